This design comes from an exercise in tuning for small area, a short achievable clock period and few clock cycles on the open sky130 flow, not from production work.
RTL that was checked went through simulation tests only; none was proved equivalent to the original.
The runs stand in the order in which they began. Some may have run side by side, so a run need not build on the results above it, and the first need not be the original design.
Not every run is shown, and edits may drop behaviour that the tests do not exercise.
Only the layout flow was run in runs 4 to 10, 13 to 15, 19 and 20; the RTL was not checked for function there.

`design/flow/run.sh`:
```
#!/bin/bash
# synth_recipe.tcl (not shown) runs the flow's synth.tcl, then flattens the netlist and writes it again
# the make line also repeats each setting of config.mk as NAME=value (left out here)
make -C /OpenROAD-flow-scripts/flow DESIGN_CONFIG=/design/flow/config.mk WORK_HOME=/design/flow/orfs CLKGATE_MAP_FILE= SYNTH_SCRIPT=/design/flow/synth_recipe.tcl finish
```
`design/flow/config.mk`:
```
export PLATFORM = sky130hd
export DESIGN_NAME = conv_top
export DESIGN_NICKNAME = conv_top
export VERILOG_FILES = /design/flow/design.v
export SDC_FILE = /design/flow/constraint.sdc
export NUM_CORES = 4
export LEC_CHECK = 0
export CAP_MARGIN = 20
export CORE_MARGIN = 2
export CORE_UTILIZATION = 40
export SLEW_MARGIN = 20
```
`design/flow/constraint.sdc`:
```
create_clock -name core_clock -period 10.0 [get_ports {CLK}]
set_input_delay 2.0000 -clock core_clock [delete_from_list [all_inputs] [get_ports {CLK}]]
set_output_delay 2.0000 -clock core_clock [all_outputs]
set_load 0.01 [all_outputs]
```
`design/flow/design.v`:
```
`timescale 1ns / 1ps
module conv_top
  #(
    parameter integer C_S00_AXIS_TDATA_WIDTH = 32
  )
  (
    input wire CLK,
    input wire RESETN,
    output wire S_AXIS_TREADY,
    input wire [C_S00_AXIS_TDATA_WIDTH-1 : 0] S_AXIS_TDATA,
    input wire [(C_S00_AXIS_TDATA_WIDTH/8)-1 : 0] S_AXIS_TKEEP,
    input wire S_AXIS_TUSER,
    input wire S_AXIS_TLAST,
    input wire S_AXIS_TVALID,
    input wire M_AXIS_TREADY,
    output wire M_AXIS_TUSER,
    output wire [C_S00_AXIS_TDATA_WIDTH-1 : 0] M_AXIS_TDATA,
    output wire [(C_S00_AXIS_TDATA_WIDTH/8)-1 : 0] M_AXIS_TKEEP,
    output wire M_AXIS_TLAST,
    output wire M_AXIS_TVALID,
    input wire [31:0] PADDR,
    input wire PSEL,
    input wire PENABLE,
    input wire PWRITE,
    input wire [31:0] PWDATA,
    output wire PSLVERR,
    output wire PREADY,
    output wire [31:0] PRDATA,
    output wire [13:0] MEM_ADDR,
    output wire [31:0] MEM_WDATA,
    output wire MEM_EN,
    output wire MEM_WE,
    input wire [31:0] MEM_RDATA
  );
  assign PREADY  = 1'b1;
  assign PSLVERR = 1'b0;
  assign M_AXIS_TUSER = 1'b0;
  assign M_AXIS_TKEEP = 4'hF;
  wire       cmd_wr;
  wire [4:0] ic, oc;
  wire       fl8;
  wire       f_done, b_done, r_done, t_done;
  wire       prdata0;
  assign PRDATA = {31'd0, prdata0};
  conv_apb u_conv_apb (
    .clk(CLK), .rstn(RESETN),
    .paddr(PADDR[15:0]), .psel(PSEL), .penable(PENABLE), .pwrite(PWRITE), .pwdata(PWDATA),
    .prdata0(prdata0),
    .f_done(f_done), .b_done(b_done), .r_done(r_done), .t_done(t_done),
    .cmd_wr(cmd_wr), .ic(ic), .oc(oc), .fl8(fl8)
  );
  conv_module u_conv_module (
    .clk(CLK), .rstn(RESETN),
    .cmd_wr(cmd_wr), .cmd(PWDATA[2:0]), .ic(ic), .oc(oc), .fl8(fl8),
    .f_done(f_done), .b_done(b_done), .r_done(r_done), .t_done(t_done),
    .s_tready(S_AXIS_TREADY), .s_tdata(S_AXIS_TDATA), .s_tlast(S_AXIS_TLAST), .s_tvalid(S_AXIS_TVALID),
    .m_tdata(M_AXIS_TDATA), .m_tlast(M_AXIS_TLAST), .m_tvalid(M_AXIS_TVALID),
    .mem_addr(MEM_ADDR), .mem_wdata(MEM_WDATA), .mem_en(MEM_EN), .mem_we(MEM_WE), .mem_rdata(MEM_RDATA)
  );
endmodule
module conv_module (
  input  wire        clk,
  input  wire        rstn,
  input  wire        cmd_wr,
  input  wire [2:0]  cmd,
  input  wire [4:0]  ic,
  input  wire [4:0]  oc,
  input  wire        fl8,
  output reg         f_done,
  output reg         b_done,
  output reg         r_done,
  output reg         t_done,
  output reg         s_tready,
  input  wire [31:0] s_tdata,
  input  wire        s_tlast,
  input  wire        s_tvalid,
  output wire [31:0] m_tdata,
  output reg         m_tlast,
  output reg         m_tvalid,
  output wire [13:0] mem_addr,
  output wire [31:0] mem_wdata,
  output reg         mem_en,
  output reg         mem_we,
  input  wire [31:0] mem_rdata
);
  localparam P_IDLE = 3'd0, P_FEAT = 3'd1, P_BIAS = 3'd2, P_WLD = 3'd3,
             P_SEND = 3'd4, P_COMP = 3'd5, P_PRE = 3'd6;
  localparam OP_NONE = 3'd0, OP_A = 3'd1, OP_W = 3'd2, OP_B = 3'd3,
             OP_BIAS = 3'd4, OP_SEND = 3'd5;
  reg  [2:0]  ph;
  reg  [10:0] ma;
  reg  [63:0] rs;           
  reg         wsel;
  assign mem_addr  = {3'b000, ma};
  assign mem_wdata = wsel ? rs[63:32] : rs[31:0];
  assign m_tdata   = rs[31:0];
  wire take = s_tvalid & s_tready;
  reg  [9:0]  cnt;
  reg  [1:0]  nrep;
  reg  [23:0] lrep;
  reg         wl_last;
  reg  [23:0] trip;
  always @(*) begin
    case (nrep)
      2'd0:    trip = s_tdata[23:0];
      2'd1:    trip = {s_tdata[15:0], lrep[23:16]};
      2'd2:    trip = {s_tdata[7:0], lrep[23:8]};
      default: trip = lrep;
    endcase
  end
  reg  [3:0]  o, i;
  reg  [2:0]  r;
  reg  [1:0]  kr, q;
  reg  [2:0]  sidx;
  reg  [9:0]  wbase;
  reg  [5:0]  wi3;
  reg  [8:0]  rptr;
  reg         have_res, dummy;
  wire [1:0]  qlast    = fl8 ? 2'd3 : 2'd2;
  wire [2:0]  flm1     = fl8 ? 3'd7 : 3'd3;
  wire        r_last   = (r == flm1);
  wire [1:0]  kr_first = (r == 3'd0) ? 2'd1 : 2'd0;
  wire [1:0]  kr_last  = r_last ? 2'd1 : 2'd2;
  wire [2:0]  y        = r + {1'b0, kr} - 3'd1;
  wire [7:0]  fa0      = fl8 ? {i, y, 1'b0} : {2'b00, i, y[1:0]};
  wire [7:0]  fa1      = {i, y, 1'b1};
  wire [9:0]  waddr    = wbase + {4'd0, wi3} + {8'd0, kr};
  wire [3:0]  o_next   = r_last ? o + 4'd1 : o;
  wire        i_last   = ({1'b0, i} == ic - 5'd1);
  wire        o_last   = ({1'b0, o} == oc - 5'd1);
  reg  [2:0]  op1, op2;
  reg  [1:0]  bs1, bs2;
  reg         last1, last2;
  reg         d1a, d2a, d3a, d4a;
  reg  [1:0]  d1q, d2q, d3q, d4q;
  reg         d1f, d2f, d3f, d4f;
  reg         s2_rot, s2_first;
  reg  [31:0] fa, fb;       
  reg  [23:0] wt;           
  reg  [7:0]  bias;
  always @(posedge clk or negedge rstn) begin
    if (!rstn) begin
      ph <= P_IDLE;
      f_done <= 1'b0; b_done <= 1'b0; r_done <= 1'b0; t_done <= 1'b0;
      s_tready <= 1'b0;
      m_tvalid <= 1'b0;
      mem_en <= 1'b0; mem_we <= 1'b0;
      op1 <= OP_NONE; op2 <= OP_NONE;
      d1a <= 1'b0; d2a <= 1'b0; d3a <= 1'b0; d4a <= 1'b0;
      s2_rot <= 1'b0;
    end else begin
      mem_en <= 1'b0;
      mem_we <= 1'b0;
      op1 <= OP_NONE;
      op2 <= op1;
      m_tvalid <= (op2 == OP_SEND);
      if (m_tvalid && m_tlast) t_done <= 1'b1;
      d1a <= (ph == P_COMP);
      d2a <= d1a; d3a <= d2a; d4a <= d3a;
      s2_rot <= d4a & (fl8 | ~d4q[1]);
      if (cmd_wr) begin
        case (cmd)
          3'd1: begin ph <= P_FEAT; s_tready <= 1'b1; end
          3'd2: begin ph <= P_BIAS; s_tready <= 1'b1; end
          3'd3: begin ph <= P_WLD;  s_tready <= 1'b1; end
          3'd4: begin ph <= P_SEND; end
          default: begin
            ph <= P_IDLE; s_tready <= 1'b0;
            f_done <= 1'b0; b_done <= 1'b0; r_done <= 1'b0; t_done <= 1'b0;
          end
        endcase
      end else begin
        case (ph)
          P_FEAT, P_BIAS: begin
            if (take) begin
              mem_en <= 1'b1; mem_we <= 1'b1;
              if (s_tlast) begin
                s_tready <= 1'b0;
                ph <= P_IDLE;
                if (ph == P_FEAT) f_done <= 1'b1; else b_done <= 1'b1;
              end
            end
          end
          P_WLD: begin
            if (take) begin
              mem_en <= 1'b1; mem_we <= 1'b1;
              s_tready <= (nrep != 2'd2) & ~s_tlast;
              if (s_tlast && nrep != 2'd2) ph <= P_PRE;
            end else if (nrep == 2'd3) begin
              mem_en <= 1'b1; mem_we <= 1'b1;
              s_tready <= ~wl_last;
              if (wl_last) ph <= P_PRE;
            end
          end
          P_PRE: begin
            mem_en <= 1'b1;
            op1 <= OP_BIAS;
            ph <= P_COMP;
          end
          P_COMP: begin
            if (q == 2'd0) begin
              mem_en <= 1'b1; op1 <= OP_A;
            end else if (q == 2'd1) begin
              mem_en <= 1'b1; op1 <= OP_W;
            end else if (q == 2'd2 && fl8) begin
              mem_en <= 1'b1; op1 <= OP_B;
            end else begin
              if (sidx == 3'd1) begin
                mem_en <= 1'b1; op1 <= OP_BIAS;
              end else if (have_res && (sidx == 3'd2 || (sidx == 3'd3 && fl8))) begin
                mem_en <= 1'b1; mem_we <= 1'b1;
              end
            end
            if (q == qlast && dummy && sidx == (fl8 ? 3'd3 : 3'd2)) begin
              ph <= P_IDLE;
              r_done <= 1'b1;
            end
          end
          P_SEND: begin
            if (cnt != rptr) begin
              mem_en <= 1'b1; op1 <= OP_SEND;
            end
          end
          default: ;
        endcase
      end
    end
  end
  reg  signed [7:0] x0, x1, x2, x3;
  always @(*) begin
    case (d4q)
      2'd0: begin x0 = 8'd0;     x1 = fa[7:0];   x2 = fa[15:8];  x3 = fa[23:16]; end
      2'd1: begin x0 = fa[15:8]; x1 = fa[23:16]; x2 = fa[31:24]; x3 = fl8 ? fb[7:0] : 8'd0; end
      2'd2: begin x0 = fa[31:24]; x1 = fb[7:0];  x2 = fb[15:8];  x3 = fb[23:16]; end
      default: begin x0 = fb[15:8]; x1 = fb[23:16]; x2 = fb[31:24]; x3 = 8'd0; end
    endcase
  end
  wire signed [7:0] w0 = wt[7:0];
  wire signed [7:0] w1 = wt[15:8];
  wire signed [7:0] w2 = wt[23:16];
  wire signed [16:0] sum0 = w0 * x0 + w1 * x1 + w2 * x2;
  wire signed [16:0] sum1 = w0 * x1 + w1 * x2 + w2 * x3;
  reg  signed [16:0] s0, s1;
  reg  signed [22:0] p0a, p0b, p1a, p1b, p2a, p2b, p3a, p3b;
  wire signed [22:0] bias64 = {{9{bias[7]}}, bias, 6'd0};
  wire signed [22:0] base_a = s2_first ? bias64 : p0a;
  wire signed [22:0] base_b = s2_first ? bias64 : p0b;
  wire signed [22:0] new_a  = base_a + {{6{s0[16]}}, s0};
  wire signed [22:0] new_b  = base_b + {{6{s1[16]}}, s1};
  function [7:0] sat;
    input [22:0] v;
    begin
      if (v[22])              sat = 8'd0;
      else if (|v[21:13])     sat = 8'h7F;
      else                    sat = {1'b0, v[12:6]};
    end
  endfunction
  always @(posedge clk) begin
    d1q <= q; d2q <= d1q; d3q <= d2q; d4q <= d3q;
    d1f <= (sidx == 3'd0); d2f <= d1f; d3f <= d2f; d4f <= d3f;
    s2_first <= d4f;
    bs2 <= bs1;
    last2 <= last1;
    s0 <= sum0;
    s1 <= sum1;
    case (op2)
      OP_A:    fa <= mem_rdata;
      OP_W:    wt <= mem_rdata[23:0];
      OP_B:    fb <= mem_rdata;
      OP_BIAS: begin
        case (bs2)
          2'd0: bias <= mem_rdata[7:0];
          2'd1: bias <= mem_rdata[15:8];
          2'd2: bias <= mem_rdata[23:16];
          default: bias <= mem_rdata[31:24];
        endcase
      end
      OP_SEND: begin
        rs[31:0] <= mem_rdata;
        m_tlast <= last2;
      end
      default: ;
    endcase
    if (s2_rot) begin
      p0a <= p1a; p0b <= p1b;
      p1a <= fl8 ? p2a : new_a;
      p1b <= fl8 ? p2b : new_b;
      p2a <= p3a; p2b <= p3b;
      p3a <= new_a; p3b <= new_b;
      if (s2_first) rs <= {sat(p0b), sat(p0a), rs[63:16]};
    end
    if (cmd_wr) begin
      cnt <= 10'd0;
      nrep <= 2'd0;
      wl_last <= 1'b0;
    end else begin
      case (ph)
        P_FEAT, P_BIAS: begin
          if (take) begin
            ma <= (ph == P_FEAT) ? {3'b000, cnt[7:0]} : {9'b001000000, cnt[1:0]};
            wsel <= 1'b0;
            rs[31:0] <= s_tdata;
            cnt <= cnt + 10'd1;
          end
        end
        P_WLD: begin
          if (take) begin
            ma <= {1'b1, cnt};
            wsel <= 1'b0;
            rs[31:0] <= {s_tdata[31:24], trip};
            cnt <= cnt + 10'd1;
            lrep <= s_tdata[31:8];
            nrep <= nrep + 2'd1;
            if (s_tlast) wl_last <= 1'b1;
          end else if (nrep == 2'd3) begin
            ma <= {1'b1, cnt};
            rs[23:0] <= lrep;
            cnt <= cnt + 10'd1;
            nrep <= 2'd0;
          end
        end
        P_PRE: begin
          ma <= {3'b001, 8'd0};
          bs1 <= 2'd0;
          o <= 4'd0; r <= 3'd0; i <= 4'd0; kr <= 2'd1; q <= 2'd0;
          sidx <= 3'd0; wbase <= 10'd0; wi3 <= 6'd0; rptr <= 9'd0;
          have_res <= 1'b0; dummy <= 1'b0;
        end
        P_COMP: begin
          if (q == 2'd0) ma <= {3'b000, fa0};
          else if (q == 2'd1) ma <= {1'b1, waddr};
          else if (q == 2'd2 && fl8) ma <= {3'b000, fa1};
          else if (sidx == 3'd1) begin
            ma <= {9'b001000000, o_next[3:2]};
            bs1 <= o_next[1:0];
          end else begin
            ma <= {3'b010, rptr[7:0]};
            wsel <= ~fl8 | (sidx == 3'd3);
            if (have_res && (sidx == 3'd2 || (sidx == 3'd3 && fl8))) rptr <= rptr + 9'd1;
          end
          if (q == qlast) begin
            q <= 2'd0;
            if (dummy) begin
              if (sidx != 3'd4) sidx <= sidx + 3'd1;
            end else if (kr != kr_last) begin
              kr <= kr + 2'd1;
              if (sidx != 3'd4) sidx <= sidx + 3'd1;
            end else if (!i_last) begin
              i <= i + 4'd1;
              wi3 <= wi3 + 6'd3;
              kr <= kr_first;
              if (sidx != 3'd4) sidx <= sidx + 3'd1;
            end else begin
              i <= 4'd0;
              wi3 <= 6'd0;
              have_res <= 1'b1;
              sidx <= 3'd0;
              if (!r_last) begin
                r <= r + 3'd1;
                kr <= 2'd0;
              end else begin
                r <= 3'd0;
                kr <= 2'd1;
                if (!o_last) begin
                  o <= o + 4'd1;
                  wbase <= wbase + {3'd0, ic, 1'b0} + {5'd0, ic};
                end else begin
                  dummy <= 1'b1;
                end
              end
            end
          end else begin
            q <= q + 2'd1;
          end
        end
        P_SEND: begin
          if (cnt[8:0] != rptr) begin
            ma <= {3'b010, cnt[7:0]};
            last1 <= (cnt[8:0] == rptr - 9'd1);
            cnt <= cnt + 10'd1;
          end
        end
        default: ;
      endcase
    end
  end
endmodule
module conv_apb (
  input  wire        clk,
  input  wire        rstn,
  input  wire [15:0] paddr,
  input  wire        psel,
  input  wire        penable,
  input  wire        pwrite,
  input  wire [31:0] pwdata,
  output reg         prdata0,
  input  wire        f_done,
  input  wire        b_done,
  input  wire        r_done,
  input  wire        t_done,
  output wire        cmd_wr,      
  output reg  [4:0]  ic,
  output reg  [4:0]  oc,
  output reg         fl8
);
  wire hi0  = (paddr[15:6] == 10'd0);
  wire wr   = psel & penable & pwrite & hi0;
  assign cmd_wr = wr & (paddr[5:2] == 4'h0);
  always @(posedge clk) begin
    if (wr && paddr[5:2] == 4'h1) ic  <= pwdata[4:0];
    if (wr && paddr[5:2] == 4'h2) oc  <= pwdata[4:0];
    if (wr && paddr[5:2] == 4'h3) fl8 <= pwdata[3];
  end
  reg st;
  always @(*) begin
    case (paddr[5:2])
      4'h8: st = f_done;
      4'h9: st = b_done;
      4'hA: st = r_done;
      4'hB: st = t_done;
      default: st = 1'b0;
    endcase
  end
  always @(posedge clk or negedge rstn) begin
    if (!rstn) prdata0 <= 1'b0;
    else       prdata0 <= psel & ~penable & ~pwrite & hi0 & st;
  end
endmodule
```
==> impl_metrics.env, run 1 <==
export IMPL_worst_slew_pin_slew_ns=1.139
export IMPL_synth_cells=4124
export IMPL_fin_crit_sh=0.7999
export IMPL_num_vias=29050
export IMPL_grt_max_degree=91
export IMPL_critPathArrivalTime_ns=8.55
export IMPL_die_area_um2=108000
export IMPL_core_rowCount=119
export IMPL_first_pass_iters=7
export IMPL_die_w_um=328.6
export IMPL_setup_violations_final=0
export IMPL_cp_end_kind="register"
export IMPL_numCtsBuffers=56
export IMPL_grt_overflow_total=0
export IMPL_endpoint="u_conv_module.s0[16]"
export IMPL_holdBufCountCts=0
export IMPL_grt_pass1_wl_mm=168.8
export IMPL_synth_cell_type_count=81
export IMPL_cpMaxStageDelayCell="a22oi_1"
export IMPL_max_stage_delay_ns=0.78
export IMPL_slew_viol_final=0
export IMPL_vias_per_cell=5.139
export IMPL_path_buf_inv=4
export IMPL_clockBufferDepth=3
export IMPL_cts_tree="built"
export IMPL_relSlewSlack=0.2406
export IMPL_finalCriticalPeriod_ns=7.999
export IMPL_drtIter0Drc=1922
export IMPL_syn_area_um2=42150
export IMPL_hold_violations=0
export IMPL_hpwl_mm=81.12
export IMPL_crit_cells=27
export IMPL_io_buffer_count=170
export IMPL_cp_max_fo=25
export IMPL_synth_area_per_cell_um2=10.22
export IMPL_htreeDepth=2
export IMPL_timing_rr_start="u_conv_module.d4q[1]"
export IMPL_async_reset_ff_frac=0.04406
export IMPL_antenna_found_initial=10
export IMPL_finalWirelength_mm=107.7
export IMPL_status="finished clean"
export IMPL_fin_tns_setup_ns=0
export IMPL_ff2ff_path_depth=27
export IMPL_grt_pass1_vias=28880
export IMPL_post_cts_resize_count=0
export IMPL_ys_ff_latch=522
export IMPL_drive_gt1_frac=0.06128
export IMPL_reg2reg_to="u_conv_module.s0[16]"
export IMPL_grt_total_usage=0.2001
export IMPL_gp_congestion=0.8822
export IMPL_synth_edf_count=404
export IMPL_synth_seq_area_share=0.3466
export IMPL_clockRootBuffer="clkbuf_16"
export IMPL_startpoint="u_conv_module.d4q[1]"
export IMPL_dp_cells=5543
export IMPL_cp_start_kind="register"
export IMPL_wire_per_inst_um=19.06
export IMPL_clock_sinks=522
export IMPL_path_clk_slew_ns=0.06
export IMPL_max_freq_mhz=125.0
export IMPL_io_pins=263
export IMPL_core_area_um2=105000
export IMPL_worstSetupPathType="register to register"
export IMPL_fin_skew_ns=0.06221
export IMPL_syn_to_final_growth_pct=11.42
export IMPL_cp_top_family="adder cells"
export IMPL_die_y_um=328.6
export IMPL_yosysWarnings=2
export IMPL_initial_core_util=0.4016
export IMPL_finalNonFillerCells=5652
export IMPL_drc=0
export IMPL_rrSetupSlack_ns=2.00
export IMPL_fin_nets=5022
export IMPL_cts_setup_buffers=0
export IMPL_rsz0062_at_grt="no"
export IMPL_worst_endpoint_required_ns=10.55
export IMPL_drv_cap=0
export IMPL_hp_class="register to register"
export IMPL_clk_insertion_delay_late_ns=0.64
export IMPL_synthFlopType="edfxtp_1"
export IMPL_ant_nets=0
==> layer usage <==
layer	share of wire	global-route usage
met1	0.45	0.2820
met3	0.045	0.02207
met4	0.024	0.05211
met5	0.00035	0
met2	0.48	0.3281
==> synth_stat cells, types with 15 or more instances <==
cell,count,area (um2)
buf_4,74,555.5
or2_2,20,125.1
edfxtp_1,404,12130
a21oi_1,266,1331
buf_1,15,56.30
a22oi_1,34,255.2
ha_1,294,3679
nand3_1,48,240.2
nand2b_1,41,256.5
a21boi_0,20,150.1
a31oi_1,26,162.7
o21ai_0,144,720.7
a21o_1,55,412.9
inv_1,645,2421
o21bai_1,21,157.7
dfrtp_1,23,575.6
clkbuf_1,128,480.5
a2bb2oi_1,16,140.1
mux2_2,65,732.0
dfxtp_1,95,1902
and2_1,203,1270
nor3_1,33,165.2
nand2_1,328,1231
xor2_1,73,639.4
nor2_1,171,641.9
fa_1,375,7507
nor2b_1,95,594.3
xnor2_1,166,1454
mux2i_1,23,230.2
==> layout by cell type (no fill, tap or decap), types with 166 or more instances in the layout <==
| cell type | count |
|---|---|
| xnor2_1 | 166 |
| fa_1 | 375 |
| edfxtp_1 | 404 |
| clkdlybuf4s50_1 | 170 |
| a21oi_1 | 259 |
| ha_1 | 294 |
| nor2_1 | 171 |
| and2_1 | 202 |
| nand2_1 | 328 |
| inv_1 | 645 |
==> stage by stage <==
step | instance area [um2] | worst slack, ns | hold slack, ns | util
floorplan | 42300 | 2.993 | 0.3096 | -
global placement | 44990 | 2.123 | 0.3103 | 0.4286
detailed placement | 45000 | 2.055 | 0.3121 | 0.4287
CTS | 46940 | 1.977 | 0.3202 | 0.4472
global route | 46970 | 1.523 | 0.3255 | 0.4474
finish | 46970 | 2.001 | 0.3244 | 0.4474
==> worst register-to-register path, stage by stage, from the launching register on <==
cell	delay (ns)
dfxtp_2	0.58
buf_4	0.44
mux2_2	0.41
a22oi_1	0.78
nor2b_1	0.12
ha_1	0.36
fa_1	0.47
ha_1	0.31
inv_1	0.06
fa_1	0.47
inv_1	0.04
ha_1	0.21
fa_1	0.47
a21o_1	0.21
a21oi_1	0.23
o21bai_1	0.09
a21oi_1	0.24
o21ai_0	0.21
a21o_1	0.22
a21oi_1	0.17
xor2_1	0.30
fa_1	0.45
inv_1	0.07
ha_1	0.24
or2_2	0.32
a21oi_1	0.17
a21oi_2	0.05
xnor2_1	0.23
==> worst min-delay path by stage <==
| stage | startpoint | end | slack (ns) | cells past startpoint |
|---|---|---|---|---|
| after CTS | u_conv_module.d2q[0] | u_conv_module.d3q[0] | 0.32 | 0 |
| after global placement | u_conv_module.d3f | u_conv_module.d4f | 0.31 | 0 |
| final | u_conv_module.d2q[0] | u_conv_module.d3q[0] | 0.32 | 0 |
| after global routing | u_conv_module.d2q[0] | u_conv_module.d3q[0] | 0.33 | 0 |
| after detailed placement | u_conv_module.d2q[0] | u_conv_module.d3q[0] | 0.31 | 0 |
| after floorplan | u_conv_module.d1f | u_conv_module.d2f | 0.31 | 0 |
==> cell families after synthesis <==
family                     Yosys count  share of synthesized area
other                                2                  0.0001782
DFF                                522                     0.3466
muxes                              102                    0.03031
buffers and inverters              870                    0.08427
adders and majority gates          670                     0.2656
xor gates and xnor gates           239                    0.04966
AOI/OAI and AO/OA                  712                     0.1049
and+or+nand+nor                   1007                     0.1185
==> registers in the layout, summed over array words and instances (netlist names), 8 cells and up <==
| name | flops |
|---|---|
| u_conv_module.ma | 11 |
| u_conv_module.wbase | 10 |
| u_conv_module.s0 | 17 |
| u_conv_module.fb | 32 |
| u_conv_module.p3b | 23 |
| u_conv_module.p2a | 23 |
| u_conv_module.s1 | 17 |
| u_conv_module.rs | 60 |
| u_conv_module.p2b | 23 |
| u_conv_module.p0b | 23 |
| u_conv_module.p1a | 23 |
| u_conv_module.p1b | 23 |
| u_conv_module.bias | 8 |
| u_conv_module.p3a | 23 |
| u_conv_module.cnt | 10 |
| u_conv_module.rptr | 9 |
| u_conv_module.wt | 24 |
| u_conv_module.fa | 32 |
| u_conv_module.p0a | 23 |
| u_conv_module.lrep | 24 |
==> cell type report <==
type	instances	area, um2
diodes	2	5.005
clock buffers	74	1521
clock inverters	31	419.2
fillers	9946	58000
inverters	646	2425
multi-input cells	2771	24200
flip-flops and latches	522	14620
well taps	1391	1740
repair buffers	215	2039
Testbench counts, summed over its fixed seeds: cycles 11,340.
Power of run 1 is not shown: the default activity estimate is doubtful for this run.
==> inputs of run 2 (changes only) <==
--- a/design/flow/design.v
+++ b/design/flow/design.v
@@ -85,7 +85,7 @@
 );
   localparam P_IDLE = 3'd0, P_FEAT = 3'd1, P_BIAS = 3'd2, P_WLD = 3'd3,
-             P_SEND = 3'd4, P_COMP = 3'd5, P_PRE = 3'd6;
+             P_SEND = 3'd4, P_COMP = 3'd5;
   localparam OP_NONE = 3'd0, OP_A = 3'd1, OP_W = 3'd2, OP_B = 3'd3,
-             OP_BIAS = 3'd4, OP_SEND = 3'd5;
+             OP_BW = 3'd4, OP_SEND = 3'd5;
   reg  [2:0]  ph;
   reg  [10:0] ma;
@@ -97,14 +97,17 @@
   wire take = s_tvalid & s_tready;
   reg  [9:0]  cnt;
-  reg  [1:0]  nrep;
-  reg  [23:0] lrep;
+  reg  [31:0] fa, fb;       
+  reg  [23:0] wt;           
+  reg  [7:0]  bias;         
+  reg  [1:0]  nrep;         
   reg         wl_last;
+  reg  [1:0]  bst;          
   reg  [23:0] trip;
   always @(*) begin
     case (nrep)
       2'd0:    trip = s_tdata[23:0];
-      2'd1:    trip = {s_tdata[15:0], lrep[23:16]};
-      2'd2:    trip = {s_tdata[7:0], lrep[23:8]};
-      default: trip = lrep;
+      2'd1:    trip = {s_tdata[15:0], fa[31:24]};
+      2'd2:    trip = {s_tdata[7:0], fa[31:16]};
+      default: trip = fa[31:8];
     endcase
   end
@@ -114,8 +117,10 @@
   reg  [2:0]  sidx;
   reg  [9:0]  wbase;
-  reg  [5:0]  wi3;
+  reg  [5:0]  wi3;          
   reg  [8:0]  rptr;
   reg         have_res, dummy;
-  wire [1:0]  qlast    = fl8 ? 2'd3 : 2'd2;
+  wire [6:0]  ic3      = {1'b0, ic, 1'b0} + {2'b00, ic};
+  wire        wr_step  = have_res & ((sidx == 3'd2) | (fl8 & (sidx == 3'd3)));
+  wire [1:0]  qlast    = fl8 ? 2'd3 : ((have_res & (sidx == 3'd2)) ? 2'd2 : 2'd1);
   wire [2:0]  flm1     = fl8 ? 3'd7 : 3'd3;
   wire        r_last   = (r == flm1);
@@ -126,9 +131,8 @@
   wire [7:0]  fa1      = {i, y, 1'b1};
   wire [9:0]  waddr    = wbase + {4'd0, wi3} + {8'd0, kr};
-  wire [3:0]  o_next   = r_last ? o + 4'd1 : o;
   wire        i_last   = ({1'b0, i} == ic - 5'd1);
   wire        o_last   = ({1'b0, o} == oc - 5'd1);
+  wire        wch_end  = ({1'b0, wi3} == ic3 - 7'd1);
   reg  [2:0]  op1, op2;
-  reg  [1:0]  bs1, bs2;
   reg         last1, last2;
   reg         d1a, d2a, d3a, d4a;
@@ -136,7 +140,10 @@
   reg         d1f, d2f, d3f, d4f;
   reg         s2_rot, s2_first;
-  reg  [31:0] fa, fb;       
-  reg  [23:0] wt;           
-  reg  [7:0]  bias;
+  wire        wl_wr    = take | ((nrep == 2'd3) & (bst == 2'd0));
+  wire [1:0]  nrep_nx  = take ? nrep + 2'd1 : 2'd0;
+  wire        bst_nx   = wch_end & (o[1:0] == 2'd3);
+  wire        wlast_nx = wl_last | (take & s_tlast);
+  wire        wl_go    = (bst == 2'd0) &
+                         (wl_wr ? (wlast_nx & (nrep_nx != 2'd3) & ~bst_nx) : wl_last);
   always @(posedge clk or negedge rstn) begin
     if (!rstn) begin
@@ -156,7 +163,7 @@
       m_tvalid <= (op2 == OP_SEND);
       if (m_tvalid && m_tlast) t_done <= 1'b1;
-      d1a <= (ph == P_COMP);
+      d1a <= (ph == P_COMP) & (fl8 | (q != 2'd2));
       d2a <= d1a; d3a <= d2a; d4a <= d3a;
-      s2_rot <= d4a & (fl8 | ~d4q[1]);
+      s2_rot <= d4a;
       if (cmd_wr) begin
         case (cmd)
@@ -183,18 +190,13 @@
           end
           P_WLD: begin
-            if (take) begin
-              mem_en <= 1'b1; mem_we <= 1'b1;
-              s_tready <= (nrep != 2'd2) & ~s_tlast;
-              if (s_tlast && nrep != 2'd2) ph <= P_PRE;
-            end else if (nrep == 2'd3) begin
+            if (bst == 2'd1) begin
+              mem_en <= 1'b1; op1 <= OP_BW;
+            end else if (bst == 2'd2) begin
+              if (op2 == OP_BW) s_tready <= (nrep != 2'd3) & ~wl_last;
+            end else if (wl_wr) begin
               mem_en <= 1'b1; mem_we <= 1'b1;
-              s_tready <= ~wl_last;
-              if (wl_last) ph <= P_PRE;
+              s_tready <= (nrep_nx != 2'd3) & ~bst_nx & ~wlast_nx;
             end
-          end
-          P_PRE: begin
-            mem_en <= 1'b1;
-            op1 <= OP_BIAS;
-            ph <= P_COMP;
+            if (wl_go) ph <= P_COMP;
           end
           P_COMP: begin
@@ -205,10 +207,6 @@
             end else if (q == 2'd2 && fl8) begin
               mem_en <= 1'b1; op1 <= OP_B;
-            end else begin
-              if (sidx == 3'd1) begin
-                mem_en <= 1'b1; op1 <= OP_BIAS;
-              end else if (have_res && (sidx == 3'd2 || (sidx == 3'd3 && fl8))) begin
-                mem_en <= 1'b1; mem_we <= 1'b1;
-              end
+            end else if (wr_step) begin
+              mem_en <= 1'b1; mem_we <= 1'b1;
             end
             if (q == qlast && dummy && sidx == (fl8 ? 3'd3 : 3'd2)) begin
@@ -218,5 +216,5 @@
           end
           P_SEND: begin
-            if (cnt != rptr) begin
+            if (cnt[8:0] != rptr) begin
               mem_en <= 1'b1; op1 <= OP_SEND;
             end
@@ -227,25 +225,23 @@
     end
   end
-  reg  signed [7:0] x0, x1, x2, x3;
+  reg  [7:0] x0, x1, x2, x3;
   always @(*) begin
     case (d4q)
-      2'd0: begin x0 = 8'd0;     x1 = fa[7:0];   x2 = fa[15:8];  x3 = fa[23:16]; end
-      2'd1: begin x0 = fa[15:8]; x1 = fa[23:16]; x2 = fa[31:24]; x3 = fl8 ? fb[7:0] : 8'd0; end
-      2'd2: begin x0 = fa[31:24]; x1 = fb[7:0];  x2 = fb[15:8];  x3 = fb[23:16]; end
+      2'd0: begin x0 = 8'd0;      x1 = fa[7:0];   x2 = fa[15:8];  x3 = fa[23:16]; end
+      2'd1: begin x0 = fa[15:8];  x1 = fa[23:16]; x2 = fa[31:24]; x3 = fb[7:0];   end
+      2'd2: begin x0 = fa[31:24]; x1 = fb[7:0];   x2 = fb[15:8];  x3 = fb[23:16]; end
       default: begin x0 = fb[15:8]; x1 = fb[23:16]; x2 = fb[31:24]; x3 = 8'd0; end
     endcase
   end
-  wire signed [7:0] w0 = wt[7:0];
-  wire signed [7:0] w1 = wt[15:8];
-  wire signed [7:0] w2 = wt[23:16];
-  wire signed [16:0] sum0 = w0 * x0 + w1 * x1 + w2 * x2;
-  wire signed [16:0] sum1 = w0 * x1 + w1 * x2 + w2 * x3;
-  reg  signed [16:0] s0, s1;
-  reg  signed [22:0] p0a, p0b, p1a, p1b, p2a, p2b, p3a, p3b;
-  wire signed [22:0] bias64 = {{9{bias[7]}}, bias, 6'd0};
-  wire signed [22:0] base_a = s2_first ? bias64 : p0a;
-  wire signed [22:0] base_b = s2_first ? bias64 : p0b;
-  wire signed [22:0] new_a  = base_a + {{6{s0[16]}}, s0};
-  wire signed [22:0] new_b  = base_b + {{6{s1[16]}}, s1};
+  wire [16:0] ra0, rb0, ra1, rb1;
+  csa3 u_m0 (.x0(x0), .x1(x1), .x2(x2), .w0(wt[7:0]), .w1(wt[15:8]), .w2(wt[23:16]), .ra(ra0), .rb(rb0));
+  csa3 u_m1 (.x0(x1), .x1(x2), .x2(x3), .w0(wt[7:0]), .w1(wt[15:8]), .w2(wt[23:16]), .ra(ra1), .rb(rb1));
+  reg  [16:0] sa0, sb0, sa1, sb1;
+  reg  [22:0] p0a, p0b, p1a, p1b, p2a, p2b, p3a, p3b;
+  wire [22:0] bias64 = {{9{bias[7]}}, bias, 6'd0};
+  wire [22:0] base_a = s2_first ? bias64 : p0a;
+  wire [22:0] base_b = s2_first ? bias64 : p0b;
+  wire [22:0] new_a  = base_a + {6'h3F, sa0} + {6'h00, sb0};
+  wire [22:0] new_b  = base_b + {6'h3F, sa1} + {6'h00, sb1};
   function [7:0] sat;
     input [22:0] v;
@@ -257,23 +253,15 @@
   endfunction
   always @(posedge clk) begin
-    d1q <= q; d2q <= d1q; d3q <= d2q; d4q <= d3q;
+    d1q <= fl8 ? q : {q[0], q[0]}; d2q <= d1q; d3q <= d2q; d4q <= d3q;
     d1f <= (sidx == 3'd0); d2f <= d1f; d3f <= d2f; d4f <= d3f;
     s2_first <= d4f;
-    bs2 <= bs1;
     last2 <= last1;
-    s0 <= sum0;
-    s1 <= sum1;
+    sa0 <= ra0; sb0 <= rb0;
+    sa1 <= ra1; sb1 <= rb1;
     case (op2)
       OP_A:    fa <= mem_rdata;
-      OP_W:    wt <= mem_rdata[23:0];
+      OP_W:    begin wt <= mem_rdata[23:0]; bias <= mem_rdata[31:24]; end
       OP_B:    fb <= mem_rdata;
-      OP_BIAS: begin
-        case (bs2)
-          2'd0: bias <= mem_rdata[7:0];
-          2'd1: bias <= mem_rdata[15:8];
-          2'd2: bias <= mem_rdata[23:16];
-          default: bias <= mem_rdata[31:24];
-        endcase
-      end
+      OP_BW:   fb <= mem_rdata;
       OP_SEND: begin
         rs[31:0] <= mem_rdata;
@@ -282,4 +270,5 @@
       default: ;
     endcase
+    if (!fl8 && d4a && d4q == 2'd0) fb <= fa;
     if (s2_rot) begin
       p0a <= p1a; p0b <= p1b;
@@ -294,4 +283,7 @@
       nrep <= 2'd0;
       wl_last <= 1'b0;
+      bst <= 2'd0;
+      o <= 4'd0;
+      wi3 <= 6'd0;
     end else begin
       case (ph)
@@ -302,28 +294,40 @@
             rs[31:0] <= s_tdata;
             cnt <= cnt + 10'd1;
+            if (ph == P_BIAS && cnt[1:0] == 2'd0) fb <= s_tdata;
           end
         end
         P_WLD: begin
-          if (take) begin
+          if (bst == 2'd1) begin
+            ma <= {9'b001000000, o[3:2]};
+            bst <= 2'd2;
+          end else if (bst == 2'd2) begin
+            if (op2 == OP_BW) bst <= 2'd0;
+          end else if (wl_wr) begin
             ma <= {1'b1, cnt};
             wsel <= 1'b0;
-            rs[31:0] <= {s_tdata[31:24], trip};
-            cnt <= cnt + 10'd1;
-            lrep <= s_tdata[31:8];
-            nrep <= nrep + 2'd1;
-            if (s_tlast) wl_last <= 1'b1;
-          end else if (nrep == 2'd3) begin
-            ma <= {1'b1, cnt};
-            rs[23:0] <= lrep;
+            case (o[1:0])
+              2'd0: rs[31:24] <= fb[7:0];
+              2'd1: rs[31:24] <= fb[15:8];
+              2'd2: rs[31:24] <= fb[23:16];
+              default: rs[31:24] <= fb[31:24];
+            endcase
+            rs[23:0] <= trip;
             cnt <= cnt + 10'd1;
-            nrep <= 2'd0;
+            nrep <= nrep_nx;
+            if (take) fa[31:8] <= s_tdata[31:8];
+            if (take && s_tlast) wl_last <= 1'b1;
+            if (wch_end) begin
+              wi3 <= 6'd0;
+              o <= o + 4'd1;
+              if (bst_nx) bst <= 2'd1;
+            end else begin
+              wi3 <= wi3 + 6'd1;
+            end
+          end
+          if (wl_go) begin
+            o <= 4'd0; r <= 3'd0; i <= 4'd0; kr <= 2'd1; q <= 2'd0;
+            sidx <= 3'd0; wbase <= 10'd0; wi3 <= 6'd0; rptr <= 9'd0;
+            have_res <= 1'b0; dummy <= 1'b0;
           end
-        end
-        P_PRE: begin
-          ma <= {3'b001, 8'd0};
-          bs1 <= 2'd0;
-          o <= 4'd0; r <= 3'd0; i <= 4'd0; kr <= 2'd1; q <= 2'd0;
-          sidx <= 3'd0; wbase <= 10'd0; wi3 <= 6'd0; rptr <= 9'd0;
-          have_res <= 1'b0; dummy <= 1'b0;
         end
         P_COMP: begin
@@ -331,11 +335,8 @@
           else if (q == 2'd1) ma <= {1'b1, waddr};
           else if (q == 2'd2 && fl8) ma <= {3'b000, fa1};
-          else if (sidx == 3'd1) begin
-            ma <= {9'b001000000, o_next[3:2]};
-            bs1 <= o_next[1:0];
-          end else begin
+          else begin
             ma <= {3'b010, rptr[7:0]};
             wsel <= ~fl8 | (sidx == 3'd3);
-            if (have_res && (sidx == 3'd2 || (sidx == 3'd3 && fl8))) rptr <= rptr + 9'd1;
+            if (wr_step) rptr <= rptr + 9'd1;
           end
           if (q == qlast) begin
@@ -364,5 +365,5 @@
                 if (!o_last) begin
                   o <= o + 4'd1;
-                  wbase <= wbase + {3'd0, ic, 1'b0} + {5'd0, ic};
+                  wbase <= wbase + {3'd0, ic3};
                 end else begin
                   dummy <= 1'b1;
@@ -386,4 +387,355 @@
   end
 endmodule
+module csa3 (
+  input  wire [7:0] x0, x1, x2, w0, w1, w2,
+  output wire [16:0] ra, rb    
+);
+  wire t1, t2;
+  assign {t2, t1} = (x0[0] & w0[6]) + (x0[1] & w0[5]) + (x0[2] & w0[4]);
+  wire t3, t4;
+  assign {t4, t3} = {~(x0[0] & w0[7])} + (x0[1] & w0[6]) + (x0[2] & w0[5]);
+  wire t5, t6;
+  assign {t6, t5} = (x0[3] & w0[4]) + (x0[4] & w0[3]) + (x0[5] & w0[2]);
+  wire t7, t8;
+  assign {t8, t7} = (x0[6] & w0[1]) + {~(x0[7] & w0[0])} + {~(x1[0] & w1[7])};
+  wire t9, t10;
+  assign {t10, t9} = {~(x0[1] & w0[7])} + (x0[2] & w0[6]) + (x0[3] & w0[5]);
+  wire t11, t12;
+  assign {t12, t11} = (x0[4] & w0[4]) + (x0[5] & w0[3]) + (x0[6] & w0[2]);
+  wire t13, t14;
+  assign {t14, t13} = {~(x0[7] & w0[1])} + {~(x1[1] & w1[7])} + (x1[2] & w1[6]);
+  wire t15, t16;
+  assign {t16, t15} = {~(x0[2] & w0[7])} + (x0[3] & w0[6]) + (x0[4] & w0[5]);
+  wire t17, t18;
+  assign {t18, t17} = (x0[5] & w0[4]) + (x0[6] & w0[3]);
+  wire t19, t20;
+  assign {t20, t19} = (x0[0] & w0[4]) + (x0[1] & w0[3]) + (x0[2] & w0[2]);
+  wire t21, t22;
+  assign {t22, t21} = (x0[0] & w0[5]) + (x0[1] & w0[4]) + (x0[2] & w0[3]);
+  wire t23, t24;
+  assign {t24, t23} = (x0[3] & w0[2]) + (x0[4] & w0[1]) + (x0[5] & w0[0]);
+  wire t25, t26;
+  assign {t26, t25} = (x1[0] & w1[5]) + (x1[1] & w1[4]) + (x1[2] & w1[3]);
+  wire t27, t28;
+  assign {t28, t27} = (x0[3] & w0[3]) + (x0[4] & w0[2]) + (x0[5] & w0[1]);
+  wire t29, t30;
+  assign {t30, t29} = (x0[6] & w0[0]) + (x1[0] & w1[6]) + (x1[1] & w1[5]);
+  wire t31, t32;
+  assign {t32, t31} = (x1[2] & w1[4]) + (x1[3] & w1[3]) + (x1[4] & w1[2]);
+  wire t33, t34;
+  assign {t34, t33} = (x1[5] & w1[1]) + (x1[6] & w1[0]) + (x2[0] & w2[6]);
+  wire t35, t36;
+  assign {t36, t35} = (x2[1] & w2[5]) + (x2[2] & w2[4]);
+  wire t37, t38;
+  assign {t38, t37} = (x1[1] & w1[6]) + (x1[2] & w1[5]) + (x1[3] & w1[4]);
+  wire t39, t40;
+  assign {t40, t39} = (x1[4] & w1[3]) + (x1[5] & w1[2]) + (x1[6] & w1[1]);
+  wire t41, t42;
+  assign {t42, t41} = {~(x1[7] & w1[0])} + {~(x2[0] & w2[7])} + (x2[1] & w2[6]);
+  wire t43, t44;
+  assign {t44, t43} = (x2[2] & w2[5]) + (x2[3] & w2[4]) + (x2[4] & w2[3]);
+  wire t45, t46;
+  assign {t46, t45} = (x2[5] & w2[2]) + (x2[6] & w2[1]) + {~(x2[7] & w2[0])};
+  wire t47, t48;
+  assign {t48, t47} = t2 + t3;
+  wire t49, t50;
+  assign {t50, t49} = (x1[3] & w1[5]) + (x1[4] & w1[4]) + (x1[5] & w1[3]);
+  wire t51, t52;
+  assign {t52, t51} = (x1[6] & w1[2]) + {~(x1[7] & w1[1])} + {~(x2[1] & w2[7])};
+  wire t53, t54;
+  assign {t54, t53} = (x2[2] & w2[6]) + (x2[3] & w2[5]) + (x2[4] & w2[4]);
+  wire t55, t56;
+  assign {t56, t55} = (x2[5] & w2[3]) + (x2[6] & w2[2]) + {~(x2[7] & w2[1])};
+  wire t57, t58;
+  assign {t58, t57} = 1'b1 + t4 + t6;
+  wire t59, t60;
+  assign {t60, t59} = t8 + t9 + t11;
+  wire t61, t62;
+  assign {t62, t61} = {~(x0[7] & w0[2])} + {~(x1[2] & w1[7])} + (x1[3] & w1[6]);
+  wire t63, t64;
+  assign {t64, t63} = (x1[4] & w1[5]) + (x1[5] & w1[4]) + (x1[6] & w1[3]);
+  wire t65, t66;
+  assign {t66, t65} = {~(x1[7] & w1[2])} + {~(x2[2] & w2[7])} + (x2[3] & w2[6]);
+  wire t67, t68;
+  assign {t68, t67} = (x2[4] & w2[5]) + (x2[5] & w2[4]) + (x2[6] & w2[3]);
+  wire t69, t70;
+  assign {t70, t69} = {~(x2[7] & w2[2])} + 1'b1 + t10;
+  wire t71, t72;
+  assign {t72, t71} = t12 + t14 + t15;
+  wire t73, t74;
+  assign {t74, t73} = {~(x0[3] & w0[7])} + (x0[4] & w0[6]) + (x0[5] & w0[5]);
+  wire t75, t76;
+  assign {t76, t75} = (x0[6] & w0[4]) + {~(x0[7] & w0[3])} + {~(x1[3] & w1[7])};
+  wire t77, t78;
+  assign {t78, t77} = (x1[4] & w1[6]) + (x1[5] & w1[5]) + (x1[6] & w1[4]);
+  wire t79, t80;
+  assign {t80, t79} = {~(x1[7] & w1[3])} + {~(x2[3] & w2[7])} + (x2[4] & w2[6]);
+  wire t81, t82;
+  assign {t82, t81} = (x2[5] & w2[5]) + (x2[6] & w2[4]) + {~(x2[7] & w2[3])};
+  wire t83, t84;
+  assign {t84, t83} = {~(x0[4] & w0[7])} + (x0[5] & w0[6]) + (x0[6] & w0[5]);
+  wire t85, t86;
+  assign {t86, t85} = {~(x0[7] & w0[4])} + {~(x1[4] & w1[7])} + (x1[5] & w1[6]);
+  wire t87, t88;
+  assign {t88, t87} = (x0[0] & w0[3]) + (x0[1] & w0[2]) + (x0[2] & w0[1]);
+  wire t89, t90;
+  assign {t90, t89} = (x0[3] & w0[0]) + (x1[0] & w1[3]);
+  wire t91, t92;
+  assign {t92, t91} = (x0[3] & w0[1]) + (x0[4] & w0[0]) + (x1[0] & w1[4]);
+  wire t93, t94;
+  assign {t94, t93} = (x1[1] & w1[3]) + (x1[2] & w1[2]) + (x1[3] & w1[1]);
+  wire t95, t96;
+  assign {t96, t95} = (x1[4] & w1[0]) + (x2[0] & w2[4]) + (x2[1] & w2[3]);
+  wire t97, t98;
+  assign {t98, t97} = (x1[3] & w1[2]) + (x1[4] & w1[1]) + (x1[5] & w1[0]);
+  wire t99, t100;
+  assign {t100, t99} = (x2[0] & w2[5]) + (x2[1] & w2[4]) + (x2[2] & w2[3]);
+  wire t101, t102;
+  assign {t102, t101} = (x2[3] & w2[2]) + (x2[4] & w2[1]) + (x2[5] & w2[0]);
+  wire t103, t104;
+  assign {t104, t103} = t20 + t21;
+  wire t105, t106;
+  assign {t106, t105} = (x2[3] & w2[3]) + (x2[4] & w2[2]) + (x2[5] & w2[1]);
+  wire t107, t108;
+  assign {t108, t107} = (x2[6] & w2[0]) + t1 + t22;
+  wire t109, t110;
+  assign {t110, t109} = t24 + t26 + t27;
+  wire t111, t112;
+  assign {t112, t111} = t29 + t31 + t33;
+  wire t113, t114;
+  assign {t114, t113} = t5 + t7 + t28;
+  wire t115, t116;
+  assign {t116, t115} = t30 + t32 + t34;
+  wire t117, t118;
+  assign {t118, t117} = t36 + t37 + t39;
+  wire t119, t120;
+  assign {t120, t119} = t41 + t43 + t45;
+  wire t121, t122;
+  assign {t122, t121} = t13 + t38 + t40;
+  wire t123, t124;
+  assign {t124, t123} = t42 + t44 + t46;
+  wire t125, t126;
+  assign {t126, t125} = t48 + t49 + t51;
+  wire t127, t128;
+  assign {t128, t127} = t53 + t55 + t57;
+  wire t129, t130;
+  assign {t130, t129} = t17 + t50 + t52;
+  wire t131, t132;
+  assign {t132, t131} = t54 + t56 + t58;
+  wire t133, t134;
+  assign {t134, t133} = t60 + t61 + t63;
+  wire t135, t136;
+  assign {t136, t135} = t65 + t67 + t69;
+  wire t137, t138;
+  assign {t138, t137} = t16 + t18 + t62;
+  wire t139, t140;
+  assign {t140, t139} = t64 + t66 + t68;
+  wire t141, t142;
+  assign {t142, t141} = t70 + t72 + t73;
+  wire t143, t144;
+  assign {t144, t143} = t75 + t77 + t79;
+  wire t145, t146;
+  assign {t146, t145} = (x1[6] & w1[5]) + {~(x1[7] & w1[4])} + {~(x2[4] & w2[7])};
+  wire t147, t148;
+  assign {t148, t147} = (x2[5] & w2[6]) + (x2[6] & w2[5]) + {~(x2[7] & w2[4])};
+  wire t149, t150;
+  assign {t150, t149} = t74 + t76 + t78;
+  wire t151, t152;
+  assign {t152, t151} = t80 + t82 + t83;
+  wire t153, t154;
+  assign {t154, t153} = {~(x0[5] & w0[7])} + (x0[6] & w0[6]) + {~(x0[7] & w0[5])};
+  wire t155, t156;
+  assign {t156, t155} = {~(x1[5] & w1[7])} + (x1[6] & w1[6]) + {~(x1[7] & w1[5])};
+  wire t157, t158;
+  assign {t158, t157} = {~(x2[5] & w2[7])} + (x2[6] & w2[6]) + {~(x2[7] & w2[5])};
+  wire t159, t160;
+  assign {t160, t159} = (x0[0] & w0[2]) + (x0[1] & w0[1]) + (x0[2] & w0[0]);
+  wire t161, t162;
+  assign {t162, t161} = (x1[0] & w1[2]) + (x1[1] & w1[1]);
+  wire t163, t164;
+  assign {t164, t163} = (x1[1] & w1[2]) + (x1[2] & w1[1]) + (x1[3] & w1[0]);
+  wire t165, t166;
+  assign {t166, t165} = (x2[0] & w2[3]) + (x2[1] & w2[2]) + (x2[2] & w2[1]);
+  wire t167, t168;
+  assign {t168, t167} = (x2[3] & w2[0]) + t87;
+  wire t169, t170;
+  assign {t170, t169} = (x2[2] & w2[2]) + (x2[3] & w2[1]) + (x2[4] & w2[0]);
+  wire t171, t172;
+  assign {t172, t171} = t19 + t88 + t90;
+  wire t173, t174;
+  assign {t174, t173} = t91 + t93 + t95;
+  wire t175, t176;
+  assign {t176, t175} = t23 + t25 + t92;
+  wire t177, t178;
+  assign {t178, t177} = t94 + t96 + t97;
+  wire t179, t180;
+  assign {t180, t179} = t99 + t101 + t103;
+  wire t181, t182;
+  assign {t182, t181} = t35 + t98 + t100;
+  wire t183, t184;
+  assign {t184, t183} = t102 + t104 + t105;
+  wire t185, t186;
+  assign {t186, t185} = t107 + t109 + t111;
+  wire t187, t188;
+  assign {t188, t187} = t47 + t106 + t108;
+  wire t189, t190;
+  assign {t190, t189} = t110 + t112 + t113;
+  wire t191, t192;
+  assign {t192, t191} = t115 + t117 + t119;
+  wire t193, t194;
+  assign {t194, t193} = t59 + t114 + t116;
+  wire t195, t196;
+  assign {t196, t195} = t118 + t120 + t121;
+  wire t197, t198;
+  assign {t198, t197} = t123 + t125 + t127;
+  wire t199, t200;
+  assign {t200, t199} = t71 + t122 + t124;
+  wire t201, t202;
+  assign {t202, t201} = t126 + t128 + t129;
+  wire t203, t204;
+  assign {t204, t203} = t131 + t133 + t135;
+  wire t205, t206;
+  assign {t206, t205} = t81 + t130 + t132;
+  wire t207, t208;
+  assign {t208, t207} = t134 + t136 + t137;
+  wire t209, t210;
+  assign {t210, t209} = t139 + t141 + t143;
+  wire t211, t212;
+  assign {t212, t211} = t85 + t138 + t140;
+  wire t213, t214;
+  assign {t214, t213} = t142 + t144 + t145;
+  wire t215, t216;
+  assign {t216, t215} = t147 + t149 + t151;
+  wire t217, t218;
+  assign {t218, t217} = t84 + t86 + t146;
+  wire t219, t220;
+  assign {t220, t219} = t148 + t150 + t152;
+  wire t221, t222;
+  assign {t222, t221} = t153 + t155 + t157;
+  wire t223, t224;
+  assign {t224, t223} = {~(x0[6] & w0[7])} + {~(x0[7] & w0[6])} + {~(x1[6] & w1[7])};
+  wire t225, t226;
+  assign {t226, t225} = {~(x1[7] & w1[6])} + {~(x2[6] & w2[7])} + {~(x2[7] & w2[6])};
+  wire t227, t228;
+  assign {t228, t227} = t154 + t156 + t158;
+  wire t229, t230;
+  assign {t230, t229} = (x0[0] & w0[1]) + (x0[1] & w0[0]) + (x1[0] & w1[1]);
+  wire t231, t232;
+  assign {t232, t231} = (x1[2] & w1[0]) + (x2[0] & w2[2]) + (x2[1] & w2[1]);
+  wire t233, t234;
+  assign {t234, t233} = (x2[2] & w2[0]) + t159;
+  wire t235, t236;
+  assign {t236, t235} = t89 + t160 + t162;
+  wire t237, t238;
+  assign {t238, t237} = t163 + t165 + t167;
+  wire t239, t240;
+  assign {t240, t239} = t164 + t166 + t168;
+  wire t241, t242;
+  assign {t242, t241} = t169 + t171 + t173;
+  wire t243, t244;
+  assign {t244, t243} = t170 + t172 + t174;
+  wire t245, t246;
+  assign {t246, t245} = t175 + t177 + t179;
+  wire t247, t248;
+  assign {t248, t247} = t176 + t178 + t180;
+  wire t249, t250;
+  assign {t250, t249} = t181 + t183 + t185;
+  wire t251, t252;
+  assign {t252, t251} = t182 + t184 + t186;
+  wire t253, t254;
+  assign {t254, t253} = t187 + t189 + t191;
+  wire t255, t256;
+  assign {t256, t255} = t188 + t190 + t192;
+  wire t257, t258;
+  assign {t258, t257} = t193 + t195 + t197;
+  wire t259, t260;
+  assign {t260, t259} = t194 + t196 + t198;
+  wire t261, t262;
+  assign {t262, t261} = t199 + t201 + t203;
+  wire t263, t264;
+  assign {t264, t263} = t200 + t202 + t204;
+  wire t265, t266;
+  assign {t266, t265} = t205 + t207 + t209;
+  wire t267, t268;
+  assign {t268, t267} = t206 + t208 + t210;
+  wire t269, t270;
+  assign {t270, t269} = t211 + t213 + t215;
+  wire t271, t272;
+  assign {t272, t271} = t212 + t214 + t216;
+  wire t273, t274;
+  assign {t274, t273} = t217 + t219 + t221;
+  wire t275, t276;
+  assign {t276, t275} = t218 + t220 + t222;
+  wire t277, t278;
+  assign {t278, t277} = t223 + t225 + t227;
+  wire t279, t280;
+  assign {t280, t279} = (x0[7] & w0[7]) + (x1[7] & w1[7]) + (x2[7] & w2[7]);
+  wire t281, t282;
+  assign {t282, t281} = t224 + t226 + t228;
+  wire t283, t284;
+  assign {t284, t283} = (x1[1] & w1[0]) + (x2[0] & w2[1]);
+  wire t285, t286;
+  assign {t286, t285} = t161 + t230 + t231;
+  wire t287, t288;
+  assign {t288, t287} = t232 + t234 + t235;
+  wire t289, t290;
+  assign {t290, t289} = t236 + t238 + t239;
+  wire t291, t292;
+  assign {t292, t291} = t240 + t242 + t243;
+  wire t293, t294;
+  assign {t294, t293} = t244 + t246 + t247;
+  wire t295, t296;
+  assign {t296, t295} = t248 + t250 + t251;
+  wire t297, t298;
+  assign {t298, t297} = t252 + t254 + t255;
+  wire t299, t300;
+  assign {t300, t299} = t256 + t258 + t259;
+  wire t301, t302;
+  assign {t302, t301} = t260 + t262 + t263;
+  wire t303, t304;
+  assign {t304, t303} = t264 + t266 + t267;
+  wire t305, t306;
+  assign {t306, t305} = t268 + t270 + t271;
+  wire t307, t308;
+  assign {t308, t307} = t272 + t274 + t275;
+  wire t309, t310;
+  assign {t310, t309} = t276 + t278 + t279;
+  wire t311, t312;
+  assign {t312, t311} = 1'b1 + t280;
+  wire t313, t314;
+  assign {t314, t313} = (x0[0] & w0[0]) + (x1[0] & w1[0]);
+  wire t315, t316;
+  assign {t316, t315} = (x2[1] & w2[0]) + t229 + t283;
+  wire t317, t318;
+  assign {t318, t317} = t233 + t284 + t285;
+  wire t319, t320;
+  assign {t320, t319} = t237 + t286 + t287;
+  wire t321, t322;
+  assign {t322, t321} = t241 + t288 + t289;
+  wire t323, t324;
+  assign {t324, t323} = t245 + t290 + t291;
+  wire t325, t326;
+  assign {t326, t325} = t249 + t292 + t293;
+  wire t327, t328;
+  assign {t328, t327} = t253 + t294 + t295;
+  wire t329, t330;
+  assign {t330, t329} = t257 + t296 + t297;
+  wire t331, t332;
+  assign {t332, t331} = t261 + t298 + t299;
+  wire t333, t334;
+  assign {t334, t333} = t265 + t300 + t301;
+  wire t335, t336;
+  assign {t336, t335} = t269 + t302 + t303;
+  wire t337, t338;
+  assign {t338, t337} = t273 + t304 + t305;
+  wire t339, t340;
+  assign {t340, t339} = t277 + t306 + t307;
+  wire t341, t342;
+  assign {t342, t341} = t281 + t308 + t309;
+  wire t343, t344;
+  assign {t344, t343} = t282 + t310 + t311;
+  assign ra = {t312, t342, t340, t338, t336, t334, t332, t330, t328, t326, t324, t322, t320, t318, t316, t314, (x2[0] & w2[0])};
+  assign rb = {t344, t343, t341, t339, t337, t335, t333, t331, t329, t327, t325, t323, t321, t319, t317, t315, t313};
+endmodule
 module conv_apb (
   input  wire        clk,
--- a/design/flow/config.mk
+++ b/design/flow/config.mk
@@ -9,3 +9,4 @@
 export CORE_MARGIN = 2
 export CORE_UTILIZATION = 40
+export SETUP_SLACK_MARGIN = 5
 export SLEW_MARGIN = 20
==> run 2 against run 1 <==
Against the previous run: maximum frequency is 61% higher; register-to-register slack better by 3.0 ns; synthesized cell count is 14% lower; worst setup slack better by 3.0 ns; cell area is 9.7% lower; wire length is 0.20% lower.
==> impl_metrics.env, run 2 <==
export IMPL_placed_area_um2=39340
export IMPL_synth_mux_area_frac=0.04150
export IMPL_syn_to_final_growth_pct=14.99
export IMPL_synthSimpleGateAreaFrac=0.1393
export IMPL_clk_insertion_delay_late_ns=0.70
export IMPL_cp_max_fo=7
export IMPL_io_buffer_count=170
export IMPL_hold_end="u_conv_module.d4f"
export IMPL_relSlewSlack=0.3056
export IMPL_drive_gt1_frac=0.1011
export IMPL_core_area_um2=91520
export IMPL_antenna_found_initial=1
export IMPL_worstHoldStart="u_conv_module.d3f"
export IMPL_max_freq_mhz=201.4
export IMPL_ys_ff_latch=530
export IMPL_drtIter0Drc=2372
export IMPL_holdBufCountCts=0
export IMPL_first_pass_iters=6
export IMPL_clockRootBuffer="clkbuf_16"
export IMPL_grt_pass1_wl_mm=163.7
export IMPL_hold_violations=0
export IMPL_fin_crit_sh=0.4965
export IMPL_vias_per_cell=5.459
export IMPL_wire_per_inst_um=21.91
export IMPL_cp_end_kind="register"
export IMPL_post_place_ws_ns=4.002
export IMPL_io_pins=263
export IMPL_htreeDepth=2
export IMPL_synth_compound_area_share=0.1130
export IMPL_timing_rr_start="u_conv_module.d4q[1]"
export IMPL_num_vias=26780
export IMPL_yosys_top_cells_count="nand2_1, fa_1, edfxtp_1"
export IMPL_synth_area_per_cell_um2=10.36
export IMPL_gp_congestion=0.9167
export IMPL_initial_core_util=0.4029
export IMPL_synth_edf_count=312
export IMPL_synth_cell_type_count=91
export IMPL_fillers=8516
export IMPL_synth_cells=3560
export IMPL_worstSetupPathType="register to register"
export IMPL_cp_start_kind="register"
export IMPL_synth_top_family_by_area="adder cells"
export IMPL_synth_top_cell_area_share=0.2541
export IMPL_grt_pass1_vias=26710
export IMPL_synth_seq_area_share=0.3756
export IMPL_core_rowCount=111
export IMPL_worst_endpoint_required_ns=10.50
export IMPL_hpwl_mm=78.02
export IMPL_grt_overflow_total=0
export IMPL_status="finished clean"
export IMPL_final_common_cell="nand2_1"
export IMPL_synth_most_common_cell="nand2_1"
export IMPL_worst_slack_ns=5.035
export IMPL_async_reset_ff_frac=0.04340
export IMPL_critPathArrivalTime_ns=5.47
export IMPL_drv_cap=0
export IMPL_worst_slew_pin_slew_ns=1.042
export IMPL_fin_nets=4292
export IMPL_yosys_area_top_type="edfxtp_1"
export IMPL_path_clk_slew_ns=0.06
export IMPL_rrSetupSlack_ns=5.04
export IMPL_grt_max_degree=91
export IMPL_synth_area_top_cells="edfxtp_1, fa_1, dfxtp_1"
export IMPL_whs_path_depth=0
export IMPL_drc=0
export IMPL_clock_sinks=530
export IMPL_ff2ff_path_depth=14
export IMPL_cts_tree="built"
export IMPL_synthFlopType="edfxtp_1"
export IMPL_clockBufferDepth=3
export IMPL_slew_viol_final=0
export IMPL_grt_total_usage=0.2271
export IMPL_setup_violations_final=0
export IMPL_layout_common_cells="nand2_1, fa_1, edfxtp_1"
export IMPL_syn_area_um2=36870
export IMPL_numCtsBuffers=60
export IMPL_largest_reg_flops=60
export IMPL_hp_class="register to register"
export IMPL_largestRegisters="u_conv_module.rs: 60 flops, u_conv_module.fa: 32 flops, u_conv_module.fb: 32 flops"
export IMPL_synth_xor_area_share=0.02701
export IMPL_fin_tns_setup_ns=0
export IMPL_reg2reg_to="u_conv_module.sb0[10]"
export IMPL_rsz0062_at_grt="yes"
export IMPL_ant_nets=0
export IMPL_synth_fa_ha_area_frac=0.2376
export IMPL_finalWirelength_mm=107.5
export IMPL_fin_area_um2=42400
export IMPL_finalCriticalPeriod_ns=4.965
export IMPL_die_y_um=307.6
export IMPL_top_register="u_conv_module.rs"
export IMPL_die_area_um2=94620
export IMPL_yosysWarnings=2
export IMPL_fin_skew_ns=0.09361
export IMPL_die_w_um=307.6
-- run 2: worst max path at each step --
stage	startpoint	endpoint	slack, ns	depth (start not counted)
final	u_conv_module.d4q[1]	u_conv_module.sb0[10]	5.04	14
after global placement	u_conv_module.d4q[0]	u_conv_module.sb0[11]	4.01	13
after global routing	u_conv_module.d4q[1]	u_conv_module.sb0[10]	4.95	14
after CTS	u_conv_module.d4q[1]	u_conv_module.sb0[11]	4.98	13
after detailed placement	u_conv_module.d4q[0]	u_conv_module.sb0[11]	4.00	13
after floorplan	u_conv_module.d4q[1]	u_conv_module.sb1[11]	5.02	15
-- run 2: per-stage QoR --
stage | hold slack (ns) | util | instances
2_1_floorplan | 0.3096 | - | 3599
3_3_place_gp | 0.3099 | 0.4298 | 4735
3_5_place_dp | 0.3121 | 0.4298 | 4735
4_1_cts | 0.3276 | 0.4597 | 4887
5_1_grt | 0.3332 | 0.4632 | 4905
6_report | 0.3237 | 0.4633 | 4906
-- run 2: cell families after synthesis --
| logic type | Yosys count |
|---|---|
| simple gates | 1066 |
| compound gates | 656 |
| mux | 144 |
| fa+ha+maj | 485 |
| buf+inv | 569 |
| xor+xnor | 108 |
| other cells | 2 |
| flops | 530 |
-- run 2: what timing repair did --
| item | CTS | global route |
|---|---|---|
| setup buffers | 35 | 17 |
| gates resized for setup | 77 | 43 |
| pin swaps | 25 | 31 |
| endpoints found under the setup margin | 42 | 21 |
| gates cloned | 3 | 1 |
-- run 2: critical path, cell delays in order, from the launching register on --
cell	delay, ns
dfxtp_4	0.47
buf_12	0.18
buf_6	0.10
mux2_4	0.29
a22o_4	0.27
and2_4	0.17
fa_1	0.49
inv_2	0.05
fa_2	0.37
fa_2	0.56
fa_2	0.45
fa_2	0.36
fa_2	0.46
fa_1	0.50
inv_2	0.05
-- run 2: final cells by class --
| class | instances | area, um2 | area share |
|---|---|---|---|
| Inverter | 308 | 1156 | 0.02727 |
| Clock inverter | 42 | 476.7 | 0.01124 |
| Sequential cell | 530 | 13860 | 0.3269 |
| Tap cell | 1186 | 1484 | 0.03500 |
| Clock buffer | 72 | 1588 | 0.03745 |
| Timing Repair Buffer | 267 | 2592 | 0.06114 |
| Multi-Input combinational cell | 2500 | 21240 | 0.5010 |
| Antenna cell | 1 | 2.502 | 0.00005902 |
-- run 2: layer usage --
| layer | vias to the layer above | part of all wire | GRT usage |
|---|---|---|---|
| met3 | 178 | 0.068 | 0.03702 |
| li1 | 12160 | - | - |
| met2 | 1071 | 0.46 | 0.3596 |
| met4 | 0 | 0.040 | 0.08406 |
| met5 | - | 0 | 0 |
| met1 | 13370 | 0.43 | 0.3137 |
Testbench counts for the RTL of run 2, summed over its fixed seeds: cycles 10,494.
Power of run 2 is not shown: the default activity estimate is doubtful for this run.
==> inputs of run 3 (changes only) <==
--- a/design/flow/config.mk
+++ b/design/flow/config.mk
@@ -9,4 +9,3 @@
 export CORE_MARGIN = 2
 export CORE_UTILIZATION = 40
-export SETUP_SLACK_MARGIN = 5
 export SLEW_MARGIN = 20
==> run 3 against run 2 <==
Against the previous run: still clean on timing, DRC and antenna; utilization is 0.97 points lower; register-to-register slack got worse by 1.1 ns; worst setup slack worse by 1.1 ns; clock-buffer cell count up 16; final cell count down 1.0%; flip-flop and latch count unchanged; worst hold slack lost 0.0015 ns.
==> impl_metrics.env, run 3 <==
export IMPL_status="finished clean"
export IMPL_io_pins=263
export IMPL_syn_area_um2=36870
export IMPL_core_area_um2=91520
export IMPL_first_pass_iters=7
export IMPL_largest_reg_flops=60
export IMPL_synth_seq_area_share=0.3756
export IMPL_layout_common_cells="nand2_1, fa_1, edfxtp_1"
export IMPL_antenna_found_initial=2
export IMPL_largestRegisters="u_conv_module.rs: 60 flops, u_conv_module.fa: 32 flops, u_conv_module.fb: 32 flops"
export IMPL_final_common_cell="nand2_1"
export IMPL_fin_skew_ns=0.06660
export IMPL_synth_area_per_cell_um2=10.36
export IMPL_vias_per_cell=5.446
export IMPL_relSlewSlack=0.2138
export IMPL_rrSetupSlack_ns=3.98
export IMPL_grt_max_degree=91
export IMPL_yosys_top_cells_count="nand2_1, fa_1, edfxtp_1"
export IMPL_holdBufCountCts=0
export IMPL_rsz0062_at_grt="no"
export IMPL_htreeDepth=3
export IMPL_wire_per_inst_um=21.64
export IMPL_cts_tree="built"
export IMPL_synthFlopType="edfxtp_1"
export IMPL_synth_cell_type_count=91
export IMPL_max_freq_mhz=166.2
export IMPL_critPathArrivalTime_ns=6.51
export IMPL_synth_cells=3560
export IMPL_num_vias=26450
export IMPL_setup_violations_final=0
export IMPL_top_register="u_conv_module.rs"
export IMPL_worst_endpoint_required_ns=10.49
export IMPL_synth_most_common_cell="nand2_1"
export IMPL_syn_to_final_growth_pct=12.60
export IMPL_async_reset_ff_frac=0.04340
export IMPL_clk_insertion_delay_late_ns=0.67
export IMPL_drv_cap=0
export IMPL_die_w_um=307.6
export IMPL_synth_top_cell_area_share=0.2541
export IMPL_grt_pass1_vias=26350
export IMPL_hp_class="register to register"
export IMPL_die_y_um=307.6
export IMPL_grt_total_usage=0.2236
export IMPL_io_buffer_count=170
export IMPL_fin_tns_setup_ns=0
export IMPL_worstSetupPathType="register to register"
export IMPL_finalCriticalPeriod_ns=6.017
export IMPL_drc=0
export IMPL_ant_nets=0
export IMPL_cp_start_kind="register"
export IMPL_grt_pass1_wl_mm=161.0
export IMPL_cp_max_fo=43
export IMPL_clockRootBuffer="clkbuf_16"
export IMPL_drtIter0Drc=2520
export IMPL_finalWirelength_mm=105.1
export IMPL_yosys_area_top_type="edfxtp_1"
export IMPL_synth_area_top_cells="edfxtp_1, fa_1, dfxtp_1"
export IMPL_grt_overflow_total=0
export IMPL_ys_ff_latch=530
export IMPL_slew_viol_final=0
export IMPL_drive_gt1_frac=0.06812
export IMPL_fin_crit_sh=0.6017
export IMPL_yosysWarnings=2
export IMPL_fin_nets=4241
export IMPL_path_clk_slew_ns=0.07
export IMPL_initial_core_util=0.4029
export IMPL_core_rowCount=111
export IMPL_cts_setup_buffers=0
export IMPL_clockBufferDepth=3
export IMPL_hpwl_mm=77.31
export IMPL_die_area_um2=94620
export IMPL_post_cts_resize_count=0
export IMPL_clock_sinks=530
export IMPL_hold_violations=0
export IMPL_gp_congestion=0.8825
export IMPL_worst_slew_pin_slew_ns=1.179
export IMPL_cp_end_kind="register"
export IMPL_numCtsBuffers=66
export IMPL_synth_edf_count=312
## run 3: cell types whose count changed in the layout (fill, tap and decap cells not counted), sizes merged
cell / before / now
clkbuf: 73 / 89
bufbuf: 2 / 0
bufinv: 7 / 3
inv: 311 / 310
clkinv: 28 / 24
clkinvlp: 4 / 5
clkdlybuf4s50: 170 / 169
buf: 94 / 40
## run 3: area by class of cell
cell class,instances,area (um2)
inverters,308,1156
clock inverters,34,424.2
multi-input cells,2500,20840
fillers,8497,50010
well taps,1186,1484
clock buffers,88,1758
diodes,1,2.502
repair buffers,210,1997
flip-flops and latches,530,13850
## run 3: cells by family (layout without fill, tap and decap cells)
kind of cell / after synthesis / in the layout / share of synthesized area
compound gates: 656 / 656 / 0.1130
xor+xnor: 108 / 108 / 0.02701
fa+ha+maj: 485 / 485 / 0.2376
buf+inv: 569 / 640 / 0.06580
flops: 530 / 530 / 0.3756
mux: 144 / 144 / 0.04150
other cells: 2 / 42 / 0.0002037
simple gates: 1066 / 1066 / 0.1393
## run 3: worst max-delay path, cell delays in order (launching register included)
cell and delay [ns]:
dfxtp_2 0.31, buf_4 0.47, mux2_2 0.41, a22oi_1 0.81, nor2b_1 0.17, fa_1 0.58, inv_1 0.05, fa_1 0.43
fa_1 0.52, fa_1 0.40, fa_1 0.50, fa_1 0.51, fa_1 0.53, inv_1 0.08
## run 3: path summary, 6_finish.rpt
check	cells after the start	to	startpoint
max	13	u_conv_module.sb0[10]	u_conv_module.d4q[1]
min	0	u_conv_module.d4q[1]	u_conv_module.d3q[1]
max reg2reg	13	u_conv_module.sb0[10]	u_conv_module.d4q[1]
min reg2reg	0	u_conv_module.d4q[1]	u_conv_module.d3q[1]
max in group asynchronous	1	u_conv_module.s2_rot	RESETN
min in group asynchronous	1	u_conv_module.r_done	RESETN
## run 3: per-layer routing
metal / GRT usage / wire [um]
met5: 0 / 0
met2: 0.3470 / 47570
met1: 0.3142 / 45910
met4: 0.07986 / 3852
met3: 0.03902 / 7776
## run 3: stage by stage
step                      utilization  hold slack, ns  cell area, um2  std cells  setup slack [ns]
after floorplan                     -          0.3096           37020       3599             3.895
after CTS                      0.4535          0.3232           41500       4855             3.982
final                          0.4536          0.3222           41520       4857             3.983
after global placement         0.4296          0.3115           39320       4733             4.107
after global routing           0.4536          0.3244           41510       4856             3.763
after detailed placement       0.4296          0.3147           39320       4733             4.053
Power of run 3 is not shown: the default activity estimate is doubtful for this run.
==> inputs of run 4 (changes only) <==
--- a/design/flow/design.v
+++ b/design/flow/design.v
@@ -97,5 +97,5 @@
   wire take = s_tvalid & s_tready;
   reg  [9:0]  cnt;
-  reg  [31:0] fa, fb;       
+  reg  [31:0] sw;           
   reg  [23:0] wt;           
   reg  [7:0]  bias;         
@@ -107,7 +107,7 @@
     case (nrep)
       2'd0:    trip = s_tdata[23:0];
-      2'd1:    trip = {s_tdata[15:0], fa[31:24]};
-      2'd2:    trip = {s_tdata[7:0], fa[31:16]};
-      default: trip = fa[31:8];
+      2'd1:    trip = {s_tdata[15:0], sw[31:24]};
+      2'd2:    trip = {s_tdata[7:0], sw[31:16]};
+      default: trip = sw[31:8];
     endcase
   end
@@ -122,5 +122,5 @@
   wire [6:0]  ic3      = {1'b0, ic, 1'b0} + {2'b00, ic};
   wire        wr_step  = have_res & ((sidx == 3'd2) | (fl8 & (sidx == 3'd3)));
-  wire [1:0]  qlast    = fl8 ? 2'd3 : ((have_res & (sidx == 3'd2)) ? 2'd2 : 2'd1);
+  wire [1:0]  qlast    = (fl8 | (have_res & (sidx == 3'd2))) ? 2'd3 : 2'd1;
   wire [2:0]  flm1     = fl8 ? 3'd7 : 3'd3;
   wire        r_last   = (r == flm1);
@@ -137,5 +137,5 @@
   reg         last1, last2;
   reg         d1a, d2a, d3a, d4a;
-  reg  [1:0]  d1q, d2q, d3q, d4q;
+  reg  [1:0]  d1q, d2q, d3q;
   reg         d1f, d2f, d3f, d4f;
   reg         s2_rot, s2_first;
@@ -163,5 +163,5 @@
       m_tvalid <= (op2 == OP_SEND);
       if (m_tvalid && m_tlast) t_done <= 1'b1;
-      d1a <= (ph == P_COMP) & (fl8 | (q != 2'd2));
+      d1a <= (ph == P_COMP) & (fl8 | ~q[1]);
       d2a <= d1a; d3a <= d2a; d4a <= d3a;
       s2_rot <= d4a;
@@ -207,5 +207,5 @@
             end else if (q == 2'd2 && fl8) begin
               mem_en <= 1'b1; op1 <= OP_B;
-            end else if (wr_step) begin
+            end else if (wr_step && (fl8 || q == 2'd2)) begin
               mem_en <= 1'b1; mem_we <= 1'b1;
             end
@@ -226,11 +226,14 @@
   end
   reg  [7:0] x0, x1, x2, x3;
+  reg  [7:0] nx0, nx1, nx2, nx3;
   always @(*) begin
-    case (d4q)
-      2'd0: begin x0 = 8'd0;      x1 = fa[7:0];   x2 = fa[15:8];  x3 = fa[23:16]; end
-      2'd1: begin x0 = fa[15:8];  x1 = fa[23:16]; x2 = fa[31:24]; x3 = fb[7:0];   end
-      2'd2: begin x0 = fa[31:24]; x1 = fb[7:0];   x2 = fb[15:8];  x3 = fb[23:16]; end
-      default: begin x0 = fb[15:8]; x1 = fb[23:16]; x2 = fb[31:24]; x3 = 8'd0; end
-    endcase
+    if (d3q == 2'd0) begin
+      nx0 = 8'd0;  nx1 = sw[7:0];  nx2 = sw[15:8];  nx3 = sw[23:16];
+    end else begin
+      nx0 = x2;    nx1 = x3;
+      nx2 = d3q[0] ? sw[31:24] : sw[15:8];
+      nx3 = (d3q == 2'd2) ? sw[23:16] : ((d3q == 2'd1 && fl8) ? mem_rdata[7:0] : 8'd0);
+    end
+    if (!d3a) begin nx0 = 8'd0; nx1 = 8'd0; nx2 = 8'd0; nx3 = 8'd0; end
   end
   wire [16:0] ra0, rb0, ra1, rb1;
@@ -253,5 +256,6 @@
   endfunction
   always @(posedge clk) begin
-    d1q <= fl8 ? q : {q[0], q[0]}; d2q <= d1q; d3q <= d2q; d4q <= d3q;
+    d1q <= q; d2q <= d1q; d3q <= d2q;
+    x0 <= nx0; x1 <= nx1; x2 <= nx2; x3 <= nx3;
     d1f <= (sidx == 3'd0); d2f <= d1f; d3f <= d2f; d4f <= d3f;
     s2_first <= d4f;
@@ -260,8 +264,8 @@
     sa1 <= ra1; sb1 <= rb1;
     case (op2)
-      OP_A:    fa <= mem_rdata;
+      OP_A:    sw <= mem_rdata;
       OP_W:    begin wt <= mem_rdata[23:0]; bias <= mem_rdata[31:24]; end
-      OP_B:    fb <= mem_rdata;
-      OP_BW:   fb <= mem_rdata;
+      OP_B:    sw <= mem_rdata;
+      OP_BW:   rs[63:32] <= mem_rdata;
       OP_SEND: begin
         rs[31:0] <= mem_rdata;
@@ -270,13 +274,10 @@
       default: ;
     endcase
-    if (!fl8 && d4a && d4q == 2'd0) fb <= fa;
-    if (s2_rot) begin
-      p0a <= p1a; p0b <= p1b;
-      p1a <= fl8 ? p2a : new_a;
-      p1b <= fl8 ? p2b : new_b;
-      p2a <= p3a; p2b <= p3b;
-      p3a <= new_a; p3b <= new_b;
-      if (s2_first) rs <= {sat(p0b), sat(p0a), rs[63:16]};
-    end
+    p0a <= p1a; p0b <= p1b;
+    p1a <= fl8 ? p2a : new_a;
+    p1b <= fl8 ? p2b : new_b;
+    p2a <= p3a; p2b <= p3b;
+    p3a <= new_a; p3b <= new_b;
+    if (s2_rot && s2_first) rs <= {sat(p0b), sat(p0a), rs[63:16]};
     if (cmd_wr) begin
       cnt <= 10'd0;
@@ -294,5 +295,5 @@
             rs[31:0] <= s_tdata;
             cnt <= cnt + 10'd1;
-            if (ph == P_BIAS && cnt[1:0] == 2'd0) fb <= s_tdata;
+            if (ph == P_BIAS && cnt[1:0] == 2'd0) rs[63:32] <= s_tdata;
           end
         end
@@ -307,13 +308,13 @@
             wsel <= 1'b0;
             case (o[1:0])
-              2'd0: rs[31:24] <= fb[7:0];
-              2'd1: rs[31:24] <= fb[15:8];
-              2'd2: rs[31:24] <= fb[23:16];
-              default: rs[31:24] <= fb[31:24];
+              2'd0: rs[31:24] <= rs[39:32];
+              2'd1: rs[31:24] <= rs[47:40];
+              2'd2: rs[31:24] <= rs[55:48];
+              default: rs[31:24] <= rs[63:56];
             endcase
             rs[23:0] <= trip;
             cnt <= cnt + 10'd1;
             nrep <= nrep_nx;
-            if (take) fa[31:8] <= s_tdata[31:8];
+            if (take) sw[31:8] <= s_tdata[31:8];
             if (take && s_tlast) wl_last <= 1'b1;
             if (wch_end) begin
@@ -338,5 +339,5 @@
             ma <= {3'b010, rptr[7:0]};
             wsel <= ~fl8 | (sidx == 3'd3);
-            if (wr_step) rptr <= rptr + 9'd1;
+            if (wr_step && (fl8 || q == 2'd2)) rptr <= rptr + 9'd1;
           end
           if (q == qlast) begin
--- a/design/flow/config.mk
+++ b/design/flow/config.mk
@@ -9,3 +9,4 @@
 export CORE_MARGIN = 2
 export CORE_UTILIZATION = 40
+export SETUP_SLACK_MARGIN = 5
 export SLEW_MARGIN = 20
==> run 4 against run 3 <==
Against the previous run: non-clock buffer count up 4; die area down 5.8%; flip-flop and latch count up 2; synthesized area down 5.9%; worst setup slack better by 1.3 ns; cell area down 5.8%; final cell count down 1.1%; global-route usage down 0.12 points; highest routed layer is now met5; utilization down 0.054 points; still clean; register-to-register slack better by 1.3 ns.
==> impl_metrics.env, run 4 <==
export IMPL_clockRootBuffer="clkbuf_16"
export IMPL_synth_area_top_cells="dfxtp_1, fa_1, edfxtp_1"
export IMPL_final_common_cell="dfxtp_1"
export IMPL_cp_start_kind="register"
export IMPL_vias_per_cell=5.316
export IMPL_grt_total_usage=0.2223
export IMPL_slew_viol_final=0
export IMPL_antenna_found_initial=5
export IMPL_clock_sinks=532
export IMPL_worst_endpoint_required_ns=10.26
export IMPL_wire_per_inst_um=20.60
export IMPL_core_area_um2=86350
export IMPL_cp_max_fo=24
export IMPL_path_cells="buf_4 > nor2b_1 > nand2_1 > inv_1 > nand3_1 > o21ai_0 > o21ai_0 > nor2_1"
export IMPL_cp_end_kind="register"
export IMPL_syn_to_final_growth_pct=12.76
export IMPL_yosys_top_cells_count="dfxtp_1, fa_1, nand2_1"
export IMPL_critPathArrivalTime_ns=4.97
export IMPL_synth_area_per_cell_um2=9.811
export IMPL_worstSetupPathType="register to register"
export IMPL_largest_reg_flops=64
export IMPL_yosys_area_top_type="dfxtp_1"
export IMPL_relSlewSlack=0.3076
export IMPL_die_area_um2=89110
export IMPL_initial_core_util=0.4018
export IMPL_drv_cap=0
export IMPL_die_y_um=298.5
export IMPL_top_register="u_conv_module.rs"
export IMPL_crit_top_cell="o21ai_0"
export IMPL_fin_crit_sh=0.4710
export IMPL_async_reset_ff_frac=0.04323
export IMPL_worst_slew_pin_slew_ns=1.039
export IMPL_synth_edf_count=100
export IMPL_layout_common_cells="dfxtp_1, fa_1, nand2_1"
export IMPL_num_vias=25550
export IMPL_synthFlopType="dfxtp_1"
export IMPL_drtIter0Drc=2015
export IMPL_clk_insertion_delay_late_ns=0.65
export IMPL_ys_ff_latch=532
export IMPL_path_clk_slew_ns=0.06
export IMPL_rsz0062_at_grt="no"
export IMPL_synth_top_cell_area_share=0.2360
export IMPL_die_w_um=298.5
export IMPL_numCtsBuffers=59
export IMPL_htreeDepth=2
export IMPL_hpwl_mm=70.65
export IMPL_grt_overflow_total=0
export IMPL_io_buffer_count=170
export IMPL_first_pass_iters=7
export IMPL_fin_nets=4223
export IMPL_status="finished clean"
export IMPL_hp_class="register to register"
export IMPL_max_freq_mhz=212.3
export IMPL_ant_nets=0
export IMPL_hold_violations=0
export IMPL_clockBufferDepth=3
export IMPL_core_rowCount=108
export IMPL_max_stage_delay_ns=0.91
export IMPL_cts_tree="built"
export IMPL_finalWirelength_mm=99.01
export IMPL_setup_violations_final=0
export IMPL_yosysWarnings=2
export IMPL_fin_tns_setup_ns=0
export IMPL_post_place_ws_ns=4.425
export IMPL_final_core_util=0.4531
export IMPL_largestRegisters="u_conv_module.rs: 64 flops, u_conv_module.sw: 32 flops, u_conv_module.wt: 24 flops"
export IMPL_drc=0
export IMPL_finalCriticalPeriod_ns=4.710
export IMPL_holdBufCountCts=0
export IMPL_grt_pass1_vias=26050
export IMPL_gp_congestion=0.8506
export IMPL_syn_area_um2=34690
export IMPL_grt_pass1_wl_mm=154.7
export IMPL_drive_gt1_frac=0.06334
export IMPL_grt_max_degree=65
export IMPL_fin_skew_ns=0.04773
export IMPL_cpMaxStageDelayCell="nor2_1"
export IMPL_io_pins=263
export IMPL_synth_most_common_cell="dfxtp_1"
export IMPL_worst_slack_ns=5.290
export IMPL_synth_cell_type_count=81
export IMPL_synth_seq_area_share=0.3392
export IMPL_synth_cells=3536
[run 4: final cells by class]
type	count	area, um2
Clock buffer	81	1712
Tap cell	1155	1445
Multi-Input combinational cell	2454	20610
Antenna cell	4	10.01
Clock inverter	30	281.5
Inverter	336	1264
Sequential cell	532	11770
Fill cell	8248	47230
Timing Repair Buffer	214	2032
[run 4: layer usage]
metal | GRT usage | vias to the layer above | part of all wire
li1 | - | 11730 | -
met1 | 0.3139 | 12680 | 0.44
met2 | 0.3567 | 968 | 0.46
met3 | 0.03162 | 164 | 0.072
met4 | 0.06222 | 2 | 0.025
met5 | 0 | - | 0.00013
[run 4: cells by family after synthesis]
kind of cell | Yosys count | synth area share
AOI/OAI and AO/OA | 619 | 0.1125
xor gates and xnor gates | 104 | 0.02690
adders and majority gates | 485 | 0.2526
muxes | 133 | 0.04075
DFF | 532 | 0.3392
and+or+nand+nor | 1072 | 0.1557
other | 2 | 0.0002165
buffers and inverters | 589 | 0.07216
[run 4: stage by stage]
step | hold WS, ns | cells | instance area (um2)
floorplan | 0.3096 | 3575 | 34840
global placement | 0.3098 | 4691 | 37110
detailed placement | 0.3121 | 4691 | 37110
global route | 0.3217 | 4802 | 39110
finish | 0.3013 | 4806 | 39120
CTS | 0.3067 | 4802 | 39110
[run 4: path summary, 6_finish.rpt]
kind	from	endpoint	slack (ns)	cells past startpoint
max	u_conv_module.ph[0]	u_conv_module.wbase[9]	5.29	8
max in group asynchronous	RESETN	u_conv_module.d2a	7.98	2
min in group asynchronous	RESETN	u_conv_module.mem_en	1.73	2
max reg2reg	u_conv_module.ph[0]	u_conv_module.wbase[9]	5.29	8
min	u_conv_module.p3b[19]	u_conv_module.p2b[19]	0.30	0
min reg2reg	u_conv_module.p3b[19]	u_conv_module.p2b[19]	0.30	0
[run 4: timing repair]
action	CTS	global route
pin swaps	0	0
buffers inserted	0	0
resized for setup	1	2
endpoints found under the setup margin	1	1
[run 4: worst max-delay path: cells and delay by family (launching register included)]
family / cells / cell delay [ns]
buf+inv: 2 / 0.84
flops: 1 / 0.32
simple gates: 4 / 1.89
compound gates: 2 / 1.25
Power of run 4 is not shown: the default activity estimate is doubtful for this run.
==> inputs of run 5 (changes only) <==
==> design/flow/design.v (replaced) <==
`timescale 1ns / 1ps
module conv_top
  #(
    parameter integer C_S00_AXIS_TDATA_WIDTH = 32
  )
  (
    input wire CLK,
    input wire RESETN,
    output wire S_AXIS_TREADY,
    input wire [C_S00_AXIS_TDATA_WIDTH-1 : 0] S_AXIS_TDATA,
    input wire [(C_S00_AXIS_TDATA_WIDTH/8)-1 : 0] S_AXIS_TKEEP,
    input wire S_AXIS_TUSER,
    input wire S_AXIS_TLAST,
    input wire S_AXIS_TVALID,
    input wire M_AXIS_TREADY,
    output wire M_AXIS_TUSER,
    output wire [C_S00_AXIS_TDATA_WIDTH-1 : 0] M_AXIS_TDATA,
    output wire [(C_S00_AXIS_TDATA_WIDTH/8)-1 : 0] M_AXIS_TKEEP,
    output wire M_AXIS_TLAST,
    output wire M_AXIS_TVALID,
    input wire [31:0] PADDR,
    input wire PSEL,
    input wire PENABLE,
    input wire PWRITE,
    input wire [31:0] PWDATA,
    output wire PSLVERR,
    output wire PREADY,
    output wire [31:0] PRDATA,
    output wire [13:0] MEM_ADDR,
    output wire [31:0] MEM_WDATA,
    output wire MEM_EN,
    output wire MEM_WE,
    input wire [31:0] MEM_RDATA
  );
  assign PREADY  = 1'b1;
  assign PSLVERR = 1'b0;
  assign M_AXIS_TUSER = 1'b0;
  assign M_AXIS_TKEEP = 4'hF;
  wire       cmd_wr;
  wire [4:0] ic, oc;
  wire       fl8;
  wire       f_done, b_done, r_done, t_done;
  wire       prdata0;
  assign PRDATA = {31'd0, prdata0};
  conv_apb u_conv_apb (
    .clk(CLK), .rstn(RESETN),
    .paddr(PADDR[15:0]), .psel(PSEL), .penable(PENABLE), .pwrite(PWRITE), .pwdata(PWDATA),
    .prdata0(prdata0),
    .f_done(f_done), .b_done(b_done), .r_done(r_done), .t_done(t_done),
    .cmd_wr(cmd_wr), .ic(ic), .oc(oc), .fl8(fl8)
  );
  conv_module u_conv_module (
    .clk(CLK), .rstn(RESETN),
    .cmd_wr(cmd_wr), .cmd(PWDATA[2:0]), .ic(ic), .oc(oc), .fl8(fl8),
    .f_done(f_done), .b_done(b_done), .r_done(r_done), .t_done(t_done),
    .s_tready(S_AXIS_TREADY), .s_tdata(S_AXIS_TDATA), .s_tlast(S_AXIS_TLAST), .s_tvalid(S_AXIS_TVALID),
    .m_tdata(M_AXIS_TDATA), .m_tlast(M_AXIS_TLAST), .m_tvalid(M_AXIS_TVALID),
    .mem_addr(MEM_ADDR), .mem_wdata(MEM_WDATA), .mem_en(MEM_EN), .mem_we(MEM_WE), .mem_rdata(MEM_RDATA)
  );
endmodule
module conv_module (
  input  wire        clk,
  input  wire        rstn,
  input  wire        cmd_wr,
  input  wire [2:0]  cmd,
  input  wire [4:0]  ic,
  input  wire [4:0]  oc,
  input  wire        fl8,
  output reg         f_done,
  output reg         b_done,
  output reg         r_done,
  output reg         t_done,
  output reg         s_tready,
  input  wire [31:0] s_tdata,
  input  wire        s_tlast,
  input  wire        s_tvalid,
  output wire [31:0] m_tdata,
  output reg         m_tlast,
  output reg         m_tvalid,
  output wire [13:0] mem_addr,
  output wire [31:0] mem_wdata,
  output reg         mem_en,
  output reg         mem_we,
  input  wire [31:0] mem_rdata
);
  localparam P_IDLE = 3'd0, P_FEAT = 3'd1, P_BIAS = 3'd2, P_WLD = 3'd3,
             P_SEND = 3'd4, P_COMP = 3'd5;
  localparam OP_NONE = 3'd0, OP_A = 3'd1, OP_W = 3'd2, OP_B = 3'd3,
             OP_BW = 3'd4, OP_SEND = 3'd5;
  reg  [2:0]  ph;
  reg  [10:0] ma;
  reg  [63:0] rs;           
  reg         wsel;
  assign mem_addr  = {3'b000, ma};
  assign mem_wdata = wsel ? rs[63:32] : rs[31:0];
  assign m_tdata   = rs[31:0];
  wire take = s_tvalid & s_tready;
  reg  [9:0]  cnt;
  reg  [31:0] sw;           
  reg  [23:0] wt;           
  reg  [7:0]  bias;         
  reg  [1:0]  nrep;         
  reg         wl_last;
  reg  [1:0]  bst;          
  reg  [23:0] trip;
  always @(*) begin
    case (nrep)
      2'd0:    trip = s_tdata[23:0];
      2'd1:    trip = {s_tdata[15:0], sw[31:24]};
      2'd2:    trip = {s_tdata[7:0], sw[31:16]};
      default: trip = sw[31:8];
    endcase
  end
  reg  [3:0]  o, i;
  reg  [2:0]  r;
  reg  [1:0]  kr, q;
  reg  [2:0]  sidx;
  reg  [9:0]  wbase;
  reg  [5:0]  wi3;          
  reg  [8:0]  rptr;
  reg         have_res, dummy;
  reg         q_end, kl_r, il_r, rl_r, r0_r, ol_r;
  wire [6:0]  ic3      = {1'b0, ic, 1'b0} + {2'b00, ic};
  wire        wr_step  = have_res & ((sidx == 3'd2) | (fl8 & (sidx == 3'd3)));
  wire [1:0]  qlast    = (fl8 | (have_res & (sidx == 3'd2))) ? 2'd3 : 2'd1;
  wire        r_last   = (r == (fl8 ? 3'd7 : 3'd3));
  wire [2:0]  y        = r + {1'b0, kr} - 3'd1;
  wire [7:0]  fa0      = fl8 ? {i, y, 1'b0} : {2'b00, i, y[1:0]};
  wire [7:0]  fa1      = {i, y, 1'b1};
  wire [9:0]  waddr    = wbase + {4'd0, wi3} + {8'd0, kr};
  wire        wch_end  = ({1'b0, wi3} == ic3 - 7'd1);
  wire        fin      = q_end & dummy & (sidx == (fl8 ? 3'd3 : 3'd2));
  reg  [2:0]  op1, op2;
  reg         last1, last2;
  reg         d1a, d2a, d3a, d4a;
  reg  [1:0]  d1q, d2q, d3q;
  reg         d1f, d2f, d3f, d4f;
  wire        wl_wr    = take | ((nrep == 2'd3) & (bst == 2'd0));
  wire [1:0]  nrep_nx  = take ? nrep + 2'd1 : 2'd0;
  wire        bst_nx   = wch_end & (o[1:0] == 2'd3);
  wire        wlast_nx = wl_last | (take & s_tlast);
  wire        wl_go    = (bst == 2'd0) &
                         (wl_wr ? (wlast_nx & (nrep_nx != 2'd3) & ~bst_nx) : wl_last);
  always @(posedge clk or negedge rstn) begin
    if (!rstn) begin
      ph <= P_IDLE;
      f_done <= 1'b0; b_done <= 1'b0; r_done <= 1'b0; t_done <= 1'b0;
      s_tready <= 1'b0;
      m_tvalid <= 1'b0;
      mem_en <= 1'b0; mem_we <= 1'b0;
      op1 <= OP_NONE; op2 <= OP_NONE;
      d1a <= 1'b0; d2a <= 1'b0; d3a <= 1'b0; d4a <= 1'b0;
    end else begin
      mem_en <= 1'b0;
      mem_we <= 1'b0;
      op1 <= OP_NONE;
      op2 <= op1;
      m_tvalid <= (op2 == OP_SEND);
      if (m_tvalid && m_tlast) t_done <= 1'b1;
      d1a <= (ph == P_COMP) & (fl8 | ~q[1]);
      d2a <= d1a; d3a <= d2a; d4a <= d3a;
      case (ph)
        P_FEAT, P_BIAS: begin
          if (take) begin
            mem_en <= 1'b1; mem_we <= 1'b1;
            if (s_tlast) begin
              s_tready <= 1'b0;
              ph <= P_IDLE;
              if (ph == P_FEAT) f_done <= 1'b1; else b_done <= 1'b1;
            end
          end
        end
        P_WLD: begin
          if (bst == 2'd1) begin
            mem_en <= 1'b1; op1 <= OP_BW;
          end else if (bst == 2'd2) begin
            if (op2 == OP_BW) s_tready <= (nrep != 2'd3) & ~wl_last;
          end else if (wl_wr) begin
            mem_en <= 1'b1; mem_we <= 1'b1;
            s_tready <= (nrep_nx != 2'd3) & ~bst_nx & ~wlast_nx;
          end
          if (wl_go) ph <= P_COMP;
        end
        P_COMP: begin
          if (q == 2'd0) begin
            mem_en <= 1'b1; op1 <= OP_A;
          end else if (q == 2'd1) begin
            mem_en <= 1'b1; op1 <= OP_W;
          end else if (q == 2'd2 && fl8) begin
            mem_en <= 1'b1; op1 <= OP_B;
          end else if (wr_step && (fl8 || q == 2'd2)) begin
            mem_en <= 1'b1; mem_we <= 1'b1;
          end
          if (fin) begin
            ph <= P_IDLE;
            r_done <= 1'b1;
          end
        end
        P_SEND: begin
          if (cnt[8:0] != rptr) begin
            mem_en <= 1'b1; op1 <= OP_SEND;
          end
        end
        default: ;
      endcase
      if (cmd_wr) begin
        case (cmd)
          3'd1: begin ph <= P_FEAT; s_tready <= 1'b1; end
          3'd2: begin ph <= P_BIAS; s_tready <= 1'b1; end
          3'd3: begin ph <= P_WLD;  s_tready <= 1'b1; end
          3'd4: begin ph <= P_SEND; end
          default: begin
            ph <= P_IDLE; s_tready <= 1'b0;
            f_done <= 1'b0; b_done <= 1'b0; r_done <= 1'b0; t_done <= 1'b0;
          end
        endcase
      end
    end
  end
  reg  [7:0] x0, x1, x2, x3;
  reg  [7:0] nx0, nx1, nx2, nx3;
  always @(*) begin
    if (d3q == 2'd0) begin
      nx0 = 8'd0;  nx1 = sw[7:0];  nx2 = sw[15:8];  nx3 = sw[23:16];
    end else begin
      nx0 = x2;    nx1 = x3;
      nx2 = d3q[0] ? sw[31:24] : sw[15:8];
      nx3 = (d3q == 2'd2) ? sw[23:16] : ((d3q == 2'd1 && fl8) ? mem_rdata[7:0] : 8'd0);
    end
    if (!d3a) begin nx0 = 8'd0; nx1 = 8'd0; nx2 = 8'd0; nx3 = 8'd0; end
  end
  wire [15:0] ra0, rb0, rc0, ra1, rb1, rc1;
  csa3 u_m0 (.x0(x0), .x1(x1), .x2(x2), .w0(wt[7:0]), .w1(wt[15:8]), .w2(wt[23:16]),
             .ra(ra0), .rb(rb0), .rc(rc0));
  csa3 u_m1 (.x0(x1), .x1(x2), .x2(x3), .w0(wt[7:0]), .w1(wt[15:8]), .w2(wt[23:16]),
             .ra(ra1), .rb(rb1), .rc(rc1));
  reg  [15:0] sa0, sb0, sc0, sa1, sb1, sc1;
  localparam [22:0] KCONST = 23'h7E8300;    
  reg  [22:0] p0a, p0b, p1a, p1b, p2a, p2b, p3a, p3b;
  wire [22:0] bias64 = {{9{bias[7]}}, bias, 6'd0};
  wire [22:0] rin_a  = fl8 ? p1a : p3a;
  wire [22:0] rin_b  = fl8 ? p1b : p3b;
  wire [22:0] new_a  = p0a + {7'd0, sa0} + {7'd0, sb0} + {7'd0, sc0} + KCONST;
  wire [22:0] new_b  = p0b + {7'd0, sa1} + {7'd0, sb1} + {7'd0, sc1} + KCONST;
  function [7:0] sat;
    input [22:0] v;
    begin
      if (v[22])              sat = 8'd0;
      else if (|v[21:13])     sat = 8'h7F;
      else                    sat = {1'b0, v[12:6]};
    end
  endfunction
  always @(posedge clk) begin
    d1q <= q; d2q <= d1q; d3q <= d2q;
    d1f <= (sidx == 3'd0); d2f <= d1f; d3f <= d2f; d4f <= d3f;
    x0 <= nx0; x1 <= nx1; x2 <= nx2; x3 <= nx3;
    last2 <= last1;
    sa0 <= ra0; sb0 <= rb0; sc0 <= rc0;
    sa1 <= ra1; sb1 <= rb1; sc1 <= rc1;
    case (op2)
      OP_A:    sw <= mem_rdata;
      OP_W:    begin wt <= mem_rdata[23:0]; bias <= mem_rdata[31:24]; end
      OP_B:    sw <= mem_rdata;
      OP_BW:   rs[63:32] <= mem_rdata;
      OP_SEND: begin
        rs[31:0] <= mem_rdata;
        m_tlast <= last2;
      end
      default: ;
    endcase
    p0a <= d4f ? bias64 : rin_a;
    p0b <= d4f ? bias64 : rin_b;
    p1a <= p2a; p1b <= p2b;
    p2a <= p3a; p2b <= p3b;
    p3a <= new_a; p3b <= new_b;
    if (d4a && d4f) rs <= {sat(rin_b), sat(rin_a), rs[63:16]};
    q_end <= (ph == P_COMP) & ~q_end & ((q + 2'd1) == qlast);
    kl_r  <= (kr == (r_last ? 2'd1 : 2'd2));
    il_r  <= ({1'b0, i} == ic - 5'd1);
    rl_r  <= r_last;
    r0_r  <= (r == 3'd0);
    ol_r  <= ({1'b0, o} == oc - 5'd1);
    case (ph)
      P_IDLE: begin
        cnt <= 10'd0;
        nrep <= 2'd0;
        wl_last <= 1'b0;
        bst <= 2'd0;
        o <= 4'd0;
        wi3 <= 6'd0;
      end
      P_FEAT, P_BIAS: begin
        if (take) begin
          ma <= (ph == P_FEAT) ? {3'b000, cnt[7:0]} : {9'b001000000, cnt[1:0]};
          wsel <= 1'b0;
          rs[31:0] <= s_tdata;
          cnt <= cnt + 10'd1;
          if (ph == P_BIAS && cnt[1:0] == 2'd0) rs[63:32] <= s_tdata;
        end
      end
      P_WLD: begin
        if (bst == 2'd1) begin
          ma <= {9'b001000000, o[3:2]};
          bst <= 2'd2;
        end else if (bst == 2'd2) begin
          if (op2 == OP_BW) bst <= 2'd0;
        end else if (wl_wr) begin
          ma <= {1'b1, cnt};
          wsel <= 1'b0;
          case (o[1:0])
            2'd0: rs[31:24] <= rs[39:32];
            2'd1: rs[31:24] <= rs[47:40];
            2'd2: rs[31:24] <= rs[55:48];
            default: rs[31:24] <= rs[63:56];
          endcase
          rs[23:0] <= trip;
          cnt <= cnt + 10'd1;
          nrep <= nrep_nx;
          if (take) sw[31:8] <= s_tdata[31:8];
          if (take && s_tlast) wl_last <= 1'b1;
          if (wch_end) begin
            wi3 <= 6'd0;
            o <= o + 4'd1;
            if (bst_nx) bst <= 2'd1;
          end else begin
            wi3 <= wi3 + 6'd1;
          end
        end
        if (wl_go) begin
          o <= 4'd0; r <= 3'd0; i <= 4'd0; kr <= 2'd1; q <= 2'd0; q_end <= 1'b0;
          sidx <= 3'd0; wbase <= 10'd0; wi3 <= 6'd0; rptr <= 9'd0;
          have_res <= 1'b0; dummy <= 1'b0;
        end
      end
      P_COMP: begin
        if (q == 2'd0) ma <= {3'b000, fa0};
        else if (q == 2'd1) ma <= {1'b1, waddr};
        else if (q == 2'd2 && fl8) ma <= {3'b000, fa1};
        else begin
          ma <= {3'b010, rptr[7:0]};
          wsel <= ~fl8 | (sidx == 3'd3);
          if (wr_step && (fl8 || q == 2'd2)) rptr <= rptr + 9'd1;
        end
        if (q_end) begin
          q <= 2'd0;
          if (dummy) begin
            if (sidx != 3'd4) sidx <= sidx + 3'd1;
          end else if (!kl_r) begin
            kr <= kr + 2'd1;
            if (sidx != 3'd4) sidx <= sidx + 3'd1;
          end else if (!il_r) begin
            i <= i + 4'd1;
            wi3 <= wi3 + 6'd3;
            kr <= r0_r ? 2'd1 : 2'd0;
            if (sidx != 3'd4) sidx <= sidx + 3'd1;
          end else begin
            i <= 4'd0;
            wi3 <= 6'd0;
            have_res <= 1'b1;
            sidx <= 3'd0;
            if (!rl_r) begin
              r <= r + 3'd1;
              kr <= 2'd0;
            end else begin
              r <= 3'd0;
              kr <= 2'd1;
              if (!ol_r) begin
                o <= o + 4'd1;
                wbase <= wbase + {3'd0, ic3};
              end else begin
                dummy <= 1'b1;
              end
            end
          end
        end else begin
          q <= q + 2'd1;
        end
      end
      P_SEND: begin
        if (cnt[8:0] != rptr) begin
          ma <= {3'b010, cnt[7:0]};
          last1 <= (cnt[8:0] == rptr - 9'd1);
          cnt <= cnt + 10'd1;
        end
      end
      default: ;
    endcase
  end
endmodule
module csa3 (
  input  wire [7:0] x0, x1, x2, w0, w1, w2,
  output wire [15:0] ra, rb, rc
);
  wire t1, t2;
  assign {t2, t1} = (x0[0] & w0[6]) + (x0[1] & w0[5]) + (x0[2] & w0[4]);
  wire t3, t4;
  assign {t4, t3} = {~(x0[0] & w0[7])} + (x0[1] & w0[6]) + (x0[2] & w0[5]);
  wire t5, t6;
  assign {t6, t5} = (x0[3] & w0[4]) + (x0[4] & w0[3]) + (x0[5] & w0[2]);
  wire t7, t8;
  assign {t8, t7} = (x0[6] & w0[1]) + {~(x0[7] & w0[0])} + {~(x1[0] & w1[7])};
  wire t9, t10;
  assign {t10, t9} = {~(x0[1] & w0[7])} + (x0[2] & w0[6]) + (x0[3] & w0[5]);
  wire t11, t12;
  assign {t12, t11} = (x0[4] & w0[4]) + (x0[5] & w0[3]) + (x0[6] & w0[2]);
  wire t13, t14;
  assign {t14, t13} = {~(x0[7] & w0[1])} + {~(x1[1] & w1[7])};
  wire t15, t16;
  assign {t16, t15} = {~(x0[2] & w0[7])} + (x0[3] & w0[6]) + (x0[4] & w0[5]);
  wire t17, t18;
  assign {t18, t17} = (x0[0] & w0[4]) + (x0[1] & w0[3]) + (x0[2] & w0[2]);
  wire t19, t20;
  assign {t20, t19} = (x0[0] & w0[5]) + (x0[1] & w0[4]) + (x0[2] & w0[3]);
  wire t21, t22;
  assign {t22, t21} = (x0[3] & w0[2]) + (x0[4] & w0[1]) + (x0[5] & w0[0]);
  wire t23, t24;
  assign {t24, t23} = (x1[0] & w1[5]) + (x1[1] & w1[4]) + (x1[2] & w1[3]);
  wire t25, t26;
  assign {t26, t25} = (x0[3] & w0[3]) + (x0[4] & w0[2]) + (x0[5] & w0[1]);
  wire t27, t28;
  assign {t28, t27} = (x0[6] & w0[0]) + (x1[0] & w1[6]) + (x1[1] & w1[5]);
  wire t29, t30;
  assign {t30, t29} = (x1[2] & w1[4]) + (x1[3] & w1[3]) + (x1[4] & w1[2]);
  wire t31, t32;
  assign {t32, t31} = (x1[5] & w1[1]) + (x1[6] & w1[0]) + (x2[0] & w2[6]);
  wire t33, t34;
  assign {t34, t33} = (x2[1] & w2[5]) + (x2[2] & w2[4]);
  wire t35, t36;
  assign {t36, t35} = (x1[1] & w1[6]) + (x1[2] & w1[5]) + (x1[3] & w1[4]);
  wire t37, t38;
  assign {t38, t37} = (x1[4] & w1[3]) + (x1[5] & w1[2]) + (x1[6] & w1[1]);
  wire t39, t40;
  assign {t40, t39} = {~(x1[7] & w1[0])} + {~(x2[0] & w2[7])} + (x2[1] & w2[6]);
  wire t41, t42;
  assign {t42, t41} = (x2[2] & w2[5]) + (x2[3] & w2[4]) + (x2[4] & w2[3]);
  wire t43, t44;
  assign {t44, t43} = (x2[5] & w2[2]) + (x2[6] & w2[1]) + {~(x2[7] & w2[0])};
  wire t45, t46;
  assign {t46, t45} = t2 + t3;
  wire t47, t48;
  assign {t48, t47} = (x1[2] & w1[6]) + (x1[3] & w1[5]) + (x1[4] & w1[4]);
  wire t49, t50;
  assign {t50, t49} = (x1[5] & w1[3]) + (x1[6] & w1[2]) + {~(x1[7] & w1[1])};
  wire t51, t52;
  assign {t52, t51} = {~(x2[1] & w2[7])} + (x2[2] & w2[6]) + (x2[3] & w2[5]);
  wire t53, t54;
  assign {t54, t53} = (x2[4] & w2[4]) + (x2[5] & w2[3]) + (x2[6] & w2[2]);
  wire t55, t56;
  assign {t56, t55} = {~(x2[7] & w2[1])} + t4 + t6;
  wire t57, t58;
  assign {t58, t57} = t8 + t9 + t11;
  wire t59, t60;
  assign {t60, t59} = (x0[5] & w0[4]) + (x0[6] & w0[3]) + {~(x0[7] & w0[2])};
  wire t61, t62;
  assign {t62, t61} = {~(x1[2] & w1[7])} + (x1[3] & w1[6]) + (x1[4] & w1[5]);
  wire t63, t64;
  assign {t64, t63} = (x1[5] & w1[4]) + (x1[6] & w1[3]) + {~(x1[7] & w1[2])};
  wire t65, t66;
  assign {t66, t65} = {~(x2[2] & w2[7])} + (x2[3] & w2[6]) + (x2[4] & w2[5]);
  wire t67, t68;
  assign {t68, t67} = (x2[5] & w2[4]) + (x2[6] & w2[3]) + {~(x2[7] & w2[2])};
  wire t69, t70;
  assign {t70, t69} = t10 + t12 + t14;
  wire t71, t72;
  assign {t72, t71} = {~(x0[3] & w0[7])} + (x0[4] & w0[6]) + (x0[5] & w0[5]);
  wire t73, t74;
  assign {t74, t73} = (x0[6] & w0[4]) + {~(x0[7] & w0[3])} + {~(x1[3] & w1[7])};
  wire t75, t76;
  assign {t76, t75} = (x1[4] & w1[6]) + (x1[5] & w1[5]) + (x1[6] & w1[4]);
  wire t77, t78;
  assign {t78, t77} = {~(x1[7] & w1[3])} + {~(x2[3] & w2[7])} + (x2[4] & w2[6]);
  wire t79, t80;
  assign {t80, t79} = (x2[5] & w2[5]) + (x2[6] & w2[4]);
  wire t81, t82;
  assign {t82, t81} = {~(x0[4] & w0[7])} + (x0[5] & w0[6]) + (x0[6] & w0[5]);
  wire t83, t84;
  assign {t84, t83} = {~(x0[7] & w0[4])} + {~(x1[4] & w1[7])} + (x1[5] & w1[6]);
  wire t85, t86;
  assign {t86, t85} = (x0[0] & w0[3]) + (x0[1] & w0[2]) + (x0[2] & w0[1]);
  wire t87, t88;
  assign {t88, t87} = (x0[3] & w0[0]) + (x1[0] & w1[3]);
  wire t89, t90;
  assign {t90, t89} = (x0[3] & w0[1]) + (x0[4] & w0[0]) + (x1[0] & w1[4]);
  wire t91, t92;
  assign {t92, t91} = (x1[1] & w1[3]) + (x1[2] & w1[2]) + (x1[3] & w1[1]);
  wire t93, t94;
  assign {t94, t93} = (x1[4] & w1[0]) + (x2[0] & w2[4]) + (x2[1] & w2[3]);
  wire t95, t96;
  assign {t96, t95} = (x1[3] & w1[2]) + (x1[4] & w1[1]) + (x1[5] & w1[0]);
  wire t97, t98;
  assign {t98, t97} = (x2[0] & w2[5]) + (x2[1] & w2[4]) + (x2[2] & w2[3]);
  wire t99, t100;
  assign {t100, t99} = (x2[3] & w2[2]) + (x2[4] & w2[1]) + (x2[5] & w2[0]);
  wire t101, t102;
  assign {t102, t101} = t18 + t19;
  wire t103, t104;
  assign {t104, t103} = (x2[3] & w2[3]) + (x2[4] & w2[2]) + (x2[5] & w2[1]);
  wire t105, t106;
  assign {t106, t105} = (x2[6] & w2[0]) + t1 + t20;
  wire t107, t108;
  assign {t108, t107} = t22 + t24 + t25;
  wire t109, t110;
  assign {t110, t109} = t27 + t29 + t31;
  wire t111, t112;
  assign {t112, t111} = t5 + t7 + t26;
  wire t113, t114;
  assign {t114, t113} = t28 + t30 + t32;
  wire t115, t116;
  assign {t116, t115} = t34 + t35 + t37;
  wire t117, t118;
  assign {t118, t117} = t39 + t41 + t43;
  wire t119, t120;
  assign {t120, t119} = t13 + t36 + t38;
  wire t121, t122;
  assign {t122, t121} = t40 + t42 + t44;
  wire t123, t124;
  assign {t124, t123} = t46 + t47 + t49;
  wire t125, t126;
  assign {t126, t125} = t51 + t53 + t55;
  wire t127, t128;
  assign {t128, t127} = t15 + t48 + t50;
  wire t129, t130;
  assign {t130, t129} = t52 + t54 + t56;
  wire t131, t132;
  assign {t132, t131} = t58 + t59 + t61;
  wire t133, t134;
  assign {t134, t133} = t63 + t65 + t67;
  wire t135, t136;
  assign {t136, t135} = {~(x2[7] & w2[3])} + t16 + t60;
  wire t137, t138;
  assign {t138, t137} = t62 + t64 + t66;
  wire t139, t140;
  assign {t140, t139} = t68 + t70 + t71;
  wire t141, t142;
  assign {t142, t141} = t73 + t75 + t77;
  wire t143, t144;
  assign {t144, t143} = (x1[6] & w1[5]) + {~(x1[7] & w1[4])} + {~(x2[4] & w2[7])};
  wire t145, t146;
  assign {t146, t145} = (x2[5] & w2[6]) + (x2[6] & w2[5]) + {~(x2[7] & w2[4])};
  wire t147, t148;
  assign {t148, t147} = t72 + t74 + t76;
  wire t149, t150;
  assign {t150, t149} = t78 + t80 + t81;
  wire t151, t152;
  assign {t152, t151} = {~(x0[5] & w0[7])} + (x0[6] & w0[6]) + {~(x0[7] & w0[5])};
  wire t153, t154;
  assign {t154, t153} = {~(x1[5] & w1[7])} + (x1[6] & w1[6]) + {~(x1[7] & w1[5])};
  wire t155, t156;
  assign {t156, t155} = {~(x2[5] & w2[7])} + (x2[6] & w2[6]) + {~(x2[7] & w2[5])};
  wire t157, t158;
  assign {t158, t157} = (x0[0] & w0[2]) + (x0[1] & w0[1]) + (x0[2] & w0[0]);
  wire t159, t160;
  assign {t160, t159} = (x1[0] & w1[2]) + (x1[1] & w1[1]);
  wire t161, t162;
  assign {t162, t161} = (x1[1] & w1[2]) + (x1[2] & w1[1]) + (x1[3] & w1[0]);
  wire t163, t164;
  assign {t164, t163} = (x2[0] & w2[3]) + (x2[1] & w2[2]) + (x2[2] & w2[1]);
  wire t165, t166;
  assign {t166, t165} = (x2[3] & w2[0]) + t85;
  wire t167, t168;
  assign {t168, t167} = (x2[2] & w2[2]) + (x2[3] & w2[1]) + (x2[4] & w2[0]);
  wire t169, t170;
  assign {t170, t169} = t17 + t86 + t88;
  wire t171, t172;
  assign {t172, t171} = t89 + t91 + t93;
  wire t173, t174;
  assign {t174, t173} = t21 + t23 + t90;
  wire t175, t176;
  assign {t176, t175} = t92 + t94 + t95;
  wire t177, t178;
  assign {t178, t177} = t97 + t99 + t101;
  wire t179, t180;
  assign {t180, t179} = t33 + t96 + t98;
  wire t181, t182;
  assign {t182, t181} = t100 + t102 + t103;
  wire t183, t184;
  assign {t184, t183} = t105 + t107 + t109;
  wire t185, t186;
  assign {t186, t185} = t45 + t104 + t106;
  wire t187, t188;
  assign {t188, t187} = t108 + t110 + t111;
  wire t189, t190;
  assign {t190, t189} = t113 + t115 + t117;
  wire t191, t192;
  assign {t192, t191} = t57 + t112 + t114;
  wire t193, t194;
  assign {t194, t193} = t116 + t118 + t119;
  wire t195, t196;
  assign {t196, t195} = t121 + t123 + t125;
  wire t197, t198;
  assign {t198, t197} = t69 + t120 + t122;
  wire t199, t200;
  assign {t200, t199} = t124 + t126 + t127;
  wire t201, t202;
  assign {t202, t201} = t129 + t131 + t133;
  wire t203, t204;
  assign {t204, t203} = t79 + t128 + t130;
  wire t205, t206;
  assign {t206, t205} = t132 + t134 + t135;
  wire t207, t208;
  assign {t208, t207} = t137 + t139 + t141;
  wire t209, t210;
  assign {t210, t209} = t83 + t136 + t138;
  wire t211, t212;
  assign {t212, t211} = t140 + t142 + t143;
  wire t213, t214;
  assign {t214, t213} = t145 + t147 + t149;
  wire t215, t216;
  assign {t216, t215} = t82 + t84 + t144;
  wire t217, t218;
  assign {t218, t217} = t146 + t148 + t150;
  wire t219, t220;
  assign {t220, t219} = t151 + t153 + t155;
  wire t221, t222;
  assign {t222, t221} = {~(x0[6] & w0[7])} + {~(x0[7] & w0[6])} + {~(x1[6] & w1[7])};
  wire t223, t224;
  assign {t224, t223} = {~(x1[7] & w1[6])} + {~(x2[6] & w2[7])} + {~(x2[7] & w2[6])};
  wire t225, t226;
  assign {t226, t225} = t152 + t154 + t156;
  wire t227, t228;
  assign {t228, t227} = (x0[0] & w0[1]) + (x0[1] & w0[0]) + (x1[0] & w1[1]);
  wire t229, t230;
  assign {t230, t229} = (x1[2] & w1[0]) + (x2[0] & w2[2]) + (x2[1] & w2[1]);
  wire t231, t232;
  assign {t232, t231} = (x2[2] & w2[0]) + t157;
  wire t233, t234;
  assign {t234, t233} = t87 + t158 + t160;
  wire t235, t236;
  assign {t236, t235} = t161 + t163 + t165;
  wire t237, t238;
  assign {t238, t237} = t162 + t164 + t166;
  wire t239, t240;
  assign {t240, t239} = t167 + t169 + t171;
  wire t241, t242;
  assign {t242, t241} = t168 + t170 + t172;
  wire t243, t244;
  assign {t244, t243} = t173 + t175 + t177;
  wire t245, t246;
  assign {t246, t245} = t174 + t176 + t178;
  wire t247, t248;
  assign {t248, t247} = t179 + t181 + t183;
  wire t249, t250;
  assign {t250, t249} = t180 + t182 + t184;
  wire t251, t252;
  assign {t252, t251} = t185 + t187 + t189;
  wire t253, t254;
  assign {t254, t253} = t186 + t188 + t190;
  wire t255, t256;
  assign {t256, t255} = t191 + t193 + t195;
  wire t257, t258;
  assign {t258, t257} = t192 + t194 + t196;
  wire t259, t260;
  assign {t260, t259} = t197 + t199 + t201;
  wire t261, t262;
  assign {t262, t261} = t198 + t200 + t202;
  wire t263, t264;
  assign {t264, t263} = t203 + t205 + t207;
  wire t265, t266;
  assign {t266, t265} = t204 + t206 + t208;
  wire t267, t268;
  assign {t268, t267} = t209 + t211 + t213;
  wire t269, t270;
  assign {t270, t269} = t210 + t212 + t214;
  wire t271, t272;
  assign {t272, t271} = t215 + t217 + t219;
  wire t273, t274;
  assign {t274, t273} = t216 + t218 + t220;
  wire t275, t276;
  assign {t276, t275} = t221 + t223 + t225;
  wire t277, t278;
  assign {t278, t277} = (x0[7] & w0[7]) + (x1[7] & w1[7]) + (x2[7] & w2[7]);
  wire t279, t280;
  assign {t280, t279} = t222 + t224 + t226;
  wire t281, t282;
  assign {t282, t281} = (x1[1] & w1[0]) + (x2[0] & w2[1]);
  wire t283, t284;
  assign {t284, t283} = t159 + t228 + t229;
  wire t285, t286;
  assign {t286, t285} = t230 + t232 + t233;
  wire t287, t288;
  assign {t288, t287} = t234 + t236 + t237;
  wire t289, t290;
  assign {t290, t289} = t238 + t240 + t241;
  wire t291, t292;
  assign {t292, t291} = t242 + t244 + t245;
  wire t293, t294;
  assign {t294, t293} = t246 + t248 + t249;
  wire t295, t296;
  assign {t296, t295} = t250 + t252 + t253;
  wire t297, t298;
  assign {t298, t297} = t254 + t256 + t257;
  wire t299, t300;
  assign {t300, t299} = t258 + t260 + t261;
  wire t301, t302;
  assign {t302, t301} = t262 + t264 + t265;
  wire t303, t304;
  assign {t304, t303} = t266 + t268 + t269;
  wire t305, t306;
  assign {t306, t305} = t270 + t272 + t273;
  wire t307, t308;
  assign {t308, t307} = t274 + t276 + t277;
  assign ra = {t278, t279, t275, t271, t267, t263, t259, t255, t251, t247, t243, t239, t235, t231, (x2[1] & w2[0]), (x0[0] & w0[0])};
  assign rb = {t280, t306, t304, t302, t300, t298, t296, t294, t292, t290, t288, t286, t284, t282, t227, (x1[0] & w1[0])};
  assign rc = {t308, t307, t305, t303, t301, t299, t297, t295, t293, t291, t289, t287, t285, t283, t281, (x2[0] & w2[0])};
endmodule
module conv_apb (
  input  wire        clk,
  input  wire        rstn,
  input  wire [15:0] paddr,
  input  wire        psel,
  input  wire        penable,
  input  wire        pwrite,
  input  wire [31:0] pwdata,
  output reg         prdata0,
  input  wire        f_done,
  input  wire        b_done,
  input  wire        r_done,
  input  wire        t_done,
  output wire        cmd_wr,      
  output reg  [4:0]  ic,
  output reg  [4:0]  oc,
  output reg         fl8
);
  wire hi0  = (paddr[15:6] == 10'd0);
  wire wr   = psel & penable & pwrite & hi0;
  assign cmd_wr = wr & (paddr[5:2] == 4'h0);
  always @(posedge clk) begin
    if (wr && paddr[5:2] == 4'h1) ic  <= pwdata[4:0];
    if (wr && paddr[5:2] == 4'h2) oc  <= pwdata[4:0];
    if (wr && paddr[5:2] == 4'h3) fl8 <= pwdata[3];
  end
  reg st;
  always @(*) begin
    case (paddr[5:2])
      4'h8: st = f_done;
      4'h9: st = b_done;
      4'hA: st = r_done;
      4'hB: st = t_done;
      default: st = 1'b0;
    endcase
  end
  always @(posedge clk or negedge rstn) begin
    if (!rstn) prdata0 <= 1'b0;
    else       prdata0 <= psel & ~penable & ~pwrite & hi0 & st;
  end
endmodule
==> run 5 against run 4 <==
Against the previous run: still clean on timing, DRC and antenna; synthesized cell count fell by 1.8%; flip-flop and latch count rose by 32; synthesized area rose by 1.8%; first-iteration DRC count rose by 4.8%; worst setup slack improved by 0.042 ns; final cell count fell by 1.0%; clock-buffer cell count rose by 17; wire length fell by 1.4%; cell area rose by 2.2%; via count fell by 1.9%; sequential share of layout area rose by 1.6 points; largest cell class unchanged.
==> impl_metrics.env, run 5 <==
export IMPL_crit_top_cell="fa_1"
export IMPL_synth_cells=3472
export IMPL_worstSetupPathType="register to register"
export IMPL_synth_top_cell_area_share=0.2365
export IMPL_syn_area_um2=35300
export IMPL_antenna_found_initial=5
export IMPL_clockBufferDepth=3
export IMPL_whs_path_depth=0
export IMPL_numCtsBuffers=67
export IMPL_drtIter0Drc=2112
export IMPL_io_buffer_count=170
export IMPL_top_register="u_conv_module.rs"
export IMPL_clockRootBuffer="clkbuf_16"
export IMPL_setup_violations_final=0
export IMPL_clock_sinks=564
export IMPL_yosys_top_cells_count="dfxtp_1, nand2_1, fa_1"
export IMPL_die_y_um=301.1
export IMPL_startpoint="u_conv_module.p0b[2]"
export IMPL_fin_crit_sh=0.4667
export IMPL_fin_nets=4204
export IMPL_met2_length_mm=44.86
export IMPL_synth_edf_count=125
export IMPL_max_freq_mhz=214.3
export IMPL_synth_area_per_cell_um2=10.17
export IMPL_grt_total_usage=0.2178
export IMPL_hpwl_mm=70.90
export IMPL_critPathArrivalTime_ns=5.17
export IMPL_finalWirelength_mm=97.61
export IMPL_gp_congestion=0.8813
export IMPL_drc=0
export IMPL_worst_slew_pin_slew_ns=1.157
export IMPL_hold_violations=0
export IMPL_first_pass_iters=8
export IMPL_grt_pass1_wl_mm=152.2
export IMPL_crit_cells=13
export IMPL_core_rowCount=108
export IMPL_grt_overflow_total=0
export IMPL_status="finished clean"
export IMPL_largest_reg_flops=64
export IMPL_cp_max_fo=3
export IMPL_cpMaxStageDelayCell="a2111oi_1"
export IMPL_grt_max_degree=98
export IMPL_wl_met3_mm=7.175
export IMPL_synth_area_top_cells="dfxtp_1, fa_1, edfxtp_1"
export IMPL_highest_layer="met5"
export IMPL_timing_rr_start="u_conv_module.p0b[2]"
export IMPL_drv_cap=0
export IMPL_finalCriticalPeriod_ns=4.667
export IMPL_drive_gt1_frac=0.05812
export IMPL_htreeDepth=3
export IMPL_wl_met1_mm=43.04
export IMPL_async_reset_ff_frac=0.03901
export IMPL_die_area_um2=90650
export IMPL_synthFlopType="dfxtp_1"
export IMPL_fillers=8301
export IMPL_endpoint="u_conv_module.p3b[22]"
export IMPL_worst_endpoint_required_ns=10.51
export IMPL_ys_ff_latch=564
export IMPL_slew_viol_final=0
export IMPL_path_clk_slew_ns=0.06
export IMPL_finalNonFillerCells=4756
export IMPL_ant_nets=0
export IMPL_reg2reg_to="u_conv_module.p3b[22]"
export IMPL_synth_cell_type_count=82
export IMPL_relSlewSlack=0.2288
export IMPL_rsz0062_at_grt="no"
export IMPL_cts_tree="built"
export IMPL_wire_per_inst_um=20.52
export IMPL_vias_per_cell=5.271
export IMPL_layout_common_cells="dfxtp_1, nand2_1, fa_1"
export IMPL_cp_start_kind="register"
export IMPL_synth_most_common_cell="dfxtp_1"
export IMPL_syn_to_final_growth_pct=13.26
export IMPL_ff2ff_path_depth=13
export IMPL_hp_class="register to register"
export IMPL_synth_seq_area_share=0.3584
export IMPL_cp_top_family="adder cells"
export IMPL_fin_skew_ns=0.04048
export IMPL_holdBufCountCts=0
export IMPL_path_buf_inv=0
export IMPL_largestRegisters="u_conv_module.rs: 64 flops, u_conv_module.sw: 32 flops, u_conv_module.wt: 24 flops"
export IMPL_max_stage_delay_ns=0.57
export IMPL_rrSetupSlack_ns=5.33
export IMPL_yosysWarnings=2
export IMPL_path_cells="fa_1 > fa_1 > ha_1 > ha_1 > fa_1 > a211o_1 > a2111oi_1 > nor3_1 > o2111ai_1 > a21boi_0 > o21a_1 > a221o_1 > xnor2_1"
export IMPL_dp_cells=4627
export IMPL_io_pins=263
export IMPL_clk_insertion_delay_late_ns=0.64
export IMPL_grt_pass1_vias=25850
export IMPL_die_w_um=301.1
export IMPL_yosys_area_top_type="dfxtp_1"
export IMPL_final_common_cell="dfxtp_1"
export IMPL_core_area_um2=87160
export IMPL_num_vias=25070
export IMPL_fin_tns_setup_ns=0
export IMPL_initial_core_util=0.4050
export IMPL_cp_end_kind="register"
-- run 5: cell count changes in the layout (fill, tap and decap cells not counted), sizes merged, moves of 17 or more --
cell,previous run,this run
ha,126,165
clkbuf,81,98
inv,342,359
mux2i,76,98
nor2,157,123
o21ai,135,210
a21oi,212,128
and2,315,279
nand3,48,71
buf,44,20
edfxtp,100,125
o22ai,37,1
and3,36,19
-- run 5: what timing repair did --
item,4_1_cts,5_1_grt
setup buffers,0,0
endpoints found under the setup margin,0,1
gates resized for setup,0,1
-- run 5: cells by family after synthesis --
kind of cell,Yosys count,share of synthesized area
AOI/OAI and AO/OA,551,0.09881
buffers and inverters,583,0.06989
other,2,0.0002127
xor gates and xnor gates,111,0.02775
and+or+nand+nor,989,0.1389
adders and majority gates,523,0.2612
DFF,564,0.3584
muxes,149,0.04483
-- run 5: worst register-to-register path: cells and delay by family, from the launching register on --
family / cells / cell delay (ns)
AND/OR/NAND/NOR: 1 / 0.21
flip-flops: 1 / 0.32
adder cells (fa/ha/maj): 5 / 2.01
XOR/XNOR: 1 / 0.12
AO/OA/AOI/OAI: 6 / 1.88
-- run 5: layout make-up --
| cell class | instances | area, um2 | area share |
|---|---|---|---|
| antenna | 5 | 12.51 | 0.0003129 |
| clock buffer | 98 | 1964 | 0.04913 |
| tap | 1155 | 1445 | 0.03614 |
| inverter | 355 | 1333 | 0.03333 |
| sequential | 564 | 12650 | 0.3164 |
| clock inverter | 26 | 346.6 | 0.008668 |
| timing repair buffer | 189 | 1839 | 0.04600 |
| multi-input combinational | 2364 | 20390 | 0.5100 |
-- run 5: worst min path at each step --
stage,from,endpoint,slack (ns)
after floorplan,u_conv_module.d1f,u_conv_module.d2f,0.31
after global placement,u_conv_module.p2b[13],u_conv_module.p1b[13],0.31
after detailed placement,u_conv_module.p2b[1],u_conv_module.p1b[1],0.31
after CTS,u_conv_module.p2b[15],u_conv_module.p1b[15],0.31
after global routing,u_conv_module.p2b[14],u_conv_module.p1b[14],0.32
final,u_conv_module.p2b[15],u_conv_module.p1b[15],0.32
-- run 5: per-layer routing --
metal  vias to the layer above  global-route usage
li1                      11520                   -
met1                     12500              0.3057
met2                       873              0.3433
met3                       177             0.04193
met4                         2             0.06053
met5                         -                   0
-- run 5: per-stage QoR --
stage	cell area (um2)	hold WS (ns)	setup slack [ns]	utilization
after floorplan	35450	0.3096	5.851	-
after global placement	37660	0.3099	5.082	0.4321
after detailed placement	37660	0.3135	5.038	0.4321
after CTS	39970	0.3136	5.209	0.4586
after global routing	39970	0.3188	5.064	0.4586
final	39980	0.3161	5.333	0.4587
Power of run 5 is not shown: the default activity estimate is doubtful for this run.
==> inputs of run 6 (changes only) <==
--- a/design/flow/config.mk
+++ b/design/flow/config.mk
@@ -8,5 +8,5 @@
 export CAP_MARGIN = 20
 export CORE_MARGIN = 2
-export CORE_UTILIZATION = 40
+export CORE_UTILIZATION = 60
 export SETUP_SLACK_MARGIN = 5
 export SLEW_MARGIN = 20
==> run 6 against run 5 <==
Against the previous run: flip-flop and latch count is the same; largest cell class unchanged; cell area shrank 1.6%; critical path depth shrank 1; wire length grew 2.3%; clock skew shrank 0.014 ns; synthesized area is the same; maximum frequency shrank 3.7%; non-clock buffer count grew 7; final cell count shrank 8.3%; critical endpoint is now u_conv_module.p3a[21]; still clean on timing, DRC and antenna; worst hold slack gained 0.0020 ns.
==> impl_metrics.env, run 6 <==
export IMPL_io_pins=263
export IMPL_grt_pass1_wl_mm=153.2
export IMPL_die_y_um=246.6
export IMPL_clock_sinks=564
export IMPL_grt_overflow_total=0
export IMPL_yosysWarnings=2
export IMPL_grt_pass1_vias=26690
export IMPL_post_place_ws_ns=5.043
export IMPL_placed_area_um2=37220
export IMPL_cpMaxStageDelayCell="a2111oi_1"
export IMPL_fin_area_um2=39350
export IMPL_final_common_cell="dfxtp_1"
export IMPL_initial_core_util=0.6096
export IMPL_synth_most_common_cell="dfxtp_1"
export IMPL_die_area_um2=60790
export IMPL_relSlewSlack=0.1986
export IMPL_drc=0
export IMPL_layout_common_cells="dfxtp_1, nand2_1, fa_1"
export IMPL_synthFlopType="dfxtp_1"
export IMPL_finalWirelength_mm=99.86
export IMPL_fin_skew_ns=0.02690
export IMPL_synth_area_top_cells="dfxtp_1, fa_1, edfxtp_1"
export IMPL_status="finished clean"
export IMPL_worstSetupPathType="register to register"
export IMPL_cp_end_kind="register"
export IMPL_fin_nets=4205
export IMPL_fin_crit_sh=0.4848
export IMPL_syn_area_um2=35300
export IMPL_htreeDepth=2
export IMPL_synth_top_cell_area_share=0.2365
export IMPL_max_stage_delay_ns=0.63
export IMPL_clockRootBuffer="clkbuf_16"
export IMPL_largestRegisters="u_conv_module.rs: 64 flops, u_conv_module.sw: 32 flops, u_conv_module.wt: 24 flops"
export IMPL_path_buf_inv=0
export IMPL_clk_insertion_delay_late_ns=0.64
export IMPL_fin_tns_setup_ns=0
export IMPL_first_pass_iters=9
export IMPL_synth_edf_count=125
export IMPL_path_clk_slew_ns=0.06
export IMPL_hpwl_mm=72.39
export IMPL_holdBufCountCts=0
export IMPL_core_rowCount=88
export IMPL_finalCriticalPeriod_ns=4.848
export IMPL_grt_max_degree=98
export IMPL_antenna_found_initial=1
export IMPL_cp_max_fo=4
export IMPL_max_freq_mhz=206.3
export IMPL_holdWs_ns=0.3180
export IMPL_io_buffer_count=170
export IMPL_largest_reg_flops=64
export IMPL_slew_viol_final=0
export IMPL_drv_cap=0
export IMPL_yosys_top_cells_count="dfxtp_1, nand2_1, fa_1"
export IMPL_top_register="u_conv_module.rs"
export IMPL_worst_slack_ns=5.152
export IMPL_drive_gt1_frac=0.05702
export IMPL_die_w_um=246.6
export IMPL_synth_cells=3472
export IMPL_synth_area_per_cell_um2=10.17
export IMPL_synth_seq_area_share=0.3584
export IMPL_clockBufferDepth=3
export IMPL_vias_per_cell=5.950
export IMPL_cts_tree="built"
export IMPL_worst_slew_pin_slew_ns=1.201
export IMPL_ant_nets=0
export IMPL_numCtsBuffers=61
export IMPL_syn_to_final_growth_pct=11.45
export IMPL_wire_per_inst_um=22.89
export IMPL_num_vias=25960
export IMPL_cp_top_family="compound AO/OA/AOI/OAI gates"
export IMPL_grt_total_usage=0.3325
export IMPL_rsz0062_at_grt="no"
export IMPL_async_reset_ff_frac=0.03901
export IMPL_gp_congestion=0.9581
export IMPL_yosys_area_top_type="dfxtp_1"
export IMPL_ys_ff_latch=564
export IMPL_synth_cell_type_count=82
export IMPL_cp_start_kind="register"
export IMPL_critPathArrivalTime_ns=5.36
export IMPL_setup_violations_final=0
export IMPL_path_cells="fa_1 > fa_1 > ha_1 > ha_1 > and2_1 > a2111oi_1 > o21ai_0 > a21oi_1 > o21ai_0 > a311o_1 > o31a_1 > xor2_1"
export IMPL_hp_class="register to register"
export IMPL_drtIter0Drc=2528
export IMPL_worst_endpoint_required_ns=10.51
export IMPL_core_area_um2=57920
export IMPL_hold_violations=0
## run 6: cell counts after synthesis
Identical to the previous run, type by type.
## run 6: metrics by stage
step                      std cells    util
after floorplan                3511       -
after global placement         4244  0.6426
after detailed placement       4244  0.6426
after CTS                      4360  0.6792
after global routing           4360  0.6793
final                          4362  0.6794
## run 6: metal layers
metal  up-vias  routed length, um  track usage
met5         -                  0            0
met4         0               4675       0.1439
met3       297               8547      0.06057
met2      1275              46860       0.5436
met1     12860              39770       0.4347
li1      11520                  -            -
## run 6: timing repair
action,in CTS,in global routing
endpoints found under the setup margin,0,2
hold endpoints to repair,0,0
gates resized for setup,0,1
buffers inserted,0,0
## run 6: area by class of cell
type                    instances  area [um2]
multi-input cells            2364       20380
well taps                     765       957.2
repair buffers                196        1892
flip-flops and latches        564       12650
clock buffers                  85        1729
fillers                      4532       18570
clock inverters                31       391.6
inverters                     355        1333
diodes                          2       5.005
## run 6: path summary, 6_finish.rpt
path | from | to | slack, ns | cells after the start
worst max-delay path | u_conv_module.p0a[5] | u_conv_module.p3a[21] | 5.15 | 12
worst min-delay path | u_conv_module.p2b[0] | u_conv_module.p1b[0] | 0.32 | 0
worst max register to register | u_conv_module.p0a[5] | u_conv_module.p3a[21] | 5.15 | 12
worst min register to register | u_conv_module.p2b[0] | u_conv_module.p1b[0] | 0.32 | 0
max in group asynchronous | RESETN | u_conv_module.d4a | 8.28 | 1
min in group asynchronous | RESETN | u_conv_module.mem_we | 1.35 | 1
## run 6: cells by family after synthesis
logic type,Yosys count,share of synthesized area
AOI/OAI and AO/OA,551,0.09881
other,2,0.0002127
adders and majority gates,523,0.2612
muxes,149,0.04483
xor gates and xnor gates,111,0.02775
and+or+nand+nor,989,0.1389
DFF,564,0.3584
buffers and inverters,583,0.06989
Power of run 6 is not shown: the default activity estimate is doubtful for this run.
==> inputs of run 7 (changes only) <==
==> design/flow/flow/run.sh (new file) <==
#!/bin/bash
# The standard layout, with ORFS's timing repair aiming further below the
# fixed 10 ns clock (the clock and constraints are unchanged).
set -euo pipefail
bash standard.sh SETUP_SLACK_MARGIN=6.5 finish > flow_make.log 2>&1
==> design/flow/standard.sh (new file) <==
#!/bin/bash
# synth_recipe.tcl (not shown) runs the flow's synth.tcl, then flattens the netlist and writes it again
# the make line also repeats each setting of config.mk as NAME=value (left out here)
make -C /OpenROAD-flow-scripts/flow DESIGN_CONFIG=/design/flow/config.mk WORK_HOME=/design/flow/orfs CLKGATE_MAP_FILE= SYNTH_SCRIPT=/design/flow/synth_recipe.tcl "${@:-finish}"
--- a/design/flow/config.mk
+++ b/design/flow/config.mk
@@ -8,5 +8,5 @@
 export CAP_MARGIN = 20
 export CORE_MARGIN = 2
-export CORE_UTILIZATION = 60
+export CORE_UTILIZATION = 40
 export SETUP_SLACK_MARGIN = 5
 export SLEW_MARGIN = 20
removed: design/flow/run.sh
==> run 7 against run 6 <==
Against the previous run: still clean on timing, DRC and antenna; synthesized area did not move; wire length rose by 2.2%; die area rose by 49%; first-iteration DRC count fell by 22%; final cell count rose by 12%; cell area rose by 7.2%; worst hold slack got worse by 0.059 ns.
==> impl_metrics.env, run 7 <==
export IMPL_met1_usage=0.3005
export IMPL_fin_nets=4348
export IMPL_grt_pass1_vias=26530
export IMPL_critPathArrivalTime_ns=4.62
export IMPL_synth_seq_area_share=0.3584
export IMPL_fin_crit_sh=0.4129
export IMPL_synthFlopType="dfxtp_1"
export IMPL_initial_core_util=0.4050
export IMPL_clockBufferDepth=3
export IMPL_layout_common_cells="dfxtp_1, nand2_1, inv_1"
export IMPL_dp_cells=4627
export IMPL_globalRoute_busiestLayer="met2"
export IMPL_drtIter0Drc=1962
export IMPL_vias_per_cell=5.311
export IMPL_num_vias=25990
export IMPL_syn_area_um2=35300
export IMPL_synth_top_cell_area_share=0.2365
export IMPL_grt_overflow_total=0
export IMPL_synth_most_common_cell="dfxtp_1"
export IMPL_synth_cells=3472
export IMPL_core_area_um2=87160
export IMPL_worst_slew_pin_slew_ns=1.103
export IMPL_setup_violations_final=0
export IMPL_fin_tns_setup_ns=0
export IMPL_clockRootBuffer="clkbuf_16"
export IMPL_synth_edf_count=125
export IMPL_yosys_top_cells_count="dfxtp_1, nand2_1, fa_1"
export IMPL_timing_rr_start="u_conv_module.p0b[2]"
export IMPL_hold_violations=0
export IMPL_antenna_found_initial=3
export IMPL_drc=0
export IMPL_io_buffer_count=170
export IMPL_worstSetupPathType="register to register"
export IMPL_diodes=0
export IMPL_yosys_area_top_type="dfxtp_1"
export IMPL_worst_endpoint_required_ns=10.49
export IMPL_reg2reg_to="u_conv_module.p3b[22]"
export IMPL_hold_end="u_conv_module.p1b[8]"
export IMPL_largest_reg_flops=64
export IMPL_synth_area_per_cell_um2=10.17
export IMPL_htreeDepth=2
export IMPL_ys_ff_latch=564
export IMPL_clk_insertion_delay_late_ns=0.68
export IMPL_wire_per_inst_um=20.86
export IMPL_final_common_cell="dfxtp_1"
export IMPL_finalCriticalPeriod_ns=4.129
export IMPL_drive_gt1_frac=0.1629
export IMPL_synth_area_top_cells="dfxtp_1, fa_1, edfxtp_1"
export IMPL_numCtsBuffers=61
export IMPL_ff2ff_path_depth=13
export IMPL_finalWirelength_mm=102.1
export IMPL_hp_class="register to register"
export IMPL_synth_cell_type_count=82
export IMPL_first_pass_iters=7
export IMPL_rsz0062_at_grt="yes"
export IMPL_clock_sinks=564
export IMPL_grt_total_usage=0.2239
export IMPL_fin_skew_ns=0.08079
export IMPL_yosysWarnings=2
export IMPL_io_pins=263
export IMPL_whs_path_depth=0
export IMPL_rrSetupSlack_ns=5.87
export IMPL_grt_util_met3=0.04279
export IMPL_max_freq_mhz=242.2
export IMPL_grt_max_degree=98
export IMPL_gr_usage_met2=0.3591
export IMPL_cp_end_kind="register"
export IMPL_worstHoldStart="u_conv_module.p2b[8]"
export IMPL_finalNonFillerCells=4893
export IMPL_holdBufCountCts=0
export IMPL_cp_max_fo=3
export IMPL_status="finished clean"
export IMPL_hpwl_mm=71.47
export IMPL_path_clk_slew_ns=0.06
export IMPL_drv_cap=0
export IMPL_die_w_um=301.1
export IMPL_slew_viol_final=0
export IMPL_relSlewSlack=0.2650
export IMPL_async_reset_ff_frac=0.03901
export IMPL_top_register="u_conv_module.rs"
export IMPL_die_y_um=301.1
export IMPL_fillers=8033
export IMPL_syn_to_final_growth_pct=19.46
export IMPL_cp_start_kind="register"
export IMPL_grt_pass1_wl_mm=156.3
export IMPL_ant_nets=0
export IMPL_cts_tree="built"
export IMPL_largestRegisters="u_conv_module.rs: 64 flops, u_conv_module.sw: 32 flops, u_conv_module.wt: 24 flops"
export IMPL_gp_congestion=0.8841
export IMPL_core_rowCount=108
export IMPL_die_area_um2=90650
run 7: cell counts after synthesis:
No cell type changed its count.
run 7: cell families after synthesis:
group	share of synthesized area
other	0.0002127
DFF	0.3584
muxes	0.04483
and+or+nand+nor	0.1389
AOI/OAI and AO/OA	0.09881
buffers and inverters	0.06989
xor gates and xnor gates	0.02775
adders and majority gates	0.2612
run 7: per-layer routing:
| metal | vias to the layer above | part of all wire |
|---|---|---|
| li1 | 11810 | - |
| met1 | 12970 | 0.43 |
| met2 | 986 | 0.46 |
| met3 | 221 | 0.072 |
| met4 | 2 | 0.037 |
| met5 | - | 0.00013 |
run 7: cell type report:
class | count | area [um2] | share of cell area
Multi-Input combinational cell | 2367 | 21370 | 0.5067
Tap cell | 1155 | 1445 | 0.03427
Clock buffer | 85 | 1800 | 0.04269
Inverter | 355 | 1333 | 0.03160
Clock inverter | 31 | 455.4 | 0.01080
Timing Repair Buffer | 336 | 3044 | 0.07218
Sequential cell | 564 | 12730 | 0.3018
run 7: worst max-delay path: stages, from the launching register on:
cell,delay [ns]
dfxtp_2,0.32
fa_1,0.50
fa_1,0.59
ha_4,0.21
ha_4,0.16
fa_2,0.34
a211o_1,0.36
a2111oi_4,0.43
nor3_2,0.11
o2111ai_2,0.22
a21boi_2,0.10
o21a_1,0.22
a221o_1,0.33
xnor2_1,0.13
run 7: worst max path at each step:
stage,start,endpoint,cells past startpoint
2_1_floorplan,u_conv_module.sb1[2],u_conv_module.p3b[22],13
3_3_place_gp,S_AXIS_TVALID,u_conv_module.rs[54],7
3_5_place_dp,S_AXIS_TVALID,u_conv_module.rs[54],7
4_1_cts,u_conv_module.sb1[2],u_conv_module.p3b[22],13
5_1_grt,u_conv_module.p0b[2],u_conv_module.p3b[22],13
6_report,u_conv_module.p0b[2],u_conv_module.p3b[22],13
run 7: through the flow:
step / utilization / hold slack (ns) / setup WS [ns] / cell area, um2
after floorplan: - / 0.3096 / 6.099 / 35790
final: 0.4839 / 0.2587 / 5.871 / 42170
after detailed placement: 0.4352 / 0.3121 / 5.313 / 37940
after global placement: 0.4352 / 0.3101 / 5.343 / 37940
after CTS: 0.4770 / 0.2592 / 5.873 / 41570
after global routing: 0.4839 / 0.2798 / 5.717 / 42170
run 7: repair_timing:
item / in CTS / in global routing
setup endpoints to repair: 259 / 197
pin swaps: 78 / 91
cloned: 4 / 2
buffers inserted: 105 / 39
resized for setup: 224 / 182
Power of run 7 is not shown: the default activity estimate is doubtful for this run.
==> inputs of run 8 (changes only) <==
--- a/design/flow/design.v
+++ b/design/flow/design.v
@@ -91,7 +91,6 @@
   reg  [10:0] ma;
   reg  [63:0] rs;           
-  reg         wsel;
   assign mem_addr  = {3'b000, ma};
-  assign mem_wdata = wsel ? rs[63:32] : rs[31:0];
+  assign mem_wdata = rs[31:0];
   assign m_tdata   = rs[31:0];
   wire take = s_tvalid & s_tready;
@@ -121,5 +120,5 @@
   reg         have_res, dummy;
   reg         q_end, kl_r, il_r, rl_r, r0_r, ol_r;
-  wire [6:0]  ic3      = {1'b0, ic, 1'b0} + {2'b00, ic};
+  reg  [6:0]  ic3;         
   wire        wr_step  = have_res & ((sidx == 3'd2) | (fl8 & (sidx == 3'd3)));
   wire [1:0]  qlast    = (fl8 | (have_res & (sidx == 3'd2))) ? 2'd3 : 2'd1;
@@ -230,17 +229,17 @@
     if (!d3a) begin nx0 = 8'd0; nx1 = 8'd0; nx2 = 8'd0; nx3 = 8'd0; end
   end
-  wire [15:0] ra0, rb0, rc0, ra1, rb1, rc1;
+  wire [22:0] ra0, rb0, rc0, ra1, rb1, rc1;
   csa3 u_m0 (.x0(x0), .x1(x1), .x2(x2), .w0(wt[7:0]), .w1(wt[15:8]), .w2(wt[23:16]),
              .ra(ra0), .rb(rb0), .rc(rc0));
   csa3 u_m1 (.x0(x1), .x1(x2), .x2(x3), .w0(wt[7:0]), .w1(wt[15:8]), .w2(wt[23:16]),
              .ra(ra1), .rb(rb1), .rc(rc1));
-  reg  [15:0] sa0, sb0, sc0, sa1, sb1, sc1;
-  localparam [22:0] KCONST = 23'h7E8300;    
+  reg  [16:0] sa0, sa1;
+  reg  [15:0] sb0, sc0, sb1, sc1;
   reg  [22:0] p0a, p0b, p1a, p1b, p2a, p2b, p3a, p3b;
   wire [22:0] bias64 = {{9{bias[7]}}, bias, 6'd0};
   wire [22:0] rin_a  = fl8 ? p1a : p3a;
   wire [22:0] rin_b  = fl8 ? p1b : p3b;
-  wire [22:0] new_a  = p0a + {7'd0, sa0} + {7'd0, sb0} + {7'd0, sc0} + KCONST;
-  wire [22:0] new_b  = p0b + {7'd0, sa1} + {7'd0, sb1} + {7'd0, sc1} + KCONST;
+  wire [22:0] new_a  = p0a + {6'h3F, sa0} + {7'd0, sb0} + {7'd0, sc0};
+  wire [22:0] new_b  = p0b + {6'h3F, sa1} + {7'd0, sb1} + {7'd0, sc1};
   function [7:0] sat;
     input [22:0] v;
@@ -256,6 +255,7 @@
     x0 <= nx0; x1 <= nx1; x2 <= nx2; x3 <= nx3;
     last2 <= last1;
-    sa0 <= ra0; sb0 <= rb0; sc0 <= rc0;
-    sa1 <= ra1; sb1 <= rb1; sc1 <= rc1;
+    sa0 <= ra0[16:0]; sb0 <= rb0[15:0]; sc0 <= rc0[15:0];
+    sa1 <= ra1[16:0]; sb1 <= rb1[15:0]; sc1 <= rc1[15:0];
+    ic3 <= {1'b0, ic, 1'b0} + {2'b00, ic};
     case (op2)
       OP_A:    sw <= mem_rdata;
@@ -274,5 +274,9 @@
     p2a <= p3a; p2b <= p3b;
     p3a <= new_a; p3b <= new_b;
-    if (d4a && d4f) rs <= {sat(rin_b), sat(rin_a), rs[63:16]};
+    if (d4a && d4f) begin
+      if (fl8) rs <= {sat(rin_b), sat(rin_a), rs[63:16]};
+      else     rs[31:0] <= {sat(rin_b), sat(rin_a), rs[31:16]};
+    end
+    if (ph == P_COMP && fl8 && sidx == 3'd3 && q == 2'd0) rs[31:0] <= rs[63:32];
     q_end <= (ph == P_COMP) & ~q_end & ((q + 2'd1) == qlast);
     kl_r  <= (kr == (r_last ? 2'd1 : 2'd2));
@@ -293,5 +297,4 @@
         if (take) begin
           ma <= (ph == P_FEAT) ? {3'b000, cnt[7:0]} : {9'b001000000, cnt[1:0]};
-          wsel <= 1'b0;
           rs[31:0] <= s_tdata;
           cnt <= cnt + 10'd1;
@@ -307,5 +310,4 @@
         end else if (wl_wr) begin
           ma <= {1'b1, cnt};
-          wsel <= 1'b0;
           case (o[1:0])
             2'd0: rs[31:24] <= rs[39:32];
@@ -339,5 +341,4 @@
         else begin
           ma <= {3'b010, rptr[7:0]};
-          wsel <= ~fl8 | (sidx == 3'd3);
           if (wr_step && (fl8 || q == 2'd2)) rptr <= rptr + 9'd1;
         end
@@ -390,5 +391,5 @@
 module csa3 (
   input  wire [7:0] x0, x1, x2, w0, w1, w2,
-  output wire [15:0] ra, rb, rc
+  output wire [22:0] ra, rb, rc
 );
   wire t1, t2;
@@ -405,302 +406,306 @@
   assign {t12, t11} = (x0[4] & w0[4]) + (x0[5] & w0[3]) + (x0[6] & w0[2]);
   wire t13, t14;
-  assign {t14, t13} = {~(x0[7] & w0[1])} + {~(x1[1] & w1[7])};
+  assign {t14, t13} = {~(x0[7] & w0[1])} + {~(x1[1] & w1[7])} + (x1[2] & w1[6]);
   wire t15, t16;
   assign {t16, t15} = {~(x0[2] & w0[7])} + (x0[3] & w0[6]) + (x0[4] & w0[5]);
   wire t17, t18;
-  assign {t18, t17} = (x0[0] & w0[4]) + (x0[1] & w0[3]) + (x0[2] & w0[2]);
+  assign {t18, t17} = (x0[5] & w0[4]) + (x0[6] & w0[3]);
   wire t19, t20;
-  assign {t20, t19} = (x0[0] & w0[5]) + (x0[1] & w0[4]) + (x0[2] & w0[3]);
+  assign {t20, t19} = (x0[0] & w0[4]) + (x0[1] & w0[3]) + (x0[2] & w0[2]);
   wire t21, t22;
-  assign {t22, t21} = (x0[3] & w0[2]) + (x0[4] & w0[1]) + (x0[5] & w0[0]);
+  assign {t22, t21} = (x0[0] & w0[5]) + (x0[1] & w0[4]) + (x0[2] & w0[3]);
   wire t23, t24;
-  assign {t24, t23} = (x1[0] & w1[5]) + (x1[1] & w1[4]) + (x1[2] & w1[3]);
+  assign {t24, t23} = (x0[3] & w0[2]) + (x0[4] & w0[1]) + (x0[5] & w0[0]);
   wire t25, t26;
-  assign {t26, t25} = (x0[3] & w0[3]) + (x0[4] & w0[2]) + (x0[5] & w0[1]);
+  assign {t26, t25} = (x1[0] & w1[5]) + (x1[1] & w1[4]) + (x1[2] & w1[3]);
   wire t27, t28;
-  assign {t28, t27} = (x0[6] & w0[0]) + (x1[0] & w1[6]) + (x1[1] & w1[5]);
+  assign {t28, t27} = (x0[3] & w0[3]) + (x0[4] & w0[2]) + (x0[5] & w0[1]);
   wire t29, t30;
-  assign {t30, t29} = (x1[2] & w1[4]) + (x1[3] & w1[3]) + (x1[4] & w1[2]);
+  assign {t30, t29} = (x0[6] & w0[0]) + (x1[0] & w1[6]) + (x1[1] & w1[5]);
   wire t31, t32;
-  assign {t32, t31} = (x1[5] & w1[1]) + (x1[6] & w1[0]) + (x2[0] & w2[6]);
+  assign {t32, t31} = (x1[2] & w1[4]) + (x1[3] & w1[3]) + (x1[4] & w1[2]);
   wire t33, t34;
-  assign {t34, t33} = (x2[1] & w2[5]) + (x2[2] & w2[4]);
+  assign {t34, t33} = (x1[5] & w1[1]) + (x1[6] & w1[0]) + (x2[0] & w2[6]);
   wire t35, t36;
-  assign {t36, t35} = (x1[1] & w1[6]) + (x1[2] & w1[5]) + (x1[3] & w1[4]);
+  assign {t36, t35} = (x2[1] & w2[5]) + (x2[2] & w2[4]);
   wire t37, t38;
-  assign {t38, t37} = (x1[4] & w1[3]) + (x1[5] & w1[2]) + (x1[6] & w1[1]);
+  assign {t38, t37} = (x1[1] & w1[6]) + (x1[2] & w1[5]) + (x1[3] & w1[4]);
   wire t39, t40;
-  assign {t40, t39} = {~(x1[7] & w1[0])} + {~(x2[0] & w2[7])} + (x2[1] & w2[6]);
+  assign {t40, t39} = (x1[4] & w1[3]) + (x1[5] & w1[2]) + (x1[6] & w1[1]);
   wire t41, t42;
-  assign {t42, t41} = (x2[2] & w2[5]) + (x2[3] & w2[4]) + (x2[4] & w2[3]);
+  assign {t42, t41} = {~(x1[7] & w1[0])} + {~(x2[0] & w2[7])} + (x2[1] & w2[6]);
   wire t43, t44;
-  assign {t44, t43} = (x2[5] & w2[2]) + (x2[6] & w2[1]) + {~(x2[7] & w2[0])};
+  assign {t44, t43} = (x2[2] & w2[5]) + (x2[3] & w2[4]) + (x2[4] & w2[3]);
   wire t45, t46;
-  assign {t46, t45} = t2 + t3;
+  assign {t46, t45} = (x2[5] & w2[2]) + (x2[6] & w2[1]) + {~(x2[7] & w2[0])};
   wire t47, t48;
-  assign {t48, t47} = (x1[2] & w1[6]) + (x1[3] & w1[5]) + (x1[4] & w1[4]);
+  assign {t48, t47} = t2 + t3;
   wire t49, t50;
-  assign {t50, t49} = (x1[5] & w1[3]) + (x1[6] & w1[2]) + {~(x1[7] & w1[1])};
+  assign {t50, t49} = (x1[3] & w1[5]) + (x1[4] & w1[4]) + (x1[5] & w1[3]);
   wire t51, t52;
-  assign {t52, t51} = {~(x2[1] & w2[7])} + (x2[2] & w2[6]) + (x2[3] & w2[5]);
+  assign {t52, t51} = (x1[6] & w1[2]) + {~(x1[7] & w1[1])} + {~(x2[1] & w2[7])};
   wire t53, t54;
-  assign {t54, t53} = (x2[4] & w2[4]) + (x2[5] & w2[3]) + (x2[6] & w2[2]);
+  assign {t54, t53} = (x2[2] & w2[6]) + (x2[3] & w2[5]) + (x2[4] & w2[4]);
   wire t55, t56;
-  assign {t56, t55} = {~(x2[7] & w2[1])} + t4 + t6;
+  assign {t56, t55} = (x2[5] & w2[3]) + (x2[6] & w2[2]) + {~(x2[7] & w2[1])};
   wire t57, t58;
-  assign {t58, t57} = t8 + t9 + t11;
+  assign {t58, t57} = 1'b1 + t4 + t6;
   wire t59, t60;
-  assign {t60, t59} = (x0[5] & w0[4]) + (x0[6] & w0[3]) + {~(x0[7] & w0[2])};
+  assign {t60, t59} = t8 + t9 + t11;
   wire t61, t62;
-  assign {t62, t61} = {~(x1[2] & w1[7])} + (x1[3] & w1[6]) + (x1[4] & w1[5]);
+  assign {t62, t61} = {~(x0[7] & w0[2])} + {~(x1[2] & w1[7])} + (x1[3] & w1[6]);
   wire t63, t64;
-  assign {t64, t63} = (x1[5] & w1[4]) + (x1[6] & w1[3]) + {~(x1[7] & w1[2])};
+  assign {t64, t63} = (x1[4] & w1[5]) + (x1[5] & w1[4]) + (x1[6] & w1[3]);
   wire t65, t66;
-  assign {t66, t65} = {~(x2[2] & w2[7])} + (x2[3] & w2[6]) + (x2[4] & w2[5]);
+  assign {t66, t65} = {~(x1[7] & w1[2])} + {~(x2[2] & w2[7])} + (x2[3] & w2[6]);
   wire t67, t68;
-  assign {t68, t67} = (x2[5] & w2[4]) + (x2[6] & w2[3]) + {~(x2[7] & w2[2])};
+  assign {t68, t67} = (x2[4] & w2[5]) + (x2[5] & w2[4]) + (x2[6] & w2[3]);
   wire t69, t70;
-  assign {t70, t69} = t10 + t12 + t14;
+  assign {t70, t69} = {~(x2[7] & w2[2])} + 1'b1 + t10;
   wire t71, t72;
-  assign {t72, t71} = {~(x0[3] & w0[7])} + (x0[4] & w0[6]) + (x0[5] & w0[5]);
+  assign {t72, t71} = t12 + t14 + t15;
   wire t73, t74;
-  assign {t74, t73} = (x0[6] & w0[4]) + {~(x0[7] & w0[3])} + {~(x1[3] & w1[7])};
+  assign {t74, t73} = {~(x0[3] & w0[7])} + (x0[4] & w0[6]) + (x0[5] & w0[5]);
   wire t75, t76;
-  assign {t76, t75} = (x1[4] & w1[6]) + (x1[5] & w1[5]) + (x1[6] & w1[4]);
+  assign {t76, t75} = (x0[6] & w0[4]) + {~(x0[7] & w0[3])} + {~(x1[3] & w1[7])};
   wire t77, t78;
-  assign {t78, t77} = {~(x1[7] & w1[3])} + {~(x2[3] & w2[7])} + (x2[4] & w2[6]);
+  assign {t78, t77} = (x1[4] & w1[6]) + (x1[5] & w1[5]) + (x1[6] & w1[4]);
   wire t79, t80;
-  assign {t80, t79} = (x2[5] & w2[5]) + (x2[6] & w2[4]);
+  assign {t80, t79} = {~(x1[7] & w1[3])} + {~(x2[3] & w2[7])} + (x2[4] & w2[6]);
   wire t81, t82;
-  assign {t82, t81} = {~(x0[4] & w0[7])} + (x0[5] & w0[6]) + (x0[6] & w0[5]);
+  assign {t82, t81} = (x2[5] & w2[5]) + (x2[6] & w2[4]) + {~(x2[7] & w2[3])};
   wire t83, t84;
-  assign {t84, t83} = {~(x0[7] & w0[4])} + {~(x1[4] & w1[7])} + (x1[5] & w1[6]);
+  assign {t84, t83} = {~(x0[4] & w0[7])} + (x0[5] & w0[6]) + (x0[6] & w0[5]);
   wire t85, t86;
-  assign {t86, t85} = (x0[0] & w0[3]) + (x0[1] & w0[2]) + (x0[2] & w0[1]);
+  assign {t86, t85} = {~(x0[7] & w0[4])} + {~(x1[4] & w1[7])} + (x1[5] & w1[6]);
   wire t87, t88;
-  assign {t88, t87} = (x0[3] & w0[0]) + (x1[0] & w1[3]);
+  assign {t88, t87} = (x0[0] & w0[3]) + (x0[1] & w0[2]) + (x0[2] & w0[1]);
   wire t89, t90;
-  assign {t90, t89} = (x0[3] & w0[1]) + (x0[4] & w0[0]) + (x1[0] & w1[4]);
+  assign {t90, t89} = (x0[3] & w0[0]) + (x1[0] & w1[3]);
   wire t91, t92;
-  assign {t92, t91} = (x1[1] & w1[3]) + (x1[2] & w1[2]) + (x1[3] & w1[1]);
+  assign {t92, t91} = (x0[3] & w0[1]) + (x0[4] & w0[0]) + (x1[0] & w1[4]);
   wire t93, t94;
-  assign {t94, t93} = (x1[4] & w1[0]) + (x2[0] & w2[4]) + (x2[1] & w2[3]);
+  assign {t94, t93} = (x1[1] & w1[3]) + (x1[2] & w1[2]) + (x1[3] & w1[1]);
   wire t95, t96;
-  assign {t96, t95} = (x1[3] & w1[2]) + (x1[4] & w1[1]) + (x1[5] & w1[0]);
+  assign {t96, t95} = (x1[4] & w1[0]) + (x2[0] & w2[4]) + (x2[1] & w2[3]);
   wire t97, t98;
-  assign {t98, t97} = (x2[0] & w2[5]) + (x2[1] & w2[4]) + (x2[2] & w2[3]);
+  assign {t98, t97} = (x1[3] & w1[2]) + (x1[4] & w1[1]) + (x1[5] & w1[0]);
   wire t99, t100;
-  assign {t100, t99} = (x2[3] & w2[2]) + (x2[4] & w2[1]) + (x2[5] & w2[0]);
+  assign {t100, t99} = (x2[0] & w2[5]) + (x2[1] & w2[4]) + (x2[2] & w2[3]);
   wire t101, t102;
-  assign {t102, t101} = t18 + t19;
+  assign {t102, t101} = (x2[3] & w2[2]) + (x2[4] & w2[1]) + (x2[5] & w2[0]);
   wire t103, t104;
-  assign {t104, t103} = (x2[3] & w2[3]) + (x2[4] & w2[2]) + (x2[5] & w2[1]);
+  assign {t104, t103} = t20 + t21;
   wire t105, t106;
-  assign {t106, t105} = (x2[6] & w2[0]) + t1 + t20;
+  assign {t106, t105} = (x2[3] & w2[3]) + (x2[4] & w2[2]) + (x2[5] & w2[1]);
   wire t107, t108;
-  assign {t108, t107} = t22 + t24 + t25;
+  assign {t108, t107} = (x2[6] & w2[0]) + t1 + t22;
   wire t109, t110;
-  assign {t110, t109} = t27 + t29 + t31;
+  assign {t110, t109} = t24 + t26 + t27;
   wire t111, t112;
-  assign {t112, t111} = t5 + t7 + t26;
+  assign {t112, t111} = t29 + t31 + t33;
   wire t113, t114;
-  assign {t114, t113} = t28 + t30 + t32;
+  assign {t114, t113} = t5 + t7 + t28;
   wire t115, t116;
-  assign {t116, t115} = t34 + t35 + t37;
+  assign {t116, t115} = t30 + t32 + t34;
   wire t117, t118;
-  assign {t118, t117} = t39 + t41 + t43;
+  assign {t118, t117} = t36 + t37 + t39;
   wire t119, t120;
-  assign {t120, t119} = t13 + t36 + t38;
+  assign {t120, t119} = t41 + t43 + t45;
   wire t121, t122;
-  assign {t122, t121} = t40 + t42 + t44;
+  assign {t122, t121} = t13 + t38 + t40;
   wire t123, t124;
-  assign {t124, t123} = t46 + t47 + t49;
+  assign {t124, t123} = t42 + t44 + t46;
   wire t125, t126;
-  assign {t126, t125} = t51 + t53 + t55;
+  assign {t126, t125} = t48 + t49 + t51;
   wire t127, t128;
-  assign {t128, t127} = t15 + t48 + t50;
+  assign {t128, t127} = t53 + t55 + t57;
   wire t129, t130;
-  assign {t130, t129} = t52 + t54 + t56;
+  assign {t130, t129} = t17 + t50 + t52;
   wire t131, t132;
-  assign {t132, t131} = t58 + t59 + t61;
+  assign {t132, t131} = t54 + t56 + t58;
   wire t133, t134;
-  assign {t134, t133} = t63 + t65 + t67;
+  assign {t134, t133} = t60 + t61 + t63;
   wire t135, t136;
-  assign {t136, t135} = {~(x2[7] & w2[3])} + t16 + t60;
+  assign {t136, t135} = t65 + t67 + t69;
   wire t137, t138;
-  assign {t138, t137} = t62 + t64 + t66;
+  assign {t138, t137} = t16 + t18 + t62;
   wire t139, t140;
-  assign {t140, t139} = t68 + t70 + t71;
+  assign {t140, t139} = t64 + t66 + t68;
   wire t141, t142;
-  assign {t142, t141} = t73 + t75 + t77;
+  assign {t142, t141} = t70 + t72 + t73;
   wire t143, t144;
-  assign {t144, t143} = (x1[6] & w1[5]) + {~(x1[7] & w1[4])} + {~(x2[4] & w2[7])};
+  assign {t144, t143} = t75 + t77 + t79;
   wire t145, t146;
-  assign {t146, t145} = (x2[5] & w2[6]) + (x2[6] & w2[5]) + {~(x2[7] & w2[4])};
+  assign {t146, t145} = (x1[6] & w1[5]) + {~(x1[7] & w1[4])} + {~(x2[4] & w2[7])};
   wire t147, t148;
-  assign {t148, t147} = t72 + t74 + t76;
+  assign {t148, t147} = (x2[5] & w2[6]) + (x2[6] & w2[5]) + {~(x2[7] & w2[4])};
   wire t149, t150;
-  assign {t150, t149} = t78 + t80 + t81;
+  assign {t150, t149} = t74 + t76 + t78;
   wire t151, t152;
-  assign {t152, t151} = {~(x0[5] & w0[7])} + (x0[6] & w0[6]) + {~(x0[7] & w0[5])};
+  assign {t152, t151} = t80 + t82 + t83;
   wire t153, t154;
-  assign {t154, t153} = {~(x1[5] & w1[7])} + (x1[6] & w1[6]) + {~(x1[7] & w1[5])};
+  assign {t154, t153} = {~(x0[5] & w0[7])} + (x0[6] & w0[6]) + {~(x0[7] & w0[5])};
   wire t155, t156;
-  assign {t156, t155} = {~(x2[5] & w2[7])} + (x2[6] & w2[6]) + {~(x2[7] & w2[5])};
+  assign {t156, t155} = {~(x1[5] & w1[7])} + (x1[6] & w1[6]) + {~(x1[7] & w1[5])};
   wire t157, t158;
-  assign {t158, t157} = (x0[0] & w0[2]) + (x0[1] & w0[1]) + (x0[2] & w0[0]);
+  assign {t158, t157} = {~(x2[5] & w2[7])} + (x2[6] & w2[6]) + {~(x2[7] & w2[5])};
   wire t159, t160;
-  assign {t160, t159} = (x1[0] & w1[2]) + (x1[1] & w1[1]);
+  assign {t160, t159} = (x0[0] & w0[2]) + (x0[1] & w0[1]) + (x0[2] & w0[0]);
   wire t161, t162;
-  assign {t162, t161} = (x1[1] & w1[2]) + (x1[2] & w1[1]) + (x1[3] & w1[0]);
+  assign {t162, t161} = (x1[0] & w1[2]) + (x1[1] & w1[1]);
   wire t163, t164;
-  assign {t164, t163} = (x2[0] & w2[3]) + (x2[1] & w2[2]) + (x2[2] & w2[1]);
+  assign {t164, t163} = (x1[1] & w1[2]) + (x1[2] & w1[1]) + (x1[3] & w1[0]);
   wire t165, t166;
-  assign {t166, t165} = (x2[3] & w2[0]) + t85;
+  assign {t166, t165} = (x2[0] & w2[3]) + (x2[1] & w2[2]) + (x2[2] & w2[1]);
   wire t167, t168;
-  assign {t168, t167} = (x2[2] & w2[2]) + (x2[3] & w2[1]) + (x2[4] & w2[0]);
+  assign {t168, t167} = (x2[3] & w2[0]) + t87;
   wire t169, t170;
-  assign {t170, t169} = t17 + t86 + t88;
+  assign {t170, t169} = (x2[2] & w2[2]) + (x2[3] & w2[1]) + (x2[4] & w2[0]);
   wire t171, t172;
-  assign {t172, t171} = t89 + t91 + t93;
+  assign {t172, t171} = t19 + t88 + t90;
   wire t173, t174;
-  assign {t174, t173} = t21 + t23 + t90;
+  assign {t174, t173} = t91 + t93 + t95;
   wire t175, t176;
-  assign {t176, t175} = t92 + t94 + t95;
+  assign {t176, t175} = t23 + t25 + t92;
   wire t177, t178;
-  assign {t178, t177} = t97 + t99 + t101;
+  assign {t178, t177} = t94 + t96 + t97;
   wire t179, t180;
-  assign {t180, t179} = t33 + t96 + t98;
+  assign {t180, t179} = t99 + t101 + t103;
   wire t181, t182;
-  assign {t182, t181} = t100 + t102 + t103;
+  assign {t182, t181} = t35 + t98 + t100;
   wire t183, t184;
-  assign {t184, t183} = t105 + t107 + t109;
+  assign {t184, t183} = t102 + t104 + t105;
   wire t185, t186;
-  assign {t186, t185} = t45 + t104 + t106;
+  assign {t186, t185} = t107 + t109 + t111;
   wire t187, t188;
-  assign {t188, t187} = t108 + t110 + t111;
+  assign {t188, t187} = t47 + t106 + t108;
   wire t189, t190;
-  assign {t190, t189} = t113 + t115 + t117;
+  assign {t190, t189} = t110 + t112 + t113;
   wire t191, t192;
-  assign {t192, t191} = t57 + t112 + t114;
+  assign {t192, t191} = t115 + t117 + t119;
   wire t193, t194;
-  assign {t194, t193} = t116 + t118 + t119;
+  assign {t194, t193} = t59 + t114 + t116;
   wire t195, t196;
-  assign {t196, t195} = t121 + t123 + t125;
+  assign {t196, t195} = t118 + t120 + t121;
   wire t197, t198;
-  assign {t198, t197} = t69 + t120 + t122;
+  assign {t198, t197} = t123 + t125 + t127;
   wire t199, t200;
-  assign {t200, t199} = t124 + t126 + t127;
+  assign {t200, t199} = t71 + t122 + t124;
   wire t201, t202;
-  assign {t202, t201} = t129 + t131 + t133;
+  assign {t202, t201} = t126 + t128 + t129;
   wire t203, t204;
-  assign {t204, t203} = t79 + t128 + t130;
+  assign {t204, t203} = t131 + t133 + t135;
   wire t205, t206;
-  assign {t206, t205} = t132 + t134 + t135;
+  assign {t206, t205} = t81 + t130 + t132;
   wire t207, t208;
-  assign {t208, t207} = t137 + t139 + t141;
+  assign {t208, t207} = t134 + t136 + t137;
   wire t209, t210;
-  assign {t210, t209} = t83 + t136 + t138;
+  assign {t210, t209} = t139 + t141 + t143;
   wire t211, t212;
-  assign {t212, t211} = t140 + t142 + t143;
+  assign {t212, t211} = t85 + t138 + t140;
   wire t213, t214;
-  assign {t214, t213} = t145 + t147 + t149;
+  assign {t214, t213} = t142 + t144 + t145;
   wire t215, t216;
-  assign {t216, t215} = t82 + t84 + t144;
+  assign {t216, t215} = t147 + t149 + t151;
   wire t217, t218;
-  assign {t218, t217} = t146 + t148 + t150;
+  assign {t218, t217} = t84 + t86 + t146;
   wire t219, t220;
-  assign {t220, t219} = t151 + t153 + t155;
+  assign {t220, t219} = t148 + t150 + t152;
   wire t221, t222;
-  assign {t222, t221} = {~(x0[6] & w0[7])} + {~(x0[7] & w0[6])} + {~(x1[6] & w1[7])};
+  assign {t222, t221} = t153 + t155 + t157;
   wire t223, t224;
-  assign {t224, t223} = {~(x1[7] & w1[6])} + {~(x2[6] & w2[7])} + {~(x2[7] & w2[6])};
+  assign {t224, t223} = {~(x0[6] & w0[7])} + {~(x0[7] & w0[6])} + {~(x1[6] & w1[7])};
   wire t225, t226;
-  assign {t226, t225} = t152 + t154 + t156;
+  assign {t226, t225} = {~(x1[7] & w1[6])} + {~(x2[6] & w2[7])} + {~(x2[7] & w2[6])};
   wire t227, t228;
-  assign {t228, t227} = (x0[0] & w0[1]) + (x0[1] & w0[0]) + (x1[0] & w1[1]);
+  assign {t228, t227} = t154 + t156 + t158;
   wire t229, t230;
-  assign {t230, t229} = (x1[2] & w1[0]) + (x2[0] & w2[2]) + (x2[1] & w2[1]);
+  assign {t230, t229} = (x0[0] & w0[1]) + (x0[1] & w0[0]) + (x1[0] & w1[1]);
   wire t231, t232;
-  assign {t232, t231} = (x2[2] & w2[0]) + t157;
+  assign {t232, t231} = (x1[2] & w1[0]) + (x2[0] & w2[2]) + (x2[1] & w2[1]);
   wire t233, t234;
-  assign {t234, t233} = t87 + t158 + t160;
+  assign {t234, t233} = (x2[2] & w2[0]) + t159;
   wire t235, t236;
-  assign {t236, t235} = t161 + t163 + t165;
+  assign {t236, t235} = t89 + t160 + t162;
   wire t237, t238;
-  assign {t238, t237} = t162 + t164 + t166;
+  assign {t238, t237} = t163 + t165 + t167;
   wire t239, t240;
-  assign {t240, t239} = t167 + t169 + t171;
+  assign {t240, t239} = t164 + t166 + t168;
   wire t241, t242;
-  assign {t242, t241} = t168 + t170 + t172;
+  assign {t242, t241} = t169 + t171 + t173;
   wire t243, t244;
-  assign {t244, t243} = t173 + t175 + t177;
+  assign {t244, t243} = t170 + t172 + t174;
   wire t245, t246;
-  assign {t246, t245} = t174 + t176 + t178;
+  assign {t246, t245} = t175 + t177 + t179;
   wire t247, t248;
-  assign {t248, t247} = t179 + t181 + t183;
+  assign {t248, t247} = t176 + t178 + t180;
   wire t249, t250;
-  assign {t250, t249} = t180 + t182 + t184;
+  assign {t250, t249} = t181 + t183 + t185;
   wire t251, t252;
-  assign {t252, t251} = t185 + t187 + t189;
+  assign {t252, t251} = t182 + t184 + t186;
   wire t253, t254;
-  assign {t254, t253} = t186 + t188 + t190;
+  assign {t254, t253} = t187 + t189 + t191;
   wire t255, t256;
-  assign {t256, t255} = t191 + t193 + t195;
+  assign {t256, t255} = t188 + t190 + t192;
   wire t257, t258;
-  assign {t258, t257} = t192 + t194 + t196;
+  assign {t258, t257} = t193 + t195 + t197;
   wire t259, t260;
-  assign {t260, t259} = t197 + t199 + t201;
+  assign {t260, t259} = t194 + t196 + t198;
   wire t261, t262;
-  assign {t262, t261} = t198 + t200 + t202;
+  assign {t262, t261} = t199 + t201 + t203;
   wire t263, t264;
-  assign {t264, t263} = t203 + t205 + t207;
+  assign {t264, t263} = t200 + t202 + t204;
   wire t265, t266;
-  assign {t266, t265} = t204 + t206 + t208;
+  assign {t266, t265} = t205 + t207 + t209;
   wire t267, t268;
-  assign {t268, t267} = t209 + t211 + t213;
+  assign {t268, t267} = t206 + t208 + t210;
   wire t269, t270;
-  assign {t270, t269} = t210 + t212 + t214;
+  assign {t270, t269} = t211 + t213 + t215;
   wire t271, t272;
-  assign {t272, t271} = t215 + t217 + t219;
+  assign {t272, t271} = t212 + t214 + t216;
   wire t273, t274;
-  assign {t274, t273} = t216 + t218 + t220;
+  assign {t274, t273} = t217 + t219 + t221;
   wire t275, t276;
-  assign {t276, t275} = t221 + t223 + t225;
+  assign {t276, t275} = t218 + t220 + t222;
   wire t277, t278;
-  assign {t278, t277} = (x0[7] & w0[7]) + (x1[7] & w1[7]) + (x2[7] & w2[7]);
+  assign {t278, t277} = t223 + t225 + t227;
   wire t279, t280;
-  assign {t280, t279} = t222 + t224 + t226;
+  assign {t280, t279} = (x0[7] & w0[7]) + (x1[7] & w1[7]) + (x2[7] & w2[7]);
   wire t281, t282;
-  assign {t282, t281} = (x1[1] & w1[0]) + (x2[0] & w2[1]);
+  assign {t282, t281} = t224 + t226 + t228;
   wire t283, t284;
-  assign {t284, t283} = t159 + t228 + t229;
+  assign {t284, t283} = (x1[1] & w1[0]) + (x2[0] & w2[1]);
   wire t285, t286;
-  assign {t286, t285} = t230 + t232 + t233;
+  assign {t286, t285} = t161 + t230 + t231;
   wire t287, t288;
-  assign {t288, t287} = t234 + t236 + t237;
+  assign {t288, t287} = t232 + t234 + t235;
   wire t289, t290;
-  assign {t290, t289} = t238 + t240 + t241;
+  assign {t290, t289} = t236 + t238 + t239;
   wire t291, t292;
-  assign {t292, t291} = t242 + t244 + t245;
+  assign {t292, t291} = t240 + t242 + t243;
   wire t293, t294;
-  assign {t294, t293} = t246 + t248 + t249;
+  assign {t294, t293} = t244 + t246 + t247;
   wire t295, t296;
-  assign {t296, t295} = t250 + t252 + t253;
+  assign {t296, t295} = t248 + t250 + t251;
   wire t297, t298;
-  assign {t298, t297} = t254 + t256 + t257;
+  assign {t298, t297} = t252 + t254 + t255;
   wire t299, t300;
-  assign {t300, t299} = t258 + t260 + t261;
+  assign {t300, t299} = t256 + t258 + t259;
   wire t301, t302;
-  assign {t302, t301} = t262 + t264 + t265;
+  assign {t302, t301} = t260 + t262 + t263;
   wire t303, t304;
-  assign {t304, t303} = t266 + t268 + t269;
+  assign {t304, t303} = t264 + t266 + t267;
   wire t305, t306;
-  assign {t306, t305} = t270 + t272 + t273;
+  assign {t306, t305} = t268 + t270 + t271;
   wire t307, t308;
-  assign {t308, t307} = t274 + t276 + t277;
-  assign ra = {t278, t279, t275, t271, t267, t263, t259, t255, t251, t247, t243, t239, t235, t231, (x2[1] & w2[0]), (x0[0] & w0[0])};
-  assign rb = {t280, t306, t304, t302, t300, t298, t296, t294, t292, t290, t288, t286, t284, t282, t227, (x1[0] & w1[0])};
-  assign rc = {t308, t307, t305, t303, t301, t299, t297, t295, t293, t291, t289, t287, t285, t283, t281, (x2[0] & w2[0])};
+  assign {t308, t307} = t272 + t274 + t275;
+  wire t309, t310;
+  assign {t310, t309} = t276 + t278 + t279;
+  wire t311, t312;
+  assign {t312, t311} = 1'b1 + t280;
+  assign ra = {1'b1, 1'b1, 1'b1, 1'b1, 1'b1, 1'b1, t312, t282, t281, t277, t273, t269, t265, t261, t257, t253, t249, t245, t241, t237, t233, (x2[1] & w2[0]), (x0[0] & w0[0])};
+  assign rb = {1'b0, 1'b0, 1'b0, 1'b0, 1'b0, 1'b0, 1'b0, t310, t308, t306, t304, t302, t300, t298, t296, t294, t292, t290, t288, t286, t284, t229, (x1[0] & w1[0])};
+  assign rc = {1'b0, 1'b0, 1'b0, 1'b0, 1'b0, 1'b0, 1'b0, t311, t309, t307, t305, t303, t301, t299, t297, t295, t293, t291, t289, t287, t285, t283, (x2[0] & w2[0])};
 endmodule
 module conv_apb (
==> design/flow/run.sh (new file) <==
#!/bin/bash
# synth_recipe.tcl (not shown) runs the flow's synth.tcl, then flattens the netlist and writes it again
# the make line also repeats each setting of config.mk as NAME=value (left out here)
make -C /OpenROAD-flow-scripts/flow DESIGN_CONFIG=/design/flow/config.mk WORK_HOME=/design/flow/orfs CLKGATE_MAP_FILE= SYNTH_SCRIPT=/design/flow/synth_recipe.tcl finish
removed: design/flow/flow/run.sh
removed: design/flow/standard.sh
==> run 8 against run 7 <==
Against the previous run: worst hold slack better by 0.061 ns; clock skew is 0.035 ns lower; largest cell class unchanged; worst setup slack worse by 0.11 ns; still clean.
==> impl_metrics.env, run 8 <==
export IMPL_yosysWarnings=2
export IMPL_wire_per_inst_um=21.38
export IMPL_endpoint="u_conv_module.sc1[10]"
export IMPL_core_area_um2=88240
export IMPL_clockBufferDepth=3
export IMPL_finalCriticalPeriod_ns=4.240
export IMPL_synth_cell_type_count=75
export IMPL_gp_congestion=0.8677
export IMPL_slew_viol_final=0
export IMPL_hpwl_mm=73.10
export IMPL_worst_slew_pin_slew_ns=1.184
export IMPL_clockRootBuffer="clkbuf_16"
export IMPL_fin_tns_setup_ns=0
export IMPL_yosys_area_top_type="dfxtp_1"
export IMPL_drive_gt1_frac=0.05040
export IMPL_cts_tree="built"
export IMPL_crit_cells=8
export IMPL_drtIter0Drc=2031
export IMPL_core_rowCount=109
export IMPL_holdBufCountCts=0
export IMPL_fin_crit_sh=0.4240
export IMPL_status="finished clean"
export IMPL_grt_pass1_vias=26190
export IMPL_worst_endpoint_required_ns=10.50
export IMPL_grt_total_usage=0.2290
export IMPL_synth_edf_count=124
export IMPL_synth_cells=3553
export IMPL_worstSetupPathType="register to register"
export IMPL_finalWirelength_mm=103.0
export IMPL_grt_overflow_total=0
export IMPL_num_vias=25550
export IMPL_synth_most_common_cell="dfxtp_1"
export IMPL_drc=0
export IMPL_max_freq_mhz=235.8
export IMPL_cpMaxStageDelayCell="dfxtp_1"
export IMPL_cts_setup_buffers=0
export IMPL_cp_end_kind="register"
export IMPL_first_pass_iters=10
export IMPL_grt_max_degree=63
export IMPL_io_pins=263
export IMPL_path_clk_slew_ns=0.06
export IMPL_numCtsBuffers=68
export IMPL_crit_top_cell="fa_1"
export IMPL_post_place_ws_ns=5.357
export IMPL_ant_nets=0
export IMPL_ff2ff_path_depth=8
export IMPL_vias_per_cell=5.305
export IMPL_startpoint="u_conv_module.x1[3]"
export IMPL_rrSetupSlack_ns=5.76
export IMPL_rsz0062_at_grt="no"
export IMPL_final_core_util=0.4539
export IMPL_hp_class="register to register"
export IMPL_synth_top_cell_area_share=0.2399
export IMPL_ys_ff_latch=572
export IMPL_io_buffer_count=170
export IMPL_antenna_found_initial=7
export IMPL_htreeDepth=3
export IMPL_synth_seq_area_share=0.3601
export IMPL_cp_top_family="adder cells"
export IMPL_die_y_um=302.1
export IMPL_worst_slack_ns=5.760
export IMPL_post_cts_resize_count=0
export IMPL_setup_violations_final=0
export IMPL_reg2reg_to="u_conv_module.sc1[10]"
export IMPL_grt_pass1_wl_mm=158.3
export IMPL_synth_area_top_cells="dfxtp_1, fa_1, edfxtp_1"
export IMPL_drv_cap=0
export IMPL_fin_nets=4231
export IMPL_top_register="u_conv_module.rs"
export IMPL_initial_core_util=0.4029
export IMPL_die_w_um=302.1
export IMPL_holdWs_ns=0.3196
export IMPL_path_cells="nand2_1 > fa_1 > fa_1 > fa_1 > fa_1 > inv_1 > fa_1 > fa_1"
export IMPL_die_area_um2=91270
export IMPL_clock_sinks=572
export IMPL_relSlewSlack=0.2104
export IMPL_async_reset_ff_frac=0.03846
export IMPL_cp_start_kind="register"
export IMPL_path_buf_inv=1
export IMPL_largest_reg_flops=64
export IMPL_cp_max_fo=16
export IMPL_hold_violations=0
export IMPL_syn_area_um2=35550
export IMPL_largestRegisters="u_conv_module.rs: 64 flops, u_conv_module.sw: 32 flops, u_conv_module.wt: 24 flops"
export IMPL_timing_rr_start="u_conv_module.x1[3]"
export IMPL_synthFlopType="dfxtp_1"
export IMPL_clk_insertion_delay_late_ns=0.63
export IMPL_syn_to_final_growth_pct=12.66
export IMPL_fin_skew_ns=0.04564
export IMPL_synth_area_per_cell_um2=10.01
export IMPL_yosys_top_cells_count="dfxtp_1, fa_1, inv_1"
export IMPL_max_stage_delay_ns=1.03
export IMPL_critPathArrivalTime_ns=4.74
export IMPL_final_common_cell="dfxtp_1"
export IMPL_layout_common_cells="dfxtp_1, fa_1, inv_1"
run 8: cell types whose count changed after synthesis, sizes merged, moves of 23 or more:
cell    change
a21oi      +82
a22oi      -32
a31oi      +23
buf        +29
ha         -29
mux2       -36
nand2      -55
nor2       +94
o21ai      -57
o221ai     +34
run 8: layer usage:
metal,part of all wire,track usage,routed length [um],vias up
met5,0,0,0,-
met4,0.034,0.08286,3465,0
met3,0.063,0.03124,6445,200
met2,0.47,0.3733,48370,965
met1,0.43,0.3120,44710,12690
li1,-,-,-,11700
run 8: kinds of logic after synthesis:
group	after synthesis	share of synthesized area
buffers and inverters	609	0.07613
and+or+nand+nor	1040	0.1447
xor gates and xnor gates	113	0.02784
DFF	572	0.3601
muxes	133	0.03829
AOI/OAI and AO/OA	590	0.1035
other	2	0.0002113
adders and majority gates	494	0.2492
run 8: per-stage QoR:
| stage | cells | cell area [um2] |
|---|---|---|
| 6_report | 4817 | 40050 |
| 3_5_place_dp | 4691 | 37740 |
| 2_1_floorplan | 3592 | 35690 |
| 3_3_place_gp | 4691 | 37740 |
| 5_1_grt | 4817 | 40050 |
| 4_1_cts | 4815 | 40020 |
run 8: how the worst min path moves through the flow:
stage	from	to	slack (ns)	cells past startpoint
5_1_grt	u_conv_module.p2b[17]	u_conv_module.p1b[17]	0.33	0
3_3_place_gp	u_conv_module.p2a[10]	u_conv_module.p1a[10]	0.31	0
2_1_floorplan	u_conv_module.d1f	u_conv_module.d2f	0.31	0
3_5_place_dp	u_conv_module.d2f	u_conv_module.d3f	0.31	0
4_1_cts	u_conv_module.p2a[16]	u_conv_module.p1a[16]	0.32	0
6_report	u_conv_module.p2a[16]	u_conv_module.p1a[16]	0.32	0
run 8: area by class of cell:
| type | instances | area (um2) |
|---|---|---|
| Inverter | 337 | 1265 |
| Tap cell | 1165 | 1458 |
| Clock inverter | 36 | 410.4 |
| Sequential cell | 572 | 12800 |
| Clock buffer | 88 | 1869 |
| Multi-Input combinational cell | 2411 | 20250 |
| Antenna cell | 1 | 2.502 |
| Fill cell | 8422 | 48190 |
| Timing Repair Buffer | 207 | 1992 |
Power of run 8 is not shown: the default activity estimate is doubtful for this run.
==> inputs of run 9 (changes only) <==
--- a/design/flow/design.v
+++ b/design/flow/design.v
@@ -240,6 +240,7 @@
   wire [22:0] rin_a  = fl8 ? p1a : p3a;
   wire [22:0] rin_b  = fl8 ? p1b : p3b;
-  wire [22:0] new_a  = p0a + {6'h3F, sa0} + {7'd0, sb0} + {7'd0, sc0};
-  wire [22:0] new_b  = p0b + {6'h3F, sa1} + {7'd0, sb1} + {7'd0, sc1};
+  wire [22:0] new_a, new_b;
+  acc4 u_acc_a (.p(p0a), .ra({6'h3F, sa0}), .rb({7'd0, sb0}), .rc({7'd0, sc0}), .s(new_a));
+  acc4 u_acc_b (.p(p0b), .ra({6'h3F, sa1}), .rb({7'd0, sb1}), .rc({7'd0, sc1}), .s(new_b));
   function [7:0] sat;
     input [22:0] v;
@@ -389,4 +390,14 @@
   end
 endmodule
+module acc4 (
+  input  wire [22:0] p, ra, rb, rc,
+  output wire [22:0] s
+);
+  wire [22:0] s1 = p ^ ra ^ rb;
+  wire [22:0] c1 = {(p[21:0] & ra[21:0]) | (p[21:0] & rb[21:0]) | (ra[21:0] & rb[21:0]), 1'b0};
+  wire [22:0] s2 = s1 ^ rc ^ c1;
+  wire [22:0] c2 = {(s1[21:0] & rc[21:0]) | (s1[21:0] & c1[21:0]) | (rc[21:0] & c1[21:0]), 1'b0};
+  assign s = s2 + c2;
+endmodule
 module csa3 (
   input  wire [7:0] x0, x1, x2, w0, w1, w2,
==> design/flow/flow/run.sh (new file) <==
#!/bin/bash
# The standard layout, with ORFS's timing repair aiming further below the
# fixed 10 ns clock (the clock and constraints are unchanged).
set -euo pipefail
bash standard.sh SETUP_SLACK_MARGIN=6.5 finish > flow_make.log 2>&1
==> design/flow/standard.sh (new file) <==
#!/bin/bash
# synth_recipe.tcl (not shown) runs the flow's synth.tcl, then flattens the netlist and writes it again
# the make line also repeats each setting of config.mk as NAME=value (left out here)
make -C /OpenROAD-flow-scripts/flow DESIGN_CONFIG=/design/flow/config.mk WORK_HOME=/design/flow/orfs CLKGATE_MAP_FILE= SYNTH_SCRIPT=/design/flow/synth_recipe.tcl "${@:-finish}"
removed: design/flow/run.sh
==> run 9 against run 8 <==
Against the previous run: still clean on timing, DRC and antenna; utilization increased by 1.8 points; synthesized area about the same; clock skew decreased by 0.017 ns; flip-flop and latch count unchanged; worst setup slack improved by 0.42 ns; non-clock buffer count increased by 88; worst hold slack got worse by 0.013 ns; synthesized cell count about the same; cell area increased by 4.0%; via count increased by 2.2%; critical path type unchanged.
==> impl_metrics.env, run 9 <==
export IMPL_path_buf_inv=1
export IMPL_die_w_um=302.1
export IMPL_cp_max_fo=2
export IMPL_core_area_um2=88240
export IMPL_num_vias=26110
export IMPL_syn_area_um2=35550
export IMPL_grt_total_usage=0.2378
export IMPL_path_clk_slew_ns=0.06
export IMPL_yosysWarnings=2
export IMPL_slew_viol_final=0
export IMPL_io_buffer_count=170
export IMPL_ys_ff_latch=572
export IMPL_synth_cell_type_count=77
export IMPL_synth_seq_area_share=0.3601
export IMPL_yosys_top_cells_count="dfxtp_1, fa_1, inv_1"
export IMPL_syn_to_final_growth_pct=17.10
export IMPL_rsz0062_at_grt="yes"
export IMPL_clock_sinks=572
export IMPL_numCtsBuffers=67
export IMPL_cpMaxStageDelayCell="fa_1"
export IMPL_clk_insertion_delay_late_ns=0.62
export IMPL_path_cells="fa_1 > fa_1 > ha_2 > inv_2 > fa_2 > nor2b_2 > o31a_1 > o311ai_4 > o211ai_1 > o41a_1 > a41o_1 > o41ai_2 > xnor2_1"
export IMPL_critPathArrivalTime_ns=4.36
export IMPL_first_pass_iters=9
export IMPL_initial_core_util=0.4029
export IMPL_grt_pass1_vias=26560
export IMPL_synth_area_per_cell_um2=9.998
export IMPL_hold_violations=0
export IMPL_crit_top_cell="fa_1"
export IMPL_ant_nets=0
export IMPL_gr_usage_met2=0.3785
export IMPL_cts_tree="built"
export IMPL_drv_cap=0
export IMPL_core_rowCount=109
export IMPL_synth_cells=3556
export IMPL_worst_endpoint_required_ns=10.54
export IMPL_globalRoute_busiestLayer="met2"
export IMPL_drc=0
export IMPL_fin_tns_setup_ns=0
export IMPL_worstSetupPathType="register to register"
export IMPL_synth_top_cell_area_share=0.2399
export IMPL_die_area_um2=91290
export IMPL_top_register="u_conv_module.rs"
export IMPL_hpwl_mm=75.94
export IMPL_gp_congestion=0.8783
export IMPL_largest_reg_flops=64
export IMPL_htreeDepth=3
export IMPL_grt_overflow_total=0
export IMPL_synthFlopType="dfxtp_1"
export IMPL_vias_per_cell=5.322
export IMPL_cp_top_family="compound AO/OA/AOI/OAI gates"
export IMPL_holdBufCountCts=0
export IMPL_relSlewSlack=0.3136
export IMPL_final_common_cell="dfxtp_1"
export IMPL_finalWirelength_mm=107.8
export IMPL_hp_class="register to register"
export IMPL_clockRootBuffer="clkbuf_16"
export IMPL_synth_edf_count=124
export IMPL_largestRegisters="u_conv_module.rs: 64 flops, u_conv_module.sw: 32 flops, u_conv_module.wt: 24 flops"
export IMPL_wire_per_inst_um=21.99
export IMPL_synth_area_top_cells="dfxtp_1, fa_1, edfxtp_1"
export IMPL_yosys_area_top_type="dfxtp_1"
export IMPL_holdWs_ns=0.3070
export IMPL_setup_violations_final=0
export IMPL_fin_nets=4319
export IMPL_grt_max_degree=85
export IMPL_drtIter0Drc=2329
export IMPL_worst_slew_pin_slew_ns=1.030
export IMPL_die_y_um=302.1
export IMPL_async_reset_ff_frac=0.03846
export IMPL_finalCriticalPeriod_ns=3.822
export IMPL_fin_crit_sh=0.3822
export IMPL_cp_start_kind="register"
export IMPL_io_pins=263
export IMPL_antenna_found_initial=3
export IMPL_met1_usage=0.3230
export IMPL_fin_skew_ns=0.02884
export IMPL_clockBufferDepth=3
export IMPL_max_freq_mhz=261.6
export IMPL_synth_most_common_cell="dfxtp_1"
export IMPL_grt_pass1_wl_mm=163.8
export IMPL_status="finished clean"
export IMPL_cp_end_kind="register"
export IMPL_max_stage_delay_ns=0.50
export IMPL_drive_gt1_frac=0.1233
export IMPL_layout_common_cells="dfxtp_1, inv_1, fa_1"
export IMPL_grt_util_met3=0.04475
## run 9: changes by cell type in the layout (fill, tap and decap cells not counted), moves of 40 or more
| cell | delta |
|---|---|
| fa_2 | +57 |
| fa_1 | -57 |
| dfxtp_1 | -40 |
| o21ai_0 | +58 |
| clkdlybuf4s50_1 | -82 |
| dlygate4sd2_1 | +80 |
| buf_4 | +57 |
## run 9: cell families (layout without fill, tap and decap cells)
family,after synthesis,count (layout),share of synthesized area
fa+ha+maj,495,495,0.2495
xor+xnor,112,112,0.02759
simple gates,995,995,0.1390
mux,135,135,0.03885
flops,572,572,0.3601
other cells,2,42,0.0002112
compound gates,631,631,0.1085
buf+inv,614,758,0.07629
## run 9: layer usage
metal / wire length, um / share of wire
met1: 46210 / 0.43
met2: 49320 / 0.46
met3: 8487 / 0.079
met4: 3805 / 0.035
met5: 8 / 0.000074
## run 9: timing repair
action	4_1_cts	5_1_grt
pin swaps	51	67
setup endpoints to repair	249	62
gates resized for setup	223	89
setup buffers	82	11
## run 9: metrics by stage
step           setup slack (ns)  utilization  std cells  instance area [um2]
5_1_grt                   6.059       0.4718       4904                41630
2_1_floorplan             6.317            -       3595                35810
6_report                  6.178       0.4718       4905                41630
4_1_cts                   6.208       0.4676       4893                41260
3_5_place_dp              5.057       0.4282       4688                37790
3_3_place_gp              5.099       0.4282       4688                37790
## run 9: path summary, 6_finish.rpt
| kind | startpoint | end | cells after the start | slack [ns] |
|---|---|---|---|---|
| worst min-delay path | u_conv_module.d2q[0] | u_conv_module.d3q[0] | 0 | 0.31 |
| worst max register to register | u_conv_module.p0b[1] | u_conv_module.p3b[21] | 13 | 6.18 |
| worst min register to register | u_conv_module.d2q[0] | u_conv_module.d3q[0] | 0 | 0.31 |
| max in group asynchronous | RESETN | u_conv_module.s_tready | 2 | 7.95 |
| worst max-delay path | u_conv_module.p0b[1] | u_conv_module.p3b[21] | 13 | 6.18 |
| min in group asynchronous | RESETN | u_conv_module.mem_we | 2 | 1.76 |
## run 9: worst register-to-register path, stage by stage, from the launching register on
cell and delay (ns):
dfxtp_2 0.32, fa_1 0.50, fa_1 0.49, ha_2 0.20, inv_2 0.05, fa_2 0.21, nor2b_2 0.05, o31a_1 0.34
o311ai_4 0.30, o211ai_1 0.17, o41a_1 0.41, a41o_1 0.29, o41ai_2 0.26, xnor2_1 0.16
## run 9: layout make-up
cell class                 count  area (um2)
clock buffer                  93        2002
clock inverter                30       345.3
tap                         1165        1458
timing repair buffer         295        2800
inverter                     340        1276
multi-input combinational   2409       20870
sequential                   572       12880
antenna                        1       2.502
fill                        8198       46610
Power of run 9 is not shown: the default activity estimate is doubtful for this run.
==> inputs of run 10 (changes only) <==
==> design/flow/flow/run.sh (replaced) <==
#!/bin/bash
# The standard layout, with ORFS's timing repair aiming further below the
# fixed 10 ns clock (the clock and constraints are unchanged).
set -euo pipefail
bash standard.sh SETUP_SLACK_MARGIN=7.0 finish > flow_make.log 2>&1
==> run 10 against run 9 <==
Against the previous run: global-route usage is 0.22 points higher; clock-buffer cell count is 3 lower; synthesized area stayed put; sequential share of layout area is 1.1 points lower; wire length is 1.1% higher; still clean on timing, DRC and antenna; utilization is 1.9 points higher.
==> impl_metrics.env, run 10 <==
export IMPL_holdBufCountCts=0
export IMPL_fin_skew_ns=0.02794
export IMPL_wire_per_inst_um=21.85
export IMPL_cpMaxStageDelayCell="or4_4"
export IMPL_hold_end="u_conv_module.p1a[10]"
export IMPL_io_pins=263
export IMPL_slew_viol_final=0
export IMPL_worst_slew_pin_slew_ns=1.091
export IMPL_drc=0
export IMPL_top_register="u_conv_module.rs"
export IMPL_yosys_area_top_type="dfxtp_1"
export IMPL_synth_seq_area_share=0.3601
export IMPL_vias_per_cell=5.287
export IMPL_reg2reg_to="u_conv_module.p3b[21]"
export IMPL_cp_max_fo=5
export IMPL_relSlewSlack=0.2706
export IMPL_syn_to_final_growth_pct=21.79
export IMPL_crit_top_cell="fa_1"
export IMPL_synth_area_top_cells="dfxtp_1, fa_1, edfxtp_1"
export IMPL_finalCriticalPeriod_ns=3.982
export IMPL_htreeDepth=3
export IMPL_layout_common_cells="dfxtp_1, inv_1, nand2_1"
export IMPL_die_area_um2=91290
export IMPL_drv_cap=0
export IMPL_fin_nets=4402
export IMPL_yosysWarnings=2
export IMPL_synth_area_per_cell_um2=9.998
export IMPL_drtIter0Drc=2314
export IMPL_cp_top_family="compound AO/OA/AOI/OAI gates"
export IMPL_clockBufferDepth=3
export IMPL_grt_pass1_vias=26700
export IMPL_grt_overflow_total=0
export IMPL_grt_pass1_wl_mm=164.4
export IMPL_num_vias=26370
export IMPL_clockRootBuffer="clkbuf_16"
export IMPL_io_buffer_count=170
export IMPL_synth_edf_count=124
export IMPL_setup_violations_final=0
export IMPL_ff2ff_path_depth=10
export IMPL_rsz0062_at_grt="yes"
export IMPL_hpwl_mm=73.30
export IMPL_worstSetupPathType="register to register"
export IMPL_first_pass_iters=8
export IMPL_timing_rr_start="u_conv_module.p0b[10]"
export IMPL_synthFlopType="dfxtp_1"
export IMPL_final_common_cell="dfxtp_1"
export IMPL_path_cells="fa_1 > fa_1 > ha_1 > or4_4 > o311ai_4 > o211ai_1 > o41a_1 > a41o_1 > o41ai_2 > xnor2_1"
export IMPL_rrSetupSlack_ns=6.02
export IMPL_fin_tns_setup_ns=0
export IMPL_clk_insertion_delay_late_ns=0.63
export IMPL_antenna_found_initial=5
export IMPL_cp_start_kind="register"
export IMPL_ys_ff_latch=572
export IMPL_cp_end_kind="register"
export IMPL_path_buf_inv=0
export IMPL_die_w_um=302.1
export IMPL_max_stage_delay_ns=0.52
export IMPL_async_reset_ff_frac=0.03846
export IMPL_largestRegisters="u_conv_module.rs: 64 flops, u_conv_module.sw: 32 flops, u_conv_module.wt: 24 flops"
export IMPL_synth_most_common_cell="dfxtp_1"
export IMPL_drive_gt1_frac=0.2070
export IMPL_cts_tree="built"
export IMPL_synth_top_cell_area_share=0.2399
export IMPL_core_rowCount=109
export IMPL_grt_total_usage=0.2400
export IMPL_initial_core_util=0.4029
export IMPL_largest_reg_flops=64
export IMPL_clock_sinks=572
export IMPL_worst_endpoint_required_ns=10.54
export IMPL_die_y_um=302.1
export IMPL_hp_class="register to register"
export IMPL_finalWirelength_mm=109.0
export IMPL_max_freq_mhz=251.2
export IMPL_fin_crit_sh=0.3982
export IMPL_gp_congestion=0.9092
export IMPL_hold_violations=0
export IMPL_whs_path_depth=0
export IMPL_numCtsBuffers=67
export IMPL_core_area_um2=88240
export IMPL_synth_cells=3556
export IMPL_worstHoldStart="u_conv_module.p2a[10]"
export IMPL_status="finished clean"
export IMPL_grt_max_degree=85
export IMPL_path_clk_slew_ns=0.06
export IMPL_synth_cell_type_count=77
export IMPL_critPathArrivalTime_ns=4.52
export IMPL_yosys_top_cells_count="dfxtp_1, fa_1, inv_1"
export IMPL_ant_nets=0
export IMPL_syn_area_um2=35550
-- run 10: kinds of logic after synthesis --
family / after synthesis / synth area share
flip-flops: 572 / 0.3601
adder cells (fa/ha/maj): 495 / 0.2495
XOR/XNOR: 112 / 0.02759
AO/OA/AOI/OAI: 631 / 0.1085
other: 2 / 0.0002112
buffers and inverters: 614 / 0.07629
multiplexers: 135 / 0.03885
AND/OR/NAND/NOR: 995 / 0.1390
-- run 10: worst max path at each step --
| stage | to | startpoint | slack (ns) | cells after the start |
|---|---|---|---|---|
| floorplan | u_conv_module.wi3[3] | S_AXIS_TLAST | 6.32 | 8 |
| global placement | u_conv_module.o[1] | S_AXIS_TVALID | 5.19 | 7 |
| detailed placement | u_conv_module.o[1] | S_AXIS_TVALID | 5.17 | 7 |
| CTS | u_conv_module.p3b[21] | u_conv_module.p0b[1] | 5.97 | 13 |
| global route | u_conv_module.p3b[21] | u_conv_module.p0b[1] | 5.91 | 13 |
| finish | u_conv_module.p3b[21] | u_conv_module.p0b[10] | 6.02 | 10 |
-- run 10: layout make-up --
class,count,area (um2)
Fill cell,8026,44940
Multi-Input combinational cell,2411,21500
Sequential cell,572,12940
Timing Repair Buffer,375,3862
Clock buffer,90,1896
Tap cell,1165,1458
Inverter,340,1280
Clock inverter,32,356.6
Timing Repair inverter,1,5.005
Antenna cell,1,2.502
-- run 10: timing repair --
item                                    4_1_cts  5_1_grt
pin swaps                                   108       97
setup buffers                               144       29
endpoints found under the setup margin      345      308
cloned                                        2        1
resized for setup                           625      139
-- run 10: per-stage QoR --
step           setup WS [ns]  area [um2]  hold WS (ns)  utilization  instances
6_report               6.018       43300        0.3136       0.4907       4987
5_1_grt                5.914       43300        0.3153       0.4907       4986
4_1_cts                5.975       42590        0.3132       0.4827       4956
3_5_place_dp           5.174       38220        0.3121       0.4332       4688
3_3_place_gp           5.186       38220        0.3097       0.4332       4688
2_1_floorplan          6.317       36370        0.3096            -       3595
-- run 10: layer usage --
| metal | share of wire | global-route usage | vias up |
|---|---|---|---|
| met1 | 0.42 | 0.3178 | 13160 |
| met3 | 0.074 | 0.04827 | 210 |
| met2 | 0.47 | 0.3939 | 952 |
| met5 | 0 | 0 | - |
| met4 | 0.034 | 0.07885 | 0 |
| li1 | - | - | 12040 |
Power of run 10 is not shown: the default activity estimate is doubtful for this run.
==> inputs of run 11 (changes only) <==
--- a/design/flow/design.v
+++ b/design/flow/design.v
@@ -93,5 +93,5 @@
   assign mem_addr  = {3'b000, ma};
   assign mem_wdata = rs[31:0];
-  assign m_tdata   = rs[31:0];
+  assign m_tdata   = sw;
   wire take = s_tvalid & s_tready;
   reg  [9:0]  cnt;
@@ -263,7 +263,7 @@
       OP_W:    begin wt <= mem_rdata[23:0]; bias <= mem_rdata[31:24]; end
       OP_B:    sw <= mem_rdata;
-      OP_BW:   rs[63:32] <= mem_rdata;
+      OP_BW:   {bias, wt} <= mem_rdata;
       OP_SEND: begin
-        rs[31:0] <= mem_rdata;
+        sw <= mem_rdata;
         m_tlast <= last2;
       end
@@ -298,7 +298,8 @@
         if (take) begin
           ma <= (ph == P_FEAT) ? {3'b000, cnt[7:0]} : {9'b001000000, cnt[1:0]};
-          rs[31:0] <= s_tdata;
+          rs[31:24] <= s_tdata[31:24];
+          rs[23:0] <= trip;         
           cnt <= cnt + 10'd1;
-          if (ph == P_BIAS && cnt[1:0] == 2'd0) rs[63:32] <= s_tdata;
+          if (ph == P_BIAS && cnt[1:0] == 2'd0) {bias, wt} <= s_tdata;
         end
       end
@@ -312,8 +313,8 @@
           ma <= {1'b1, cnt};
           case (o[1:0])
-            2'd0: rs[31:24] <= rs[39:32];
-            2'd1: rs[31:24] <= rs[47:40];
-            2'd2: rs[31:24] <= rs[55:48];
-            default: rs[31:24] <= rs[63:56];
+            2'd0: rs[31:24] <= wt[7:0];
+            2'd1: rs[31:24] <= wt[15:8];
+            2'd2: rs[31:24] <= wt[23:16];
+            default: rs[31:24] <= bias;
           endcase
           rs[23:0] <= trip;
==> design/flow/run.sh (new file) <==
#!/bin/bash
# synth_recipe.tcl (not shown) runs the flow's synth.tcl, then flattens the netlist and writes it again
# the make line also repeats each setting of config.mk as NAME=value (left out here)
make -C /OpenROAD-flow-scripts/flow DESIGN_CONFIG=/design/flow/config.mk WORK_HOME=/design/flow/orfs CLKGATE_MAP_FILE= SYNTH_SCRIPT=/design/flow/synth_recipe.tcl finish
removed: design/flow/flow/run.sh
removed: design/flow/standard.sh
==> run 11 against run 10 <==
Against the previous run: synthesized cell count decreased by 4.3%; worst hold slack improved by 0.0094 ns; utilization decreased by 2.8 points; still clean on timing, DRC and antenna; critical endpoint is now u_conv_module.wi3[2].
==> impl_metrics.env, run 11 <==
export IMPL_die_w_um=298.0
export IMPL_largestRegisters="u_conv_module.rs: 60 flops, u_conv_module.sw: 32 flops, u_conv_module.wt: 24 flops"
export IMPL_cts_tree="built"
export IMPL_drtIter0Drc=2129
export IMPL_path_buf_inv=1
export IMPL_finalWirelength_mm=102.4
export IMPL_grt_pass1_vias=25660
export IMPL_placed_area_um2=37130
export IMPL_synth_cells=3403
export IMPL_syn_area_um2=34590
export IMPL_synth_cell_type_count=84
export IMPL_die_y_um=298.0
export IMPL_synth_area_top_cells="dfxtp_1, fa_1, edfxtp_1"
export IMPL_grt_pass1_wl_mm=158.3
export IMPL_fin_tns_setup_ns=0
export IMPL_core_rowCount=107
export IMPL_numCtsBuffers=67
export IMPL_register_area_um2=12680
export IMPL_finalCriticalPeriod_ns=4.399
export IMPL_synth_most_common_cell="dfxtp_1"
export IMPL_yosys_top_cells_count="dfxtp_1, fa_1, inv_1"
export IMPL_layout_common_cells="dfxtp_1, fa_1, inv_1"
export IMPL_fin_area_um2=39490
export IMPL_synth_xor_area_share=0.02786
export IMPL_clockBufferDepth=3
export IMPL_largest_reg_flops=60
export IMPL_cpMaxStageDelayCell="a21boi_0"
export IMPL_wire_per_inst_um=21.78
export IMPL_antenna_found_initial=7
export IMPL_worst_endpoint_required_ns=10.24
export IMPL_async_reset_ff_frac=0.03873
export IMPL_holdBufCountCts=0
export IMPL_fillers=8144
export IMPL_cts_setup_buffers=0
export IMPL_io_pins=263
export IMPL_fin_crit_sh=0.4399
export IMPL_grt_overflow_total=0
export IMPL_grt_util_met3=0.04660
export IMPL_fin_skew_ns=0.03795
export IMPL_core_area_um2=85410
export IMPL_hp_class="register to register"
export IMPL_startpoint="S_AXIS_TVALID"
export IMPL_gr_usage_met2=0.3874
export IMPL_synth_edf_count=120
export IMPL_endpoint="u_conv_module.wi3[2]"
export IMPL_critPathArrivalTime_ns=4.64
export IMPL_ant_nets=0
export IMPL_clockRootBuffer="clkbuf_16"
export IMPL_drc=0
export IMPL_vias_per_cell=5.283
export IMPL_hold_violations=0
export IMPL_synth_seq_area_share=0.3667
export IMPL_max_freq_mhz=227.3
export IMPL_die_area_um2=88830
export IMPL_cp_start_kind="input pin"
export IMPL_synth_top_cell_area_share=0.2466
export IMPL_grt_max_degree=65
export IMPL_yosys_area_top_type="dfxtp_1"
export IMPL_synth_mux_area_frac=0.03372
export IMPL_timing_rr_start="u_conv_module.p0b[1]"
export IMPL_drive_gt1_frac=0.05229
export IMPL_final_common_cell="dfxtp_1"
export IMPL_num_vias=24840
export IMPL_synth_compound_area_share=0.09779
export IMPL_post_cts_resize_count=0
export IMPL_multi_input_area_um2=19690
export IMPL_rsz0062_at_grt="no"
export IMPL_clk_insertion_delay_late_ns=0.63
export IMPL_cp_top_family="compound AO/OA/AOI/OAI gates"
export IMPL_synth_top_family_by_area="adder cells"
export IMPL_cp_end_kind="register"
export IMPL_globalRoute_busiestLayer="met2"
export IMPL_met1_usage=0.3077
export IMPL_hpwl_mm=75.20
export IMPL_slew_viol_final=0
export IMPL_ff2ff_path_depth=14
export IMPL_initial_core_util=0.4049
export IMPL_synthSimpleGateAreaFrac=0.1473
export IMPL_worst_slew_pin_slew_ns=1.195
export IMPL_yosysWarnings=2
export IMPL_top_register="u_conv_module.rs"
export IMPL_fin_nets=4139
export IMPL_crit_cells=7
export IMPL_status="finished clean"
export IMPL_path_cells="clkdlybuf4s50_1 > and2_1 > nand3_1 > o2111ai_2 > and2_2 > a32oi_1 > a21boi_0"
export IMPL_synth_fa_ha_area_frac=0.2568
export IMPL_syn_to_final_growth_pct=14.17
export IMPL_gp_congestion=0.8994
export IMPL_htreeDepth=3
export IMPL_worstSetupPathType="input pin to register"
export IMPL_synthFlopType="dfxtp_1"
export IMPL_ys_ff_latch=568
export IMPL_rrSetupSlack_ns=5.75
export IMPL_first_pass_iters=10
export IMPL_path_clk_slew_ns=0.06
export IMPL_synth_area_per_cell_um2=10.16
export IMPL_setup_violations_final=0
export IMPL_max_stage_delay_ns=0.84
export IMPL_drv_cap=0
export IMPL_cp_max_fo=8
export IMPL_reg2reg_to="u_conv_module.p3b[21]"
export IMPL_relSlewSlack=0.2023
export IMPL_clock_sinks=568
export IMPL_grt_total_usage=0.2351
export IMPL_io_buffer_count=170
## run 11: final cells by class
class,count,share of cell area
diodes,1,0.00006337
repair buffers,215,0.05152
clock buffers,85,0.04674
inverters,342,0.03251
clock inverters,37,0.01299
multi-input cells,2310,0.4987
flip-flops and latches,568,0.3212
well taps,1144,0.03625
## run 11: cell families after synthesis
kind of cell             count (synthesis)
multiplexers                           115
flip-flops                             568
buffers and inverters                  564
adder cells (fa/ha/maj)                496
AO/OA/AOI/OAI                          532
AND/OR/NAND/NOR                       1016
other                                    2
XOR/XNOR                               110
## run 11: worst min-delay path by stage
stage | startpoint | endpoint | slack [ns] | cells after the start
final | u_conv_module.p2b[7] | u_conv_module.p1b[7] | 0.32 | 0
after CTS | u_conv_module.p2b[7] | u_conv_module.p1b[7] | 0.32 | 0
after global placement | u_conv_module.p2b[12] | u_conv_module.p1b[12] | 0.31 | 0
after floorplan | u_conv_module.d1f | u_conv_module.d2f | 0.31 | 0
after detailed placement | u_conv_module.p2a[22] | u_conv_module.p1a[22] | 0.31 | 0
after global routing | u_conv_module.p2b[7] | u_conv_module.p1b[7] | 0.32 | 0
## run 11: per-layer routing
layer	vias up	part of all wire	routed length, um
met4	2	0.036	3678
met5	-	0.00013	13
met2	1006	0.47	48400
met3	208	0.078	7950
met1	12310	0.41	42390
li1	11310	-	-
## run 11: worst reg2reg max path: stages, from the launching register on
cell      delay [ns]
dfxtp_1         0.32
fa_1            0.51
fa_1            0.55
ha_1            0.16
inv_1           0.06
fa_1            0.40
nor2b_1         0.14
o21ai_1         0.10
a21boi_1        0.41
o311a_1         0.26
o21a_1          0.28
nor2_1          0.14
nor4_1          0.49
o31a_1          0.24
xor2_1          0.15
## run 11: through the flow
| step | setup slack [ns] | hold WS (ns) | instances | utilization |
|---|---|---|---|---|
| after floorplan | 5.861 | 0.3096 | 3442 | - |
| after global placement | 4.978 | 0.3096 | 4578 | 0.4346 |
| after detailed placement | 4.921 | 0.3121 | 4579 | 0.4347 |
| after CTS | 5.590 | 0.3207 | 4701 | 0.4623 |
| after global routing | 5.495 | 0.3243 | 4702 | 0.4623 |
| final | 5.601 | 0.3230 | 4702 | 0.4623 |
Testbench counts for the RTL of run 11, summed over its fixed seeds: cycles 10,602.
Power of run 11 is not shown: the default activity estimate is doubtful for this run.
==> inputs of run 12 (changes only) <==
==> design/flow/flow/run.sh (new file) <==
#!/bin/bash
# The standard layout, with ORFS's timing repair aiming further below the
# fixed 10 ns clock (the clock and constraints are unchanged).
set -euo pipefail
bash standard.sh SETUP_SLACK_MARGIN=6.5 finish > flow_make.log 2>&1
==> design/flow/standard.sh (new file) <==
#!/bin/bash
# synth_recipe.tcl (not shown) runs the flow's synth.tcl, then flattens the netlist and writes it again
# the make line also repeats each setting of config.mk as NAME=value (left out here)
make -C /OpenROAD-flow-scripts/flow DESIGN_CONFIG=/design/flow/config.mk WORK_HOME=/design/flow/orfs CLKGATE_MAP_FILE= SYNTH_SCRIPT=/design/flow/synth_recipe.tcl "${@:-finish}"
removed: design/flow/run.sh
==> run 12 against run 11 <==
Against the previous run: clock skew up 0.00081 ns; die area unchanged; still clean; global-route usage down 0.20 points; clock-buffer cell count up 2.
==> impl_metrics.env, run 12 <==
export IMPL_wl_met1_mm=43.30
export IMPL_grt_max_degree=93
export IMPL_slew_viol_final=0
export IMPL_cpMaxStageDelayCell="fa_1"
export IMPL_finalCriticalPeriod_ns=3.754
export IMPL_timing_rr_start="u_conv_module.sa1[2]"
export IMPL_cp_top_family="adder cells"
export IMPL_worst_slew_pin_slew_ns=1.115
export IMPL_relSlewSlack=0.2511
export IMPL_crit_top_cell="fa_1"
export IMPL_layout_common_cells="dfxtp_1, inv_1, fa_1"
export IMPL_yosysWarnings=2
export IMPL_cts_tree="built"
export IMPL_gp_congestion=0.9174
export IMPL_register_area_um2=12850
export IMPL_hp_class="register to register"
export IMPL_path_cells="fa_1 > fa_1 > ha_1 > a21oi_2 > nand4b_1 > nand4_1 > a41o_4 > a22oi_2 > o21ai_2 > or3_4 > a2111oi_4 > nor3_1"
export IMPL_initial_core_util=0.4049
export IMPL_numCtsBuffers=67
export IMPL_io_buffer_count=170
export IMPL_htreeDepth=3
export IMPL_rrSetupSlack_ns=6.25
export IMPL_worstSetupPathType="register to register"
export IMPL_yosys_top_cells_count="dfxtp_1, fa_1, inv_1"
export IMPL_hpwl_mm=74.13
export IMPL_ant_nets=0
export IMPL_grt_pass1_vias=25160
export IMPL_hold_violations=0
export IMPL_holdBufCountCts=0
export IMPL_status="finished clean"
export IMPL_grt_total_usage=0.2331
export IMPL_die_area_um2=88830
export IMPL_vias_per_cell=5.215
export IMPL_cp_start_kind="register"
export IMPL_grt_pass1_wl_mm=156.8
export IMPL_synth_most_common_cell="dfxtp_1"
export IMPL_syn_area_um2=34590
export IMPL_async_reset_ff_frac=0.03873
export IMPL_worst_endpoint_required_ns=10.48
export IMPL_largest_reg_flops=60
export IMPL_synth_top_cell_area_share=0.2466
export IMPL_critPathArrivalTime_ns=4.23
export IMPL_wire_per_inst_um=21.60
export IMPL_fillers=8083
export IMPL_max_stage_delay_ns=0.55
export IMPL_synth_seq_area_share=0.3667
export IMPL_multi_input_area_um2=20200
export IMPL_drc=0
export IMPL_core_rowCount=107
export IMPL_yosys_area_top_type="dfxtp_1"
export IMPL_synth_area_per_cell_um2=10.16
export IMPL_drive_gt1_frac=0.1158
export IMPL_worstHoldStart="u_conv_module.p2a[13]"
export IMPL_finalNonFillerCells=4766
export IMPL_fin_nets=4199
export IMPL_first_pass_iters=8
export IMPL_clock_sinks=568
export IMPL_wl_met3_mm=7.085
export IMPL_finalWirelength_mm=103.0
export IMPL_clk_insertion_delay_late_ns=0.63
export IMPL_die_y_um=298.0
export IMPL_synth_cell_type_count=84
export IMPL_highest_layer="met4"
export IMPL_rsz0062_at_grt="yes"
export IMPL_fin_tns_setup_ns=0
export IMPL_synth_area_top_cells="dfxtp_1, fa_1, edfxtp_1"
export IMPL_synth_edf_count=120
export IMPL_setup_violations_final=0
export IMPL_path_clk_slew_ns=0.06
export IMPL_dp_cells=4570
export IMPL_num_vias=24850
export IMPL_clockBufferDepth=3
export IMPL_path_buf_inv=0
export IMPL_ys_ff_latch=568
export IMPL_antenna_found_initial=5
export IMPL_synthFlopType="dfxtp_1"
export IMPL_met2_length_mm=48.69
export IMPL_syn_to_final_growth_pct=17.74
export IMPL_largestRegisters="u_conv_module.rs: 60 flops, u_conv_module.sw: 32 flops, u_conv_module.wt: 24 flops"
export IMPL_top_register="u_conv_module.rs"
export IMPL_drtIter0Drc=2128
export IMPL_fin_skew_ns=0.03875
export IMPL_grt_overflow_total=0
export IMPL_final_common_cell="dfxtp_1"
export IMPL_drv_cap=0
export IMPL_die_w_um=298.0
export IMPL_synth_cells=3403
export IMPL_startpoint="u_conv_module.sa1[2]"
export IMPL_fin_crit_sh=0.3754
export IMPL_core_area_um2=85410
export IMPL_max_freq_mhz=266.4
export IMPL_final_core_util=0.4767
export IMPL_cp_max_fo=3
export IMPL_io_pins=263
export IMPL_cp_end_kind="register"
export IMPL_clockRootBuffer="clkbuf_16"
run 12: cell counts after synthesis:
No cell type changed its count.
run 12: cell families after synthesis:
group                      count (synthesis)  synth area share
and+or+nand+nor                         1016            0.1473
DFF                                      568            0.3667
buffers and inverters                    564           0.06957
AOI/OAI and AO/OA                        532           0.09779
adders and majority gates                496            0.2568
muxes                                    115           0.03372
xor gates and xnor gates                 110           0.02786
other                                      2         0.0002171
run 12: repair_timing:
| item | 4_1_cts | 5_1_grt |
|---|---|---|
| gates resized for setup | 235 | 106 |
| buffers inserted | 38 | 30 |
| cloned | 0 | 1 |
| hold endpoints to repair | 0 | 0 |
| pin swaps | 37 | 62 |
| setup endpoints to repair | 235 | 85 |
run 12: stage by stage:
stage	hold WS, ns	area (um2)	worst slack [ns]
CTS	0.3187	40130	6.294
floorplan	0.3096	34870	6.285
detailed placement	0.3121	37160	5.326
global placement	0.3100	37160	5.403
global route	0.3254	40710	6.151
finish	0.3178	40720	6.246
run 12: final cells by class:
cell class | count | share of cell area
Multi-Input combinational cell | 2310 | 0.4962
Sequential cell | 568 | 0.3155
Timing Repair Buffer | 275 | 0.06342
Clock buffer | 87 | 0.04603
Tap cell | 1144 | 0.03515
Inverter | 342 | 0.03153
Clock inverter | 36 | 0.01198
Antenna cell | 4 | 0.0002458
run 12: path summary, 6_finish.rpt:
kind	cells past startpoint	endpoint
max in group asynchronous	2	u_conv_module.ph[2]
hold reg to reg	0	u_conv_module.p1a[13]
setup / recovery	12	u_conv_module.p3b[22]
min in group asynchronous	2	u_conv_module.mem_we
hold / removal	0	u_conv_module.p1a[13]
setup reg to reg	12	u_conv_module.p3b[22]
run 12: metal layers:
layer | global-route usage | up-vias
met4 | 0.07980 | 0
met5 | 0 | -
met1 | 0.3061 | 12410
met3 | 0.04565 | 187
li1 | - | 11430
met2 | 0.3846 | 828
run 12: worst register-to-register path: cells and delay by family (launching register included):
kind,cells,cell delay (ns)
DFF,1,0.32
AOI/OAI and AO/OA,5,1.13
adders and majority gates,3,1.29
and+or+nand+nor,4,0.90
Power of run 12 is not shown: the default activity estimate is doubtful for this run.
==> inputs of run 13 (changes only) <==
--- a/design/flow/design.v
+++ b/design/flow/design.v
@@ -236,11 +236,18 @@
   reg  [16:0] sa0, sa1;
   reg  [15:0] sb0, sc0, sb1, sc1;
-  reg  [22:0] p0a, p0b, p1a, p1b, p2a, p2b, p3a, p3b;
+  reg  [22:0] p0a, p0b, p1a, p1b, p2a, p2b;
+  reg  [11:0] mla, mlb;
+  reg         mca, mcb;
+  reg  [10:0] mha, mhb, mka, mkb;
   wire [22:0] bias64 = {{9{bias[7]}}, bias, 6'd0};
-  wire [22:0] rin_a  = fl8 ? p1a : p3a;
-  wire [22:0] rin_b  = fl8 ? p1b : p3b;
-  wire [22:0] new_a, new_b;
-  acc4 u_acc_a (.p(p0a), .ra({6'h3F, sa0}), .rb({7'd0, sb0}), .rc({7'd0, sc0}), .s(new_a));
-  acc4 u_acc_b (.p(p0b), .ra({6'h3F, sa1}), .rb({7'd0, sb1}), .rc({7'd0, sc1}), .s(new_b));
+  wire [22:0] fin_a  = {mha + mka + {10'd0, mca}, mla};
+  wire [22:0] fin_b  = {mhb + mkb + {10'd0, mcb}, mlb};
+  wire [22:0] rin_a  = fl8 ? p1a : fin_a;
+  wire [22:0] rin_b  = fl8 ? p1b : fin_b;
+  wire [22:0] u1a, u2a, u1b, u2b;
+  csa4 u_acc_a (.p(p0a), .ra({6'h3F, sa0}), .rb({7'd0, sb0}), .rc({7'd0, sc0}), .s1(u1a), .s2(u2a));
+  csa4 u_acc_b (.p(p0b), .ra({6'h3F, sa1}), .rb({7'd0, sb1}), .rc({7'd0, sc1}), .s1(u1b), .s2(u2b));
+  wire [12:0] lo_a = {1'b0, u1a[11:0]} + {1'b0, u2a[11:0]};
+  wire [12:0] lo_b = {1'b0, u1b[11:0]} + {1'b0, u2b[11:0]};
   function [7:0] sat;
     input [22:0] v;
@@ -273,6 +280,7 @@
     p0b <= d4f ? bias64 : rin_b;
     p1a <= p2a; p1b <= p2b;
-    p2a <= p3a; p2b <= p3b;
-    p3a <= new_a; p3b <= new_b;
+    p2a <= fin_a; p2b <= fin_b;
+    mla <= lo_a[11:0]; mca <= lo_a[12]; mha <= u1a[22:12]; mka <= u2a[22:12];
+    mlb <= lo_b[11:0]; mcb <= lo_b[12]; mhb <= u1b[22:12]; mkb <= u2b[22:12];
     if (d4a && d4f) begin
       if (fl8) rs <= {sat(rin_b), sat(rin_a), rs[63:16]};
@@ -391,13 +399,12 @@
   end
 endmodule
-module acc4 (
+module csa4 (
   input  wire [22:0] p, ra, rb, rc,
-  output wire [22:0] s
+  output wire [22:0] s1, s2
 );
-  wire [22:0] s1 = p ^ ra ^ rb;
+  wire [22:0] t1 = p ^ ra ^ rb;
   wire [22:0] c1 = {(p[21:0] & ra[21:0]) | (p[21:0] & rb[21:0]) | (ra[21:0] & rb[21:0]), 1'b0};
-  wire [22:0] s2 = s1 ^ rc ^ c1;
-  wire [22:0] c2 = {(s1[21:0] & rc[21:0]) | (s1[21:0] & c1[21:0]) | (rc[21:0] & c1[21:0]), 1'b0};
-  assign s = s2 + c2;
+  assign s1 = t1 ^ rc ^ c1;
+  assign s2 = {(t1[21:0] & rc[21:0]) | (t1[21:0] & c1[21:0]) | (rc[21:0] & c1[21:0]), 1'b0};
 endmodule
 module csa3 (
==> run 13 against run 12 <==
Against the previous run: still clean; maximum frequency up 7.6%; worst setup slack better by 0.27 ns; synthesized area grew 1.9%; clock skew fell by 0.010 ns; critical path type unchanged; critical endpoint is now u_conv_module.sc1[10]; largest cell class unchanged; highest routed layer is now met5.
==> impl_metrics.env, run 13 <==
export IMPL_status="finished clean"
export IMPL_vias_per_cell=5.256
export IMPL_worst_endpoint_required_ns=10.48
export IMPL_htreeDepth=3
export IMPL_top_register="u_conv_module.rs"
export IMPL_synthFlopType="dfxtp_1"
export IMPL_ant_nets=0
export IMPL_grt_max_degree=65
export IMPL_fin_area_um2=41180
export IMPL_gp_congestion=0.8933
export IMPL_hpwl_mm=73.89
export IMPL_drv_cap=0
export IMPL_grt_overflow_total=0
export IMPL_grt_total_usage=0.2335
export IMPL_fin_skew_ns=0.02841
export IMPL_largest_reg_flops=60
export IMPL_holdBufCountCts=0
export IMPL_clk_insertion_delay_late_ns=0.63
export IMPL_yosys_top_cells_count="dfxtp_1, inv_1, fa_1"
export IMPL_cp_max_fo=5
export IMPL_setup_violations_final=0
export IMPL_final_common_cell="dfxtp_1"
export IMPL_die_area_um2=90500
export IMPL_cpMaxStageDelayCell="fa_1"
export IMPL_numCtsBuffers=68
export IMPL_hold_violations=0
export IMPL_cp_start_kind="register"
export IMPL_num_vias=25280
export IMPL_crit_top_cell="fa_2"
export IMPL_syn_to_final_growth_pct=16.83
export IMPL_synth_cell_type_count=96
export IMPL_first_pass_iters=10
export IMPL_synth_edf_count=120
export IMPL_worst_slew_pin_slew_ns=1.089
export IMPL_slew_viol_final=0
export IMPL_die_w_um=300.8
export IMPL_relSlewSlack=0.2741
export IMPL_cts_tree="built"
export IMPL_synth_seq_area_share=0.3735
export IMPL_grt_pass1_wl_mm=159.6
export IMPL_cp_top_family="adder cells"
export IMPL_synth_cells=3444
export IMPL_max_freq_mhz=286.7
export IMPL_core_rowCount=108
export IMPL_finalWirelength_mm=104.4
export IMPL_synth_area_per_cell_um2=10.23
export IMPL_max_stage_delay_ns=0.53
export IMPL_core_area_um2=87020
export IMPL_wire_per_inst_um=21.72
export IMPL_largestRegisters="u_conv_module.rs: 60 flops, u_conv_module.sw: 32 flops, u_conv_module.wt: 24 flops"
export IMPL_synth_area_top_cells="dfxtp_1, fa_1, edfxtp_1"
export IMPL_path_clk_slew_ns=0.06
export IMPL_drc=0
export IMPL_io_pins=263
export IMPL_path_cells="buf_8 > and2_4 > fa_1 > inv_1 > fa_2 > fa_2 > fa_2 > inv_1 > fa_2 > fa_1"
export IMPL_synth_top_cell_area_share=0.2556
export IMPL_hp_class="register to register"
export IMPL_io_buffer_count=170
export IMPL_cp_end_kind="register"
export IMPL_layout_common_cells="dfxtp_1, inv_1, fa_1"
export IMPL_path_buf_inv=3
export IMPL_clockBufferDepth=3
export IMPL_clockRootBuffer="clkbuf_16"
export IMPL_critPathArrivalTime_ns=3.97
export IMPL_yosysWarnings=2
export IMPL_grt_pass1_vias=25890
export IMPL_synth_most_common_cell="dfxtp_1"
export IMPL_fin_nets=4235
export IMPL_yosys_area_top_type="dfxtp_1"
export IMPL_fin_crit_sh=0.3488
export IMPL_fin_tns_setup_ns=0
export IMPL_antenna_found_initial=2
export IMPL_syn_area_um2=35250
export IMPL_drive_gt1_frac=0.1057
export IMPL_drtIter0Drc=2136
export IMPL_initial_core_util=0.4050
export IMPL_clock_sinks=592
export IMPL_finalCriticalPeriod_ns=3.488
export IMPL_rsz0062_at_grt="yes"
export IMPL_ys_ff_latch=592
export IMPL_async_reset_ff_frac=0.03716
export IMPL_worstSetupPathType="register to register"
export IMPL_die_y_um=300.8
export IMPL_placed_area_um2=37880
==> run 13: layout make-up <==
| class | count | area (um2) |
|---|---|---|
| inverter | 375 | 1408 |
| timing repair buffer | 269 | 2618 |
| clock inverter | 22 | 252.7 |
| sequential | 592 | 13280 |
| clock buffer | 103 | 2038 |
| tap | 1155 | 1445 |
| antenna | 1 | 2.502 |
| multi-input combinational | 2292 | 20140 |
| fill | 8175 | 45850 |
==> run 13: logic make-up after synthesis <==
logic type	synth area share
adder cells (fa/ha/maj)	0.2535
buffers and inverters	0.07217
other	0.0002131
flip-flops	0.3735
AND/OR/NAND/NOR	0.1445
multiplexers	0.03170
AO/OA/AOI/OAI	0.1008
XOR/XNOR	0.02361
==> run 13: layer usage <==
metal	wire, um	GRT usage	up-vias
met2	47680	0.3723	951
met1	44780	0.3157	12590
met4	3124	0.07202	2
met3	8855	0.05346	189
met5	7	0	-
li1	-	-	11540
==> run 13: what timing repair did <==
item                       CTS  global route
resized for setup          208            95
buffers inserted            28            23
setup endpoints to repair  232            88
cloned                       0             1
pin swaps                   33            45
==> run 13: metrics by stage <==
stage               setup WS [ns]  instances    util  hold WS, ns
global route                6.426       4808  0.4732       0.3275
floorplan                   6.358       3483       -       0.3096
global placement            5.458       4631  0.4353       0.3096
detailed placement          5.433       4631  0.4352       0.3121
CTS                         6.448       4784  0.4674       0.3138
finish                      6.512       4809  0.4732       0.3134
==> run 13: final timing paths <==
| check | slack, ns | endpoint | startpoint | cells past startpoint |
|---|---|---|---|---|
| worst max-delay path | 6.51 | u_conv_module.sc1[10] | u_conv_module.x1[4] | 10 |
| worst min register to register | 0.31 | u_conv_module.p1b[2] | u_conv_module.p2b[2] | 0 |
| worst max register to register | 6.51 | u_conv_module.sc1[10] | u_conv_module.x1[4] | 10 |
| max in group asynchronous | 8.24 | u_conv_module.s_tready | RESETN | 1 |
| min in group asynchronous | 1.36 | u_conv_module.mem_en | RESETN | 1 |
| worst min-delay path | 0.31 | u_conv_module.p1b[2] | u_conv_module.p2b[2] | 0 |
Power of run 13 is not shown: the default activity estimate is doubtful for this run.
==> inputs of run 14 (changes only) <==
--- a/design/flow/design.v
+++ b/design/flow/design.v
@@ -229,11 +229,13 @@
     if (!d3a) begin nx0 = 8'd0; nx1 = 8'd0; nx2 = 8'd0; nx3 = 8'd0; end
   end
-  wire [22:0] ra0, rb0, rc0, ra1, rb1, rc1;
+  wire [22:0] ra0, rb0, rc0, rd0, ra1, rb1, rc1, rd1;
   csa3 u_m0 (.x0(x0), .x1(x1), .x2(x2), .w0(wt[7:0]), .w1(wt[15:8]), .w2(wt[23:16]),
-             .ra(ra0), .rb(rb0), .rc(rc0));
+             .ra(ra0), .rb(rb0), .rc(rc0), .rd(rd0));
   csa3 u_m1 (.x0(x1), .x1(x2), .x2(x3), .w0(wt[7:0]), .w1(wt[15:8]), .w2(wt[23:16]),
-             .ra(ra1), .rb(rb1), .rc(rc1));
-  reg  [16:0] sa0, sa1;
+             .ra(ra1), .rb(rb1), .rc(rc1), .rd(rd1));
+  reg  [14:0] sa0, sa1;
   reg  [15:0] sb0, sc0, sb1, sc1;
+  reg  [13:0] sd0, sd1;
+  wire [22:0] csa_ka = 23'h7E8000;
   reg  [22:0] p0a, p0b, p1a, p1b, p2a, p2b;
   reg  [11:0] mla, mlb;
@@ -246,6 +248,8 @@
   wire [22:0] rin_b  = fl8 ? p1b : fin_b;
   wire [22:0] u1a, u2a, u1b, u2b;
-  csa4 u_acc_a (.p(p0a), .ra({6'h3F, sa0}), .rb({7'd0, sb0}), .rc({7'd0, sc0}), .s1(u1a), .s2(u2a));
-  csa4 u_acc_b (.p(p0b), .ra({6'h3F, sa1}), .rb({7'd0, sb1}), .rc({7'd0, sc1}), .s1(u1b), .s2(u2b));
+  csa5 u_acc_a (.p(p0a), .ra(csa_ka | {8'd0, sa0}), .rb({7'd0, sb0}), .rc({7'd0, sc0}),
+                .rd({8'd0, sd0, 1'b0}), .s1(u1a), .s2(u2a));
+  csa5 u_acc_b (.p(p0b), .ra(csa_ka | {8'd0, sa1}), .rb({7'd0, sb1}), .rc({7'd0, sc1}),
+                .rd({8'd0, sd1, 1'b0}), .s1(u1b), .s2(u2b));
   wire [12:0] lo_a = {1'b0, u1a[11:0]} + {1'b0, u2a[11:0]};
   wire [12:0] lo_b = {1'b0, u1b[11:0]} + {1'b0, u2b[11:0]};
@@ -263,6 +267,6 @@
     x0 <= nx0; x1 <= nx1; x2 <= nx2; x3 <= nx3;
     last2 <= last1;
-    sa0 <= ra0[16:0]; sb0 <= rb0[15:0]; sc0 <= rc0[15:0];
-    sa1 <= ra1[16:0]; sb1 <= rb1[15:0]; sc1 <= rc1[15:0];
+    sa0 <= ra0[14:0]; sb0 <= rb0[15:0]; sc0 <= rc0[15:0]; sd0 <= rd0[14:1];
+    sa1 <= ra1[14:0]; sb1 <= rb1[15:0]; sc1 <= rc1[15:0]; sd1 <= rd1[14:1];
     ic3 <= {1'b0, ic, 1'b0} + {2'b00, ic};
     case (op2)
@@ -399,16 +403,18 @@
   end
 endmodule
-module csa4 (
-  input  wire [22:0] p, ra, rb, rc,
+module csa5 (
+  input  wire [22:0] p, ra, rb, rc, rd,
   output wire [22:0] s1, s2
 );
   wire [22:0] t1 = p ^ ra ^ rb;
   wire [22:0] c1 = {(p[21:0] & ra[21:0]) | (p[21:0] & rb[21:0]) | (ra[21:0] & rb[21:0]), 1'b0};
-  assign s1 = t1 ^ rc ^ c1;
-  assign s2 = {(t1[21:0] & rc[21:0]) | (t1[21:0] & c1[21:0]) | (rc[21:0] & c1[21:0]), 1'b0};
+  wire [22:0] t2 = t1 ^ rc ^ rd;
+  wire [22:0] c2 = {(t1[21:0] & rc[21:0]) | (t1[21:0] & rd[21:0]) | (rc[21:0] & rd[21:0]), 1'b0};
+  assign s1 = t2 ^ c1 ^ c2;
+  assign s2 = {(t2[21:0] & c1[21:0]) | (t2[21:0] & c2[21:0]) | (c1[21:0] & c2[21:0]), 1'b0};
 endmodule
 module csa3 (
   input  wire [7:0] x0, x1, x2, w0, w1, w2,
-  output wire [22:0] ra, rb, rc
+  output wire [22:0] ra, rb, rc, rd
 );
   wire t1, t2;
@@ -694,37 +700,8 @@
   wire t281, t282;
   assign {t282, t281} = t224 + t226 + t228;
-  wire t283, t284;
-  assign {t284, t283} = (x1[1] & w1[0]) + (x2[0] & w2[1]);
-  wire t285, t286;
-  assign {t286, t285} = t161 + t230 + t231;
-  wire t287, t288;
-  assign {t288, t287} = t232 + t234 + t235;
-  wire t289, t290;
-  assign {t290, t289} = t236 + t238 + t239;
-  wire t291, t292;
-  assign {t292, t291} = t240 + t242 + t243;
-  wire t293, t294;
-  assign {t294, t293} = t244 + t246 + t247;
-  wire t295, t296;
-  assign {t296, t295} = t248 + t250 + t251;
-  wire t297, t298;
-  assign {t298, t297} = t252 + t254 + t255;
-  wire t299, t300;
-  assign {t300, t299} = t256 + t258 + t259;
-  wire t301, t302;
-  assign {t302, t301} = t260 + t262 + t263;
-  wire t303, t304;
-  assign {t304, t303} = t264 + t266 + t267;
-  wire t305, t306;
-  assign {t306, t305} = t268 + t270 + t271;
-  wire t307, t308;
-  assign {t308, t307} = t272 + t274 + t275;
-  wire t309, t310;
-  assign {t310, t309} = t276 + t278 + t279;
-  wire t311, t312;
-  assign {t312, t311} = 1'b1 + t280;
-  assign ra = {1'b1, 1'b1, 1'b1, 1'b1, 1'b1, 1'b1, t312, t282, t281, t277, t273, t269, t265, t261, t257, t253, t249, t245, t241, t237, t233, (x2[1] & w2[0]), (x0[0] & w0[0])};
-  assign rb = {1'b0, 1'b0, 1'b0, 1'b0, 1'b0, 1'b0, 1'b0, t310, t308, t306, t304, t302, t300, t298, t296, t294, t292, t290, t288, t286, t284, t229, (x1[0] & w1[0])};
-  assign rc = {1'b0, 1'b0, 1'b0, 1'b0, 1'b0, 1'b0, 1'b0, t311, t309, t307, t305, t303, t301, t299, t297, t295, t293, t291, t289, t287, t285, t283, (x2[0] & w2[0])};
+  assign ra = {1'b1, 1'b1, 1'b1, 1'b1, 1'b1, 1'b1, 1'b0, 1'b1, t276, t272, t268, t264, t260, t256, t252, t248, t244, t240, t236, t232, t161, (x1[1] & w1[0]), (x0[0] & w0[0])};
+  assign rb = {1'b0, 1'b0, 1'b0, 1'b0, 1'b0, 1'b0, 1'b0, t280, t278, t274, t270, t266, t262, t258, t254, t250, t246, t242, t238, t234, t230, (x2[0] & w2[1]), (x1[0] & w1[0])};
+  assign rc = {1'b0, 1'b0, 1'b0, 1'b0, 1'b0, 1'b0, 1'b0, t282, t279, t275, t271, t267, t263, t259, t255, t251, t247, t243, t239, t235, t231, (x2[1] & w2[0]), (x2[0] & w2[0])};
+  assign rd = {1'b0, 1'b0, 1'b0, 1'b0, 1'b0, 1'b0, 1'b0, 1'b0, t281, t277, t273, t269, t265, t261, t257, t253, t249, t245, t241, t237, t233, t229, 1'b0};
 endmodule
 module conv_apb (
==> run 14 against run 13 <==
Against the previous run: non-clock buffer count fell by 13; worst hold slack worse by 0.026 ns; sequential share of layout area grew 0.52 points; first-iteration DRC count increased by 1.2%; critical path depth is 6 higher; global-route usage up 0.053 points; final cell count rose by 2.4%; via count up 0.70%; flip-flop and latch count up 22; clock skew up 0.025 ns; critical path type unchanged.
==> impl_metrics.env, run 14 <==
export IMPL_yosys_area_top_type="dfxtp_1"
export IMPL_ant_nets=0
export IMPL_worst_endpoint_required_ns=10.51
export IMPL_initial_core_util=0.4048
export IMPL_synthFlopType="dfxtp_1"
export IMPL_fillers=8351
export IMPL_clk_insertion_delay_late_ns=0.63
export IMPL_synth_edf_count=120
export IMPL_synth_cells=3558
export IMPL_io_buffer_count=170
export IMPL_hpwl_mm=74.81
export IMPL_top_register="u_conv_module.rs"
export IMPL_htreeDepth=3
export IMPL_syn_to_final_growth_pct=16.49
export IMPL_fin_crit_sh=0.3620
export IMPL_die_w_um=303.5
export IMPL_ys_ff_latch=614
export IMPL_setup_violations_final=0
export IMPL_multi_input_area_um2=19960
export IMPL_worst_slew_pin_slew_ns=1.015
export IMPL_cp_max_fo=2
export IMPL_relSlewSlack=0.3234
export IMPL_worstSetupPathType="register to register"
export IMPL_grt_total_usage=0.2340
export IMPL_drv_cap=0
export IMPL_first_pass_iters=9
export IMPL_synth_seq_area_share=0.3791
export IMPL_drc=0
export IMPL_synth_area_top_cells="dfxtp_1, fa_1, edfxtp_1"
export IMPL_diodes=0
export IMPL_die_area_um2=92120
export IMPL_vias_per_cell=5.170
export IMPL_hold_violations=0
export IMPL_largest_reg_flops=60
export IMPL_cp_end_kind="register"
export IMPL_clock_sinks=614
export IMPL_largestRegisters="u_conv_module.rs: 60 flops, u_conv_module.sw: 32 flops, u_conv_module.wt: 24 flops"
export IMPL_syn_area_um2=35880
export IMPL_io_pins=263
export IMPL_wire_per_inst_um=21.38
export IMPL_slew_viol_final=0
export IMPL_num_vias=25450
export IMPL_status="finished clean"
export IMPL_fin_nets=4333
export IMPL_async_reset_ff_frac=0.03583
export IMPL_rsz0062_at_grt="yes"
export IMPL_gp_congestion=0.8886
export IMPL_yosysWarnings=2
export IMPL_finalCriticalPeriod_ns=3.620
export IMPL_synth_top_cell_area_share=0.2633
export IMPL_holdWs_ns=0.2876
export IMPL_cp_start_kind="register"
export IMPL_die_y_um=303.5
export IMPL_drtIter0Drc=2162
export IMPL_holdBufCountCts=0
export IMPL_register_area_um2=13700
export IMPL_fin_skew_ns=0.05372
export IMPL_hp_class="register to register"
export IMPL_numCtsBuffers=72
export IMPL_core_rowCount=109
export IMPL_path_clk_slew_ns=0.06
export IMPL_final_common_cell="inv_1"
export IMPL_grt_pass1_vias=26240
export IMPL_layout_common_cells="inv_1, dfxtp_1, fa_1"
export IMPL_synth_area_per_cell_um2=10.09
export IMPL_antenna_found_initial=2
export IMPL_rrSetupSlack_ns=6.38
export IMPL_fin_tns_setup_ns=0
export IMPL_grt_pass1_wl_mm=161.2
export IMPL_core_area_um2=88650
export IMPL_grt_overflow_total=0
export IMPL_cts_tree="built"
export IMPL_grt_max_degree=65
export IMPL_clockRootBuffer="clkbuf_16"
export IMPL_finalWirelength_mm=105.3
export IMPL_max_freq_mhz=276.2
export IMPL_clockBufferDepth=3
export IMPL_yosys_top_cells_count="dfxtp_1, inv_1, fa_1"
export IMPL_drive_gt1_frac=0.1022
export IMPL_synth_cell_type_count=88
export IMPL_critPathArrivalTime_ns=4.13
[run 14: cell types whose count changed after synthesis, sizes merged, moves of 9 or more]
cell,before,now
a22oi,4,16
and2,296,309
buf,92,110
clkbuf,132,121
dfxtp,450,472
inv,375,473
o21ai,158,173
or3,17,8
[run 14: layer usage]
metal  GRT usage  vias to the layer above  wire, um
met4     0.08287                        0      4068
met2      0.3784                      973     48440
li1            -                    11660         -
met3     0.04926                      236      8346
met5           0                        -         0
met1      0.3108                    12580     44400
[run 14: stage by stage]
stage / instances / util / worst slack (ns) / instance area, um2
final: 4923 / 0.4715 / 6.380 / 41800
after floorplan: 3597 / - / 6.400 / 36140
after global placement: 4737 / 0.4329 / 5.185 / 38380
after detailed placement: 4737 / 0.4329 / 5.168 / 38380
after global routing: 4923 / 0.4715 / 6.180 / 41800
after CTS: 4905 / 0.4671 / 6.327 / 41400
[run 14: layout make-up]
class	count	share of cell area
clock buffers	94	0.04879
clock inverters	36	0.01200
inverters	475	0.04289
multi-input cells	2282	0.4775
flip-flops and latches	614	0.3277
well taps	1165	0.03487
repair buffers	256	0.05618
repair inverters	1	0.0001197
[run 14: timing repair]
action,in CTS,in global routing
setup buffers,32,18
resized for setup,199,58
cloned,6,0
pin swaps,42,35
setup endpoints to repair,267,80
[run 14: worst max-delay path, stage by stage (launching register included)]
cell,delay (ns)
dfxtp_2,0.32
fa_1,0.54
inv_2,0.04
fa_1,0.49
fa_1,0.42
inv_2,0.09
ha_4,0.14
inv_2,0.03
fa_2,0.34
nor2b_2,0.14
o21ai_2,0.09
a21boi_2,0.23
o21a_1,0.17
o21ai_1,0.07
nand2b_1,0.15
a21oi_2,0.10
xnor2_1,0.14
[run 14: final timing paths]
kind                                  startpoint  cells after the start                    end
setup / recovery            u_conv_module.sa0[2]                     16  u_conv_module.mla[10]
hold / removal             u_conv_module.p2b[12]                      0  u_conv_module.p1b[12]
setup reg to reg            u_conv_module.sa0[2]                     16  u_conv_module.mla[10]
hold reg to reg            u_conv_module.p2b[12]                      0  u_conv_module.p1b[12]
max in group asynchronous                 RESETN                      2    u_conv_module.ph[0]
min in group asynchronous                 RESETN                      2     u_conv_apb.prdata0
[run 14: cells by family (layout without fill, tap and decap cells)]
family                     Yosys count  count (layout)  share of synthesized area
DFF                                614             614                     0.3791
buffers and inverters              706             862                    0.08340
xor gates and xnor gates           103             103                    0.02514
AOI/OAI and AO/OA                  530             530                    0.09306
adders and majority gates          493             493                     0.2477
muxes                              109             109                    0.03121
other                                2              41                  0.0002093
and+or+nand+nor                   1001            1006                     0.1402
Power of run 14 is not shown: the default activity estimate is doubtful for this run.
==> inputs of run 15 (changes only) <==
==> design/flow/design.v: back to that of run 13 <==
==> design/flow/flow/run.sh (replaced) <==
#!/bin/bash
# The standard layout, with ORFS's timing repair aiming further below the
# fixed 10 ns clock (the clock and constraints are unchanged).
set -euo pipefail
bash standard.sh SETUP_SLACK_MARGIN=7.0 finish > flow_make.log 2>&1
==> run 15 against run 14 <==
Against the previous run: still clean; sequential share of layout area shrank 2.1 points; non-clock buffer count grew 172; first-iteration DRC count grew 8.5%; final cell count grew 0.98%; flip-flop and latch count shrank 22; critical endpoint is now u_conv_module.sc1[10]; highest routed layer unchanged.
==> impl_metrics.env, run 15 <==
export IMPL_largest_reg_flops=60
export IMPL_fin_skew_ns=0.03174
export IMPL_cp_top_family="adder cells"
export IMPL_first_pass_iters=9
export IMPL_grt_pass1_wl_mm=163.8
export IMPL_synthFlopType="dfxtp_1"
export IMPL_final_core_util=0.5051
export IMPL_clockRootBuffer="clkbuf_16"
export IMPL_holdWs_ns=0.3178
export IMPL_top_register="u_conv_module.rs"
export IMPL_wire_per_inst_um=21.98
export IMPL_register_area_um2=13470
export IMPL_holdBufCountCts=0
export IMPL_io_pins=263
export IMPL_critPathArrivalTime_ns=4.13
export IMPL_yosys_area_top_type="dfxtp_1"
export IMPL_syn_area_um2=35250
export IMPL_grt_total_usage=0.2400
export IMPL_rsz0062_at_grt="yes"
export IMPL_synth_cell_type_count=96
export IMPL_gp_congestion=0.8798
export IMPL_hp_class="register to register"
export IMPL_max_freq_mhz=280.9
export IMPL_crit_top_cell="fa_2"
export IMPL_cpMaxStageDelayCell="fa_1"
export IMPL_synth_cells=3444
export IMPL_die_w_um=300.8
export IMPL_clk_insertion_delay_late_ns=0.62
export IMPL_die_y_um=300.8
export IMPL_worstSetupPathType="register to register"
export IMPL_hpwl_mm=72.87
export IMPL_synth_seq_area_share=0.3735
export IMPL_htreeDepth=3
export IMPL_grt_overflow_total=0
export IMPL_yosys_top_cells_count="dfxtp_1, inv_1, fa_1"
export IMPL_path_buf_inv=2
export IMPL_fin_nets=4397
export IMPL_io_buffer_count=170
export IMPL_synth_most_common_cell="dfxtp_1"
export IMPL_fillers=7910
export IMPL_fin_crit_sh=0.3560
export IMPL_synth_edf_count=120
export IMPL_path_clk_slew_ns=0.07
export IMPL_antenna_found_initial=4
export IMPL_path_cells="and2_4 > fa_1 > inv_2 > fa_2 > fa_2 > fa_1 > inv_2 > fa_2 > fa_2"
export IMPL_setup_violations_final=0
export IMPL_grt_pass1_vias=26570
export IMPL_clockBufferDepth=3
export IMPL_synth_top_cell_area_share=0.2556
export IMPL_fin_tns_setup_ns=0
export IMPL_relSlewSlack=0.2519
export IMPL_max_stage_delay_ns=0.57
export IMPL_cp_end_kind="register"
export IMPL_cp_start_kind="register"
export IMPL_syn_to_final_growth_pct=24.72
export IMPL_ys_ff_latch=592
export IMPL_drv_cap=0
export IMPL_slew_viol_final=0
export IMPL_synth_area_per_cell_um2=10.23
export IMPL_layout_common_cells="dfxtp_1, inv_1, nand2_1"
export IMPL_status="finished clean"
export IMPL_final_common_cell="dfxtp_1"
export IMPL_largestRegisters="u_conv_module.rs: 60 flops, u_conv_module.sw: 32 flops, u_conv_module.wt: 24 flops"
export IMPL_clock_sinks=592
export IMPL_finalWirelength_mm=109.3
export IMPL_die_area_um2=90500
export IMPL_vias_per_cell=5.286
export IMPL_fin_area_um2=43960
export IMPL_ant_nets=0
export IMPL_finalCriticalPeriod_ns=3.560
export IMPL_cp_max_fo=5
export IMPL_numCtsBuffers=70
export IMPL_worst_slew_pin_slew_ns=1.122
export IMPL_worst_endpoint_required_ns=10.57
export IMPL_multi_input_area_um2=21250
export IMPL_core_rowCount=108
export IMPL_grt_max_degree=65
export IMPL_yosysWarnings=2
export IMPL_hold_violations=0
export IMPL_num_vias=26280
export IMPL_drtIter0Drc=2345
export IMPL_drc=0
export IMPL_drive_gt1_frac=0.2470
export IMPL_synth_area_top_cells="dfxtp_1, fa_1, edfxtp_1"
export IMPL_cts_tree="built"
export IMPL_async_reset_ff_frac=0.03716
export IMPL_placed_area_um2=38190
export IMPL_initial_core_util=0.4050
export IMPL_core_area_um2=87020
## run 15: cell count changes after synthesis, sizes merged, moves of 9 or more
cell and delta:
dfxtp -22, inv -98, buf -18, and2 -13, clkbuf +11, or3 +9, o21ai -15, a22oi -12
## run 15: cells by family after synthesis
group           share of synthesized area
simple gates                       0.1445
buf+inv                           0.07217
flops                              0.3735
compound gates                     0.1008
fa+ha+maj                          0.2535
mux                               0.03170
xor+xnor                          0.02361
other cells                     0.0002131
## run 15: repair_timing
item / in CTS / in global routing
pin swaps: 152 / 124
setup endpoints to repair: 369 / 250
cloned: 4 / 0
buffers inserted: 186 / 33
gates resized for setup: 850 / 134
## run 15: path summary, 6_finish.rpt
check | from | to | slack, ns | cells past startpoint
max | u_conv_module.wt[4] | u_conv_module.sc1[10] | 6.44 | 9
min | u_conv_module.p2a[5] | u_conv_module.p1a[5] | 0.32 | 0
max reg2reg | u_conv_module.wt[4] | u_conv_module.sc1[10] | 6.44 | 9
min reg2reg | u_conv_module.p2a[5] | u_conv_module.p1a[5] | 0.32 | 0
max in group asynchronous | RESETN | u_conv_module.s_tready | 8.27 | 1
min in group asynchronous | RESETN | u_conv_module.ph[1] | 1.34 | 1
## run 15: cell type report
type / count / share of cell area
multi-input cells: 2293 / 0.4834
flip-flops and latches: 592 / 0.3065
repair buffers: 428 / 0.09376
clock buffers: 104 / 0.04645
well taps: 1155 / 0.03288
inverters: 375 / 0.03216
clock inverters: 21 / 0.004668
diodes: 3 / 0.0001708
## run 15: metrics by stage
step,worst slack [ns],std cells
4_1_cts,6.489,4935
5_1_grt,6.388,4969
2_1_floorplan,6.359,3483
3_5_place_dp,5.450,4620
6_report,6.440,4971
3_3_place_gp,5.462,4620
## run 15: per-layer routing
layer | vias up | GRT usage | part of all wire
li1 | 11850 | - | -
met1 | 13110 | 0.3308 | 0.43
met2 | 1098 | 0.3773 | 0.45
met3 | 225 | 0.04776 | 0.082
met4 | 0 | 0.08162 | 0.035
met5 | - | 0 | 0
## run 15: worst register-to-register path: cells and delay by family, from the launching register on
| kind | cells | cell delay [ns] |
|---|---|---|
| simple gates | 1 | 0.17 |
| fa+ha+maj | 6 | 2.85 |
| buf+inv | 2 | 0.09 |
| flops | 1 | 0.39 |
Power of run 15 is not shown: the default activity estimate is doubtful for this run.
==> inputs of run 16 (changes only) <==
--- a/design/flow/design.v
+++ b/design/flow/design.v
@@ -119,4 +119,6 @@
   reg  [8:0]  rptr;
   reg         have_res, dummy;
+  reg         drain;        
+  reg  [2:0]  dc;
   reg         q_end, kl_r, il_r, rl_r, r0_r, ol_r;
   reg  [6:0]  ic3;         
@@ -129,5 +131,6 @@
   wire [9:0]  waddr    = wbase + {4'd0, wi3} + {8'd0, kr};
   wire        wch_end  = ({1'b0, wi3} == ic3 - 7'd1);
-  wire        fin      = q_end & dummy & (sidx == (fl8 ? 3'd3 : 3'd2));
+  wire        dr_wr    = drain & ((dc == 3'd3) | (fl8 & (dc == 3'd4)));
+  wire        fin      = drain & (dc == (fl8 ? 3'd4 : 3'd3));
   reg  [2:0]  op1, op2;
   reg         last1, last2;
@@ -157,5 +160,5 @@
       m_tvalid <= (op2 == OP_SEND);
       if (m_tvalid && m_tlast) t_done <= 1'b1;
-      d1a <= (ph == P_COMP) & (fl8 | ~q[1]);
+      d1a <= (ph == P_COMP) & ~drain & (fl8 | ~q[1]);
       d2a <= d1a; d3a <= d2a; d4a <= d3a;
       case (ph)
@@ -182,5 +185,9 @@
         end
         P_COMP: begin
-          if (q == 2'd0) begin
+          if (drain) begin
+            if (dr_wr) begin
+              mem_en <= 1'b1; mem_we <= 1'b1;
+            end
+          end else if (q == 2'd0) begin
             mem_en <= 1'b1; op1 <= OP_A;
           end else if (q == 2'd1) begin
@@ -287,5 +294,6 @@
       else     rs[31:0] <= {sat(rin_b), sat(rin_a), rs[31:16]};
     end
-    if (ph == P_COMP && fl8 && sidx == 3'd3 && q == 2'd0) rs[31:0] <= rs[63:32];
+    if (ph == P_COMP && fl8 && (drain ? (dc == 3'd4) : (sidx == 3'd3 && q == 2'd0)))
+      rs[31:0] <= rs[63:32];
     q_end <= (ph == P_COMP) & ~q_end & ((q + 2'd1) == qlast);
     kl_r  <= (kr == (r_last ? 2'd1 : 2'd2));
@@ -342,8 +350,14 @@
           o <= 4'd0; r <= 3'd0; i <= 4'd0; kr <= 2'd1; q <= 2'd0; q_end <= 1'b0;
           sidx <= 3'd0; wbase <= 10'd0; wi3 <= 6'd0; rptr <= 9'd0;
-          have_res <= 1'b0; dummy <= 1'b0;
+          have_res <= 1'b0; dummy <= 1'b0; drain <= 1'b0;
         end
       end
-      P_COMP: begin
+      P_COMP: if (drain) begin
+        dc <= dc + 3'd1;
+        if (dr_wr) begin
+          ma <= {3'b010, rptr[7:0]};
+          rptr <= rptr + 9'd1;
+        end
+      end else begin
         if (q == 2'd0) ma <= {3'b000, fa0};
         else if (q == 2'd1) ma <= {1'b1, waddr};
@@ -356,5 +370,6 @@
           q <= 2'd0;
           if (dummy) begin
-            if (sidx != 3'd4) sidx <= sidx + 3'd1;
+            drain <= 1'b1;
+            dc <= 3'd0;
           end else if (!kl_r) begin
             kr <= kr + 2'd1;
==> design/flow/flow/run.sh (replaced) <==
#!/bin/bash
# The standard layout, with ORFS's timing repair aiming further below the
# fixed 10 ns clock (the clock and constraints are unchanged).
set -euo pipefail
bash standard.sh SETUP_SLACK_MARGIN=6.5 finish > flow_make.log 2>&1
==> run 16 against run 15 <==
Against the previous run: non-clock buffer count down 169; clock-buffer cell count decreased by 12; utilization decreased by 3.4 points; via count fell by 2.8%; register-to-register slack gained 0.05 ns; synthesized area is 1.2% higher; maximum frequency is 1.4% higher; wire length down 7.1%; cell area fell by 5.3%; final cell count shrank 1.8%; synthesized cell count rose by 2.4%; sequential share of layout area increased by 1.6 points.
==> impl_metrics.env, run 16 <==
export IMPL_synth_seq_area_share=0.3724
export IMPL_clockRootBuffer="clkbuf_16"
export IMPL_register_area_um2=13430
export IMPL_synth_area_top_cells="dfxtp_1, fa_1, edfxtp_1"
export IMPL_path_buf_inv=2
export IMPL_cpMaxStageDelayCell="fa_2"
export IMPL_critPathArrivalTime_ns=3.97
export IMPL_num_vias=25530
export IMPL_synthFlopType="dfxtp_1"
export IMPL_grt_pass1_wl_mm=156.5
export IMPL_vias_per_cell=5.228
export IMPL_relSlewSlack=0.2516
export IMPL_fin_nets=4301
export IMPL_cp_max_fo=5
export IMPL_die_area_um2=91580
export IMPL_top_register="u_conv_module.rs"
export IMPL_largest_reg_flops=60
export IMPL_post_place_ws_ns=5.142
export IMPL_wire_per_inst_um=20.78
export IMPL_max_stage_delay_ns=0.53
export IMPL_yosys_area_top_type="dfxtp_1"
export IMPL_gp_congestion=0.8777
export IMPL_cp_end_kind="register"
export IMPL_clock_sinks=596
export IMPL_hpwl_mm=72.30
export IMPL_syn_area_um2=35670
export IMPL_first_pass_iters=9
export IMPL_core_rowCount=109
export IMPL_cp_start_kind="register"
export IMPL_setup_violations_final=0
export IMPL_layout_common_cells="dfxtp_1, inv_1, nand2_1"
export IMPL_drc=0
export IMPL_hp_class="register to register"
export IMPL_yosys_top_cells_count="dfxtp_1, inv_1, fa_1"
export IMPL_htreeDepth=3
export IMPL_worst_endpoint_required_ns=10.46
export IMPL_synth_most_common_cell="dfxtp_1"
export IMPL_fin_skew_ns=0.07247
export IMPL_io_buffer_count=170
export IMPL_grt_pass1_vias=25770
export IMPL_ant_nets=0
export IMPL_io_pins=263
export IMPL_synth_edf_count=124
export IMPL_fin_crit_sh=0.3510
export IMPL_numCtsBuffers=68
export IMPL_rsz0062_at_grt="yes"
export IMPL_grt_total_usage=0.2253
export IMPL_grt_overflow_total=0
export IMPL_yosysWarnings=2
export IMPL_initial_core_util=0.4036
export IMPL_worstSetupPathType="register to register"
export IMPL_largestRegisters="u_conv_module.rs: 60 flops, u_conv_module.sw: 32 flops, u_conv_module.wt: 24 flops"
export IMPL_drtIter0Drc=2139
export IMPL_fin_tns_setup_ns=0
export IMPL_syn_to_final_growth_pct=16.69
export IMPL_synth_area_per_cell_um2=10.12
export IMPL_clk_insertion_delay_late_ns=0.65
export IMPL_status="finished clean"
export IMPL_cp_top_family="adder cells"
export IMPL_path_clk_slew_ns=0.06
export IMPL_async_reset_ff_frac=0.03691
export IMPL_fillers=8296
export IMPL_path_cells="and2_4 > fa_1 > inv_1 > fa_2 > fa_2 > fa_2 > inv_1 > fa_2 > fa_1"
export IMPL_antenna_found_initial=1
export IMPL_cts_tree="built"
export IMPL_worst_slack_ns=6.490
export IMPL_die_y_um=302.6
export IMPL_synth_top_cell_area_share=0.2526
export IMPL_crit_top_cell="fa_2"
export IMPL_finalWirelength_mm=101.5
export IMPL_max_freq_mhz=284.9
export IMPL_slew_viol_final=0
export IMPL_drive_gt1_frac=0.1122
export IMPL_drv_cap=0
export IMPL_grt_max_degree=65
export IMPL_finalCriticalPeriod_ns=3.510
export IMPL_multi_input_area_um2=20430
export IMPL_hold_violations=0
export IMPL_final_common_cell="dfxtp_1"
export IMPL_ys_ff_latch=596
export IMPL_synth_cells=3526
export IMPL_synth_cell_type_count=95
export IMPL_clockBufferDepth=3
export IMPL_die_w_um=302.6
export IMPL_worst_slew_pin_slew_ns=1.123
export IMPL_core_area_um2=88370
==> run 16: per-layer routing <==
| metal | share of wire | up-vias | GRT usage |
|---|---|---|---|
| li1 | - | 11750 | - |
| met4 | 0.039 | 0 | 0.08222 |
| met1 | 0.44 | 12600 | 0.3162 |
| met3 | 0.070 | 203 | 0.03566 |
| met2 | 0.45 | 987 | 0.3526 |
| met5 | 0 | - | 0 |
==> run 16: layout make-up <==
| type | instances | area share |
|---|---|---|
| antenna | 2 | 0.0001202 |
| clock buffer | 92 | 0.04599 |
| clock inverter | 34 | 0.01028 |
| inverter | 395 | 0.03562 |
| multi-input combinational | 2341 | 0.4908 |
| sequential | 596 | 0.3226 |
| tap | 1165 | 0.03502 |
| timing repair buffer | 259 | 0.05958 |
==> run 16: timing repair <==
action                     CTS  global route
setup endpoints to repair  248            76
resized for setup          245            84
setup buffers               46             3
pin swaps                   31            43
hold buffers                 0             0
==> run 16: cells by family (layout without fill, tap and decap cells) <==
logic type,Yosys count,after routing,synth area share
simple gates,1059,1059,0.1480
buf+inv,628,780,0.07447
xor+xnor,96,96,0.02399
mux,108,108,0.03094
compound gates,536,536,0.09843
other cells,2,43,0.0002105
fa+ha+maj,501,501,0.2516
flops,596,596,0.3724
==> run 16: through the flow <==
step | hold slack [ns] | cell area, um2 | utilization | instances
2_1_floorplan | 0.3096 | 35960 | - | 3565
3_3_place_gp | 0.3096 | 38220 | 0.4325 | 4707
3_5_place_dp | 0.3121 | 38220 | 0.4325 | 4707
4_1_cts | 0.3089 | 41290 | 0.4672 | 4879
5_1_grt | 0.3095 | 41620 | 0.4709 | 4882
6_report | 0.3095 | 41620 | 0.4710 | 4884
==> run 16: final timing paths <==
kind | start | endpoint | slack (ns) | cells past startpoint
max in group asynchronous | RESETN | u_conv_module.s_tready | 8.25 | 1
min in group asynchronous | RESETN | u_conv_module.d1a | 1.35 | 1
worst max register to register | u_conv_module.wt[4] | u_conv_module.sc0[10] | 6.49 | 9
worst max-delay path | u_conv_module.wt[4] | u_conv_module.sc0[10] | 6.49 | 9
worst min-delay path | u_conv_module.p2b[7] | u_conv_module.p1b[7] | 0.31 | 0
worst min register to register | u_conv_module.p2b[7] | u_conv_module.p1b[7] | 0.31 | 0
Testbench counts for the RTL of run 16, summed over its fixed seeds: cycles 10,530.
Power of run 16 is not shown: the default activity estimate is doubtful for this run.
==> inputs of run 17 (changes only) <==
--- a/design/flow/config.mk
+++ b/design/flow/config.mk
@@ -9,4 +9,5 @@
 export CORE_MARGIN = 2
 export CORE_UTILIZATION = 40
+export PLACE_DENSITY = 0.75
 export SETUP_SLACK_MARGIN = 5
 export SLEW_MARGIN = 20
==> run 17 against run 16 <==
Against the previous run: still clean on timing, DRC and antenna; final cell count hardly changed; utilization decreased by 0.11 points; wire length decreased by 0.80%; sequential share of layout area increased by 0.12 points; global-route usage down 0.36 points; critical path depth stayed put; critical endpoint is now u_conv_module.sc1[11].
==> impl_metrics.env, run 17 <==
export IMPL_async_reset_ff_frac=0.03691
export IMPL_wire_per_inst_um=20.61
export IMPL_hold_violations=0
export IMPL_finalWirelength_mm=100.7
export IMPL_fin_nets=4306
export IMPL_cp_start_kind="register"
export IMPL_synth_most_common_cell="dfxtp_1"
export IMPL_final_common_cell="dfxtp_1"
export IMPL_initial_core_util=0.4036
export IMPL_clock_sinks=596
export IMPL_slew_viol_final=0
export IMPL_grt_max_degree=65
export IMPL_htreeDepth=3
export IMPL_multi_input_area_um2=20360
export IMPL_clockBufferDepth=3
export IMPL_drv_cap=0
export IMPL_ys_ff_latch=596
export IMPL_drc=0
export IMPL_syn_to_final_growth_pct=16.43
export IMPL_rsz0062_at_grt="yes"
export IMPL_core_rowCount=109
export IMPL_worst_slew_pin_slew_ns=1.115
export IMPL_fillers=7975
export IMPL_worst_endpoint_required_ns=10.54
export IMPL_yosys_area_top_type="dfxtp_1"
export IMPL_gp_congestion=0.9042
export IMPL_synth_top_cell_area_share=0.2526
export IMPL_clk_insertion_delay_late_ns=0.62
export IMPL_drtIter0Drc=2859
export IMPL_max_freq_mhz=286.2
export IMPL_top_register="u_conv_module.rs"
export IMPL_numCtsBuffers=67
export IMPL_grt_pass1_wl_mm=156.0
export IMPL_worstSetupPathType="register to register"
export IMPL_vias_per_cell=5.390
export IMPL_syn_area_um2=35670
export IMPL_synth_cells=3526
export IMPL_num_vias=26330
export IMPL_die_w_um=302.6
export IMPL_grt_overflow_total=0
export IMPL_fin_tns_setup_ns=0
export IMPL_cp_end_kind="register"
export IMPL_first_pass_iters=9
export IMPL_synth_seq_area_share=0.3724
export IMPL_status="finished clean"
export IMPL_grt_pass1_vias=26960
export IMPL_largest_reg_flops=60
export IMPL_cp_max_fo=4
export IMPL_synthFlopType="dfxtp_1"
export IMPL_synth_area_per_cell_um2=10.12
export IMPL_io_buffer_count=170
export IMPL_clockRootBuffer="clkbuf_16"
export IMPL_synth_cell_type_count=95
export IMPL_die_y_um=302.6
export IMPL_critPathArrivalTime_ns=4.03
export IMPL_grt_total_usage=0.2218
export IMPL_fin_crit_sh=0.3494
export IMPL_holdBufCountCts=0
export IMPL_rrSetupSlack_ns=6.51
export IMPL_die_area_um2=91580
export IMPL_fin_skew_ns=0.05101
export IMPL_hpwl_mm=70.42
export IMPL_finalCriticalPeriod_ns=3.494
export IMPL_hp_class="register to register"
export IMPL_yosysWarnings=2
export IMPL_core_area_um2=88370
export IMPL_register_area_um2=13450
export IMPL_synth_area_top_cells="dfxtp_1, fa_1, edfxtp_1"
export IMPL_ant_nets=0
export IMPL_layout_common_cells="dfxtp_1, inv_1, nand2_1"
export IMPL_path_clk_slew_ns=0.07
export IMPL_relSlewSlack=0.2489
export IMPL_synth_edf_count=124
export IMPL_yosys_top_cells_count="dfxtp_1, inv_1, fa_1"
export IMPL_cts_tree="built"
export IMPL_drive_gt1_frac=0.1097
export IMPL_setup_violations_final=0
export IMPL_largestRegisters="u_conv_module.rs: 60 flops, u_conv_module.sw: 32 flops, u_conv_module.wt: 24 flops"
export IMPL_antenna_found_initial=2
export IMPL_io_pins=263
-- run 17: cell counts after synthesis --
Identical to the previous run, type by type.
-- run 17: cell families after synthesis --
family / after synthesis / synth area share
compound gates: 536 / 0.09843
xor+xnor: 96 / 0.02399
mux: 108 / 0.03094
other cells: 2 / 0.0002105
fa+ha+maj: 501 / 0.2516
flops: 596 / 0.3724
buf+inv: 628 / 0.07447
simple gates: 1059 / 0.1480
-- run 17: path summary, 6_finish.rpt --
check | startpoint | to | cells after the start
max | u_conv_module.wt[7] | u_conv_module.sc1[11] | 9
min | u_conv_module.p2a[18] | u_conv_module.p1a[18] | 0
max reg2reg | u_conv_module.wt[7] | u_conv_module.sc1[11] | 9
min reg2reg | u_conv_module.p2a[18] | u_conv_module.p1a[18] | 0
max in group asynchronous | RESETN | u_conv_module.d3a | 1
min in group asynchronous | RESETN | u_conv_module.ph[1] | 1
-- run 17: critical path, cell delays in order (launching register included) --
cell     delay (ns)
dfxtp_4        0.36
buf_12         0.13
and2_4         0.13
fa_1           0.45
fa_2           0.37
fa_1           0.50
fa_2           0.55
inv_2          0.04
fa_2           0.34
fa_2           0.54
-- run 17: timing repair --
item / CTS / global route
gates cloned: 0 / 2
pin swaps: 8 / 51
endpoints found under the hold margin: 0 / 0
gates resized for setup: 206 / 98
setup endpoints to repair: 266 / 103
buffers inserted: 29 / 33
-- run 17: metrics by stage --
| stage | hold slack (ns) | instance area, um2 | util | std cells | setup WS [ns] |
|---|---|---|---|---|---|
| 2_1_floorplan | 0.3096 | 35960 | - | 3565 | 6.385 |
| 3_3_place_gp | 0.3098 | 38150 | 0.4317 | 4698 | 5.490 |
| 3_5_place_dp | 0.3121 | 38150 | 0.4317 | 4698 | 5.474 |
| 4_1_cts | 0.2986 | 40890 | 0.4627 | 4848 | 6.501 |
| 5_1_grt | 0.3082 | 41520 | 0.4699 | 4883 | 6.421 |
| 6_report | 0.3062 | 41530 | 0.4699 | 4885 | 6.506 |
-- run 17: per-layer routing --
metal  GRT usage  part of all wire  vias up
met5           0                 0        -
li1            -                 -    11730
met2      0.3535              0.45     1424
met3     0.05199              0.10      319
met1      0.2815              0.38    12860
met4      0.1145             0.060        0
-- run 17: layout make-up --
type                    count  share of cell area
multi-input cells        2341              0.4904
flip-flops and latches    596              0.3238
repair buffers            265             0.06059
clock buffers              95             0.04607
inverters                 395             0.03570
well taps                1165             0.03510
clock inverters            26            0.008315
diodes                      2           0.0001205
Power of run 17 is not shown: the default activity estimate is doubtful for this run.
==> inputs of run 18 (changes only) <==
--- a/design/flow/config.mk
+++ b/design/flow/config.mk
@@ -9,5 +9,5 @@
 export CORE_MARGIN = 2
 export CORE_UTILIZATION = 40
-export PLACE_DENSITY = 0.75
+export CTS_BUF_LIST = sky130_fd_sc_hd__clkbuf_4 sky130_fd_sc_hd__clkbuf_8
 export SETUP_SLACK_MARGIN = 5
 export SLEW_MARGIN = 20
==> run 18 against run 17 <==
Against the previous run: still clean; sequential share of layout area is 0.13 points lower; wire length is 1.3% higher; die area stayed put; cell area is 0.44% higher; global-route usage is 0.41 points higher; critical path depth is 3 lower; non-clock buffer count is 7 higher; clock skew is 0.034 ns higher; highest routed layer unchanged.
==> impl_metrics.env, run 18 <==
export IMPL_fin_tns_setup_ns=0
export IMPL_wire_per_inst_um=20.55
export IMPL_io_pins=263
export IMPL_clk_insertion_delay_late_ns=0.76
export IMPL_vias_per_cell=5.203
export IMPL_numCtsBuffers=103
export IMPL_drive_gt1_frac=0.1383
export IMPL_num_vias=25820
export IMPL_core_area_um2=88370
export IMPL_fin_skew_ns=0.08471
export IMPL_grt_max_degree=65
export IMPL_yosysWarnings=2
export IMPL_die_y_um=302.6
export IMPL_critPathArrivalTime_ns=3.94
export IMPL_layout_common_cells="inv_1, dfxtp_1, nand2_1"
export IMPL_cpMaxStageDelayCell="nand2_1"
export IMPL_hold_violations=0
export IMPL_antenna_found_initial=3
export IMPL_grt_pass1_wl_mm=157.2
export IMPL_async_reset_ff_frac=0.03691
export IMPL_path_buf_inv=1
export IMPL_grt_overflow_total=0
export IMPL_first_pass_iters=8
export IMPL_synth_area_per_cell_um2=10.12
export IMPL_post_place_ws_ns=5.142
export IMPL_clockRootBuffer="clkbuf_8"
export IMPL_worstSetupPathType="input pin to register"
export IMPL_max_freq_mhz=281.9
export IMPL_ys_ff_latch=596
export IMPL_top_register="u_conv_module.rs"
export IMPL_slew_viol_final=0
export IMPL_synth_most_common_cell="dfxtp_1"
export IMPL_drv_cap=0
export IMPL_setup_violations_final=0
export IMPL_finalNonFillerCells=4962
export IMPL_core_rowCount=109
export IMPL_drtIter0Drc=2175
export IMPL_finalCriticalPeriod_ns=3.547
export IMPL_synth_edf_count=124
export IMPL_clock_sinks=596
export IMPL_synth_area_top_cells="dfxtp_1, fa_1, edfxtp_1"
export IMPL_cp_start_kind="input pin"
export IMPL_final_common_cell="inv_1"
export IMPL_path_cells="clkdlybuf4s50_1 > and3_4 > or2_4 > a31o_2 > nand3_1 > nand2_1"
export IMPL_relSlewSlack=0.2616
export IMPL_syn_to_final_growth_pct=16.95
export IMPL_rsz0062_at_grt="yes"
export IMPL_worst_slack_ns=6.453
export IMPL_initial_core_util=0.4036
export IMPL_finalWirelength_mm=102.0
export IMPL_die_area_um2=91580
export IMPL_dp_cells=4707
export IMPL_cp_end_kind="register"
export IMPL_htreeDepth=3
export IMPL_max_stage_delay_ns=0.59
export IMPL_holdBufCountCts=0
export IMPL_hp_class="register to register"
export IMPL_grt_pass1_vias=26170
export IMPL_drc=0
export IMPL_synth_cell_type_count=95
export IMPL_fin_nets=4349
export IMPL_cts_tree="built"
export IMPL_holdWs_ns=0.3230
export IMPL_yosys_top_cells_count="dfxtp_1, inv_1, fa_1"
export IMPL_largest_reg_flops=60
export IMPL_ant_nets=0
export IMPL_hpwl_mm=72.30
export IMPL_yosys_area_top_type="dfxtp_1"
export IMPL_grt_total_usage=0.2258
export IMPL_largestRegisters="u_conv_module.rs: 60 flops, u_conv_module.sw: 32 flops, u_conv_module.wt: 24 flops"
export IMPL_synth_top_cell_area_share=0.2526
export IMPL_cp_max_fo=9
export IMPL_syn_area_um2=35670
export IMPL_cp_top_family="simple AND/OR/NAND/NOR gates"
export IMPL_worst_endpoint_required_ns=10.39
export IMPL_path_clk_slew_ns=0.06
export IMPL_io_buffer_count=170
export IMPL_synthFlopType="dfxtp_1"
export IMPL_worst_slew_pin_slew_ns=1.108
export IMPL_synth_seq_area_share=0.3724
export IMPL_clockBufferDepth=3
export IMPL_gp_congestion=0.8777
export IMPL_fin_crit_sh=0.3547
export IMPL_die_w_um=302.6
export IMPL_synth_cells=3526
export IMPL_status="finished clean"
-- run 18: changes by cell type in the layout (fill, tap and decap cells not counted), moves of 6 or more --
cell | before | now
clkinv_2 | 7 | 19
clkbuf_1 | 16 | 0
clkbuf_8 | 11 | 118
clkinv_1 | 2 | 11
buf_6 | 3 | 12
dfxtp_1 | 386 | 378
dfxtp_2 | 32 | 41
fa_1 | 334 | 319
fa_2 | 27 | 42
clkbuf_4 | 0 | 26
clkbuf_16 | 70 | 0
clkdlybuf4s15_1 | 0 | 7
dlygate4sd2_1 | 77 | 71
-- run 18: timing repair --
item                                    CTS  global route
hold endpoints to repair                  0             0
gates cloned                              0             0
gates resized for setup                 272           102
pin swaps                                38            56
setup buffers                            40            22
endpoints found under the setup margin  240            92
-- run 18: through the flow --
stage | util | area, um2
final | 0.4720 | 41710
after global routing | 0.4720 | 41710
after CTS | 0.4659 | 41170
after detailed placement | 0.4325 | 38220
after global placement | 0.4325 | 38220
after floorplan | - | 35960
-- run 18: cell families after synthesis --
logic type | share of synthesized area
AOI/OAI and AO/OA | 0.09843
adders and majority gates | 0.2516
and+or+nand+nor | 0.1480
DFF | 0.3724
other | 0.0002105
xor gates and xnor gates | 0.02399
buffers and inverters | 0.07447
muxes | 0.03094
-- run 18: layout make-up --
type,count,area [um2]
tap,1165,1458
timing repair buffer,272,2574
inverter,395,1483
antenna,2,5.005
fill,8340,46660
multi-input combinational,2341,20460
clock inverter,47,464.2
clock buffer,144,1819
sequential,596,13450
-- run 18: layer usage --
metal	wire, um	global-route usage	up-vias
met1	45120	0.3140	12770
met2	45690	0.3526	992
met4	4096	0.08715	0
li1	-	-	11850
met5	0	0	-
met3	7079	0.03824	201
-- run 18: path summary, 6_finish.rpt --
path / startpoint / end / slack [ns] / depth (start not counted)
setup reg to reg: u_conv_module.wt[5] / u_conv_module.sc0[10] / 6.47 / 10
hold reg to reg: u_conv_module.d1q[1] / u_conv_module.d2q[1] / 0.32 / 0
max in group asynchronous: RESETN / u_conv_module.s_tready / 8.38 / 1
hold / removal: u_conv_module.d1q[1] / u_conv_module.d2q[1] / 0.32 / 0
setup / recovery: S_AXIS_TLAST / u_conv_module.rptr[1] / 6.45 / 6
min in group asynchronous: RESETN / u_conv_module.ph[1] / 1.23 / 1
Power of run 18 is not shown: the default activity estimate is doubtful for this run.
==> inputs of run 19 (changes only) <==
--- a/design/flow/design.v
+++ b/design/flow/design.v
@@ -236,25 +236,29 @@
     if (!d3a) begin nx0 = 8'd0; nx1 = 8'd0; nx2 = 8'd0; nx3 = 8'd0; end
   end
-  wire [22:0] ra0, rb0, rc0, ra1, rb1, rc1;
+  wire [22:0] ra0, rb0, rc0, rd0, ra1, rb1, rc1, rd1;
   csa3 u_m0 (.x0(x0), .x1(x1), .x2(x2), .w0(wt[7:0]), .w1(wt[15:8]), .w2(wt[23:16]),
-             .ra(ra0), .rb(rb0), .rc(rc0));
+             .ra(ra0), .rb(rb0), .rc(rc0), .rd(rd0));
   csa3 u_m1 (.x0(x1), .x1(x2), .x2(x3), .w0(wt[7:0]), .w1(wt[15:8]), .w2(wt[23:16]),
-             .ra(ra1), .rb(rb1), .rc(rc1));
-  reg  [16:0] sa0, sa1;
+             .ra(ra1), .rb(rb1), .rc(rc1), .rd(rd1));
+  reg  [14:0] sa0, sa1;
   reg  [15:0] sb0, sc0, sb1, sc1;
+  reg  [13:0] sd0, sd1;
+  wire [22:0] csa_ka = 23'h7E8000;
   reg  [22:0] p0a, p0b, p1a, p1b, p2a, p2b;
-  reg  [11:0] mla, mlb;
+  reg  [7:0]  mla, mlb;
   reg         mca, mcb;
-  reg  [10:0] mha, mhb, mka, mkb;
+  reg  [14:0] mha, mhb, mka, mkb;
   wire [22:0] bias64 = {{9{bias[7]}}, bias, 6'd0};
-  wire [22:0] fin_a  = {mha + mka + {10'd0, mca}, mla};
-  wire [22:0] fin_b  = {mhb + mkb + {10'd0, mcb}, mlb};
+  wire [22:0] fin_a  = {mha + mka + {14'd0, mca}, mla};
+  wire [22:0] fin_b  = {mhb + mkb + {14'd0, mcb}, mlb};
   wire [22:0] rin_a  = fl8 ? p1a : fin_a;
   wire [22:0] rin_b  = fl8 ? p1b : fin_b;
   wire [22:0] u1a, u2a, u1b, u2b;
-  csa4 u_acc_a (.p(p0a), .ra({6'h3F, sa0}), .rb({7'd0, sb0}), .rc({7'd0, sc0}), .s1(u1a), .s2(u2a));
-  csa4 u_acc_b (.p(p0b), .ra({6'h3F, sa1}), .rb({7'd0, sb1}), .rc({7'd0, sc1}), .s1(u1b), .s2(u2b));
-  wire [12:0] lo_a = {1'b0, u1a[11:0]} + {1'b0, u2a[11:0]};
-  wire [12:0] lo_b = {1'b0, u1b[11:0]} + {1'b0, u2b[11:0]};
+  csa5 u_acc_a (.p(p0a), .ra(csa_ka | {8'd0, sa0}), .rb({7'd0, sb0}), .rc({7'd0, sc0}),
+                .rd({8'd0, sd0, 1'b0}), .s1(u1a), .s2(u2a));
+  csa5 u_acc_b (.p(p0b), .ra(csa_ka | {8'd0, sa1}), .rb({7'd0, sb1}), .rc({7'd0, sc1}),
+                .rd({8'd0, sd1, 1'b0}), .s1(u1b), .s2(u2b));
+  wire [8:0]  lo_a = {1'b0, u1a[7:0]} + {1'b0, u2a[7:0]};
+  wire [8:0]  lo_b = {1'b0, u1b[7:0]} + {1'b0, u2b[7:0]};
   function [7:0] sat;
     input [22:0] v;
@@ -270,6 +274,6 @@
     x0 <= nx0; x1 <= nx1; x2 <= nx2; x3 <= nx3;
     last2 <= last1;
-    sa0 <= ra0[16:0]; sb0 <= rb0[15:0]; sc0 <= rc0[15:0];
-    sa1 <= ra1[16:0]; sb1 <= rb1[15:0]; sc1 <= rc1[15:0];
+    sa0 <= ra0[14:0]; sb0 <= rb0[15:0]; sc0 <= rc0[15:0]; sd0 <= rd0[14:1];
+    sa1 <= ra1[14:0]; sb1 <= rb1[15:0]; sc1 <= rc1[15:0]; sd1 <= rd1[14:1];
     ic3 <= {1'b0, ic, 1'b0} + {2'b00, ic};
     case (op2)
@@ -288,6 +292,6 @@
     p1a <= p2a; p1b <= p2b;
     p2a <= fin_a; p2b <= fin_b;
-    mla <= lo_a[11:0]; mca <= lo_a[12]; mha <= u1a[22:12]; mka <= u2a[22:12];
-    mlb <= lo_b[11:0]; mcb <= lo_b[12]; mhb <= u1b[22:12]; mkb <= u2b[22:12];
+    mla <= lo_a[7:0]; mca <= lo_a[8]; mha <= u1a[22:8]; mka <= u2a[22:8];
+    mlb <= lo_b[7:0]; mcb <= lo_b[8]; mhb <= u1b[22:8]; mkb <= u2b[22:8];
     if (d4a && d4f) begin
       if (fl8) rs <= {sat(rin_b), sat(rin_a), rs[63:16]};
@@ -414,16 +418,18 @@
   end
 endmodule
-module csa4 (
-  input  wire [22:0] p, ra, rb, rc,
+module csa5 (
+  input  wire [22:0] p, ra, rb, rc, rd,
   output wire [22:0] s1, s2
 );
   wire [22:0] t1 = p ^ ra ^ rb;
   wire [22:0] c1 = {(p[21:0] & ra[21:0]) | (p[21:0] & rb[21:0]) | (ra[21:0] & rb[21:0]), 1'b0};
-  assign s1 = t1 ^ rc ^ c1;
-  assign s2 = {(t1[21:0] & rc[21:0]) | (t1[21:0] & c1[21:0]) | (rc[21:0] & c1[21:0]), 1'b0};
+  wire [22:0] t2 = t1 ^ rc ^ rd;
+  wire [22:0] c2 = {(t1[21:0] & rc[21:0]) | (t1[21:0] & rd[21:0]) | (rc[21:0] & rd[21:0]), 1'b0};
+  assign s1 = t2 ^ c1 ^ c2;
+  assign s2 = {(t2[21:0] & c1[21:0]) | (t2[21:0] & c2[21:0]) | (c1[21:0] & c2[21:0]), 1'b0};
 endmodule
 module csa3 (
   input  wire [7:0] x0, x1, x2, w0, w1, w2,
-  output wire [22:0] ra, rb, rc
+  output wire [22:0] ra, rb, rc, rd
 );
   wire t1, t2;
@@ -709,37 +715,8 @@
   wire t281, t282;
   assign {t282, t281} = t224 + t226 + t228;
-  wire t283, t284;
-  assign {t284, t283} = (x1[1] & w1[0]) + (x2[0] & w2[1]);
-  wire t285, t286;
-  assign {t286, t285} = t161 + t230 + t231;
-  wire t287, t288;
-  assign {t288, t287} = t232 + t234 + t235;
-  wire t289, t290;
-  assign {t290, t289} = t236 + t238 + t239;
-  wire t291, t292;
-  assign {t292, t291} = t240 + t242 + t243;
-  wire t293, t294;
-  assign {t294, t293} = t244 + t246 + t247;
-  wire t295, t296;
-  assign {t296, t295} = t248 + t250 + t251;
-  wire t297, t298;
-  assign {t298, t297} = t252 + t254 + t255;
-  wire t299, t300;
-  assign {t300, t299} = t256 + t258 + t259;
-  wire t301, t302;
-  assign {t302, t301} = t260 + t262 + t263;
-  wire t303, t304;
-  assign {t304, t303} = t264 + t266 + t267;
-  wire t305, t306;
-  assign {t306, t305} = t268 + t270 + t271;
-  wire t307, t308;
-  assign {t308, t307} = t272 + t274 + t275;
-  wire t309, t310;
-  assign {t310, t309} = t276 + t278 + t279;
-  wire t311, t312;
-  assign {t312, t311} = 1'b1 + t280;
-  assign ra = {1'b1, 1'b1, 1'b1, 1'b1, 1'b1, 1'b1, t312, t282, t281, t277, t273, t269, t265, t261, t257, t253, t249, t245, t241, t237, t233, (x2[1] & w2[0]), (x0[0] & w0[0])};
-  assign rb = {1'b0, 1'b0, 1'b0, 1'b0, 1'b0, 1'b0, 1'b0, t310, t308, t306, t304, t302, t300, t298, t296, t294, t292, t290, t288, t286, t284, t229, (x1[0] & w1[0])};
-  assign rc = {1'b0, 1'b0, 1'b0, 1'b0, 1'b0, 1'b0, 1'b0, t311, t309, t307, t305, t303, t301, t299, t297, t295, t293, t291, t289, t287, t285, t283, (x2[0] & w2[0])};
+  assign ra = {1'b1, 1'b1, 1'b1, 1'b1, 1'b1, 1'b1, 1'b0, 1'b1, t276, t272, t268, t264, t260, t256, t252, t248, t244, t240, t236, t232, t161, (x1[1] & w1[0]), (x0[0] & w0[0])};
+  assign rb = {1'b0, 1'b0, 1'b0, 1'b0, 1'b0, 1'b0, 1'b0, t280, t278, t274, t270, t266, t262, t258, t254, t250, t246, t242, t238, t234, t230, (x2[0] & w2[1]), (x1[0] & w1[0])};
+  assign rc = {1'b0, 1'b0, 1'b0, 1'b0, 1'b0, 1'b0, 1'b0, t282, t279, t275, t271, t267, t263, t259, t255, t251, t247, t243, t239, t235, t231, (x2[1] & w2[0]), (x2[0] & w2[0])};
+  assign rd = {1'b0, 1'b0, 1'b0, 1'b0, 1'b0, 1'b0, 1'b0, 1'b0, t281, t277, t273, t269, t265, t261, t257, t253, t249, t245, t241, t237, t233, t229, 1'b0};
 endmodule
 module conv_apb (
==> design/flow/flow/run.sh (replaced) <==
#!/bin/bash
# The standard layout, with ORFS's timing repair aiming further below the
# fixed 10 ns clock (the clock and constraints are unchanged).
set -euo pipefail
bash standard.sh SETUP_SLACK_MARGIN=7.0 finish > flow_make.log 2>&1
--- a/design/flow/config.mk
+++ b/design/flow/config.mk
@@ -9,5 +9,4 @@
 export CORE_MARGIN = 2
 export CORE_UTILIZATION = 40
-export CTS_BUF_LIST = sky130_fd_sc_hd__clkbuf_4 sky130_fd_sc_hd__clkbuf_8
 export SETUP_SLACK_MARGIN = 5
 export SLEW_MARGIN = 20
==> run 19 against run 18 <==
Against the previous run: worst hold slack lost 0.0095 ns; die area grew 2.8%; worst setup slack gained 0.20 ns; critical endpoint is now M_AXIS_TDATA[5].
==> impl_metrics.env, run 19 <==
export IMPL_io_pins=263
export IMPL_core_area_um2=91250
export IMPL_critPathArrivalTime_ns=1.34
export IMPL_worst_slew_pin_slew_ns=1.083
export IMPL_fin_skew_ns=0.05888
export IMPL_synthFlopType="dfxtp_1"
export IMPL_path_clk_slew_ns=0.06
export IMPL_wl_met1_mm=49.14
export IMPL_top_register="u_conv_module.rs"
export IMPL_cpMaxStageDelayCell="edfxtp_1"
export IMPL_clockRootBuffer="clkbuf_16"
export IMPL_cp_start_kind="register"
export IMPL_fillers=8309
export IMPL_yosysWarnings=2
export IMPL_die_w_um=306.8
export IMPL_synth_most_common_cell="dfxtp_1"
export IMPL_slew_viol_final=0
export IMPL_layout_common_cells="inv_1, dfxtp_1, fa_1"
export IMPL_die_area_um2=94120
export IMPL_rrSetupSlack_ns=6.82
export IMPL_fin_nets=4532
export IMPL_hpwl_mm=76.11
export IMPL_finalCriticalPeriod_ns=3.344
export IMPL_reg2reg_to="u_conv_module.sd1[8]"
export IMPL_cp_max_fo=2
export IMPL_syn_to_final_growth_pct=22.04
export IMPL_ys_ff_latch=626
export IMPL_synth_edf_count=124
export IMPL_async_reset_ff_frac=0.03514
export IMPL_num_vias=27460
export IMPL_holdBufCountCts=0
export IMPL_grt_pass1_wl_mm=166.0
export IMPL_hold_violations=0
export IMPL_initial_core_util=0.4019
export IMPL_clk_insertion_delay_late_ns=0.67
export IMPL_worstSetupPathType="register to output port"
export IMPL_clockBufferDepth=3
export IMPL_htreeDepth=3
export IMPL_synth_seq_area_share=0.3786
export IMPL_largest_reg_flops=60
export IMPL_max_freq_mhz=299.0
export IMPL_fin_tns_setup_ns=0
export IMPL_finalWirelength_mm=110.9
export IMPL_final_core_util=0.4905
export IMPL_core_rowCount=111
export IMPL_drv_cap=0
export IMPL_largestRegisters="u_conv_module.rs: 60 flops, u_conv_module.sw: 32 flops, u_conv_module.wt: 24 flops"
export IMPL_clock_sinks=626
export IMPL_status="finished clean"
export IMPL_gp_congestion=0.8742
export IMPL_cts_tree="built"
export IMPL_cp_end_kind="output port"
export IMPL_synth_top_cell_area_share=0.2620
export IMPL_first_pass_iters=13
export IMPL_wl_met3_mm=9.917
export IMPL_drc=0
export IMPL_syn_area_um2=36670
export IMPL_grt_max_degree=65
export IMPL_drtIter0Drc=2731
export IMPL_timing_rr_start="u_conv_module.x1[4]"
export IMPL_antenna_found_initial=9
export IMPL_synth_cells=3631
export IMPL_hp_class="register to register"
export IMPL_final_common_cell="inv_1"
export IMPL_rsz0062_at_grt="yes"
export IMPL_grt_pass1_vias=27140
export IMPL_synth_cell_type_count=88
export IMPL_finalNonFillerCells=5143
export IMPL_grt_overflow_total=0
export IMPL_io_buffer_count=170
export IMPL_synth_area_per_cell_um2=10.10
export IMPL_yosys_top_cells_count="dfxtp_1, inv_1, fa_1"
export IMPL_wire_per_inst_um=21.56
export IMPL_fin_crit_sh=0.3344
export IMPL_highest_layer="met5"
export IMPL_die_y_um=306.8
export IMPL_yosys_area_top_type="dfxtp_1"
export IMPL_whs_path_depth=0
export IMPL_ant_nets=0
export IMPL_setup_violations_final=0
export IMPL_drive_gt1_frac=0.1982
export IMPL_path_cells="buf_12 > buf_6"
export IMPL_synth_area_top_cells="dfxtp_1, fa_1, edfxtp_1"
export IMPL_relSlewSlack=0.2571
export IMPL_max_stage_delay_ns=0.41
export IMPL_vias_per_cell=5.340
export IMPL_grt_total_usage=0.2339
export IMPL_met2_length_mm=48.12
export IMPL_worst_endpoint_required_ns=8.00
export IMPL_ff2ff_path_depth=8
export IMPL_hold_end="u_conv_module.p1b[10]"
export IMPL_dp_cells=4811
export IMPL_worstHoldStart="u_conv_module.p2b[10]"
export IMPL_numCtsBuffers=72
## run 19: cell count changes after synthesis, moves of 18 or more
cell	change
a21oi_1	+29
inv_1	+51
dfxtp_1	+30
nand2_1	-45
a21o_1	+18
nor2_1	-18
## run 19: critical path, delay by kind of cell, from the launching register on
family | cells | cell delay, ns
buffers and inverters | 2 | 0.29
DFF | 1 | 0.41
## run 19: cell type report
cell class	instances	area (um2)	share of cell area
diodes	2	5.005	0.0001118
clock buffers	102	2130	0.04758
clock inverters	29	372.9	0.008331
inverters	445	1674	0.03741
multi-input cells	2357	21210	0.4740
flip-flops and latches	626	14200	0.3173
well taps	1186	1484	0.03316
repair buffers	396	3675	0.08211
## run 19: what timing repair did
action / CTS / global route
buffers inserted: 152 / 43
setup endpoints to repair: 355 / 204
cloned: 2 / 2
pin swaps: 105 / 92
gates resized for setup: 755 / 143
endpoints found under the hold margin: 0 / 0
## run 19: worst max-delay path by stage
stage | startpoint | to | slack (ns) | cells after the start
floorplan | PADDR[9] | u_conv_module.s_tready | 6.40 | 7
global placement | S_AXIS_TVALID | u_conv_module.wbase[3] | 5.27 | 7
detailed placement | S_AXIS_TVALID | u_conv_module.wbase[6] | 5.24 | 7
CTS | u_conv_module.sw[5] | M_AXIS_TDATA[5] | 6.63 | 2
global route | u_conv_module.sw[5] | M_AXIS_TDATA[5] | 6.62 | 2
finish | u_conv_module.sw[5] | M_AXIS_TDATA[5] | 6.66 | 2
## run 19: per-stage QoR
step | hold WS, ns | instance area, um2 | setup WS, ns
2_1_floorplan | 0.3096 | 37340 | 6.404
3_3_place_gp | 0.3098 | 39350 | 5.272
3_5_place_dp | 0.3121 | 39350 | 5.236
4_1_cts | 0.3205 | 43840 | 6.628
5_1_grt | 0.3207 | 44750 | 6.616
6_report | 0.3135 | 44760 | 6.656
## run 19: cells by family (layout without fill, tap and decap cells)
logic type / count (synthesis) / in the layout / share of synthesized area
flops: 626 / 626 / 0.3786
mux: 107 / 107 / 0.02972
other cells: 2 / 43 / 0.0002048
fa+ha+maj: 494 / 494 / 0.2428
compound gates: 589 / 589 / 0.1031
buf+inv: 688 / 972 / 0.07902
xor+xnor: 99 / 99 / 0.02405
simple gates: 1026 / 1027 / 0.1425
## run 19: per-layer routing
| layer | GRT usage | vias up |
|---|---|---|
| met4 | 0.07399 | 2 |
| met1 | 0.3363 | 13750 |
| met2 | 0.3519 | 1180 |
| met5 | 0 | - |
| li1 | - | 12320 |
| met3 | 0.04955 | 212 |
Power of run 19 is not shown: the default activity estimate is doubtful for this run.
==> inputs of run 20 (changes only) <==
==> design/flow/flow/run.sh (replaced) <==
#!/bin/bash
# The standard layout, with ORFS's timing repair aiming further below the
# fixed 10 ns clock (the clock and constraints are unchanged).
set -euo pipefail
bash standard.sh SETUP_SLACK_MARGIN=6.5 finish > flow_make.log 2>&1
==> run 20 against run 19 <==
Against the previous run: final cell count down 3.2%; die area unchanged; worst hold slack better by 0.0098 ns; largest cell class unchanged; utilization down 2.9 points; synthesized cell count did not move; highest routed layer is now met4; register-to-register slack lost 0.31 ns; worst setup slack worse by 0.14 ns; first-iteration DRC count decreased by 12%.
==> impl_metrics.env, run 20 <==
export IMPL_status="finished clean"
export IMPL_clockRootBuffer="clkbuf_16"
export IMPL_antenna_found_initial=5
export IMPL_path_buf_inv=1
export IMPL_synth_cell_type_count=88
export IMPL_grt_total_usage=0.2334
export IMPL_worstSetupPathType="register to register"
export IMPL_io_buffer_count=170
export IMPL_finalCriticalPeriod_ns=3.485
export IMPL_largest_reg_flops=60
export IMPL_crit_top_cell="fa_1"
export IMPL_layout_common_cells="inv_1, dfxtp_1, fa_1"
export IMPL_slew_viol_final=0
export IMPL_crit_cells=6
export IMPL_gp_congestion=0.9267
export IMPL_synth_area_per_cell_um2=10.10
export IMPL_clk_insertion_delay_late_ns=0.65
export IMPL_fin_crit_sh=0.3485
export IMPL_synth_top_cell_area_share=0.2620
export IMPL_ff2ff_path_depth=6
export IMPL_htreeDepth=3
export IMPL_rsz0062_at_grt="no"
export IMPL_cp_top_family="adder cells"
export IMPL_synth_seq_area_share=0.3786
export IMPL_hold_violations=0
export IMPL_wire_per_inst_um=21.88
export IMPL_drive_gt1_frac=0.07993
export IMPL_die_area_um2=94120
export IMPL_cp_max_fo=17
export IMPL_cts_tree="built"
export IMPL_yosysWarnings=2
export IMPL_first_pass_iters=8
export IMPL_core_rowCount=111
export IMPL_cpMaxStageDelayCell="dfxtp_1"
export IMPL_drv_cap=0
export IMPL_io_pins=263
export IMPL_numCtsBuffers=73
export IMPL_clockBufferDepth=3
export IMPL_syn_to_final_growth_pct=14.81
export IMPL_hpwl_mm=79.53
export IMPL_synth_cells=3631
export IMPL_core_area_um2=91250
export IMPL_hp_class="register to register"
export IMPL_holdBufCountCts=0
export IMPL_grt_pass1_wl_mm=165.4
export IMPL_path_clk_slew_ns=0.06
export IMPL_finalWirelength_mm=109.0
export IMPL_worst_endpoint_required_ns=10.51
export IMPL_synthFlopType="dfxtp_1"
export IMPL_relSlewSlack=0.2540
export IMPL_setup_violations_final=0
export IMPL_die_y_um=306.8
export IMPL_final_common_cell="inv_1"
export IMPL_critPathArrivalTime_ns=4.00
export IMPL_drc=0
export IMPL_vias_per_cell=5.307
export IMPL_whs_path_depth=0
export IMPL_final_core_util=0.4614
export IMPL_grt_overflow_total=0
export IMPL_worst_slack_ns=6.515
export IMPL_synth_edf_count=124
export IMPL_worst_slew_pin_slew_ns=1.088
export IMPL_yosys_area_top_type="dfxtp_1"
export IMPL_cp_end_kind="register"
export IMPL_max_freq_mhz=286.9
export IMPL_async_reset_ff_frac=0.03514
export IMPL_initial_core_util=0.4019
export IMPL_die_w_um=306.8
export IMPL_synth_area_top_cells="dfxtp_1, fa_1, edfxtp_1"
export IMPL_cp_start_kind="register"
export IMPL_path_cells="and2_1 > fa_1 > fa_1 > fa_1 > fa_1 > inv_1"
export IMPL_yosys_top_cells_count="dfxtp_1, inv_1, fa_1"
export IMPL_ys_ff_latch=626
export IMPL_fin_nets=4369
export IMPL_drtIter0Drc=2398
export IMPL_num_vias=26430
export IMPL_ant_nets=0
export IMPL_grt_max_degree=65
export IMPL_syn_area_um2=36670
export IMPL_post_place_ws_ns=5.510
export IMPL_largestRegisters="u_conv_module.rs: 60 flops, u_conv_module.sw: 32 flops, u_conv_module.wt: 24 flops"
export IMPL_top_register="u_conv_module.rs"
export IMPL_synth_most_common_cell="dfxtp_1"
export IMPL_fin_tns_setup_ns=0
export IMPL_grt_pass1_vias=26550
export IMPL_clock_sinks=626
export IMPL_max_stage_delay_ns=1.01
export IMPL_fin_skew_ns=0.04457
-- run 20: changes by cell type in the layout (fill, tap and decap cells not counted), sizes merged --
cell,delta
clkdlybuf4s15,+1
bufinv,+5
clkinv,+1
dlygate4sd2,+73
clkdlybuf4s50,+11
nand2,-1
dlymetal6s2s,+7
buf,-252
clkbuf,-10
inv,+1
-- run 20: worst paths after layout --
kind                                     endpoint                  start  slack, ns
min                         u_conv_module.p1b[19]  u_conv_module.p2b[19]       0.32
max in group asynchronous  u_conv_module.s_tready                 RESETN       8.25
max                          u_conv_module.sd1[9]    u_conv_module.x2[3]       6.51
max reg2reg                  u_conv_module.sd1[9]    u_conv_module.x2[3]       6.51
min reg2reg                 u_conv_module.p1b[19]  u_conv_module.p2b[19]       0.32
min in group asynchronous    u_conv_module.f_done                 RESETN       1.36
-- run 20: layer usage --
| metal | up-vias | share of wire | global-route usage |
|---|---|---|---|
| met5 | - | 0 | 0 |
| met4 | 0 | 0.046 | 0.09838 |
| met3 | 249 | 0.074 | 0.04342 |
| met1 | 13160 | 0.41 | 0.3033 |
| li1 | 11990 | - | - |
| met2 | 1028 | 0.47 | 0.3823 |
-- run 20: cells by family after synthesis --
kind of cell / count (synthesis) / share of synthesized area
flops: 626 / 0.3786
fa+ha+maj: 494 / 0.2428
compound gates: 589 / 0.1031
simple gates: 1026 / 0.1425
other cells: 2 / 0.0002048
buf+inv: 688 / 0.07902
xor+xnor: 99 / 0.02405
mux: 107 / 0.02972
-- run 20: layout make-up --
type	count	area, um2
Antenna cell	2	5.005
Clock buffer	95	2031
Clock inverter	36	445.4
Fill cell	8543	49140
Inverter	445	1673
Multi-Input combinational cell	2356	20360
Sequential cell	626	13960
Tap cell	1186	1484
Timing Repair Buffer	233	2143
-- run 20: through the flow --
stage / hold WS, ns / area (um2) / instances
after CTS: 0.3239 / 41860 / 4966
after detailed placement: 0.3121 / 39260 / 4827
after floorplan: 0.3096 / 36940 / 3670
after global routing: 0.3273 / 42100 / 4978
final: 0.3233 / 42100 / 4979
after global placement: 0.3096 / 39260 / 4827
-- run 20: what timing repair did --
action / CTS / global route
resized for setup: 155 / 44
endpoints found under the setup margin: 221 / 62
endpoints found under the hold margin: 0 / 0
buffers inserted: 8 / 11
pin swaps: 8 / 13
Power of run 20 is not shown: the default activity estimate is doubtful for this run.
==> inputs of run 21 (changes only) <==
--- a/design/flow/design.v
+++ b/design/flow/design.v
@@ -119,10 +119,12 @@
   reg  [8:0]  rptr;
   reg         have_res, dummy;
+  reg         rpar;         
   reg         drain;        
   reg  [2:0]  dc;
   reg         q_end, kl_r, il_r, rl_r, r0_r, ol_r;
   reg  [6:0]  ic3;         
-  wire        wr_step  = have_res & ((sidx == 3'd2) | (fl8 & (sidx == 3'd3)));
-  wire [1:0]  qlast    = (fl8 | (have_res & (sidx == 3'd2))) ? 2'd3 : 2'd1;
+  wire        wr_step  = have_res & (fl8 ? ((sidx == 3'd2) | (sidx == 3'd3))
+                                         : ((sidx == 3'd2) & ~rpar));
+  wire [1:0]  qlast    = (fl8 | wr_step) ? 2'd3 : 2'd1;
   wire        r_last   = (r == (fl8 ? 3'd7 : 3'd3));
   wire [2:0]  y        = r + {1'b0, kr} - 3'd1;
@@ -131,6 +133,6 @@
   wire [9:0]  waddr    = wbase + {4'd0, wi3} + {8'd0, kr};
   wire        wch_end  = ({1'b0, wi3} == ic3 - 7'd1);
-  wire        dr_wr    = drain & ((dc == 3'd3) | (fl8 & (dc == 3'd4)));
-  wire        fin      = drain & (dc == (fl8 ? 3'd4 : 3'd3));
+  wire        dr_wr    = drain & ((dc == 3'd3) | (dc == 3'd4));
+  wire        fin      = drain & (dc == 3'd4);
   reg  [2:0]  op1, op2;
   reg         last1, last2;
@@ -195,5 +197,5 @@
           end else if (q == 2'd2 && fl8) begin
             mem_en <= 1'b1; op1 <= OP_B;
-          end else if (wr_step && (fl8 || q == 2'd2)) begin
+          end else if (wr_step) begin
             mem_en <= 1'b1; mem_we <= 1'b1;
           end
@@ -236,29 +238,25 @@
     if (!d3a) begin nx0 = 8'd0; nx1 = 8'd0; nx2 = 8'd0; nx3 = 8'd0; end
   end
-  wire [22:0] ra0, rb0, rc0, rd0, ra1, rb1, rc1, rd1;
+  wire [22:0] ra0, rb0, rc0, ra1, rb1, rc1;
   csa3 u_m0 (.x0(x0), .x1(x1), .x2(x2), .w0(wt[7:0]), .w1(wt[15:8]), .w2(wt[23:16]),
-             .ra(ra0), .rb(rb0), .rc(rc0), .rd(rd0));
+             .ra(ra0), .rb(rb0), .rc(rc0));
   csa3 u_m1 (.x0(x1), .x1(x2), .x2(x3), .w0(wt[7:0]), .w1(wt[15:8]), .w2(wt[23:16]),
-             .ra(ra1), .rb(rb1), .rc(rc1), .rd(rd1));
-  reg  [14:0] sa0, sa1;
+             .ra(ra1), .rb(rb1), .rc(rc1));
+  reg  [16:0] sa0, sa1;
   reg  [15:0] sb0, sc0, sb1, sc1;
-  reg  [13:0] sd0, sd1;
-  wire [22:0] csa_ka = 23'h7E8000;
   reg  [22:0] p0a, p0b, p1a, p1b, p2a, p2b;
-  reg  [7:0]  mla, mlb;
+  reg  [11:0] mla, mlb;
   reg         mca, mcb;
-  reg  [14:0] mha, mhb, mka, mkb;
+  reg  [10:0] mha, mhb, mka, mkb;
   wire [22:0] bias64 = {{9{bias[7]}}, bias, 6'd0};
-  wire [22:0] fin_a  = {mha + mka + {14'd0, mca}, mla};
-  wire [22:0] fin_b  = {mhb + mkb + {14'd0, mcb}, mlb};
+  wire [22:0] fin_a  = {mha + mka + {10'd0, mca}, mla};
+  wire [22:0] fin_b  = {mhb + mkb + {10'd0, mcb}, mlb};
   wire [22:0] rin_a  = fl8 ? p1a : fin_a;
   wire [22:0] rin_b  = fl8 ? p1b : fin_b;
   wire [22:0] u1a, u2a, u1b, u2b;
-  csa5 u_acc_a (.p(p0a), .ra(csa_ka | {8'd0, sa0}), .rb({7'd0, sb0}), .rc({7'd0, sc0}),
-                .rd({8'd0, sd0, 1'b0}), .s1(u1a), .s2(u2a));
-  csa5 u_acc_b (.p(p0b), .ra(csa_ka | {8'd0, sa1}), .rb({7'd0, sb1}), .rc({7'd0, sc1}),
-                .rd({8'd0, sd1, 1'b0}), .s1(u1b), .s2(u2b));
-  wire [8:0]  lo_a = {1'b0, u1a[7:0]} + {1'b0, u2a[7:0]};
-  wire [8:0]  lo_b = {1'b0, u1b[7:0]} + {1'b0, u2b[7:0]};
+  csa4 u_acc_a (.p(p0a), .ra({6'h3F, sa0}), .rb({7'd0, sb0}), .rc({7'd0, sc0}), .s1(u1a), .s2(u2a));
+  csa4 u_acc_b (.p(p0b), .ra({6'h3F, sa1}), .rb({7'd0, sb1}), .rc({7'd0, sc1}), .s1(u1b), .s2(u2b));
+  wire [12:0] lo_a = {1'b0, u1a[11:0]} + {1'b0, u2a[11:0]};
+  wire [12:0] lo_b = {1'b0, u1b[11:0]} + {1'b0, u2b[11:0]};
   function [7:0] sat;
     input [22:0] v;
@@ -274,6 +272,6 @@
     x0 <= nx0; x1 <= nx1; x2 <= nx2; x3 <= nx3;
     last2 <= last1;
-    sa0 <= ra0[14:0]; sb0 <= rb0[15:0]; sc0 <= rc0[15:0]; sd0 <= rd0[14:1];
-    sa1 <= ra1[14:0]; sb1 <= rb1[15:0]; sc1 <= rc1[15:0]; sd1 <= rd1[14:1];
+    sa0 <= ra0[16:0]; sb0 <= rb0[15:0]; sc0 <= rc0[15:0];
+    sa1 <= ra1[16:0]; sb1 <= rb1[15:0]; sc1 <= rc1[15:0];
     ic3 <= {1'b0, ic, 1'b0} + {2'b00, ic};
     case (op2)
@@ -292,11 +290,13 @@
     p1a <= p2a; p1b <= p2b;
     p2a <= fin_a; p2b <= fin_b;
-    mla <= lo_a[7:0]; mca <= lo_a[8]; mha <= u1a[22:8]; mka <= u2a[22:8];
-    mlb <= lo_b[7:0]; mcb <= lo_b[8]; mhb <= u1b[22:8]; mkb <= u2b[22:8];
+    mla <= lo_a[11:0]; mca <= lo_a[12]; mha <= u1a[22:12]; mka <= u2a[22:12];
+    mlb <= lo_b[11:0]; mcb <= lo_b[12]; mhb <= u1b[22:12]; mkb <= u2b[22:12];
     if (d4a && d4f) begin
       if (fl8) rs <= {sat(rin_b), sat(rin_a), rs[63:16]};
-      else     rs[31:0] <= {sat(rin_b), sat(rin_a), rs[31:16]};
+      else     rs[63:32] <= {sat(rin_b), sat(rin_a), rs[63:48]};
     end
-    if (ph == P_COMP && fl8 && (drain ? (dc == 3'd4) : (sidx == 3'd3 && q == 2'd0)))
+    if (ph == P_COMP && (drain ? (dc == 3'd4) :
+        fl8 ? (sidx == 3'd3 && q == 2'd0) :
+        (have_res && (rpar ? (sidx == 3'd3 && q == 2'd1) : (sidx == 3'd2 && q == 2'd3)))))
       rs[31:0] <= rs[63:32];
     q_end <= (ph == P_COMP) & ~q_end & ((q + 2'd1) == qlast);
@@ -354,5 +354,5 @@
           o <= 4'd0; r <= 3'd0; i <= 4'd0; kr <= 2'd1; q <= 2'd0; q_end <= 1'b0;
           sidx <= 3'd0; wbase <= 10'd0; wi3 <= 6'd0; rptr <= 9'd0;
-          have_res <= 1'b0; dummy <= 1'b0; drain <= 1'b0;
+          have_res <= 1'b0; dummy <= 1'b0; drain <= 1'b0; rpar <= 1'b0;
         end
       end
@@ -369,5 +369,5 @@
         else begin
           ma <= {3'b010, rptr[7:0]};
-          if (wr_step && (fl8 || q == 2'd2)) rptr <= rptr + 9'd1;
+          if (wr_step) rptr <= rptr + 9'd1;
         end
         if (q_end) begin
@@ -388,4 +388,5 @@
             wi3 <= 6'd0;
             have_res <= 1'b1;
+            rpar <= ~rpar;
             sidx <= 3'd0;
             if (!rl_r) begin
@@ -418,18 +419,16 @@
   end
 endmodule
-module csa5 (
-  input  wire [22:0] p, ra, rb, rc, rd,
+module csa4 (
+  input  wire [22:0] p, ra, rb, rc,
   output wire [22:0] s1, s2
 );
   wire [22:0] t1 = p ^ ra ^ rb;
   wire [22:0] c1 = {(p[21:0] & ra[21:0]) | (p[21:0] & rb[21:0]) | (ra[21:0] & rb[21:0]), 1'b0};
-  wire [22:0] t2 = t1 ^ rc ^ rd;
-  wire [22:0] c2 = {(t1[21:0] & rc[21:0]) | (t1[21:0] & rd[21:0]) | (rc[21:0] & rd[21:0]), 1'b0};
-  assign s1 = t2 ^ c1 ^ c2;
-  assign s2 = {(t2[21:0] & c1[21:0]) | (t2[21:0] & c2[21:0]) | (c1[21:0] & c2[21:0]), 1'b0};
+  assign s1 = t1 ^ rc ^ c1;
+  assign s2 = {(t1[21:0] & rc[21:0]) | (t1[21:0] & c1[21:0]) | (rc[21:0] & c1[21:0]), 1'b0};
 endmodule
 module csa3 (
   input  wire [7:0] x0, x1, x2, w0, w1, w2,
-  output wire [22:0] ra, rb, rc, rd
+  output wire [22:0] ra, rb, rc
 );
   wire t1, t2;
@@ -715,8 +714,37 @@
   wire t281, t282;
   assign {t282, t281} = t224 + t226 + t228;
-  assign ra = {1'b1, 1'b1, 1'b1, 1'b1, 1'b1, 1'b1, 1'b0, 1'b1, t276, t272, t268, t264, t260, t256, t252, t248, t244, t240, t236, t232, t161, (x1[1] & w1[0]), (x0[0] & w0[0])};
-  assign rb = {1'b0, 1'b0, 1'b0, 1'b0, 1'b0, 1'b0, 1'b0, t280, t278, t274, t270, t266, t262, t258, t254, t250, t246, t242, t238, t234, t230, (x2[0] & w2[1]), (x1[0] & w1[0])};
-  assign rc = {1'b0, 1'b0, 1'b0, 1'b0, 1'b0, 1'b0, 1'b0, t282, t279, t275, t271, t267, t263, t259, t255, t251, t247, t243, t239, t235, t231, (x2[1] & w2[0]), (x2[0] & w2[0])};
-  assign rd = {1'b0, 1'b0, 1'b0, 1'b0, 1'b0, 1'b0, 1'b0, 1'b0, t281, t277, t273, t269, t265, t261, t257, t253, t249, t245, t241, t237, t233, t229, 1'b0};
+  wire t283, t284;
+  assign {t284, t283} = (x1[1] & w1[0]) + (x2[0] & w2[1]);
+  wire t285, t286;
+  assign {t286, t285} = t161 + t230 + t231;
+  wire t287, t288;
+  assign {t288, t287} = t232 + t234 + t235;
+  wire t289, t290;
+  assign {t290, t289} = t236 + t238 + t239;
+  wire t291, t292;
+  assign {t292, t291} = t240 + t242 + t243;
+  wire t293, t294;
+  assign {t294, t293} = t244 + t246 + t247;
+  wire t295, t296;
+  assign {t296, t295} = t248 + t250 + t251;
+  wire t297, t298;
+  assign {t298, t297} = t252 + t254 + t255;
+  wire t299, t300;
+  assign {t300, t299} = t256 + t258 + t259;
+  wire t301, t302;
+  assign {t302, t301} = t260 + t262 + t263;
+  wire t303, t304;
+  assign {t304, t303} = t264 + t266 + t267;
+  wire t305, t306;
+  assign {t306, t305} = t268 + t270 + t271;
+  wire t307, t308;
+  assign {t308, t307} = t272 + t274 + t275;
+  wire t309, t310;
+  assign {t310, t309} = t276 + t278 + t279;
+  wire t311, t312;
+  assign {t312, t311} = 1'b1 + t280;
+  assign ra = {1'b1, 1'b1, 1'b1, 1'b1, 1'b1, 1'b1, t312, t282, t281, t277, t273, t269, t265, t261, t257, t253, t249, t245, t241, t237, t233, (x2[1] & w2[0]), (x0[0] & w0[0])};
+  assign rb = {1'b0, 1'b0, 1'b0, 1'b0, 1'b0, 1'b0, 1'b0, t310, t308, t306, t304, t302, t300, t298, t296, t294, t292, t290, t288, t286, t284, t229, (x1[0] & w1[0])};
+  assign rc = {1'b0, 1'b0, 1'b0, 1'b0, 1'b0, 1'b0, 1'b0, t311, t309, t307, t305, t303, t301, t299, t297, t295, t293, t291, t289, t287, t285, t283, (x2[0] & w2[0])};
 endmodule
 module conv_apb (
==> run 21 against run 20 <==
Against the previous run: flip-flop and latch count fell by 29; critical endpoint is now u_conv_module.sc0[10]; highest routed layer unchanged; sequential share of layout area fell by 0.30 points; critical path depth rose by 4; final cell count fell by 3.9%; clock skew fell by 0.020 ns; die area fell by 3.3%; synthesized area fell by 3.4%.
==> impl_metrics.env, run 21 <==
export IMPL_yosys_top_cells_count="dfxtp_1, inv_1, fa_1"
export IMPL_die_w_um=301.7
export IMPL_antenna_found_initial=8
export IMPL_fin_crit_sh=0.3507
export IMPL_max_freq_mhz=285.1
export IMPL_hp_class="register to register"
export IMPL_ys_ff_latch=597
export IMPL_grt_max_degree=65
export IMPL_synth_cells=3442
export IMPL_fillers=8334
export IMPL_grt_overflow_total=0
export IMPL_die_area_um2=91000
export IMPL_cp_start_kind="register"
export IMPL_synth_most_common_cell="dfxtp_1"
export IMPL_synth_seq_area_share=0.3757
export IMPL_worst_endpoint_required_ns=10.54
export IMPL_initial_core_util=0.4022
export IMPL_worst_slack_ns=6.493
export IMPL_status="finished clean"
export IMPL_io_pins=263
export IMPL_worst_slew_pin_slew_ns=1.057
export IMPL_synth_area_per_cell_um2=10.30
export IMPL_finalCriticalPeriod_ns=3.507
export IMPL_drtIter0Drc=1636
export IMPL_holdBufCountCts=0
export IMPL_cts_tree="built"
export IMPL_yosysWarnings=2
export IMPL_yosys_area_top_type="dfxtp_1"
export IMPL_largest_reg_flops=60
export IMPL_core_area_um2=88100
export IMPL_synth_cell_type_count=88
export IMPL_rsz0062_at_grt="yes"
export IMPL_hpwl_mm=69.32
export IMPL_io_buffer_count=170
export IMPL_synth_top_cell_area_share=0.2542
export IMPL_gp_congestion=0.8551
export IMPL_drv_cap=0
export IMPL_clock_sinks=597
export IMPL_numCtsBuffers=66
export IMPL_first_pass_iters=6
export IMPL_cp_max_fo=8
export IMPL_num_vias=24670
export IMPL_slew_viol_final=0
export IMPL_synthFlopType="dfxtp_1"
export IMPL_core_rowCount=109
export IMPL_async_reset_ff_frac=0.03685
export IMPL_grt_pass1_vias=25270
export IMPL_relSlewSlack=0.2953
export IMPL_syn_to_final_growth_pct=15.50
export IMPL_synth_edf_count=125
export IMPL_clockRootBuffer="clkbuf_16"
export IMPL_path_clk_slew_ns=0.06
export IMPL_final_common_cell="dfxtp_1"
export IMPL_fin_tns_setup_ns=0
export IMPL_vias_per_cell=5.156
export IMPL_finalWirelength_mm=96.14
export IMPL_layout_common_cells="dfxtp_1, inv_1, fa_1"
export IMPL_fin_nets=4207
export IMPL_largestRegisters="u_conv_module.rs: 60 flops, u_conv_module.sw: 32 flops, u_conv_module.wt: 24 flops"
export IMPL_drive_gt1_frac=0.09096
export IMPL_syn_area_um2=35440
export IMPL_drc=0
export IMPL_worstSetupPathType="register to register"
export IMPL_post_place_ws_ns=5.446
export IMPL_htreeDepth=3
export IMPL_top_register="u_conv_module.rs"
export IMPL_grt_pass1_wl_mm=148.0
export IMPL_clk_insertion_delay_late_ns=0.62
export IMPL_die_y_um=301.7
export IMPL_clockBufferDepth=3
export IMPL_setup_violations_final=0
export IMPL_hold_violations=0
export IMPL_cp_end_kind="register"
export IMPL_critPathArrivalTime_ns=4.05
export IMPL_fin_skew_ns=0.02456
export IMPL_wire_per_inst_um=20.09
export IMPL_synth_area_top_cells="dfxtp_1, fa_1, edfxtp_1"
export IMPL_ant_nets=0
export IMPL_grt_total_usage=0.2127
[run 21: worst max-delay path: stages (launching register included)]
cell and delay (ns):
dfxtp_4 0.36, buf_12 0.13, and2_4 0.15, fa_1 0.47, inv_1 0.05, fa_2 0.35
fa_2 0.47, fa_1 0.51, inv_1 0.05, fa_2 0.34, fa_2 0.55
[run 21: path summary, 6_finish.rpt]
| kind | startpoint | endpoint | slack [ns] | depth (start not counted) |
|---|---|---|---|---|
| setup / recovery | u_conv_module.wt[2] | u_conv_module.sc0[10] | 6.49 | 10 |
| hold / removal | u_conv_module.p2b[9] | u_conv_module.p1b[9] | 0.32 | 0 |
| setup reg to reg | u_conv_module.wt[2] | u_conv_module.sc0[10] | 6.49 | 10 |
| hold reg to reg | u_conv_module.p2b[9] | u_conv_module.p1b[9] | 0.32 | 0 |
| max in group asynchronous | RESETN | u_conv_module.s_tready | 7.96 | 2 |
| min in group asynchronous | RESETN | u_conv_module.mem_en | 1.75 | 2 |
[run 21: final cells by class]
| type | instances | area, um2 | share of cell area |
|---|---|---|---|
| Multi-Input combinational cell | 2292 | 20020 | 0.4890 |
| Timing Repair Buffer | 245 | 2384 | 0.05823 |
| Inverter | 365 | 1370 | 0.03347 |
| Clock inverter | 24 | 307.8 | 0.007519 |
| Antenna cell | 3 | 7.507 | 0.0001834 |
| Sequential cell | 597 | 13450 | 0.3285 |
| Tap cell | 1165 | 1458 | 0.03561 |
| Clock buffer | 94 | 1942 | 0.04744 |
[run 21: through the flow]
stage / cells / cell area, um2 / hold slack (ns) / utilization
after floorplan: 3481 / 35670 / 0.3096 / -
after global placement: 4628 / 37990 / 0.3101 / 0.4312
after detailed placement: 4628 / 37990 / 0.3121 / 0.4312
after CTS: 4773 / 40670 / 0.3203 / 0.4616
after global routing: 4783 / 40930 / 0.3287 / 0.4646
final: 4785 / 40930 / 0.3217 / 0.4646
[run 21: kinds of logic after synthesis]
family	count (synthesis)	share of synthesized area
xor+xnor	101	0.02496
fa+ha+maj	501	0.2532
compound gates	507	0.08929
simple gates	991	0.1422
flops	597	0.3757
buf+inv	592	0.07111
other cells	2	0.0002119
mux	151	0.04336
[run 21: what timing repair did]
item / 4_1_cts / 5_1_grt
setup buffers: 25 / 8
gates resized for setup: 186 / 59
cloned: 2 / 0
setup endpoints to repair: 221 / 147
pin swaps: 15 / 30
[run 21: per-layer routing]
| metal | vias to the layer above | share of wire | track usage |
|---|---|---|---|
| met4 | 0 | 0.039 | 0.08392 |
| met3 | 183 | 0.056 | 0.03098 |
| met1 | 12340 | 0.42 | 0.2778 |
| met5 | - | 0 | 0 |
| li1 | 11410 | - | - |
| met2 | 737 | 0.49 | 0.3554 |
Testbench counts for the RTL of run 21, summed over its fixed seeds: cycles 10,440.
Power of run 21 is not shown: the default activity estimate is doubtful for this run.
==> inputs of run 22 (changes only) <==
==> design/flow/flow/run.sh (replaced) <==
#!/bin/bash
# The standard layout, with ORFS's timing repair aiming further below the
# fixed 10 ns clock (the clock and constraints are unchanged).
set -euo pipefail
bash standard.sh SETUP_SLACK_MARGIN=6.0 finish > flow_make.log 2>&1
==> run 22 against run 21 <==
Against the previous run: still clean; synthesized area unchanged; clock-buffer cell count increased by 2; cell area decreased by 1.7%; highest routed layer unchanged.
==> impl_metrics.env, run 22 <==
export IMPL_status="finished clean"
export IMPL_max_freq_mhz=256.0
export IMPL_synth_cells=3442
export IMPL_antenna_found_initial=6
export IMPL_holdWs_ns=0.2984
export IMPL_finalWirelength_mm=96.86
export IMPL_synth_cell_type_count=88
export IMPL_yosys_top_cells_count="dfxtp_1, inv_1, fa_1"
export IMPL_cts_setup_buffers=0
export IMPL_synth_most_common_cell="dfxtp_1"
export IMPL_final_core_util=0.4567
export IMPL_wl_met3_mm=7.483
export IMPL_wire_per_inst_um=20.38
export IMPL_top_register="u_conv_module.rs"
export IMPL_worstSetupPathType="register to register"
export IMPL_cp_top_family="adder cells"
export IMPL_crit_top_cell="fa_1"
export IMPL_yosysWarnings=2
export IMPL_hp_class="register to register"
export IMPL_syn_to_final_growth_pct=13.54
export IMPL_hpwl_mm=69.92
export IMPL_synth_top_cell_area_share=0.2542
export IMPL_path_buf_inv=1
export IMPL_fin_area_um2=40240
export IMPL_placed_area_um2=37910
export IMPL_clock_sinks=597
export IMPL_largest_reg_flops=60
export IMPL_grt_max_degree=65
export IMPL_synth_area_top_cells="dfxtp_1, fa_1, edfxtp_1"
export IMPL_fin_crit_sh=0.3906
export IMPL_die_y_um=301.7
export IMPL_fillers=8426
export IMPL_met2_length_mm=43.57
export IMPL_die_w_um=301.7
export IMPL_largestRegisters="u_conv_module.rs: 60 flops, u_conv_module.sw: 32 flops, u_conv_module.wt: 24 flops"
export IMPL_relSlewSlack=0.2729
export IMPL_drv_cap=0
export IMPL_crit_cells=7
export IMPL_initial_core_util=0.4022
export IMPL_rrSetupSlack_ns=6.09
export IMPL_hold_violations=0
export IMPL_fin_nets=4170
export IMPL_ff2ff_path_depth=7
export IMPL_core_area_um2=88100
export IMPL_post_cts_resize_count=10
export IMPL_cts_tree="built"
export IMPL_clk_insertion_delay_late_ns=0.63
export IMPL_num_vias=24500
export IMPL_path_cells="nand2_1 > fa_1 > fa_1 > fa_1 > inv_1 > fa_1 > fa_1"
export IMPL_drtIter0Drc=2033
export IMPL_cp_max_fo=17
export IMPL_layout_common_cells="dfxtp_1, inv_1, fa_1"
export IMPL_slew_viol_final=0
export IMPL_first_pass_iters=9
export IMPL_io_pins=263
export IMPL_drc=0
export IMPL_cp_end_kind="register"
export IMPL_synth_seq_area_share=0.3757
export IMPL_synth_area_per_cell_um2=10.30
export IMPL_grt_pass1_wl_mm=151.2
export IMPL_fin_tns_setup_ns=0
export IMPL_core_rowCount=109
export IMPL_grt_overflow_total=0
export IMPL_grt_pass1_vias=25150
export IMPL_fin_skew_ns=0.06015
export IMPL_numCtsBuffers=70
export IMPL_ys_ff_latch=597
export IMPL_async_reset_ff_frac=0.03685
export IMPL_finalCriticalPeriod_ns=3.906
export IMPL_ant_nets=0
export IMPL_worst_slew_pin_slew_ns=1.089
export IMPL_clockBufferDepth=3
export IMPL_synth_edf_count=125
export IMPL_gp_congestion=0.8750
export IMPL_holdBufCountCts=0
export IMPL_vias_per_cell=5.154
export IMPL_die_area_um2=91000
export IMPL_wl_met1_mm=42.73
export IMPL_htreeDepth=3
export IMPL_cpMaxStageDelayCell="dfxtp_1"
export IMPL_clockRootBuffer="clkbuf_16"
export IMPL_final_common_cell="dfxtp_1"
export IMPL_critPathArrivalTime_ns=4.35
export IMPL_highest_layer="met4"
export IMPL_worst_endpoint_required_ns=10.45
export IMPL_io_buffer_count=170
export IMPL_max_stage_delay_ns=1.00
export IMPL_grt_total_usage=0.2184
export IMPL_setup_violations_final=0
export IMPL_yosys_area_top_type="dfxtp_1"
export IMPL_syn_area_um2=35440
export IMPL_whs_path_depth=0
export IMPL_drive_gt1_frac=0.05910
export IMPL_path_clk_slew_ns=0.06
export IMPL_rsz0062_at_grt="yes"
export IMPL_cp_start_kind="register"
export IMPL_synthFlopType="dfxtp_1"
## run 22: cell types whose count changed in the layout (fill, tap and decap cells not counted), moves of 5 or more
cell	before	now
buf_4	57	33
dlymetal6s2s_1	6	0
dfxtp_4	24	1
dfxtp_2	35	21
dlygate4sd2_1	82	0
fa_2	21	0
clkdlybuf4s50_1	80	170
dfxtp_1	391	428
inv_6	0	5
fa_1	340	361
buf_12	11	0
## run 22: path summary, 6_finish.rpt
check                                      from              endpoint
min                        u_conv_module.p2a[5]  u_conv_module.p1a[5]
min reg2reg                u_conv_module.p2a[5]  u_conv_module.p1a[5]
max                         u_conv_module.x2[1]  u_conv_module.sc0[8]
min in group asynchronous                RESETN  u_conv_module.mem_en
max in group asynchronous                RESETN   u_conv_module.ph[1]
max reg2reg                 u_conv_module.x2[1]  u_conv_module.sc0[8]
## run 22: metal layers
| layer | vias to the layer above | track usage |
|---|---|---|
| li1 | 11350 | - |
| met4 | 0 | 0.07202 |
| met2 | 898 | 0.3455 |
| met1 | 12070 | 0.3018 |
| met5 | - | 0 |
| met3 | 185 | 0.04034 |
## run 22: cells by family after synthesis
kind of cell             Yosys count  share of synthesized area
AO/OA/AOI/OAI                    507                    0.08929
XOR/XNOR                         101                    0.02496
adder cells (fa/ha/maj)          501                     0.2532
buffers and inverters            592                    0.07111
flip-flops                       597                     0.3757
multiplexers                     151                    0.04336
other                              2                  0.0002119
AND/OR/NAND/NOR                  991                     0.1422
## run 22: final cells by class
class	count	area, um2	share of cell area
Timing Repair Buffer	204	1961	0.04873
Sequential cell	597	13340	0.3316
Clock inverter	33	301.5	0.007494
Inverter	365	1370	0.03405
Multi-Input combinational cell	2292	19810	0.4923
Clock buffer	96	1992	0.04950
Tap cell	1165	1458	0.03623
Antenna cell	1	2.502	0.00006219
## run 22: per-stage QoR
step           worst slack [ns]  std cells
6_report                  6.094       4753
5_1_grt                   5.993       4752
4_1_cts                   6.002       4752
3_5_place_dp              5.536       4623
3_3_place_gp              5.535       4623
2_1_floorplan             6.209       3481
Power of run 22 is not shown: the default activity estimate is doubtful for this run.
==> inputs of run 23 (changes only) <==
==> design/flow/flow/run.sh (replaced) <==
#!/bin/bash
# The standard layout, with ORFS's timing repair aiming further below the
# fixed 10 ns clock (the clock and constraints are unchanged).
set -euo pipefail
bash standard.sh SETUP_SLACK_MARGIN=6.8 finish > flow_make.log 2>&1
==> run 23 against run 22 <==
Against the previous run: still clean on timing, DRC and antenna; utilization grew 2.3 points; clock-buffer cell count increased by 1; register-to-register slack better by 0.38 ns; worst hold slack better by 0.022 ns; synthesized cell count is the same; first-iteration DRC count decreased by 4.2%; critical endpoint is now u_conv_module.sc1[10]; highest routed layer is now met5.
==> impl_metrics.env, run 23 <==
export IMPL_status="finished clean"
export IMPL_cp_max_fo=6
export IMPL_worst_slack_ns=6.477
export IMPL_initial_core_util=0.4022
export IMPL_drv_cap=0
export IMPL_grt_util_met3=0.04222
export IMPL_globalRoute_busiestLayer="met2"
export IMPL_synthFlopType="dfxtp_1"
export IMPL_largest_reg_flops=60
export IMPL_critPathArrivalTime_ns=4.08
export IMPL_finalNonFillerCells=4875
export IMPL_yosysWarnings=2
export IMPL_hp_class="register to register"
export IMPL_die_area_um2=91000
export IMPL_finalCriticalPeriod_ns=3.523
export IMPL_relSlewSlack=0.2930
export IMPL_gr_usage_met2=0.3588
export IMPL_grt_max_degree=65
export IMPL_register_area_um2=13520
export IMPL_die_w_um=301.7
export IMPL_synth_seq_area_share=0.3757
export IMPL_worst_slew_pin_slew_ns=1.060
export IMPL_fin_skew_ns=0.03589
export IMPL_slew_viol_final=0
export IMPL_die_y_um=301.7
export IMPL_worstSetupPathType="register to register"
export IMPL_wire_per_inst_um=20.71
export IMPL_grt_pass1_wl_mm=155.0
export IMPL_fillers=8270
export IMPL_numCtsBuffers=71
export IMPL_timing_rr_start="u_conv_module.wt[3]"
export IMPL_syn_area_um2=35440
export IMPL_io_pins=263
export IMPL_gp_congestion=0.8748
export IMPL_clk_insertion_delay_late_ns=0.62
export IMPL_async_reset_ff_frac=0.03685
export IMPL_antenna_found_initial=7
export IMPL_startpoint="u_conv_module.wt[3]"
export IMPL_vias_per_cell=5.163
export IMPL_setup_violations_final=0
export IMPL_grt_overflow_total=0
export IMPL_final_common_cell="dfxtp_1"
export IMPL_fin_tns_setup_ns=0
export IMPL_synth_top_cell_area_share=0.2542
export IMPL_worstHoldStart="u_conv_module.p2a[0]"
export IMPL_synth_edf_count=125
export IMPL_top_register="u_conv_module.rs"
export IMPL_max_freq_mhz=283.8
export IMPL_ys_ff_latch=597
export IMPL_io_buffer_count=170
export IMPL_drive_gt1_frac=0.1861
export IMPL_path_clk_slew_ns=0.06
export IMPL_drtIter0Drc=1948
export IMPL_clock_sinks=597
export IMPL_htreeDepth=3
export IMPL_synth_cells=3442
export IMPL_multi_input_area_um2=20560
export IMPL_hold_violations=0
export IMPL_synth_cell_type_count=88
export IMPL_cp_end_kind="register"
export IMPL_hpwl_mm=69.55
export IMPL_grt_total_usage=0.2244
export IMPL_fin_crit_sh=0.3523
export IMPL_cp_start_kind="register"
export IMPL_num_vias=25170
export IMPL_cts_tree="built"
export IMPL_yosys_top_cells_count="dfxtp_1, inv_1, fa_1"
export IMPL_ant_nets=0
export IMPL_dp_cells=4635
export IMPL_synth_area_top_cells="dfxtp_1, fa_1, edfxtp_1"
export IMPL_rsz0062_at_grt="yes"
export IMPL_first_pass_iters=7
export IMPL_yosys_area_top_type="dfxtp_1"
export IMPL_clockBufferDepth=3
export IMPL_worst_endpoint_required_ns=10.56
export IMPL_layout_common_cells="dfxtp_1, inv_1, nand2_1"
export IMPL_synth_xor_area_share=0.02496
export IMPL_fin_nets=4290
export IMPL_synth_most_common_cell="dfxtp_1"
export IMPL_drc=0
export IMPL_post_place_ws_ns=5.714
export IMPL_synth_mux_area_frac=0.04336
export IMPL_grt_pass1_vias=26020
export IMPL_synth_area_per_cell_um2=10.30
export IMPL_synth_compound_area_share=0.08929
export IMPL_core_area_um2=88100
export IMPL_syn_to_final_growth_pct=19.20
export IMPL_clockRootBuffer="clkbuf_16"
export IMPL_largestRegisters="u_conv_module.rs: 60 flops, u_conv_module.sw: 32 flops, u_conv_module.wt: 24 flops"
export IMPL_met1_usage=0.3013
export IMPL_holdBufCountCts=0
export IMPL_core_rowCount=109
export IMPL_finalWirelength_mm=101.0
export IMPL_synth_fa_ha_area_frac=0.2532
export IMPL_synthSimpleGateAreaFrac=0.1422
export IMPL_synth_top_family_by_area="adder cells"
-- run 23: cell counts after synthesis --
No cell type changed its count.
-- run 23: per-layer routing --
layer,vias up,part of all wire
met4,4,0.039
li1,11560,-
met1,12440,0.43
met3,211,0.079
met5,-,0.00021
met2,956,0.45
-- run 23: worst max-delay path, cell delays in order, from the launching register on --
cell     delay, ns
dfxtp_2       0.34
buf_12        0.15
and2_4        0.16
fa_1          0.53
inv_1         0.05
fa_2          0.35
fa_2          0.43
fa_2          0.55
inv_2         0.04
fa_2          0.33
fa_2          0.52
-- run 23: metrics by stage --
step | util | cell area (um2) | hold slack (ns)
floorplan | - | 36020 | 0.3096
global placement | 0.4341 | 38240 | 0.3097
detailed placement | 0.4342 | 38250 | 0.3128
CTS | 0.4736 | 41720 | 0.3234
global route | 0.4795 | 42240 | 0.3271
finish | 0.4795 | 42240 | 0.3209
-- run 23: path summary, 6_finish.rpt --
path                            slack, ns  cells after the start                endpoint
worst max-delay path                 6.48                     10   u_conv_module.sc1[10]
worst min-delay path                 0.32                      0    u_conv_module.p1a[0]
worst max register to register       6.48                     10   u_conv_module.sc1[10]
worst min register to register       0.32                      0    u_conv_module.p1a[0]
max in group asynchronous            8.24                      1  u_conv_module.s_tready
min in group asynchronous            1.36                      1     u_conv_module.ph[0]
-- run 23: cells by family (layout without fill, tap and decap cells) --
logic type / after synthesis / after routing
AO/OA/AOI/OAI: 507 / 507
XOR/XNOR: 101 / 101
adder cells (fa/ha/maj): 501 / 501
buffers and inverters: 592 / 818
flip-flops: 597 / 597
multiplexers: 151 / 151
other: 2 / 44
AND/OR/NAND/NOR: 991 / 991
-- run 23: cell type report --
type                       instances  area share
antenna                            3   0.0001777
tap                             1165     0.03451
multi-input combinational       2292      0.4868
clock inverter                    33     0.01016
sequential                       597      0.3201
clock buffer                      97     0.04748
timing repair buffer             323     0.06836
inverter                         365     0.03243
-- run 23: what timing repair did --
| item | 4_1_cts | 5_1_grt |
|---|---|---|
| endpoints found under the setup margin | 336 | 101 |
| gates resized for setup | 610 | 118 |
| setup buffers | 82 | 23 |
| cloned | 2 | 0 |
| pin swaps | 60 | 48 |
Power of run 23 is not shown: the default activity estimate is doubtful for this run.
==> inputs of run 24 (changes only) <==
==> design/flow/run.sh (new file) <==
#!/bin/bash
# synth_recipe.tcl (not shown) runs the flow's synth.tcl, then flattens the netlist and writes it again
# the make line also repeats each setting of config.mk as NAME=value (left out here)
make -C /OpenROAD-flow-scripts/flow DESIGN_CONFIG=/design/flow/config.mk WORK_HOME=/design/flow/orfs CLKGATE_MAP_FILE= SYNTH_SCRIPT=/design/flow/synth_recipe.tcl finish
removed: design/flow/flow/run.sh
removed: design/flow/standard.sh
==> run 24 against run 23 <==
Against the previous run: worst setup slack lost 0.79 ns; utilization is 2.3 points lower; synthesized cell count did not move; worst hold slack worse by 0.022 ns; global-route usage down 0.60 points; register-to-register slack got worse by 0.79 ns; first-iteration DRC count up 2.9%; synthesized area stayed put; die area is the same; clock skew rose by 0.022 ns; critical path type unchanged; highest routed layer is now met4.
==> impl_metrics.env, run 24 <==
export IMPL_die_w_um=301.7
export IMPL_drc=0
export IMPL_synth_most_common_cell="dfxtp_1"
export IMPL_num_vias=24560
export IMPL_synth_cell_type_count=88
export IMPL_synth_area_top_cells="dfxtp_1, fa_1, edfxtp_1"
export IMPL_rrSetupSlack_ns=5.68
export IMPL_hold_violations=0
export IMPL_layout_common_cells="dfxtp_1, inv_1, fa_1"
export IMPL_gp_congestion=0.8750
export IMPL_io_buffer_count=170
export IMPL_fin_skew_ns=0.05808
export IMPL_cts_setup_buffers=0
export IMPL_io_pins=263
export IMPL_grt_pass1_vias=25150
export IMPL_finalCriticalPeriod_ns=4.318
export IMPL_drive_gt1_frac=0.05381
export IMPL_max_freq_mhz=231.6
export IMPL_vias_per_cell=5.168
export IMPL_diodes=0
export IMPL_worstSetupPathType="register to register"
export IMPL_syn_to_final_growth_pct=13.45
export IMPL_path_clk_slew_ns=0.06
export IMPL_final_common_cell="dfxtp_1"
export IMPL_worst_slew_pin_slew_ns=1.267
export IMPL_critPathArrivalTime_ns=4.80
export IMPL_top_register="u_conv_module.rs"
export IMPL_core_rowCount=109
export IMPL_yosys_area_top_type="dfxtp_1"
export IMPL_grt_max_degree=65
export IMPL_numCtsBuffers=70
export IMPL_hpwl_mm=69.92
export IMPL_synth_area_per_cell_um2=10.30
export IMPL_initial_core_util=0.4022
export IMPL_clk_insertion_delay_late_ns=0.63
export IMPL_fin_nets=4170
export IMPL_finalWirelength_mm=96.85
export IMPL_async_reset_ff_frac=0.03685
export IMPL_ant_nets=0
export IMPL_cts_tree="built"
export IMPL_cp_end_kind="register"
export IMPL_yosys_top_cells_count="dfxtp_1, inv_1, fa_1"
export IMPL_yosysWarnings=2
export IMPL_fin_crit_sh=0.4318
export IMPL_antenna_found_initial=6
export IMPL_status="finished clean"
export IMPL_die_area_um2=91000
export IMPL_first_pass_iters=12
export IMPL_drtIter0Drc=2005
export IMPL_cp_start_kind="register"
export IMPL_worst_endpoint_required_ns=10.48
export IMPL_setup_violations_final=0
export IMPL_largestRegisters="u_conv_module.rs: 60 flops, u_conv_module.sw: 32 flops, u_conv_module.wt: 24 flops"
export IMPL_drv_cap=0
export IMPL_synth_seq_area_share=0.3757
export IMPL_cp_max_fo=18
export IMPL_clockRootBuffer="clkbuf_16"
export IMPL_hp_class="register to register"
export IMPL_synth_edf_count=125
export IMPL_core_area_um2=88100
export IMPL_die_y_um=301.7
export IMPL_holdBufCountCts=0
export IMPL_grt_pass1_wl_mm=151.2
export IMPL_largest_reg_flops=60
export IMPL_synth_cells=3442
export IMPL_synthFlopType="dfxtp_1"
export IMPL_fin_tns_setup_ns=0
export IMPL_htreeDepth=3
export IMPL_post_cts_resize_count=0
export IMPL_grt_overflow_total=0
export IMPL_ys_ff_latch=597
export IMPL_syn_area_um2=35440
export IMPL_grt_total_usage=0.2184
export IMPL_relSlewSlack=0.1541
export IMPL_clock_sinks=597
export IMPL_clockBufferDepth=3
export IMPL_slew_viol_final=0
export IMPL_rsz0062_at_grt="no"
export IMPL_wire_per_inst_um=20.38
export IMPL_synth_top_cell_area_share=0.2542
run 24: cell counts after synthesis:
Identical to the previous run, type by type.
run 24: area by class of cell:
cell class / count / area, um2
Fill cell: 8438 / 47900
Clock buffer: 96 / 1992
Tap cell: 1165 / 1458
Sequential cell: 597 / 13320
Multi-Input combinational cell: 2292 / 19810
Clock inverter: 33 / 301.5
Inverter: 365 / 1370
Timing Repair Buffer: 204 / 1957
run 24: path summary, 6_finish.rpt:
kind | from | to | cells after the start
worst max-delay path | u_conv_module.wt[1] | u_conv_module.sc0[10] | 8
worst min-delay path | u_conv_module.p2a[5] | u_conv_module.p1a[5] | 0
worst max register to register | u_conv_module.wt[1] | u_conv_module.sc0[10] | 8
worst min register to register | u_conv_module.p2a[5] | u_conv_module.p1a[5] | 0
max in group asynchronous | RESETN | u_conv_module.ph[1] | 1
min in group asynchronous | RESETN | u_conv_module.mem_en | 1
run 24: stage by stage:
step / instance area (um2) / utilization / setup WS (ns) / std cells / hold slack [ns]
2_1_floorplan: 35590 / - / 6.209 / 3481 / 0.3096
3_5_place_dp: 37910 / 0.4302 / 5.536 / 4623 / 0.3121
4_1_cts: 40200 / 0.4563 / 5.734 / 4752 / 0.2948
6_report: 40200 / 0.4563 / 5.682 / 4752 / 0.2986
5_1_grt: 40200 / 0.4563 / 5.548 / 4752 / 0.3110
3_3_place_gp: 37900 / 0.4302 / 5.535 / 4623 / 0.3096
run 24: per-layer routing:
metal,vias up,track usage,wire [um]
li1,11340,-,-
met1,12130,0.3018,42810
met2,906,0.3455,43650
met3,184,0.04034,7422
met4,0,0.07202,2971
met5,-,0,0
run 24: critical path, stage by stage, from the launching register on:
cell and delay, ns:
dfxtp_1 1.07, nand2_1 0.20, fa_1 0.49, fa_1 0.47, fa_1 0.55, fa_1 0.50
inv_1 0.05, fa_1 0.41, fa_1 0.44
run 24: kinds of logic after synthesis:
| family | Yosys count | share of synthesized area |
|---|---|---|
| AO/OA/AOI/OAI | 507 | 0.08929 |
| XOR/XNOR | 101 | 0.02496 |
| adder cells (fa/ha/maj) | 501 | 0.2532 |
| buffers and inverters | 592 | 0.07111 |
| flip-flops | 597 | 0.3757 |
| multiplexers | 151 | 0.04336 |
| other | 2 | 0.0002119 |
| AND/OR/NAND/NOR | 991 | 0.1422 |
Power of run 24 is not shown: the default activity estimate is doubtful for this run.
==> inputs of run 25 (changes only) <==
==> design/flow/flow/run.sh (new file) <==
#!/bin/bash
# The standard layout, with ORFS's timing repair aiming further below the
# fixed 10 ns clock (the clock and constraints are unchanged).
set -euo pipefail
bash standard.sh SETUP_SLACK_MARGIN=6.5 finish > flow_make.log 2>&1
==> design/flow/standard.sh (new file) <==
#!/bin/bash
# synth_recipe.tcl (not shown) runs the flow's synth.tcl, then flattens the netlist and writes it again
# the make line also repeats each setting of config.mk as NAME=value (left out here)
make -C /OpenROAD-flow-scripts/flow DESIGN_CONFIG=/design/flow/config.mk WORK_HOME=/design/flow/orfs CLKGATE_MAP_FILE= SYNTH_SCRIPT=/design/flow/synth_recipe.tcl "${@:-finish}"
--- a/design/flow/config.mk
+++ b/design/flow/config.mk
@@ -8,5 +8,5 @@
 export CAP_MARGIN = 20
 export CORE_MARGIN = 2
-export CORE_UTILIZATION = 40
+export CORE_UTILIZATION = 30
 export SETUP_SLACK_MARGIN = 5
 export SLEW_MARGIN = 20
removed: design/flow/run.sh
==> run 25 against run 24 <==
Against the previous run: cell area grew 3.5%; non-clock buffer count up 54; critical path type unchanged; via count grew 2.0%; clock skew is 0.022 ns lower; register-to-register slack better by 0.80 ns; sequential share of layout area shrank 0.68 points; global-route usage decreased by 4.0 points; die area up 33%.
==> impl_metrics.env, run 25 <==
export IMPL_fin_tns_setup_ns=0
export IMPL_initial_core_util=0.3013
export IMPL_grt_pass1_vias=25520
export IMPL_gp_congestion=0.8789
export IMPL_die_y_um=347.7
export IMPL_numCtsBuffers=68
export IMPL_grt_total_usage=0.1786
export IMPL_fin_nets=4222
export IMPL_clk_insertion_delay_late_ns=0.63
export IMPL_fillers=11800
export IMPL_clockBufferDepth=3
export IMPL_ys_ff_latch=597
export IMPL_hold_violations=0
export IMPL_grt_pass1_wl_mm=162.8
export IMPL_clock_sinks=597
export IMPL_startpoint="u_conv_module.x0[5]"
export IMPL_synth_area_per_cell_um2=10.30
export IMPL_synth_top_cell_area_share=0.2542
export IMPL_grt_max_degree=65
export IMPL_drv_cap=0
export IMPL_synth_seq_area_share=0.3757
export IMPL_synthFlopType="dfxtp_1"
export IMPL_max_freq_mhz=284.3
export IMPL_critPathArrivalTime_ns=4.01
export IMPL_io_pins=263
export IMPL_synth_cell_type_count=88
export IMPL_rsz0062_at_grt="yes"
export IMPL_yosys_top_cells_count="dfxtp_1, inv_1, fa_1"
export IMPL_ant_nets=0
export IMPL_cts_tree="built"
export IMPL_syn_to_final_growth_pct=17.42
export IMPL_synth_most_common_cell="dfxtp_1"
export IMPL_core_area_um2=117600
export IMPL_io_buffer_count=170
export IMPL_async_reset_ff_frac=0.03685
export IMPL_finalCriticalPeriod_ns=3.518
export IMPL_relSlewSlack=0.2699
export IMPL_die_area_um2=120900
export IMPL_register_area_um2=13500
export IMPL_syn_area_um2=35440
export IMPL_die_w_um=347.7
export IMPL_worst_slew_pin_slew_ns=1.091
export IMPL_drc=0
export IMPL_drive_gt1_frac=0.1024
export IMPL_synth_edf_count=125
export IMPL_hp_class="register to register"
export IMPL_multi_input_area_um2=20020
export IMPL_first_pass_iters=7
export IMPL_slew_viol_final=0
export IMPL_hpwl_mm=79.44
export IMPL_worstHoldStart="u_conv_module.p2a[18]"
export IMPL_wire_per_inst_um=20.88
export IMPL_fin_skew_ns=0.03640
export IMPL_largestRegisters="u_conv_module.rs: 60 flops, u_conv_module.sw: 32 flops, u_conv_module.wt: 24 flops"
export IMPL_num_vias=25040
export IMPL_yosysWarnings=2
export IMPL_cp_end_kind="register"
export IMPL_holdBufCountCts=0
export IMPL_status="finished clean"
export IMPL_drtIter0Drc=2192
export IMPL_path_clk_slew_ns=0.06
export IMPL_synth_area_top_cells="dfxtp_1, fa_1, edfxtp_1"
export IMPL_clockRootBuffer="clkbuf_16"
export IMPL_final_common_cell="dfxtp_1"
export IMPL_vias_per_cell=4.843
export IMPL_fin_crit_sh=0.3518
export IMPL_top_register="u_conv_module.rs"
export IMPL_worstSetupPathType="register to register"
export IMPL_largest_reg_flops=60
export IMPL_yosys_area_top_type="dfxtp_1"
export IMPL_htreeDepth=3
export IMPL_grt_overflow_total=0
export IMPL_setup_violations_final=0
export IMPL_core_rowCount=126
export IMPL_cp_max_fo=8
export IMPL_final_core_util=0.3538
export IMPL_antenna_found_initial=19
export IMPL_finalWirelength_mm=108.0
export IMPL_worst_endpoint_required_ns=10.49
export IMPL_cp_start_kind="register"
export IMPL_synth_cells=3442
export IMPL_layout_common_cells="dfxtp_1, inv_1, fa_1"
export IMPL_timing_rr_start="u_conv_module.x0[5]"
==> run 25: kinds of logic (layout without fill, tap and decap cells) <==
family | count (synthesis) | count (layout) | share of synthesized area
other | 2 | 43 | 0.0002119
buffers and inverters | 592 | 744 | 0.07111
AO/OA/AOI/OAI | 507 | 507 | 0.08929
XOR/XNOR | 101 | 101 | 0.02496
AND/OR/NAND/NOR | 991 | 991 | 0.1422
flip-flops | 597 | 597 | 0.3757
multiplexers | 151 | 151 | 0.04336
adder cells (fa/ha/maj) | 501 | 501 | 0.2532
==> run 25: layout make-up <==
cell class,count,area share
well taps,1536,0.04618
clock buffers,92,0.04751
clock inverters,29,0.009561
repair buffers,258,0.05812
inverters,365,0.03292
flip-flops and latches,597,0.3244
diodes,2,0.0001203
multi-input cells,2292,0.4812
==> run 25: worst max-delay path, cell delays in order (launching register included) <==
cell,delay [ns]
dfxtp_1,0.46
and2_1,0.23
fa_1,0.47
inv_1,0.05
fa_2,0.34
fa_2,0.46
fa_2,0.58
inv_1,0.05
fa_2,0.33
fa_1,0.43
==> run 25: stage by stage <==
stage	hold slack (ns)	cell area (um2)	std cells	setup WS, ns
floorplan	0.3096	35670	3481	6.401
global placement	0.3101	38380	4989	5.476
detailed placement	0.3121	38380	4989	5.431
CTS	0.3228	41350	5153	6.461
global route	0.3271	41610	5169	6.423
finish	0.3238	41610	5171	6.482
==> run 25: path summary, 6_finish.rpt <==
kind,slack (ns),endpoint,cells past startpoint
setup / recovery,6.48,u_conv_module.sc0[10],9
hold / removal,0.32,u_conv_module.p1a[18],0
setup reg to reg,6.48,u_conv_module.sc0[10],9
hold reg to reg,0.32,u_conv_module.p1a[18],0
max in group asynchronous,7.96,u_conv_module.m_tvalid,2
min in group asynchronous,1.74,u_conv_apb.prdata0,2
==> run 25: layer usage <==
metal,up-vias,routed length (um),GRT usage
li1,11420,-,-
met1,12460,47010,0.2415
met5,-,105,0
met3,177,9764,0.04574
met2,962,47580,0.2775
met4,18,3511,0.05963
==> run 25: what timing repair did <==
action | CTS | global route
endpoints found under the setup margin | 247 | 151
pin swaps | 22 | 22
gates resized for setup | 238 | 58
buffers inserted | 41 | 16
gates cloned | 2 | 0
Power of run 25 is not shown: the default activity estimate is doubtful for this run.

[static timing again, ports no longer ideal]
No port has a modelled driver above. Below, the same layouts with a new extraction and two added sets of constraints. Step 1 sets driving cells, clkbuf_16 on the clock port and buf_2 on the other inputs (assumed; they add their load-dependent delay and slew). Step 2 moves the port delays by t, midway between the first and last clock arrival at a register: inputs arrive t later, outputs are due t later. That takes back most of the time a late clock gives input paths. Three values: ideal, step 1, step 2; two values: the first two.
| run | t (ns) | setup WS [ns] | worst setup path at the end | worst register clock-pin slew, ns |
|---|---|---|---|---|
| run 1 | 0.677 | 2.001 / 2.001 / 2.001 | register to register | 0.07 / 0.07 |
| run 2 | 0.727 | 5.035 / 5.035 / 4.679 | input to register | 0.07 / 0.07 |
| run 3 | 0.707 | 3.983 / 3.983 / 3.983 | register to register | 0.07 / 0.07 |
| run 4 | 0.684 | 5.290 / 5.290 / 4.745 | input to register | 0.07 / 0.07 |
| run 5 | 0.688 | 5.333 / 5.333 / 5.049 | input to register | 0.07 / 0.07 |
| run 6 | 0.700 | 5.152 / 5.152 / 4.949 | input to register | 0.07 / 0.07 |
| run 7 | 0.711 | 5.871 / 5.871 / 5.815 | input to register | 0.07 / 0.07 |
| run 8 | 0.682 | 5.760 / 5.760 / 5.367 | input to register | 0.06 / 0.06 |
| run 9 | 0.677 | 6.178 / 6.178 / 5.938 | input to register | 0.06 / 0.06 |
| run 10 | 0.679 | 6.018 / 6.018 / 6.018 | register to register | 0.07 / 0.07 |
| run 11 | 0.677 | 5.601 / 5.633 / 4.955 | input to register | 0.07 / 0.07 |
| run 12 | 0.674 | 6.246 / 6.246 / 5.905 | input to register | 0.07 / 0.07 |
| run 13 | 0.679 | 6.512 / 6.475 / 5.887 | input to register | 0.07 / 0.07 |
| run 14 | 0.676 | 6.380 / 6.380 / 5.907 | input to register | 0.06 / 0.06 |
| run 15 | 0.685 | 6.440 / 6.440 / 6.223 | input to register | 0.07 / 0.07 |
| run 16 | 0.689 | 6.490 / 6.485 / 5.874 | input to register | 0.07 / 0.07 |
| run 17 | 0.657 | 6.506 / 6.494 / 5.999 | input to register | 0.07 / 0.07 |
| run 18 | 0.785 | 6.453 / 6.467 / 5.691 | input to register | 0.07 / 0.07 |
| run 19 | 0.708 | 6.656 / 6.584 / 6.202 | input to register | 0.07 / 0.07 |
| run 20 | 0.695 | 6.515 / 6.467 / 5.940 | input to register | 0.06 / 0.06 |
| run 21 | 0.675 | 6.493 / 6.453 / 5.969 | input to register | 0.06 / 0.06 |
| run 22 | 0.667 | 6.094 / 6.094 / 5.539 | input to register | 0.06 / 0.06 |
| run 23 | 0.669 | 6.477 / 6.477 / 6.219 | input to register | 0.06 / 0.06 |
| run 24 | 0.666 | 5.682 / 5.682 / 5.499 | input to register | 0.06 / 0.06 |
| run 25 | 0.682 | 6.482 / 6.438 / 5.931 | input to register | 0.07 / 0.07 |
After both steps every run listed still meets setup and hold. For run 18, which loses most, drivers alone change the setup slack by +0.014 ns; drivers and shift together by -0.762 ns.
